Context: an optimization exercise on an open-source flow, tuned for small area and a short achievable clock period. The choices shown serve that exercise and are no tape-out recipe. At most, simulation tests tie the RTL to the original design; equivalence was not proved. Order is by start time. A run may have started before the one above it ended, and the first run may already hold edits. The series may have gaps, and a smaller design here may also do less where the tests do not look. For runs 4, 6, 7, 10, 13, 15 and 22, only the layout was checked, not whether the RTL still works.

==> flow/design.v <==
module RegFile(clk, reset, WriteData, WriteRegister, RegWrite, ReadReg1, ReadReg2, 
               ReadData1, ReadData2);
   output [31:0] ReadData1, ReadData2;
   reg [31:0]    ReadData1, ReadData2;
   input         reset;
   input [31:0]  WriteData;
   input [4:0]   WriteRegister, ReadReg1, ReadReg2;
   input         RegWrite, clk;
   integer       i;
   reg [31:0]    Reg_File[31:0];  
   always @(*)
     begin
        ReadData1 = Reg_File[ReadReg1];
        ReadData2 = Reg_File[ReadReg2];
        if (RegWrite && ReadReg1 == WriteRegister && (ReadReg1 != 0) )
          ReadData1 = WriteData;
        if (RegWrite && ReadReg2 == WriteRegister && (ReadReg2 != 0) )
          ReadData2 = WriteData;
     end
   always @(posedge clk)
     begin
        if (reset) 
          begin
             for (i=0; i<32; i=i+1)
               Reg_File[i] <= 0;
          end
        else if (RegWrite)
          begin
             if (WriteRegister != 32'd0)
               Reg_File[WriteRegister] <= WriteData;
          end
     end
endmodule
module alu(a, b, aluop, shamt,  result, hi, lo);
   input signed    [31:0]    a, b;
   input [3:0]               aluop;
   input [4:0]               shamt;
   output signed [31:0]      result, hi, lo;
   reg signed [31:0]         result, hi, lo;
   always @(a or b or aluop or shamt)
     begin
        lo = 0;
        hi = 0;
        result = 0;
        case (aluop)
          4'b0000:    result = a & b;           
          4'b0001:    result = a | b;           
          4'b0010:    result = a+b;             
          4'b0011:    result = b << shamt;      
          4'b0100:    result = b >> shamt;      
          4'b0101:    result = b << 16;         
          4'b0110:    result = a-b;             
          4'b0111:             
            if (a < b)
              result = 1;
            else
              result = 0;
          4'b1000:    begin                 
             {hi,lo} = a*b;
          end
          default:     result = 0;
        endcase
     end
endmodule
module alucontrol(funct,opcode,aluop, shamt, aluout);
   input [5:0]    funct,opcode;
   input [1:0]    aluop;
   output [8:0]   aluout;
   reg [3:0]      alu;
   input [4:0]    shamt;    
   assign  aluout = {shamt, alu};
   always @(funct or aluop or opcode)
     begin
        case (aluop)
          2'b00:    alu = 4'b0010;         
          2'b01:    alu = 4'b0110;         
          2'b10: begin
             case (funct)
               0:    alu = 4'b0011;        
               2:    alu = 4'b0100;        
               32:   alu = 4'b0010;        
               34:   alu = 4'b0110;        
               33:   alu = 4'b0010;        
               35:   alu = 4'b0110;        
               24:   alu = 4'b1000;        
               26:   alu = 4'b1001;        
               16:   alu = 4'b0010;        
               18:   alu = 4'b0010;        
               36:   alu = 4'b0000;        
               37:   alu = 4'b0001;        
               42:   alu = 4'b0111;        
               default: alu = 4'b1111; 
             endcase
          end
          2'b11: begin                 
             case (opcode)
               8:    alu = 4'b0010;        
               12:   alu = 4'b0000;        
               13:   alu = 4'b0001;        
               10:   alu = 4'b0111;        
               15:   alu = 4'b0101;        
               default: alu = 4'b1111;
             endcase
          end
        endcase
     end
endmodule
module hazardunit(IFIDWrite,PCWrite,HazardMux);
   output     IFIDWrite, PCWrite, HazardMux;
   assign IFIDWrite = 1;
   assign PCWrite = 1;
   assign HazardMux = 0;
endmodule
module incrementer(out, in);
   output [31:0] out;
   input [31:0]  in;
   reg [31:0]    out;
   always @(in)
     out = in + 1;
endmodule
module jumpadd(BranchAddress, JOffset, BOffset, OpCode, IDEX_PC);
   output  [31:0] BranchAddress;
   reg [31:0]     BranchAddress;
   input [25:0]   JOffset;
   input [31:0]   IDEX_PC;
   input [15:0]   BOffset;
   input [5:0]    OpCode;
   always @ (JOffset or BOffset or IDEX_PC or OpCode)
     if(OpCode == 2)
       if(JOffset[25] == 1)
         BranchAddress = {6'b111111,JOffset} + IDEX_PC;
       else
         BranchAddress = {6'b0000,JOffset} + IDEX_PC;
     else
       if(BOffset[15] == 1)
         BranchAddress = {16'hffff,BOffset} + IDEX_PC;
       else
         BranchAddress = {16'h0000,BOffset} + IDEX_PC;
endmodule
module multiplycontrol(Opcode,Funct,AluMux,HiLoEnable);
   input  [5:0] Funct, Opcode;
   output [1:0] AluMux;
   output       HiLoEnable;
   reg [1:0]    AluMux;
   reg          HiLoEnable;
   always @ (Funct or Opcode)
     begin
        AluMux = 0;
        HiLoEnable = 0;
        if (Opcode == 0)
          begin
             if (Funct == 24)
               begin
                  HiLoEnable = 1;
                  AluMux = 0;
               end
             if (Funct == 16)
               begin
                  HiLoEnable = 0;
                  AluMux = 2'b01;
               end
             if (Funct == 18)
               begin
                  HiLoEnable = 0;
                  AluMux = 2'b10;
               end
          end
     end
endmodule
module mux2to1(out, in0, in1, sel);
   output [31:0] out;
   reg [31:0]    out;
   input [31:0]  in0, in1;
   input         sel;
   always @(in0, in1, sel)
     out = sel ? in1: in0;
endmodule
module mux2to1_1bit(out, in0, in1, sel);
   output  out;
   reg     out;
   input   in0, in1;
   input   sel;
   always @(in0, in1, sel)
     out = sel ? in1: in0;
endmodule
module mux2to1_5bit(out, in0, in1, sel);
   output [4:0] out;
   reg [4:0]    out;
   input [4:0]  in0, in1;
   input        sel;
   always @(in0, in1, sel)
     out = sel ? in1: in0;
endmodule
module mux3to1_32bit(out, in0,in1,in2,select);
   output [31:0] out;
   reg [31:0]    out;
   input [31:0]  in0, in1, in2;
   input [1:0]   select;
   always @(select or in0 or in2 or in1)
     begin
        case(select)
          0:    out = in0;
          1:    out = in1;
          2:    out = in2;
          default: out = in0;
        endcase
     end
endmodule
module pipecontrol(opcode, equal, RegDst, AluOp, AluSrc, BranchMux, MemRead, MemWrite, ZeroMux, RegWrite, MemToReg, IfFlush);
   input     [5:0] opcode;
   input           equal;
   output [1:0]    AluOp, BranchMux;
   output          RegDst, AluSrc, MemRead, MemWrite, ZeroMux, RegWrite, MemToReg, IfFlush;
   reg [1:0]       AluOp;
   reg             RegDst, AluSrc, MemRead, MemWrite, ZeroMux, RegWrite, MemToReg, IfFlush;
   reg [2:0]       caseoperation;
   reg [1:0]       BranchMux;
   parameter rformat = 0;
   parameter    iformat = 1;
   parameter lw    = 2;
   parameter    sw = 3;
   parameter    beq = 4;
   parameter    bne = 5;
   parameter     j = 6;
   always @ (opcode)
     begin
        caseoperation = 0;
        if (opcode == 0)
          caseoperation = rformat;
        if (opcode == 6'd8 || opcode == 6'd10 || opcode == 6'd12 || opcode == 6'd13 || opcode == 6'd15)
          caseoperation = iformat;
        if (opcode == 6'd35)
          caseoperation = lw;
        if (opcode == 6'd43)
          caseoperation = sw;
        if (opcode == 6'd4)
          caseoperation = beq;
        if (opcode == 6'd5)
          caseoperation = bne;
        if (opcode == 6'd2)
          caseoperation = j;
     end 
   always @ (caseoperation or equal)
     begin
        RegDst = 0; AluOp = 2'b00; AluSrc = 0; BranchMux = 0; MemRead = 0;
        MemWrite = 0; ZeroMux = 0; RegWrite = 0; MemToReg = 0; IfFlush = 0;
        case (caseoperation)
          rformat: begin
             RegDst = 1;
             AluOp = 2'b10;
             AluSrc = 0;
             BranchMux = 0;
             MemRead = 0;
             MemWrite = 0;
             ZeroMux = 1;         
             RegWrite = 1;
             MemToReg = 0;
             IfFlush = 0;
          end
          iformat: begin
             RegDst = 0;          
             AluOp = 2'b11;
             AluSrc = 1;
             BranchMux = 0;
             MemRead = 0;
             MemWrite = 0;
             ZeroMux = 1;         
             RegWrite = 1;
             MemToReg = 0;
             IfFlush = 0;
          end
          lw: begin
             RegDst = 0;
             AluOp = 2'b00;
             AluSrc = 1;
             BranchMux = 0;
             MemRead = 1;
             MemWrite = 0;
             ZeroMux = 1;         
             RegWrite = 1;
             MemToReg = 1;
             IfFlush = 0;
          end
          sw: begin
             RegDst = 0;             
             AluOp = 2'b00;
             AluSrc = 1;
             BranchMux = 0;
             MemRead = 0;
             MemWrite = 1;
             ZeroMux = 1;         
             RegWrite = 0;
             MemToReg = 0;         
             IfFlush = 0;
          end
          beq: begin
             RegDst = 0;             
             AluOp = 2'b01;
             AluSrc = 0;
             MemRead = 0;
             MemWrite = 0;
             ZeroMux = 0;         
             RegWrite = 0;
             MemToReg = 0;         
             if (equal == 1)
               begin IfFlush = 1; BranchMux = 1; end
             else begin IfFlush = 0; BranchMux = 0; end
          end
          bne: begin
             RegDst = 0;             
             AluOp = 2'b01;
             AluSrc = 0;
             MemRead = 0;
             MemWrite = 0;
             ZeroMux = 1;         
             RegWrite = 0;
             MemToReg = 0;         
             if (equal == 1)
               begin IfFlush = 1; BranchMux = 1; end
             else begin IfFlush = 0; BranchMux = 0; end
          end
          j: begin
             RegDst = 0;             
             AluOp = 2'b00;         
             AluSrc = 0;             
             BranchMux = 2;            
             MemRead = 0;
             MemWrite = 0;        
             ZeroMux = 0;         
             RegWrite = 0;
             MemToReg = 0;         
             IfFlush = 1;
          end
        endcase
     end
endmodule
module reg_14bitne(out, in, reset, clk);
   output [13:0]  out;
   reg [13:0]     out;
   input [13:0]   in;
   input          clk, reset;
   always @(posedge clk)
     begin
        if(reset == 1'b1)
          out <= 0;
        else
          out <= in;
     end
endmodule
module reg_2bitne(out, in, reset, clk);
   output  [1:0]  out;
   reg [1:0]      out;
   input [1:0]    in;
   input          clk, reset;
   always @(posedge clk)
     begin
        if(reset == 1'b1)
          out <= 0;
        else
          out <= in;
     end
endmodule
module reg_32bit(out, in, enable, reset, clk);
   output [31:0] out;
   reg [31:0]    out;
   input [31:0]  in;
   input         enable, clk, reset;
   always @(posedge clk)
     begin
        if(reset)
          out <= 0;
        else
          if(enable)
            out <= in;
     end
endmodule
module reg_32bitne(out, in, reset, clk);
   output [31:0] out;
   reg [31:0]    out;
   input [31:0]  in;
   input         clk, reset;
   always @(posedge clk)
     begin
        if(reset == 1'b1)
          out <= 0;
        else
          out <= in;
     end
endmodule
module reg_5bitne(out, in, reset, clk);
   output  [4:0] out;
   reg [4:0]     out;
   input [4:0]   in;
   input         clk, reset;
   always @(posedge clk)
     begin
        if(reset == 1'b1)
          out <= 0;
        else
          out <= in;
     end
endmodule
module signextend(extendout, in);
   input [15:0] in;
   output [31:0] extendout;
   reg [31:0]    extendout;
   always @(in)
     if (in[15] == 1)
       extendout = {16'hffff,in};
     else
       extendout = {16'h0000,in};
endmodule
module signextend26(extendout, in);
   input [25:0] in;
   output [31:0] extendout;
   reg [31:0]    extendout;
   always @(in)
     if (in[25] == 1)
       extendout = {6'b111111,in};
     else
       extendout = {6'b000000,in};
endmodule
module stallmux(wb, m, ex, MemToReg, RegWrite,
                MemRead, MemWrite,
                RegDst, AluOp, AluSrc, AluMux, HiLoEnable,
                HazardMuxSelect);
   output [1:0] wb;
   output [1:0] m;
   output [13:0] ex;
   reg [1:0]    wb;
   reg [1:0]    m;
   reg [13:0]   ex;
   input        MemToReg, RegWrite, MemRead, MemWrite, RegDst, AluSrc, HazardMuxSelect;
   input [1:0]  AluMux;
   input        HiLoEnable;
   input [8:0]  AluOp;
   always @(MemToReg or RegWrite or MemRead or MemWrite or RegDst or AluOp or AluSrc or HazardMuxSelect
            or AluMux or HiLoEnable)
     begin
        if(~HazardMuxSelect)
          begin
             wb = {MemToReg, RegWrite};
             m  = {MemRead, MemWrite};
             ex =    {RegDst, AluOp, AluSrc, AluMux, HiLoEnable};
          end
        else
          begin
             wb = 0;
             m  = 0;
             ex = 0;
          end
     end
endmodule
module CPU(clk, Reset, imem_addr, imem_data, dmem_addr, dmem_wdata, dmem_we, dmem_re,
           dmem_rdata, wb_we, wb_dest, wb_data);
   input         Reset, clk;
   output [31:0] imem_addr;
   input [31:0]  imem_data;
   output [31:0] dmem_addr, dmem_wdata;
   output        dmem_we, dmem_re;
   input [31:0]  dmem_rdata;
   output        wb_we;
   output [4:0]  wb_dest;
   output [31:0] wb_data;
   wire [31:0]   PCIn, PCOut, IncrementedAddress, BranchAddress, InstructionOut;
   wire [31:0]   LoadAddress, InstructionAddress, JumpAddress;
   wire          PCWrite, IF_Flush, IF_FlushorReset, IFID_Enable;
   wire [1:0]    PCSelect;
   wire [31:0]   IDEX_Instruction, IDEX_PC;
   wire          HazardMuxSelect;
   wire [5:0]    OpCode;
   assign OpCode = IDEX_Instruction[31:26];
   wire          RegDst, Equal, AluSrc, MemRead, MemWrite;
   wire          ZeroMuxSelect, RegWrite, MemToReg;
   wire [1:0]    AluOp;
   wire [5:0]    Funct;
   assign Funct = IDEX_Instruction[5:0];
   wire [1:0]    AluMux;
   wire          HiLoEnable;
   wire [1:0]    WBControl, MEMControl;
   wire [13:0]   EXControl;
   wire [15:0]   BOffset;
   assign BOffset = IDEX_Instruction[15:0];
   wire [25:0]   JOffset;
   assign JOffset     = IDEX_Instruction[25:0];
   wire          CompareOut;
   assign CompareOut = (RegSrcA == RegSrcB);
   wire [4:0]    ReadReg1, ReadReg2;
   assign ReadReg1 = IDEX_Instruction[25:21];
   assign ReadReg2 = IDEX_Instruction[20:16];
   wire [31:0]   RegSrcA, RegSrcB;
   wire [31:0]   Immediate;
   wire [8:0]    AluCntrlOut;
   wire [4:0]    Shamt;
   assign Shamt = IDEX_Instruction[10:6];
   wire [1:0]    IDEX_WBControl, IDEX_MEMControl;
   wire [13:0]   IDEX_EXControl;
   wire [31:0]   IDEX_A, IDEX_B;
   wire [31:0]   IDEX_Immediate;
   wire [4:0]    IDEX_Rs, IDEX_Rt, IDEX_Rd;
   wire          MemReadEx;
   assign MemReadEx = IDEX_MEMControl[1];
   wire [1:0]    MuxASelect;
   wire [1:0]    MuxBSelect;
   wire [31:0]   AluA, AluB, AluIB;
   wire          EX_AluSrc,  EX_HiLoEnable, EX_RegDst;
   wire [8:0]    EX_AluCntrlOut;
   wire [1:0]    EX_AluMuxSelect;
   assign EX_HiLoEnable = IDEX_EXControl[0];
   assign EX_AluMuxSelect = IDEX_EXControl[2:1];
   assign EX_AluSrc = IDEX_EXControl[3];
   assign EX_AluCntrlOut = IDEX_EXControl[12:4];
   assign EX_RegDst =     IDEX_EXControl[13];
   wire [31:0]   AluResult, Hi, Lo, AluMuxResult;
   wire [31:0]   HiRegOut, LoRegOut;
   wire [4:0]    RegDestMuxOut;
   wire [1:0]    EXMEM_WBControl;
   wire [1:0]    EXMEM_MEMControl;
   wire [31:0]   MEM_Data;
   wire [31:0]   MemAluOut;
   wire [4:0]    MemDest;
   wire          MEM_RegWrite;
   assign MEM_RegWrite = EXMEM_WBControl[0];   
   wire          MEM_MemRead;
   wire          MEM_MemWrite;
   assign MEM_MemRead = EXMEM_MEMControl[1];
   assign MEM_MemWrite = EXMEM_MEMControl[0];
   wire [31:0]   MemOut;
   wire [1:0]    WB_WBControl;
   wire [31:0]   WBMemOut, WBAluOut;
   wire          RegWriteWB;
   assign RegWriteWB =  WB_WBControl[0];
   wire          MemToRegSelect;
   assign MemToRegSelect = WB_WBControl[1];
   wire [31:0]   WriteBackData;
   wire [4:0]    WriteBackDest;
   assign wb_data = WriteBackData;
   assign wb_dest = WriteBackDest;
   assign wb_we = RegWriteWB & (WriteBackDest != 5'd0);
   reg_32bit             PC(PCOut, PCIn, PCWrite, Reset, clk);
   assign imem_addr = PCOut;
   assign InstructionOut = imem_data;
   incrementer            Increment(IncrementedAddress, PCOut);
   mux3to1_32bit                BranchMux(PCIn, IncrementedAddress, BranchAddress, JumpAddress, PCSelect);
   reg_32bit            IFID_PCReg(IDEX_PC, IncrementedAddress, IFID_Enable, IF_FlushorReset, clk);
   or                     FlushOr(IF_FlushorReset, IF_Flush, Reset);
   reg_32bit            IFID_InstructionReg(IDEX_Instruction, InstructionOut, IFID_Enable, IF_FlushorReset, clk);
   hazardunit       HazardDetectionUnit(IFID_Enable,PCWrite,HazardMuxSelect);
   pipecontrol       Control(OpCode, Equal, RegDst, AluOp, AluSrc, PCSelect, MemRead, MemWrite,
                             ZeroMuxSelect, RegWrite, MemToReg, IF_Flush);
   multiplycontrol  MultControl(OpCode,Funct,AluMux,HiLoEnable);
   stallmux StalMux(WBControl, MEMControl, EXControl, MemToReg, RegWrite,
                    MemRead, MemWrite,
                    RegDst, AluCntrlOut, AluSrc, AluMux, HiLoEnable,
                    HazardMuxSelect);
   jumpadd  SmartAddressAdder(BranchAddress, JOffset, BOffset, OpCode, IDEX_PC);
   mux2to1_1bit ZeroMux(Equal, CompareOut, ~CompareOut, ZeroMuxSelect);
   RegFile RegisterFile(clk, Reset, WriteBackData, WriteBackDest, RegWriteWB, ReadReg1, ReadReg2, 
                        RegSrcA, RegSrcB);
   signextend SignExtender(Immediate, BOffset);
   signextend26 SignExtender26(JumpAddress, IDEX_Instruction[25:0]);
   alucontrol AluCntrl(Funct, OpCode, AluOp , Shamt, AluCntrlOut);
   reg_2bitne  IDEX_WBReg(IDEX_WBControl, WBControl, Reset, clk);
   reg_2bitne  IDEX_MEMReg(IDEX_MEMControl, MEMControl, Reset, clk);
   reg_14bitne IDEX_EXReg(IDEX_EXControl, EXControl, Reset, clk);
   reg_32bitne IDEX_RegSrcA(IDEX_A, RegSrcA, Reset, clk);
   reg_32bitne IDEX_RegSrcB(IDEX_B, RegSrcB, Reset, clk);
   reg_32bitne IDEX_ImmediateReg(IDEX_Immediate,
                                 HazardMuxSelect?0:Immediate,
                                 Reset, clk);
   reg_5bitne  IDEX_RsReg(IDEX_Rs,
                          HazardMuxSelect?0:IDEX_Instruction[25:21],
                          Reset, clk);
   reg_5bitne  IDEX_RtReg(IDEX_Rt,
                          HazardMuxSelect?0:IDEX_Instruction[20:16],
                          Reset, clk);
   reg_5bitne  IDEX_RdReg(IDEX_Rd,
                          HazardMuxSelect?0:IDEX_Instruction[15:11],
                          Reset, clk);
   mux2to1 ImmAluBMux(AluIB, IDEX_B, IDEX_Immediate, EX_AluSrc);
   alu MarkAlu(IDEX_A,
               AluIB,
               EX_AluCntrlOut[3:0],
               EX_AluCntrlOut[8:4],
               AluResult,
               Hi,
               Lo);
   reg_32bit HiReg(HiRegOut, Hi, EX_HiLoEnable, Reset, clk);
   reg_32bit LoReg(LoRegOut, Lo, EX_HiLoEnable, Reset, clk);
   mux3to1_32bit AluResultMux(AluMuxResult,
                              AluResult,
                              HiRegOut,
                              LoRegOut,
                              EX_AluMuxSelect);
   mux2to1_5bit RegDstMux(RegDestMuxOut, IDEX_Rt, IDEX_Rd, EX_RegDst);
   reg_2bitne  EXMEM_WBReg(EXMEM_WBControl, IDEX_WBControl, Reset, clk);
   reg_2bitne  EXMEM_MEMReg(EXMEM_MEMControl, IDEX_MEMControl, Reset, clk);
   reg_32bitne EXMEM_ALUReg(MemAluOut, AluMuxResult, Reset, clk);
   reg_5bitne  EXMEM_RegDest(MemDest, RegDestMuxOut, Reset, clk);
   reg_32bitne EXMEM_MemData(MEM_Data, IDEX_B, Reset, clk);
   assign dmem_addr = MemAluOut;
   assign dmem_wdata = MEM_Data;
   assign dmem_we = MEM_MemWrite;
   assign dmem_re = MEM_MemRead;
   assign MemOut = dmem_rdata;
   reg_2bitne  MEMWB_WBControl(WB_WBControl, EXMEM_WBControl, Reset, clk);
   reg_32bitne MEMWB_MemDataReg(WBMemOut, MemOut, Reset, clk);
   reg_32bitne MEMWB_ALUReg(WBAluOut, MemAluOut, Reset, clk);
   reg_5bitne MEMWB_DataMem(WriteBackDest, MemDest, Reset, clk);
   mux2to1 MemToRegMux(WriteBackData, WBAluOut, WBMemOut, MemToRegSelect);
endmodule
==> flow/run.sh <==
#!/bin/bash
# synth_recipe.tcl (not shown) runs the flow's synth.tcl, then flattens the netlist and writes it again
# the make line also repeats each setting of config.mk as NAME=value (left out here)
make -C /OpenROAD-flow-scripts/flow DESIGN_CONFIG=/design/flow/config.mk WORK_HOME=/design/flow/orfs CLKGATE_MAP_FILE= SYNTH_SCRIPT=/design/flow/synth_recipe.tcl finish
==> flow/config.mk <==
export PLATFORM = sky130hd
export DESIGN_NAME = CPU
export DESIGN_NICKNAME = CPU
export VERILOG_FILES = /design/flow/design.v
export SDC_FILE = /design/flow/constraint.sdc
export NUM_CORES = 8
export LEC_CHECK = 0
export CAP_MARGIN = 20
export CORE_MARGIN = 2
export CORE_UTILIZATION = 40
export SLEW_MARGIN = 20
==> flow/constraint.sdc <==
create_clock -name core_clock -period 11.0 [get_ports {clk}]
set_input_delay 2.2000 -clock core_clock [delete_from_list [all_inputs] [get_ports {clk}]]
set_output_delay 2.2000 -clock core_clock [all_outputs]
set_load 0.01 [all_outputs]
==> results.txt, run 1 <==
* Post-synth top area cell: edfxtp_1
* # rows at 192
* CTS H-tree lvls at 4
* CP delay by family, top: adder cells
* Crit path largest cell delay at 0.67 ns
* Syn. warnings at 22
* Simple-Gate Fraction of Synth Area at 12.6%
* Layout Nets at 11.6k
* Core footprint at 274000 µm²
* Period utilization at 94.6%
* Maximum clock frequency at 0.0961 GHz
* Starting Density at 40.2%
* Post-CTS Hold Fix Bufs at 0
* TritonCTS clock tree: built
* Clk buf depth at 3
* Max_cap viols at 0
* CP Data Required Time at 11.77 ns
* Synth unique cells at 83
* Setup TNS at 0 ns
* Vias at 84.6k
* M2 GR Usage at 51.4%
* Status: complete, no violations
* P&R area growth vs syn at 11.0%
* Synthesized area at 110000 µm²
* RSZ-0062 raised after global routing: false
* Worst hold path depth at 1
* # fillers at 25.4k
* First-pass GRT wire length at 634 mm
* GR Overflow Total at 0
* Drt total wl at 446 mm
* Area taken by multi-input logic gates at 64800 µm²
* Dpl hpwl at 314 mm
* Top-area cell type share of the netlist area at 28.0%
* CP max FO at 18
* Synth top area cells: edfxtp_1, fa_1, mux4_2, dfxtp_1, nor2_1
* Critical path arrival at 11.19 ns
* Root buf cell: clkbuf_16
* Routed len/inst at 32.1 µm
* Final hold vios at 0
* Post-route DRC violation count at 0
* Crit-path slowest cell: dfxtp_2
* Endpoint class of the critical path: flip-flop
* ANT nets after route at 0
* Max Slew Vio Count at 0
* DIE AREA at 279000 µm²
* DRT Pass-1 Iters at 7
* Layout cells sized above 1 at 12.3%
* Most Frequent Cell on Critical Path: fa_1
* Die outline height at 528 µm
* TritonCTS buffer count at 150
* Buf/Inv on CP at 7
* Post-synth top cells: nor2_1, inv_1, fa_1
* Clock tree sinks at 1428
* GR Util met1 at 37.2%
* GRT Overall Usage at 31.8%
* Hold WC Path Type: flip-flop to flip-flop
* Pin slew with the least headroom to its limit at 1.18 ns
* Multiplexer share of the synthesized area at 12.8%
* Critical path class: flip-flop to flip-flop
* Busiest grt layer: met2
* Largest family of logic cells by synthesized area: adder cells
* Mean Syn Cell Area at 10.8 µm²
* Sequential Area at 38900 µm²
* Crit path depth at 30
* Cell depth of the worst flop-to-flop path at 30
* Crit start category: flip-flop
* Synth async-reset ratio at 0%
* Count of flip-flops with a built-in enable after synthesis at 1024
* Synthesized netlist cell count at 10.2k
* Worst skew pair latency at 0.87 ns
* Clock skew at 0.0593 ns
* Setup bufs post-CTS at 0
* Final min period at 10.41 ns
* CTS resizes at 0
* Port bufs at 201
* Synth Area in Adders at 23.4%
* Seq cells post-synth at 1428
* Largest net degree at the start of global routing at 102
* Gpl congestion at 1.04
* Most numerous cell in the Yosys netlist: nor2_1
* Initial antenna violation count at 25
* Final setup vio count at 0
* First DRT Iteration DRCs at 10.1k
* GR Util met3 at 6.69%
* Register area share after synthesis at 35.3%
* Synth Area in XOR/XNOR at 1.45%
* Clock slew at reported path FFs at 0.06 ns
* Die width at 528 µm
* Slew headroom at 19.5%
* Vias per cell at 6.09
* Vias in the first global route at 87.9k
* Compound-Gate Fraction of Synth Area at 7.63%
* IO Pins at 202
* Synth Flop Type: edfxtp_1
[cell usage in the layout (no fill, tap or decap), types with 23 or more instances in the layout]
master,netlist,final
a211oi_1,65,63
a21o_1,81,81
a21oi_1,288,278
a221oi_1,78,78
a22oi_1,182,182
a31oi_1,31,30
and2_1,46,46
buf_4,32,314
clkbuf_1,585,33
clkbuf_16,0,153
clkdlybuf4s50_1,0,200
clkinv_1,27,53
conb_1,1,32
dfxtp_1,404,382
edfxtp_1,1024,1024
fa_1,1085,1085
ha_1,317,316
inv_1,1118,1117
mux2i_1,309,262
mux2i_4,0,44
mux4_2,486,486
nand2_1,738,707
nand2_2,1,31
nand2b_1,69,38
nand2b_4,0,28
nand3_1,77,77
nand4_1,44,44
nor2_1,1853,1849
nor2b_1,196,191
nor3_1,58,55
nor3_2,28,31
nor4_1,27,23
o211ai_1,23,23
o21ai_0,231,231
o21bai_1,24,24
o22ai_1,50,50
xnor2_1,100,100
xor2_1,82,82
[registers in the layout (all words and copies together), names as in the netlist, 5 cells and up, named ones only]
| register | count |
|---|---|
| PC.out | 32 |
| MEMWB_ALUReg.out | 32 |
| IDEX_RegSrcB.out | 32 |
| IFID_InstructionReg.out | 32 |
| MEMWB_MemDataReg.out | 32 |
| IDEX_ImmediateReg.out | 11 |
| IDEX_EXReg.out | 14 |
| EXMEM_MemData.out | 32 |
| MEMWB_DataMem.out | 5 |
| LoReg.out | 32 |
| HiReg.out | 32 |
| IFID_PCReg.out | 32 |
| RegisterFile.Reg_File | 1024 |
| IDEX_RtReg.out | 5 |
| IDEX_RegSrcA.out | 32 |
| EXMEM_RegDest.out | 5 |
| EXMEM_ALUReg.out | 32 |
[worst paths after layout]
kind / end / slack [ns] / startpoint
min: MEMWB_DataMem.out[2]$_SDFF_PP0_ / 0.42 / EXMEM_RegDest.out[2]$_SDFF_PP0_
min reg2reg: MEMWB_DataMem.out[2]$_SDFF_PP0_ / 0.42 / EXMEM_RegDest.out[2]$_SDFF_PP0_
max reg2reg: HiReg.out[30]$_SDFFE_PP0P_ / 0.59 / IDEX_EXReg.out[3]$_SDFF_PP0_
max: HiReg.out[30]$_SDFFE_PP0P_ / 0.59 / IDEX_EXReg.out[3]$_SDFF_PP0_
[cell families after synthesis]
family | Yosys count
xor gates and xnor gates | 182
adders and majority gates | 1402
buffers and inverters | 1904
other | 1
AOI/OAI and AO/OA | 1254
and+or+nand+nor | 3248
DFF | 1428
muxes | 801
[cell type report]
cell class | instances | share of cell area [%]
clock buffers | 191 | 3.28
diodes | 9 | 0.0184
inverters | 1150 | 3.54
flip-flops and latches | 1428 | 31.8
well taps | 3589 | 3.68
repair buffers | 527 | 3.78
multi-input cells | 6919 | 53.1
clock inverters | 77 | 0.756
[per-layer routing]
layer	up-vias	part of all wire, %
li1	34500	-
met4	16	9.1
met2	5537	47
met3	1558	10
met1	43000	34
met5	-	0.026
[metrics by stage]
| stage | cells | instance area [µm²] | hold WS (ns) | setup WS, ns | utilization, % |
|---|---|---|---|---|---|
| 6_report | 13900 | 122000 | 0.422 | 0.589 | 44.6 |
| 5_1_grt | 13900 | 122000 | 0.443 | 0.281 | 44.6 |
| 4_1_cts | 13900 | 122000 | 0.426 | 0.687 | 44.6 |
| 3_5_place_dp | 13600 | 117000 | 0.426 | 0.782 | 42.8 |
| 3_3_place_gp | 13600 | 117000 | 0.421 | 0.704 | 42.8 |
| 2_1_floorplan | 10300 | 110000 | 0.403 | 1.77 | - |
Power of run 1 is not shown: the default activity estimate is doubtful for this run.
==> inputs of run 2 (changes only) <==
==> flow/design.v (replaced) <==
module mul_tree(a, neg, one, two, accs, accc, s, c);
  input [31:0] a;
  input [7:0] neg, one, two;
  input [47:0] accs, accc;
  output [63:0] s, c;
  wire pp1;
  wire pp2;
  wire pp3;
  wire pp4;
  wire pp5;
  wire pp6;
  wire pp7;
  wire pp8;
  wire pp9;
  wire pp10;
  wire pp11;
  wire pp12;
  wire pp13;
  wire pp14;
  wire pp15;
  wire pp16;
  wire pp17;
  wire pp18;
  wire pp19;
  wire pp20;
  wire pp21;
  wire pp22;
  wire pp23;
  wire pp24;
  wire pp25;
  wire pp26;
  wire pp27;
  wire pp28;
  wire pp29;
  wire pp30;
  wire pp31;
  wire pp32;
  wire pp33;
  wire pp34;
  wire pp35;
  wire pp36;
  wire pp37;
  wire pp38;
  wire pp39;
  wire pp40;
  wire pp41;
  wire pp42;
  wire pp43;
  wire pp44;
  wire pp45;
  wire pp46;
  wire pp47;
  wire pp48;
  wire pp49;
  wire pp50;
  wire pp51;
  wire pp52;
  wire pp53;
  wire pp54;
  wire pp55;
  wire pp56;
  wire pp57;
  wire pp58;
  wire pp59;
  wire pp60;
  wire pp61;
  wire pp62;
  wire pp63;
  wire pp64;
  wire pp65;
  wire pp66;
  wire pp67;
  wire pp68;
  wire pp69;
  wire pp70;
  wire pp71;
  wire pp72;
  wire pp73;
  wire pp74;
  wire pp75;
  wire pp76;
  wire pp77;
  wire pp78;
  wire pp79;
  wire pp80;
  wire pp81;
  wire pp82;
  wire pp83;
  wire pp84;
  wire pp85;
  wire pp86;
  wire pp87;
  wire pp88;
  wire pp89;
  wire pp90;
  wire pp91;
  wire pp92;
  wire pp93;
  wire pp94;
  wire pp95;
  wire pp96;
  wire pp97;
  wire pp98;
  wire pp99;
  wire pp100;
  wire pp101;
  wire pp102;
  wire pp103;
  wire pp104;
  wire pp105;
  wire pp106;
  wire pp107;
  wire pp108;
  wire pp109;
  wire pp110;
  wire pp111;
  wire pp112;
  wire pp113;
  wire pp114;
  wire pp115;
  wire pp116;
  wire pp117;
  wire pp118;
  wire pp119;
  wire pp120;
  wire pp121;
  wire pp122;
  wire pp123;
  wire pp124;
  wire pp125;
  wire pp126;
  wire pp127;
  wire pp128;
  wire pp129;
  wire pp130;
  wire pp131;
  wire pp132;
  wire pp133;
  wire pp134;
  wire pp135;
  wire pp136;
  wire pp137;
  wire pp138;
  wire pp139;
  wire pp140;
  wire pp141;
  wire pp142;
  wire pp143;
  wire pp144;
  wire pp145;
  wire pp146;
  wire pp147;
  wire pp148;
  wire pp149;
  wire pp150;
  wire pp151;
  wire pp152;
  wire pp153;
  wire pp154;
  wire pp155;
  wire pp156;
  wire pp157;
  wire pp158;
  wire pp159;
  wire pp160;
  wire pp161;
  wire pp162;
  wire pp163;
  wire pp164;
  wire pp165;
  wire pp166;
  wire pp167;
  wire pp168;
  wire pp169;
  wire pp170;
  wire pp171;
  wire pp172;
  wire pp173;
  wire pp174;
  wire pp175;
  wire pp176;
  wire pp177;
  wire pp178;
  wire pp179;
  wire pp180;
  wire pp181;
  wire pp182;
  wire pp183;
  wire pp184;
  wire pp185;
  wire pp186;
  wire pp187;
  wire pp188;
  wire pp189;
  wire pp190;
  wire pp191;
  wire pp192;
  wire pp193;
  wire pp194;
  wire pp195;
  wire pp196;
  wire pp197;
  wire pp198;
  wire pp199;
  wire pp200;
  wire pp201;
  wire pp202;
  wire pp203;
  wire pp204;
  wire pp205;
  wire pp206;
  wire pp207;
  wire pp208;
  wire pp209;
  wire pp210;
  wire pp211;
  wire pp212;
  wire pp213;
  wire pp214;
  wire pp215;
  wire pp216;
  wire pp217;
  wire pp218;
  wire pp219;
  wire pp220;
  wire pp221;
  wire pp222;
  wire pp223;
  wire pp224;
  wire pp225;
  wire pp226;
  wire pp227;
  wire pp228;
  wire pp229;
  wire pp230;
  wire pp231;
  wire pp232;
  wire pp233;
  wire pp234;
  wire pp235;
  wire pp236;
  wire pp237;
  wire pp238;
  wire pp239;
  wire pp240;
  wire pp241;
  wire pp242;
  wire pp243;
  wire pp244;
  wire pp245;
  wire pp246;
  wire pp247;
  wire pp248;
  wire pp249;
  wire pp250;
  wire pp251;
  wire pp252;
  wire pp253;
  wire pp254;
  wire pp255;
  wire pp256;
  wire pp257;
  wire pp258;
  wire pp259;
  wire pp260;
  wire pp261;
  wire pp262;
  wire pp263;
  wire pp264;
  wire s265;
  wire c266;
  wire s267;
  wire c268;
  wire s269;
  wire c270;
  wire s271;
  wire c272;
  wire s273;
  wire c274;
  wire s275;
  wire c276;
  wire s277;
  wire c278;
  wire s279;
  wire c280;
  wire s281;
  wire c282;
  wire s283;
  wire c284;
  wire s285;
  wire c286;
  wire s287;
  wire c288;
  wire s289;
  wire c290;
  wire s291;
  wire c292;
  wire s293;
  wire c294;
  wire s295;
  wire c296;
  wire s297;
  wire c298;
  wire s299;
  wire c300;
  wire s301;
  wire c302;
  wire s303;
  wire c304;
  wire s305;
  wire c306;
  wire s307;
  wire c308;
  wire s309;
  wire c310;
  wire s311;
  wire c312;
  wire s313;
  wire c314;
  wire s315;
  wire c316;
  wire s317;
  wire c318;
  wire s319;
  wire c320;
  wire s321;
  wire c322;
  wire s323;
  wire c324;
  wire s325;
  wire c326;
  wire s327;
  wire c328;
  wire s329;
  wire c330;
  wire s331;
  wire c332;
  wire s333;
  wire c334;
  wire s335;
  wire c336;
  wire s337;
  wire c338;
  wire s339;
  wire c340;
  wire s341;
  wire c342;
  wire s343;
  wire c344;
  wire s345;
  wire c346;
  wire s347;
  wire c348;
  wire s349;
  wire c350;
  wire s351;
  wire c352;
  wire s353;
  wire c354;
  wire s355;
  wire c356;
  wire s357;
  wire c358;
  wire s359;
  wire c360;
  wire s361;
  wire c362;
  wire s363;
  wire c364;
  wire s365;
  wire c366;
  wire s367;
  wire c368;
  wire s369;
  wire c370;
  wire s371;
  wire c372;
  wire s373;
  wire c374;
  wire s375;
  wire c376;
  wire s377;
  wire c378;
  wire s379;
  wire c380;
  wire s381;
  wire c382;
  wire s383;
  wire c384;
  wire s385;
  wire c386;
  wire s387;
  wire c388;
  wire s389;
  wire c390;
  wire s391;
  wire c392;
  wire s393;
  wire c394;
  wire s395;
  wire c396;
  wire s397;
  wire c398;
  wire s399;
  wire c400;
  wire s401;
  wire c402;
  wire s403;
  wire c404;
  wire s405;
  wire c406;
  wire s407;
  wire c408;
  wire s409;
  wire c410;
  wire s411;
  wire c412;
  wire s413;
  wire c414;
  wire s415;
  wire c416;
  wire s417;
  wire c418;
  wire s419;
  wire c420;
  wire s421;
  wire c422;
  wire s423;
  wire c424;
  wire s425;
  wire c426;
  wire s427;
  wire c428;
  wire s429;
  wire c430;
  wire s431;
  wire c432;
  wire s433;
  wire c434;
  wire s435;
  wire c436;
  wire s437;
  wire c438;
  wire s439;
  wire c440;
  wire s441;
  wire c442;
  wire s443;
  wire c444;
  wire s445;
  wire c446;
  wire s447;
  wire c448;
  wire s449;
  wire c450;
  wire s451;
  wire c452;
  wire s453;
  wire c454;
  wire s455;
  wire c456;
  wire s457;
  wire c458;
  wire s459;
  wire c460;
  wire s461;
  wire c462;
  wire s463;
  wire c464;
  wire s465;
  wire c466;
  wire s467;
  wire c468;
  wire s469;
  wire c470;
  wire s471;
  wire c472;
  wire s473;
  wire c474;
  wire s475;
  wire c476;
  wire s477;
  wire c478;
  wire s479;
  wire c480;
  wire s481;
  wire c482;
  wire s483;
  wire c484;
  wire s485;
  wire c486;
  wire s487;
  wire c488;
  wire s489;
  wire c490;
  wire s491;
  wire c492;
  wire s493;
  wire c494;
  wire s495;
  wire c496;
  wire s497;
  wire c498;
  wire s499;
  wire c500;
  wire s501;
  wire c502;
  wire s503;
  wire c504;
  wire s505;
  wire c506;
  wire s507;
  wire c508;
  wire s509;
  wire c510;
  wire s511;
  wire c512;
  wire s513;
  wire c514;
  wire s515;
  wire c516;
  wire s517;
  wire c518;
  wire s519;
  wire c520;
  wire s521;
  wire c522;
  wire s523;
  wire c524;
  wire s525;
  wire c526;
  wire s527;
  wire c528;
  wire s529;
  wire c530;
  wire s531;
  wire c532;
  wire s533;
  wire c534;
  wire s535;
  wire c536;
  wire s537;
  wire c538;
  wire s539;
  wire c540;
  wire s541;
  wire c542;
  wire s543;
  wire c544;
  wire s545;
  wire c546;
  wire s547;
  wire c548;
  wire s549;
  wire c550;
  wire s551;
  wire c552;
  wire s553;
  wire c554;
  wire s555;
  wire c556;
  wire s557;
  wire c558;
  wire s559;
  wire c560;
  wire s561;
  wire c562;
  wire s563;
  wire c564;
  wire s565;
  wire c566;
  wire s567;
  wire c568;
  wire s569;
  wire c570;
  wire s571;
  wire c572;
  wire s573;
  wire c574;
  wire s575;
  wire c576;
  wire s577;
  wire c578;
  wire s579;
  wire c580;
  wire s581;
  wire c582;
  wire s583;
  wire c584;
  wire s585;
  wire c586;
  wire s587;
  wire c588;
  wire s589;
  wire c590;
  wire s591;
  wire c592;
  wire s593;
  wire c594;
  wire s595;
  wire c596;
  wire s597;
  wire c598;
  wire s599;
  wire c600;
  wire s601;
  wire c602;
  wire s603;
  wire c604;
  wire s605;
  wire c606;
  wire s607;
  wire c608;
  wire s609;
  wire c610;
  wire s611;
  wire c612;
  wire s613;
  wire c614;
  wire s615;
  wire c616;
  wire s617;
  wire c618;
  wire s619;
  wire c620;
  wire s621;
  wire c622;
  wire s623;
  wire c624;
  wire s625;
  wire c626;
  wire s627;
  wire c628;
  wire s629;
  wire c630;
  wire s631;
  wire c632;
  wire s633;
  wire c634;
  wire s635;
  wire c636;
  wire s637;
  wire c638;
  wire s639;
  wire c640;
  wire s641;
  wire c642;
  wire s643;
  wire c644;
  wire s645;
  wire c646;
  wire s647;
  wire c648;
  wire s649;
  wire c650;
  wire s651;
  wire c652;
  wire s653;
  wire c654;
  wire s655;
  wire c656;
  wire s657;
  wire c658;
  wire s659;
  wire c660;
  wire s661;
  wire c662;
  wire s663;
  wire c664;
  wire s665;
  wire c666;
  wire s667;
  wire c668;
  wire s669;
  wire c670;
  wire s671;
  wire c672;
  wire s673;
  wire c674;
  wire s675;
  wire c676;
  wire s677;
  wire c678;
  wire s679;
  wire c680;
  wire s681;
  wire c682;
  wire s683;
  wire c684;
  wire s685;
  wire c686;
  wire s687;
  wire c688;
  wire s689;
  wire c690;
  wire s691;
  wire c692;
  wire s693;
  wire c694;
  wire s695;
  wire c696;
  wire s697;
  wire c698;
  wire s699;
  wire c700;
  wire s701;
  wire c702;
  wire s703;
  wire c704;
  wire s705;
  wire c706;
  wire s707;
  wire c708;
  wire s709;
  wire c710;
  wire s711;
  wire c712;
  wire s713;
  wire c714;
  wire s715;
  wire c716;
  wire s717;
  wire c718;
  wire s719;
  wire c720;
  wire s721;
  wire c722;
  wire s723;
  wire c724;
  wire s725;
  wire c726;
  wire s727;
  wire c728;
  wire s729;
  wire c730;
  wire s731;
  wire c732;
  wire s733;
  wire c734;
  wire s735;
  wire c736;
  wire s737;
  wire c738;
  wire s739;
  wire c740;
  wire s741;
  wire c742;
  wire s743;
  wire c744;
  wire s745;
  wire c746;
  wire s747;
  wire c748;
  wire s749;
  wire c750;
  wire s751;
  wire c752;
  wire s753;
  wire c754;
  wire s755;
  wire c756;
  wire s757;
  wire c758;
  wire s759;
  wire c760;
  wire s761;
  wire c762;
  wire s763;
  wire c764;
  wire s765;
  wire c766;
  wire s767;
  wire c768;
  wire s769;
  wire c770;
  wire s771;
  wire c772;
  wire s773;
  wire c774;
  wire s775;
  wire c776;
  wire s777;
  wire c778;
  wire s779;
  wire c780;
  wire s781;
  wire c782;
  wire s783;
  wire c784;
  wire s785;
  wire c786;
  wire s787;
  wire c788;
  wire s789;
  wire c790;
  wire s791;
  wire c792;
  wire s793;
  wire c794;
  wire s795;
  wire c796;
  wire s797;
  wire c798;
  wire s799;
  wire c800;
  wire s801;
  wire c802;
  wire s803;
  wire c804;
  wire s805;
  wire c806;
  wire s807;
  wire c808;
  wire s809;
  wire c810;
  wire s811;
  wire c812;
  wire s813;
  wire c814;
  wire s815;
  wire c816;
  wire s817;
  wire c818;
  wire s819;
  wire c820;
  wire s821;
  wire c822;
  wire s823;
  wire c824;
  wire s825;
  wire c826;
  wire s827;
  wire c828;
  wire s829;
  wire c830;
  wire s831;
  wire c832;
  wire s833;
  wire c834;
  wire s835;
  wire c836;
  wire s837;
  wire c838;
  wire s839;
  wire c840;
  wire s841;
  wire c842;
  wire s843;
  wire c844;
  wire s845;
  wire c846;
  wire s847;
  wire c848;
  wire s849;
  wire c850;
  wire s851;
  wire c852;
  wire s853;
  wire c854;
  wire s855;
  wire c856;
  wire s857;
  wire c858;
  wire s859;
  wire c860;
  wire s861;
  wire c862;
  wire s863;
  wire c864;
  wire s865;
  wire c866;
  wire s867;
  wire c868;
  wire s869;
  wire c870;
  wire s871;
  wire c872;
  assign pp1 = (one[0] & a[0]) ^ neg[0];
  assign pp2 = ((one[0] & a[1]) | (two[0] & a[0])) ^ neg[0];
  assign pp3 = ((one[0] & a[2]) | (two[0] & a[1])) ^ neg[0];
  assign pp4 = ((one[0] & a[3]) | (two[0] & a[2])) ^ neg[0];
  assign pp5 = ((one[0] & a[4]) | (two[0] & a[3])) ^ neg[0];
  assign pp6 = ((one[0] & a[5]) | (two[0] & a[4])) ^ neg[0];
  assign pp7 = ((one[0] & a[6]) | (two[0] & a[5])) ^ neg[0];
  assign pp8 = ((one[0] & a[7]) | (two[0] & a[6])) ^ neg[0];
  assign pp9 = ((one[0] & a[8]) | (two[0] & a[7])) ^ neg[0];
  assign pp10 = ((one[0] & a[9]) | (two[0] & a[8])) ^ neg[0];
  assign pp11 = ((one[0] & a[10]) | (two[0] & a[9])) ^ neg[0];
  assign pp12 = ((one[0] & a[11]) | (two[0] & a[10])) ^ neg[0];
  assign pp13 = ((one[0] & a[12]) | (two[0] & a[11])) ^ neg[0];
  assign pp14 = ((one[0] & a[13]) | (two[0] & a[12])) ^ neg[0];
  assign pp15 = ((one[0] & a[14]) | (two[0] & a[13])) ^ neg[0];
  assign pp16 = ((one[0] & a[15]) | (two[0] & a[14])) ^ neg[0];
  assign pp17 = ((one[0] & a[16]) | (two[0] & a[15])) ^ neg[0];
  assign pp18 = ((one[0] & a[17]) | (two[0] & a[16])) ^ neg[0];
  assign pp19 = ((one[0] & a[18]) | (two[0] & a[17])) ^ neg[0];
  assign pp20 = ((one[0] & a[19]) | (two[0] & a[18])) ^ neg[0];
  assign pp21 = ((one[0] & a[20]) | (two[0] & a[19])) ^ neg[0];
  assign pp22 = ((one[0] & a[21]) | (two[0] & a[20])) ^ neg[0];
  assign pp23 = ((one[0] & a[22]) | (two[0] & a[21])) ^ neg[0];
  assign pp24 = ((one[0] & a[23]) | (two[0] & a[22])) ^ neg[0];
  assign pp25 = ((one[0] & a[24]) | (two[0] & a[23])) ^ neg[0];
  assign pp26 = ((one[0] & a[25]) | (two[0] & a[24])) ^ neg[0];
  assign pp27 = ((one[0] & a[26]) | (two[0] & a[25])) ^ neg[0];
  assign pp28 = ((one[0] & a[27]) | (two[0] & a[26])) ^ neg[0];
  assign pp29 = ((one[0] & a[28]) | (two[0] & a[27])) ^ neg[0];
  assign pp30 = ((one[0] & a[29]) | (two[0] & a[28])) ^ neg[0];
  assign pp31 = ((one[0] & a[30]) | (two[0] & a[29])) ^ neg[0];
  assign pp32 = ((one[0] & a[31]) | (two[0] & a[30])) ^ neg[0];
  assign pp33 = ~(((one[0] & a[31]) | (two[0] & a[31])) ^ neg[0]);
  assign pp34 = (one[1] & a[0]) ^ neg[1];
  assign pp35 = ((one[1] & a[1]) | (two[1] & a[0])) ^ neg[1];
  assign pp36 = ((one[1] & a[2]) | (two[1] & a[1])) ^ neg[1];
  assign pp37 = ((one[1] & a[3]) | (two[1] & a[2])) ^ neg[1];
  assign pp38 = ((one[1] & a[4]) | (two[1] & a[3])) ^ neg[1];
  assign pp39 = ((one[1] & a[5]) | (two[1] & a[4])) ^ neg[1];
  assign pp40 = ((one[1] & a[6]) | (two[1] & a[5])) ^ neg[1];
  assign pp41 = ((one[1] & a[7]) | (two[1] & a[6])) ^ neg[1];
  assign pp42 = ((one[1] & a[8]) | (two[1] & a[7])) ^ neg[1];
  assign pp43 = ((one[1] & a[9]) | (two[1] & a[8])) ^ neg[1];
  assign pp44 = ((one[1] & a[10]) | (two[1] & a[9])) ^ neg[1];
  assign pp45 = ((one[1] & a[11]) | (two[1] & a[10])) ^ neg[1];
  assign pp46 = ((one[1] & a[12]) | (two[1] & a[11])) ^ neg[1];
  assign pp47 = ((one[1] & a[13]) | (two[1] & a[12])) ^ neg[1];
  assign pp48 = ((one[1] & a[14]) | (two[1] & a[13])) ^ neg[1];
  assign pp49 = ((one[1] & a[15]) | (two[1] & a[14])) ^ neg[1];
  assign pp50 = ((one[1] & a[16]) | (two[1] & a[15])) ^ neg[1];
  assign pp51 = ((one[1] & a[17]) | (two[1] & a[16])) ^ neg[1];
  assign pp52 = ((one[1] & a[18]) | (two[1] & a[17])) ^ neg[1];
  assign pp53 = ((one[1] & a[19]) | (two[1] & a[18])) ^ neg[1];
  assign pp54 = ((one[1] & a[20]) | (two[1] & a[19])) ^ neg[1];
  assign pp55 = ((one[1] & a[21]) | (two[1] & a[20])) ^ neg[1];
  assign pp56 = ((one[1] & a[22]) | (two[1] & a[21])) ^ neg[1];
  assign pp57 = ((one[1] & a[23]) | (two[1] & a[22])) ^ neg[1];
  assign pp58 = ((one[1] & a[24]) | (two[1] & a[23])) ^ neg[1];
  assign pp59 = ((one[1] & a[25]) | (two[1] & a[24])) ^ neg[1];
  assign pp60 = ((one[1] & a[26]) | (two[1] & a[25])) ^ neg[1];
  assign pp61 = ((one[1] & a[27]) | (two[1] & a[26])) ^ neg[1];
  assign pp62 = ((one[1] & a[28]) | (two[1] & a[27])) ^ neg[1];
  assign pp63 = ((one[1] & a[29]) | (two[1] & a[28])) ^ neg[1];
  assign pp64 = ((one[1] & a[30]) | (two[1] & a[29])) ^ neg[1];
  assign pp65 = ((one[1] & a[31]) | (two[1] & a[30])) ^ neg[1];
  assign pp66 = ~(((one[1] & a[31]) | (two[1] & a[31])) ^ neg[1]);
  assign pp67 = (one[2] & a[0]) ^ neg[2];
  assign pp68 = ((one[2] & a[1]) | (two[2] & a[0])) ^ neg[2];
  assign pp69 = ((one[2] & a[2]) | (two[2] & a[1])) ^ neg[2];
  assign pp70 = ((one[2] & a[3]) | (two[2] & a[2])) ^ neg[2];
  assign pp71 = ((one[2] & a[4]) | (two[2] & a[3])) ^ neg[2];
  assign pp72 = ((one[2] & a[5]) | (two[2] & a[4])) ^ neg[2];
  assign pp73 = ((one[2] & a[6]) | (two[2] & a[5])) ^ neg[2];
  assign pp74 = ((one[2] & a[7]) | (two[2] & a[6])) ^ neg[2];
  assign pp75 = ((one[2] & a[8]) | (two[2] & a[7])) ^ neg[2];
  assign pp76 = ((one[2] & a[9]) | (two[2] & a[8])) ^ neg[2];
  assign pp77 = ((one[2] & a[10]) | (two[2] & a[9])) ^ neg[2];
  assign pp78 = ((one[2] & a[11]) | (two[2] & a[10])) ^ neg[2];
  assign pp79 = ((one[2] & a[12]) | (two[2] & a[11])) ^ neg[2];
  assign pp80 = ((one[2] & a[13]) | (two[2] & a[12])) ^ neg[2];
  assign pp81 = ((one[2] & a[14]) | (two[2] & a[13])) ^ neg[2];
  assign pp82 = ((one[2] & a[15]) | (two[2] & a[14])) ^ neg[2];
  assign pp83 = ((one[2] & a[16]) | (two[2] & a[15])) ^ neg[2];
  assign pp84 = ((one[2] & a[17]) | (two[2] & a[16])) ^ neg[2];
  assign pp85 = ((one[2] & a[18]) | (two[2] & a[17])) ^ neg[2];
  assign pp86 = ((one[2] & a[19]) | (two[2] & a[18])) ^ neg[2];
  assign pp87 = ((one[2] & a[20]) | (two[2] & a[19])) ^ neg[2];
  assign pp88 = ((one[2] & a[21]) | (two[2] & a[20])) ^ neg[2];
  assign pp89 = ((one[2] & a[22]) | (two[2] & a[21])) ^ neg[2];
  assign pp90 = ((one[2] & a[23]) | (two[2] & a[22])) ^ neg[2];
  assign pp91 = ((one[2] & a[24]) | (two[2] & a[23])) ^ neg[2];
  assign pp92 = ((one[2] & a[25]) | (two[2] & a[24])) ^ neg[2];
  assign pp93 = ((one[2] & a[26]) | (two[2] & a[25])) ^ neg[2];
  assign pp94 = ((one[2] & a[27]) | (two[2] & a[26])) ^ neg[2];
  assign pp95 = ((one[2] & a[28]) | (two[2] & a[27])) ^ neg[2];
  assign pp96 = ((one[2] & a[29]) | (two[2] & a[28])) ^ neg[2];
  assign pp97 = ((one[2] & a[30]) | (two[2] & a[29])) ^ neg[2];
  assign pp98 = ((one[2] & a[31]) | (two[2] & a[30])) ^ neg[2];
  assign pp99 = ~(((one[2] & a[31]) | (two[2] & a[31])) ^ neg[2]);
  assign pp100 = (one[3] & a[0]) ^ neg[3];
  assign pp101 = ((one[3] & a[1]) | (two[3] & a[0])) ^ neg[3];
  assign pp102 = ((one[3] & a[2]) | (two[3] & a[1])) ^ neg[3];
  assign pp103 = ((one[3] & a[3]) | (two[3] & a[2])) ^ neg[3];
  assign pp104 = ((one[3] & a[4]) | (two[3] & a[3])) ^ neg[3];
  assign pp105 = ((one[3] & a[5]) | (two[3] & a[4])) ^ neg[3];
  assign pp106 = ((one[3] & a[6]) | (two[3] & a[5])) ^ neg[3];
  assign pp107 = ((one[3] & a[7]) | (two[3] & a[6])) ^ neg[3];
  assign pp108 = ((one[3] & a[8]) | (two[3] & a[7])) ^ neg[3];
  assign pp109 = ((one[3] & a[9]) | (two[3] & a[8])) ^ neg[3];
  assign pp110 = ((one[3] & a[10]) | (two[3] & a[9])) ^ neg[3];
  assign pp111 = ((one[3] & a[11]) | (two[3] & a[10])) ^ neg[3];
  assign pp112 = ((one[3] & a[12]) | (two[3] & a[11])) ^ neg[3];
  assign pp113 = ((one[3] & a[13]) | (two[3] & a[12])) ^ neg[3];
  assign pp114 = ((one[3] & a[14]) | (two[3] & a[13])) ^ neg[3];
  assign pp115 = ((one[3] & a[15]) | (two[3] & a[14])) ^ neg[3];
  assign pp116 = ((one[3] & a[16]) | (two[3] & a[15])) ^ neg[3];
  assign pp117 = ((one[3] & a[17]) | (two[3] & a[16])) ^ neg[3];
  assign pp118 = ((one[3] & a[18]) | (two[3] & a[17])) ^ neg[3];
  assign pp119 = ((one[3] & a[19]) | (two[3] & a[18])) ^ neg[3];
  assign pp120 = ((one[3] & a[20]) | (two[3] & a[19])) ^ neg[3];
  assign pp121 = ((one[3] & a[21]) | (two[3] & a[20])) ^ neg[3];
  assign pp122 = ((one[3] & a[22]) | (two[3] & a[21])) ^ neg[3];
  assign pp123 = ((one[3] & a[23]) | (two[3] & a[22])) ^ neg[3];
  assign pp124 = ((one[3] & a[24]) | (two[3] & a[23])) ^ neg[3];
  assign pp125 = ((one[3] & a[25]) | (two[3] & a[24])) ^ neg[3];
  assign pp126 = ((one[3] & a[26]) | (two[3] & a[25])) ^ neg[3];
  assign pp127 = ((one[3] & a[27]) | (two[3] & a[26])) ^ neg[3];
  assign pp128 = ((one[3] & a[28]) | (two[3] & a[27])) ^ neg[3];
  assign pp129 = ((one[3] & a[29]) | (two[3] & a[28])) ^ neg[3];
  assign pp130 = ((one[3] & a[30]) | (two[3] & a[29])) ^ neg[3];
  assign pp131 = ((one[3] & a[31]) | (two[3] & a[30])) ^ neg[3];
  assign pp132 = ~(((one[3] & a[31]) | (two[3] & a[31])) ^ neg[3]);
  assign pp133 = (one[4] & a[0]) ^ neg[4];
  assign pp134 = ((one[4] & a[1]) | (two[4] & a[0])) ^ neg[4];
  assign pp135 = ((one[4] & a[2]) | (two[4] & a[1])) ^ neg[4];
  assign pp136 = ((one[4] & a[3]) | (two[4] & a[2])) ^ neg[4];
  assign pp137 = ((one[4] & a[4]) | (two[4] & a[3])) ^ neg[4];
  assign pp138 = ((one[4] & a[5]) | (two[4] & a[4])) ^ neg[4];
  assign pp139 = ((one[4] & a[6]) | (two[4] & a[5])) ^ neg[4];
  assign pp140 = ((one[4] & a[7]) | (two[4] & a[6])) ^ neg[4];
  assign pp141 = ((one[4] & a[8]) | (two[4] & a[7])) ^ neg[4];
  assign pp142 = ((one[4] & a[9]) | (two[4] & a[8])) ^ neg[4];
  assign pp143 = ((one[4] & a[10]) | (two[4] & a[9])) ^ neg[4];
  assign pp144 = ((one[4] & a[11]) | (two[4] & a[10])) ^ neg[4];
  assign pp145 = ((one[4] & a[12]) | (two[4] & a[11])) ^ neg[4];
  assign pp146 = ((one[4] & a[13]) | (two[4] & a[12])) ^ neg[4];
  assign pp147 = ((one[4] & a[14]) | (two[4] & a[13])) ^ neg[4];
  assign pp148 = ((one[4] & a[15]) | (two[4] & a[14])) ^ neg[4];
  assign pp149 = ((one[4] & a[16]) | (two[4] & a[15])) ^ neg[4];
  assign pp150 = ((one[4] & a[17]) | (two[4] & a[16])) ^ neg[4];
  assign pp151 = ((one[4] & a[18]) | (two[4] & a[17])) ^ neg[4];
  assign pp152 = ((one[4] & a[19]) | (two[4] & a[18])) ^ neg[4];
  assign pp153 = ((one[4] & a[20]) | (two[4] & a[19])) ^ neg[4];
  assign pp154 = ((one[4] & a[21]) | (two[4] & a[20])) ^ neg[4];
  assign pp155 = ((one[4] & a[22]) | (two[4] & a[21])) ^ neg[4];
  assign pp156 = ((one[4] & a[23]) | (two[4] & a[22])) ^ neg[4];
  assign pp157 = ((one[4] & a[24]) | (two[4] & a[23])) ^ neg[4];
  assign pp158 = ((one[4] & a[25]) | (two[4] & a[24])) ^ neg[4];
  assign pp159 = ((one[4] & a[26]) | (two[4] & a[25])) ^ neg[4];
  assign pp160 = ((one[4] & a[27]) | (two[4] & a[26])) ^ neg[4];
  assign pp161 = ((one[4] & a[28]) | (two[4] & a[27])) ^ neg[4];
  assign pp162 = ((one[4] & a[29]) | (two[4] & a[28])) ^ neg[4];
  assign pp163 = ((one[4] & a[30]) | (two[4] & a[29])) ^ neg[4];
  assign pp164 = ((one[4] & a[31]) | (two[4] & a[30])) ^ neg[4];
  assign pp165 = ~(((one[4] & a[31]) | (two[4] & a[31])) ^ neg[4]);
  assign pp166 = (one[5] & a[0]) ^ neg[5];
  assign pp167 = ((one[5] & a[1]) | (two[5] & a[0])) ^ neg[5];
  assign pp168 = ((one[5] & a[2]) | (two[5] & a[1])) ^ neg[5];
  assign pp169 = ((one[5] & a[3]) | (two[5] & a[2])) ^ neg[5];
  assign pp170 = ((one[5] & a[4]) | (two[5] & a[3])) ^ neg[5];
  assign pp171 = ((one[5] & a[5]) | (two[5] & a[4])) ^ neg[5];
  assign pp172 = ((one[5] & a[6]) | (two[5] & a[5])) ^ neg[5];
  assign pp173 = ((one[5] & a[7]) | (two[5] & a[6])) ^ neg[5];
  assign pp174 = ((one[5] & a[8]) | (two[5] & a[7])) ^ neg[5];
  assign pp175 = ((one[5] & a[9]) | (two[5] & a[8])) ^ neg[5];
  assign pp176 = ((one[5] & a[10]) | (two[5] & a[9])) ^ neg[5];
  assign pp177 = ((one[5] & a[11]) | (two[5] & a[10])) ^ neg[5];
  assign pp178 = ((one[5] & a[12]) | (two[5] & a[11])) ^ neg[5];
  assign pp179 = ((one[5] & a[13]) | (two[5] & a[12])) ^ neg[5];
  assign pp180 = ((one[5] & a[14]) | (two[5] & a[13])) ^ neg[5];
  assign pp181 = ((one[5] & a[15]) | (two[5] & a[14])) ^ neg[5];
  assign pp182 = ((one[5] & a[16]) | (two[5] & a[15])) ^ neg[5];
  assign pp183 = ((one[5] & a[17]) | (two[5] & a[16])) ^ neg[5];
  assign pp184 = ((one[5] & a[18]) | (two[5] & a[17])) ^ neg[5];
  assign pp185 = ((one[5] & a[19]) | (two[5] & a[18])) ^ neg[5];
  assign pp186 = ((one[5] & a[20]) | (two[5] & a[19])) ^ neg[5];
  assign pp187 = ((one[5] & a[21]) | (two[5] & a[20])) ^ neg[5];
  assign pp188 = ((one[5] & a[22]) | (two[5] & a[21])) ^ neg[5];
  assign pp189 = ((one[5] & a[23]) | (two[5] & a[22])) ^ neg[5];
  assign pp190 = ((one[5] & a[24]) | (two[5] & a[23])) ^ neg[5];
  assign pp191 = ((one[5] & a[25]) | (two[5] & a[24])) ^ neg[5];
  assign pp192 = ((one[5] & a[26]) | (two[5] & a[25])) ^ neg[5];
  assign pp193 = ((one[5] & a[27]) | (two[5] & a[26])) ^ neg[5];
  assign pp194 = ((one[5] & a[28]) | (two[5] & a[27])) ^ neg[5];
  assign pp195 = ((one[5] & a[29]) | (two[5] & a[28])) ^ neg[5];
  assign pp196 = ((one[5] & a[30]) | (two[5] & a[29])) ^ neg[5];
  assign pp197 = ((one[5] & a[31]) | (two[5] & a[30])) ^ neg[5];
  assign pp198 = ~(((one[5] & a[31]) | (two[5] & a[31])) ^ neg[5]);
  assign pp199 = (one[6] & a[0]) ^ neg[6];
  assign pp200 = ((one[6] & a[1]) | (two[6] & a[0])) ^ neg[6];
  assign pp201 = ((one[6] & a[2]) | (two[6] & a[1])) ^ neg[6];
  assign pp202 = ((one[6] & a[3]) | (two[6] & a[2])) ^ neg[6];
  assign pp203 = ((one[6] & a[4]) | (two[6] & a[3])) ^ neg[6];
  assign pp204 = ((one[6] & a[5]) | (two[6] & a[4])) ^ neg[6];
  assign pp205 = ((one[6] & a[6]) | (two[6] & a[5])) ^ neg[6];
  assign pp206 = ((one[6] & a[7]) | (two[6] & a[6])) ^ neg[6];
  assign pp207 = ((one[6] & a[8]) | (two[6] & a[7])) ^ neg[6];
  assign pp208 = ((one[6] & a[9]) | (two[6] & a[8])) ^ neg[6];
  assign pp209 = ((one[6] & a[10]) | (two[6] & a[9])) ^ neg[6];
  assign pp210 = ((one[6] & a[11]) | (two[6] & a[10])) ^ neg[6];
  assign pp211 = ((one[6] & a[12]) | (two[6] & a[11])) ^ neg[6];
  assign pp212 = ((one[6] & a[13]) | (two[6] & a[12])) ^ neg[6];
  assign pp213 = ((one[6] & a[14]) | (two[6] & a[13])) ^ neg[6];
  assign pp214 = ((one[6] & a[15]) | (two[6] & a[14])) ^ neg[6];
  assign pp215 = ((one[6] & a[16]) | (two[6] & a[15])) ^ neg[6];
  assign pp216 = ((one[6] & a[17]) | (two[6] & a[16])) ^ neg[6];
  assign pp217 = ((one[6] & a[18]) | (two[6] & a[17])) ^ neg[6];
  assign pp218 = ((one[6] & a[19]) | (two[6] & a[18])) ^ neg[6];
  assign pp219 = ((one[6] & a[20]) | (two[6] & a[19])) ^ neg[6];
  assign pp220 = ((one[6] & a[21]) | (two[6] & a[20])) ^ neg[6];
  assign pp221 = ((one[6] & a[22]) | (two[6] & a[21])) ^ neg[6];
  assign pp222 = ((one[6] & a[23]) | (two[6] & a[22])) ^ neg[6];
  assign pp223 = ((one[6] & a[24]) | (two[6] & a[23])) ^ neg[6];
  assign pp224 = ((one[6] & a[25]) | (two[6] & a[24])) ^ neg[6];
  assign pp225 = ((one[6] & a[26]) | (two[6] & a[25])) ^ neg[6];
  assign pp226 = ((one[6] & a[27]) | (two[6] & a[26])) ^ neg[6];
  assign pp227 = ((one[6] & a[28]) | (two[6] & a[27])) ^ neg[6];
  assign pp228 = ((one[6] & a[29]) | (two[6] & a[28])) ^ neg[6];
  assign pp229 = ((one[6] & a[30]) | (two[6] & a[29])) ^ neg[6];
  assign pp230 = ((one[6] & a[31]) | (two[6] & a[30])) ^ neg[6];
  assign pp231 = ~(((one[6] & a[31]) | (two[6] & a[31])) ^ neg[6]);
  assign pp232 = (one[7] & a[0]) ^ neg[7];
  assign pp233 = ((one[7] & a[1]) | (two[7] & a[0])) ^ neg[7];
  assign pp234 = ((one[7] & a[2]) | (two[7] & a[1])) ^ neg[7];
  assign pp235 = ((one[7] & a[3]) | (two[7] & a[2])) ^ neg[7];
  assign pp236 = ((one[7] & a[4]) | (two[7] & a[3])) ^ neg[7];
  assign pp237 = ((one[7] & a[5]) | (two[7] & a[4])) ^ neg[7];
  assign pp238 = ((one[7] & a[6]) | (two[7] & a[5])) ^ neg[7];
  assign pp239 = ((one[7] & a[7]) | (two[7] & a[6])) ^ neg[7];
  assign pp240 = ((one[7] & a[8]) | (two[7] & a[7])) ^ neg[7];
  assign pp241 = ((one[7] & a[9]) | (two[7] & a[8])) ^ neg[7];
  assign pp242 = ((one[7] & a[10]) | (two[7] & a[9])) ^ neg[7];
  assign pp243 = ((one[7] & a[11]) | (two[7] & a[10])) ^ neg[7];
  assign pp244 = ((one[7] & a[12]) | (two[7] & a[11])) ^ neg[7];
  assign pp245 = ((one[7] & a[13]) | (two[7] & a[12])) ^ neg[7];
  assign pp246 = ((one[7] & a[14]) | (two[7] & a[13])) ^ neg[7];
  assign pp247 = ((one[7] & a[15]) | (two[7] & a[14])) ^ neg[7];
  assign pp248 = ((one[7] & a[16]) | (two[7] & a[15])) ^ neg[7];
  assign pp249 = ((one[7] & a[17]) | (two[7] & a[16])) ^ neg[7];
  assign pp250 = ((one[7] & a[18]) | (two[7] & a[17])) ^ neg[7];
  assign pp251 = ((one[7] & a[19]) | (two[7] & a[18])) ^ neg[7];
  assign pp252 = ((one[7] & a[20]) | (two[7] & a[19])) ^ neg[7];
  assign pp253 = ((one[7] & a[21]) | (two[7] & a[20])) ^ neg[7];
  assign pp254 = ((one[7] & a[22]) | (two[7] & a[21])) ^ neg[7];
  assign pp255 = ((one[7] & a[23]) | (two[7] & a[22])) ^ neg[7];
  assign pp256 = ((one[7] & a[24]) | (two[7] & a[23])) ^ neg[7];
  assign pp257 = ((one[7] & a[25]) | (two[7] & a[24])) ^ neg[7];
  assign pp258 = ((one[7] & a[26]) | (two[7] & a[25])) ^ neg[7];
  assign pp259 = ((one[7] & a[27]) | (two[7] & a[26])) ^ neg[7];
  assign pp260 = ((one[7] & a[28]) | (two[7] & a[27])) ^ neg[7];
  assign pp261 = ((one[7] & a[29]) | (two[7] & a[28])) ^ neg[7];
  assign pp262 = ((one[7] & a[30]) | (two[7] & a[29])) ^ neg[7];
  assign pp263 = ((one[7] & a[31]) | (two[7] & a[30])) ^ neg[7];
  assign pp264 = ~(((one[7] & a[31]) | (two[7] & a[31])) ^ neg[7]);
  assign s265 = accs[0] ^ accc[0];
  assign c266 = accs[0] & accc[0];
  assign s267 = accs[1] ^ accc[1] ^ pp18;
  assign c268 = (accs[1] & accc[1]) | (pp18 & (accs[1] ^ accc[1]));
  assign s269 = accs[2] ^ accc[2] ^ pp19;
  assign c270 = (accs[2] & accc[2]) | (pp19 & (accs[2] ^ accc[2]));
  assign s271 = accs[3] ^ accc[3] ^ pp20;
  assign c272 = (accs[3] & accc[3]) | (pp20 & (accs[3] ^ accc[3]));
  assign s273 = accs[4] ^ accc[4] ^ pp21;
  assign c274 = (accs[4] & accc[4]) | (pp21 & (accs[4] ^ accc[4]));
  assign s275 = accs[5] ^ accc[5] ^ pp22;
  assign c276 = (accs[5] & accc[5]) | (pp22 & (accs[5] ^ accc[5]));
  assign s277 = accs[6] ^ accc[6] ^ pp23;
  assign c278 = (accs[6] & accc[6]) | (pp23 & (accs[6] ^ accc[6]));
  assign s279 = accs[7] ^ accc[7] ^ pp24;
  assign c280 = (accs[7] & accc[7]) | (pp24 & (accs[7] ^ accc[7]));
  assign s281 = accs[8] ^ accc[8] ^ pp25;
  assign c282 = (accs[8] & accc[8]) | (pp25 & (accs[8] ^ accc[8]));
  assign s283 = accs[9] ^ accc[9] ^ pp26;
  assign c284 = (accs[9] & accc[9]) | (pp26 & (accs[9] ^ accc[9]));
  assign s285 = accs[10] ^ accc[10] ^ pp27;
  assign c286 = (accs[10] & accc[10]) | (pp27 & (accs[10] ^ accc[10]));
  assign s287 = accs[11] ^ accc[11] ^ pp28;
  assign c288 = (accs[11] & accc[11]) | (pp28 & (accs[11] ^ accc[11]));
  assign s289 = accs[12] ^ accc[12] ^ pp29;
  assign c290 = (accs[12] & accc[12]) | (pp29 & (accs[12] ^ accc[12]));
  assign s291 = accs[13] ^ accc[13] ^ pp30;
  assign c292 = (accs[13] & accc[13]) | (pp30 & (accs[13] ^ accc[13]));
  assign s293 = accs[14] ^ accc[14] ^ pp31;
  assign c294 = (accs[14] & accc[14]) | (pp31 & (accs[14] ^ accc[14]));
  assign s295 = accs[15] ^ accc[15] ^ pp32;
  assign c296 = (accs[15] & accc[15]) | (pp32 & (accs[15] ^ accc[15]));
  assign s297 = 1'b1 ^ accs[16] ^ accc[16];
  assign c298 = (1'b1 & accs[16]) | (accc[16] & (1'b1 ^ accs[16]));
  assign s299 = pp33 ^ pp64;
  assign c300 = pp33 & pp64;
  assign s301 = 1'b1 ^ accs[17] ^ accc[17];
  assign c302 = (1'b1 & accs[17]) | (accc[17] & (1'b1 ^ accs[17]));
  assign s303 = pp65 ^ pp96;
  assign c304 = pp65 & pp96;
  assign s305 = accs[18] ^ accc[18] ^ pp66;
  assign c306 = (accs[18] & accc[18]) | (pp66 & (accs[18] ^ accc[18]));
  assign s307 = 1'b1 ^ accs[19];
  assign c308 = 1'b1 & accs[19];
  assign s309 = neg[5] ^ pp11;
  assign c310 = neg[5] & pp11;
  assign s311 = pp12 ^ pp43;
  assign c312 = pp12 & pp43;
  assign s313 = neg[6] ^ pp13 ^ pp44;
  assign c314 = (neg[6] & pp13) | (pp44 & (neg[6] ^ pp13));
  assign s315 = pp75 ^ pp106;
  assign c316 = pp75 & pp106;
  assign s317 = pp14 ^ pp45 ^ pp76;
  assign c318 = (pp14 & pp45) | (pp76 & (pp14 ^ pp45));
  assign s319 = pp107 ^ pp138;
  assign c320 = pp107 & pp138;
  assign s321 = neg[7] ^ pp15 ^ pp46;
  assign c322 = (neg[7] & pp15) | (pp46 & (neg[7] ^ pp15));
  assign s323 = pp77 ^ pp108 ^ pp139;
  assign c324 = (pp77 & pp108) | (pp139 & (pp77 ^ pp108));
  assign s325 = pp170 ^ pp201;
  assign c326 = pp170 & pp201;
  assign s327 = pp16 ^ pp47 ^ pp78;
  assign c328 = (pp16 & pp47) | (pp78 & (pp16 ^ pp47));
  assign s329 = pp109 ^ pp140 ^ pp171;
  assign c330 = (pp109 & pp140) | (pp171 & (pp109 ^ pp140));
  assign s331 = pp202 ^ pp233;
  assign c332 = pp202 & pp233;
  assign s333 = s265 ^ pp17 ^ pp48;
  assign c334 = (s265 & pp17) | (pp48 & (s265 ^ pp17));
  assign s335 = pp79 ^ pp110 ^ pp141;
  assign c336 = (pp79 & pp110) | (pp141 & (pp79 ^ pp110));
  assign s337 = pp172 ^ pp203 ^ pp234;
  assign c338 = (pp172 & pp203) | (pp234 & (pp172 ^ pp203));
  assign s339 = c266 ^ pp49 ^ pp80;
  assign c340 = (c266 & pp49) | (pp80 & (c266 ^ pp49));
  assign s341 = pp111 ^ pp142 ^ pp173;
  assign c342 = (pp111 & pp142) | (pp173 & (pp111 ^ pp142));
  assign s343 = pp204 ^ pp235 ^ s267;
  assign c344 = (pp204 & pp235) | (s267 & (pp204 ^ pp235));
  assign s345 = pp50 ^ pp81 ^ pp112;
  assign c346 = (pp50 & pp81) | (pp112 & (pp50 ^ pp81));
  assign s347 = pp143 ^ pp174 ^ pp205;
  assign c348 = (pp143 & pp174) | (pp205 & (pp143 ^ pp174));
  assign s349 = pp236 ^ c268 ^ s269;
  assign c350 = (pp236 & c268) | (s269 & (pp236 ^ c268));
  assign s351 = pp51 ^ pp82 ^ pp113;
  assign c352 = (pp51 & pp82) | (pp113 & (pp51 ^ pp82));
  assign s353 = pp144 ^ pp175 ^ pp206;
  assign c354 = (pp144 & pp175) | (pp206 & (pp144 ^ pp175));
  assign s355 = pp237 ^ c270 ^ s271;
  assign c356 = (pp237 & c270) | (s271 & (pp237 ^ c270));
  assign s357 = pp52 ^ pp83 ^ pp114;
  assign c358 = (pp52 & pp83) | (pp114 & (pp52 ^ pp83));
  assign s359 = pp145 ^ pp176 ^ pp207;
  assign c360 = (pp145 & pp176) | (pp207 & (pp145 ^ pp176));
  assign s361 = pp238 ^ c272 ^ s273;
  assign c362 = (pp238 & c272) | (s273 & (pp238 ^ c272));
  assign s363 = pp53 ^ pp84 ^ pp115;
  assign c364 = (pp53 & pp84) | (pp115 & (pp53 ^ pp84));
  assign s365 = pp146 ^ pp177 ^ pp208;
  assign c366 = (pp146 & pp177) | (pp208 & (pp146 ^ pp177));
  assign s367 = pp239 ^ c274 ^ s275;
  assign c368 = (pp239 & c274) | (s275 & (pp239 ^ c274));
  assign s369 = pp54 ^ pp85 ^ pp116;
  assign c370 = (pp54 & pp85) | (pp116 & (pp54 ^ pp85));
  assign s371 = pp147 ^ pp178 ^ pp209;
  assign c372 = (pp147 & pp178) | (pp209 & (pp147 ^ pp178));
  assign s373 = pp240 ^ c276 ^ s277;
  assign c374 = (pp240 & c276) | (s277 & (pp240 ^ c276));
  assign s375 = pp55 ^ pp86 ^ pp117;
  assign c376 = (pp55 & pp86) | (pp117 & (pp55 ^ pp86));
  assign s377 = pp148 ^ pp179 ^ pp210;
  assign c378 = (pp148 & pp179) | (pp210 & (pp148 ^ pp179));
  assign s379 = pp241 ^ c278 ^ s279;
  assign c380 = (pp241 & c278) | (s279 & (pp241 ^ c278));
  assign s381 = pp56 ^ pp87 ^ pp118;
  assign c382 = (pp56 & pp87) | (pp118 & (pp56 ^ pp87));
  assign s383 = pp149 ^ pp180 ^ pp211;
  assign c384 = (pp149 & pp180) | (pp211 & (pp149 ^ pp180));
  assign s385 = pp242 ^ c280 ^ s281;
  assign c386 = (pp242 & c280) | (s281 & (pp242 ^ c280));
  assign s387 = pp57 ^ pp88 ^ pp119;
  assign c388 = (pp57 & pp88) | (pp119 & (pp57 ^ pp88));
  assign s389 = pp150 ^ pp181 ^ pp212;
  assign c390 = (pp150 & pp181) | (pp212 & (pp150 ^ pp181));
  assign s391 = pp243 ^ c282 ^ s283;
  assign c392 = (pp243 & c282) | (s283 & (pp243 ^ c282));
  assign s393 = pp58 ^ pp89 ^ pp120;
  assign c394 = (pp58 & pp89) | (pp120 & (pp58 ^ pp89));
  assign s395 = pp151 ^ pp182 ^ pp213;
  assign c396 = (pp151 & pp182) | (pp213 & (pp151 ^ pp182));
  assign s397 = pp244 ^ c284 ^ s285;
  assign c398 = (pp244 & c284) | (s285 & (pp244 ^ c284));
  assign s399 = pp59 ^ pp90 ^ pp121;
  assign c400 = (pp59 & pp90) | (pp121 & (pp59 ^ pp90));
  assign s401 = pp152 ^ pp183 ^ pp214;
  assign c402 = (pp152 & pp183) | (pp214 & (pp152 ^ pp183));
  assign s403 = pp245 ^ c286 ^ s287;
  assign c404 = (pp245 & c286) | (s287 & (pp245 ^ c286));
  assign s405 = pp60 ^ pp91 ^ pp122;
  assign c406 = (pp60 & pp91) | (pp122 & (pp60 ^ pp91));
  assign s407 = pp153 ^ pp184 ^ pp215;
  assign c408 = (pp153 & pp184) | (pp215 & (pp153 ^ pp184));
  assign s409 = pp246 ^ c288 ^ s289;
  assign c410 = (pp246 & c288) | (s289 & (pp246 ^ c288));
  assign s411 = pp61 ^ pp92 ^ pp123;
  assign c412 = (pp61 & pp92) | (pp123 & (pp61 ^ pp92));
  assign s413 = pp154 ^ pp185 ^ pp216;
  assign c414 = (pp154 & pp185) | (pp216 & (pp154 ^ pp185));
  assign s415 = pp247 ^ c290 ^ s291;
  assign c416 = (pp247 & c290) | (s291 & (pp247 ^ c290));
  assign s417 = pp62 ^ pp93 ^ pp124;
  assign c418 = (pp62 & pp93) | (pp124 & (pp62 ^ pp93));
  assign s419 = pp155 ^ pp186 ^ pp217;
  assign c420 = (pp155 & pp186) | (pp217 & (pp155 ^ pp186));
  assign s421 = pp248 ^ c292 ^ s293;
  assign c422 = (pp248 & c292) | (s293 & (pp248 ^ c292));
  assign s423 = pp63 ^ pp94 ^ pp125;
  assign c424 = (pp63 & pp94) | (pp125 & (pp63 ^ pp94));
  assign s425 = pp156 ^ pp187 ^ pp218;
  assign c426 = (pp156 & pp187) | (pp218 & (pp156 ^ pp187));
  assign s427 = pp249 ^ c294 ^ s295;
  assign c428 = (pp249 & c294) | (s295 & (pp249 ^ c294));
  assign s429 = s297 ^ pp95 ^ pp126;
  assign c430 = (s297 & pp95) | (pp126 & (s297 ^ pp95));
  assign s431 = pp157 ^ pp188 ^ pp219;
  assign c432 = (pp157 & pp188) | (pp219 & (pp157 ^ pp188));
  assign s433 = pp250 ^ s299 ^ c296;
  assign c434 = (pp250 & s299) | (c296 & (pp250 ^ s299));
  assign s435 = c298 ^ s301 ^ pp127;
  assign c436 = (c298 & s301) | (pp127 & (c298 ^ s301));
  assign s437 = pp158 ^ pp189 ^ pp220;
  assign c438 = (pp158 & pp189) | (pp220 & (pp158 ^ pp189));
  assign s439 = pp251 ^ c300 ^ s303;
  assign c440 = (pp251 & c300) | (s303 & (pp251 ^ c300));
  assign s441 = c302 ^ pp97 ^ pp128;
  assign c442 = (c302 & pp97) | (pp128 & (c302 ^ pp97));
  assign s443 = pp159 ^ pp190 ^ pp221;
  assign c444 = (pp159 & pp190) | (pp221 & (pp159 ^ pp190));
  assign s445 = pp252 ^ c304 ^ s305;
  assign c446 = (pp252 & c304) | (s305 & (pp252 ^ c304));
  assign s447 = accc[19] ^ s307 ^ pp98;
  assign c448 = (accc[19] & s307) | (pp98 & (accc[19] ^ s307));
  assign s449 = pp129 ^ pp160 ^ pp191;
  assign c450 = (pp129 & pp160) | (pp191 & (pp129 ^ pp160));
  assign s451 = pp222 ^ pp253 ^ c306;
  assign c452 = (pp222 & pp253) | (c306 & (pp222 ^ pp253));
  assign s453 = accs[20] ^ accc[20] ^ c308;
  assign c454 = (accs[20] & accc[20]) | (c308 & (accs[20] ^ accc[20]));
  assign s455 = pp99 ^ pp130 ^ pp161;
  assign c456 = (pp99 & pp130) | (pp161 & (pp99 ^ pp130));
  assign s457 = pp192 ^ pp223 ^ pp254;
  assign c458 = (pp192 & pp223) | (pp254 & (pp192 ^ pp223));
  assign s459 = 1'b1 ^ accs[21] ^ accc[21];
  assign c460 = (1'b1 & accs[21]) | (accc[21] & (1'b1 ^ accs[21]));
  assign s461 = pp131 ^ pp162 ^ pp193;
  assign c462 = (pp131 & pp162) | (pp193 & (pp131 ^ pp162));
  assign s463 = pp224 ^ pp255;
  assign c464 = pp224 & pp255;
  assign s465 = accs[22] ^ accc[22] ^ pp132;
  assign c466 = (accs[22] & accc[22]) | (pp132 & (accs[22] ^ accc[22]));
  assign s467 = pp163 ^ pp194 ^ pp225;
  assign c468 = (pp163 & pp194) | (pp225 & (pp163 ^ pp194));
  assign s469 = 1'b1 ^ accs[23] ^ accc[23];
  assign c470 = (1'b1 & accs[23]) | (accc[23] & (1'b1 ^ accs[23]));
  assign s471 = pp164 ^ pp195;
  assign c472 = pp164 & pp195;
  assign s473 = accs[24] ^ accc[24] ^ pp165;
  assign c474 = (accs[24] & accc[24]) | (pp165 & (accs[24] ^ accc[24]));
  assign s475 = 1'b1 ^ accs[25];
  assign c476 = 1'b1 & accs[25];
  assign s477 = neg[3] ^ pp7;
  assign c478 = neg[3] & pp7;
  assign s479 = pp8 ^ pp39;
  assign c480 = pp8 & pp39;
  assign s481 = neg[4] ^ pp9 ^ pp40;
  assign c482 = (neg[4] & pp9) | (pp40 & (neg[4] ^ pp9));
  assign s483 = pp71 ^ pp102;
  assign c484 = pp71 & pp102;
  assign s485 = pp10 ^ pp41 ^ pp72;
  assign c486 = (pp10 & pp41) | (pp72 & (pp10 ^ pp41));
  assign s487 = pp103 ^ pp134;
  assign c488 = pp103 & pp134;
  assign s489 = pp42 ^ pp73 ^ pp104;
  assign c490 = (pp42 & pp73) | (pp104 & (pp42 ^ pp73));
  assign s491 = pp135 ^ pp166 ^ s309;
  assign c492 = (pp135 & pp166) | (s309 & (pp135 ^ pp166));
  assign s493 = pp74 ^ pp105 ^ pp136;
  assign c494 = (pp74 & pp105) | (pp136 & (pp74 ^ pp105));
  assign s495 = pp167 ^ c310 ^ s311;
  assign c496 = (pp167 & c310) | (s311 & (pp167 ^ c310));
  assign s497 = pp137 ^ pp168 ^ pp199;
  assign c498 = (pp137 & pp168) | (pp199 & (pp137 ^ pp168));
  assign s499 = c312 ^ s315 ^ s313;
  assign c500 = (c312 & s315) | (s313 & (c312 ^ s315));
  assign s501 = pp169 ^ pp200 ^ c316;
  assign c502 = (pp169 & pp200) | (c316 & (pp169 ^ pp200));
  assign s503 = s319 ^ c314 ^ s317;
  assign c504 = (s319 & c314) | (s317 & (s319 ^ c314));
  assign s505 = pp232 ^ c320 ^ s325;
  assign c506 = (pp232 & c320) | (s325 & (pp232 ^ c320));
  assign s507 = c318 ^ s321 ^ s323;
  assign c508 = (c318 & s321) | (s323 & (c318 ^ s321));
  assign s509 = c326 ^ s331 ^ c322;
  assign c510 = (c326 & s331) | (c322 & (c326 ^ s331));
  assign s511 = c324 ^ s327 ^ s329;
  assign c512 = (c324 & s327) | (s329 & (c324 ^ s327));
  assign s513 = c332 ^ c328 ^ c330;
  assign c514 = (c332 & c328) | (c330 & (c332 ^ c328));
  assign s515 = s333 ^ s335 ^ s337;
  assign c516 = (s333 & s335) | (s337 & (s333 ^ s335));
  assign s517 = c334 ^ c336 ^ c338;
  assign c518 = (c334 & c336) | (c338 & (c334 ^ c336));
  assign s519 = s339 ^ s341 ^ s343;
  assign c520 = (s339 & s341) | (s343 & (s339 ^ s341));
  assign s521 = c340 ^ c342 ^ s345;
  assign c522 = (c340 & c342) | (s345 & (c340 ^ c342));
  assign s523 = s347 ^ c344 ^ s349;
  assign c524 = (s347 & c344) | (s349 & (s347 ^ c344));
  assign s525 = c346 ^ c348 ^ s351;
  assign c526 = (c346 & c348) | (s351 & (c346 ^ c348));
  assign s527 = s353 ^ c350 ^ s355;
  assign c528 = (s353 & c350) | (s355 & (s353 ^ c350));
  assign s529 = c352 ^ c354 ^ s357;
  assign c530 = (c352 & c354) | (s357 & (c352 ^ c354));
  assign s531 = s359 ^ c356 ^ s361;
  assign c532 = (s359 & c356) | (s361 & (s359 ^ c356));
  assign s533 = c358 ^ c360 ^ s363;
  assign c534 = (c358 & c360) | (s363 & (c358 ^ c360));
  assign s535 = s365 ^ c362 ^ s367;
  assign c536 = (s365 & c362) | (s367 & (s365 ^ c362));
  assign s537 = c364 ^ c366 ^ s369;
  assign c538 = (c364 & c366) | (s369 & (c364 ^ c366));
  assign s539 = s371 ^ c368 ^ s373;
  assign c540 = (s371 & c368) | (s373 & (s371 ^ c368));
  assign s541 = c370 ^ c372 ^ s375;
  assign c542 = (c370 & c372) | (s375 & (c370 ^ c372));
  assign s543 = s377 ^ c374 ^ s379;
  assign c544 = (s377 & c374) | (s379 & (s377 ^ c374));
  assign s545 = c376 ^ c378 ^ s381;
  assign c546 = (c376 & c378) | (s381 & (c376 ^ c378));
  assign s547 = s383 ^ c380 ^ s385;
  assign c548 = (s383 & c380) | (s385 & (s383 ^ c380));
  assign s549 = c382 ^ c384 ^ s387;
  assign c550 = (c382 & c384) | (s387 & (c382 ^ c384));
  assign s551 = s389 ^ c386 ^ s391;
  assign c552 = (s389 & c386) | (s391 & (s389 ^ c386));
  assign s553 = c388 ^ c390 ^ s393;
  assign c554 = (c388 & c390) | (s393 & (c388 ^ c390));
  assign s555 = s395 ^ c392 ^ s397;
  assign c556 = (s395 & c392) | (s397 & (s395 ^ c392));
  assign s557 = c394 ^ c396 ^ s399;
  assign c558 = (c394 & c396) | (s399 & (c394 ^ c396));
  assign s559 = s401 ^ c398 ^ s403;
  assign c560 = (s401 & c398) | (s403 & (s401 ^ c398));
  assign s561 = c400 ^ c402 ^ s405;
  assign c562 = (c400 & c402) | (s405 & (c400 ^ c402));
  assign s563 = s407 ^ c404 ^ s409;
  assign c564 = (s407 & c404) | (s409 & (s407 ^ c404));
  assign s565 = c406 ^ c408 ^ s411;
  assign c566 = (c406 & c408) | (s411 & (c406 ^ c408));
  assign s567 = s413 ^ c410 ^ s415;
  assign c568 = (s413 & c410) | (s415 & (s413 ^ c410));
  assign s569 = c412 ^ c414 ^ s417;
  assign c570 = (c412 & c414) | (s417 & (c412 ^ c414));
  assign s571 = s419 ^ c416 ^ s421;
  assign c572 = (s419 & c416) | (s421 & (s419 ^ c416));
  assign s573 = c418 ^ c420 ^ s423;
  assign c574 = (c418 & c420) | (s423 & (c418 ^ c420));
  assign s575 = s425 ^ c422 ^ s427;
  assign c576 = (s425 & c422) | (s427 & (s425 ^ c422));
  assign s577 = c424 ^ c426 ^ s429;
  assign c578 = (c424 & c426) | (s429 & (c424 ^ c426));
  assign s579 = s431 ^ c428 ^ s433;
  assign c580 = (s431 & c428) | (s433 & (s431 ^ c428));
  assign s581 = c430 ^ c432 ^ s435;
  assign c582 = (c430 & c432) | (s435 & (c430 ^ c432));
  assign s583 = s437 ^ c434 ^ s439;
  assign c584 = (s437 & c434) | (s439 & (s437 ^ c434));
  assign s585 = c436 ^ c438 ^ s441;
  assign c586 = (c436 & c438) | (s441 & (c436 ^ c438));
  assign s587 = s443 ^ c440 ^ s445;
  assign c588 = (s443 & c440) | (s445 & (s443 ^ c440));
  assign s589 = c442 ^ c444 ^ s447;
  assign c590 = (c442 & c444) | (s447 & (c442 ^ c444));
  assign s591 = s449 ^ c446 ^ s451;
  assign c592 = (s449 & c446) | (s451 & (s449 ^ c446));
  assign s593 = s453 ^ c448 ^ c450;
  assign c594 = (s453 & c448) | (c450 & (s453 ^ c448));
  assign s595 = s455 ^ s457 ^ c452;
  assign c596 = (s455 & s457) | (c452 & (s455 ^ s457));
  assign s597 = s459 ^ c454 ^ s463;
  assign c598 = (s459 & c454) | (s463 & (s459 ^ c454));
  assign s599 = c456 ^ c458 ^ s461;
  assign c600 = (c456 & c458) | (s461 & (c456 ^ c458));
  assign s601 = c460 ^ pp256 ^ c464;
  assign c602 = (c460 & pp256) | (c464 & (c460 ^ pp256));
  assign s603 = c462 ^ s465 ^ s467;
  assign c604 = (c462 & s465) | (s467 & (c462 ^ s465));
  assign s605 = s469 ^ pp226 ^ pp257;
  assign c606 = (s469 & pp226) | (pp257 & (s469 ^ pp226));
  assign s607 = s471 ^ c466 ^ c468;
  assign c608 = (s471 & c466) | (c468 & (s471 ^ c466));
  assign s609 = c470 ^ pp196 ^ pp227;
  assign c610 = (c470 & pp196) | (pp227 & (c470 ^ pp196));
  assign s611 = pp258 ^ c472 ^ s473;
  assign c612 = (pp258 & c472) | (s473 & (pp258 ^ c472));
  assign s613 = accc[25] ^ s475 ^ pp197;
  assign c614 = (accc[25] & s475) | (pp197 & (accc[25] ^ s475));
  assign s615 = pp228 ^ pp259 ^ c474;
  assign c616 = (pp228 & pp259) | (c474 & (pp228 ^ pp259));
  assign s617 = accs[26] ^ accc[26] ^ c476;
  assign c618 = (accs[26] & accc[26]) | (c476 & (accs[26] ^ accc[26]));
  assign s619 = pp198 ^ pp229 ^ pp260;
  assign c620 = (pp198 & pp229) | (pp260 & (pp198 ^ pp229));
  assign s621 = 1'b1 ^ accs[27] ^ accc[27];
  assign c622 = (1'b1 & accs[27]) | (accc[27] & (1'b1 ^ accs[27]));
  assign s623 = pp230 ^ pp261;
  assign c624 = pp230 & pp261;
  assign s625 = accs[28] ^ accc[28] ^ pp231;
  assign c626 = (accs[28] & accc[28]) | (pp231 & (accs[28] ^ accc[28]));
  assign s627 = 1'b1 ^ accs[29];
  assign c628 = 1'b1 & accs[29];
  assign s629 = neg[2] ^ pp5;
  assign c630 = neg[2] & pp5;
  assign s631 = pp6 ^ pp37;
  assign c632 = pp6 & pp37;
  assign s633 = pp38 ^ pp69 ^ pp100;
  assign c634 = (pp38 & pp69) | (pp100 & (pp38 ^ pp69));
  assign s635 = pp70 ^ pp101 ^ c478;
  assign c636 = (pp70 & pp101) | (c478 & (pp70 ^ pp101));
  assign s637 = pp133 ^ c480 ^ s483;
  assign c638 = (pp133 & c480) | (s483 & (pp133 ^ c480));
  assign s639 = c484 ^ s487 ^ c482;
  assign c640 = (c484 & s487) | (c482 & (c484 ^ s487));
  assign s641 = c488 ^ c486 ^ s489;
  assign c642 = (c488 & c486) | (s489 & (c488 ^ c486));
  assign s643 = c490 ^ s493 ^ c492;
  assign c644 = (c490 & s493) | (c492 & (c490 ^ s493));
  assign s645 = c494 ^ s497 ^ c496;
  assign c646 = (c494 & s497) | (c496 & (c494 ^ s497));
  assign s647 = c498 ^ s501 ^ c500;
  assign c648 = (c498 & s501) | (c500 & (c498 ^ s501));
  assign s649 = c502 ^ s505 ^ c504;
  assign c650 = (c502 & s505) | (c504 & (c502 ^ s505));
  assign s651 = c506 ^ c508 ^ s509;
  assign c652 = (c506 & c508) | (s509 & (c506 ^ c508));
  assign s653 = c510 ^ c512 ^ s513;
  assign c654 = (c510 & c512) | (s513 & (c510 ^ c512));
  assign s655 = c514 ^ c516 ^ s517;
  assign c656 = (c514 & c516) | (s517 & (c514 ^ c516));
  assign s657 = c518 ^ s521 ^ c520;
  assign c658 = (c518 & s521) | (c520 & (c518 ^ s521));
  assign s659 = c522 ^ s525 ^ c524;
  assign c660 = (c522 & s525) | (c524 & (c522 ^ s525));
  assign s661 = c526 ^ s529 ^ c528;
  assign c662 = (c526 & s529) | (c528 & (c526 ^ s529));
  assign s663 = c530 ^ s533 ^ c532;
  assign c664 = (c530 & s533) | (c532 & (c530 ^ s533));
  assign s665 = c534 ^ s537 ^ c536;
  assign c666 = (c534 & s537) | (c536 & (c534 ^ s537));
  assign s667 = c538 ^ s541 ^ c540;
  assign c668 = (c538 & s541) | (c540 & (c538 ^ s541));
  assign s669 = c542 ^ s545 ^ c544;
  assign c670 = (c542 & s545) | (c544 & (c542 ^ s545));
  assign s671 = c546 ^ s549 ^ c548;
  assign c672 = (c546 & s549) | (c548 & (c546 ^ s549));
  assign s673 = c550 ^ s553 ^ c552;
  assign c674 = (c550 & s553) | (c552 & (c550 ^ s553));
  assign s675 = c554 ^ s557 ^ c556;
  assign c676 = (c554 & s557) | (c556 & (c554 ^ s557));
  assign s677 = c558 ^ s561 ^ c560;
  assign c678 = (c558 & s561) | (c560 & (c558 ^ s561));
  assign s679 = c562 ^ s565 ^ c564;
  assign c680 = (c562 & s565) | (c564 & (c562 ^ s565));
  assign s681 = c566 ^ s569 ^ c568;
  assign c682 = (c566 & s569) | (c568 & (c566 ^ s569));
  assign s683 = c570 ^ s573 ^ c572;
  assign c684 = (c570 & s573) | (c572 & (c570 ^ s573));
  assign s685 = c574 ^ s577 ^ c576;
  assign c686 = (c574 & s577) | (c576 & (c574 ^ s577));
  assign s687 = c578 ^ s581 ^ c580;
  assign c688 = (c578 & s581) | (c580 & (c578 ^ s581));
  assign s689 = c582 ^ s585 ^ c584;
  assign c690 = (c582 & s585) | (c584 & (c582 ^ s585));
  assign s691 = c586 ^ s589 ^ c588;
  assign c692 = (c586 & s589) | (c588 & (c586 ^ s589));
  assign s693 = c590 ^ s593 ^ c592;
  assign c694 = (c590 & s593) | (c592 & (c590 ^ s593));
  assign s695 = c594 ^ s597 ^ s599;
  assign c696 = (c594 & s597) | (s599 & (c594 ^ s597));
  assign s697 = s601 ^ c598 ^ c600;
  assign c698 = (s601 & c598) | (c600 & (s601 ^ c598));
  assign s699 = s605 ^ c602 ^ c604;
  assign c700 = (s605 & c602) | (c604 & (s605 ^ c602));
  assign s701 = c606 ^ s609 ^ c608;
  assign c702 = (c606 & s609) | (c608 & (c606 ^ s609));
  assign s703 = c610 ^ s613 ^ c612;
  assign c704 = (c610 & s613) | (c612 & (c610 ^ s613));
  assign s705 = s617 ^ c614 ^ s619;
  assign c706 = (s617 & c614) | (s619 & (s617 ^ c614));
  assign s707 = s621 ^ c618 ^ s623;
  assign c708 = (s621 & c618) | (s623 & (s621 ^ c618));
  assign s709 = c622 ^ pp262 ^ c624;
  assign c710 = (c622 & pp262) | (c624 & (c622 ^ pp262));
  assign s711 = accc[29] ^ s627 ^ pp263;
  assign c712 = (accc[29] & s627) | (pp263 & (accc[29] ^ s627));
  assign s713 = accs[30] ^ accc[30] ^ c628;
  assign c714 = (accs[30] & accc[30]) | (c628 & (accs[30] ^ accc[30]));
  assign s715 = 1'b1 ^ accs[31];
  assign c716 = 1'b1 & accs[31];
  assign s717 = 1'b1 ^ accs[32];
  assign c718 = 1'b1 & accs[32];
  assign s719 = 1'b1 ^ accs[33];
  assign c720 = 1'b1 & accs[33];
  assign s721 = 1'b1 ^ accs[34];
  assign c722 = 1'b1 & accs[34];
  assign s723 = 1'b1 ^ accs[35];
  assign c724 = 1'b1 & accs[35];
  assign s725 = 1'b1 ^ accs[36];
  assign c726 = 1'b1 & accs[36];
  assign s727 = 1'b1 ^ accs[37];
  assign c728 = 1'b1 & accs[37];
  assign s729 = 1'b1 ^ accs[38];
  assign c730 = 1'b1 & accs[38];
  assign s731 = 1'b1 ^ accs[39];
  assign c732 = 1'b1 & accs[39];
  assign s733 = 1'b1 ^ accs[40];
  assign c734 = 1'b1 & accs[40];
  assign s735 = 1'b1 ^ accs[41];
  assign c736 = 1'b1 & accs[41];
  assign s737 = 1'b1 ^ accs[42];
  assign c738 = 1'b1 & accs[42];
  assign s739 = 1'b1 ^ accs[43];
  assign c740 = 1'b1 & accs[43];
  assign s741 = 1'b1 ^ accs[44];
  assign c742 = 1'b1 & accs[44];
  assign s743 = 1'b1 ^ accs[45];
  assign c744 = 1'b1 & accs[45];
  assign s745 = 1'b1 ^ accs[46];
  assign c746 = 1'b1 & accs[46];
  assign s747 = 1'b1 ^ accs[47];
  assign c748 = 1'b1 & accs[47];
  assign s749 = neg[1] ^ pp3;
  assign c750 = neg[1] & pp3;
  assign s751 = pp4 ^ pp35;
  assign c752 = pp4 & pp35;
  assign s753 = pp36 ^ pp67 ^ s629;
  assign c754 = (pp36 & pp67) | (s629 & (pp36 ^ pp67));
  assign s755 = pp68 ^ c630 ^ s631;
  assign c756 = (pp68 & c630) | (s631 & (pp68 ^ c630));
  assign s757 = c632 ^ s477 ^ s633;
  assign c758 = (c632 & s477) | (s633 & (c632 ^ s477));
  assign s759 = s479 ^ c634 ^ s635;
  assign c760 = (s479 & c634) | (s635 & (s479 ^ c634));
  assign s761 = s481 ^ c636 ^ s637;
  assign c762 = (s481 & c636) | (s637 & (s481 ^ c636));
  assign s763 = s485 ^ c638 ^ s639;
  assign c764 = (s485 & c638) | (s639 & (s485 ^ c638));
  assign s765 = c640 ^ s491 ^ s641;
  assign c766 = (c640 & s491) | (s641 & (c640 ^ s491));
  assign s767 = s495 ^ c642 ^ s643;
  assign c768 = (s495 & c642) | (s643 & (s495 ^ c642));
  assign s769 = s499 ^ c644 ^ s645;
  assign c770 = (s499 & c644) | (s645 & (s499 ^ c644));
  assign s771 = s503 ^ c646 ^ s647;
  assign c772 = (s503 & c646) | (s647 & (s503 ^ c646));
  assign s773 = s507 ^ c648 ^ s649;
  assign c774 = (s507 & c648) | (s649 & (s507 ^ c648));
  assign s775 = s511 ^ c650 ^ s651;
  assign c776 = (s511 & c650) | (s651 & (s511 ^ c650));
  assign s777 = s515 ^ c652 ^ s653;
  assign c778 = (s515 & c652) | (s653 & (s515 ^ c652));
  assign s779 = c654 ^ s655 ^ s519;
  assign c780 = (c654 & s655) | (s519 & (c654 ^ s655));
  assign s781 = c656 ^ s523 ^ s657;
  assign c782 = (c656 & s523) | (s657 & (c656 ^ s523));
  assign s783 = s527 ^ c658 ^ s659;
  assign c784 = (s527 & c658) | (s659 & (s527 ^ c658));
  assign s785 = s531 ^ c660 ^ s661;
  assign c786 = (s531 & c660) | (s661 & (s531 ^ c660));
  assign s787 = s535 ^ c662 ^ s663;
  assign c788 = (s535 & c662) | (s663 & (s535 ^ c662));
  assign s789 = s539 ^ c664 ^ s665;
  assign c790 = (s539 & c664) | (s665 & (s539 ^ c664));
  assign s791 = s543 ^ c666 ^ s667;
  assign c792 = (s543 & c666) | (s667 & (s543 ^ c666));
  assign s793 = s547 ^ c668 ^ s669;
  assign c794 = (s547 & c668) | (s669 & (s547 ^ c668));
  assign s795 = s551 ^ c670 ^ s671;
  assign c796 = (s551 & c670) | (s671 & (s551 ^ c670));
  assign s797 = s555 ^ c672 ^ s673;
  assign c798 = (s555 & c672) | (s673 & (s555 ^ c672));
  assign s799 = s559 ^ c674 ^ s675;
  assign c800 = (s559 & c674) | (s675 & (s559 ^ c674));
  assign s801 = s563 ^ c676 ^ s677;
  assign c802 = (s563 & c676) | (s677 & (s563 ^ c676));
  assign s803 = s567 ^ c678 ^ s679;
  assign c804 = (s567 & c678) | (s679 & (s567 ^ c678));
  assign s805 = s571 ^ c680 ^ s681;
  assign c806 = (s571 & c680) | (s681 & (s571 ^ c680));
  assign s807 = s575 ^ c682 ^ s683;
  assign c808 = (s575 & c682) | (s683 & (s575 ^ c682));
  assign s809 = s579 ^ c684 ^ s685;
  assign c810 = (s579 & c684) | (s685 & (s579 ^ c684));
  assign s811 = s583 ^ c686 ^ s687;
  assign c812 = (s583 & c686) | (s687 & (s583 ^ c686));
  assign s813 = s587 ^ c688 ^ s689;
  assign c814 = (s587 & c688) | (s689 & (s587 ^ c688));
  assign s815 = s591 ^ c690 ^ s691;
  assign c816 = (s591 & c690) | (s691 & (s591 ^ c690));
  assign s817 = s595 ^ c692 ^ s693;
  assign c818 = (s595 & c692) | (s693 & (s595 ^ c692));
  assign s819 = c596 ^ s695 ^ c694;
  assign c820 = (c596 & s695) | (c694 & (c596 ^ s695));
  assign s821 = s603 ^ c696 ^ s697;
  assign c822 = (s603 & c696) | (s697 & (s603 ^ c696));
  assign s823 = s607 ^ c698 ^ s699;
  assign c824 = (s607 & c698) | (s699 & (s607 ^ c698));
  assign s825 = s611 ^ c700 ^ s701;
  assign c826 = (s611 & c700) | (s701 & (s611 ^ c700));
  assign s827 = s615 ^ c702 ^ s703;
  assign c828 = (s615 & c702) | (s703 & (s615 ^ c702));
  assign s829 = c616 ^ s705 ^ c704;
  assign c830 = (c616 & s705) | (c704 & (c616 ^ s705));
  assign s831 = c620 ^ s707 ^ c706;
  assign c832 = (c620 & s707) | (c706 & (c620 ^ s707));
  assign s833 = s625 ^ s709 ^ c708;
  assign c834 = (s625 & s709) | (c708 & (s625 ^ s709));
  assign s835 = c626 ^ s711 ^ c710;
  assign c836 = (c626 & s711) | (c710 & (c626 ^ s711));
  assign s837 = pp264 ^ s713 ^ c712;
  assign c838 = (pp264 & s713) | (c712 & (pp264 ^ s713));
  assign s839 = accc[31] ^ s715 ^ c714;
  assign c840 = (accc[31] & s715) | (c714 & (accc[31] ^ s715));
  assign s841 = accc[32] ^ c716 ^ s717;
  assign c842 = (accc[32] & c716) | (s717 & (accc[32] ^ c716));
  assign s843 = accc[33] ^ c718 ^ s719;
  assign c844 = (accc[33] & c718) | (s719 & (accc[33] ^ c718));
  assign s845 = accc[34] ^ c720 ^ s721;
  assign c846 = (accc[34] & c720) | (s721 & (accc[34] ^ c720));
  assign s847 = accc[35] ^ c722 ^ s723;
  assign c848 = (accc[35] & c722) | (s723 & (accc[35] ^ c722));
  assign s849 = accc[36] ^ c724 ^ s725;
  assign c850 = (accc[36] & c724) | (s725 & (accc[36] ^ c724));
  assign s851 = accc[37] ^ c726 ^ s727;
  assign c852 = (accc[37] & c726) | (s727 & (accc[37] ^ c726));
  assign s853 = accc[38] ^ c728 ^ s729;
  assign c854 = (accc[38] & c728) | (s729 & (accc[38] ^ c728));
  assign s855 = accc[39] ^ c730 ^ s731;
  assign c856 = (accc[39] & c730) | (s731 & (accc[39] ^ c730));
  assign s857 = accc[40] ^ c732 ^ s733;
  assign c858 = (accc[40] & c732) | (s733 & (accc[40] ^ c732));
  assign s859 = accc[41] ^ c734 ^ s735;
  assign c860 = (accc[41] & c734) | (s735 & (accc[41] ^ c734));
  assign s861 = accc[42] ^ c736 ^ s737;
  assign c862 = (accc[42] & c736) | (s737 & (accc[42] ^ c736));
  assign s863 = accc[43] ^ c738 ^ s739;
  assign c864 = (accc[43] & c738) | (s739 & (accc[43] ^ c738));
  assign s865 = accc[44] ^ c740 ^ s741;
  assign c866 = (accc[44] & c740) | (s741 & (accc[44] ^ c740));
  assign s867 = accc[45] ^ c742 ^ s743;
  assign c868 = (accc[45] & c742) | (s743 & (accc[45] ^ c742));
  assign s869 = accc[46] ^ c744 ^ s745;
  assign c870 = (accc[46] & c744) | (s745 & (accc[46] ^ c744));
  assign s871 = accc[47] ^ c746 ^ s747;
  assign c872 = (accc[47] & c746) | (s747 & (accc[47] ^ c746));
  assign s[0] = neg[0];
  assign c[0] = pp1;
  assign s[1] = pp2;
  assign c[1] = 1'b0;
  assign s[2] = s749;
  assign c[2] = pp34;
  assign s[3] = c750;
  assign c[3] = s751;
  assign s[4] = c752;
  assign c[4] = s753;
  assign s[5] = c754;
  assign c[5] = s755;
  assign s[6] = c756;
  assign c[6] = s757;
  assign s[7] = c758;
  assign c[7] = s759;
  assign s[8] = c760;
  assign c[8] = s761;
  assign s[9] = c762;
  assign c[9] = s763;
  assign s[10] = c764;
  assign c[10] = s765;
  assign s[11] = c766;
  assign c[11] = s767;
  assign s[12] = c768;
  assign c[12] = s769;
  assign s[13] = c770;
  assign c[13] = s771;
  assign s[14] = c772;
  assign c[14] = s773;
  assign s[15] = c774;
  assign c[15] = s775;
  assign s[16] = c776;
  assign c[16] = s777;
  assign s[17] = c778;
  assign c[17] = s779;
  assign s[18] = c780;
  assign c[18] = s781;
  assign s[19] = c782;
  assign c[19] = s783;
  assign s[20] = c784;
  assign c[20] = s785;
  assign s[21] = c786;
  assign c[21] = s787;
  assign s[22] = c788;
  assign c[22] = s789;
  assign s[23] = c790;
  assign c[23] = s791;
  assign s[24] = c792;
  assign c[24] = s793;
  assign s[25] = c794;
  assign c[25] = s795;
  assign s[26] = c796;
  assign c[26] = s797;
  assign s[27] = c798;
  assign c[27] = s799;
  assign s[28] = c800;
  assign c[28] = s801;
  assign s[29] = c802;
  assign c[29] = s803;
  assign s[30] = c804;
  assign c[30] = s805;
  assign s[31] = c806;
  assign c[31] = s807;
  assign s[32] = c808;
  assign c[32] = s809;
  assign s[33] = c810;
  assign c[33] = s811;
  assign s[34] = c812;
  assign c[34] = s813;
  assign s[35] = c814;
  assign c[35] = s815;
  assign s[36] = c816;
  assign c[36] = s817;
  assign s[37] = c818;
  assign c[37] = s819;
  assign s[38] = c820;
  assign c[38] = s821;
  assign s[39] = c822;
  assign c[39] = s823;
  assign s[40] = c824;
  assign c[40] = s825;
  assign s[41] = c826;
  assign c[41] = s827;
  assign s[42] = c828;
  assign c[42] = s829;
  assign s[43] = c830;
  assign c[43] = s831;
  assign s[44] = c832;
  assign c[44] = s833;
  assign s[45] = c834;
  assign c[45] = s835;
  assign s[46] = c836;
  assign c[46] = s837;
  assign s[47] = c838;
  assign c[47] = s839;
  assign s[48] = c840;
  assign c[48] = s841;
  assign s[49] = c842;
  assign c[49] = s843;
  assign s[50] = c844;
  assign c[50] = s845;
  assign s[51] = c846;
  assign c[51] = s847;
  assign s[52] = c848;
  assign c[52] = s849;
  assign s[53] = c850;
  assign c[53] = s851;
  assign s[54] = c852;
  assign c[54] = s853;
  assign s[55] = c854;
  assign c[55] = s855;
  assign s[56] = c856;
  assign c[56] = s857;
  assign s[57] = c858;
  assign c[57] = s859;
  assign s[58] = c860;
  assign c[58] = s861;
  assign s[59] = c862;
  assign c[59] = s863;
  assign s[60] = c864;
  assign c[60] = s865;
  assign s[61] = c866;
  assign c[61] = s867;
  assign s[62] = c868;
  assign c[62] = s869;
  assign s[63] = c870;
  assign c[63] = s871;
endmodule
module CPU(clk, Reset, imem_addr, imem_data, dmem_addr, dmem_wdata, dmem_we, dmem_re,
           dmem_rdata, wb_we, wb_dest, wb_data);
   input         Reset, clk;
   output [31:0] imem_addr;
   input [31:0]  imem_data;
   output [31:0] dmem_addr, dmem_wdata;
   output        dmem_we, dmem_re;
   input [31:0]  dmem_rdata;
   output        wb_we;
   output [4:0]  wb_dest;
   output [31:0] wb_data;
   integer       i;
   reg [31:0]    pc;
   reg [31:0]    ir;                  
   reg           idv;                 
   reg [31:0]    e_a, e_b;            
   reg [15:0]    e_imm;
   reg [4:0]     e_sh, e_dest;
   reg           e_we, e_mr, e_mw, e_mult;
   reg           e_src, e_add, e_sub, e_and, e_or, e_slt, e_sll, e_srl, e_mfhi, e_mflo;
   reg [31:0]    m_res, m_sd;         
   reg [4:0]     m_dest;
   reg           m_we, m_mr, m_mw, m_mfhi, m_mflo;
   reg [31:0]    w_data;              
   reg [4:0]     w_dest;
   reg           w_we;
   reg           rclr;                
   reg [31:0]    ma;                  
   reg [7:0]     cneg, cone, ctwo;    
   reg [7:0]     lneg, lone, ltwo;    
   reg [63:0]    hs, hc;              
   reg           p2;                  
   reg           hz;                  
   reg [31:0]    rf [1:31];
   wire [4:0]    rs = ir[25:21];
   wire [4:0]    rt = ir[20:16];
   wire [4:0]    rd = ir[15:11];
   reg [31:0]    rf_a, rf_b;
   always @(*) begin
      rf_a = 32'd0;
      rf_b = 32'd0;
      for (i = 1; i < 32; i = i + 1) begin
         rf_a = rf_a | ({32{rs == i}} & rf[i]);
         rf_b = rf_b | ({32{rt == i}} & rf[i]);
      end
   end
   wire [31:0]   va = (w_we && w_dest == rs) ? w_data : rf_a;
   wire [31:0]   vb = (w_we && w_dest == rt) ? w_data : rf_b;
   always @(posedge clk) begin
      for (i = 1; i < 32; i = i + 1)
        if (rclr || (w_we && w_dest == i))
          rf[i] <= rclr ? 32'd0 : w_data;
   end
   wire [5:0]    op = ir[31:26];
   wire [5:0]    fn = ir[5:0];
   wire          d_j    = op == 6'd2;
   wire          d_beq  = op == 6'd4;
   wire          d_bne  = op == 6'd5;
   wire          d_addi = op == 6'd8;
   wire          d_slti = op == 6'd10;
   wire          d_andi = op == 6'd12;
   wire          d_ori  = op == 6'd13;
   wire          d_lui  = op == 6'd15;
   wire          d_lw   = op == 6'd35;
   wire          d_sw   = op == 6'd43;
   wire          d_imm  = d_addi | d_slti | d_andi | d_ori | d_lui;
   wire          d_r    = ~(d_j | d_beq | d_bne | d_imm | d_lw | d_sw);
   wire          d_op0  = op == 6'd0;
   wire          f_add  = fn == 6'd32 || fn == 6'd33 || (!d_op0 && (fn == 6'd16 || fn == 6'd18));
   wire          f_sub  = fn == 6'd34 || fn == 6'd35;
   wire [4:0]    d_dest = d_r ? rd : rt;
   wire          d_we   = idv & (d_r | d_imm | d_lw) & (d_dest != 5'd0);
   wire          d_mult = idv & d_op0 & (fn == 6'd24);
   wire          eq     = va == vb;
   wire          taken  = idv & ((d_beq & eq) | (d_bne & ~eq));
   wire          jump   = idv & d_j;
   wire [31:0]   target = pc + {{16{ir[15]}}, ir[15:0]};
   wire [31:0]   pc_next = taken ? target : jump ? {{6{ir[25]}}, ir[25:0]} : pc + 32'd1;
   assign imem_addr = pc;
   always @(posedge clk) begin
      ir <= imem_data;
      if (Reset) begin
         pc <= 32'd0;
         idv <= 1'b0;
      end else begin
         pc <= pc_next;
         idv <= ~(taken | jump);
      end
   end
   wire [32:0]   bx = {vb, 1'b0};
   reg [15:0]    bneg, bone, btwo;
   always @(*) begin
      for (i = 0; i < 16; i = i + 1) begin
         bone[i] = bx[2*i+1] ^ bx[2*i];
         btwo[i] = (bx[2*i+2] & ~bx[2*i+1] & ~bx[2*i]) | (~bx[2*i+2] & bx[2*i+1] & bx[2*i]);
         bneg[i] = bx[2*i+2] & ~(bx[2*i+1] & bx[2*i]);
      end
   end
   always @(posedge clk) begin
      e_a <= va;
      e_b <= vb;
      e_imm <= ir[15:0];
      e_sh <= d_lui ? 5'd16 : ir[10:6];
      e_dest <= d_dest;
      e_src <= ~d_r;
      e_add <= d_lw | d_sw | d_addi | (d_r & f_add);
      e_sub <= d_r & f_sub;
      e_and <= d_andi | (d_r & fn == 6'd36);
      e_or  <= d_ori | (d_r & fn == 6'd37);
      e_slt <= d_slti | (d_r & fn == 6'd42);
      e_sll <= d_lui | (d_r & fn == 6'd0);
      e_srl <= d_r & fn == 6'd2;
      e_mfhi <= d_op0 & fn == 6'd16;
      e_mflo <= d_op0 & fn == 6'd18;
      if (Reset) begin
         e_we <= 1'b0;
         e_mr <= 1'b0;
         e_mw <= 1'b0;
         e_mult <= 1'b0;
      end else begin
         e_we <= d_we;
         e_mr <= idv & d_lw;
         e_mw <= idv & d_sw;
         e_mult <= d_mult;
      end
   end
   wire [31:0]   b = e_src ? {{16{e_imm[15]}}, e_imm} : e_b;
   wire          sub = e_sub | e_slt;
   wire [31:0]   sum = e_a + (b ^ {32{sub}}) + {31'd0, sub};
   wire          lt = (e_a[31] ^ b[31]) ? e_a[31] : sum[31];
   reg [31:0]    brev, srev;
   wire [31:0]   sin = e_srl ? brev : b;
   wire [31:0]   sout = sin << e_sh;
   always @(*)
     for (i = 0; i < 32; i = i + 1) begin
        brev[i] = b[31-i];
        srev[i] = sout[31-i];
     end
   wire [31:0]   res = ({32{e_add | e_sub}} & sum)
                     | ({32{e_and}} & (e_a & b))
                     | ({32{e_or}} & (e_a | b))
                     | {31'd0, e_slt & lt}
                     | ({32{e_sll}} & sout)
                     | ({32{e_srl}} & srev);
   always @(posedge clk) begin
      m_res <= res;
      m_sd <= e_b;
      m_dest <= e_dest;
      m_mfhi <= e_mfhi;
      m_mflo <= e_mflo;
      if (Reset) begin
         m_we <= 1'b0;
         m_mr <= 1'b0;
         m_mw <= 1'b0;
      end else begin
         m_we <= e_we;
         m_mr <= e_mr;
         m_mw <= e_mw;
      end
   end
   wire          it2 = p2 & ~e_mult;
   wire [63:0]   ts, tc;
   mul_tree tree(.a(ma), .neg(cneg), .one(cone), .two(ctwo),
                 .accs(hs[47:0] & {48{it2}}), .accc(hc[47:0] & {48{it2}}),
                 .s(ts), .c(tc));
   always @(posedge clk) begin
      if (d_mult) begin
         ma <= va;
         cneg <= bneg[15:8];
         cone <= bone[15:8];
         ctwo <= btwo[15:8];
         lneg <= bneg[7:0];
         lone <= bone[7:0];
         ltwo <= btwo[7:0];
      end else if (e_mult) begin
         cneg <= lneg;
         cone <= lone;
         ctwo <= ltwo;
      end
      if (e_mult | it2) begin
         hs <= ts;
         hc <= tc;
      end
      p2 <= ~Reset & e_mult;
      if (Reset)
        hz <= 1'b1;
      else if (e_mult)
        hz <= 1'b0;
   end
   wire [63:0]   hilo = hs + hc;
   assign dmem_addr = m_res;
   assign dmem_wdata = m_sd;
   assign dmem_we = m_mw;
   assign dmem_re = m_mr;
   always @(posedge clk) begin
      rclr <= Reset;
      w_dest <= m_dest;
      w_we <= ~Reset & m_we;
      if (m_mr)
        w_data <= dmem_rdata;
      else if (m_mfhi)
        w_data <= hz ? 32'd0 : hilo[63:32];
      else if (m_mflo)
        w_data <= hz ? 32'd0 : hilo[31:0];
      else
        w_data <= m_res;
   end
   assign wb_we = w_we;
   assign wb_dest = w_dest;
   assign wb_data = w_data;
endmodule
==> results.txt, run 2 <==
* Max Slew Vio Count at 0
* First DRT Iteration DRCs at 14.3k
* TritonCTS buffer count at 160
* Final setup vio count at 0
* GR Overflow Total at 0
* Layout Nets at 7473
* DIE AREA at 205000 µm²
* Post-route DRC violation count at 0
* Commonest non-fill, non-tap cell in the layout: edfxtp_1
* CP cell instances: buf_4 -> nand2b_1 -> nor2_4 -> buf_4 -> a22oi_1 -> nand4_1 -> nor4_1 -> buf_4 -> nor2_1 -> xnor2_1 -> nand4_1 -> nor4_2 -> nand4b_2 -> mux2i_4 -> buf_4 -> mux2_1
* Core footprint at 200000 µm²
* Die outline height at 453 µm
* RSZ-0062 raised after global routing: false
* Drt total wl at 404 mm
* Register area share after synthesis at 51.8%
* Root buf cell: clkbuf_16
* Top Registers: rf x992, hs x64, hc x63
* Worst r2r src: ir[19]$_DFF_P_
* Synthesized area at 80600 µm²
* Critical path class: flip-flop to flip-flop
* R2R Path End: pc[19]$_SDFF_PP0_
* Worst skew pair latency at 0.85 ns
* Clk buf depth at 3
* Placed cell area at 86100 µm²
* Most numerous cell in the Yosys netlist: edfxtp_1
* Flop-to-flop setup slack at 4.21 ns
* Vias per cell at 7.06
* Synthesized netlist cell count at 6915
* ANT nets after route at 0
* Mean Syn Cell Area at 11.7 µm²
* Starting Density at 40.3%
* Vias at 69.3k
* Synth top area cells: edfxtp_1, a22oi_1, dfxtp_1, fa_1, xor2_1
* Clock slew at reported path FFs at 0.06 ns
* Period utilization at 61.7%
* Post-synth top cells: edfxtp_1, a22oi_1, nand2_1
* Layout cells sized above 1 at 9.99%
* Clock skew at 0.0679 ns
* Status: complete, no violations
* P&R area growth vs syn at 13.6%
* Synth Flop Type: edfxtp_1
* Critical path arrival at 7.50 ns
* First-pass GRT wire length at 543 mm
* Port bufs at 201
* Worst setup endpoint: pc[19]$_SDFF_PP0_
* Slew headroom at 6.86%
* Top-area cell type share of the netlist area at 44.7%
* Cell depth of the worst flop-to-flop path at 16
* Most Frequent Cell on Critical Path: buf_4
* Crit-path slowest cell: nor2_4
* Post-synth top area cell: edfxtp_1
* Most flops, register: rf
* Final hold vios at 0
* Buf/Inv on CP at 4
* IO Pins at 202
* Vias in the first global route at 65.0k
* Count of flip-flops with a built-in enable after synthesis at 1199
* Setup bufs post-CTS at 0
* CP Data Required Time at 11.71 ns
* Crit path largest cell delay at 1.19 ns
* Most frequent cells in the layout: edfxtp_1, a22oi_1, nand2_1
* Crit path depth at 16
* # rows at 164
* Synth async-reset ratio at 0%
* Endpoint class of the critical path: flip-flop
* Max reg flops at 992
* CTS resizes at 0
* Max_cap viols at 0
* Final min period at 6.79 ns
* Setup crit start: ir[19]$_DFF_P_
* Pin slew with the least headroom to its limit at 1.40 ns
* CP delay by family, top: simple AND/OR/NAND/NOR gates
* TritonCTS clock tree: built
* CP max FO at 33
* Clock tree sinks at 1483
* Initial antenna violation count at 35
* Hold Startpoint: e_dest[3]$_DFF_P_
* Syn. warnings at 2
* Post-CTS Hold Fix Bufs at 0
* Die width at 453 µm
* Setup TNS at 0 ns
* Dpl hpwl at 260 mm
* DRT Pass-1 Iters at 14
* Routed len/inst at 41.2 µm
* Maximum clock frequency at 0.147 GHz
* Seq cells post-synth at 1483
* GRT Overall Usage at 38.2%
* Synth unique cells at 100
* Crit start category: flip-flop
* Gpl congestion at 1.03
* Final Non-Filler Cells at 9806
* Largest net degree at the start of global routing at 95
* Hold WC Path Type: flip-flop to flip-flop
* CTS H-tree lvls at 4
* Design Area, Final at 91500 µm²
* DP Cell Count at 9472
[run 2: cell count changes in the layout (fill, tap and decap cells not counted), moves of 131 or more]
cell | previous run | this run
nor2_1 | 1849 | 322
fa_1 | 1085 | 259
inv_1 | 1117 | 310
a22oi_1 | 182 | 856
mux4_2 | 486 | 18
nand2_1 | 707 | 437
mux2i_1 | 262 | 46
edfxtp_1 | 1024 | 1199
xor2_1 | 82 | 242
ha_1 | 316 | 168
a22o_1 | 20 | 151
[run 2: worst min-delay path by stage]
stage / slack, ns / endpoint / cells past startpoint
after detailed placement: 0.31 / m_dest[2]$_DFF_P_ / 0
after CTS: 0.33 / m_dest[0]$_DFF_P_ / 0
after floorplan: 0.31 / m_dest[0]$_DFF_P_ / 0
after global placement: 0.31 / w_dest[3]$_DFF_P_ / 0
final: 0.33 / m_dest[3]$_DFF_P_ / 0
after global routing: 0.33 / m_dest[0]$_DFF_P_ / 0
[run 2: metal layers]
layer  vias to the layer above  wire length [µm]  part of all wire [%]  track usage [%]
met4                        29             38800                   9.6             28.8
met3                      2081             56000                    14             14.2
met1                     33900            140000                    35             46.2
met5                         -               361                 0.089             1.07
met2                      6760            168000                    42             55.3
li1                      26500                 -                     -                -
[run 2: layout make-up]
cell class,instances,area [µm²]
Multi-Input combinational cell,4603,36300
Fill cell,18200,108000
Antenna cell,33,82.6
Clock buffer,208,4340
Clock inverter,91,921
Inverter,318,1190
Sequential cell,1483,41700
Timing Repair Buffer,414,3630
Tap cell,2656,3320
[run 2: cell families after synthesis]
group | after synthesis | share of synthesized area (%)
compound gates | 2053 | 18.7
simple gates | 1518 | 9.08
flops | 1483 | 51.8
buf+inv | 829 | 4.20
xor+xnor | 469 | 5.10
fa+ha+maj | 427 | 9.05
mux | 136 | 2.10
[run 2: per-stage QoR]
stage / util [%] / hold slack (ns) / setup slack [ns]
finish: 45.8 / 0.328 / 4.21
global route: 45.8 / 0.330 / 4.19
CTS: 45.7 / 0.327 / 4.64
detailed placement: 43.1 / 0.312 / 4.68
global placement: 43.1 / 0.312 / 4.72
floorplan: - / 0.310 / 6.35
Power of run 2 is not shown: the default activity estimate is doubtful for this run.
==> inputs of run 3 (changes only) <==
==> flow/flow/run.sh (new file) <==
#!/bin/bash
# Standard ORFS layout; repair_timing asked for extra setup slack.
set -uo pipefail
bash standard.sh SETUP_SLACK_MARGIN=7.3 finish > standard.log 2>&1
==> flow/standard.sh (new file) <==
#!/bin/bash
# synth_recipe.tcl (not shown) runs the flow's synth.tcl, then flattens the netlist and writes it again
# the make line also repeats each setting of config.mk as NAME=value (left out here)
make -C /OpenROAD-flow-scripts/flow DESIGN_CONFIG=/design/flow/config.mk WORK_HOME=/design/flow/orfs CLKGATE_MAP_FILE= SYNTH_SCRIPT=/design/flow/synth_recipe.tcl "${@:-finish}"
removed: flow/run.sh
==> results.txt, run 3 <==
* Root buf cell: clkbuf_16
* First DRT Iteration DRCs at 15.4k
* Status: complete, no violations
* First-pass GRT wire length at 578 mm
* Crit start category: flip-flop
* Initial antenna violation count at 31
* Routed len/inst at 42.0 µm
* Starting Density at 40.3%
* Maximum clock frequency at 0.207 GHz
* Endpoint class of the critical path: flip-flop
* Mean Syn Cell Area at 11.7 µm²
* Vias in the first global route at 68.5k
* # rows at 164
* Post-CTS Hold Fix Bufs at 0
* Critical path arrival at 5.57 ns
* CP cell instances: buf_12 -> buf_4 -> nor3_1 -> buf_4 -> a22oi_1 -> a2bb2oi_1 -> a41oi_4 -> xnor2_1 -> nand4_1 -> nor4_4 -> nand4b_4 -> mux2i_4 -> buf_12 -> buf_12 -> buf_16 -> mux2_4
* Max_cap viols at 0
* Synth unique cells at 100
* Hold WC Path Type: flip-flop to flip-flop
* Cell depth of the worst flop-to-flop path at 16
* Crit-path slowest cell: nor3_1
* Slew headroom at 10.4%
* Die outline height at 453 µm
* GR Overflow Total at 0
* Worst hold path depth at 0
* Busiest grt layer: met2
* CTS H-tree lvls at 4
* Synthesized netlist cell count at 6915
* Clk buf depth at 3
* GRT Overall Usage at 41.0%
* Layout Nets at 7975
* Final min period at 4.82 ns
* Post-route DRC violation count at 0
* Final setup vio count at 0
* DRT Pass-1 Iters at 15
* Core footprint at 200000 µm²
* Critical path class: flip-flop to flip-flop
* Setup TNS at 0 ns
* Vias at 73.0k
* Hold Path End: w_dest[4]$_DFF_P_
* Die width at 453 µm
* Clock tree sinks at 1483
* Hold Startpoint: m_dest[4]$_DFF_P_
* TritonCTS buffer count at 162
* Most frequent cells in the layout: edfxtp_1, a22oi_1, buf_4
* Flop-to-flop setup slack at 6.18 ns
* Most numerous cell in the Yosys netlist: edfxtp_1
* M2 GR Usage at 58.3%
* CP max FO at 8
* Port bufs at 201
* Register area share after synthesis at 51.8%
* Post-synth top cells: edfxtp_1, a22oi_1, nand2_1
* GR Util met1 at 48.2%
* Clock skew at 0.0744 ns
* Worst skew pair latency at 0.89 ns
* Largest net degree at the start of global routing at 68
* Top-area cell type share of the netlist area at 44.7%
* Commonest non-fill, non-tap cell in the layout: edfxtp_1
* Worst r2r src: ir[19]$_DFF_P_
* Most Frequent Cell on Critical Path: buf_12
* Most flops, register: rf
* ANT nets after route at 0
* Seq cells post-synth at 1483
* Setup crit start: ir[19]$_DFF_P_
* RSZ-0062 raised after global routing: true
* Synth top area cells: edfxtp_1, a22oi_1, dfxtp_1, fa_1, xor2_1
* Count of flip-flops with a built-in enable after synthesis at 1199
* Clock slew at reported path FFs at 0.06 ns
* Layout cells sized above 1 at 24.1%
* Synth async-reset ratio at 0%
* R2R Path End: pc[11]$_SDFF_PP0_
* Top Registers: rf x992, hs x64, hc x63
* Final hold vios at 0
* Period utilization at 43.9%
* Synthesized area at 80600 µm²
* Vias per cell at 7.08
* Max reg flops at 992
* Drt total wl at 433 mm
* Crit path largest cell delay at 0.97 ns
* TritonCTS clock tree: built
* Dpl hpwl at 267 mm
* Synth Flop Type: edfxtp_1
* IO Pins at 202
* P&R area growth vs syn at 24.6%
* Syn. warnings at 2
* CP Data Required Time at 11.75 ns
* GR Util met3 at 17.5%
* Post-synth top area cell: edfxtp_1
* Max Slew Vio Count at 0
* DIE AREA at 205000 µm²
* Pin slew with the least headroom to its limit at 1.34 ns
* Gpl congestion at 1.05
==> run 3: cell counts after synthesis <==
No cell type changed its count.
==> run 3: cell type report <==
cell class	instances	area [µm²]
fillers	17600	99500
flip-flops and latches	1483	42100
multi-input cells	4604	38700
repair buffers	912	9410
clock buffers	199	4280
well taps	2656	3320
clock inverters	101	1240
inverters	318	1210
diodes	39	97.6
repair inverters	1	7.51
==> run 3: worst max path at each step <==
stage                                   end  slack [ns]
after global routing      pc[26]$_SDFF_PP0_        6.26
after detailed placement  pc[30]$_SDFF_PP0_        4.62
after global placement     pc[3]$_SDFF_PP0_        4.63
final                     pc[11]$_SDFF_PP0_        6.18
after CTS                 pc[25]$_SDFF_PP0_        6.57
after floorplan           m_res[30]$_DFF_P_        6.97
==> run 3: worst max-delay path, delay by kind of cell (launching register included) <==
kind	cells	cell delay [ns]
and+or+nand+nor	4	1.71
AOI/OAI and AO/OA	3	0.77
muxes	2	0.53
DFF	1	0.35
xor gates and xnor gates	1	0.17
buffers and inverters	6	1.09
==> run 3: timing repair <==
action / 4_1_cts / 5_1_grt
resized for setup: 1217 / 236
setup endpoints to repair: 405 / 206
pin swaps: 231 / 101
cloned: 34 / 3
buffers inserted: 368 / 80
==> run 3: layer usage <==
metal,wire length [µm],up-vias
met4,46600,28
met3,63500,2443
met5,459,-
met1,145000,35800
li1,-,27600
met2,178000,7165
==> run 3: kinds of logic after synthesis <==
logic type	Yosys count	synth area share (%)
simple gates	1518	9.08
compound gates	2053	18.7
fa+ha+maj	427	9.05
mux	136	2.10
flops	1483	51.8
xor+xnor	469	5.10
buf+inv	829	4.20
==> run 3: per-stage QoR <==
step	utilization, %	hold slack, ns	worst slack [ns]	instance area, µm²	cells
final	50.2	0.321	6.18	100000	10300
after global routing	50.2	0.325	6.26	100000	10300
after CTS	49.5	0.323	6.57	99000	10200
after detailed placement	43.2	0.312	4.62	86300	9489
after global placement	43.1	0.310	4.63	86200	9486
after floorplan	-	0.310	6.97	80700	6915
Power of run 3 is not shown: the default activity estimate is doubtful for this run.
==> inputs of run 4 (changes only) <==
--- a/flow/design.v
+++ b/flow/design.v
@@ -1891,6 +1891,9 @@
    reg [31:0]    pc;
    reg [31:0]    ir;                  
    reg           idv;                 
+   reg [31:1]    sa, sb;              
+   reg           ba, bb;              
+   reg           i_j, i_beq, i_bne;   
    reg [31:0]    e_a, e_b;            
    reg [15:0]    e_imm;
    reg [4:0]     e_sh, e_dest;
@@ -1900,6 +1903,7 @@
    reg [4:0]     m_dest;
    reg           m_we, m_mr, m_mw, m_mfhi, m_mflo;
    reg [31:0]    w_data;              
+   reg [31:0]    w_rfd;               
    reg [4:0]     w_dest;
    reg           w_we;
    reg           rclr;                
@@ -1913,21 +1917,19 @@
    wire [4:0]    rs = ir[25:21];
    wire [4:0]    rt = ir[20:16];
    wire [4:0]    rd = ir[15:11];
-   reg [31:0]    rf_a, rf_b;
+   reg [31:0]    va, vb;
    always @(*) begin
-      rf_a = 32'd0;
-      rf_b = 32'd0;
+      va = {32{ba}} & w_rfd;
+      vb = {32{bb}} & w_rfd;
       for (i = 1; i < 32; i = i + 1) begin
-         rf_a = rf_a | ({32{rs == i}} & rf[i]);
-         rf_b = rf_b | ({32{rt == i}} & rf[i]);
+         va = va | ({32{sa[i]}} & rf[i]);
+         vb = vb | ({32{sb[i]}} & rf[i]);
       end
    end
-   wire [31:0]   va = (w_we && w_dest == rs) ? w_data : rf_a;
-   wire [31:0]   vb = (w_we && w_dest == rt) ? w_data : rf_b;
    always @(posedge clk) begin
       for (i = 1; i < 32; i = i + 1)
         if (rclr || (w_we && w_dest == i))
-          rf[i] <= rclr ? 32'd0 : w_data;
+          rf[i] <= w_rfd;
    end
    wire [5:0]    op = ir[31:26];
    wire [5:0]    fn = ir[5:0];
@@ -1946,17 +1948,33 @@
    wire          d_op0  = op == 6'd0;
    wire          f_add  = fn == 6'd32 || fn == 6'd33 || (!d_op0 && (fn == 6'd16 || fn == 6'd18));
    wire          f_sub  = fn == 6'd34 || fn == 6'd35;
+   wire          d_subm = (d_r & f_sub) | d_slti | (d_r & fn == 6'd42);
    wire [4:0]    d_dest = d_r ? rd : rt;
    wire          d_we   = idv & (d_r | d_imm | d_lw) & (d_dest != 5'd0);
    wire          d_mult = idv & d_op0 & (fn == 6'd24);
    wire          eq     = va == vb;
-   wire          taken  = idv & ((d_beq & eq) | (d_bne & ~eq));
-   wire          jump   = idv & d_j;
+   wire          taken  = idv & ((i_beq & eq) | (i_bne & ~eq));
+   wire          jump   = idv & i_j;
    wire [31:0]   target = pc + {{16{ir[15]}}, ir[15:0]};
    wire [31:0]   pc_next = taken ? target : jump ? {{6{ir[25]}}, ir[25:0]} : pc + 32'd1;
    assign imem_addr = pc;
+   wire [5:0]    f_op = imem_data[31:26];
+   wire [4:0]    f_rs = imem_data[25:21];
+   wire [4:0]    f_rt = imem_data[20:16];
+   wire          f_wbe = ~Reset & m_we;      
+   wire          f_ba = f_wbe && m_dest == f_rs;
+   wire          f_bb = f_wbe && m_dest == f_rt;
    always @(posedge clk) begin
       ir <= imem_data;
+      i_j <= f_op == 6'd2;
+      i_beq <= f_op == 6'd4;
+      i_bne <= f_op == 6'd5;
+      ba <= f_ba;
+      bb <= f_bb;
+      for (i = 1; i < 32; i = i + 1) begin
+         sa[i] <= ~f_ba && f_rs == i;
+         sb[i] <= ~f_bb && f_rt == i;
+      end
       if (Reset) begin
          pc <= 32'd0;
          idv <= 1'b0;
@@ -1976,8 +1994,8 @@
    end
    always @(posedge clk) begin
       e_a <= va;
-      e_b <= vb;
-      e_imm <= ir[15:0];
+      e_b <= vb ^ {32{d_subm}};       
+      e_imm <= ir[15:0] ^ {16{d_subm}};
       e_sh <= d_lui ? 5'd16 : ir[10:6];
       e_dest <= d_dest;
       e_src <= ~d_r;
@@ -2004,8 +2022,8 @@
    end
    wire [31:0]   b = e_src ? {{16{e_imm[15]}}, e_imm} : e_b;
    wire          sub = e_sub | e_slt;
-   wire [31:0]   sum = e_a + (b ^ {32{sub}}) + {31'd0, sub};
-   wire          lt = (e_a[31] ^ b[31]) ? e_a[31] : sum[31];
+   wire [31:0]   sum = e_a + b + {31'd0, sub};
+   wire          lt = (e_a[31] ^ ~b[31]) ? e_a[31] : sum[31];
    reg [31:0]    brev, srev;
    wire [31:0]   sin = e_srl ? brev : b;
    wire [31:0]   sout = sin << e_sh;
@@ -2070,18 +2088,16 @@
    assign dmem_wdata = m_sd;
    assign dmem_we = m_mw;
    assign dmem_re = m_mr;
+   wire [31:0]   wsel = m_mr ? dmem_rdata
+                      : m_mfhi ? (hz ? 32'd0 : hilo[63:32])
+                      : m_mflo ? (hz ? 32'd0 : hilo[31:0])
+                      : m_res;
    always @(posedge clk) begin
       rclr <= Reset;
       w_dest <= m_dest;
       w_we <= ~Reset & m_we;
-      if (m_mr)
-        w_data <= dmem_rdata;
-      else if (m_mfhi)
-        w_data <= hz ? 32'd0 : hilo[63:32];
-      else if (m_mflo)
-        w_data <= hz ? 32'd0 : hilo[31:0];
-      else
-        w_data <= m_res;
+      w_data <= wsel;
+      w_rfd <= Reset ? 32'd0 : wsel;
    end
    assign wb_we = w_we;
    assign wb_dest = w_dest;
==> flow/flow/run.sh (replaced) <==
#!/bin/bash
# Standard ORFS layout with stronger timing repair: repair_timing aims for
# extra setup slack and may swap cells across footprints; ports get buf_2
# buffers instead of the default delay-cell buffers; a denser core.
set -uo pipefail
bash standard.sh \
  SETUP_SLACK_MARGIN=7.2 \
  MATCH_CELL_FOOTPRINT=0 \
  "BUFFER_PORTS_ARGS=-buffer_cell sky130_fd_sc_hd__buf_2" \
  CORE_UTILIZATION=55 \
  PLACE_DENSITY=0.65 \
  finish > standard.log 2>&1
==> results.txt, run 4 <==
* Mean Syn Cell Area at 11.9 µm²
* Status: complete, no violations
* Post-synth top cells: a22oi_1, edfxtp_1, inv_1
* Synth async-reset ratio at 0%
* Layout Nets at 7673
* Most flops, register: rf
* Synth Flop Type: edfxtp_1
* Maximum clock frequency at 0.243 GHz
* Gpl congestion at 0.998
* First DRT Iteration DRCs at 14.4k
* CP cell instances: buf_12 -> mux2_4 -> inv_2 -> fa_2 -> nor2b_2 -> o21ai_2 -> a21boi_2 -> o211ai_1 -> a21oi_1 -> nor2b_2 -> o31a_1 -> o31a_1 -> a21oi_2 -> nand2_1 -> a21oi_2 -> fa_2 -> inv_2 -> a222oi_1 -> o21ai_1 -> a31oi_1 -> o21ai_1
* Critical path class: flip-flop to flip-flop
* Drt total wl at 364 mm
* Max_cap viols at 0
* Root buf cell: clkbuf_16
* Port bufs at 201
* RSZ-0062 raised after global routing: true
* CTS H-tree lvls at 4
* Pin slew with the least headroom to its limit at 1.21 ns
* Core footprint at 148000 µm²
* Final hold vios at 0
* Buf/Inv on CP at 3
* Synthesized area at 81900 µm²
* Die width at 390 µm
* Max reg flops at 992
* Core Util, Final at 64.5%
* Most frequent cells in the layout: a22oi_1, edfxtp_1, inv_1
* Endpoint class of the critical path: flip-flop
* Count of flip-flops with a built-in enable after synthesis at 1199
* Post-synth top area cell: edfxtp_1
* Hold WC Path Type: flip-flop to flip-flop
* Max Slew Vio Count at 0
* Crit-path slowest cell: dfxtp_4
* Area taken by multi-input logic gates at 36300 µm²
* Hold slack at 0.329 ns
* Crit path largest cell delay at 0.36 ns
* DP Cell Count at 8715
* DIE AREA at 152000 µm²
* Final setup vio count at 0
* Vias per cell at 7.49
* Largest net degree at the start of global routing at 81
* Post-CTS Hold Fix Bufs at 0
* Top-area cell type share of the netlist area at 44.0%
* # rows at 141
* Starting Density at 55.4%
* Slew headroom at 19.4%
* DRT Pass-1 Iters at 11
* CP delay by family, top: compound AO/OA/AOI/OAI gates
* P&R area growth vs syn at 16.5%
* CP Data Required Time at 11.67 ns
* Commonest non-fill, non-tap cell in the layout: a22oi_1
* Layout cells sized above 1 at 19.0%
* Synth top area cells: edfxtp_1, a22oi_1, dfxtp_1, fa_1, ha_1
* Post-route DRC violation count at 0
* # fillers at 11.2k
* Dpl hpwl at 215 mm
* Clk buf depth at 3
* Final min period at 4.12 ns
* Top Registers: rf x992, hs x64, hc x63
* Crit start category: flip-flop
* Syn. warnings at 2
* Clock slew at reported path FFs at 0.06 ns
* Period utilization at 37.5%
* First-pass GRT wire length at 492 mm
* ANT nets after route at 0
* Initial antenna violation count at 27
* GRT Overall Usage at 46.2%
* Vias at 69.2k
* IO Pins at 202
* Clock skew at 0.0615 ns
* Synthesized netlist cell count at 6887
* Register area share after synthesis at 53.3%
* TritonCTS clock tree: built
* Seq cells post-synth at 1582
* Critical path arrival at 4.79 ns
* GR Overflow Total at 0
* Most numerous cell in the Yosys netlist: a22oi_1
* Sequential Area at 43900 µm²
* Routed len/inst at 39.3 µm
* Setup TNS at 0 ns
* Worst skew pair latency at 0.84 ns
* Die outline height at 390 µm
* TritonCTS buffer count at 162
* Vias in the first global route at 64.1k
* Synth unique cells at 83
* Clock tree sinks at 1582
* CP max FO at 7
* Final Non-Filler Cells at 9243
-- run 4: cell count changes after synthesis, moves of 91 or more --
cell | before | now
nand4_1 | 157 | 282
nand2_1 | 446 | 355
a221oi_1 | 143 | 15
buf_2 | 140 | 48
nor2_1 | 376 | 265
dfxtp_1 | 284 | 383
a22o_1 | 151 | 2
a22oi_1 | 856 | 1294
inv_1 | 310 | 423
-- run 4: layout make-up --
type	instances	share of cell area, %
Tap cell	1930	2.53
Timing Repair Buffer	589	5.65
Inverter	431	1.70
Multi-Input combinational cell	4379	38.0
Sequential cell	1582	46.0
Clock buffer	199	4.58
Clock inverter	104	1.43
Timing Repair inverter	1	0.00525
Antenna cell	28	0.0734
-- run 4: final timing paths --
path	cells past startpoint	to	slack [ns]	from
setup / recovery	21	m_res[0]$_DFF_P_	6.88	e_src$_DFF_P_
hold / removal	0	m_mfhi$_DFF_P_	0.33	e_mfhi$_DFF_P_
setup reg to reg	21	m_res[0]$_DFF_P_	6.88	e_src$_DFF_P_
hold reg to reg	0	m_mfhi$_DFF_P_	0.33	e_mfhi$_DFF_P_
-- run 4: logic make-up (layout without fill, tap and decap cells) --
group	after synthesis	in the layout	synth area share (%)
multiplexers	112	112	1.80
XOR/XNOR	476	476	5.09
other	0	28	0
AO/OA/AOI/OAI	2038	2038	17.9
AND/OR/NAND/NOR	1292	1292	8.10
adder cells (fa/ha/maj)	461	461	9.44
flip-flops	1582	1582	53.3
buffers and inverters	926	1324	4.38
-- run 4: metal layers --
layer	up-vias	GRT usage [%]	part of all wire, %	routed length, µm
met4	17	33.4	10	37500
met2	7104	64.7	40	146000
met5	-	0	0.065	237
li1	26700	-	-	-
met1	33100	58.0	33	120000
met3	2224	18.5	17	60100
-- run 4: through the flow --
stage / area, µm² / setup WS [ns]
after floorplan: 82000 / 7.09
after global placement: 85300 / 6.00
after detailed placement: 85300 / 5.99
after CTS: 92800 / 6.95
after global routing: 95400 / 6.71
final: 95400 / 6.88
-- run 4: repair_timing --
| action | in CTS | in global routing |
|---|---|---|
| pin swaps | 99 | 118 |
| buffers inserted | 64 | 112 |
| gates resized for setup | 300 | 329 |
| cloned | 10 | 10 |
| setup endpoints to repair | 170 | 123 |
-- run 4: worst reg2reg max path, cell delays in order, from the launching register on --
cell and delay [ns]:
dfxtp_4 0.36, buf_12 0.15, mux2_4 0.21, inv_2 0.04, fa_2 0.36, nor2b_2 0.14, o21ai_2 0.07, a21boi_2 0.18
o211ai_1 0.20, a21oi_1 0.21, nor2b_2 0.07, o31a_1 0.31, o31a_1 0.30, a21oi_2 0.18, nand2_1 0.10, a21oi_2 0.17
fa_2 0.22, inv_2 0.03, a222oi_1 0.34, o21ai_1 0.12, a31oi_1 0.14, o21ai_1 0.08
Power of run 4 is not shown: the default activity estimate is doubtful for this run.
==> inputs of run 5 (changes only) <==
--- a/flow/design.v
+++ b/flow/design.v
@@ -1903,7 +1903,6 @@
    reg [4:0]     m_dest;
    reg           m_we, m_mr, m_mw, m_mfhi, m_mflo;
    reg [31:0]    w_data;              
-   reg [31:0]    w_rfd;               
    reg [4:0]     w_dest;
    reg           w_we;
    reg           rclr;                
@@ -1919,8 +1918,8 @@
    wire [4:0]    rd = ir[15:11];
    reg [31:0]    va, vb;
    always @(*) begin
-      va = {32{ba}} & w_rfd;
-      vb = {32{bb}} & w_rfd;
+      va = {32{ba}} & w_data;
+      vb = {32{bb}} & w_data;
       for (i = 1; i < 32; i = i + 1) begin
          va = va | ({32{sa[i]}} & rf[i]);
          vb = vb | ({32{sb[i]}} & rf[i]);
@@ -1929,7 +1928,7 @@
    always @(posedge clk) begin
       for (i = 1; i < 32; i = i + 1)
         if (rclr || (w_we && w_dest == i))
-          rf[i] <= w_rfd;
+          rf[i] <= rclr ? 32'd0 : w_data;
    end
    wire [5:0]    op = ir[31:26];
    wire [5:0]    fn = ir[5:0];
@@ -1948,7 +1947,6 @@
    wire          d_op0  = op == 6'd0;
    wire          f_add  = fn == 6'd32 || fn == 6'd33 || (!d_op0 && (fn == 6'd16 || fn == 6'd18));
    wire          f_sub  = fn == 6'd34 || fn == 6'd35;
-   wire          d_subm = (d_r & f_sub) | d_slti | (d_r & fn == 6'd42);
    wire [4:0]    d_dest = d_r ? rd : rt;
    wire          d_we   = idv & (d_r | d_imm | d_lw) & (d_dest != 5'd0);
    wire          d_mult = idv & d_op0 & (fn == 6'd24);
@@ -1994,8 +1992,8 @@
    end
    always @(posedge clk) begin
       e_a <= va;
-      e_b <= vb ^ {32{d_subm}};       
-      e_imm <= ir[15:0] ^ {16{d_subm}};
+      e_b <= vb;
+      e_imm <= ir[15:0];
       e_sh <= d_lui ? 5'd16 : ir[10:6];
       e_dest <= d_dest;
       e_src <= ~d_r;
@@ -2022,8 +2020,8 @@
    end
    wire [31:0]   b = e_src ? {{16{e_imm[15]}}, e_imm} : e_b;
    wire          sub = e_sub | e_slt;
-   wire [31:0]   sum = e_a + b + {31'd0, sub};
-   wire          lt = (e_a[31] ^ ~b[31]) ? e_a[31] : sum[31];
+   wire [31:0]   sum = e_a + (b ^ {32{sub}}) + {31'd0, sub};
+   wire          lt = (e_a[31] ^ b[31]) ? e_a[31] : sum[31];
    reg [31:0]    brev, srev;
    wire [31:0]   sin = e_srl ? brev : b;
    wire [31:0]   sout = sin << e_sh;
@@ -2088,16 +2086,18 @@
    assign dmem_wdata = m_sd;
    assign dmem_we = m_mw;
    assign dmem_re = m_mr;
-   wire [31:0]   wsel = m_mr ? dmem_rdata
-                      : m_mfhi ? (hz ? 32'd0 : hilo[63:32])
-                      : m_mflo ? (hz ? 32'd0 : hilo[31:0])
-                      : m_res;
    always @(posedge clk) begin
       rclr <= Reset;
       w_dest <= m_dest;
       w_we <= ~Reset & m_we;
-      w_data <= wsel;
-      w_rfd <= Reset ? 32'd0 : wsel;
+      if (m_mr)
+        w_data <= dmem_rdata;
+      else if (m_mfhi)
+        w_data <= hz ? 32'd0 : hilo[63:32];
+      else if (m_mflo)
+        w_data <= hz ? 32'd0 : hilo[31:0];
+      else
+        w_data <= m_res;
    end
    assign wb_we = w_we;
    assign wb_dest = w_dest;
==> flow/flow/run.sh (replaced) <==
#!/bin/bash
# Standard ORFS layout with stronger timing repair: repair_timing aims for
# extra setup slack, may swap cells across footprints, and ports get buf_4
# buffers instead of the default delay-cell buffers.
set -uo pipefail
bash standard.sh \
  SETUP_SLACK_MARGIN=7.2 \
  MATCH_CELL_FOOTPRINT=0 \
  "BUFFER_PORTS_ARGS=-buffer_cell sky130_fd_sc_hd__buf_4" \
  finish > standard.log 2>&1
==> results.txt, run 5 <==
* Synth top area cells: edfxtp_1, a22oi_1, dfxtp_1, fa_1, ha_1
* First-pass GRT wire length at 520 mm
* Endpoint class of the critical path: flip-flop
* TritonCTS buffer count at 161
* Final setup vio count at 0
* Cell depth of the worst flop-to-flop path at 12
* Vias per cell at 7.05
* DIE AREA at 205000 µm²
* Core footprint at 200000 µm²
* Count of flip-flops with a built-in enable after synthesis at 1199
* Post-CTS Hold Fix Bufs at 0
* Post-route DRC violation count at 0
* Layout Nets at 7520
* Hold WC Path Type: flip-flop to flip-flop
* DRT Pass-1 Iters at 15
* Status: complete, no violations
* Register area share after synthesis at 53.3%
* Drt total wl at 386 mm
* Port bufs at 201
* Synth async-reset ratio at 0%
* Die outline height at 453 µm
* Setup TNS at 0 ns
* Starting Density at 40.4%
* # rows at 164
* Pre-CTS setup slack at 6.52 ns
* Clock slew at reported path FFs at 0.07 ns
* Slew headroom at 20.3%
* Clock tree sinks at 1550
* Largest net degree at the start of global routing at 82
* Die width at 453 µm
* Gpl congestion at 0.955
* Commonest non-fill, non-tap cell in the layout: a22oi_1
* RSZ-0062 raised after global routing: true
* P&R area growth vs syn at 17.5%
* Worst skew pair latency at 0.84 ns
* Most flops, register: rf
* Max reg flops at 992
* Synth Flop Type: edfxtp_1
* Vias in the first global route at 65.0k
* Layout cells sized above 1 at 17.9%
* Post-synth top cells: a22oi_1, edfxtp_1, clkbuf_1
* IO Pins at 202
* CP Data Required Time at 11.56 ns
* GR Util met3 at 17.4%
* Final hold vios at 0
* TritonCTS clock tree: built
* Vias at 69.4k
* Clk buf depth at 3
* Max Slew Vio Count at 0
* Max_cap viols at 0
* GRT Overall Usage at 36.1%
* Post-synth top area cell: edfxtp_1
* Pin slew with the least headroom to its limit at 1.20 ns
* Final min period at 3.89 ns
* M2 GR Usage at 51.7%
* Seq cells post-synth at 1550
* First DRT Iteration DRCs at 14.8k
* Dpl hpwl at 213 mm
* GR Util met1 at 43.0%
* Syn. warnings at 2
* Crit start category: flip-flop
* # fillers at 17.6k
* Top-area cell type share of the netlist area at 44.6%
* Flop-to-flop setup slack at 7.11 ns
* Synthesized netlist cell count at 6751
* Maximum clock frequency at 0.257 GHz
* Critical path class: flip-flop to flip-flop
* Busiest grt layer: met2
* Synthesized area at 80700 µm²
* Most frequent cells in the layout: a22oi_1, edfxtp_1, buf_4
* Worst hold path depth at 0
* GR Overflow Total at 0
* Top Registers: rf x992, hs x64, hc x63
* Root buf cell: clkbuf_16
* ANT nets after route at 0
* Routed len/inst at 39.2 µm
* CP max FO at 7
* Mean Syn Cell Area at 12.0 µm²
* Period utilization at 35.4%
* Initial antenna violation count at 25
* CTS H-tree lvls at 4
* Critical path arrival at 4.45 ns
* Clock skew at 0.0346 ns
* Most numerous cell in the Yosys netlist: a22oi_1
* PnR worst setup slack at 7.11 ns
* Synth unique cells at 80
[run 5: cell count changes after synthesis, sizes merged, moves of 24 or more]
cell,before,now
inv,424,346
nor2b,35,71
dfxtp,383,351
ha,200,168
clkbuf,391,362
mux2,29,53
[run 5: kinds of logic after synthesis]
| kind of cell | count (synthesis) | synth area share (%) |
|---|---|---|
| xor+xnor | 458 | 4.97 |
| compound gates | 2061 | 18.3 |
| fa+ha+maj | 427 | 9.03 |
| simple gates | 1298 | 8.43 |
| flops | 1550 | 53.3 |
| buf+inv | 834 | 4.00 |
| mux | 123 | 1.98 |
[run 5: final cells by class]
type	instances	area (µm²)	share of cell area (%)
diodes	31	77.6	0.0818
flip-flops and latches	1550	43300	45.6
multi-input cells	4367	35600	37.6
inverters	349	1310	1.38
clock inverters	99	1030	1.09
clock buffers	198	4340	4.57
well taps	2656	3320	3.50
repair buffers	598	5880	6.20
[run 5: worst paths after layout]
| path | startpoint | end |
|---|---|---|
| max | ctwo[0]$_DFFE_PP_ | hc[22]$_DFFE_PP_ |
| min | e_dest[2]$_DFF_P_ | m_dest[2]$_DFF_P_ |
| max reg2reg | ctwo[0]$_DFFE_PP_ | hc[22]$_DFFE_PP_ |
| min reg2reg | e_dest[2]$_DFF_P_ | m_dest[2]$_DFF_P_ |
[run 5: routing by layer]
metal / share of wire [%] / vias to the layer above
met5: 0.29 / -
met4: 8.7 / 31
met3: 16 / 2217
met2: 41 / 6994
met1: 34 / 33700
li1: - / 26500
[run 5: timing repair]
| item | in CTS | in global routing |
|---|---|---|
| gates cloned | 7 | 6 |
| resized for setup | 205 | 198 |
| setup endpoints to repair | 151 | 98 |
| pin swaps | 43 | 88 |
| buffers inserted | 128 | 84 |
[run 5: critical path, stage by stage (launching register included)]
cell and delay [ns]:
edfxtp_1 0.45, buf_12 0.18, buf_4 0.15, a22oi_2 0.20, xor2_1 0.22, fa_1 0.49, fa_1 0.55, inv_2 0.05
fa_2 0.33, inv_2 0.06, fa_1 0.45, inv_2 0.08, fa_1 0.42
[run 5: per-stage QoR]
| step | instances | instance area, µm² | utilization (%) | hold WS [ns] |
|---|---|---|---|---|
| finish | 9848 | 94900 | 47.4 | 0.321 |
| detailed placement | 9295 | 85400 | 42.7 | 0.313 |
| CTS | 9727 | 93100 | 46.5 | 0.320 |
| global placement | 9295 | 85400 | 42.7 | 0.316 |
| global route | 9819 | 94800 | 47.4 | 0.323 |
| floorplan | 6751 | 80800 | - | 0.310 |
Power of run 5 is not shown: the default activity estimate is doubtful for this run.
==> inputs of run 6 (changes only) <==
--- a/flow/design.v
+++ b/flow/design.v
@@ -1902,10 +1902,12 @@
    reg [31:0]    m_res, m_sd;         
    reg [4:0]     m_dest;
    reg           m_we, m_mr, m_mw, m_mfhi, m_mflo;
+   reg           m_ld;                
    reg [31:0]    w_data;              
+   reg [31:0]    w_rfd;               
    reg [4:0]     w_dest;
    reg           w_we;
-   reg           rclr;                
+   reg [31:1]    wen;                 
    reg [31:0]    ma;                  
    reg [7:0]     cneg, cone, ctwo;    
    reg [7:0]     lneg, lone, ltwo;    
@@ -1916,19 +1918,16 @@
    wire [4:0]    rs = ir[25:21];
    wire [4:0]    rt = ir[20:16];
    wire [4:0]    rd = ir[15:11];
-   reg [31:0]    va, vb;
-   always @(*) begin
-      va = {32{ba}} & w_data;
-      vb = {32{bb}} & w_data;
-      for (i = 1; i < 32; i = i + 1) begin
-         va = va | ({32{sa[i]}} & rf[i]);
-         vb = vb | ({32{sb[i]}} & rf[i]);
-      end
-   end
+   reg [991:0]   rfv;                 
+   always @(*)
+     for (i = 1; i < 32; i = i + 1)
+       rfv[32*i-32 +: 32] = rf[i];
+   wire [31:0]   va, vb, pc_next;
+   wire          redirect;
    always @(posedge clk) begin
       for (i = 1; i < 32; i = i + 1)
-        if (rclr || (w_we && w_dest == i))
-          rf[i] <= rclr ? 32'd0 : w_data;
+        if (wen[i])
+          rf[i] <= w_rfd;
    end
    wire [5:0]    op = ir[31:26];
    wire [5:0]    fn = ir[5:0];
@@ -1947,14 +1946,13 @@
    wire          d_op0  = op == 6'd0;
    wire          f_add  = fn == 6'd32 || fn == 6'd33 || (!d_op0 && (fn == 6'd16 || fn == 6'd18));
    wire          f_sub  = fn == 6'd34 || fn == 6'd35;
+   wire          d_subm = (d_r & f_sub) | d_slti | (d_r & fn == 6'd42);
    wire [4:0]    d_dest = d_r ? rd : rt;
    wire          d_we   = idv & (d_r | d_imm | d_lw) & (d_dest != 5'd0);
    wire          d_mult = idv & d_op0 & (fn == 6'd24);
-   wire          eq     = va == vb;
-   wire          taken  = idv & ((i_beq & eq) | (i_bne & ~eq));
-   wire          jump   = idv & i_j;
-   wire [31:0]   target = pc + {{16{ir[15]}}, ir[15:0]};
-   wire [31:0]   pc_next = taken ? target : jump ? {{6{ir[25]}}, ir[25:0]} : pc + 32'd1;
+   idread idr(.rfv(rfv), .sa(sa), .sb(sb), .ba(ba), .bb(bb), .wd(w_rfd),
+              .pc(pc), .ir(ir[25:0]), .idv(idv), .i_beq(i_beq), .i_bne(i_bne), .i_j(i_j),
+              .va(va), .vb(vb), .pc_next(pc_next), .redirect(redirect));
    assign imem_addr = pc;
    wire [5:0]    f_op = imem_data[31:26];
    wire [4:0]    f_rs = imem_data[25:21];
@@ -1978,7 +1976,7 @@
          idv <= 1'b0;
       end else begin
          pc <= pc_next;
-         idv <= ~(taken | jump);
+         idv <= ~redirect;
       end
    end
    wire [32:0]   bx = {vb, 1'b0};
@@ -1992,8 +1990,8 @@
    end
    always @(posedge clk) begin
       e_a <= va;
-      e_b <= vb;
-      e_imm <= ir[15:0];
+      e_b <= vb ^ {32{d_subm}};       
+      e_imm <= ir[15:0] ^ {16{d_subm}};
       e_sh <= d_lui ? 5'd16 : ir[10:6];
       e_dest <= d_dest;
       e_src <= ~d_r;
@@ -2018,29 +2016,16 @@
          e_mult <= d_mult;
       end
    end
-   wire [31:0]   b = e_src ? {{16{e_imm[15]}}, e_imm} : e_b;
-   wire          sub = e_sub | e_slt;
-   wire [31:0]   sum = e_a + (b ^ {32{sub}}) + {31'd0, sub};
-   wire          lt = (e_a[31] ^ b[31]) ? e_a[31] : sum[31];
-   reg [31:0]    brev, srev;
-   wire [31:0]   sin = e_srl ? brev : b;
-   wire [31:0]   sout = sin << e_sh;
-   always @(*)
-     for (i = 0; i < 32; i = i + 1) begin
-        brev[i] = b[31-i];
-        srev[i] = sout[31-i];
-     end
-   wire [31:0]   res = ({32{e_add | e_sub}} & sum)
-                     | ({32{e_and}} & (e_a & b))
-                     | ({32{e_or}} & (e_a | b))
-                     | {31'd0, e_slt & lt}
-                     | ({32{e_sll}} & sout)
-                     | ({32{e_srl}} & srev);
+   wire [31:0]   res;
+   alu32 alu(.a(e_a), .bq(e_b), .imm(e_imm), .src(e_src), .sh(e_sh),
+             .op_add(e_add), .op_sub(e_sub), .op_and(e_and), .op_or(e_or),
+             .op_slt(e_slt), .op_sll(e_sll), .op_srl(e_srl), .res(res));
    always @(posedge clk) begin
       m_res <= res;
       m_sd <= e_b;
       m_dest <= e_dest;
       m_mfhi <= e_mfhi;
+      m_ld <= e_mr;
       m_mflo <= e_mflo;
       if (Reset) begin
          m_we <= 1'b0;
@@ -2058,19 +2043,13 @@
                  .accs(hs[47:0] & {48{it2}}), .accc(hc[47:0] & {48{it2}}),
                  .s(ts), .c(tc));
    always @(posedge clk) begin
-      if (d_mult) begin
-         ma <= va;
-         cneg <= bneg[15:8];
-         cone <= bone[15:8];
-         ctwo <= btwo[15:8];
-         lneg <= bneg[7:0];
-         lone <= bone[7:0];
-         ltwo <= btwo[7:0];
-      end else if (e_mult) begin
-         cneg <= lneg;
-         cone <= lone;
-         ctwo <= ltwo;
-      end
+      ma <= d_mult ? va : e_a;
+      lneg <= bneg[7:0];
+      lone <= bone[7:0];
+      ltwo <= btwo[7:0];
+      cneg <= d_mult ? bneg[15:8] : lneg;
+      cone <= d_mult ? bone[15:8] : lone;
+      ctwo <= d_mult ? btwo[15:8] : ltwo;
       if (e_mult | it2) begin
          hs <= ts;
          hc <= tc;
@@ -2081,25 +2060,88 @@
       else if (e_mult)
         hz <= 1'b0;
    end
-   wire [63:0]   hilo = hs + hc;
    assign dmem_addr = m_res;
    assign dmem_wdata = m_sd;
    assign dmem_we = m_mw;
    assign dmem_re = m_mr;
+   wire [31:0]   wsel;
+   wbsel wbs(.hs(hs), .hc(hc), .hz(hz), .ld(m_ld), .mfhi(m_mfhi), .mflo(m_mflo),
+             .rdata(dmem_rdata), .res(m_res), .wsel(wsel));
    always @(posedge clk) begin
-      rclr <= Reset;
+      for (i = 1; i < 32; i = i + 1)
+        wen[i] <= Reset | (m_we && m_dest == i);
       w_dest <= m_dest;
       w_we <= ~Reset & m_we;
-      if (m_mr)
-        w_data <= dmem_rdata;
-      else if (m_mfhi)
-        w_data <= hz ? 32'd0 : hilo[63:32];
-      else if (m_mflo)
-        w_data <= hz ? 32'd0 : hilo[31:0];
-      else
-        w_data <= m_res;
+      w_data <= wsel;
+      w_rfd <= Reset ? 32'd0 : wsel;
    end
    assign wb_we = w_we;
    assign wb_dest = w_dest;
    assign wb_data = w_data;
 endmodule
+module idread(rfv, sa, sb, ba, bb, wd, pc, ir, idv, i_beq, i_bne, i_j,
+              va, vb, pc_next, redirect);
+   input [991:0] rfv;
+   input [31:1]  sa, sb;
+   input         ba, bb;
+   input [31:0]  wd, pc;
+   input [25:0]  ir;
+   input         idv, i_beq, i_bne, i_j;
+   output reg [31:0] va, vb;
+   output [31:0] pc_next;
+   output        redirect;
+   integer       i;
+   always @(*) begin
+      va = {32{ba}} & wd;
+      vb = {32{bb}} & wd;
+      for (i = 1; i < 32; i = i + 1) begin
+         va = va | ({32{sa[i]}} & rfv[32*i-32 +: 32]);
+         vb = vb | ({32{sb[i]}} & rfv[32*i-32 +: 32]);
+      end
+   end
+   wire          eq     = va == vb;
+   wire          taken  = idv & ((i_beq & eq) | (i_bne & ~eq));
+   wire          jump   = idv & i_j;
+   wire [31:0]   target = pc + {{16{ir[15]}}, ir[15:0]};
+   assign pc_next = taken ? target : jump ? {{6{ir[25]}}, ir[25:0]} : pc + 32'd1;
+   assign redirect = taken | jump;
+endmodule
+module alu32(a, bq, imm, src, sh, op_add, op_sub, op_and, op_or, op_slt, op_sll, op_srl, res);
+   input [31:0]  a, bq;
+   input [15:0]  imm;
+   input         src;
+   input [4:0]   sh;
+   input         op_add, op_sub, op_and, op_or, op_slt, op_sll, op_srl;
+   output [31:0] res;
+   integer       i;
+   wire [31:0]   b = src ? {{16{imm[15]}}, imm} : bq;
+   wire          sub = op_sub | op_slt;
+   wire [32:0]   sum1 = {a, 1'b1} + {b, sub};    
+   wire [31:0]   sum = sum1[32:1];
+   wire          lt = (a[31] ^ ~b[31]) ? a[31] : sum[31];
+   reg [31:0]    brev, srev;
+   wire [31:0]   sin = op_srl ? brev : b;
+   wire [31:0]   sout = sin << sh;
+   always @(*)
+     for (i = 0; i < 32; i = i + 1) begin
+        brev[i] = b[31-i];
+        srev[i] = sout[31-i];
+     end
+   assign res = ({32{op_add | op_sub}} & sum)
+              | ({32{op_and}} & (a & b))
+              | ({32{op_or}} & (a | b))
+              | {31'd0, op_slt & lt}
+              | ({32{op_sll}} & sout)
+              | ({32{op_srl}} & srev);
+endmodule
+module wbsel(hs, hc, hz, ld, mfhi, mflo, rdata, res, wsel);
+   input [63:0]  hs, hc;
+   input         hz, ld, mfhi, mflo;
+   input [31:0]  rdata, res;
+   output [31:0] wsel;
+   wire [63:0]   hilo = hs + hc;
+   assign wsel = ld ? rdata
+               : mfhi ? (hz ? 32'd0 : hilo[63:32])
+               : mflo ? (hz ? 32'd0 : hilo[31:0])
+               : res;
+endmodule
==> flow/flow/run.sh (replaced) <==
#!/bin/bash
# Standard ORFS layout with stronger timing repair: repair_timing aims for
# extra setup slack and may swap cells across footprints; ports get buf_2
# buffers instead of the default delay-cell buffers; clock tree leaves drive
# sink clusters of up to 20 and no dummy loads are added.
set -uo pipefail
bash standard.sh \
  SETUP_SLACK_MARGIN=7.3 \
  MATCH_CELL_FOOTPRINT=0 \
  SYNTH_HIERARCHICAL=1 \
  "BUFFER_PORTS_ARGS=-buffer_cell sky130_fd_sc_hd__buf_2" \
  CORE_UTILIZATION=45 \
  "CTS_ARGS=-sink_clustering_enable -repair_clock_nets -dont_use_dummy_load -sink_clustering_size 20 -sink_clustering_max_diameter 60" \
  finish > standard.log 2>&1
==> results.txt, run 6 <==
* Post-route DRC violation count at 0
* Slew headroom at 21.5%
* DP Cell Count at 9542
* Final setup vio count at 0
* Syn. warnings at 10
* Pin slew with the least headroom to its limit at 1.18 ns
* Critical path arrival at 4.68 ns
* Routed len/inst at 40.1 µm
* Clock skew at 0.110 ns
* Top Registers: rf x992, hc x64, hs x64
* GR Overflow Total at 0
* Period utilization at 36.6%
* Most numerous cell in the Yosys netlist: a22oi_1
* Synthesized netlist cell count at 7270
* Layout cells sized above 1 at 21.7%
* Post-synth top area cell: edfxtp_1
* Max Slew Vio Count at 0
* Vias per cell at 7.17
* Die width at 443 µm
* Synth async-reset ratio at 0%
* Most frequent cells in the layout: a22oi_1, edfxtp_1, inv_1
* Gpl congestion at 0.969
* Hold WC Path Type: flip-flop to flip-flop
* Pre-CTS setup slack at 6.05 ns
* Max_cap viols at 0
* Core footprint at 192000 µm²
* Endpoint class of the critical path: flip-flop
* Starting Density at 45.1%
* RSZ-0062 raised after global routing: true
* Seq cells post-synth at 1614
* Maximum clock frequency at 0.248 GHz
* DRT Pass-1 Iters at 9
* CP max FO at 32
* Status: complete, no violations
* Top-area cell type share of the netlist area at 38.8%
* TritonCTS buffer count at 139
* TritonCTS clock tree: built
* Commonest non-fill, non-tap cell in the layout: a22oi_1
* PnR worst setup slack at 6.97 ns
* Synth unique cells at 112
* Drt total wl at 397 mm
* Layout Nets at 7887
* P&R area growth vs syn at 12.1%
* Largest net degree at the start of global routing at 72
* First DRT Iteration DRCs at 15.2k
* DIE AREA at 196000 µm²
* Clock slew at reported path FFs at 0.08 ns
* Worst skew pair latency at 0.84 ns
* Max reg flops at 992
* Final hold vios at 0
* Clk buf depth at 3
* CP Data Required Time at 11.65 ns
* Synth Flop Type: edfxtp_1
* Clock tree sinks at 1614
* Final Non-Filler Cells at 9905
* Crit start category: flip-flop
* Setup TNS at 0 ns
* Register area share after synthesis at 50.2%
* ANT nets after route at 0
* Die outline height at 443 µm
* First-pass GRT wire length at 528 mm
* GRT Overall Usage at 38.5%
* Port bufs at 201
* Count of flip-flops with a built-in enable after synthesis at 1120
* Vias at 71.0k
* Initial antenna violation count at 25
* Mean Syn Cell Area at 11.9 µm²
* Root buf cell: clkbuf_16
* Critical path class: flip-flop to flip-flop
* Core Util, Final at 50.6%
* Synthesized area at 86600 µm²
* Dpl hpwl at 226 mm
* # rows at 161
* CTS H-tree lvls at 4
* Most flops, register: rf
* Vias in the first global route at 66.4k
* Post-synth top cells: a22oi_1, edfxtp_1, dfxtp_1
* Post-CTS Hold Fix Bufs at 0
* Synth top area cells: edfxtp_1, dfxtp_1, a22oi_1, fa_1, ha_1
* Final min period at 4.03 ns
* IO Pins at 202
==> run 6: cell families (layout without fill, tap and decap cells) <==
logic type | count (synthesis) | after routing | share of synthesized area [%]
adder cells (fa/ha/maj) | 461 | 461 | 8.93
flip-flops | 1614 | 1614 | 50.2
other | 1 | 22 | 0.00433
XOR/XNOR | 480 | 480 | 4.85
buffers and inverters | 1081 | 1169 | 6.44
multiplexers | 274 | 274 | 3.99
AND/OR/NAND/NOR | 1309 | 1309 | 8.13
AO/OA/AOI/OAI | 2050 | 2050 | 17.4
==> run 6: routing by layer <==
metal	global-route usage [%]	part of all wire, %	routed length (µm)
met1	48.2	35	138000
met3	14.7	15	60000
met2	54.9	41	163000
met5	0.562	0.033	133
met4	25.8	9.2	36500
==> run 6: what timing repair did <==
item | in CTS | in global routing
setup endpoints to repair | 203 | 140
pin swaps | 138 | 144
cloned | 12 | 11
buffers inserted | 70 | 110
hold endpoints to repair | 0 | 0
gates resized for setup | 576 | 288
==> run 6: layout make-up <==
class / count / area [µm²]
fill: 16700 / 94900
sequential: 1614 / 43800
multi-input combinational: 4575 / 39600
timing repair buffer: 576 / 5240
clock buffer: 139 / 3480
tap: 2526 / 3160
inverter: 453 / 1750
antenna: 21 / 52.6
timing repair inverter: 1 / 5.00
==> run 6: critical path, cell delays in order (launching register included) <==
cell and delay [ns]:
dfxtp_2 0.32, buf_6 0.22, a22oi_1 0.29, nand4_1 0.20
or4_4 0.71, xor2_1 0.20, nor4_1 0.32, nand4_1 0.20
nor2_4 0.28, mux2i_4 0.33, buf_12 0.17, mux2_4 0.30
nor2b_4 0.12
==> run 6: path summary, 6_finish.rpt <==
| path | depth (start not counted) | slack, ns | to | start |
|---|---|---|---|---|
| max | 12 | 6.97 | pc[10]$_SDFF_PP0_ | sa[15]$_DFF_P_ |
| min | 0 | 0.33 | m_dest[0]$_DFF_P_ | e_dest[0]$_DFF_P_ |
| max reg2reg | 12 | 6.97 | pc[10]$_SDFF_PP0_ | sa[15]$_DFF_P_ |
| min reg2reg | 0 | 0.33 | m_dest[0]$_DFF_P_ | e_dest[0]$_DFF_P_ |
==> run 6: Yosys stat by module (local to each module, per instance) <==
module | cells | times used | flip-flops and latches
CPU | 2263 | 1 | 1614
idread | 1981 | 1 | 0
mul_tree | 1418 | 1 | 0
alu32 | 889 | 1 | 0
wbsel | 719 | 1 | 0
==> run 6: through the flow <==
stage | hold WS, ns | cell area, µm²
final | 0.331 | 97100
after global routing | 0.340 | 97100
after CTS | 0.331 | 94600
after detailed placement | 0.312 | 88500
after global placement | 0.311 | 88400
after floorplan | 0.310 | 86700
Power of run 6 is not shown: the default activity estimate is doubtful for this run.
==> inputs of run 7 (changes only) <==
--- a/flow/design.v
+++ b/flow/design.v
@@ -1918,12 +1918,15 @@
    wire [4:0]    rs = ir[25:21];
    wire [4:0]    rt = ir[20:16];
    wire [4:0]    rd = ir[15:11];
-   reg [991:0]   rfv;                 
-   always @(*)
-     for (i = 1; i < 32; i = i + 1)
-       rfv[32*i-32 +: 32] = rf[i];
-   wire [31:0]   va, vb, pc_next;
-   wire          redirect;
+   reg [31:0]    va, vb;
+   always @(*) begin
+      va = {32{ba}} & w_rfd;
+      vb = {32{bb}} & w_rfd;
+      for (i = 1; i < 32; i = i + 1) begin
+         va = va | ({32{sa[i]}} & rf[i]);
+         vb = vb | ({32{sb[i]}} & rf[i]);
+      end
+   end
    always @(posedge clk) begin
       for (i = 1; i < 32; i = i + 1)
         if (wen[i])
@@ -1950,9 +1953,11 @@
    wire [4:0]    d_dest = d_r ? rd : rt;
    wire          d_we   = idv & (d_r | d_imm | d_lw) & (d_dest != 5'd0);
    wire          d_mult = idv & d_op0 & (fn == 6'd24);
-   idread idr(.rfv(rfv), .sa(sa), .sb(sb), .ba(ba), .bb(bb), .wd(w_rfd),
-              .pc(pc), .ir(ir[25:0]), .idv(idv), .i_beq(i_beq), .i_bne(i_bne), .i_j(i_j),
-              .va(va), .vb(vb), .pc_next(pc_next), .redirect(redirect));
+   wire          eq     = va == vb;
+   wire          taken  = idv & ((i_beq & eq) | (i_bne & ~eq));
+   wire          jump   = idv & i_j;
+   wire [31:0]   target = pc + {{16{ir[15]}}, ir[15:0]};
+   wire [31:0]   pc_next = taken ? target : jump ? {{6{ir[25]}}, ir[25:0]} : pc + 32'd1;
    assign imem_addr = pc;
    wire [5:0]    f_op = imem_data[31:26];
    wire [4:0]    f_rs = imem_data[25:21];
@@ -1976,7 +1981,7 @@
          idv <= 1'b0;
       end else begin
          pc <= pc_next;
-         idv <= ~redirect;
+         idv <= ~(taken | jump);
       end
    end
    wire [32:0]   bx = {vb, 1'b0};
@@ -2016,10 +2021,25 @@
          e_mult <= d_mult;
       end
    end
-   wire [31:0]   res;
-   alu32 alu(.a(e_a), .bq(e_b), .imm(e_imm), .src(e_src), .sh(e_sh),
-             .op_add(e_add), .op_sub(e_sub), .op_and(e_and), .op_or(e_or),
-             .op_slt(e_slt), .op_sll(e_sll), .op_srl(e_srl), .res(res));
+   wire [31:0]   b = e_src ? {{16{e_imm[15]}}, e_imm} : e_b;
+   wire          sub = e_sub | e_slt;
+   wire [32:0]   sum1 = {e_a, 1'b1} + {b, sub};    
+   wire [31:0]   sum = sum1[32:1];
+   wire          lt = (e_a[31] ^ ~b[31]) ? e_a[31] : sum[31];
+   reg [31:0]    brev, srev;
+   wire [31:0]   sin = e_srl ? brev : b;
+   wire [31:0]   sout = sin << e_sh;
+   always @(*)
+     for (i = 0; i < 32; i = i + 1) begin
+        brev[i] = b[31-i];
+        srev[i] = sout[31-i];
+     end
+   wire [31:0]   res = ({32{e_add | e_sub}} & sum)
+                     | ({32{e_and}} & (e_a & b))
+                     | ({32{e_or}} & (e_a | b))
+                     | {31'd0, e_slt & lt}
+                     | ({32{e_sll}} & sout)
+                     | ({32{e_srl}} & srev);
    always @(posedge clk) begin
       m_res <= res;
       m_sd <= e_b;
@@ -2060,13 +2080,15 @@
       else if (e_mult)
         hz <= 1'b0;
    end
+   wire [63:0]   hilo = hs + hc;
    assign dmem_addr = m_res;
    assign dmem_wdata = m_sd;
    assign dmem_we = m_mw;
    assign dmem_re = m_mr;
-   wire [31:0]   wsel;
-   wbsel wbs(.hs(hs), .hc(hc), .hz(hz), .ld(m_ld), .mfhi(m_mfhi), .mflo(m_mflo),
-             .rdata(dmem_rdata), .res(m_res), .wsel(wsel));
+   wire [31:0]   wsel = m_ld ? dmem_rdata
+                      : m_mfhi ? (hz ? 32'd0 : hilo[63:32])
+                      : m_mflo ? (hz ? 32'd0 : hilo[31:0])
+                      : m_res;
    always @(posedge clk) begin
       for (i = 1; i < 32; i = i + 1)
         wen[i] <= Reset | (m_we && m_dest == i);
@@ -2079,69 +2101,3 @@
    assign wb_dest = w_dest;
    assign wb_data = w_data;
 endmodule
-module idread(rfv, sa, sb, ba, bb, wd, pc, ir, idv, i_beq, i_bne, i_j,
-              va, vb, pc_next, redirect);
-   input [991:0] rfv;
-   input [31:1]  sa, sb;
-   input         ba, bb;
-   input [31:0]  wd, pc;
-   input [25:0]  ir;
-   input         idv, i_beq, i_bne, i_j;
-   output reg [31:0] va, vb;
-   output [31:0] pc_next;
-   output        redirect;
-   integer       i;
-   always @(*) begin
-      va = {32{ba}} & wd;
-      vb = {32{bb}} & wd;
-      for (i = 1; i < 32; i = i + 1) begin
-         va = va | ({32{sa[i]}} & rfv[32*i-32 +: 32]);
-         vb = vb | ({32{sb[i]}} & rfv[32*i-32 +: 32]);
-      end
-   end
-   wire          eq     = va == vb;
-   wire          taken  = idv & ((i_beq & eq) | (i_bne & ~eq));
-   wire          jump   = idv & i_j;
-   wire [31:0]   target = pc + {{16{ir[15]}}, ir[15:0]};
-   assign pc_next = taken ? target : jump ? {{6{ir[25]}}, ir[25:0]} : pc + 32'd1;
-   assign redirect = taken | jump;
-endmodule
-module alu32(a, bq, imm, src, sh, op_add, op_sub, op_and, op_or, op_slt, op_sll, op_srl, res);
-   input [31:0]  a, bq;
-   input [15:0]  imm;
-   input         src;
-   input [4:0]   sh;
-   input         op_add, op_sub, op_and, op_or, op_slt, op_sll, op_srl;
-   output [31:0] res;
-   integer       i;
-   wire [31:0]   b = src ? {{16{imm[15]}}, imm} : bq;
-   wire          sub = op_sub | op_slt;
-   wire [32:0]   sum1 = {a, 1'b1} + {b, sub};    
-   wire [31:0]   sum = sum1[32:1];
-   wire          lt = (a[31] ^ ~b[31]) ? a[31] : sum[31];
-   reg [31:0]    brev, srev;
-   wire [31:0]   sin = op_srl ? brev : b;
-   wire [31:0]   sout = sin << sh;
-   always @(*)
-     for (i = 0; i < 32; i = i + 1) begin
-        brev[i] = b[31-i];
-        srev[i] = sout[31-i];
-     end
-   assign res = ({32{op_add | op_sub}} & sum)
-              | ({32{op_and}} & (a & b))
-              | ({32{op_or}} & (a | b))
-              | {31'd0, op_slt & lt}
-              | ({32{op_sll}} & sout)
-              | ({32{op_srl}} & srev);
-endmodule
-module wbsel(hs, hc, hz, ld, mfhi, mflo, rdata, res, wsel);
-   input [63:0]  hs, hc;
-   input         hz, ld, mfhi, mflo;
-   input [31:0]  rdata, res;
-   output [31:0] wsel;
-   wire [63:0]   hilo = hs + hc;
-   assign wsel = ld ? rdata
-               : mfhi ? (hz ? 32'd0 : hilo[63:32])
-               : mflo ? (hz ? 32'd0 : hilo[31:0])
-               : res;
-endmodule
--- a/flow/flow/run.sh
+++ b/flow/flow/run.sh
@@ -7,7 +7,6 @@
 bash standard.sh \
   SETUP_SLACK_MARGIN=7.3 \
   MATCH_CELL_FOOTPRINT=0 \
-  SYNTH_HIERARCHICAL=1 \
   "BUFFER_PORTS_ARGS=-buffer_cell sky130_fd_sc_hd__buf_2" \
   CORE_UTILIZATION=45 \
   "CTS_ARGS=-sink_clustering_enable -repair_clock_nets -dont_use_dummy_load -sink_clustering_size 20 -sink_clustering_max_diameter 60" \
==> results.txt, run 7 <==
* Status: complete, no violations
* # rows at 156
* RSZ-0062 raised after global routing: true
* Synth unique cells at 93
* Clock slew at reported path FFs at 0.08 ns
* GRT Overall Usage at 39.2%
* Core footprint at 181000 µm²
* Seq cells post-synth at 1613
* Crit path largest cell delay at 0.46 ns
* Post-synth top area cell: edfxtp_1
* Dpl hpwl at 227 mm
* CTS H-tree lvls at 4
* Post-synth top cells: a22oi_1, edfxtp_1, dfxtp_1
* Synthesized area at 82200 µm²
* Clock tree sinks at 1613
* TritonCTS buffer count at 132
* Setup TNS at 0 ns
* Final Non-Filler Cells at 9679
* ANT nets after route at 0
* Initial antenna violation count at 21
* Top Registers: rf x992, hs x64, hc x63
* Critical path class: flip-flop to flip-flop
* Most flops, register: rf
* Pin slew with the least headroom to its limit at 1.16 ns
* Port bufs at 201
* Most frequent cells in the layout: a22oi_1, edfxtp_1, inv_1
* DRT Pass-1 Iters at 13
* GR Overflow Total at 0
* Clock skew at 0.130 ns
* Synthesized netlist cell count at 7029
* Max reg flops at 992
* Die width at 431 µm
* DP Cell Count at 9297
* Synth top area cells: edfxtp_1, dfxtp_1, a22oi_1, fa_1, ha_1
* Slew headroom at 22.5%
* Count of flip-flops with a built-in enable after synthesis at 1119
* Final min period at 4.24 ns
* Maximum clock frequency at 0.236 GHz
* Crit start category: flip-flop
* Endpoint class of the critical path: flip-flop
* Most numerous cell in the Yosys netlist: a22oi_1
* CP max FO at 6
* Register area share after synthesis at 52.9%
* TritonCTS clock tree: built
* Pre-CTS setup slack at 5.74 ns
* P&R area growth vs syn at 15.4%
* Clk buf depth at 3
* Syn. warnings at 2
* Cell depth of the worst flop-to-flop path at 18
* Commonest non-fill, non-tap cell in the layout: a22oi_1
* Vias in the first global route at 65.0k
* Max Slew Vio Count at 0
* Starting Density at 45.4%
* Drt total wl at 378 mm
* CP cell instances: buf_12 -> mux2i_4 -> inv_2 -> ha_2 -> or3_1 -> a211oi_2 -> o31a_1 -> o311a_1 -> nor3_4 -> a311oi_2 -> o21bai_1 -> a21o_1 -> a211oi_2 -> o21bai_1 -> fa_2 -> a21oi_2 -> o21ai_1 -> a21o_1
* Post-CTS Hold Fix Bufs at 0
* Root buf cell: clkbuf_16
* Routed len/inst at 39.1 µm
* Worst hold path depth at 0
* CP Data Required Time at 11.65 ns
* Mean Syn Cell Area at 11.7 µm²
* DIE AREA at 186000 µm²
* Layout cells sized above 1 at 20.0%
* Die outline height at 431 µm
* Period utilization at 38.6%
* Final setup vio count at 0
* PnR worst setup slack at 6.76 ns
* Top-area cell type share of the netlist area at 40.9%
* Crit-path slowest cell: fa_2
* Vias at 69.2k
* Final hold vios at 0
* Largest net degree at the start of global routing at 106
* Vias per cell at 7.15
* Synth Flop Type: edfxtp_1
* Gpl congestion at 1.02
* Synth async-reset ratio at 0%
* Max_cap viols at 0
* Hold WC Path Type: flip-flop to flip-flop
* First DRT Iteration DRCs at 14.4k
* Post-route DRC violation count at 0
* Critical path arrival at 4.89 ns
* Worst skew pair latency at 0.83 ns
* First-pass GRT wire length at 513 mm
* Layout Nets at 7827
* IO Pins at 202
run 7: cell types whose count changed in the layout (fill, tap and decap cells not counted), sizes merged, moves of 62 or more:
cell | before | now
or4 | 64 | 1
mux2i | 133 | 62
buf | 558 | 628
nand2 | 267 | 398
nor4 | 12 | 74
and2 | 121 | 46
mux2 | 108 | 35
run 7: cell type report:
class / instances / area, µm²
Multi-Input combinational cell: 4468 / 37300
Timing Repair Buffer: 642 / 5710
Antenna cell: 10 / 25.0
Sequential cell: 1613 / 43900
Inverter: 444 / 1680
Clock buffer: 132 / 3300
Fill cell: 15500 / 86300
Tap cell: 2370 / 2970
run 7: kinds of logic (layout without fill, tap and decap cells):
| kind of cell | Yosys count | after routing | synth area share [%] |
|---|---|---|---|
| AOI/OAI and AO/OA | 2072 | 2072 | 17.9 |
| DFF | 1613 | 1613 | 52.9 |
| and+or+nand+nor | 1332 | 1332 | 8.33 |
| buffers and inverters | 948 | 1218 | 4.43 |
| xor gates and xnor gates | 485 | 485 | 5.17 |
| adders and majority gates | 460 | 460 | 9.38 |
| muxes | 119 | 119 | 1.84 |
| other | 0 | 10 | 0 |
run 7: per-layer routing:
layer | GRT usage [%] | part of all wire, % | wire (µm) | up-vias
met4 | 25.4 | 9.0 | 34100 | 20
met3 | 16.1 | 15 | 57700 | 2117
met5 | 0.494 | 0.084 | 316 | -
li1 | - | - | - | 26900
met1 | 48.7 | 35 | 131000 | 33500
met2 | 56.2 | 41 | 155000 | 6635
run 7: worst max-delay path: cells and delay by family, from the launching register on:
family                   cells  cell delay (ns)
AO/OA/AOI/OAI               11             2.10
adder cells (fa/ha/maj)      2             0.67
buffers and inverters        2             0.21
flip-flops                   1             0.38
multiplexers                 1             0.27
AND/OR/NAND/NOR              2             0.46
run 7: worst paths after layout:
| kind | endpoint | startpoint | slack (ns) |
|---|---|---|---|
| max | m_res[31]$_DFF_P_ | e_src$_DFF_P_ | 6.76 |
| min | m_dest[3]$_DFF_P_ | e_dest[3]$_DFF_P_ | 0.30 |
| max reg2reg | m_res[31]$_DFF_P_ | e_src$_DFF_P_ | 6.76 |
| min reg2reg | m_dest[3]$_DFF_P_ | e_dest[3]$_DFF_P_ | 0.30 |
run 7: repair_timing:
action,in CTS,in global routing
endpoints found under the setup margin,256,168
gates cloned,13,4
pin swaps,108,167
buffers inserted,119,104
resized for setup,524,308
run 7: per-stage QoR:
stage | util [%] | hold slack [ns] | cell area [µm²]
after global placement | 47.5 | 0.311 | 86100
after floorplan | - | 0.310 | 82300
after detailed placement | 47.5 | 0.312 | 86100
after global routing | 52.4 | 0.295 | 94800
after CTS | 51.2 | 0.296 | 92700
final | 52.4 | 0.296 | 94900
Power of run 7 is not shown: the default activity estimate is doubtful for this run.
==> inputs of run 8 (changes only) <==
==> flow/design.v: back to that of run 5 <==
--- a/flow/flow/run.sh
+++ b/flow/flow/run.sh
@@ -5,9 +5,8 @@
 # sink clusters of up to 20 and no dummy loads are added.
 set -uo pipefail
 bash standard.sh \
-  SETUP_SLACK_MARGIN=7.3 \
+  SETUP_SLACK_MARGIN=7.2 \
   MATCH_CELL_FOOTPRINT=0 \
   "BUFFER_PORTS_ARGS=-buffer_cell sky130_fd_sc_hd__buf_2" \
-  CORE_UTILIZATION=45 \
   "CTS_ARGS=-sink_clustering_enable -repair_clock_nets -dont_use_dummy_load -sink_clustering_size 20 -sink_clustering_max_diameter 60" \
   finish > standard.log 2>&1
==> results.txt, run 8 <==
* Largest family of logic cells by synthesized area: compound AO/OA/AOI/OAI gates
* Slew headroom at 21.3%
* Compound-Gate Fraction of Synth Area at 18.3%
* CP delay by family, top: adder cells
* Syn. warnings at 2
* First-pass GRT wire length at 516 mm
* Port bufs at 201
* CP Data Required Time at 11.47 ns
* Multiplexer share of the synthesized area at 1.98%
* GRT Overall Usage at 36.0%
* Dpl hpwl at 211 mm
* Maximum clock frequency at 0.252 GHz
* Most flops, register: rf
* GR Overflow Total at 0
* Final setup vio count at 0
* Status: complete, no violations
* Top-area cell type share of the netlist area at 44.6%
* RSZ-0062 raised after global routing: true
* Root buf cell: clkbuf_16
* Simple-Gate Fraction of Synth Area at 8.43%
* Synthesized netlist cell count at 6751
* Layout cells sized above 1 at 17.7%
* Post-synth top cells: a22oi_1, edfxtp_1, clkbuf_1
* CP cell instances: buf_4 -> buf_6 -> clkbuf_16 -> a22oi_2 -> xor2_1 -> fa_2 -> fa_1 -> inv_2 -> fa_2 -> inv_2 -> fa_1 -> inv_2 -> fa_1
* Largest net degree at the start of global routing at 80
* Synth async-reset ratio at 0%
* Layout Nets at 7533
* Gpl congestion at 0.962
* Setup TNS at 0 ns
* Routed len/inst at 39.9 µm
* Final hold vios at 0
* Synth top area cells: edfxtp_1, a22oi_1, dfxtp_1, fa_1, ha_1
* Synth unique cells at 80
* Max Slew Vio Count at 0
* Clk buf depth at 3
* Synthesized area at 80700 µm²
* Crit start category: flip-flop
* Clock slew at reported path FFs at 0.07 ns
* Endpoint class of the critical path: flip-flop
* Critical path arrival at 4.44 ns
* Post-synth top area cell: edfxtp_1
* Synth Area in Adders at 9.03%
* Count of flip-flops with a built-in enable after synthesis at 1199
* P&R area growth vs syn at 15.1%
* Hold WC Path Type: flip-flop to flip-flop
* Commonest non-fill, non-tap cell in the layout: a22oi_1
* Die width at 453 µm
* Buf/Inv on CP at 6
* Critical path class: flip-flop to flip-flop
* Initial antenna violation count at 34
* Synth Area in XOR/XNOR at 4.97%
* CTS H-tree lvls at 3
* # rows at 164
* Synth Flop Type: edfxtp_1
* Clock skew at 0.123 ns
* TritonCTS buffer count at 117
* Period utilization at 36.1%
* Pin slew with the least headroom to its limit at 1.18 ns
* Most frequent cells in the layout: a22oi_1, edfxtp_1, nand2_1
* Max reg flops at 992
* Worst skew pair latency at 0.85 ns
* Post-route DRC violation count at 0
* Top Registers: rf x992, hs x64, hc x63
* Mean Syn Cell Area at 12.0 µm²
* Vias at 69.4k
* Final min period at 3.98 ns
* Max_cap viols at 0
* Vias per cell at 7.13
* Vias in the first global route at 63.6k
* DRT Pass-1 Iters at 17
* IO Pins at 202
* TritonCTS clock tree: built
* Die outline height at 453 µm
* First DRT Iteration DRCs at 15.3k
* Crit path largest cell delay at 0.53 ns
* Clock tree sinks at 1550
* Drt total wl at 388 mm
* CP max FO at 8
* Starting Density at 40.4%
* Crit-path slowest cell: fa_1
* DIE AREA at 205000 µm²
* Register area share after synthesis at 53.3%
* ANT nets after route at 0
* # fillers at 17.9k
* Most numerous cell in the Yosys netlist: a22oi_1
* Core footprint at 200000 µm²
* Seq cells post-synth at 1550
==> run 8: kinds of logic (layout without fill, tap and decap cells) <==
kind of cell	after synthesis	count (layout)
adder cells (fa/ha/maj)	427	427
AO/OA/AOI/OAI	2061	2061
other	0	44
buffers and inverters	834	1120
multiplexers	123	123
AND/OR/NAND/NOR	1298	1299
flip-flops	1550	1550
XOR/XNOR	458	458
==> run 8: path summary, 6_finish.rpt <==
check | slack [ns] | to | depth (start not counted) | startpoint
min reg2reg | 0.32 | m_dest[1]$_DFF_P_ | 0 | e_dest[1]$_DFF_P_
min | 0.32 | m_dest[1]$_DFF_P_ | 0 | e_dest[1]$_DFF_P_
max | 7.02 | hc[31]$_DFFE_PP_ | 13 | ctwo[0]$_DFFE_PP_
max reg2reg | 7.02 | hc[31]$_DFFE_PP_ | 13 | ctwo[0]$_DFFE_PP_
==> run 8: layout make-up <==
cell class | instances | area [µm²] | area share, %
diodes | 44 | 110 | 0.118
clock buffers | 117 | 2930 | 3.15
inverters | 349 | 1310 | 1.41
multi-input cells | 4368 | 35700 | 38.4
flip-flops and latches | 1550 | 43300 | 46.6
well taps | 2656 | 3320 | 3.58
repair buffers | 654 | 6300 | 6.78
==> run 8: metal layers <==
metal	part of all wire, %	track usage (%)	wire length, µm	vias to the layer above
met1	34	42.6	131000	33700
met4	8.9	22.7	34600	40
met5	0.29	1.70	1140	-
li1	-	-	-	26400
met3	16	17.4	63300	2193
met2	41	51.8	159000	6998
==> run 8: metrics by stage <==
stage | cells | util (%) | hold slack [ns] | setup slack (ns) | instance area [µm²]
after global placement | 9290 | 42.4 | 0.316 | 6.62 | 84900
final | 9738 | 46.4 | 0.324 | 7.02 | 92900
after global routing | 9706 | 46.4 | 0.332 | 6.93 | 92800
after detailed placement | 9290 | 42.4 | 0.314 | 6.53 | 84900
after floorplan | 6751 | - | 0.310 | 7.09 | 80800
after CTS | 9564 | 45.3 | 0.327 | 7.06 | 90700
==> run 8: timing repair <==
item	CTS	global route
gates resized for setup	229	194
buffers inserted	150	120
pin swaps	86	87
gates cloned	7	10
hold buffers	0	0
endpoints found under the setup margin	151	127
Power of run 8 is not shown: the default activity estimate is doubtful for this run.
==> inputs of run 9 (changes only) <==
--- a/flow/flow/run.sh
+++ b/flow/flow/run.sh
@@ -5,7 +5,7 @@
 # sink clusters of up to 20 and no dummy loads are added.
 set -uo pipefail
 bash standard.sh \
-  SETUP_SLACK_MARGIN=7.2 \
+  SETUP_SLACK_MARGIN=7.5 \
   MATCH_CELL_FOOTPRINT=0 \
   "BUFFER_PORTS_ARGS=-buffer_cell sky130_fd_sc_hd__buf_2" \
   "CTS_ARGS=-sink_clustering_enable -repair_clock_nets -dont_use_dummy_load -sink_clustering_size 20 -sink_clustering_max_diameter 60" \
==> results.txt, run 9 <==
* Count of flip-flops with a built-in enable after synthesis at 1199
* P&R area growth vs syn at 17.9%
* Maximum clock frequency at 0.260 GHz
* Area taken by multi-input logic gates at 36300 µm²
* Worst skew pair latency at 0.84 ns
* Worst r2r src: sb[28]$_DFF_P_
* DIE AREA at 205000 µm²
* Critical path class: flip-flop to flip-flop
* Layout cells sized above 1 at 21.2%
* Commonest non-fill, non-tap cell in the layout: a22oi_1
* RSZ-0062 raised after global routing: true
* Post-CTS Hold Fix Bufs at 0
* Max Slew Vio Count at 0
* CTS H-tree lvls at 4
* Post-synth top cells: a22oi_1, edfxtp_1, clkbuf_1
* Vias at 69.0k
* Post-synth top area cell: edfxtp_1
* Pin slew with the least headroom to its limit at 1.18 ns
* Synthesized area at 80700 µm²
* Top-area cell type share of the netlist area at 44.6%
* Clock skew at 0.0823 ns
* Status: complete, no violations
* Port bufs at 201
* Register area share after synthesis at 53.3%
* # fillers at 17.7k
* Root buf cell: clkbuf_16
* Crit-path slowest cell: dfxtp_4
* Largest net degree at the start of global routing at 73
* TritonCTS buffer count at 130
* Final hold vios at 0
* CP cell instances: buf_8 -> a22oi_1 -> nand4_1 -> nor4_4 -> buf_4 -> xnor2_1 -> nor4_2 -> nand2_1 -> o311ai_4 -> o41ai_4 -> buf_6 -> clkbuf_16 -> a211o_1 -> a21oi_2
* TritonCTS clock tree: built
* Setup crit start: sb[28]$_DFF_P_
* Setup TNS at 0 ns
* Vias in the first global route at 65.0k
* Drt total wl at 381 mm
* Gpl congestion at 0.979
* ANT nets after route at 0
* Max reg flops at 992
* Syn. warnings at 2
* Synth Flop Type: edfxtp_1
* Clk buf depth at 3
* Endpoint class of the critical path: flip-flop
* Crit start category: flip-flop
* Clock tree sinks at 1550
* Dpl hpwl at 216 mm
* Die outline height at 453 µm
* DRT Pass-1 Iters at 12
* Vias per cell at 7.04
* First DRT Iteration DRCs at 13.5k
* Critical path arrival at 4.54 ns
* CP delay by family, top: simple AND/OR/NAND/NOR gates
* Top Registers: rf x992, hs x64, hc x63
* Layout Nets at 7624
* Die width at 453 µm
* Mean Syn Cell Area at 12.0 µm²
* CP Data Required Time at 11.69 ns
* Sequential Area at 43500 µm²
* Core footprint at 200000 µm²
* Hold Startpoint: e_dest[1]$_DFF_P_
* Crit path largest cell delay at 0.46 ns
* Routed len/inst at 38.9 µm
* Most flops, register: rf
* Post-route DRC violation count at 0
* Hold WC Path Type: flip-flop to flip-flop
* Synth top area cells: edfxtp_1, a22oi_1, dfxtp_1, fa_1, ha_1
* Synth async-reset ratio at 0%
* CP max FO at 20
* # rows at 164
* Final min period at 3.85 ns
* PnR worst setup slack at 7.15 ns
* Synthesized netlist cell count at 6751
* Pre-CTS setup slack at 6.45 ns
* GR Overflow Total at 0
* Synth unique cells at 80
* GRT Overall Usage at 35.8%
* Initial antenna violation count at 20
* Max_cap viols at 0
* IO Pins at 202
* Most numerous cell in the Yosys netlist: a22oi_1
* Clock slew at reported path FFs at 0.07 ns
* Buf/Inv on CP at 4
* Final setup vio count at 0
* Seq cells post-synth at 1550
* Flop-to-flop setup slack at 7.15 ns
* First-pass GRT wire length at 515 mm
* Slew headroom at 21.4%
* Most frequent cells in the layout: a22oi_1, edfxtp_1, buf_4
* Period utilization at 35.0%
* Starting Density at 40.4%
[run 9: per-layer routing]
layer  track usage [%]  part of all wire, %
met5              1.31                 0.11
met4              22.7                  8.7
met3              14.7                   16
met2              52.9                   42
met1              43.2                   34
[run 9: path summary, 6_finish.rpt]
kind                            depth (start not counted)           endpoint
worst max-delay path                                   14  pc[29]$_SDFF_PP0_
worst min register to register                          0  m_dest[1]$_DFF_P_
worst max register to register                         14  pc[29]$_SDFF_PP0_
worst min-delay path                                    0  m_dest[1]$_DFF_P_
[run 9: cell families after synthesis]
logic type / count (synthesis) / synth area share [%]
and+or+nand+nor: 1298 / 8.43
buffers and inverters: 834 / 4.00
muxes: 123 / 1.98
AOI/OAI and AO/OA: 2061 / 18.3
xor gates and xnor gates: 458 / 4.97
DFF: 1550 / 53.3
adders and majority gates: 427 / 9.03
[run 9: metrics by stage]
step	cells	instance area (µm²)	hold slack, ns	util [%]
after floorplan	6751	81200	0.310	-
after global placement	9310	85100	0.313	42.5
after detailed placement	9310	85100	0.312	42.5
after CTS	9725	93700	0.314	46.9
after global routing	9786	95100	0.328	47.5
final	9799	95200	0.312	47.6
[run 9: cell type report]
| class | instances | share of cell area, % |
|---|---|---|
| Antenna cell | 14 | 0.0368 |
| Clock buffer | 130 | 3.42 |
| Inverter | 349 | 1.38 |
| Multi-Input combinational cell | 4367 | 38.1 |
| Sequential cell | 1550 | 45.7 |
| Tap cell | 2656 | 3.49 |
| Timing Repair Buffer | 733 | 7.82 |
[run 9: timing repair]
action | 4_1_cts | 5_1_grt
cloned | 24 | 1
endpoints found under the setup margin | 265 | 183
resized for setup | 689 | 218
pin swaps | 73 | 109
buffers inserted | 261 | 59
hold endpoints to repair | 0 | 0
Power of run 9 is not shown: the default activity estimate is doubtful for this run.
==> inputs of run 10 (changes only) <==
--- a/flow/design.v
+++ b/flow/design.v
@@ -1951,10 +1951,15 @@
    wire          d_we   = idv & (d_r | d_imm | d_lw) & (d_dest != 5'd0);
    wire          d_mult = idv & d_op0 & (fn == 6'd24);
    wire          eq     = va == vb;
-   wire          taken  = idv & ((i_beq & eq) | (i_bne & ~eq));
    wire          jump   = idv & i_j;
+   wire          br_eq  = idv & i_beq;    
+   wire          br_ne  = idv & i_bne;    
    wire [31:0]   target = pc + {{16{ir[15]}}, ir[15:0]};
-   wire [31:0]   pc_next = taken ? target : jump ? {{6{ir[25]}}, ir[25:0]} : pc + 32'd1;
+   wire [31:0]   seq    = jump ? {{6{ir[25]}}, ir[25:0]} : pc + 32'd1;
+   wire [31:0]   pc_eq  = br_eq ? target : seq;
+   wire [31:0]   pc_ne  = br_ne ? target : seq;
+   wire [31:0]   pc_next = eq ? pc_eq : pc_ne;
+   wire          redirect = eq ? (br_eq | jump) : (br_ne | jump);
    assign imem_addr = pc;
    wire [5:0]    f_op = imem_data[31:26];
    wire [4:0]    f_rs = imem_data[25:21];
@@ -1978,7 +1983,7 @@
          idv <= 1'b0;
       end else begin
          pc <= pc_next;
-         idv <= ~(taken | jump);
+         idv <= ~redirect;
       end
    end
    wire [32:0]   bx = {vb, 1'b0};
--- a/flow/flow/run.sh
+++ b/flow/flow/run.sh
@@ -5,7 +5,7 @@
 # sink clusters of up to 20 and no dummy loads are added.
 set -uo pipefail
 bash standard.sh \
-  SETUP_SLACK_MARGIN=7.5 \
+  SETUP_SLACK_MARGIN=7.4 \
   MATCH_CELL_FOOTPRINT=0 \
   "BUFFER_PORTS_ARGS=-buffer_cell sky130_fd_sc_hd__buf_2" \
   "CTS_ARGS=-sink_clustering_enable -repair_clock_nets -dont_use_dummy_load -sink_clustering_size 20 -sink_clustering_max_diameter 60" \
==> results.txt, run 10 <==
* Clk buf depth at 3
* Gpl congestion at 0.991
* Synth top area cells: edfxtp_1, a22oi_1, dfxtp_1, fa_1, ha_1
* Clock tree sinks at 1550
* Met3 wire length at 58.0 mm
* Max Slew Vio Count at 0
* Worst hold path depth at 0
* Vias per cell at 7.09
* CP Data Required Time at 11.77 ns
* GR Overflow Total at 0
* Final hold vios at 0
* Synth Flop Type: edfxtp_1
* Dpl hpwl at 235 mm
* Setup TNS at 0 ns
* ANT nets after route at 0
* Setup crit start: sb[16]$_DFF_P_
* Flop-to-flop setup slack at 6.96 ns
* Met2 Routed Length at 172 mm
* Routed len/inst at 40.9 µm
* Count of flip-flops with a built-in enable after synthesis at 1199
* Die outline height at 453 µm
* Pre-CTS setup slack at 6.17 ns
* Design Area, Final at 96900 µm²
* Hold Path End: m_dest[4]$_DFF_P_
* GRT Overall Usage at 38.0%
* Post-Route M1 WL at 141 mm
* Cell depth of the worst flop-to-flop path at 13
* R2R Path End: pc[15]$_SDFF_PP0_
* Final setup vio count at 0
* DRT Pass-1 Iters at 15
* Register area share after synthesis at 53.4%
* Port bufs at 201
* DIE AREA at 205000 µm²
* Most flops, register: rf
* Highest routed layer: met5
* Initial antenna violation count at 16
* Placed cell area at 85300 µm²
* Layout cells sized above 1 at 22.8%
* Clock skew at 0.0958 ns
* Maximum clock frequency at 0.248 GHz
* Top Registers: rf x992, hs x64, hc x63
* Synthesized netlist cell count at 6770
* Synthesized area at 80600 µm²
* TritonCTS buffer count at 136
* Starting Density at 40.3%
* Most numerous cell in the Yosys netlist: a22oi_1
* Synth unique cells at 78
* Endpoint class of the critical path: flip-flop
* Status: complete, no violations
* Hold WC Path Type: flip-flop to flip-flop
* Top-area cell type share of the netlist area at 44.7%
* Slew headroom at 21.3%
* PnR worst setup slack at 6.96 ns
* Max_cap viols at 0
* Period utilization at 36.7%
* Critical path class: flip-flop to flip-flop
* Largest net degree at the start of global routing at 76
* Post-synth top cells: a22oi_1, edfxtp_1, inv_1
* Post-synth top area cell: edfxtp_1
* Final min period at 4.04 ns
* Critical path arrival at 4.81 ns
* Max reg flops at 992
* Worst r2r src: sb[16]$_DFF_P_
* Core footprint at 200000 µm²
* Root buf cell: clkbuf_16
* Crit start category: flip-flop
* Pin slew with the least headroom to its limit at 1.18 ns
* First DRT Iteration DRCs at 14.4k
* Drt total wl at 407 mm
* Hold Startpoint: e_dest[4]$_DFF_P_
* Clock slew at reported path FFs at 0.08 ns
* P&R area growth vs syn at 20.1%
* Vias at 70.5k
* Synth async-reset ratio at 0%
* # rows at 164
* First-pass GRT wire length at 541 mm
* RSZ-0062 raised after global routing: true
* Layout Nets at 7764
* IO Pins at 202
* Mean Syn Cell Area at 11.9 µm²
* Worst skew pair latency at 0.84 ns
* Commonest non-fill, non-tap cell in the layout: a22oi_1
* CP max FO at 32
* Syn. warnings at 2
* Most frequent cells in the layout: a22oi_1, edfxtp_1, buf_4
* Vias in the first global route at 65.8k
* Post-route DRC violation count at 0
* CTS H-tree lvls at 4
* Seq cells post-synth at 1550
* Die width at 453 µm
* TritonCTS clock tree: built
-- run 10: worst max-delay path by stage --
stage	end	slack, ns	cells after the start
finish	pc[15]$_SDFF_PP0_	6.96	13
global route	pc[15]$_SDFF_PP0_	7.03	14
detailed placement	pc[15]$_SDFF_PP0_	6.17	12
global placement	pc[15]$_SDFF_PP0_	5.31	13
floorplan	rf[25][0]$_DFFE_PP_	7.09	4
CTS	hc[23]$_DFFE_PP_	7.17	12
-- run 10: logic make-up after synthesis --
family                     after synthesis  share of synthesized area, %
muxes                                  120                          1.94
and+or+nand+nor                       1301                          8.20
buffers and inverters                  848                          4.07
DFF                                   1550                          53.4
xor gates and xnor gates               463                          5.03
adders and majority gates              427                          9.04
AOI/OAI and AO/OA                     2061                          18.3
-- run 10: metal layers --
metal	vias up	GRT usage [%]
met5	-	1.21
met3	2132	14.6
met1	34700	46.1
li1	26900	-
met2	6753	56.1
met4	18	24.9
-- run 10: layout make-up --
cell class / count / area (µm²)
Antenna cell: 22 / 55.1
Clock buffer: 136 / 3400
Fill cell: 17700 / 103000
Inverter: 366 / 1390
Multi-Input combinational cell: 4372 / 36500
Sequential cell: 1550 / 43500
Tap cell: 2656 / 3320
Timing Repair Buffer: 843 / 8680
Timing Repair inverter: 2 / 12.5
-- run 10: timing repair --
action	CTS	global route
setup endpoints to repair	235	162
resized for setup	737	287
pin swaps	125	142
cloned	35	13
buffers inserted	269	106
hold buffers	0	0
-- run 10: metrics by stage --
stage / util [%] / instances / hold slack [ns]
2_1_floorplan: - / 6770 / 0.310
3_3_place_gp: 42.6 / 9359 / 0.313
3_5_place_dp: 42.6 / 9366 / 0.312
4_1_cts: 47.2 / 9806 / 0.309
5_1_grt: 48.4 / 9926 / 0.319
6_report: 48.4 / 9947 / 0.314
-- run 10: worst max-delay path, cell delays in order, from the launching register on --
cell and delay (ns):
dfxtp_2 0.33, buf_12 0.19, a22oi_1 0.24, nand4_1 0.18, nor4_4 0.53, buf_6 0.18, xnor2_1 0.11, nand4_1 0.40
nor4b_4 0.57, a21oi_2 0.11, a41o_4 0.32, buf_12 0.16, or3_1 0.37, a21oi_1 0.15
Power of run 10 is not shown: the default activity estimate is doubtful for this run.
==> inputs of run 11 (changes only) <==
--- a/flow/design.v
+++ b/flow/design.v
@@ -1910,7 +1910,7 @@
    reg [7:0]     cneg, cone, ctwo;    
    reg [7:0]     lneg, lone, ltwo;    
    reg [63:0]    hs, hc;              
-   reg           p2;                  
+   reg           it2;                 
    reg           hz;                  
    reg [31:0]    rf [1:31];
    wire [4:0]    rs = ir[25:21];
@@ -2057,30 +2057,23 @@
          m_mw <= e_mw;
       end
    end
-   wire          it2 = p2 & ~e_mult;
    wire [63:0]   ts, tc;
    mul_tree tree(.a(ma), .neg(cneg), .one(cone), .two(ctwo),
                  .accs(hs[47:0] & {48{it2}}), .accc(hc[47:0] & {48{it2}}),
                  .s(ts), .c(tc));
    always @(posedge clk) begin
-      if (d_mult) begin
-         ma <= va;
-         cneg <= bneg[15:8];
-         cone <= bone[15:8];
-         ctwo <= btwo[15:8];
-         lneg <= bneg[7:0];
-         lone <= bone[7:0];
-         ltwo <= btwo[7:0];
-      end else if (e_mult) begin
-         cneg <= lneg;
-         cone <= lone;
-         ctwo <= ltwo;
-      end
+      ma <= d_mult ? va : e_a;
+      lneg <= bneg[7:0];
+      lone <= bone[7:0];
+      ltwo <= btwo[7:0];
+      cneg <= d_mult ? bneg[15:8] : lneg;
+      cone <= d_mult ? bone[15:8] : lone;
+      ctwo <= d_mult ? btwo[15:8] : ltwo;
       if (e_mult | it2) begin
          hs <= ts;
          hc <= tc;
       end
-      p2 <= ~Reset & e_mult;
+      it2 <= ~Reset & e_mult & ~d_mult;
       if (Reset)
         hz <= 1'b1;
       else if (e_mult)
==> results.txt, run 11 <==
* Status: complete, no violations
* First-pass GRT wire length at 514 mm
* Dpl hpwl at 220 mm
* Synthesized area at 80100 µm²
* Commonest non-fill, non-tap cell in the layout: a22oi_1
* Synth unique cells at 100
* Crit path largest cell delay at 0.56 ns
* Die outline height at 452 µm
* Crit start category: flip-flop
* Mean Syn Cell Area at 11.7 µm²
* Max reg flops at 992
* Die width at 452 µm
* ANT nets after route at 0
* Cell depth of the worst flop-to-flop path at 12
* Most flops, register: rf
* Compound-Gate Fraction of Synth Area at 18.5%
* Root buf cell: clkbuf_16
* Worst skew pair latency at 0.85 ns
* Top-area cell type share of the netlist area at 41.9%
* Starting Density at 40.2%
* Max Slew Vio Count at 0
* IO Pins at 202
* Final hold vios at 0
* TritonCTS clock tree: built
* Period utilization at 34.6%
* Hold slack at 0.333 ns
* GRT Overall Usage at 35.8%
* CP max FO at 5
* Synth Flop Type: edfxtp_1
* First DRT Iteration DRCs at 14.6k
* # rows at 164
* Register area share after synthesis at 52.7%
* Multiplexer share of the synthesized area at 1.76%
* Slew headroom at 25.2%
* Simple-Gate Fraction of Synth Area at 8.47%
* GR Overflow Total at 0
* RSZ-0062 raised after global routing: true
* Clock slew at reported path FFs at 0.07 ns
* DRT Pass-1 Iters at 16
* Post-synth top cells: a22oi_1, edfxtp_1, dfxtp_1
* Flop-to-flop setup slack at 7.20 ns
* Post-route DRC violation count at 0
* Top Registers: rf x992, hs x64, hc x63
* Max_cap viols at 0
* CTS H-tree lvls at 4
* Critical path arrival at 4.29 ns
* Final setup vio count at 0
* Critical path class: flip-flop to flip-flop
* Most numerous cell in the Yosys netlist: a22oi_1
* Setup TNS at 0 ns
* Clk buf depth at 3
* Seq cells post-synth at 1548
* Core footprint at 199000 µm²
* Endpoint class of the critical path: flip-flop
* Most frequent cells in the layout: a22oi_1, edfxtp_1, nand2_1
* Post-synth top area cell: edfxtp_1
* Vias per cell at 7.02
* Drt total wl at 379 mm
* Gpl congestion at 0.996
* Most Frequent Cell on Critical Path: fa_2
* Layout Nets at 7692
* Hold WC Path Type: flip-flop to flip-flop
* Synth Area in Adders at 9.10%
* P&R area growth vs syn at 17.3%
* Count of flip-flops with a built-in enable after synthesis at 1119
* DIE AREA at 204000 µm²
* Crit-path slowest cell: fa_2
* Vias at 69.3k
* Synth Area in XOR/XNOR at 5.16%
* CP Data Required Time at 11.49 ns
* Largest net degree at the start of global routing at 107
* Syn. warnings at 2
* Core Util, Final at 47.1%
* Vias in the first global route at 65.0k
* Maximum clock frequency at 0.263 GHz
* Routed len/inst at 38.4 µm
* Synth top area cells: edfxtp_1, a22oi_1, dfxtp_1, fa_1, ha_1
* Final min period at 3.80 ns
* # fillers at 17.9k
* Layout cells sized above 1 at 21.2%
* Synth async-reset ratio at 0%
* Port bufs at 201
* Synthesized netlist cell count at 6849
* Largest family of logic cells by synthesized area: compound AO/OA/AOI/OAI gates
* Pin slew with the least headroom to its limit at 1.12 ns
* CP cell instances: clkbuf_16 -> buf_12 -> a22oi_2 -> xor2_1 -> fa_2 -> fa_2 -> inv_2 -> fa_2 -> inv_2 -> fa_1 -> inv_2 -> fa_2
* Clock tree sinks at 1548
* Clock skew at 0.131 ns
* Initial antenna violation count at 22
* Worst hold path depth at 0
* TritonCTS buffer count at 134
## run 11: cell count changes after synthesis, sizes merged, moves of 12 or more
cell,delta
mux2,-12
o21ai,+27
edfxtp,-80
nand2,+64
a21o,-20
nor2b,-14
or4,-14
a21oi,+13
buf,-23
clkbuf,+42
dfxtp,+78
## run 11: critical path, delay by kind of cell (launching register included)
family	cells	cell delay [ns]
AOI/OAI and AO/OA	1	0.14
xor gates and xnor gates	1	0.23
adders and majority gates	5	2.23
buffers and inverters	5	0.47
DFF	1	0.40
## run 11: worst paths after layout
kind                                         from                 to
worst min-delay path            e_dest[1]$_DFF_P_  m_dest[1]$_DFF_P_
worst max-delay path              cone[0]$_DFF_P_   hc[23]$_DFFE_PP_
worst min register to register  e_dest[1]$_DFF_P_  m_dest[1]$_DFF_P_
worst max register to register    cone[0]$_DFF_P_   hc[23]$_DFFE_PP_
## run 11: cells by family (layout without fill, tap and decap cells)
kind of cell    after synthesis  after routing
xor+xnor                    472            472
mux                         103            103
buf+inv                     877           1225
other cells                   0             11
compound gates             2079           2079
fa+ha+maj                   427            427
flops                      1548           1548
simple gates               1343           1343
## run 11: layout make-up
type                       instances  area (µm²)  share of cell area (%)
sequential                      1548       42800                    45.5
multi-input combinational       4424       36600                    39.0
timing repair buffer             716        6470                    6.88
clock buffer                     134        3350                    3.57
tap                             2656        3320                    3.54
inverter                         373        1410                    1.50
antenna                           11        27.5                  0.0293
timing repair inverter             2        12.5                  0.0133
## run 11: through the flow
stage               cell area [µm²]  instances  worst slack (ns)
floorplan                     80300       6849              7.09
global placement              84600       9425              6.33
detailed placement            84600       9425              6.50
CTS                           92200       9759              7.26
global route                  94000       9856              7.11
finish                        94000       9864              7.20
## run 11: layer usage
layer  share of wire [%]  global-route usage [%]
met1                  35                    45.9
met2                  39                    49.0
met5               0.065                  0.0933
met4                 8.6                    22.3
met3                  17                    15.9
## run 11: what timing repair did
item	CTS	global route
hold buffers	0	0
endpoints found under the hold margin	0	0
cloned	19	4
setup endpoints to repair	249	142
resized for setup	697	230
pin swaps	145	123
setup buffers	181	90
Power of run 11 is not shown: the default activity estimate is doubtful for this run.
==> inputs of run 12 (changes only) <==
--- a/flow/flow/run.sh
+++ b/flow/flow/run.sh
@@ -5,7 +5,7 @@
 # sink clusters of up to 20 and no dummy loads are added.
 set -uo pipefail
 bash standard.sh \
-  SETUP_SLACK_MARGIN=7.4 \
+  SETUP_SLACK_MARGIN=7.6 \
   MATCH_CELL_FOOTPRINT=0 \
   "BUFFER_PORTS_ARGS=-buffer_cell sky130_fd_sc_hd__buf_2" \
   "CTS_ARGS=-sink_clustering_enable -repair_clock_nets -dont_use_dummy_load -sink_clustering_size 20 -sink_clustering_max_diameter 60" \
==> results.txt, run 12 <==
* Status: complete, no violations
* Clock skew at 0.122 ns
* Most Frequent Cell on Critical Path: nand4_1
* Post-route DRC violation count at 0
* Vias at 71.2k
* Vias per cell at 7.07
* # fillers at 17.4k
* Starting Density at 40.2%
* Design Area, Final at 98100 µm²
* Most flops, register: rf
* Post-CTS Hold Fix Bufs at 0
* Post-Route M1 WL at 147 mm
* Port bufs at 201
* Worst skew pair latency at 0.87 ns
* Crit path largest cell delay at 0.47 ns
* P&R area growth vs syn at 22.4%
* GRT Overall Usage at 38.6%
* Pin slew with the least headroom to its limit at 1.19 ns
* Top-area cell type share of the netlist area at 41.9%
* Post-synth top area cell: edfxtp_1
* Largest net degree at the start of global routing at 79
* Clock tree sinks at 1548
* Hold WC Path Type: flip-flop to flip-flop
* Synth Area in XOR/XNOR at 5.16%
* Crit start category: flip-flop
* Vias in the first global route at 67.1k
* Critical path class: flip-flop to flip-flop
* DRT Pass-1 Iters at 15
* Critical path arrival at 4.52 ns
* Clk buf depth at 3
* Clock slew at reported path FFs at 0.08 ns
* Setup TNS at 0 ns
* Synth Flop Type: edfxtp_1
* # rows at 164
* Core footprint at 199000 µm²
* ANT nets after route at 0
* First-pass GRT wire length at 547 mm
* Layout cells sized above 1 at 25.9%
* Max_cap viols at 0
* Post-synth top cells: a22oi_1, edfxtp_1, dfxtp_1
* TritonCTS buffer count at 136
* Maximum clock frequency at 0.263 GHz
* CP Data Required Time at 11.71 ns
* Commonest non-fill, non-tap cell in the layout: a22oi_1
* Routed len/inst at 40.8 µm
* Multiplexer share of the synthesized area at 1.76%
* Gpl congestion at 1.03
* Max reg flops at 992
* First DRT Iteration DRCs at 15.2k
* Met3 wire length at 68.0 mm
* Largest family of logic cells by synthesized area: compound AO/OA/AOI/OAI gates
* Register area share after synthesis at 52.7%
* Period utilization at 34.6%
* Die outline height at 452 µm
* Seq cells post-synth at 1548
* Met2 Routed Length at 160 mm
* CTS H-tree lvls at 4
* Count of flip-flops with a built-in enable after synthesis at 1119
* Hold slack at 0.322 ns
* Most numerous cell in the Yosys netlist: a22oi_1
* DIE AREA at 204000 µm²
* Slew headroom at 20.5%
* Final min period at 3.81 ns
* Synth top area cells: edfxtp_1, a22oi_1, dfxtp_1, fa_1, ha_1
* Crit-path slowest cell: dfxtp_4
* Compound-Gate Fraction of Synth Area at 18.5%
* Final setup vio count at 0
* Most frequent cells in the layout: a22oi_1, edfxtp_1, buf_4
* Dpl hpwl at 242 mm
* Highest routed layer: met5
* CP max FO at 19
* DP Cell Count at 9416
* Final Non-Filler Cells at 10.1k
* Syn. warnings at 2
* Synth async-reset ratio at 0%
* Simple-Gate Fraction of Synth Area at 8.47%
* IO Pins at 202
* Synth Area in Adders at 9.10%
* TritonCTS clock tree: built
* Synth unique cells at 100
* Layout Nets at 7897
* Mean Syn Cell Area at 11.7 µm²
* Synthesized area at 80100 µm²
* GR Overflow Total at 0
* Endpoint class of the critical path: flip-flop
* RSZ-0062 raised after global routing: true
* Drt total wl at 411 mm
* Final hold vios at 0
* Root buf cell: clkbuf_16
* Die width at 452 µm
* Initial antenna violation count at 25
* Max Slew Vio Count at 0
* Synthesized netlist cell count at 6849
* Placed cell area at 84700 µm²
* Top Registers: rf x992, hs x64, hc x63
* CP cell instances: buf_8 -> a22oi_1 -> nand4_1 -> nor4_4 -> buf_6 -> xnor2_1 -> nand4_1 -> nor4_2 -> nand2_2 -> mux2i_2 -> nor2b_4 -> buf_12 -> clkbuf_16 -> a211o_1 -> a21oi_2
## run 12: repair_timing
action | in CTS | in global routing
gates cloned | 31 | 9
resized for setup | 1013 | 341
buffers inserted | 327 | 139
setup endpoints to repair | 295 | 284
pin swaps | 161 | 189
## run 12: through the flow
step | setup WS, ns | util, %
2_1_floorplan | 7.09 | -
6_report | 7.19 | 49.2
3_5_place_dp | 6.49 | 42.5
3_3_place_gp | 6.05 | 42.5
4_1_cts | 7.23 | 47.8
5_1_grt | 7.17 | 49.2
## run 12: worst paths after layout
check                                        from                end  slack [ns]  cells past startpoint
worst max-delay path               sb[19]$_DFF_P_  pc[12]$_SDFF_PP0_        7.19                     15
worst min-delay path            e_dest[2]$_DFF_P_  m_dest[2]$_DFF_P_        0.32                      0
worst max register to register     sb[19]$_DFF_P_  pc[12]$_SDFF_PP0_        7.19                     15
worst min register to register  e_dest[2]$_DFF_P_  m_dest[2]$_DFF_P_        0.32                      0
## run 12: cell families after synthesis
logic type                 Yosys count
buffers and inverters              877
DFF                               1548
and+or+nand+nor                   1343
AOI/OAI and AO/OA                 2079
muxes                              103
adders and majority gates          427
xor gates and xnor gates           472
## run 12: final cells by class
class,count,area [µm²],area share (%)
Antenna cell,11,27.5,0.0281
Clock buffer,136,3400,3.47
Inverter,373,1420,1.45
Multi-Input combinational cell,4425,37400,38.1
Sequential cell,1548,42900,43.8
Tap cell,2656,3320,3.39
Timing Repair Buffer,918,9590,9.77
Timing Repair inverter,2,15.0,0.0153
## run 12: layer usage
metal  GRT usage (%)  vias to the layer above
li1                -                    27100
met1            49.9                    35000
met2            52.8                     7107
met3            16.4                     1928
met4            24.4                       30
met5           0.163                        -
## run 12: critical path, delay by kind of cell, from the launching register on
family | cells | cell delay [ns]
xor gates and xnor gates | 1 | 0.13
buffers and inverters | 4 | 0.80
muxes | 1 | 0.27
and+or+nand+nor | 6 | 1.31
DFF | 1 | 0.47
AOI/OAI and AO/OA | 3 | 0.67
Power of run 12 is not shown: the default activity estimate is doubtful for this run.
==> inputs of run 13 (changes only) <==
--- a/flow/design.v
+++ b/flow/design.v
@@ -1895,10 +1895,10 @@
    reg           ba, bb;              
    reg           i_j, i_beq, i_bne;   
    reg [31:0]    e_a, e_b;            
-   reg [15:0]    e_imm;
+   reg [31:0]    e_sd;                
    reg [4:0]     e_sh, e_dest;
    reg           e_we, e_mr, e_mw, e_mult;
-   reg           e_src, e_add, e_sub, e_and, e_or, e_slt, e_sll, e_srl, e_mfhi, e_mflo;
+   reg           e_add, e_sub, e_and, e_or, e_slt, e_sll, e_srl, e_mfhi, e_mflo;
    reg [31:0]    m_res, m_sd;         
    reg [4:0]     m_dest;
    reg           m_we, m_mr, m_mw, m_mfhi, m_mflo;
@@ -1947,6 +1947,7 @@
    wire          d_op0  = op == 6'd0;
    wire          f_add  = fn == 6'd32 || fn == 6'd33 || (!d_op0 && (fn == 6'd16 || fn == 6'd18));
    wire          f_sub  = fn == 6'd34 || fn == 6'd35;
+   wire          d_subm = (d_r & (f_sub | fn == 6'd42)) | d_slti;
    wire [4:0]    d_dest = d_r ? rd : rt;
    wire          d_we   = idv & (d_r | d_imm | d_lw) & (d_dest != 5'd0);
    wire          d_mult = idv & d_op0 & (fn == 6'd24);
@@ -1997,11 +1998,10 @@
    end
    always @(posedge clk) begin
       e_a <= va;
-      e_b <= vb;
-      e_imm <= ir[15:0];
+      e_b <= (d_r ? vb : {{16{ir[15]}}, ir[15:0]}) ^ {32{d_subm}};
+      e_sd <= vb;
       e_sh <= d_lui ? 5'd16 : ir[10:6];
       e_dest <= d_dest;
-      e_src <= ~d_r;
       e_add <= d_lw | d_sw | d_addi | (d_r & f_add);
       e_sub <= d_r & f_sub;
       e_and <= d_andi | (d_r & fn == 6'd36);
@@ -2023,10 +2023,10 @@
          e_mult <= d_mult;
       end
    end
-   wire [31:0]   b = e_src ? {{16{e_imm[15]}}, e_imm} : e_b;
+   wire [31:0]   b = e_b;
    wire          sub = e_sub | e_slt;
-   wire [31:0]   sum = e_a + (b ^ {32{sub}}) + {31'd0, sub};
-   wire          lt = (e_a[31] ^ b[31]) ? e_a[31] : sum[31];
+   wire [31:0]   sum = e_a + b + {31'd0, sub};
+   wire          lt = (e_a[31] ^ ~b[31]) ? e_a[31] : sum[31];
    reg [31:0]    brev, srev;
    wire [31:0]   sin = e_srl ? brev : b;
    wire [31:0]   sout = sin << e_sh;
@@ -2043,7 +2043,7 @@
                      | ({32{e_srl}} & srev);
    always @(posedge clk) begin
       m_res <= res;
-      m_sd <= e_b;
+      m_sd <= e_sd;
       m_dest <= e_dest;
       m_mfhi <= e_mfhi;
       m_mflo <= e_mflo;
--- a/flow/flow/run.sh
+++ b/flow/flow/run.sh
@@ -5,7 +5,7 @@
 # sink clusters of up to 20 and no dummy loads are added.
 set -uo pipefail
 bash standard.sh \
-  SETUP_SLACK_MARGIN=7.6 \
+  SETUP_SLACK_MARGIN=7.4 \
   MATCH_CELL_FOOTPRINT=0 \
   "BUFFER_PORTS_ARGS=-buffer_cell sky130_fd_sc_hd__buf_2" \
   "CTS_ARGS=-sink_clustering_enable -repair_clock_nets -dont_use_dummy_load -sink_clustering_size 20 -sink_clustering_max_diameter 60" \
==> results.txt, run 13 <==
* Critical path arrival at 4.70 ns
* Starting Density at 40.1%
* Synth top area cells: edfxtp_1, dfxtp_1, a22oi_1, fa_1, ha_1
* Top-area cell type share of the netlist area at 41.5%
* Endpoint class of the critical path: flip-flop
* Synthesized area at 81000 µm²
* Top Registers: rf x992, hs x64, hc x63
* Register area share after synthesis at 52.5%
* Synth Flop Type: edfxtp_1
* R2R Path End: pc[10]$_SDFF_PP0_
* Post-synth top cells: edfxtp_1, a22oi_1, dfxtp_1
* Crit start category: flip-flop
* Status: complete, no violations
* Synth unique cells at 83
* Crit path largest cell delay at 0.60 ns
* TritonCTS clock tree: built
* Crit-path slowest cell: or4_4
* CP max FO at 32
* Largest net degree at the start of global routing at 88
* Core footprint at 202000 µm²
* Final setup vio count at 0
* Max_cap viols at 0
* Initial antenna violation count at 25
* Gpl congestion at 1.01
* DIE AREA at 206000 µm²
* Synthesized netlist cell count at 6920
* P&R area growth vs syn at 18.1%
* CTS H-tree lvls at 4
* Max reg flops at 992
* Post-route DRC violation count at 0
* Vias at 70.6k
* GR Overflow Total at 0
* Root buf cell: clkbuf_16
* Pin slew with the least headroom to its limit at 1.20 ns
* Mean Syn Cell Area at 11.7 µm²
* Layout Nets at 7813
* Hold Path End: m_mfhi$_DFF_P_
* Period utilization at 36.4%
* Vias in the first global route at 65.9k
* Dpl hpwl at 233 mm
* Count of flip-flops with a built-in enable after synthesis at 1119
* Worst skew pair latency at 0.87 ns
* Drt total wl at 401 mm
* Clock slew at reported path FFs at 0.06 ns
* Routed len/inst at 40.1 µm
* TritonCTS buffer count at 135
* Maximum clock frequency at 0.250 GHz
* IO Pins at 202
* Hold Startpoint: e_mfhi$_DFF_P_
* # rows at 165
* Slew headroom at 19.1%
* ANT nets after route at 0
* RSZ-0062 raised after global routing: true
* Port bufs at 201
* Sequential Area at 43000 µm²
* Commonest non-fill, non-tap cell in the layout: edfxtp_1
* Die width at 454 µm
* Most flops, register: rf
* Clock tree sinks at 1563
* Syn. warnings at 2
* DRT Pass-1 Iters at 17
* Most frequent cells in the layout: edfxtp_1, a22oi_1, nand2_1
* Hold WC Path Type: flip-flop to flip-flop
* Cell depth of the worst flop-to-flop path at 15
* Final hold vios at 0
* Final min period at 4.00 ns
* CP Data Required Time at 11.70 ns
* Seq cells post-synth at 1563
* Critical path class: flip-flop to flip-flop
* First-pass GRT wire length at 536 mm
* First DRT Iteration DRCs at 14.8k
* Vias per cell at 7.07
* Post-CTS Hold Fix Bufs at 0
* Worst r2r src: sa[9]$_DFF_P_
* Setup TNS at 0 ns
* Layout cells sized above 1 at 21.5%
* Synth async-reset ratio at 0%
* Most numerous cell in the Yosys netlist: edfxtp_1
* Die outline height at 454 µm
* # fillers at 17.9k
* Max Slew Vio Count at 0
* Clock skew at 0.147 ns
* Post-synth top area cell: edfxtp_1
* Area taken by multi-input logic gates at 36700 µm²
* Worst hold path depth at 0
* CP cell instances: buf_12 -> a22o_1 -> a221oi_1 -> nand3_1 -> or4_4 -> xnor2_1 -> nand4_1 -> nor4_2 -> nand2_2 -> mux2i_2 -> nor2b_4 -> buf_6 -> clkbuf_16 -> a211o_1 -> a21oi_2
* Flop-to-flop setup slack at 7.00 ns
* GRT Overall Usage at 37.5%
* Clk buf depth at 3
[run 13: final cells by class]
type / count / share of cell area, %
Antenna cell: 25 / 0.0654
Sequential cell: 1563 / 45.0
Clock buffer: 135 / 3.53
Timing Repair Buffer: 739 / 7.86
Inverter: 400 / 1.58
Multi-Input combinational cell: 4447 / 38.4
Tap cell: 2672 / 3.50
[run 13: stage by stage]
step / cells / hold WS (ns) / worst slack (ns) / utilization, % / instance area (µm²)
floorplan: 6920 / 0.310 / 7.39 / - / 81100
global placement: 9484 / 0.311 / 5.95 / 42.2 / 85100
detailed placement: 9484 / 0.312 / 6.03 / 42.2 / 85100
CTS: 9889 / 0.315 / 7.21 / 46.6 / 94100
global route: 9968 / 0.332 / 7.10 / 47.4 / 95600
finish: 9981 / 0.313 / 7.00 / 47.4 / 95600
[run 13: cells by family (layout without fill, tap and decap cells)]
logic type,after synthesis,after routing,synth area share [%]
AOI/OAI and AO/OA,2038,2038,18.3
xor gates and xnor gates,472,472,5.12
adders and majority gates,461,461,9.55
buffers and inverters,910,1274,4.42
DFF,1563,1563,52.5
muxes,91,91,1.64
other,0,25,0
and+or+nand+nor,1385,1385,8.45
[run 13: worst max-delay path by stage]
stage	from	to	slack, ns	cells past startpoint
after floorplan	ma[17]$_DFF_P_	hc[19]$_DFFE_PP_	7.39	12
after global placement	sb[21]$_DFF_P_	pc[30]$_SDFF_PP0_	5.95	15
after detailed placement	sb[21]$_DFF_P_	pc[30]$_SDFF_PP0_	6.03	15
after CTS	ctwo[0]$_DFF_P_	hc[27]$_DFFE_PP_	7.21	11
after global routing	sb[5]$_DFF_P_	pc[11]$_SDFF_PP0_	7.10	16
final	sa[9]$_DFF_P_	pc[10]$_SDFF_PP0_	7.00	15
[run 13: repair_timing]
| action | in CTS | in global routing |
|---|---|---|
| setup endpoints to repair | 260 | 133 |
| pin swaps | 159 | 120 |
| setup buffers | 239 | 61 |
| resized for setup | 847 | 186 |
| gates cloned | 31 | 6 |
[run 13: layer usage]
| metal | up-vias | track usage [%] | share of wire [%] |
|---|---|---|---|
| met5 | - | 1.70 | 0.19 |
| met4 | 28 | 26.5 | 9.6 |
| met3 | 2330 | 17.2 | 16 |
| met2 | 7191 | 54.1 | 41 |
| met1 | 34200 | 44.0 | 33 |
| li1 | 26800 | - | - |
[run 13: critical path: cells and delay by family, from the launching register on]
kind                   cells  cell delay, ns
XOR/XNOR                   1            0.19
flip-flops                 1            0.32
AO/OA/AOI/OAI              4            1.14
multiplexers               1            0.25
buffers and inverters      3            0.45
AND/OR/NAND/NOR            6            1.38
Power of run 13 is not shown: the default activity estimate is doubtful for this run.
==> inputs of run 14 (changes only) <==
--- a/flow/design.v
+++ b/flow/design.v
@@ -1895,10 +1895,10 @@
    reg           ba, bb;              
    reg           i_j, i_beq, i_bne;   
    reg [31:0]    e_a, e_b;            
-   reg [31:0]    e_sd;                
+   reg [15:0]    e_imm;
    reg [4:0]     e_sh, e_dest;
    reg           e_we, e_mr, e_mw, e_mult;
-   reg           e_add, e_sub, e_and, e_or, e_slt, e_sll, e_srl, e_mfhi, e_mflo;
+   reg           e_src, e_add, e_sub, e_and, e_or, e_slt, e_sll, e_srl, e_mfhi, e_mflo;
    reg [31:0]    m_res, m_sd;         
    reg [4:0]     m_dest;
    reg           m_we, m_mr, m_mw, m_mfhi, m_mflo;
@@ -1947,7 +1947,6 @@
    wire          d_op0  = op == 6'd0;
    wire          f_add  = fn == 6'd32 || fn == 6'd33 || (!d_op0 && (fn == 6'd16 || fn == 6'd18));
    wire          f_sub  = fn == 6'd34 || fn == 6'd35;
-   wire          d_subm = (d_r & (f_sub | fn == 6'd42)) | d_slti;
    wire [4:0]    d_dest = d_r ? rd : rt;
    wire          d_we   = idv & (d_r | d_imm | d_lw) & (d_dest != 5'd0);
    wire          d_mult = idv & d_op0 & (fn == 6'd24);
@@ -1998,10 +1997,11 @@
    end
    always @(posedge clk) begin
       e_a <= va;
-      e_b <= (d_r ? vb : {{16{ir[15]}}, ir[15:0]}) ^ {32{d_subm}};
-      e_sd <= vb;
+      e_b <= vb;
+      e_imm <= ir[15:0];
       e_sh <= d_lui ? 5'd16 : ir[10:6];
       e_dest <= d_dest;
+      e_src <= ~d_r;
       e_add <= d_lw | d_sw | d_addi | (d_r & f_add);
       e_sub <= d_r & f_sub;
       e_and <= d_andi | (d_r & fn == 6'd36);
@@ -2023,10 +2023,10 @@
          e_mult <= d_mult;
       end
    end
-   wire [31:0]   b = e_b;
+   wire [31:0]   b = e_src ? {{16{e_imm[15]}}, e_imm} : e_b;
    wire          sub = e_sub | e_slt;
-   wire [31:0]   sum = e_a + b + {31'd0, sub};
-   wire          lt = (e_a[31] ^ ~b[31]) ? e_a[31] : sum[31];
+   wire [31:0]   sum = e_a + (b ^ {32{sub}}) + {31'd0, sub};
+   wire          lt = (e_a[31] ^ b[31]) ? e_a[31] : sum[31];
    reg [31:0]    brev, srev;
    wire [31:0]   sin = e_srl ? brev : b;
    wire [31:0]   sout = sin << e_sh;
@@ -2043,7 +2043,7 @@
                      | ({32{e_srl}} & srev);
    always @(posedge clk) begin
       m_res <= res;
-      m_sd <= e_sd;
+      m_sd <= e_b;
       m_dest <= e_dest;
       m_mfhi <= e_mfhi;
       m_mflo <= e_mflo;
==> flow/flow/run.sh (replaced) <==
#!/bin/bash
# Standard ORFS layout with stronger timing repair: repair_timing aims for
# extra setup slack and may swap cells across footprints; ports get buf_2
# buffers instead of the default delay-cell buffers; clock tree leaves drive
# sink clusters of up to 25 and no dummy loads are added; design repair aims
# closer to the slew and capacitance limits.
set -uo pipefail
bash standard.sh \
  SETUP_SLACK_MARGIN=7.4 \
  MATCH_CELL_FOOTPRINT=0 \
  "BUFFER_PORTS_ARGS=-buffer_cell sky130_fd_sc_hd__buf_2" \
  CAP_MARGIN=10 \
  SLEW_MARGIN=10 \
  "CTS_ARGS=-sink_clustering_enable -repair_clock_nets -dont_use_dummy_load -sink_clustering_size 25 -sink_clustering_max_diameter 80" \
  finish > standard.log 2>&1
==> results.txt, run 14 <==
* IO Pins at 202
* CP Data Required Time at 11.68 ns
* Most numerous cell in the Yosys netlist: a22oi_1
* Routed len/inst at 38.7 µm
* Clock slew at reported path FFs at 0.10 ns
* Flop-to-flop setup slack at 7.25 ns
* Top-area cell type share of the netlist area at 41.9%
* Final min period at 3.75 ns
* Syn. warnings at 2
* Gpl congestion at 0.996
* Pin slew with the least headroom to its limit at 1.13 ns
* Max Slew Vio Count at 0
* Synth Flop Type: edfxtp_1
* RSZ-0062 raised after global routing: true
* Crit start category: flip-flop
* Final setup vio count at 0
* Synthesized area at 80100 µm²
* CP max FO at 32
* Setup TNS at 0 ns
* Most flops, register: rf
* Largest net degree at the start of global routing at 107
* Synth async-reset ratio at 0%
* Synth unique cells at 100
* Post-synth top area cell: edfxtp_1
* First-pass GRT wire length at 512 mm
* GRT Overall Usage at 35.6%
* Top Registers: rf x992, hs x64, hc x63
* CTS H-tree lvls at 3
* DIE AREA at 204000 µm²
* Vias at 69.2k
* Maximum clock frequency at 0.266 GHz
* Critical path arrival at 4.44 ns
* GR Overflow Total at 0
* Hold slack at 0.332 ns
* Post-synth top cells: a22oi_1, edfxtp_1, dfxtp_1
* P&R area growth vs syn at 16.2%
* Layout Nets at 7629
* Initial antenna violation count at 30
* Seq cells post-synth at 1548
* Synth top area cells: edfxtp_1, a22oi_1, dfxtp_1, fa_1, ha_1
* Mean Syn Cell Area at 11.7 µm²
* Final Non-Filler Cells at 9804
* First DRT Iteration DRCs at 15.1k
* # rows at 164
* Drt total wl at 380 mm
* DRT Pass-1 Iters at 14
* Max_cap viols at 0
* Worst skew pair latency at 0.82 ns
* Clock skew at 0.124 ns
* TritonCTS clock tree: built
* Register area share after synthesis at 52.7%
* # fillers at 17.9k
* Synthesized netlist cell count at 6849
* Vias in the first global route at 64.5k
* Max reg flops at 992
* Critical path class: flip-flop to flip-flop
* Post-route DRC violation count at 0
* Clock tree sinks at 1548
* Dpl hpwl at 220 mm
* Post-CTS Hold Fix Bufs at 0
* Port bufs at 201
* ANT nets after route at 0
* Layout cells sized above 1 at 20.8%
* Core Util, Final at 46.7%
* Clk buf depth at 3
* Commonest non-fill, non-tap cell in the layout: a22oi_1
* Status: complete, no violations
* Hold WC Path Type: flip-flop to flip-flop
* Period utilization at 34.1%
* Final hold vios at 0
* Die outline height at 452 µm
* Core footprint at 199000 µm²
* Most frequent cells in the layout: a22oi_1, edfxtp_1, nand2_1
* Area taken by multi-input logic gates at 36900 µm²
* Count of flip-flops with a built-in enable after synthesis at 1119
* TritonCTS buffer count at 97
* Slew headroom at 24.3%
* Die width at 452 µm
* Starting Density at 40.2%
* DP Cell Count at 9425
* Endpoint class of the critical path: flip-flop
* Vias per cell at 7.06
* Root buf cell: clkbuf_16
* Sequential Area at 42700 µm²
[run 14: cell types whose count changed in the layout (fill, tap and decap cells not counted), moves of 56 or more]
cell / previous run / this run
a221oi_1: 79 / 6
a22o_1: 118 / 10
a22oi_1: 1052 / 1230
clkbuf_16: 169 / 113
nand3_1: 153 / 65
nand4_1: 179 / 290
[run 14: worst max-delay path, cell delays in order, from the launching register on]
cell	delay, ns
dfxtp_2	0.34
buf_12	0.17
a22oi_1	0.33
nand4_1	0.20
nor4_4	0.48
buf_6	0.20
xnor2_4	0.13
nand4_1	0.13
nor4_2	0.33
nand2_2	0.17
mux2i_2	0.26
nor2b_4	0.08
buf_8	0.15
clkbuf_16	0.17
a211o_1	0.24
a21oi_2	0.11
[run 14: logic make-up after synthesis]
family          count (synthesis)  share of synthesized area, %
flops                        1548                          52.7
simple gates                 1343                          8.47
compound gates               2079                          18.5
xor+xnor                      472                          5.16
mux                           103                          1.76
fa+ha+maj                     427                          9.10
buf+inv                       877                          4.30
[run 14: area by class of cell]
cell class | instances | area share, %
Tap cell | 2656 | 3.57
Timing Repair Buffer | 690 | 6.75
Inverter | 373 | 1.52
Clock buffer | 97 | 2.61
Antenna cell | 14 | 0.0376
Sequential cell | 1548 | 45.9
Multi-Input combinational cell | 4424 | 39.6
Timing Repair inverter | 2 | 0.0134
[run 14: metrics by stage]
stage / setup slack (ns) / cell area, µm²
5_1_grt: 7.22 / 93100
3_5_place_dp: 6.48 / 84600
3_3_place_gp: 6.33 / 84600
4_1_cts: 7.31 / 91200
6_report: 7.25 / 93100
2_1_floorplan: 7.09 / 80300
[run 14: what timing repair did]
item	CTS	global route
resized for setup	674	296
pin swaps	120	157
setup buffers	180	67
gates cloned	15	6
setup endpoints to repair	241	148
[run 14: per-layer routing]
| layer | GRT usage, % | share of wire (%) |
|---|---|---|
| met3 | 15.3 | 17 |
| met5 | 0.746 | 0.11 |
| met4 | 21.4 | 8.4 |
| met1 | 46.1 | 35 |
| met2 | 48.9 | 39 |
[run 14: final timing paths]
path                            cells after the start                 to      startpoint
worst min register to register                      0     m_mfhi$_DFF_P_  e_mfhi$_DFF_P_
worst max-delay path                               15  pc[27]$_SDFF_PP0_  sb[14]$_DFF_P_
worst min-delay path                                0     m_mfhi$_DFF_P_  e_mfhi$_DFF_P_
worst max register to register                     15  pc[27]$_SDFF_PP0_  sb[14]$_DFF_P_
Power of run 14 is not shown: the default activity estimate is doubtful for this run.
==> inputs of run 15 (changes only) <==
==> flow/design.v (replaced) <==
module mul_tree(a, neg, one, two, accs, accc, s, c);
  input [31:0] a;
  input [7:0] neg, one, two;
  input [47:0] accs, accc;
  output [63:0] s, c;
  wire pp1;
  wire pp2;
  wire pp3;
  wire pp4;
  wire pp5;
  wire pp6;
  wire pp7;
  wire pp8;
  wire pp9;
  wire pp10;
  wire pp11;
  wire pp12;
  wire pp13;
  wire pp14;
  wire pp15;
  wire pp16;
  wire pp17;
  wire pp18;
  wire pp19;
  wire pp20;
  wire pp21;
  wire pp22;
  wire pp23;
  wire pp24;
  wire pp25;
  wire pp26;
  wire pp27;
  wire pp28;
  wire pp29;
  wire pp30;
  wire pp31;
  wire pp32;
  wire pp33;
  wire pp34;
  wire pp35;
  wire pp36;
  wire pp37;
  wire pp38;
  wire pp39;
  wire pp40;
  wire pp41;
  wire pp42;
  wire pp43;
  wire pp44;
  wire pp45;
  wire pp46;
  wire pp47;
  wire pp48;
  wire pp49;
  wire pp50;
  wire pp51;
  wire pp52;
  wire pp53;
  wire pp54;
  wire pp55;
  wire pp56;
  wire pp57;
  wire pp58;
  wire pp59;
  wire pp60;
  wire pp61;
  wire pp62;
  wire pp63;
  wire pp64;
  wire pp65;
  wire pp66;
  wire pp67;
  wire pp68;
  wire pp69;
  wire pp70;
  wire pp71;
  wire pp72;
  wire pp73;
  wire pp74;
  wire pp75;
  wire pp76;
  wire pp77;
  wire pp78;
  wire pp79;
  wire pp80;
  wire pp81;
  wire pp82;
  wire pp83;
  wire pp84;
  wire pp85;
  wire pp86;
  wire pp87;
  wire pp88;
  wire pp89;
  wire pp90;
  wire pp91;
  wire pp92;
  wire pp93;
  wire pp94;
  wire pp95;
  wire pp96;
  wire pp97;
  wire pp98;
  wire pp99;
  wire pp100;
  wire pp101;
  wire pp102;
  wire pp103;
  wire pp104;
  wire pp105;
  wire pp106;
  wire pp107;
  wire pp108;
  wire pp109;
  wire pp110;
  wire pp111;
  wire pp112;
  wire pp113;
  wire pp114;
  wire pp115;
  wire pp116;
  wire pp117;
  wire pp118;
  wire pp119;
  wire pp120;
  wire pp121;
  wire pp122;
  wire pp123;
  wire pp124;
  wire pp125;
  wire pp126;
  wire pp127;
  wire pp128;
  wire pp129;
  wire pp130;
  wire pp131;
  wire pp132;
  wire pp133;
  wire pp134;
  wire pp135;
  wire pp136;
  wire pp137;
  wire pp138;
  wire pp139;
  wire pp140;
  wire pp141;
  wire pp142;
  wire pp143;
  wire pp144;
  wire pp145;
  wire pp146;
  wire pp147;
  wire pp148;
  wire pp149;
  wire pp150;
  wire pp151;
  wire pp152;
  wire pp153;
  wire pp154;
  wire pp155;
  wire pp156;
  wire pp157;
  wire pp158;
  wire pp159;
  wire pp160;
  wire pp161;
  wire pp162;
  wire pp163;
  wire pp164;
  wire pp165;
  wire pp166;
  wire pp167;
  wire pp168;
  wire pp169;
  wire pp170;
  wire pp171;
  wire pp172;
  wire pp173;
  wire pp174;
  wire pp175;
  wire pp176;
  wire pp177;
  wire pp178;
  wire pp179;
  wire pp180;
  wire pp181;
  wire pp182;
  wire pp183;
  wire pp184;
  wire pp185;
  wire pp186;
  wire pp187;
  wire pp188;
  wire pp189;
  wire pp190;
  wire pp191;
  wire pp192;
  wire pp193;
  wire pp194;
  wire pp195;
  wire pp196;
  wire pp197;
  wire pp198;
  wire pp199;
  wire pp200;
  wire pp201;
  wire pp202;
  wire pp203;
  wire pp204;
  wire pp205;
  wire pp206;
  wire pp207;
  wire pp208;
  wire pp209;
  wire pp210;
  wire pp211;
  wire pp212;
  wire pp213;
  wire pp214;
  wire pp215;
  wire pp216;
  wire pp217;
  wire pp218;
  wire pp219;
  wire pp220;
  wire pp221;
  wire pp222;
  wire pp223;
  wire pp224;
  wire pp225;
  wire pp226;
  wire pp227;
  wire pp228;
  wire pp229;
  wire pp230;
  wire pp231;
  wire pp232;
  wire pp233;
  wire pp234;
  wire pp235;
  wire pp236;
  wire pp237;
  wire pp238;
  wire pp239;
  wire pp240;
  wire pp241;
  wire pp242;
  wire pp243;
  wire pp244;
  wire pp245;
  wire pp246;
  wire pp247;
  wire pp248;
  wire pp249;
  wire pp250;
  wire pp251;
  wire pp252;
  wire pp253;
  wire pp254;
  wire pp255;
  wire pp256;
  wire pp257;
  wire pp258;
  wire pp259;
  wire pp260;
  wire pp261;
  wire pp262;
  wire pp263;
  wire pp264;
  wire t265;
  wire t266;
  wire t267;
  wire co268;
  wire s269;
  wire cy270;
  wire t271;
  wire t272;
  wire t273;
  wire co274;
  wire s275;
  wire cy276;
  wire t277;
  wire t278;
  wire t279;
  wire co280;
  wire s281;
  wire cy282;
  wire t283;
  wire t284;
  wire t285;
  wire co286;
  wire s287;
  wire cy288;
  wire t289;
  wire t290;
  wire t291;
  wire co292;
  wire s293;
  wire cy294;
  wire t295;
  wire t296;
  wire t297;
  wire co298;
  wire s299;
  wire cy300;
  wire t301;
  wire t302;
  wire t303;
  wire co304;
  wire s305;
  wire cy306;
  wire t307;
  wire t308;
  wire t309;
  wire co310;
  wire s311;
  wire cy312;
  wire t313;
  wire t314;
  wire t315;
  wire co316;
  wire s317;
  wire cy318;
  wire t319;
  wire t320;
  wire t321;
  wire co322;
  wire s323;
  wire cy324;
  wire t325;
  wire t326;
  wire t327;
  wire co328;
  wire s329;
  wire cy330;
  wire t331;
  wire t332;
  wire t333;
  wire co334;
  wire s335;
  wire cy336;
  wire t337;
  wire t338;
  wire t339;
  wire co340;
  wire s341;
  wire cy342;
  wire t343;
  wire t344;
  wire t345;
  wire co346;
  wire s347;
  wire cy348;
  wire t349;
  wire t350;
  wire t351;
  wire co352;
  wire s353;
  wire cy354;
  wire t355;
  wire t356;
  wire t357;
  wire co358;
  wire s359;
  wire cy360;
  wire t361;
  wire t362;
  wire t363;
  wire co364;
  wire s365;
  wire cy366;
  wire t367;
  wire t368;
  wire t369;
  wire co370;
  wire s371;
  wire cy372;
  wire t373;
  wire t374;
  wire t375;
  wire co376;
  wire s377;
  wire cy378;
  wire t379;
  wire t380;
  wire t381;
  wire co382;
  wire s383;
  wire cy384;
  wire t385;
  wire t386;
  wire t387;
  wire co388;
  wire s389;
  wire cy390;
  wire t391;
  wire t392;
  wire t393;
  wire co394;
  wire s395;
  wire cy396;
  wire t397;
  wire t398;
  wire t399;
  wire co400;
  wire s401;
  wire cy402;
  wire t403;
  wire t404;
  wire t405;
  wire co406;
  wire s407;
  wire cy408;
  wire t409;
  wire t410;
  wire t411;
  wire co412;
  wire s413;
  wire cy414;
  wire t415;
  wire t416;
  wire t417;
  wire co418;
  wire s419;
  wire cy420;
  wire t421;
  wire t422;
  wire t423;
  wire co424;
  wire s425;
  wire cy426;
  wire t427;
  wire t428;
  wire t429;
  wire co430;
  wire s431;
  wire cy432;
  wire t433;
  wire t434;
  wire t435;
  wire co436;
  wire s437;
  wire cy438;
  wire t439;
  wire t440;
  wire t441;
  wire co442;
  wire s443;
  wire cy444;
  wire t445;
  wire t446;
  wire t447;
  wire co448;
  wire s449;
  wire cy450;
  wire t451;
  wire t452;
  wire t453;
  wire co454;
  wire s455;
  wire cy456;
  wire t457;
  wire t458;
  wire t459;
  wire co460;
  wire s461;
  wire cy462;
  wire t463;
  wire t464;
  wire t465;
  wire co466;
  wire s467;
  wire cy468;
  wire t469;
  wire t470;
  wire t471;
  wire co472;
  wire s473;
  wire cy474;
  wire s475;
  wire c476;
  wire t477;
  wire t478;
  wire t479;
  wire co480;
  wire s481;
  wire cy482;
  wire t483;
  wire t484;
  wire t485;
  wire co486;
  wire s487;
  wire cy488;
  wire t489;
  wire t490;
  wire t491;
  wire co492;
  wire s493;
  wire cy494;
  wire t495;
  wire t496;
  wire t497;
  wire co498;
  wire s499;
  wire cy500;
  wire s501;
  wire c502;
  wire t503;
  wire t504;
  wire t505;
  wire co506;
  wire s507;
  wire cy508;
  wire t509;
  wire t510;
  wire t511;
  wire co512;
  wire s513;
  wire cy514;
  wire t515;
  wire t516;
  wire t517;
  wire co518;
  wire s519;
  wire cy520;
  wire t521;
  wire t522;
  wire t523;
  wire co524;
  wire s525;
  wire cy526;
  wire t527;
  wire t528;
  wire t529;
  wire co530;
  wire s531;
  wire cy532;
  wire t533;
  wire t534;
  wire t535;
  wire co536;
  wire s537;
  wire cy538;
  wire t539;
  wire t540;
  wire t541;
  wire co542;
  wire s543;
  wire cy544;
  wire t545;
  wire t546;
  wire t547;
  wire co548;
  wire s549;
  wire cy550;
  wire t551;
  wire t552;
  wire t553;
  wire co554;
  wire s555;
  wire cy556;
  wire t557;
  wire t558;
  wire t559;
  wire co560;
  wire s561;
  wire cy562;
  wire t563;
  wire t564;
  wire t565;
  wire co566;
  wire s567;
  wire cy568;
  wire t569;
  wire t570;
  wire t571;
  wire co572;
  wire s573;
  wire cy574;
  wire t575;
  wire t576;
  wire t577;
  wire co578;
  wire s579;
  wire cy580;
  wire t581;
  wire t582;
  wire t583;
  wire co584;
  wire s585;
  wire cy586;
  wire t587;
  wire t588;
  wire t589;
  wire co590;
  wire s591;
  wire cy592;
  wire t593;
  wire t594;
  wire t595;
  wire co596;
  wire s597;
  wire cy598;
  wire t599;
  wire t600;
  wire t601;
  wire co602;
  wire s603;
  wire cy604;
  wire t605;
  wire t606;
  wire t607;
  wire co608;
  wire s609;
  wire cy610;
  wire t611;
  wire t612;
  wire t613;
  wire co614;
  wire s615;
  wire cy616;
  wire t617;
  wire t618;
  wire t619;
  wire co620;
  wire s621;
  wire cy622;
  wire t623;
  wire t624;
  wire t625;
  wire co626;
  wire s627;
  wire cy628;
  wire t629;
  wire t630;
  wire t631;
  wire co632;
  wire s633;
  wire cy634;
  wire t635;
  wire t636;
  wire t637;
  wire co638;
  wire s639;
  wire cy640;
  wire t641;
  wire t642;
  wire t643;
  wire co644;
  wire s645;
  wire cy646;
  wire t647;
  wire t648;
  wire t649;
  wire co650;
  wire s651;
  wire cy652;
  wire t653;
  wire t654;
  wire t655;
  wire co656;
  wire s657;
  wire cy658;
  wire t659;
  wire t660;
  wire t661;
  wire co662;
  wire s663;
  wire cy664;
  wire t665;
  wire t666;
  wire t667;
  wire co668;
  wire s669;
  wire cy670;
  wire t671;
  wire t672;
  wire t673;
  wire co674;
  wire s675;
  wire cy676;
  wire t677;
  wire t678;
  wire t679;
  wire co680;
  wire s681;
  wire cy682;
  wire t683;
  wire t684;
  wire t685;
  wire co686;
  wire s687;
  wire cy688;
  wire t689;
  wire t690;
  wire t691;
  wire co692;
  wire s693;
  wire cy694;
  wire t695;
  wire t696;
  wire t697;
  wire co698;
  wire s699;
  wire cy700;
  wire t701;
  wire t702;
  wire t703;
  wire co704;
  wire s705;
  wire cy706;
  wire t707;
  wire t708;
  wire t709;
  wire co710;
  wire s711;
  wire cy712;
  wire t713;
  wire t714;
  wire t715;
  wire co716;
  wire s717;
  wire cy718;
  wire t719;
  wire t720;
  wire t721;
  wire co722;
  wire s723;
  wire cy724;
  wire t725;
  wire t726;
  wire t727;
  wire co728;
  wire s729;
  wire cy730;
  wire t731;
  wire t732;
  wire t733;
  wire co734;
  wire s735;
  wire cy736;
  wire t737;
  wire t738;
  wire t739;
  wire co740;
  wire s741;
  wire cy742;
  wire t743;
  wire t744;
  wire t745;
  wire co746;
  wire s747;
  wire cy748;
  wire t749;
  wire t750;
  wire t751;
  wire co752;
  wire s753;
  wire cy754;
  wire t755;
  wire t756;
  wire t757;
  wire co758;
  wire s759;
  wire cy760;
  wire t761;
  wire t762;
  wire t763;
  wire co764;
  wire s765;
  wire cy766;
  wire t767;
  wire t768;
  wire t769;
  wire co770;
  wire s771;
  wire cy772;
  wire t773;
  wire t774;
  wire t775;
  wire co776;
  wire s777;
  wire cy778;
  wire t779;
  wire t780;
  wire t781;
  wire co782;
  wire s783;
  wire cy784;
  wire t785;
  wire t786;
  wire t787;
  wire co788;
  wire s789;
  wire cy790;
  wire t791;
  wire t792;
  wire t793;
  wire co794;
  wire s795;
  wire cy796;
  wire t797;
  wire t798;
  wire t799;
  wire co800;
  wire s801;
  wire cy802;
  wire s803;
  wire c804;
  wire s805;
  wire c806;
  wire s807;
  wire c808;
  wire s809;
  wire c810;
  wire s811;
  wire c812;
  wire s813;
  wire c814;
  wire s815;
  wire c816;
  wire s817;
  wire c818;
  wire s819;
  wire c820;
  wire s821;
  wire c822;
  wire s823;
  wire c824;
  wire s825;
  wire c826;
  wire s827;
  wire c828;
  wire s829;
  wire c830;
  wire s831;
  wire c832;
  wire s833;
  wire c834;
  wire s835;
  wire c836;
  wire s837;
  wire c838;
  wire s839;
  wire c840;
  wire s841;
  wire c842;
  wire s843;
  wire c844;
  wire s845;
  wire c846;
  wire s847;
  wire c848;
  wire s849;
  wire c850;
  wire s851;
  wire c852;
  wire s853;
  wire c854;
  wire s855;
  wire c856;
  wire s857;
  wire c858;
  wire s859;
  wire c860;
  wire s861;
  wire c862;
  wire s863;
  wire c864;
  wire s865;
  wire c866;
  wire s867;
  wire c868;
  wire s869;
  wire c870;
  wire s871;
  wire c872;
  wire s873;
  wire c874;
  wire s875;
  wire c876;
  wire s877;
  wire c878;
  wire s879;
  wire c880;
  wire s881;
  wire c882;
  wire s883;
  wire c884;
  wire s885;
  wire c886;
  wire s887;
  wire c888;
  wire s889;
  wire c890;
  wire s891;
  wire c892;
  wire s893;
  wire c894;
  wire s895;
  wire c896;
  wire s897;
  wire c898;
  wire s899;
  wire c900;
  wire s901;
  wire c902;
  wire s903;
  wire c904;
  wire s905;
  wire c906;
  wire s907;
  wire c908;
  wire s909;
  wire c910;
  wire s911;
  wire c912;
  wire s913;
  wire c914;
  wire s915;
  wire c916;
  wire s917;
  wire c918;
  wire s919;
  wire c920;
  wire s921;
  wire c922;
  wire s923;
  wire c924;
  wire s925;
  wire c926;
  wire s927;
  wire c928;
  wire s929;
  wire c930;
  wire s931;
  wire c932;
  wire s933;
  wire c934;
  wire s935;
  wire c936;
  wire s937;
  wire c938;
  wire s939;
  wire c940;
  wire s941;
  wire c942;
  wire s943;
  wire c944;
  wire s945;
  wire c946;
  wire s947;
  wire c948;
  wire s949;
  wire c950;
  wire s951;
  wire c952;
  wire s953;
  wire c954;
  wire s955;
  wire c956;
  wire s957;
  wire c958;
  wire s959;
  wire c960;
  wire s961;
  wire c962;
  wire s963;
  wire c964;
  wire s965;
  wire c966;
  wire s967;
  wire c968;
  wire s969;
  wire c970;
  wire s971;
  wire c972;
  wire s973;
  wire c974;
  wire s975;
  wire c976;
  wire s977;
  wire c978;
  wire s979;
  wire c980;
  wire s981;
  wire c982;
  wire s983;
  wire c984;
  wire s985;
  wire c986;
  wire s987;
  wire c988;
  wire s989;
  wire c990;
  wire s991;
  wire c992;
  wire s993;
  wire c994;
  wire s995;
  wire c996;
  wire s997;
  wire c998;
  wire s999;
  wire c1000;
  wire s1001;
  wire c1002;
  wire s1003;
  wire c1004;
  wire s1005;
  wire c1006;
  wire s1007;
  wire c1008;
  wire s1009;
  wire c1010;
  wire s1011;
  wire c1012;
  wire s1013;
  wire c1014;
  wire s1015;
  wire c1016;
  wire s1017;
  wire c1018;
  wire s1019;
  wire c1020;
  wire s1021;
  wire c1022;
  wire s1023;
  wire c1024;
  wire s1025;
  wire c1026;
  wire s1027;
  wire c1028;
  wire s1029;
  wire c1030;
  wire s1031;
  wire c1032;
  wire s1033;
  wire c1034;
  wire s1035;
  wire c1036;
  wire s1037;
  wire c1038;
  wire s1039;
  wire c1040;
  wire s1041;
  wire c1042;
  wire s1043;
  wire c1044;
  wire s1045;
  wire c1046;
  wire s1047;
  wire c1048;
  wire s1049;
  wire c1050;
  wire s1051;
  wire c1052;
  wire s1053;
  wire c1054;
  assign pp1 = (one[0] & a[0]) ^ neg[0];
  assign pp2 = ((one[0] & a[1]) | (two[0] & a[0])) ^ neg[0];
  assign pp3 = ((one[0] & a[2]) | (two[0] & a[1])) ^ neg[0];
  assign pp4 = ((one[0] & a[3]) | (two[0] & a[2])) ^ neg[0];
  assign pp5 = ((one[0] & a[4]) | (two[0] & a[3])) ^ neg[0];
  assign pp6 = ((one[0] & a[5]) | (two[0] & a[4])) ^ neg[0];
  assign pp7 = ((one[0] & a[6]) | (two[0] & a[5])) ^ neg[0];
  assign pp8 = ((one[0] & a[7]) | (two[0] & a[6])) ^ neg[0];
  assign pp9 = ((one[0] & a[8]) | (two[0] & a[7])) ^ neg[0];
  assign pp10 = ((one[0] & a[9]) | (two[0] & a[8])) ^ neg[0];
  assign pp11 = ((one[0] & a[10]) | (two[0] & a[9])) ^ neg[0];
  assign pp12 = ((one[0] & a[11]) | (two[0] & a[10])) ^ neg[0];
  assign pp13 = ((one[0] & a[12]) | (two[0] & a[11])) ^ neg[0];
  assign pp14 = ((one[0] & a[13]) | (two[0] & a[12])) ^ neg[0];
  assign pp15 = ((one[0] & a[14]) | (two[0] & a[13])) ^ neg[0];
  assign pp16 = ((one[0] & a[15]) | (two[0] & a[14])) ^ neg[0];
  assign pp17 = ((one[0] & a[16]) | (two[0] & a[15])) ^ neg[0];
  assign pp18 = ((one[0] & a[17]) | (two[0] & a[16])) ^ neg[0];
  assign pp19 = ((one[0] & a[18]) | (two[0] & a[17])) ^ neg[0];
  assign pp20 = ((one[0] & a[19]) | (two[0] & a[18])) ^ neg[0];
  assign pp21 = ((one[0] & a[20]) | (two[0] & a[19])) ^ neg[0];
  assign pp22 = ((one[0] & a[21]) | (two[0] & a[20])) ^ neg[0];
  assign pp23 = ((one[0] & a[22]) | (two[0] & a[21])) ^ neg[0];
  assign pp24 = ((one[0] & a[23]) | (two[0] & a[22])) ^ neg[0];
  assign pp25 = ((one[0] & a[24]) | (two[0] & a[23])) ^ neg[0];
  assign pp26 = ((one[0] & a[25]) | (two[0] & a[24])) ^ neg[0];
  assign pp27 = ((one[0] & a[26]) | (two[0] & a[25])) ^ neg[0];
  assign pp28 = ((one[0] & a[27]) | (two[0] & a[26])) ^ neg[0];
  assign pp29 = ((one[0] & a[28]) | (two[0] & a[27])) ^ neg[0];
  assign pp30 = ((one[0] & a[29]) | (two[0] & a[28])) ^ neg[0];
  assign pp31 = ((one[0] & a[30]) | (two[0] & a[29])) ^ neg[0];
  assign pp32 = ((one[0] & a[31]) | (two[0] & a[30])) ^ neg[0];
  assign pp33 = ~(((one[0] & a[31]) | (two[0] & a[31])) ^ neg[0]);
  assign pp34 = (one[1] & a[0]) ^ neg[1];
  assign pp35 = ((one[1] & a[1]) | (two[1] & a[0])) ^ neg[1];
  assign pp36 = ((one[1] & a[2]) | (two[1] & a[1])) ^ neg[1];
  assign pp37 = ((one[1] & a[3]) | (two[1] & a[2])) ^ neg[1];
  assign pp38 = ((one[1] & a[4]) | (two[1] & a[3])) ^ neg[1];
  assign pp39 = ((one[1] & a[5]) | (two[1] & a[4])) ^ neg[1];
  assign pp40 = ((one[1] & a[6]) | (two[1] & a[5])) ^ neg[1];
  assign pp41 = ((one[1] & a[7]) | (two[1] & a[6])) ^ neg[1];
  assign pp42 = ((one[1] & a[8]) | (two[1] & a[7])) ^ neg[1];
  assign pp43 = ((one[1] & a[9]) | (two[1] & a[8])) ^ neg[1];
  assign pp44 = ((one[1] & a[10]) | (two[1] & a[9])) ^ neg[1];
  assign pp45 = ((one[1] & a[11]) | (two[1] & a[10])) ^ neg[1];
  assign pp46 = ((one[1] & a[12]) | (two[1] & a[11])) ^ neg[1];
  assign pp47 = ((one[1] & a[13]) | (two[1] & a[12])) ^ neg[1];
  assign pp48 = ((one[1] & a[14]) | (two[1] & a[13])) ^ neg[1];
  assign pp49 = ((one[1] & a[15]) | (two[1] & a[14])) ^ neg[1];
  assign pp50 = ((one[1] & a[16]) | (two[1] & a[15])) ^ neg[1];
  assign pp51 = ((one[1] & a[17]) | (two[1] & a[16])) ^ neg[1];
  assign pp52 = ((one[1] & a[18]) | (two[1] & a[17])) ^ neg[1];
  assign pp53 = ((one[1] & a[19]) | (two[1] & a[18])) ^ neg[1];
  assign pp54 = ((one[1] & a[20]) | (two[1] & a[19])) ^ neg[1];
  assign pp55 = ((one[1] & a[21]) | (two[1] & a[20])) ^ neg[1];
  assign pp56 = ((one[1] & a[22]) | (two[1] & a[21])) ^ neg[1];
  assign pp57 = ((one[1] & a[23]) | (two[1] & a[22])) ^ neg[1];
  assign pp58 = ((one[1] & a[24]) | (two[1] & a[23])) ^ neg[1];
  assign pp59 = ((one[1] & a[25]) | (two[1] & a[24])) ^ neg[1];
  assign pp60 = ((one[1] & a[26]) | (two[1] & a[25])) ^ neg[1];
  assign pp61 = ((one[1] & a[27]) | (two[1] & a[26])) ^ neg[1];
  assign pp62 = ((one[1] & a[28]) | (two[1] & a[27])) ^ neg[1];
  assign pp63 = ((one[1] & a[29]) | (two[1] & a[28])) ^ neg[1];
  assign pp64 = ((one[1] & a[30]) | (two[1] & a[29])) ^ neg[1];
  assign pp65 = ((one[1] & a[31]) | (two[1] & a[30])) ^ neg[1];
  assign pp66 = ~(((one[1] & a[31]) | (two[1] & a[31])) ^ neg[1]);
  assign pp67 = (one[2] & a[0]) ^ neg[2];
  assign pp68 = ((one[2] & a[1]) | (two[2] & a[0])) ^ neg[2];
  assign pp69 = ((one[2] & a[2]) | (two[2] & a[1])) ^ neg[2];
  assign pp70 = ((one[2] & a[3]) | (two[2] & a[2])) ^ neg[2];
  assign pp71 = ((one[2] & a[4]) | (two[2] & a[3])) ^ neg[2];
  assign pp72 = ((one[2] & a[5]) | (two[2] & a[4])) ^ neg[2];
  assign pp73 = ((one[2] & a[6]) | (two[2] & a[5])) ^ neg[2];
  assign pp74 = ((one[2] & a[7]) | (two[2] & a[6])) ^ neg[2];
  assign pp75 = ((one[2] & a[8]) | (two[2] & a[7])) ^ neg[2];
  assign pp76 = ((one[2] & a[9]) | (two[2] & a[8])) ^ neg[2];
  assign pp77 = ((one[2] & a[10]) | (two[2] & a[9])) ^ neg[2];
  assign pp78 = ((one[2] & a[11]) | (two[2] & a[10])) ^ neg[2];
  assign pp79 = ((one[2] & a[12]) | (two[2] & a[11])) ^ neg[2];
  assign pp80 = ((one[2] & a[13]) | (two[2] & a[12])) ^ neg[2];
  assign pp81 = ((one[2] & a[14]) | (two[2] & a[13])) ^ neg[2];
  assign pp82 = ((one[2] & a[15]) | (two[2] & a[14])) ^ neg[2];
  assign pp83 = ((one[2] & a[16]) | (two[2] & a[15])) ^ neg[2];
  assign pp84 = ((one[2] & a[17]) | (two[2] & a[16])) ^ neg[2];
  assign pp85 = ((one[2] & a[18]) | (two[2] & a[17])) ^ neg[2];
  assign pp86 = ((one[2] & a[19]) | (two[2] & a[18])) ^ neg[2];
  assign pp87 = ((one[2] & a[20]) | (two[2] & a[19])) ^ neg[2];
  assign pp88 = ((one[2] & a[21]) | (two[2] & a[20])) ^ neg[2];
  assign pp89 = ((one[2] & a[22]) | (two[2] & a[21])) ^ neg[2];
  assign pp90 = ((one[2] & a[23]) | (two[2] & a[22])) ^ neg[2];
  assign pp91 = ((one[2] & a[24]) | (two[2] & a[23])) ^ neg[2];
  assign pp92 = ((one[2] & a[25]) | (two[2] & a[24])) ^ neg[2];
  assign pp93 = ((one[2] & a[26]) | (two[2] & a[25])) ^ neg[2];
  assign pp94 = ((one[2] & a[27]) | (two[2] & a[26])) ^ neg[2];
  assign pp95 = ((one[2] & a[28]) | (two[2] & a[27])) ^ neg[2];
  assign pp96 = ((one[2] & a[29]) | (two[2] & a[28])) ^ neg[2];
  assign pp97 = ((one[2] & a[30]) | (two[2] & a[29])) ^ neg[2];
  assign pp98 = ((one[2] & a[31]) | (two[2] & a[30])) ^ neg[2];
  assign pp99 = ~(((one[2] & a[31]) | (two[2] & a[31])) ^ neg[2]);
  assign pp100 = (one[3] & a[0]) ^ neg[3];
  assign pp101 = ((one[3] & a[1]) | (two[3] & a[0])) ^ neg[3];
  assign pp102 = ((one[3] & a[2]) | (two[3] & a[1])) ^ neg[3];
  assign pp103 = ((one[3] & a[3]) | (two[3] & a[2])) ^ neg[3];
  assign pp104 = ((one[3] & a[4]) | (two[3] & a[3])) ^ neg[3];
  assign pp105 = ((one[3] & a[5]) | (two[3] & a[4])) ^ neg[3];
  assign pp106 = ((one[3] & a[6]) | (two[3] & a[5])) ^ neg[3];
  assign pp107 = ((one[3] & a[7]) | (two[3] & a[6])) ^ neg[3];
  assign pp108 = ((one[3] & a[8]) | (two[3] & a[7])) ^ neg[3];
  assign pp109 = ((one[3] & a[9]) | (two[3] & a[8])) ^ neg[3];
  assign pp110 = ((one[3] & a[10]) | (two[3] & a[9])) ^ neg[3];
  assign pp111 = ((one[3] & a[11]) | (two[3] & a[10])) ^ neg[3];
  assign pp112 = ((one[3] & a[12]) | (two[3] & a[11])) ^ neg[3];
  assign pp113 = ((one[3] & a[13]) | (two[3] & a[12])) ^ neg[3];
  assign pp114 = ((one[3] & a[14]) | (two[3] & a[13])) ^ neg[3];
  assign pp115 = ((one[3] & a[15]) | (two[3] & a[14])) ^ neg[3];
  assign pp116 = ((one[3] & a[16]) | (two[3] & a[15])) ^ neg[3];
  assign pp117 = ((one[3] & a[17]) | (two[3] & a[16])) ^ neg[3];
  assign pp118 = ((one[3] & a[18]) | (two[3] & a[17])) ^ neg[3];
  assign pp119 = ((one[3] & a[19]) | (two[3] & a[18])) ^ neg[3];
  assign pp120 = ((one[3] & a[20]) | (two[3] & a[19])) ^ neg[3];
  assign pp121 = ((one[3] & a[21]) | (two[3] & a[20])) ^ neg[3];
  assign pp122 = ((one[3] & a[22]) | (two[3] & a[21])) ^ neg[3];
  assign pp123 = ((one[3] & a[23]) | (two[3] & a[22])) ^ neg[3];
  assign pp124 = ((one[3] & a[24]) | (two[3] & a[23])) ^ neg[3];
  assign pp125 = ((one[3] & a[25]) | (two[3] & a[24])) ^ neg[3];
  assign pp126 = ((one[3] & a[26]) | (two[3] & a[25])) ^ neg[3];
  assign pp127 = ((one[3] & a[27]) | (two[3] & a[26])) ^ neg[3];
  assign pp128 = ((one[3] & a[28]) | (two[3] & a[27])) ^ neg[3];
  assign pp129 = ((one[3] & a[29]) | (two[3] & a[28])) ^ neg[3];
  assign pp130 = ((one[3] & a[30]) | (two[3] & a[29])) ^ neg[3];
  assign pp131 = ((one[3] & a[31]) | (two[3] & a[30])) ^ neg[3];
  assign pp132 = ~(((one[3] & a[31]) | (two[3] & a[31])) ^ neg[3]);
  assign pp133 = (one[4] & a[0]) ^ neg[4];
  assign pp134 = ((one[4] & a[1]) | (two[4] & a[0])) ^ neg[4];
  assign pp135 = ((one[4] & a[2]) | (two[4] & a[1])) ^ neg[4];
  assign pp136 = ((one[4] & a[3]) | (two[4] & a[2])) ^ neg[4];
  assign pp137 = ((one[4] & a[4]) | (two[4] & a[3])) ^ neg[4];
  assign pp138 = ((one[4] & a[5]) | (two[4] & a[4])) ^ neg[4];
  assign pp139 = ((one[4] & a[6]) | (two[4] & a[5])) ^ neg[4];
  assign pp140 = ((one[4] & a[7]) | (two[4] & a[6])) ^ neg[4];
  assign pp141 = ((one[4] & a[8]) | (two[4] & a[7])) ^ neg[4];
  assign pp142 = ((one[4] & a[9]) | (two[4] & a[8])) ^ neg[4];
  assign pp143 = ((one[4] & a[10]) | (two[4] & a[9])) ^ neg[4];
  assign pp144 = ((one[4] & a[11]) | (two[4] & a[10])) ^ neg[4];
  assign pp145 = ((one[4] & a[12]) | (two[4] & a[11])) ^ neg[4];
  assign pp146 = ((one[4] & a[13]) | (two[4] & a[12])) ^ neg[4];
  assign pp147 = ((one[4] & a[14]) | (two[4] & a[13])) ^ neg[4];
  assign pp148 = ((one[4] & a[15]) | (two[4] & a[14])) ^ neg[4];
  assign pp149 = ((one[4] & a[16]) | (two[4] & a[15])) ^ neg[4];
  assign pp150 = ((one[4] & a[17]) | (two[4] & a[16])) ^ neg[4];
  assign pp151 = ((one[4] & a[18]) | (two[4] & a[17])) ^ neg[4];
  assign pp152 = ((one[4] & a[19]) | (two[4] & a[18])) ^ neg[4];
  assign pp153 = ((one[4] & a[20]) | (two[4] & a[19])) ^ neg[4];
  assign pp154 = ((one[4] & a[21]) | (two[4] & a[20])) ^ neg[4];
  assign pp155 = ((one[4] & a[22]) | (two[4] & a[21])) ^ neg[4];
  assign pp156 = ((one[4] & a[23]) | (two[4] & a[22])) ^ neg[4];
  assign pp157 = ((one[4] & a[24]) | (two[4] & a[23])) ^ neg[4];
  assign pp158 = ((one[4] & a[25]) | (two[4] & a[24])) ^ neg[4];
  assign pp159 = ((one[4] & a[26]) | (two[4] & a[25])) ^ neg[4];
  assign pp160 = ((one[4] & a[27]) | (two[4] & a[26])) ^ neg[4];
  assign pp161 = ((one[4] & a[28]) | (two[4] & a[27])) ^ neg[4];
  assign pp162 = ((one[4] & a[29]) | (two[4] & a[28])) ^ neg[4];
  assign pp163 = ((one[4] & a[30]) | (two[4] & a[29])) ^ neg[4];
  assign pp164 = ((one[4] & a[31]) | (two[4] & a[30])) ^ neg[4];
  assign pp165 = ~(((one[4] & a[31]) | (two[4] & a[31])) ^ neg[4]);
  assign pp166 = (one[5] & a[0]) ^ neg[5];
  assign pp167 = ((one[5] & a[1]) | (two[5] & a[0])) ^ neg[5];
  assign pp168 = ((one[5] & a[2]) | (two[5] & a[1])) ^ neg[5];
  assign pp169 = ((one[5] & a[3]) | (two[5] & a[2])) ^ neg[5];
  assign pp170 = ((one[5] & a[4]) | (two[5] & a[3])) ^ neg[5];
  assign pp171 = ((one[5] & a[5]) | (two[5] & a[4])) ^ neg[5];
  assign pp172 = ((one[5] & a[6]) | (two[5] & a[5])) ^ neg[5];
  assign pp173 = ((one[5] & a[7]) | (two[5] & a[6])) ^ neg[5];
  assign pp174 = ((one[5] & a[8]) | (two[5] & a[7])) ^ neg[5];
  assign pp175 = ((one[5] & a[9]) | (two[5] & a[8])) ^ neg[5];
  assign pp176 = ((one[5] & a[10]) | (two[5] & a[9])) ^ neg[5];
  assign pp177 = ((one[5] & a[11]) | (two[5] & a[10])) ^ neg[5];
  assign pp178 = ((one[5] & a[12]) | (two[5] & a[11])) ^ neg[5];
  assign pp179 = ((one[5] & a[13]) | (two[5] & a[12])) ^ neg[5];
  assign pp180 = ((one[5] & a[14]) | (two[5] & a[13])) ^ neg[5];
  assign pp181 = ((one[5] & a[15]) | (two[5] & a[14])) ^ neg[5];
  assign pp182 = ((one[5] & a[16]) | (two[5] & a[15])) ^ neg[5];
  assign pp183 = ((one[5] & a[17]) | (two[5] & a[16])) ^ neg[5];
  assign pp184 = ((one[5] & a[18]) | (two[5] & a[17])) ^ neg[5];
  assign pp185 = ((one[5] & a[19]) | (two[5] & a[18])) ^ neg[5];
  assign pp186 = ((one[5] & a[20]) | (two[5] & a[19])) ^ neg[5];
  assign pp187 = ((one[5] & a[21]) | (two[5] & a[20])) ^ neg[5];
  assign pp188 = ((one[5] & a[22]) | (two[5] & a[21])) ^ neg[5];
  assign pp189 = ((one[5] & a[23]) | (two[5] & a[22])) ^ neg[5];
  assign pp190 = ((one[5] & a[24]) | (two[5] & a[23])) ^ neg[5];
  assign pp191 = ((one[5] & a[25]) | (two[5] & a[24])) ^ neg[5];
  assign pp192 = ((one[5] & a[26]) | (two[5] & a[25])) ^ neg[5];
  assign pp193 = ((one[5] & a[27]) | (two[5] & a[26])) ^ neg[5];
  assign pp194 = ((one[5] & a[28]) | (two[5] & a[27])) ^ neg[5];
  assign pp195 = ((one[5] & a[29]) | (two[5] & a[28])) ^ neg[5];
  assign pp196 = ((one[5] & a[30]) | (two[5] & a[29])) ^ neg[5];
  assign pp197 = ((one[5] & a[31]) | (two[5] & a[30])) ^ neg[5];
  assign pp198 = ~(((one[5] & a[31]) | (two[5] & a[31])) ^ neg[5]);
  assign pp199 = (one[6] & a[0]) ^ neg[6];
  assign pp200 = ((one[6] & a[1]) | (two[6] & a[0])) ^ neg[6];
  assign pp201 = ((one[6] & a[2]) | (two[6] & a[1])) ^ neg[6];
  assign pp202 = ((one[6] & a[3]) | (two[6] & a[2])) ^ neg[6];
  assign pp203 = ((one[6] & a[4]) | (two[6] & a[3])) ^ neg[6];
  assign pp204 = ((one[6] & a[5]) | (two[6] & a[4])) ^ neg[6];
  assign pp205 = ((one[6] & a[6]) | (two[6] & a[5])) ^ neg[6];
  assign pp206 = ((one[6] & a[7]) | (two[6] & a[6])) ^ neg[6];
  assign pp207 = ((one[6] & a[8]) | (two[6] & a[7])) ^ neg[6];
  assign pp208 = ((one[6] & a[9]) | (two[6] & a[8])) ^ neg[6];
  assign pp209 = ((one[6] & a[10]) | (two[6] & a[9])) ^ neg[6];
  assign pp210 = ((one[6] & a[11]) | (two[6] & a[10])) ^ neg[6];
  assign pp211 = ((one[6] & a[12]) | (two[6] & a[11])) ^ neg[6];
  assign pp212 = ((one[6] & a[13]) | (two[6] & a[12])) ^ neg[6];
  assign pp213 = ((one[6] & a[14]) | (two[6] & a[13])) ^ neg[6];
  assign pp214 = ((one[6] & a[15]) | (two[6] & a[14])) ^ neg[6];
  assign pp215 = ((one[6] & a[16]) | (two[6] & a[15])) ^ neg[6];
  assign pp216 = ((one[6] & a[17]) | (two[6] & a[16])) ^ neg[6];
  assign pp217 = ((one[6] & a[18]) | (two[6] & a[17])) ^ neg[6];
  assign pp218 = ((one[6] & a[19]) | (two[6] & a[18])) ^ neg[6];
  assign pp219 = ((one[6] & a[20]) | (two[6] & a[19])) ^ neg[6];
  assign pp220 = ((one[6] & a[21]) | (two[6] & a[20])) ^ neg[6];
  assign pp221 = ((one[6] & a[22]) | (two[6] & a[21])) ^ neg[6];
  assign pp222 = ((one[6] & a[23]) | (two[6] & a[22])) ^ neg[6];
  assign pp223 = ((one[6] & a[24]) | (two[6] & a[23])) ^ neg[6];
  assign pp224 = ((one[6] & a[25]) | (two[6] & a[24])) ^ neg[6];
  assign pp225 = ((one[6] & a[26]) | (two[6] & a[25])) ^ neg[6];
  assign pp226 = ((one[6] & a[27]) | (two[6] & a[26])) ^ neg[6];
  assign pp227 = ((one[6] & a[28]) | (two[6] & a[27])) ^ neg[6];
  assign pp228 = ((one[6] & a[29]) | (two[6] & a[28])) ^ neg[6];
  assign pp229 = ((one[6] & a[30]) | (two[6] & a[29])) ^ neg[6];
  assign pp230 = ((one[6] & a[31]) | (two[6] & a[30])) ^ neg[6];
  assign pp231 = ~(((one[6] & a[31]) | (two[6] & a[31])) ^ neg[6]);
  assign pp232 = (one[7] & a[0]) ^ neg[7];
  assign pp233 = ((one[7] & a[1]) | (two[7] & a[0])) ^ neg[7];
  assign pp234 = ((one[7] & a[2]) | (two[7] & a[1])) ^ neg[7];
  assign pp235 = ((one[7] & a[3]) | (two[7] & a[2])) ^ neg[7];
  assign pp236 = ((one[7] & a[4]) | (two[7] & a[3])) ^ neg[7];
  assign pp237 = ((one[7] & a[5]) | (two[7] & a[4])) ^ neg[7];
  assign pp238 = ((one[7] & a[6]) | (two[7] & a[5])) ^ neg[7];
  assign pp239 = ((one[7] & a[7]) | (two[7] & a[6])) ^ neg[7];
  assign pp240 = ((one[7] & a[8]) | (two[7] & a[7])) ^ neg[7];
  assign pp241 = ((one[7] & a[9]) | (two[7] & a[8])) ^ neg[7];
  assign pp242 = ((one[7] & a[10]) | (two[7] & a[9])) ^ neg[7];
  assign pp243 = ((one[7] & a[11]) | (two[7] & a[10])) ^ neg[7];
  assign pp244 = ((one[7] & a[12]) | (two[7] & a[11])) ^ neg[7];
  assign pp245 = ((one[7] & a[13]) | (two[7] & a[12])) ^ neg[7];
  assign pp246 = ((one[7] & a[14]) | (two[7] & a[13])) ^ neg[7];
  assign pp247 = ((one[7] & a[15]) | (two[7] & a[14])) ^ neg[7];
  assign pp248 = ((one[7] & a[16]) | (two[7] & a[15])) ^ neg[7];
  assign pp249 = ((one[7] & a[17]) | (two[7] & a[16])) ^ neg[7];
  assign pp250 = ((one[7] & a[18]) | (two[7] & a[17])) ^ neg[7];
  assign pp251 = ((one[7] & a[19]) | (two[7] & a[18])) ^ neg[7];
  assign pp252 = ((one[7] & a[20]) | (two[7] & a[19])) ^ neg[7];
  assign pp253 = ((one[7] & a[21]) | (two[7] & a[20])) ^ neg[7];
  assign pp254 = ((one[7] & a[22]) | (two[7] & a[21])) ^ neg[7];
  assign pp255 = ((one[7] & a[23]) | (two[7] & a[22])) ^ neg[7];
  assign pp256 = ((one[7] & a[24]) | (two[7] & a[23])) ^ neg[7];
  assign pp257 = ((one[7] & a[25]) | (two[7] & a[24])) ^ neg[7];
  assign pp258 = ((one[7] & a[26]) | (two[7] & a[25])) ^ neg[7];
  assign pp259 = ((one[7] & a[27]) | (two[7] & a[26])) ^ neg[7];
  assign pp260 = ((one[7] & a[28]) | (two[7] & a[27])) ^ neg[7];
  assign pp261 = ((one[7] & a[29]) | (two[7] & a[28])) ^ neg[7];
  assign pp262 = ((one[7] & a[30]) | (two[7] & a[29])) ^ neg[7];
  assign pp263 = ((one[7] & a[31]) | (two[7] & a[30])) ^ neg[7];
  assign pp264 = ~(((one[7] & a[31]) | (two[7] & a[31])) ^ neg[7]);
  assign t265 = neg[7] ^ pp15;
  assign t266 = pp46 ^ pp77;
  assign t267 = t265 ^ t266;
  assign co268 = (neg[7] & pp46) | (pp15 & (neg[7] | pp46));
  assign s269 = t267;
  assign cy270 = pp77 & ~t267;
  assign t271 = pp16 ^ pp47;
  assign t272 = pp78 ^ pp109;
  assign t273 = t271 ^ t272;
  assign co274 = (pp16 & pp78) | (pp47 & (pp16 | pp78));
  assign s275 = t273 ^ co268;
  assign cy276 = t273 ? co268 : pp109;
  assign t277 = accs[0] ^ accc[0];
  assign t278 = pp17 ^ pp48;
  assign t279 = t277 ^ t278;
  assign co280 = (accs[0] & pp17) | (accc[0] & (accs[0] | pp17));
  assign s281 = t279 ^ co274;
  assign cy282 = t279 ? co274 : pp48;
  assign t283 = accs[1] ^ accc[1];
  assign t284 = pp18 ^ pp49;
  assign t285 = t283 ^ t284;
  assign co286 = (accs[1] & pp18) | (accc[1] & (accs[1] | pp18));
  assign s287 = t285 ^ co280;
  assign cy288 = t285 ? co280 : pp49;
  assign t289 = accs[2] ^ accc[2];
  assign t290 = pp19 ^ pp50;
  assign t291 = t289 ^ t290;
  assign co292 = (accs[2] & pp19) | (accc[2] & (accs[2] | pp19));
  assign s293 = t291 ^ co286;
  assign cy294 = t291 ? co286 : pp50;
  assign t295 = accs[3] ^ accc[3];
  assign t296 = pp20 ^ pp51;
  assign t297 = t295 ^ t296;
  assign co298 = (accs[3] & pp20) | (accc[3] & (accs[3] | pp20));
  assign s299 = t297 ^ co292;
  assign cy300 = t297 ? co292 : pp51;
  assign t301 = accs[4] ^ accc[4];
  assign t302 = pp21 ^ pp52;
  assign t303 = t301 ^ t302;
  assign co304 = (accs[4] & pp21) | (accc[4] & (accs[4] | pp21));
  assign s305 = t303 ^ co298;
  assign cy306 = t303 ? co298 : pp52;
  assign t307 = accs[5] ^ accc[5];
  assign t308 = pp22 ^ pp53;
  assign t309 = t307 ^ t308;
  assign co310 = (accs[5] & pp22) | (accc[5] & (accs[5] | pp22));
  assign s311 = t309 ^ co304;
  assign cy312 = t309 ? co304 : pp53;
  assign t313 = accs[6] ^ accc[6];
  assign t314 = pp23 ^ pp54;
  assign t315 = t313 ^ t314;
  assign co316 = (accs[6] & pp23) | (accc[6] & (accs[6] | pp23));
  assign s317 = t315 ^ co310;
  assign cy318 = t315 ? co310 : pp54;
  assign t319 = accs[7] ^ accc[7];
  assign t320 = pp24 ^ pp55;
  assign t321 = t319 ^ t320;
  assign co322 = (accs[7] & pp24) | (accc[7] & (accs[7] | pp24));
  assign s323 = t321 ^ co316;
  assign cy324 = t321 ? co316 : pp55;
  assign t325 = accs[8] ^ accc[8];
  assign t326 = pp25 ^ pp56;
  assign t327 = t325 ^ t326;
  assign co328 = (accs[8] & pp25) | (accc[8] & (accs[8] | pp25));
  assign s329 = t327 ^ co322;
  assign cy330 = t327 ? co322 : pp56;
  assign t331 = accs[9] ^ accc[9];
  assign t332 = pp26 ^ pp57;
  assign t333 = t331 ^ t332;
  assign co334 = (accs[9] & pp26) | (accc[9] & (accs[9] | pp26));
  assign s335 = t333 ^ co328;
  assign cy336 = t333 ? co328 : pp57;
  assign t337 = accs[10] ^ accc[10];
  assign t338 = pp27 ^ pp58;
  assign t339 = t337 ^ t338;
  assign co340 = (accs[10] & pp27) | (accc[10] & (accs[10] | pp27));
  assign s341 = t339 ^ co334;
  assign cy342 = t339 ? co334 : pp58;
  assign t343 = accs[11] ^ accc[11];
  assign t344 = pp28 ^ pp59;
  assign t345 = t343 ^ t344;
  assign co346 = (accs[11] & pp28) | (accc[11] & (accs[11] | pp28));
  assign s347 = t345 ^ co340;
  assign cy348 = t345 ? co340 : pp59;
  assign t349 = accs[12] ^ accc[12];
  assign t350 = pp29 ^ pp60;
  assign t351 = t349 ^ t350;
  assign co352 = (accs[12] & pp29) | (accc[12] & (accs[12] | pp29));
  assign s353 = t351 ^ co346;
  assign cy354 = t351 ? co346 : pp60;
  assign t355 = accs[13] ^ accc[13];
  assign t356 = pp30 ^ pp61;
  assign t357 = t355 ^ t356;
  assign co358 = (accs[13] & pp30) | (accc[13] & (accs[13] | pp30));
  assign s359 = t357 ^ co352;
  assign cy360 = t357 ? co352 : pp61;
  assign t361 = accs[14] ^ accc[14];
  assign t362 = pp31 ^ pp62;
  assign t363 = t361 ^ t362;
  assign co364 = (accs[14] & pp31) | (accc[14] & (accs[14] | pp31));
  assign s365 = t363 ^ co358;
  assign cy366 = t363 ? co358 : pp62;
  assign t367 = accs[15] ^ accc[15];
  assign t368 = pp32 ^ pp63;
  assign t369 = t367 ^ t368;
  assign co370 = (accs[15] & pp32) | (accc[15] & (accs[15] | pp32));
  assign s371 = t369 ^ co364;
  assign cy372 = t369 ? co364 : pp63;
  assign t373 = 1'b1 ^ accs[16];
  assign t374 = accc[16] ^ pp33;
  assign t375 = t373 ^ t374;
  assign co376 = (1'b1 & accc[16]) | (accs[16] & (1'b1 | accc[16]));
  assign s377 = t375 ^ co370;
  assign cy378 = t375 ? co370 : pp33;
  assign t379 = pp64 ^ pp95;
  assign t380 = pp126 ^ pp157;
  assign t381 = t379 ^ t380;
  assign co382 = (pp64 & pp126) | (pp95 & (pp64 | pp126));
  assign s383 = t381;
  assign cy384 = pp157 & ~t381;
  assign t385 = 1'b1 ^ accs[17];
  assign t386 = accc[17] ^ pp65;
  assign t387 = t385 ^ t386;
  assign co388 = (1'b1 & accc[17]) | (accs[17] & (1'b1 | accc[17]));
  assign s389 = t387 ^ co376;
  assign cy390 = t387 ? co376 : pp65;
  assign t391 = pp96 ^ pp127;
  assign t392 = pp158 ^ pp189;
  assign t393 = t391 ^ t392;
  assign co394 = (pp96 & pp158) | (pp127 & (pp96 | pp158));
  assign s395 = t393 ^ co382;
  assign cy396 = t393 ? co382 : pp189;
  assign t397 = accs[18] ^ accc[18];
  assign t398 = pp66 ^ pp97;
  assign t399 = t397 ^ t398;
  assign co400 = (accs[18] & pp66) | (accc[18] & (accs[18] | pp66));
  assign s401 = t399 ^ co388;
  assign cy402 = t399 ? co388 : pp97;
  assign t403 = pp128 ^ pp159;
  assign t404 = pp190 ^ pp221;
  assign t405 = t403 ^ t404;
  assign co406 = (pp128 & pp190) | (pp159 & (pp128 | pp190));
  assign s407 = t405 ^ co394;
  assign cy408 = t405 ? co394 : pp221;
  assign t409 = 1'b1 ^ accs[19];
  assign t410 = accc[19] ^ pp98;
  assign t411 = t409 ^ t410;
  assign co412 = (1'b1 & accc[19]) | (accs[19] & (1'b1 | accc[19]));
  assign s413 = t411 ^ co400;
  assign cy414 = t411 ? co400 : pp98;
  assign t415 = pp129 ^ pp160;
  assign t416 = pp191 ^ pp222;
  assign t417 = t415 ^ t416;
  assign co418 = (pp129 & pp191) | (pp160 & (pp129 | pp191));
  assign s419 = t417 ^ co406;
  assign cy420 = t417 ? co406 : pp222;
  assign t421 = accs[20] ^ accc[20];
  assign t422 = pp99 ^ pp130;
  assign t423 = t421 ^ t422;
  assign co424 = (accs[20] & pp99) | (accc[20] & (accs[20] | pp99));
  assign s425 = t423 ^ co412;
  assign cy426 = t423 ? co412 : pp130;
  assign t427 = 1'b1 ^ accs[21];
  assign t428 = accc[21] ^ pp131;
  assign t429 = t427 ^ t428;
  assign co430 = (1'b1 & accc[21]) | (accs[21] & (1'b1 | accc[21]));
  assign s431 = t429 ^ co424;
  assign cy432 = t429 ? co424 : pp131;
  assign t433 = accs[22] ^ accc[22];
  assign t434 = pp132 ^ pp163;
  assign t435 = t433 ^ t434;
  assign co436 = (accs[22] & pp132) | (accc[22] & (accs[22] | pp132));
  assign s437 = t435 ^ co430;
  assign cy438 = t435 ? co430 : pp163;
  assign t439 = 1'b1 ^ accs[23];
  assign t440 = accc[23] ^ pp164;
  assign t441 = t439 ^ t440;
  assign co442 = (1'b1 & accc[23]) | (accs[23] & (1'b1 | accc[23]));
  assign s443 = t441 ^ co436;
  assign cy444 = t441 ? co436 : pp164;
  assign t445 = neg[3] ^ pp7;
  assign t446 = pp38 ^ pp69;
  assign t447 = t445 ^ t446;
  assign co448 = (neg[3] & pp38) | (pp7 & (neg[3] | pp38));
  assign s449 = t447;
  assign cy450 = pp69 & ~t447;
  assign t451 = pp8 ^ pp39;
  assign t452 = pp70 ^ pp101;
  assign t453 = t451 ^ t452;
  assign co454 = (pp8 & pp70) | (pp39 & (pp8 | pp70));
  assign s455 = t453 ^ co448;
  assign cy456 = t453 ? co448 : pp101;
  assign t457 = neg[4] ^ pp9;
  assign t458 = pp40 ^ pp71;
  assign t459 = t457 ^ t458;
  assign co460 = (neg[4] & pp40) | (pp9 & (neg[4] | pp40));
  assign s461 = t459 ^ co454;
  assign cy462 = t459 ? co454 : pp71;
  assign t463 = pp10 ^ pp41;
  assign t464 = pp72 ^ pp103;
  assign t465 = t463 ^ t464;
  assign co466 = (pp10 & pp72) | (pp41 & (pp10 | pp72));
  assign s467 = t465 ^ co460;
  assign cy468 = t465 ? co460 : pp103;
  assign t469 = neg[5] ^ pp11;
  assign t470 = pp42 ^ pp73;
  assign t471 = t469 ^ t470;
  assign co472 = (neg[5] & pp42) | (pp11 & (neg[5] | pp42));
  assign s473 = t471 ^ co466;
  assign cy474 = t471 ? co466 : pp73;
  assign s475 = pp104 ^ pp135 ^ pp166;
  assign c476 = (pp104 & pp135) | (pp166 & (pp104 ^ pp135));
  assign t477 = pp12 ^ pp43;
  assign t478 = pp74 ^ pp105;
  assign t479 = t477 ^ t478;
  assign co480 = (pp12 & pp74) | (pp43 & (pp12 | pp74));
  assign s481 = t479 ^ co472;
  assign cy482 = t479 ? co472 : pp105;
  assign t483 = neg[6] ^ pp13;
  assign t484 = pp44 ^ pp75;
  assign t485 = t483 ^ t484;
  assign co486 = (neg[6] & pp44) | (pp13 & (neg[6] | pp44));
  assign s487 = t485 ^ co480;
  assign cy488 = t485 ? co480 : pp75;
  assign t489 = pp106 ^ pp137;
  assign t490 = pp168 ^ pp199;
  assign t491 = t489 ^ t490;
  assign co492 = (pp106 & pp168) | (pp137 & (pp106 | pp168));
  assign s493 = t491;
  assign cy494 = pp199 & ~t491;
  assign t495 = pp14 ^ pp45;
  assign t496 = pp76 ^ pp107;
  assign t497 = t495 ^ t496;
  assign co498 = (pp14 & pp76) | (pp45 & (pp14 | pp76));
  assign s499 = t497 ^ co486;
  assign cy500 = t497 ? co486 : pp107;
  assign s501 = pp138 ^ pp169 ^ pp200;
  assign c502 = (pp138 & pp169) | (pp200 & (pp138 ^ pp169));
  assign t503 = pp108 ^ pp139;
  assign t504 = pp170 ^ pp201;
  assign t505 = t503 ^ t504;
  assign co506 = (pp108 & pp170) | (pp139 & (pp108 | pp170));
  assign s507 = t505 ^ co498;
  assign cy508 = t505 ? co498 : pp201;
  assign t509 = pp140 ^ pp171;
  assign t510 = pp202 ^ pp233;
  assign t511 = t509 ^ t510;
  assign co512 = (pp140 & pp202) | (pp171 & (pp140 | pp202));
  assign s513 = t511 ^ co506;
  assign cy514 = t511 ? co506 : pp233;
  assign t515 = pp79 ^ pp110;
  assign t516 = pp141 ^ pp172;
  assign t517 = t515 ^ t516;
  assign co518 = (pp79 & pp141) | (pp110 & (pp79 | pp141));
  assign s519 = t517 ^ co512;
  assign cy520 = t517 ? co512 : pp172;
  assign t521 = pp203 ^ pp234;
  assign t522 = s281 ^ cy276;
  assign t523 = t521 ^ t522;
  assign co524 = (pp203 & s281) | (pp234 & (pp203 | s281));
  assign s525 = t523;
  assign cy526 = cy276 & ~t523;
  assign t527 = pp80 ^ pp111;
  assign t528 = pp142 ^ pp173;
  assign t529 = t527 ^ t528;
  assign co530 = (pp80 & pp142) | (pp111 & (pp80 | pp142));
  assign s531 = t529 ^ co518;
  assign cy532 = t529 ? co518 : pp173;
  assign t533 = pp204 ^ pp235;
  assign t534 = s287 ^ cy282;
  assign t535 = t533 ^ t534;
  assign co536 = (pp204 & s287) | (pp235 & (pp204 | s287));
  assign s537 = t535 ^ co524;
  assign cy538 = t535 ? co524 : cy282;
  assign t539 = pp81 ^ pp112;
  assign t540 = pp143 ^ pp174;
  assign t541 = t539 ^ t540;
  assign co542 = (pp81 & pp143) | (pp112 & (pp81 | pp143));
  assign s543 = t541 ^ co530;
  assign cy544 = t541 ? co530 : pp174;
  assign t545 = pp205 ^ pp236;
  assign t546 = s293 ^ cy288;
  assign t547 = t545 ^ t546;
  assign co548 = (pp205 & s293) | (pp236 & (pp205 | s293));
  assign s549 = t547 ^ co536;
  assign cy550 = t547 ? co536 : cy288;
  assign t551 = pp82 ^ pp113;
  assign t552 = pp144 ^ pp175;
  assign t553 = t551 ^ t552;
  assign co554 = (pp82 & pp144) | (pp113 & (pp82 | pp144));
  assign s555 = t553 ^ co542;
  assign cy556 = t553 ? co542 : pp175;
  assign t557 = pp206 ^ pp237;
  assign t558 = s299 ^ cy294;
  assign t559 = t557 ^ t558;
  assign co560 = (pp206 & s299) | (pp237 & (pp206 | s299));
  assign s561 = t559 ^ co548;
  assign cy562 = t559 ? co548 : cy294;
  assign t563 = pp83 ^ pp114;
  assign t564 = pp145 ^ pp176;
  assign t565 = t563 ^ t564;
  assign co566 = (pp83 & pp145) | (pp114 & (pp83 | pp145));
  assign s567 = t565 ^ co554;
  assign cy568 = t565 ? co554 : pp176;
  assign t569 = pp207 ^ pp238;
  assign t570 = s305 ^ cy300;
  assign t571 = t569 ^ t570;
  assign co572 = (pp207 & s305) | (pp238 & (pp207 | s305));
  assign s573 = t571 ^ co560;
  assign cy574 = t571 ? co560 : cy300;
  assign t575 = pp84 ^ pp115;
  assign t576 = pp146 ^ pp177;
  assign t577 = t575 ^ t576;
  assign co578 = (pp84 & pp146) | (pp115 & (pp84 | pp146));
  assign s579 = t577 ^ co566;
  assign cy580 = t577 ? co566 : pp177;
  assign t581 = pp208 ^ pp239;
  assign t582 = s311 ^ cy306;
  assign t583 = t581 ^ t582;
  assign co584 = (pp208 & s311) | (pp239 & (pp208 | s311));
  assign s585 = t583 ^ co572;
  assign cy586 = t583 ? co572 : cy306;
  assign t587 = pp85 ^ pp116;
  assign t588 = pp147 ^ pp178;
  assign t589 = t587 ^ t588;
  assign co590 = (pp85 & pp147) | (pp116 & (pp85 | pp147));
  assign s591 = t589 ^ co578;
  assign cy592 = t589 ? co578 : pp178;
  assign t593 = pp209 ^ pp240;
  assign t594 = s317 ^ cy312;
  assign t595 = t593 ^ t594;
  assign co596 = (pp209 & s317) | (pp240 & (pp209 | s317));
  assign s597 = t595 ^ co584;
  assign cy598 = t595 ? co584 : cy312;
  assign t599 = pp86 ^ pp117;
  assign t600 = pp148 ^ pp179;
  assign t601 = t599 ^ t600;
  assign co602 = (pp86 & pp148) | (pp117 & (pp86 | pp148));
  assign s603 = t601 ^ co590;
  assign cy604 = t601 ? co590 : pp179;
  assign t605 = pp210 ^ pp241;
  assign t606 = s323 ^ cy318;
  assign t607 = t605 ^ t606;
  assign co608 = (pp210 & s323) | (pp241 & (pp210 | s323));
  assign s609 = t607 ^ co596;
  assign cy610 = t607 ? co596 : cy318;
  assign t611 = pp87 ^ pp118;
  assign t612 = pp149 ^ pp180;
  assign t613 = t611 ^ t612;
  assign co614 = (pp87 & pp149) | (pp118 & (pp87 | pp149));
  assign s615 = t613 ^ co602;
  assign cy616 = t613 ? co602 : pp180;
  assign t617 = pp211 ^ pp242;
  assign t618 = s329 ^ cy324;
  assign t619 = t617 ^ t618;
  assign co620 = (pp211 & s329) | (pp242 & (pp211 | s329));
  assign s621 = t619 ^ co608;
  assign cy622 = t619 ? co608 : cy324;
  assign t623 = pp88 ^ pp119;
  assign t624 = pp150 ^ pp181;
  assign t625 = t623 ^ t624;
  assign co626 = (pp88 & pp150) | (pp119 & (pp88 | pp150));
  assign s627 = t625 ^ co614;
  assign cy628 = t625 ? co614 : pp181;
  assign t629 = pp212 ^ pp243;
  assign t630 = s335 ^ cy330;
  assign t631 = t629 ^ t630;
  assign co632 = (pp212 & s335) | (pp243 & (pp212 | s335));
  assign s633 = t631 ^ co620;
  assign cy634 = t631 ? co620 : cy330;
  assign t635 = pp89 ^ pp120;
  assign t636 = pp151 ^ pp182;
  assign t637 = t635 ^ t636;
  assign co638 = (pp89 & pp151) | (pp120 & (pp89 | pp151));
  assign s639 = t637 ^ co626;
  assign cy640 = t637 ? co626 : pp182;
  assign t641 = pp213 ^ pp244;
  assign t642 = s341 ^ cy336;
  assign t643 = t641 ^ t642;
  assign co644 = (pp213 & s341) | (pp244 & (pp213 | s341));
  assign s645 = t643 ^ co632;
  assign cy646 = t643 ? co632 : cy336;
  assign t647 = pp90 ^ pp121;
  assign t648 = pp152 ^ pp183;
  assign t649 = t647 ^ t648;
  assign co650 = (pp90 & pp152) | (pp121 & (pp90 | pp152));
  assign s651 = t649 ^ co638;
  assign cy652 = t649 ? co638 : pp183;
  assign t653 = pp214 ^ pp245;
  assign t654 = s347 ^ cy342;
  assign t655 = t653 ^ t654;
  assign co656 = (pp214 & s347) | (pp245 & (pp214 | s347));
  assign s657 = t655 ^ co644;
  assign cy658 = t655 ? co644 : cy342;
  assign t659 = pp91 ^ pp122;
  assign t660 = pp153 ^ pp184;
  assign t661 = t659 ^ t660;
  assign co662 = (pp91 & pp153) | (pp122 & (pp91 | pp153));
  assign s663 = t661 ^ co650;
  assign cy664 = t661 ? co650 : pp184;
  assign t665 = pp215 ^ pp246;
  assign t666 = s353 ^ cy348;
  assign t667 = t665 ^ t666;
  assign co668 = (pp215 & s353) | (pp246 & (pp215 | s353));
  assign s669 = t667 ^ co656;
  assign cy670 = t667 ? co656 : cy348;
  assign t671 = pp92 ^ pp123;
  assign t672 = pp154 ^ pp185;
  assign t673 = t671 ^ t672;
  assign co674 = (pp92 & pp154) | (pp123 & (pp92 | pp154));
  assign s675 = t673 ^ co662;
  assign cy676 = t673 ? co662 : pp185;
  assign t677 = pp216 ^ pp247;
  assign t678 = s359 ^ cy354;
  assign t679 = t677 ^ t678;
  assign co680 = (pp216 & s359) | (pp247 & (pp216 | s359));
  assign s681 = t679 ^ co668;
  assign cy682 = t679 ? co668 : cy354;
  assign t683 = pp93 ^ pp124;
  assign t684 = pp155 ^ pp186;
  assign t685 = t683 ^ t684;
  assign co686 = (pp93 & pp155) | (pp124 & (pp93 | pp155));
  assign s687 = t685 ^ co674;
  assign cy688 = t685 ? co674 : pp186;
  assign t689 = pp217 ^ pp248;
  assign t690 = s365 ^ cy360;
  assign t691 = t689 ^ t690;
  assign co692 = (pp217 & s365) | (pp248 & (pp217 | s365));
  assign s693 = t691 ^ co680;
  assign cy694 = t691 ? co680 : cy360;
  assign t695 = pp94 ^ pp125;
  assign t696 = pp156 ^ pp187;
  assign t697 = t695 ^ t696;
  assign co698 = (pp94 & pp156) | (pp125 & (pp94 | pp156));
  assign s699 = t697 ^ co686;
  assign cy700 = t697 ? co686 : pp187;
  assign t701 = pp218 ^ pp249;
  assign t702 = s371 ^ cy366;
  assign t703 = t701 ^ t702;
  assign co704 = (pp218 & s371) | (pp249 & (pp218 | s371));
  assign s705 = t703 ^ co692;
  assign cy706 = t703 ? co692 : cy366;
  assign t707 = pp188 ^ pp219;
  assign t708 = pp250 ^ s383;
  assign t709 = t707 ^ t708;
  assign co710 = (pp188 & pp250) | (pp219 & (pp188 | pp250));
  assign s711 = t709 ^ co698;
  assign cy712 = t709 ? co698 : s383;
  assign t713 = pp220 ^ pp251;
  assign t714 = cy384 ^ s389;
  assign t715 = t713 ^ t714;
  assign co716 = (pp220 & cy384) | (pp251 & (pp220 | cy384));
  assign s717 = t715 ^ co710;
  assign cy718 = t715 ? co710 : s389;
  assign t719 = pp252 ^ s401;
  assign t720 = s407 ^ cy390;
  assign t721 = t719 ^ t720;
  assign co722 = (pp252 & s407) | (s401 & (pp252 | s407));
  assign s723 = t721 ^ co716;
  assign cy724 = t721 ? co716 : cy390;
  assign t725 = pp253 ^ s413;
  assign t726 = s419 ^ cy402;
  assign t727 = t725 ^ t726;
  assign co728 = (pp253 & s419) | (s413 & (pp253 | s419));
  assign s729 = t727 ^ co722;
  assign cy730 = t727 ? co722 : cy402;
  assign t731 = pp161 ^ pp192;
  assign t732 = pp223 ^ pp254;
  assign t733 = t731 ^ t732;
  assign co734 = (pp161 & pp223) | (pp192 & (pp161 | pp223));
  assign s735 = t733 ^ co728;
  assign cy736 = t733 ? co728 : pp254;
  assign t737 = co418 ^ s425;
  assign t738 = cy414 ^ cy420;
  assign t739 = t737 ^ t738;
  assign co740 = (co418 & cy414) | (s425 & (co418 | cy414));
  assign s741 = t739;
  assign cy742 = cy420 & ~t739;
  assign t743 = pp162 ^ pp193;
  assign t744 = pp224 ^ pp255;
  assign t745 = t743 ^ t744;
  assign co746 = (pp162 & pp224) | (pp193 & (pp162 | pp224));
  assign s747 = t745 ^ co734;
  assign cy748 = t745 ? co734 : pp255;
  assign t749 = pp194 ^ pp225;
  assign t750 = pp256 ^ s437;
  assign t751 = t749 ^ t750;
  assign co752 = (pp194 & pp256) | (pp225 & (pp194 | pp256));
  assign s753 = t751 ^ co746;
  assign cy754 = t751 ? co746 : s437;
  assign t755 = pp195 ^ pp226;
  assign t756 = pp257 ^ s443;
  assign t757 = t755 ^ t756;
  assign co758 = (pp195 & pp257) | (pp226 & (pp195 | pp257));
  assign s759 = t757 ^ co752;
  assign cy760 = t757 ? co752 : s443;
  assign t761 = accs[24] ^ accc[24];
  assign t762 = co442 ^ pp165;
  assign t763 = t761 ^ t762;
  assign co764 = (accs[24] & co442) | (accc[24] & (accs[24] | co442));
  assign s765 = t763 ^ co758;
  assign cy766 = t763 ? co758 : pp165;
  assign t767 = pp196 ^ pp227;
  assign t768 = pp258 ^ cy444;
  assign t769 = t767 ^ t768;
  assign co770 = (pp196 & pp258) | (pp227 & (pp196 | pp258));
  assign s771 = t769;
  assign cy772 = cy444 & ~t769;
  assign t773 = 1'b1 ^ accs[25];
  assign t774 = accc[25] ^ pp197;
  assign t775 = t773 ^ t774;
  assign co776 = (1'b1 & accc[25]) | (accs[25] & (1'b1 | accc[25]));
  assign s777 = t775 ^ co764;
  assign cy778 = t775 ? co764 : pp197;
  assign t779 = accs[26] ^ accc[26];
  assign t780 = pp198 ^ pp229;
  assign t781 = t779 ^ t780;
  assign co782 = (accs[26] & pp198) | (accc[26] & (accs[26] | pp198));
  assign s783 = t781 ^ co776;
  assign cy784 = t781 ? co776 : pp229;
  assign t785 = 1'b1 ^ accs[27];
  assign t786 = accc[27] ^ pp230;
  assign t787 = t785 ^ t786;
  assign co788 = (1'b1 & accc[27]) | (accs[27] & (1'b1 | accc[27]));
  assign s789 = t787 ^ co782;
  assign cy790 = t787 ? co782 : pp230;
  assign t791 = accs[28] ^ accc[28];
  assign t792 = pp231 ^ pp262;
  assign t793 = t791 ^ t792;
  assign co794 = (accs[28] & pp231) | (accc[28] & (accs[28] | pp231));
  assign s795 = t793 ^ co788;
  assign cy796 = t793 ? co788 : pp262;
  assign t797 = 1'b1 ^ accs[29];
  assign t798 = accc[29] ^ pp263;
  assign t799 = t797 ^ t798;
  assign co800 = (1'b1 & accc[29]) | (accs[29] & (1'b1 | accc[29]));
  assign s801 = t799 ^ co794;
  assign cy802 = t799 ? co794 : pp263;
  assign s803 = accs[30] ^ accc[30] ^ pp264;
  assign c804 = (accs[30] & accc[30]) | (pp264 & (accs[30] ^ accc[30]));
  assign s805 = pp136 ^ pp167;
  assign c806 = pp136 & pp167;
  assign s807 = co492 ^ s501;
  assign c808 = co492 & s501;
  assign s809 = pp232 ^ s269 ^ c502;
  assign c810 = (pp232 & s269) | (c502 & (pp232 ^ s269));
  assign s811 = cy270 ^ s513;
  assign c812 = cy270 & s513;
  assign s813 = s377 ^ cy372 ^ cy700;
  assign c814 = (s377 & cy372) | (cy700 & (s377 ^ cy372));
  assign s815 = s395 ^ cy378;
  assign c816 = s395 & cy378;
  assign s817 = s747 ^ s431 ^ cy426;
  assign c818 = (s747 & s431) | (cy426 & (s747 ^ s431));
  assign s819 = pp228 ^ pp259 ^ co770;
  assign c820 = (pp228 & pp259) | (co770 & (pp228 ^ pp259));
  assign s821 = neg[2] ^ pp5;
  assign c822 = neg[2] & pp5;
  assign s823 = pp6 ^ pp37;
  assign c824 = pp6 & pp37;
  assign s825 = pp102 ^ pp133;
  assign c826 = pp102 & pp133;
  assign s827 = pp134 ^ s467;
  assign c828 = pp134 & s467;
  assign s829 = s475 ^ s473;
  assign c830 = s475 & s473;
  assign s831 = s805 ^ c476 ^ s481;
  assign c832 = (s805 & c476) | (s481 & (s805 ^ c476));
  assign s833 = c806 ^ s493 ^ s487;
  assign c834 = (c806 & s493) | (s487 & (c806 ^ s493));
  assign s835 = cy494 ^ s499 ^ cy488;
  assign c836 = (cy494 & s499) | (cy488 & (cy494 ^ s499));
  assign s837 = s507 ^ cy500 ^ c808;
  assign c838 = (s507 & cy500) | (c808 & (s507 ^ cy500));
  assign s839 = s275 ^ cy508 ^ c810;
  assign c840 = (s275 & cy508) | (c810 & (s275 ^ cy508));
  assign s841 = s519 ^ cy514 ^ c812;
  assign c842 = (s519 & cy514) | (c812 & (s519 ^ cy514));
  assign s843 = s531 ^ cy520 ^ cy526;
  assign c844 = (s531 & cy520) | (cy526 & (s531 ^ cy520));
  assign s845 = s543 ^ cy532 ^ s549;
  assign c846 = (s543 & cy532) | (s549 & (s543 ^ cy532));
  assign s847 = s555 ^ cy544 ^ s561;
  assign c848 = (s555 & cy544) | (s561 & (s555 ^ cy544));
  assign s849 = s567 ^ cy556 ^ s573;
  assign c850 = (s567 & cy556) | (s573 & (s567 ^ cy556));
  assign s851 = s579 ^ cy568 ^ s585;
  assign c852 = (s579 & cy568) | (s585 & (s579 ^ cy568));
  assign s853 = s591 ^ cy580 ^ s597;
  assign c854 = (s591 & cy580) | (s597 & (s591 ^ cy580));
  assign s855 = s603 ^ cy592 ^ s609;
  assign c856 = (s603 & cy592) | (s609 & (s603 ^ cy592));
  assign s857 = s615 ^ cy604 ^ s621;
  assign c858 = (s615 & cy604) | (s621 & (s615 ^ cy604));
  assign s859 = s627 ^ cy616 ^ s633;
  assign c860 = (s627 & cy616) | (s633 & (s627 ^ cy616));
  assign s861 = s639 ^ cy628 ^ s645;
  assign c862 = (s639 & cy628) | (s645 & (s639 ^ cy628));
  assign s863 = s651 ^ cy640 ^ s657;
  assign c864 = (s651 & cy640) | (s657 & (s651 ^ cy640));
  assign s865 = s663 ^ cy652 ^ s669;
  assign c866 = (s663 & cy652) | (s669 & (s663 ^ cy652));
  assign s867 = s675 ^ cy664 ^ s681;
  assign c868 = (s675 & cy664) | (s681 & (s675 ^ cy664));
  assign s869 = s687 ^ cy676 ^ s693;
  assign c870 = (s687 & cy676) | (s693 & (s687 ^ cy676));
  assign s871 = s699 ^ cy688 ^ s705;
  assign c872 = (s699 & cy688) | (s705 & (s699 ^ cy688));
  assign s873 = co704 ^ s711 ^ s813;
  assign c874 = (co704 & s711) | (s813 & (co704 ^ s711));
  assign s875 = s815 ^ cy712 ^ c814;
  assign c876 = (s815 & cy712) | (c814 & (s815 ^ cy712));
  assign s877 = cy396 ^ c816 ^ s723;
  assign c878 = (cy396 & c816) | (s723 & (cy396 ^ c816));
  assign s879 = cy408 ^ s729;
  assign c880 = cy408 & s729;
  assign s881 = s741 ^ s735;
  assign c882 = s741 & s735;
  assign s883 = co740 ^ s817 ^ cy736;
  assign c884 = (co740 & s817) | (cy736 & (co740 ^ s817));
  assign s885 = cy432 ^ cy748 ^ c818;
  assign c886 = (cy432 & cy748) | (c818 & (cy432 ^ cy748));
  assign s887 = cy438 ^ s759;
  assign c888 = cy438 & s759;
  assign s889 = s765 ^ s771;
  assign c890 = s765 & s771;
  assign s891 = s777 ^ cy766 ^ s819;
  assign c892 = (s777 & cy766) | (s819 & (s777 ^ cy766));
  assign s893 = pp260 ^ s783 ^ cy778;
  assign c894 = (pp260 & s783) | (cy778 & (pp260 ^ s783));
  assign s895 = pp261 ^ s789;
  assign c896 = pp261 & s789;
  assign s897 = 1'b1 ^ accs[31];
  assign c898 = 1'b1 & accs[31];
  assign s899 = 1'b1 ^ accs[32];
  assign c900 = 1'b1 & accs[32];
  assign s901 = 1'b1 ^ accs[33];
  assign c902 = 1'b1 & accs[33];
  assign s903 = 1'b1 ^ accs[34];
  assign c904 = 1'b1 & accs[34];
  assign s905 = 1'b1 ^ accs[35];
  assign c906 = 1'b1 & accs[35];
  assign s907 = 1'b1 ^ accs[36];
  assign c908 = 1'b1 & accs[36];
  assign s909 = 1'b1 ^ accs[37];
  assign c910 = 1'b1 & accs[37];
  assign s911 = 1'b1 ^ accs[38];
  assign c912 = 1'b1 & accs[38];
  assign s913 = 1'b1 ^ accs[39];
  assign c914 = 1'b1 & accs[39];
  assign s915 = 1'b1 ^ accs[40];
  assign c916 = 1'b1 & accs[40];
  assign s917 = 1'b1 ^ accs[41];
  assign c918 = 1'b1 & accs[41];
  assign s919 = 1'b1 ^ accs[42];
  assign c920 = 1'b1 & accs[42];
  assign s921 = 1'b1 ^ accs[43];
  assign c922 = 1'b1 & accs[43];
  assign s923 = 1'b1 ^ accs[44];
  assign c924 = 1'b1 & accs[44];
  assign s925 = 1'b1 ^ accs[45];
  assign c926 = 1'b1 & accs[45];
  assign s927 = 1'b1 ^ accs[46];
  assign c928 = 1'b1 & accs[46];
  assign s929 = 1'b1 ^ accs[47];
  assign c930 = 1'b1 & accs[47];
  assign s931 = neg[1] ^ pp3;
  assign c932 = neg[1] & pp3;
  assign s933 = pp4 ^ pp35;
  assign c934 = pp4 & pp35;
  assign s935 = pp36 ^ pp67 ^ s821;
  assign c936 = (pp36 & pp67) | (s821 & (pp36 ^ pp67));
  assign s937 = pp68 ^ c822 ^ s823;
  assign c938 = (pp68 & c822) | (s823 & (pp68 ^ c822));
  assign s939 = pp100 ^ c824 ^ s449;
  assign c940 = (pp100 & c824) | (s449 & (pp100 ^ c824));
  assign s941 = cy450 ^ s455;
  assign c942 = cy450 & s455;
  assign s943 = s825 ^ s461 ^ cy456;
  assign c944 = (s825 & s461) | (cy456 & (s825 ^ s461));
  assign s945 = c826 ^ cy462 ^ s827;
  assign c946 = (c826 & cy462) | (s827 & (c826 ^ cy462));
  assign s947 = cy468 ^ c828 ^ s829;
  assign c948 = (cy468 & c828) | (s829 & (cy468 ^ c828));
  assign s949 = cy474 ^ c830 ^ s831;
  assign c950 = (cy474 & c830) | (s831 & (cy474 ^ c830));
  assign s951 = cy482 ^ c832 ^ s833;
  assign c952 = (cy482 & c832) | (s833 & (cy482 ^ c832));
  assign s953 = s807 ^ c834 ^ s835;
  assign c954 = (s807 & c834) | (s835 & (s807 ^ c834));
  assign s955 = s809 ^ c836 ^ s837;
  assign c956 = (s809 & c836) | (s837 & (s809 ^ c836));
  assign s957 = s811 ^ c838 ^ s839;
  assign c958 = (s811 & c838) | (s839 & (s811 ^ c838));
  assign s959 = s525 ^ c840 ^ s841;
  assign c960 = (s525 & c840) | (s841 & (s525 ^ c840));
  assign s961 = c842 ^ s537 ^ s843;
  assign c962 = (c842 & s537) | (s843 & (c842 ^ s537));
  assign s963 = cy538 ^ c844 ^ s845;
  assign c964 = (cy538 & c844) | (s845 & (cy538 ^ c844));
  assign s965 = cy550 ^ c846 ^ s847;
  assign c966 = (cy550 & c846) | (s847 & (cy550 ^ c846));
  assign s967 = cy562 ^ c848 ^ s849;
  assign c968 = (cy562 & c848) | (s849 & (cy562 ^ c848));
  assign s969 = cy574 ^ c850 ^ s851;
  assign c970 = (cy574 & c850) | (s851 & (cy574 ^ c850));
  assign s971 = cy586 ^ c852 ^ s853;
  assign c972 = (cy586 & c852) | (s853 & (cy586 ^ c852));
  assign s973 = cy598 ^ c854 ^ s855;
  assign c974 = (cy598 & c854) | (s855 & (cy598 ^ c854));
  assign s975 = cy610 ^ c856 ^ s857;
  assign c976 = (cy610 & c856) | (s857 & (cy610 ^ c856));
  assign s977 = cy622 ^ c858 ^ s859;
  assign c978 = (cy622 & c858) | (s859 & (cy622 ^ c858));
  assign s979 = cy634 ^ c860 ^ s861;
  assign c980 = (cy634 & c860) | (s861 & (cy634 ^ c860));
  assign s981 = cy646 ^ c862 ^ s863;
  assign c982 = (cy646 & c862) | (s863 & (cy646 ^ c862));
  assign s983 = cy658 ^ c864 ^ s865;
  assign c984 = (cy658 & c864) | (s865 & (cy658 ^ c864));
  assign s985 = cy670 ^ c866 ^ s867;
  assign c986 = (cy670 & c866) | (s867 & (cy670 ^ c866));
  assign s987 = cy682 ^ c868 ^ s869;
  assign c988 = (cy682 & c868) | (s869 & (cy682 ^ c868));
  assign s989 = cy694 ^ c870 ^ s871;
  assign c990 = (cy694 & c870) | (s871 & (cy694 ^ c870));
  assign s991 = cy706 ^ s873 ^ c872;
  assign c992 = (cy706 & s873) | (c872 & (cy706 ^ s873));
  assign s993 = s717 ^ c874 ^ s875;
  assign c994 = (s717 & c874) | (s875 & (s717 ^ c874));
  assign s995 = cy718 ^ c876 ^ s877;
  assign c996 = (cy718 & c876) | (s877 & (cy718 ^ c876));
  assign s997 = cy724 ^ s879 ^ c878;
  assign c998 = (cy724 & s879) | (c878 & (cy724 ^ s879));
  assign s999 = cy730 ^ c880 ^ s881;
  assign c1000 = (cy730 & c880) | (s881 & (cy730 ^ c880));
  assign s1001 = cy742 ^ c882 ^ s883;
  assign c1002 = (cy742 & c882) | (s883 & (cy742 ^ c882));
  assign s1003 = s753 ^ s885 ^ c884;
  assign c1004 = (s753 & s885) | (c884 & (s753 ^ s885));
  assign s1005 = cy754 ^ c886 ^ s887;
  assign c1006 = (cy754 & c886) | (s887 & (cy754 ^ c886));
  assign s1007 = cy760 ^ s889 ^ c888;
  assign c1008 = (cy760 & s889) | (c888 & (cy760 ^ s889));
  assign s1009 = cy772 ^ c890 ^ s891;
  assign c1010 = (cy772 & c890) | (s891 & (cy772 ^ c890));
  assign s1011 = c820 ^ s893 ^ c892;
  assign c1012 = (c820 & s893) | (c892 & (c820 ^ s893));
  assign s1013 = cy784 ^ s895 ^ c894;
  assign c1014 = (cy784 & s895) | (c894 & (cy784 ^ s895));
  assign s1015 = s795 ^ cy790 ^ c896;
  assign c1016 = (s795 & cy790) | (c896 & (s795 ^ cy790));
  assign s1017 = s801 ^ cy796;
  assign c1018 = s801 & cy796;
  assign s1019 = co800 ^ s803 ^ cy802;
  assign c1020 = (co800 & s803) | (cy802 & (co800 ^ s803));
  assign s1021 = accc[31] ^ s897 ^ c804;
  assign c1022 = (accc[31] & s897) | (c804 & (accc[31] ^ s897));
  assign s1023 = accc[32] ^ c898 ^ s899;
  assign c1024 = (accc[32] & c898) | (s899 & (accc[32] ^ c898));
  assign s1025 = accc[33] ^ c900 ^ s901;
  assign c1026 = (accc[33] & c900) | (s901 & (accc[33] ^ c900));
  assign s1027 = accc[34] ^ c902 ^ s903;
  assign c1028 = (accc[34] & c902) | (s903 & (accc[34] ^ c902));
  assign s1029 = accc[35] ^ c904 ^ s905;
  assign c1030 = (accc[35] & c904) | (s905 & (accc[35] ^ c904));
  assign s1031 = accc[36] ^ c906 ^ s907;
  assign c1032 = (accc[36] & c906) | (s907 & (accc[36] ^ c906));
  assign s1033 = accc[37] ^ c908 ^ s909;
  assign c1034 = (accc[37] & c908) | (s909 & (accc[37] ^ c908));
  assign s1035 = accc[38] ^ c910 ^ s911;
  assign c1036 = (accc[38] & c910) | (s911 & (accc[38] ^ c910));
  assign s1037 = accc[39] ^ c912 ^ s913;
  assign c1038 = (accc[39] & c912) | (s913 & (accc[39] ^ c912));
  assign s1039 = accc[40] ^ c914 ^ s915;
  assign c1040 = (accc[40] & c914) | (s915 & (accc[40] ^ c914));
  assign s1041 = accc[41] ^ c916 ^ s917;
  assign c1042 = (accc[41] & c916) | (s917 & (accc[41] ^ c916));
  assign s1043 = accc[42] ^ c918 ^ s919;
  assign c1044 = (accc[42] & c918) | (s919 & (accc[42] ^ c918));
  assign s1045 = accc[43] ^ c920 ^ s921;
  assign c1046 = (accc[43] & c920) | (s921 & (accc[43] ^ c920));
  assign s1047 = accc[44] ^ c922 ^ s923;
  assign c1048 = (accc[44] & c922) | (s923 & (accc[44] ^ c922));
  assign s1049 = accc[45] ^ c924 ^ s925;
  assign c1050 = (accc[45] & c924) | (s925 & (accc[45] ^ c924));
  assign s1051 = accc[46] ^ c926 ^ s927;
  assign c1052 = (accc[46] & c926) | (s927 & (accc[46] ^ c926));
  assign s1053 = accc[47] ^ c928 ^ s929;
  assign c1054 = (accc[47] & c928) | (s929 & (accc[47] ^ c928));
  assign s[0] = neg[0];
  assign c[0] = pp1;
  assign s[1] = pp2;
  assign c[1] = 1'b0;
  assign s[2] = s931;
  assign c[2] = pp34;
  assign s[3] = c932;
  assign c[3] = s933;
  assign s[4] = c934;
  assign c[4] = s935;
  assign s[5] = c936;
  assign c[5] = s937;
  assign s[6] = c938;
  assign c[6] = s939;
  assign s[7] = c940;
  assign c[7] = s941;
  assign s[8] = c942;
  assign c[8] = s943;
  assign s[9] = c944;
  assign c[9] = s945;
  assign s[10] = c946;
  assign c[10] = s947;
  assign s[11] = c948;
  assign c[11] = s949;
  assign s[12] = c950;
  assign c[12] = s951;
  assign s[13] = c952;
  assign c[13] = s953;
  assign s[14] = c954;
  assign c[14] = s955;
  assign s[15] = c956;
  assign c[15] = s957;
  assign s[16] = c958;
  assign c[16] = s959;
  assign s[17] = c960;
  assign c[17] = s961;
  assign s[18] = c962;
  assign c[18] = s963;
  assign s[19] = c964;
  assign c[19] = s965;
  assign s[20] = c966;
  assign c[20] = s967;
  assign s[21] = c968;
  assign c[21] = s969;
  assign s[22] = c970;
  assign c[22] = s971;
  assign s[23] = c972;
  assign c[23] = s973;
  assign s[24] = c974;
  assign c[24] = s975;
  assign s[25] = c976;
  assign c[25] = s977;
  assign s[26] = c978;
  assign c[26] = s979;
  assign s[27] = c980;
  assign c[27] = s981;
  assign s[28] = c982;
  assign c[28] = s983;
  assign s[29] = c984;
  assign c[29] = s985;
  assign s[30] = c986;
  assign c[30] = s987;
  assign s[31] = c988;
  assign c[31] = s989;
  assign s[32] = c990;
  assign c[32] = s991;
  assign s[33] = c992;
  assign c[33] = s993;
  assign s[34] = c994;
  assign c[34] = s995;
  assign s[35] = c996;
  assign c[35] = s997;
  assign s[36] = c998;
  assign c[36] = s999;
  assign s[37] = c1000;
  assign c[37] = s1001;
  assign s[38] = c1002;
  assign c[38] = s1003;
  assign s[39] = c1004;
  assign c[39] = s1005;
  assign s[40] = c1006;
  assign c[40] = s1007;
  assign s[41] = c1008;
  assign c[41] = s1009;
  assign s[42] = c1010;
  assign c[42] = s1011;
  assign s[43] = c1012;
  assign c[43] = s1013;
  assign s[44] = c1014;
  assign c[44] = s1015;
  assign s[45] = c1016;
  assign c[45] = s1017;
  assign s[46] = c1018;
  assign c[46] = s1019;
  assign s[47] = c1020;
  assign c[47] = s1021;
  assign s[48] = c1022;
  assign c[48] = s1023;
  assign s[49] = c1024;
  assign c[49] = s1025;
  assign s[50] = c1026;
  assign c[50] = s1027;
  assign s[51] = c1028;
  assign c[51] = s1029;
  assign s[52] = c1030;
  assign c[52] = s1031;
  assign s[53] = c1032;
  assign c[53] = s1033;
  assign s[54] = c1034;
  assign c[54] = s1035;
  assign s[55] = c1036;
  assign c[55] = s1037;
  assign s[56] = c1038;
  assign c[56] = s1039;
  assign s[57] = c1040;
  assign c[57] = s1041;
  assign s[58] = c1042;
  assign c[58] = s1043;
  assign s[59] = c1044;
  assign c[59] = s1045;
  assign s[60] = c1046;
  assign c[60] = s1047;
  assign s[61] = c1048;
  assign c[61] = s1049;
  assign s[62] = c1050;
  assign c[62] = s1051;
  assign s[63] = c1052;
  assign c[63] = s1053;
endmodule
module CPU(clk, Reset, imem_addr, imem_data, dmem_addr, dmem_wdata, dmem_we, dmem_re,
           dmem_rdata, wb_we, wb_dest, wb_data);
   input         Reset, clk;
   output [31:0] imem_addr;
   input [31:0]  imem_data;
   output [31:0] dmem_addr, dmem_wdata;
   output        dmem_we, dmem_re;
   input [31:0]  dmem_rdata;
   output        wb_we;
   output [4:0]  wb_dest;
   output [31:0] wb_data;
   integer       i;
   reg [31:0]    pc;
   reg [31:0]    ir;                  
   reg           idv;                 
   reg [31:1]    sa, sb;              
   reg           ba, bb;              
   reg           i_j, i_beq, i_bne;   
   reg [31:0]    e_a, e_b;            
   reg [15:0]    e_imm;
   reg [4:0]     e_sh, e_dest;
   reg           e_we, e_mr, e_mw, e_mult;
   reg           e_src, e_add, e_sub, e_and, e_or, e_slt, e_sll, e_srl, e_mfhi, e_mflo;
   reg [31:0]    m_res, m_sd;         
   reg [4:0]     m_dest;
   reg           m_we, m_mr, m_mw, m_mfhi, m_mflo;
   reg [31:0]    w_data;              
   reg [4:0]     w_dest;
   reg           w_we;
   reg           rclr;                
   reg [31:0]    ma;                  
   reg [7:0]     cneg, cone, ctwo;    
   reg [7:0]     lneg, lone, ltwo;    
   reg [63:0]    hs, hc;              
   reg           it2;                 
   reg           hz;                  
   reg [31:0]    rf [1:31];
   wire [4:0]    rs = ir[25:21];
   wire [4:0]    rt = ir[20:16];
   wire [4:0]    rd = ir[15:11];
   reg [31:0]    va, vb;
   always @(*) begin
      va = {32{ba}} & w_data;
      vb = {32{bb}} & w_data;
      for (i = 1; i < 32; i = i + 1) begin
         va = va | ({32{sa[i]}} & rf[i]);
         vb = vb | ({32{sb[i]}} & rf[i]);
      end
   end
   always @(posedge clk) begin
      for (i = 1; i < 32; i = i + 1)
        if (rclr || (w_we && w_dest == i))
          rf[i] <= rclr ? 32'd0 : w_data;
   end
   wire [5:0]    op = ir[31:26];
   wire [5:0]    fn = ir[5:0];
   wire          d_j    = op == 6'd2;
   wire          d_beq  = op == 6'd4;
   wire          d_bne  = op == 6'd5;
   wire          d_addi = op == 6'd8;
   wire          d_slti = op == 6'd10;
   wire          d_andi = op == 6'd12;
   wire          d_ori  = op == 6'd13;
   wire          d_lui  = op == 6'd15;
   wire          d_lw   = op == 6'd35;
   wire          d_sw   = op == 6'd43;
   wire          d_imm  = d_addi | d_slti | d_andi | d_ori | d_lui;
   wire          d_r    = ~(d_j | d_beq | d_bne | d_imm | d_lw | d_sw);
   wire          d_op0  = op == 6'd0;
   wire          f_add  = fn == 6'd32 || fn == 6'd33 || (!d_op0 && (fn == 6'd16 || fn == 6'd18));
   wire          f_sub  = fn == 6'd34 || fn == 6'd35;
   wire [4:0]    d_dest = d_r ? rd : rt;
   wire          d_we   = idv & (d_r | d_imm | d_lw) & (d_dest != 5'd0);
   wire          d_mult = idv & d_op0 & (fn == 6'd24);
   wire          eq     = va == vb;
   wire          jump   = idv & i_j;
   wire          br_eq  = idv & i_beq;    
   wire          br_ne  = idv & i_bne;    
   wire [31:0]   target = pc + {{16{ir[15]}}, ir[15:0]};
   wire [31:0]   seq    = jump ? {{6{ir[25]}}, ir[25:0]} : pc + 32'd1;
   wire [31:0]   pc_eq  = br_eq ? target : seq;
   wire [31:0]   pc_ne  = br_ne ? target : seq;
   wire [31:0]   pc_next = eq ? pc_eq : pc_ne;
   wire          redirect = eq ? (br_eq | jump) : (br_ne | jump);
   assign imem_addr = pc;
   wire [5:0]    f_op = imem_data[31:26];
   wire [4:0]    f_rs = imem_data[25:21];
   wire [4:0]    f_rt = imem_data[20:16];
   wire          f_wbe = ~Reset & m_we;      
   wire          f_ba = f_wbe && m_dest == f_rs;
   wire          f_bb = f_wbe && m_dest == f_rt;
   always @(posedge clk) begin
      ir <= imem_data;
      i_j <= f_op == 6'd2;
      i_beq <= f_op == 6'd4;
      i_bne <= f_op == 6'd5;
      ba <= f_ba;
      bb <= f_bb;
      for (i = 1; i < 32; i = i + 1) begin
         sa[i] <= ~f_ba && f_rs == i;
         sb[i] <= ~f_bb && f_rt == i;
      end
      if (Reset) begin
         pc <= 32'd0;
         idv <= 1'b0;
      end else begin
         pc <= pc_next;
         idv <= ~redirect;
      end
   end
   wire [32:0]   bx = {vb, 1'b0};
   reg [15:0]    bneg, bone, btwo;
   always @(*) begin
      for (i = 0; i < 16; i = i + 1) begin
         bone[i] = bx[2*i+1] ^ bx[2*i];
         btwo[i] = (bx[2*i+2] & ~bx[2*i+1] & ~bx[2*i]) | (~bx[2*i+2] & bx[2*i+1] & bx[2*i]);
         bneg[i] = bx[2*i+2] & ~(bx[2*i+1] & bx[2*i]);
      end
   end
   always @(posedge clk) begin
      e_a <= va;
      e_b <= vb;
      e_imm <= ir[15:0];
      e_sh <= d_lui ? 5'd16 : ir[10:6];
      e_dest <= d_dest;
      e_src <= ~d_r;
      e_add <= d_lw | d_sw | d_addi | (d_r & f_add);
      e_sub <= d_r & f_sub;
      e_and <= d_andi | (d_r & fn == 6'd36);
      e_or  <= d_ori | (d_r & fn == 6'd37);
      e_slt <= d_slti | (d_r & fn == 6'd42);
      e_sll <= d_lui | (d_r & fn == 6'd0);
      e_srl <= d_r & fn == 6'd2;
      e_mfhi <= d_op0 & fn == 6'd16;
      e_mflo <= d_op0 & fn == 6'd18;
      if (Reset) begin
         e_we <= 1'b0;
         e_mr <= 1'b0;
         e_mw <= 1'b0;
         e_mult <= 1'b0;
      end else begin
         e_we <= d_we;
         e_mr <= idv & d_lw;
         e_mw <= idv & d_sw;
         e_mult <= d_mult;
      end
   end
   wire [31:0]   b = e_src ? {{16{e_imm[15]}}, e_imm} : e_b;
   wire          sub = e_sub | e_slt;
   wire [31:0]   sum = e_a + (b ^ {32{sub}}) + {31'd0, sub};
   wire          lt = (e_a[31] ^ b[31]) ? e_a[31] : sum[31];
   reg [31:0]    brev, srev;
   wire [31:0]   sin = e_srl ? brev : b;
   wire [31:0]   sout = sin << e_sh;
   always @(*)
     for (i = 0; i < 32; i = i + 1) begin
        brev[i] = b[31-i];
        srev[i] = sout[31-i];
     end
   wire [31:0]   res = ({32{e_add | e_sub}} & sum)
                     | ({32{e_and}} & (e_a & b))
                     | ({32{e_or}} & (e_a | b))
                     | {31'd0, e_slt & lt}
                     | ({32{e_sll}} & sout)
                     | ({32{e_srl}} & srev);
   always @(posedge clk) begin
      m_res <= res;
      m_sd <= e_b;
      m_dest <= e_dest;
      m_mfhi <= e_mfhi;
      m_mflo <= e_mflo;
      if (Reset) begin
         m_we <= 1'b0;
         m_mr <= 1'b0;
         m_mw <= 1'b0;
      end else begin
         m_we <= e_we;
         m_mr <= e_mr;
         m_mw <= e_mw;
      end
   end
   wire [63:0]   ts, tc;
   mul_tree tree(.a(ma), .neg(cneg), .one(cone), .two(ctwo),
                 .accs(hs[47:0] & {48{it2}}), .accc(hc[47:0] & {48{it2}}),
                 .s(ts), .c(tc));
   always @(posedge clk) begin
      ma <= d_mult ? va : e_a;
      lneg <= bneg[7:0];
      lone <= bone[7:0];
      ltwo <= btwo[7:0];
      cneg <= d_mult ? bneg[15:8] : lneg;
      cone <= d_mult ? bone[15:8] : lone;
      ctwo <= d_mult ? btwo[15:8] : ltwo;
      if (e_mult | it2) begin
         hs <= ts;
         hc <= tc;
      end
      it2 <= ~Reset & e_mult & ~d_mult;
      if (Reset)
        hz <= 1'b1;
      else if (e_mult)
        hz <= 1'b0;
   end
   wire [63:0]   hilo = hs + hc;
   assign dmem_addr = m_res;
   assign dmem_wdata = m_sd;
   assign dmem_we = m_mw;
   assign dmem_re = m_mr;
   always @(posedge clk) begin
      rclr <= Reset;
      w_dest <= m_dest;
      w_we <= ~Reset & m_we;
      if (m_mr)
        w_data <= dmem_rdata;
      else if (m_mfhi)
        w_data <= hz ? 32'd0 : hilo[63:32];
      else if (m_mflo)
        w_data <= hz ? 32'd0 : hilo[31:0];
      else
        w_data <= m_res;
   end
   assign wb_we = w_we;
   assign wb_dest = w_dest;
   assign wb_data = w_data;
endmodule
==> results.txt, run 15 <==
* Status: complete, no violations
* GRT Overall Usage at 38.3%
* Endpoint class of the critical path: flip-flop
* P&R area growth vs syn at 19.8%
* Most frequent cells in the layout: edfxtp_1, a22oi_1, nand2_1
* Count of flip-flops with a built-in enable after synthesis at 1119
* Seq cells post-synth at 1548
* Max reg flops at 992
* Register area share after synthesis at 51.3%
* IO Pins at 202
* Post-CTS Hold Fix Bufs at 0
* Initial antenna violation count at 41
* Critical path arrival at 4.59 ns
* Layout Nets at 8186
* ANT nets after route at 0
* Most flops, register: rf
* RSZ-0062 raised after global routing: true
* DRT Pass-1 Iters at 21
* TritonCTS clock tree: built
* Synth top area cells: edfxtp_1, dfxtp_1, a22oi_1, xnor2_1, nand2_1
* Die outline height at 457 µm
* First-pass GRT wire length at 561 mm
* Post-synth top cells: edfxtp_1, a22oi_1, xnor2_1
* Most numerous cell in the Yosys netlist: edfxtp_1
* Vias per cell at 7.24
* Starting Density at 40.2%
* Synth async-reset ratio at 0%
* Max_cap viols at 0
* CP Data Required Time at 11.62 ns
* Dpl hpwl at 243 mm
* Vias in the first global route at 68.9k
* # fillers at 18.3k
* Top Registers: rf x992, hs x64, hc x63
* Top-area cell type share of the netlist area at 40.9%
* GR Overflow Total at 0
* Pin slew with the least headroom to its limit at 1.25 ns
* Final min period at 3.97 ns
* Critical path class: flip-flop to flip-flop
* CP max FO at 13
* Setup TNS at 0 ns
* Synth unique cells at 89
* Mean Syn Cell Area at 11.2 µm²
* Drt total wl at 428 mm
* CTS H-tree lvls at 3
* Worst skew pair latency at 0.85 ns
* Routed len/inst at 40.4 µm
* Vias at 76.7k
* Syn. warnings at 2
* Slew headroom at 16.8%
* Commonest non-fill, non-tap cell in the layout: edfxtp_1
* Core footprint at 204000 µm²
* Final hold vios at 0
* Hold WC Path Type: flip-flop to flip-flop
* Max Slew Vio Count at 0
* Clock tree sinks at 1548
* Root buf cell: clkbuf_16
* Clock slew at reported path FFs at 0.10 ns
* First DRT Iteration DRCs at 16.3k
* Period utilization at 36.0%
* Post-route DRC violation count at 0
* Clock skew at 0.166 ns
* Crit start category: flip-flop
* Area taken by multi-input logic gates at 39900 µm²
* # rows at 166
* Synthesized area at 82200 µm²
* DIE AREA at 209000 µm²
* Die width at 457 µm
* Synth Flop Type: edfxtp_1
* Port bufs at 201
* Sequential Area at 42800 µm²
* Post-synth top area cell: edfxtp_1
* Synthesized netlist cell count at 7370
* Largest net degree at the start of global routing at 71
* Maximum clock frequency at 0.252 GHz
* Gpl congestion at 1.01
* Clk buf depth at 3
* TritonCTS buffer count at 99
* Final setup vio count at 0
* Layout cells sized above 1 at 22.2%
[run 15: cell types whose count changed after synthesis, moves of 138 or more]
cell,before,now
xnor2_1,233,598
a22oi_1,1298,1024
inv_1,366,186
nand2_1,410,589
fa_1,259,92
a22o_1,10,157
a221oi_1,9,147
[run 15: critical path: stages (launching register included)]
cell	delay [ns]
dfxtp_2	0.34
buf_8	0.18
clkbuf_16	0.25
a221oi_2	0.29
nand3_1	0.12
or4_4	0.68
xnor2_2	0.18
nand4_1	0.18
nor4_4	0.31
buf_4	0.19
a21bo_1	0.15
a21boi_4	0.10
buf_12	0.15
buf_8	0.13
a211o_1	0.28
a21oi_2	0.16
[run 15: worst paths after layout]
| check | end | depth (start not counted) | start | slack, ns |
|---|---|---|---|---|
| worst max-delay path | pc[18]$_SDFF_PP0_ | 15 | sb[8]$_DFF_P_ | 7.03 |
| worst min-delay path | m_dest[3]$_DFF_P_ | 0 | e_dest[3]$_DFF_P_ | 0.33 |
| worst max register to register | pc[18]$_SDFF_PP0_ | 15 | sb[8]$_DFF_P_ | 7.03 |
| worst min register to register | m_dest[3]$_DFF_P_ | 0 | e_dest[3]$_DFF_P_ | 0.33 |
[run 15: layer usage]
metal	track usage (%)	routed length [µm]	vias up
li1	-	-	29100
met1	47.1	145000	37000
met2	52.6	167000	8106
met3	17.4	73700	2437
met4	27.3	42200	40
met5	0.918	633	-
[run 15: timing repair]
| action | 4_1_cts | 5_1_grt |
|---|---|---|
| gates resized for setup | 802 | 338 |
| endpoints found under the setup margin | 220 | 147 |
| pin swaps | 124 | 198 |
| gates cloned | 34 | 23 |
| buffers inserted | 260 | 185 |
[run 15: logic make-up (layout without fill, tap and decap cells)]
family | after synthesis | in the layout | share of synthesized area [%]
AO/OA/AOI/OAI | 2212 | 2212 | 19.7
XOR/XNOR | 784 | 784 | 8.37
adder cells (fa/ha/maj) | 322 | 322 | 5.53
buffers and inverters | 705 | 1199 | 3.42
flip-flops | 1548 | 1548 | 51.3
multiplexers | 125 | 125 | 1.98
other | 0 | 38 | 0
AND/OR/NAND/NOR | 1674 | 1674 | 9.70
[run 15: metrics by stage]
stage | cell area, µm² | setup WS (ns) | std cells | util [%] | hold slack [ns]
after global routing | 98400 | 7.00 | 10600 | 48.2 | 0.339
after detailed placement | 86400 | 5.98 | 9951 | 42.3 | 0.315
after global placement | 86400 | 5.91 | 9951 | 42.3 | 0.316
final | 98500 | 7.03 | 10600 | 48.2 | 0.334
after floorplan | 82300 | 7.09 | 7370 | - | 0.310
after CTS | 94800 | 7.24 | 10300 | 46.4 | 0.336
[run 15: final cells by class]
cell class | instances | share of cell area (%)
sequential | 1548 | 43.4
timing repair inverter | 1 | 0.00508
antenna | 38 | 0.0965
inverter | 194 | 0.749
timing repair buffer | 905 | 9.27
multi-input combinational | 5117 | 40.5
clock buffer | 99 | 2.52
tap | 2688 | 3.41
Power of run 15 is not shown: the default activity estimate is doubtful for this run.
==> inputs of run 16 (changes only) <==
==> flow/design.v: back to that of run 11 <==
--- a/flow/flow/run.sh
+++ b/flow/flow/run.sh
@@ -6,7 +6,7 @@
 # closer to the slew and capacitance limits.
 set -uo pipefail
 bash standard.sh \
-  SETUP_SLACK_MARGIN=7.4 \
+  SETUP_SLACK_MARGIN=7.25 \
   MATCH_CELL_FOOTPRINT=0 \
   "BUFFER_PORTS_ARGS=-buffer_cell sky130_fd_sc_hd__buf_2" \
   CAP_MARGIN=10 \
==> results.txt, run 16 <==
* Port bufs at 201
* Vias in the first global route at 64.1k
* Gpl congestion at 1.03
* Synthesized area at 80100 µm²
* CTS H-tree lvls at 3
* P&R area growth vs syn at 12.9%
* Hold Startpoint: e_dest[0]$_DFF_P_
* ANT nets after route at 0
* Clock skew at 0.125 ns
* First DRT Iteration DRCs at 14.4k
* DRT Pass-1 Iters at 22
* Layout Nets at 7483
* Vias per cell at 7.06
* Most frequent cells in the layout: a22oi_1, edfxtp_1, nand2_1
* CP max FO at 18
* Worst hold path depth at 0
* Initial antenna violation count at 33
* Largest net degree at the start of global routing at 96
* Vias at 68.1k
* First-pass GRT wire length at 524 mm
* Flop-to-flop setup slack at 6.95 ns
* Most flops, register: rf
* Most numerous cell in the Yosys netlist: a22oi_1
* TritonCTS clock tree: built
* Drt total wl at 389 mm
* Syn. warnings at 2
* Post-route DRC violation count at 0
* # rows at 164
* Synth async-reset ratio at 0%
* Worst r2r src: sb[29]$_DFF_P_
* Maximum clock frequency at 0.247 GHz
* Synth top area cells: edfxtp_1, a22oi_1, dfxtp_1, fa_1, ha_1
* Commonest non-fill, non-tap cell in the layout: a22oi_1
* Setup TNS at 0 ns
* Sequential Area at 42600 µm²
* IO Pins at 202
* R2R Path End: pc[4]$_SDFF_PP0_
* Crit start category: flip-flop
* Critical path class: flip-flop to flip-flop
* Core footprint at 199000 µm²
* Max_cap viols at 0
* Slew headroom at 22.4%
* Hold Path End: m_dest[0]$_DFF_P_
* Routed len/inst at 40.3 µm
* Clk buf depth at 3
* Critical path arrival at 4.66 ns
* Pin slew with the least headroom to its limit at 1.16 ns
* Clock tree sinks at 1548
* Synth unique cells at 100
* Synth Flop Type: edfxtp_1
* Post-synth top area cell: edfxtp_1
* Clock slew at reported path FFs at 0.08 ns
* Top-area cell type share of the netlist area at 41.9%
* Die width at 452 µm
* Dpl hpwl at 242 mm
* Layout cells sized above 1 at 16.8%
* Endpoint class of the critical path: flip-flop
* CP Data Required Time at 11.61 ns
* Final hold vios at 0
* Worst skew pair latency at 0.81 ns
* Synthesized netlist cell count at 6849
* GRT Overall Usage at 36.7%
* DIE AREA at 204000 µm²
* Status: complete, no violations
* TritonCTS buffer count at 97
* Post-CTS Hold Fix Bufs at 0
* Hold WC Path Type: flip-flop to flip-flop
* Root buf cell: clkbuf_16
* Mean Syn Cell Area at 11.7 µm²
* # fillers at 18.2k
* GR Overflow Total at 0
* Starting Density at 40.2%
* Cell depth of the worst flop-to-flop path at 14
* Count of flip-flops with a built-in enable after synthesis at 1119
* Final min period at 4.05 ns
* Final setup vio count at 0
* Max reg flops at 992
* Period utilization at 36.8%
* Register area share after synthesis at 52.7%
* Post-synth top cells: a22oi_1, edfxtp_1, dfxtp_1
* Area taken by multi-input logic gates at 36100 µm²
* RSZ-0062 raised after global routing: true
* Top Registers: rf x992, hs x64, hc x63
* Max Slew Vio Count at 0
* Seq cells post-synth at 1548
* Die outline height at 452 µm
==> run 16: cell types whose count changed after synthesis, moves of 94 or more <==
cell      previous run  this run
xnor2_1            598       233
a22oi_1           1024      1298
inv_1              186       366
nand2_1            589       410
fa_1                92       259
a22o_1             157        10
a221oi_1           147         9
nand4_1            195       290
nor2_1             356       262
==> run 16: cell families (layout without fill, tap and decap cells) <==
kind of cell | after synthesis | after routing | share of synthesized area (%)
AOI/OAI and AO/OA | 2079 | 2079 | 18.5
muxes | 103 | 103 | 1.76
buffers and inverters | 877 | 1015 | 4.30
other | 0 | 7 | 0
xor gates and xnor gates | 472 | 472 | 5.16
DFF | 1548 | 1548 | 52.7
adders and majority gates | 427 | 427 | 9.10
and+or+nand+nor | 1343 | 1344 | 8.47
==> run 16: cell type report <==
type                            count  share of cell area [%]
Multi-Input combinational cell   4425                    39.9
Tap cell                         2656                    3.67
Clock buffer                       97                    2.68
Timing Repair Buffer              543                    5.11
Inverter                          373                    1.56
Timing Repair inverter              2                  0.0138
Antenna cell                        7                  0.0194
Sequential cell                  1548                    47.1
==> run 16: critical path, cell delays in order, from the launching register on <==
cell	delay [ns]
dfxtp_4	0.50
buf_6	0.29
a22oi_1	0.20
nand4_1	0.19
nor4_4	0.77
xnor2_1	0.20
nand4_1	0.13
nor4_2	0.32
nand2_2	0.17
mux2i_2	0.27
nor2b_4	0.09
buf_12	0.15
clkbuf_16	0.16
a211o_1	0.22
a21oi_1	0.13
==> run 16: stage by stage <==
step / setup slack (ns) / area [µm²] / hold WS, ns / utilization [%] / instances
2_1_floorplan: 7.09 / 80200 / 0.310 / - / 6849
3_3_place_gp: 6.12 / 84600 / 0.311 / 42.4 / 9419
3_5_place_dp: 6.17 / 84600 / 0.313 / 42.4 / 9419
4_1_cts: 7.23 / 89200 / 0.325 / 44.7 / 9591
5_1_grt: 7.07 / 90400 / 0.336 / 45.3 / 9646
6_report: 6.95 / 90400 / 0.325 / 45.3 / 9651
==> run 16: per-layer routing <==
| layer | vias up | share of wire (%) | global-route usage (%) |
|---|---|---|---|
| met5 | - | 0.090 | 0.560 |
| met3 | 1630 | 16 | 14.7 |
| met1 | 33600 | 36 | 48.0 |
| met4 | 34 | 7.9 | 21.7 |
| li1 | 26200 | - | - |
| met2 | 6608 | 40 | 50.9 |
==> run 16: worst max-delay path by stage <==
| stage | endpoint | slack (ns) | start |
|---|---|---|---|
| floorplan | rf[25][0]$_DFFE_PP_ | 7.09 | w_dest[3]$_DFF_P_ |
| global placement | pc[30]$_SDFF_PP0_ | 6.12 | sa[24]$_DFF_P_ |
| detailed placement | pc[16]$_SDFF_PP0_ | 6.17 | sa[24]$_DFF_P_ |
| CTS | hs[20]$_DFFE_PP_ | 7.23 | ctwo[0]$_DFF_P_ |
| global route | pc[4]$_SDFF_PP0_ | 7.07 | sa[6]$_DFF_P_ |
| finish | pc[4]$_SDFF_PP0_ | 6.95 | sb[29]$_DFF_P_ |
==> run 16: timing repair <==
item / 4_1_cts / 5_1_grt
pin swaps: 68 / 120
setup buffers: 65 / 46
cloned: 10 / 7
endpoints found under the hold margin: 0 / 0
resized for setup: 408 / 204
endpoints found under the setup margin: 177 / 101
Power of run 16 is not shown: the default activity estimate is doubtful for this run.
==> inputs of run 17 (changes only) <==
--- a/flow/flow/run.sh
+++ b/flow/flow/run.sh
@@ -6,10 +6,11 @@
 # closer to the slew and capacitance limits.
 set -uo pipefail
 bash standard.sh \
-  SETUP_SLACK_MARGIN=7.25 \
+  SETUP_SLACK_MARGIN=7.4 \
   MATCH_CELL_FOOTPRINT=0 \
   "BUFFER_PORTS_ARGS=-buffer_cell sky130_fd_sc_hd__buf_2" \
   CAP_MARGIN=10 \
+  PLACE_DENSITY=0.70 \
   SLEW_MARGIN=10 \
   "CTS_ARGS=-sink_clustering_enable -repair_clock_nets -dont_use_dummy_load -sink_clustering_size 25 -sink_clustering_max_diameter 80" \
   finish > standard.log 2>&1
==> results.txt, run 17 <==
* Port bufs at 201
* Post-synth top cells: a22oi_1, edfxtp_1, dfxtp_1
* Commonest non-fill, non-tap cell in the layout: a22oi_1
* Endpoint class of the critical path: flip-flop
* Most frequent cells in the layout: a22oi_1, edfxtp_1, nand2_1
* Busiest grt layer: met2
* Buf/Inv on CP at 5
* Status: complete, no violations
* GR Overflow Total at 0
* Worst skew pair latency at 0.84 ns
* Flop-to-flop setup slack at 7.19 ns
* Synthesized netlist cell count at 6849
* Clk buf depth at 3
* Worst r2r src: ctwo[0]$_DFF_P_
* Slew headroom at 22.5%
* Hold WC Path Type: flip-flop to flip-flop
* Post-CTS Hold Fix Bufs at 0
* Layout Nets at 7579
* Post-synth top area cell: edfxtp_1
* Clock tree sinks at 1548
* First DRT Iteration DRCs at 14.6k
* Max_cap viols at 0
* Dpl hpwl at 215 mm
* Starting Density at 40.2%
* Initial antenna violation count at 22
* Post-route DRC violation count at 0
* CP max FO at 8
* Critical path class: flip-flop to flip-flop
* TritonCTS clock tree: built
* Synthesized area at 80100 µm²
* Largest net degree at the start of global routing at 107
* M2 GR Usage at 48.6%
* CP delay by family, top: adder cells
* Final setup vio count at 0
* Pin slew with the least headroom to its limit at 1.16 ns
* Final hold vios at 0
* CTS H-tree lvls at 3
* Max reg flops at 992
* Register area share after synthesis at 52.7%
* Crit-path slowest cell: fa_1
* Cell depth of the worst flop-to-flop path at 12
* DRT Pass-1 Iters at 10
* Crit path depth at 12
* Setup TNS at 0 ns
* Vias at 69.5k
* GR Util met3 at 14.8%
* Synth async-reset ratio at 0%
* Most flops, register: rf
* # rows at 164
* Most numerous cell in the Yosys netlist: a22oi_1
* CP Data Required Time at 11.49 ns
* Die width at 452 µm
* Crit start category: flip-flop
* GR Util met1 at 43.8%
* Setup crit start: ctwo[0]$_DFF_P_
* Drt total wl at 375 mm
* Top-area cell type share of the netlist area at 41.9%
* Mean Syn Cell Area at 11.7 µm²
* R2R Path End: hc[24]$_DFFE_PP_
* Max Slew Vio Count at 0
* First-pass GRT wire length at 503 mm
* Syn. warnings at 2
* Crit path largest cell delay at 0.58 ns
* # fillers at 17.9k
* Clock skew at 0.159 ns
* IO Pins at 202
* Period utilization at 34.6%
* GRT Overall Usage at 34.8%
* Vias per cell at 7.13
* Clock slew at reported path FFs at 0.09 ns
* Die outline height at 452 µm
* Synth Flop Type: edfxtp_1
* Worst setup endpoint: hc[24]$_DFFE_PP_
* Top Registers: rf x992, hs x64, hc x63
* Critical path arrival at 4.30 ns
* Routed len/inst at 38.5 µm
* TritonCTS buffer count at 96
* Maximum clock frequency at 0.263 GHz
* CP cell instances: clkbuf_16 -> buf_4 -> a22oi_2 -> xor2_2 -> fa_1 -> fa_1 -> inv_2 -> fa_2 -> inv_2 -> fa_1 -> inv_2 -> fa_2
* Seq cells post-synth at 1548
* Root buf cell: clkbuf_16
* DIE AREA at 204000 µm²
* Final min period at 3.81 ns
* Core footprint at 199000 µm²
* Synth top area cells: edfxtp_1, a22oi_1, dfxtp_1, fa_1, ha_1
* Count of flip-flops with a built-in enable after synthesis at 1119
* RSZ-0062 raised after global routing: true
* Gpl congestion at 1.02
* ANT nets after route at 0
* P&R area growth vs syn at 15.5%
* Synth unique cells at 100
* Vias in the first global route at 64.6k
* Layout cells sized above 1 at 20.4%
-- run 17: cell count changes in the layout (fill, tap and decap cells not counted), moves of 17 or more --
cell,change
buf_2,-31
a22oi_1,-87
buf_8,+18
dfxtp_2,+30
buf_6,+19
a22oi_2,+87
dfxtp_4,+17
dfxtp_1,-47
buf_4,+73
-- run 17: layout make-up --
cell class / instances / area [µm²] / share of cell area (%)
sequential: 1548 / 42700 / 46.1
multi-input combinational: 4424 / 36800 / 39.8
timing repair buffer: 642 / 5910 / 6.39
tap: 2656 / 3320 / 3.59
clock buffer: 96 / 2400 / 2.60
inverter: 373 / 1410 / 1.52
antenna: 9 / 22.5 / 0.0243
timing repair inverter: 1 / 5.00 / 0.00541
-- run 17: worst min path at each step --
| stage | slack, ns | from | cells past startpoint | endpoint |
|---|---|---|---|---|
| 4_1_cts | 0.33 | e_mflo$_DFF_P_ | 0 | m_mflo$_DFF_P_ |
| 5_1_grt | 0.34 | e_mfhi$_DFF_P_ | 0 | m_mfhi$_DFF_P_ |
| 3_5_place_dp | 0.31 | e_dest[1]$_DFF_P_ | 0 | m_dest[1]$_DFF_P_ |
| 2_1_floorplan | 0.31 | e_dest[0]$_DFF_P_ | 0 | m_dest[0]$_DFF_P_ |
| 6_report | 0.34 | e_mflo$_DFF_P_ | 0 | m_mflo$_DFF_P_ |
| 3_3_place_gp | 0.31 | e_dest[1]$_DFF_P_ | 0 | m_dest[1]$_DFF_P_ |
-- run 17: what timing repair did --
item / CTS / global route
endpoints found under the setup margin: 226 / 152
pin swaps: 116 / 151
cloned: 9 / 13
buffers inserted: 94 / 119
gates resized for setup: 535 / 442
-- run 17: cells by family (layout without fill, tap and decap cells) --
kind of cell | after synthesis | in the layout | synth area share (%)
muxes | 103 | 103 | 1.76
DFF | 1548 | 1548 | 52.7
adders and majority gates | 427 | 427 | 9.10
xor gates and xnor gates | 472 | 472 | 5.16
and+or+nand+nor | 1343 | 1343 | 8.47
AOI/OAI and AO/OA | 2079 | 2079 | 18.5
buffers and inverters | 877 | 1112 | 4.30
other | 0 | 9 | 0
-- run 17: worst reg2reg max path, cell delays in order, from the launching register on --
cell	delay (ns)
dfxtp_4	0.41
clkbuf_16	0.19
buf_4	0.15
a22oi_2	0.22
xor2_2	0.19
fa_1	0.48
fa_1	0.58
inv_2	0.04
fa_2	0.32
inv_2	0.06
fa_1	0.42
inv_2	0.07
fa_2	0.42
-- run 17: through the flow --
step / hold WS, ns / utilization, % / setup WS, ns / cell area [µm²] / instances
global route: 0.344 / 46.4 / 7.11 / 92600 / 9744
floorplan: 0.310 / - / 7.09 / 80300 / 6849
global placement: 0.313 / 42.4 / 6.26 / 84500 / 9408
finish: 0.337 / 46.4 / 7.19 / 92600 / 9749
detailed placement: 0.313 / 42.4 / 6.43 / 84500 / 9409
CTS: 0.335 / 44.9 / 7.21 / 89500 / 9608
-- run 17: metal layers --
metal  share of wire, %  routed length (µm)
met5              0.048                 181
met2                 39              148000
met3                 18               65900
met4                9.4               35300
met1                 34              126000
Power of run 17 is not shown: the default activity estimate is doubtful for this run.
==> inputs of run 18 (changes only) <==
--- a/flow/flow/run.sh
+++ b/flow/flow/run.sh
@@ -6,11 +6,10 @@
 # closer to the slew and capacitance limits.
 set -uo pipefail
 bash standard.sh \
-  SETUP_SLACK_MARGIN=7.4 \
+  SETUP_SLACK_MARGIN=7.5 \
   MATCH_CELL_FOOTPRINT=0 \
   "BUFFER_PORTS_ARGS=-buffer_cell sky130_fd_sc_hd__buf_2" \
   CAP_MARGIN=10 \
-  PLACE_DENSITY=0.70 \
   SLEW_MARGIN=10 \
   "CTS_ARGS=-sink_clustering_enable -repair_clock_nets -dont_use_dummy_load -sink_clustering_size 25 -sink_clustering_max_diameter 80" \
   finish > standard.log 2>&1
==> results.txt, run 18 <==
* Status: complete, no violations
* Compound-Gate Fraction of Synth Area at 18.5%
* Mean Syn Cell Area at 11.7 µm²
* GR Overflow Total at 0
* Top Registers: rf x992, hs x64, hc x63
* P&R area growth vs syn at 17.3%
* Max Slew Vio Count at 0
* TritonCTS buffer count at 102
* Slew headroom at 18.5%
* Dpl hpwl at 221 mm
* Period utilization at 35.2%
* Synth unique cells at 100
* Hold WC Path Type: flip-flop to flip-flop
* Clock tree sinks at 1548
* CP cell instances: buf_8 -> a22oi_1 -> nand4_1 -> nor4_4 -> buf_6 -> xnor2_4 -> nand4_1 -> nor4_2 -> nand2_2 -> mux2i_2 -> nor2b_4 -> buf_12 -> buf_12 -> a211o_1 -> a21oi_2
* Synth Flop Type: edfxtp_1
* IO Pins at 202
* Port bufs at 201
* Top-area cell type share of the netlist area at 41.9%
* Most numerous cell in the Yosys netlist: a22oi_1
* Post-synth top area cell: edfxtp_1
* Critical path arrival at 4.49 ns
* Final min period at 3.87 ns
* Synth Area in XOR/XNOR at 5.16%
* Setup crit start: sa[24]$_DFF_P_
* Setup TNS at 0 ns
* Syn. warnings at 2
* Synth Area in Adders at 9.10%
* Critical path class: flip-flop to flip-flop
* Final setup vio count at 0
* Clk buf depth at 3
* Pin slew with the least headroom to its limit at 1.22 ns
* Largest family of logic cells by synthesized area: compound AO/OA/AOI/OAI gates
* Hold Startpoint: e_dest[3]$_DFF_P_
* TritonCTS clock tree: built
* # fillers at 17.8k
* Post-synth top cells: a22oi_1, edfxtp_1, dfxtp_1
* Crit path largest cell delay at 0.34 ns
* Die width at 452 µm
* Worst r2r src: sa[24]$_DFF_P_
* Simple-Gate Fraction of Synth Area at 8.47%
* CTS H-tree lvls at 3
* CP max FO at 32
* Drt total wl at 385 mm
* Largest net degree at the start of global routing at 106
* Synthesized area at 80100 µm²
* Commonest non-fill, non-tap cell in the layout: a22oi_1
* Initial antenna violation count at 26
* First DRT Iteration DRCs at 14.3k
* Root buf cell: clkbuf_16
* Seq cells post-synth at 1548
* Final hold vios at 0
* Crit start category: flip-flop
* Design Area, Final at 94000 µm²
* Synthesized netlist cell count at 6849
* Count of flip-flops with a built-in enable after synthesis at 1119
* Vias in the first global route at 65.0k
* Post-CTS Hold Fix Bufs at 0
* Layout cells sized above 1 at 22.1%
* Maximum clock frequency at 0.258 GHz
* Clock slew at reported path FFs at 0.10 ns
* Synth async-reset ratio at 0%
* Crit-path slowest cell: dfxtp_2
* Most flops, register: rf
* DRT Pass-1 Iters at 12
* Die outline height at 452 µm
* Routed len/inst at 39.1 µm
* Post-route DRC violation count at 0
* DIE AREA at 204000 µm²
* Max reg flops at 992
* Vias at 69.0k
* Synth top area cells: edfxtp_1, a22oi_1, dfxtp_1, fa_1, ha_1
* Layout Nets at 7680
* Gpl congestion at 0.996
* Placed cell area at 84700 µm²
* # rows at 164
* First-pass GRT wire length at 520 mm
* ANT nets after route at 0
* Vias per cell at 7.00
* Max_cap viols at 0
* Worst skew pair latency at 0.80 ns
* Endpoint class of the critical path: flip-flop
* CP delay by family, top: simple AND/OR/NAND/NOR gates
* CP Data Required Time at 11.62 ns
* Core footprint at 199000 µm²
* Starting Density at 40.2%
* GRT Overall Usage at 36.3%
* Register area share after synthesis at 52.7%
* Multiplexer share of the synthesized area at 1.76%
* Clock skew at 0.107 ns
* RSZ-0062 raised after global routing: true
* Most frequent cells in the layout: a22oi_1, edfxtp_1, nand2_1
* Buf/Inv on CP at 4
run 18: cell counts after synthesis:
No cell type changed its count.
run 18: logic make-up (layout without fill, tap and decap cells):
kind of cell / after synthesis / in the layout
DFF: 1548 / 1548
other: 0 / 6
xor gates and xnor gates: 472 / 472
buffers and inverters: 877 / 1213
AOI/OAI and AO/OA: 2079 / 2079
muxes: 103 / 103
and+or+nand+nor: 1343 / 1343
adders and majority gates: 427 / 427
run 18: worst paths after layout:
path	endpoint	slack (ns)	depth (start not counted)
worst max-delay path	pc[12]$_SDFF_PP0_	7.13	15
worst min-delay path	m_dest[3]$_DFF_P_	0.33	0
worst max register to register	pc[12]$_SDFF_PP0_	7.13	15
worst min register to register	m_dest[3]$_DFF_P_	0.33	0
run 18: area by class of cell:
cell class              instances  area (µm²)  share of cell area, %
flip-flops and latches       1548       42800                   45.6
multi-input cells            4424       37000                   39.3
repair buffers                735        6880                   7.32
well taps                    2656        3320                   3.54
clock buffers                 102        2550                   2.72
inverters                     373        1420                   1.51
repair inverters                3        22.5                 0.0240
diodes                          6        15.0                 0.0160
run 18: per-layer routing:
metal	up-vias	wire (µm)	GRT usage, %
met5	-	241	0.140
met1	33600	137000	46.8
li1	26600	-	-
met3	1786	65500	15.8
met2	6961	152000	50.3
met4	34	30700	21.1
run 18: repair_timing:
action,4_1_cts,5_1_grt
gates cloned,21,5
setup endpoints to repair,262,160
pin swaps,159,152
setup buffers,208,85
endpoints found under the hold margin,0,0
gates resized for setup,854,246
run 18: stage by stage:
step                hold slack (ns)  cells  setup slack (ns)  util [%]
finish                        0.333   9847              7.13      47.1
global placement              0.312   9419              6.40      42.4
global route                  0.343   9842              7.15      47.1
CTS                           0.334   9751              7.24      46.2
detailed placement            0.314   9420              6.46      42.4
floorplan                     0.310   6849              7.09         -
Power of run 18 is not shown: the default activity estimate is doubtful for this run.
==> inputs of run 19 (changes only) <==
==> flow/flow/run.sh (replaced) <==
#!/bin/bash
# Standard ORFS layout with stronger timing repair: repair_timing aims for
# extra setup slack and may swap cells across footprints; ports get buf_1
# buffers instead of the default delay-cell buffers; clock tree leaves drive
# sink clusters of up to 27 and no dummy loads are added; design repair aims
# closer to the slew and capacitance limits.
set -uo pipefail
bash standard.sh \
  SETUP_SLACK_MARGIN=7.4 \
  MATCH_CELL_FOOTPRINT=0 \
  "BUFFER_PORTS_ARGS=-buffer_cell sky130_fd_sc_hd__buf_1" \
  CAP_MARGIN=10 \
  SLEW_MARGIN=10 \
  "CTS_ARGS=-sink_clustering_enable -repair_clock_nets -dont_use_dummy_load -sink_clustering_size 27 -sink_clustering_max_diameter 80" \
  finish > standard.log 2>&1
==> results.txt, run 19 <==
* Worst r2r src: sb[26]$_DFF_P_
* Cell depth of the worst flop-to-flop path at 15
* Vias at 68.8k
* TritonCTS clock tree: built
* Mean Syn Cell Area at 11.7 µm²
* CP cell instances: buf_8 -> a22oi_1 -> nand4_1 -> nor4_4 -> buf_6 -> xnor2_1 -> nand4_1 -> nor4_4 -> nand2_2 -> mux2i_2 -> nor2b_4 -> buf_12 -> clkbuf_16 -> a211o_1 -> a21oi_2
* CP max FO at 22
* Largest net degree at the start of global routing at 107
* P&R area growth vs syn at 15.5%
* Critical path arrival at 4.46 ns
* Synth unique cells at 100
* Die outline height at 452 µm
* Initial antenna violation count at 29
* Post-synth top cells: a22oi_1, edfxtp_1, dfxtp_1
* Clock skew at 0.140 ns
* GRT Overall Usage at 36.5%
* Max_cap viols at 0
* Drt total wl at 388 mm
* Synthesized area at 80100 µm²
* Max reg flops at 992
* First-pass GRT wire length at 524 mm
* Final hold vios at 0
* Setup TNS at 0 ns
* Worst skew pair latency at 0.83 ns
* Max Slew Vio Count at 0
* Synth async-reset ratio at 0%
* Sequential Area at 42700 µm²
* CTS H-tree lvls at 3
* Syn. warnings at 2
* Post-CTS Hold Fix Bufs at 0
* Register area share after synthesis at 52.7%
* Vias in the first global route at 64.8k
* Final setup vio count at 0
* Dpl hpwl at 228 mm
* Most flops, register: rf
* Synth Flop Type: edfxtp_1
* Post-route DRC violation count at 0
* Clock tree sinks at 1548
* Hold Startpoint: e_dest[4]$_DFF_P_
* Crit-path slowest cell: dfxtp_4
* Count of flip-flops with a built-in enable after synthesis at 1119
* Most numerous cell in the Yosys netlist: a22oi_1
* Clk buf depth at 3
* Layout Nets at 7607
* IO Pins at 202
* Critical path class: flip-flop to flip-flop
* Port bufs at 201
* R2R Path End: pc[2]$_SDFF_PP0_
* Gpl congestion at 0.982
* Commonest non-fill, non-tap cell in the layout: a22oi_1
* Die width at 452 µm
* # rows at 164
* Clock slew at reported path FFs at 0.10 ns
* Period utilization at 34.5%
* TritonCTS buffer count at 98
* Synth top area cells: edfxtp_1, a22oi_1, dfxtp_1, fa_1, ha_1
* Worst hold path depth at 0
* GR Overflow Total at 0
* Final min period at 3.79 ns
* Post-synth top area cell: edfxtp_1
* DIE AREA at 204000 µm²
* Crit start category: flip-flop
* First DRT Iteration DRCs at 14.2k
* Vias per cell at 7.04
* CP Data Required Time at 11.67 ns
* Status: complete, no violations
* ANT nets after route at 0
* Top Registers: rf x992, hs x64, hc x63
* Routed len/inst at 39.7 µm
* Pin slew with the least headroom to its limit at 1.18 ns
* Slew headroom at 21.6%
* Hold WC Path Type: flip-flop to flip-flop
* Hold Path End: m_dest[4]$_DFF_P_
* # fillers at 18.0k
* Starting Density at 40.2%
* Layout cells sized above 1 at 17.6%
* Root buf cell: clkbuf_16
* Area taken by multi-input logic gates at 36700 µm²
* Crit path largest cell delay at 0.49 ns
* Maximum clock frequency at 0.264 GHz
* Flop-to-flop setup slack at 7.21 ns
* Synthesized netlist cell count at 6849
* Core footprint at 199000 µm²
* Endpoint class of the critical path: flip-flop
* Most frequent cells in the layout: a22oi_1, edfxtp_1, nand2_1
* RSZ-0062 raised after global routing: true
* Top-area cell type share of the netlist area at 41.9%
* Seq cells post-synth at 1548
* DRT Pass-1 Iters at 12
-- run 19: repair_timing --
action | in CTS | in global routing
setup buffers | 140 | 74
endpoints found under the setup margin | 237 | 124
gates resized for setup | 704 | 234
gates cloned | 16 | 7
pin swaps | 102 | 158
-- run 19: area by class of cell --
cell class / count / share of cell area, %
antenna: 9 / 0.0243
clock buffer: 98 / 2.65
inverter: 373 / 1.52
multi-input combinational: 4424 / 39.6
sequential: 1548 / 46.2
tap: 2656 / 3.59
timing repair buffer: 669 / 6.38
-- run 19: per-layer routing --
layer | GRT usage (%) | share of wire, %
met1 | 47.6 | 35
met2 | 50.2 | 40
met3 | 15.5 | 17
met4 | 21.9 | 8.0
met5 | 0.443 | 0.15
-- run 19: critical path: cells and delay by family (launching register included) --
kind / cells / cell delay, ns
and+or+nand+nor: 6 / 1.30
buffers and inverters: 4 / 0.81
AOI/OAI and AO/OA: 3 / 0.65
DFF: 1 / 0.49
muxes: 1 / 0.25
xor gates and xnor gates: 1 / 0.12
-- run 19: worst max-delay path by stage --
stage	start	slack, ns	end
after floorplan	w_dest[3]$_DFF_P_	7.09	rf[25][0]$_DFFE_PP_
after global placement	sb[30]$_DFF_P_	6.34	pc[29]$_SDFF_PP0_
after detailed placement	sb[30]$_DFF_P_	6.34	pc[7]$_SDFF_PP0_
after CTS	cone[0]$_DFF_P_	7.29	hc[19]$_DFFE_PP_
after global routing	sb[22]$_DFF_P_	7.20	pc[18]$_SDFF_PP0_
final	sb[26]$_DFF_P_	7.21	pc[2]$_SDFF_PP0_
-- run 19: logic make-up after synthesis --
| group | synth area share (%) |
|---|---|
| DFF | 52.7 |
| and+or+nand+nor | 8.47 |
| xor gates and xnor gates | 5.16 |
| AOI/OAI and AO/OA | 18.5 |
| muxes | 1.76 |
| buffers and inverters | 4.30 |
| adders and majority gates | 9.10 |
-- run 19: stage by stage --
step                hold slack [ns]  worst slack (ns)  std cells  util, %  cell area, µm²
CTS                           0.320              7.29       9687     45.6           90900
finish                        0.315              7.21       9777     46.4           92500
detailed placement            0.314              6.34       9433     42.3           84400
floorplan                     0.310              7.09       6849        -           80300
global route                  0.317              7.20       9770     46.4           92500
global placement              0.314              6.34       9433     42.3           84400
Power of run 19 is not shown: the default activity estimate is doubtful for this run.
==> inputs of run 20 (changes only) <==
==> flow/flow/run.sh (replaced) <==
#!/bin/bash
# Standard ORFS layout with stronger timing repair: repair_timing aims for
# extra setup slack and may swap cells across footprints; ports get buf_2
# buffers instead of the default delay-cell buffers; clock tree leaves drive
# sink clusters of up to 25 and no dummy loads are added; design repair aims
# closer to the slew and capacitance limits.
set -uo pipefail
bash standard.sh \
  SETUP_SLACK_MARGIN=7.35 \
  MATCH_CELL_FOOTPRINT=0 \
  "BUFFER_PORTS_ARGS=-buffer_cell sky130_fd_sc_hd__buf_2" \
  CAP_MARGIN=10 \
  SLEW_MARGIN=10 \
  "CTS_ARGS=-sink_clustering_enable -repair_clock_nets -dont_use_dummy_load -sink_clustering_size 25 -sink_clustering_max_diameter 80" \
  finish > standard.log 2>&1
==> results.txt, run 20 <==
* Cell depth of the worst flop-to-flop path at 15
* RSZ-0062 raised after global routing: true
* Setup TNS at 0 ns
* Slew headroom at 23.7%
* Critical path class: flip-flop to flip-flop
* Most numerous cell in the Yosys netlist: a22oi_1
* TritonCTS clock tree: built
* Synth Flop Type: edfxtp_1
* Vias per cell at 7.07
* Count of flip-flops with a built-in enable after synthesis at 1119
* Syn. warnings at 2
* Layout Nets at 7609
* Max_cap viols at 0
* Dpl hpwl at 226 mm
* Vias at 69.1k
* CTS H-tree lvls at 3
* Die width at 452 µm
* Root buf cell: clkbuf_16
* Maximum clock frequency at 0.262 GHz
* Max reg flops at 992
* P&R area growth vs syn at 15.7%
* Top-area cell type share of the netlist area at 41.9%
* Post-route DRC violation count at 0
* Crit path largest cell delay at 0.37 ns
* Design Area, Final at 92700 µm²
* Worst hold path depth at 0
* Max Slew Vio Count at 0
* Endpoint class of the critical path: flip-flop
* Routed len/inst at 39.3 µm
* Placed cell area at 84700 µm²
* DRT Pass-1 Iters at 12
* Vias in the first global route at 63.8k
* Final min period at 3.82 ns
* Clk buf depth at 3
* Final setup vio count at 0
* Crit path depth at 15
* Period utilization at 34.7%
* Sequential Area at 42700 µm²
* Synth async-reset ratio at 0%
* Most frequent cells in the layout: a22oi_1, edfxtp_1, nand2_1
* Hold WC Path Type: flip-flop to flip-flop
* Layout cells sized above 1 at 19.6%
* Clock tree sinks at 1548
* Die outline height at 452 µm
* Core footprint at 199000 µm²
* DIE AREA at 204000 µm²
* Status: complete, no violations
* Core Util, Final at 46.5%
* CP delay by family, top: simple AND/OR/NAND/NOR gates
* Gpl congestion at 0.988
* Area taken by multi-input logic gates at 36400 µm²
* Initial antenna violation count at 19
* # fillers at 18.0k
* First DRT Iteration DRCs at 15.4k
* Synthesized area at 80100 µm²
* Synth unique cells at 100
* # rows at 164
* Post-synth top cells: a22oi_1, edfxtp_1, dfxtp_1
* CP Data Required Time at 11.65 ns
* Post-CTS Hold Fix Bufs at 0
* Commonest non-fill, non-tap cell in the layout: a22oi_1
* TritonCTS buffer count at 101
* First-pass GRT wire length at 511 mm
* CP cell instances: buf_6 -> a22oi_1 -> nand4_1 -> nor4_4 -> buf_6 -> xnor2_1 -> nand4_1 -> nor4_2 -> nand2_2 -> mux2i_2 -> nor2b_4 -> buf_12 -> clkbuf_16 -> a211o_1 -> a21oi_2
* Critical path arrival at 4.46 ns
* Most flops, register: rf
* Top Registers: rf x992, hs x64, hc x63
* Final hold vios at 0
* Pin slew with the least headroom to its limit at 1.14 ns
* ANT nets after route at 0
* Seq cells post-synth at 1548
* Largest net degree at the start of global routing at 107
* Port bufs at 201
* Clock slew at reported path FFs at 0.10 ns
* Register area share after synthesis at 52.7%
* Mean Syn Cell Area at 11.7 µm²
* GRT Overall Usage at 35.7%
* GR Overflow Total at 0
* Buf/Inv on CP at 4
* Post-synth top area cell: edfxtp_1
* Synth top area cells: edfxtp_1, a22oi_1, dfxtp_1, fa_1, ha_1
* Crit-path slowest cell: a22oi_1
* Worst skew pair latency at 0.81 ns
* Starting Density at 40.2%
* Crit start category: flip-flop
* Clock skew at 0.111 ns
* CP max FO at 32
* Drt total wl at 385 mm
* Synthesized netlist cell count at 6849
* IO Pins at 202
-- run 20: routing by layer --
metal  GRT usage, %  vias to the layer above  share of wire (%)
met2           50.2                     6953                 40
li1               -                    26500                  -
met1           46.5                    33900                 35
met3           14.5                     1806                 17
met5           1.05                        -              0.090
met4           19.8                       20                7.9
-- run 20: final cells by class --
type | instances | share of cell area [%]
sequential | 1548 | 46.0
multi-input combinational | 4424 | 39.2
timing repair buffer | 667 | 6.86
tap | 2656 | 3.59
clock buffer | 101 | 2.73
inverter | 373 | 1.52
antenna | 16 | 0.0432
timing repair inverter | 1 | 0.00810
-- run 20: cell families after synthesis --
logic type / Yosys count / synth area share, %
AOI/OAI and AO/OA: 2079 / 18.5
xor gates and xnor gates: 472 / 5.16
adders and majority gates: 427 / 9.10
buffers and inverters: 877 / 4.30
DFF: 1548 / 52.7
muxes: 103 / 1.76
and+or+nand+nor: 1343 / 8.47
-- run 20: final timing paths --
path	start	to	slack, ns
worst max-delay path	sb[24]$_DFF_P_	pc[17]$_SDFF_PP0_	7.18
worst min-delay path	e_dest[1]$_DFF_P_	m_dest[1]$_DFF_P_	0.32
worst max register to register	sb[24]$_DFF_P_	pc[17]$_SDFF_PP0_	7.18
worst min register to register	e_dest[1]$_DFF_P_	m_dest[1]$_DFF_P_	0.32
-- run 20: through the flow --
stage / hold slack (ns) / cells / setup slack (ns)
floorplan: 0.310 / 6849 / 7.09
global placement: 0.314 / 9429 / 6.47
detailed placement: 0.313 / 9430 / 6.37
CTS: 0.328 / 9638 / 7.25
global route: 0.335 / 9772 / 7.13
finish: 0.321 / 9786 / 7.18
-- run 20: repair_timing --
item | in CTS | in global routing
gates resized for setup | 522 | 311
setup endpoints to repair | 220 | 131
gates cloned | 10 | 18
buffers inserted | 97 | 114
pin swaps | 92 | 131
Power of run 20 is not shown: the default activity estimate is doubtful for this run.
==> inputs of run 21 (changes only) <==
--- a/flow/flow/run.sh
+++ b/flow/flow/run.sh
@@ -6,7 +6,7 @@
 # closer to the slew and capacitance limits.
 set -uo pipefail
 bash standard.sh \
-  SETUP_SLACK_MARGIN=7.35 \
+  SETUP_SLACK_MARGIN=7.45 \
   MATCH_CELL_FOOTPRINT=0 \
   "BUFFER_PORTS_ARGS=-buffer_cell sky130_fd_sc_hd__buf_2" \
   CAP_MARGIN=10 \
==> results.txt, run 21 <==
* Status: complete, no violations
* Root buf cell: clkbuf_16
* Largest net degree at the start of global routing at 107
* ANT nets after route at 0
* Period utilization at 34.7%
* Dpl hpwl at 221 mm
* RSZ-0062 raised after global routing: true
* # rows at 164
* Vias at 69.5k
* Top-area cell type share of the netlist area at 41.9%
* Setup crit start: sb[7]$_DFF_P_
* Worst skew pair latency at 0.85 ns
* Top Registers: rf x992, hs x64, hc x63
* Routed len/inst at 39.8 µm
* Vias per cell at 7.04
* Commonest non-fill, non-tap cell in the layout: a22oi_1
* Slew headroom at 21.6%
* Cell depth of the worst flop-to-flop path at 15
* Layout Nets at 7685
* Die width at 452 µm
* Final Non-Filler Cells at 9866
* R2R Path End: pc[11]$_SDFF_PP0_
* Post-synth top area cell: edfxtp_1
* Most numerous cell in the Yosys netlist: a22oi_1
* PnR worst setup slack at 7.18 ns
* TritonCTS buffer count at 103
* First-pass GRT wire length at 528 mm
* Most flops, register: rf
* Core Util, Final at 47.3%
* CP max FO at 32
* Flop-to-flop setup slack at 7.18 ns
* Maximum clock frequency at 0.262 GHz
* Layout cells sized above 1 at 21.8%
* Seq cells post-synth at 1548
* Clock skew at 0.147 ns
* DRT Pass-1 Iters at 14
* Crit start category: flip-flop
* Clk buf depth at 3
* Post-route DRC violation count at 0
* Vias in the first global route at 65.2k
* Final hold vios at 0
* Final setup vio count at 0
* Final min period at 3.82 ns
* Critical path arrival at 4.48 ns
* Synthesized netlist cell count at 6849
* Syn. warnings at 2
* Endpoint class of the critical path: flip-flop
* Count of flip-flops with a built-in enable after synthesis at 1119
* Synth async-reset ratio at 0%
* TritonCTS clock tree: built
* Max_cap viols at 0
* GR Overflow Total at 0
* Hold WC Path Type: flip-flop to flip-flop
* Worst setup endpoint: pc[11]$_SDFF_PP0_
* Max reg flops at 992
* Synth unique cells at 100
* Most frequent cells in the layout: a22oi_1, edfxtp_1, nand2_1
* P&R area growth vs syn at 17.8%
* Die outline height at 452 µm
* Pre-CTS setup slack at 6.37 ns
* Max Slew Vio Count at 0
* DIE AREA at 204000 µm²
* Synthesized area at 80100 µm²
* Initial antenna violation count at 24
* Pin slew with the least headroom to its limit at 1.18 ns
* Synth top area cells: edfxtp_1, a22oi_1, dfxtp_1, fa_1, ha_1
* CTS H-tree lvls at 3
* First DRT Iteration DRCs at 14.5k
* Mean Syn Cell Area at 11.7 µm²
* Register area share after synthesis at 52.7%
* Core footprint at 199000 µm²
* Post-synth top cells: a22oi_1, edfxtp_1, dfxtp_1
* Drt total wl at 393 mm
* IO Pins at 202
* Clock tree sinks at 1548
* Hold Startpoint: e_mfhi$_DFF_P_
* CP Data Required Time at 11.66 ns
* Setup TNS at 0 ns
* GRT Overall Usage at 36.9%
* Worst r2r src: sb[7]$_DFF_P_
* Port bufs at 201
* Gpl congestion at 0.987
* Synth Flop Type: edfxtp_1
* Clock slew at reported path FFs at 0.09 ns
* DP Cell Count at 9419
* Starting Density at 40.2%
* Critical path class: flip-flop to flip-flop
run 21: through the flow:
stage | area, µm² | hold WS [ns]
3_3_place_gp | 84600 | 0.314
3_5_place_dp | 84600 | 0.316
4_1_cts | 92500 | 0.328
2_1_floorplan | 80400 | 0.310
6_report | 94400 | 0.318
5_1_grt | 94400 | 0.330
run 21: worst min path at each step:
stage | to | slack [ns] | cells past startpoint
6_report | m_mfhi$_DFF_P_ | 0.32 | 0
3_3_place_gp | m_dest[4]$_DFF_P_ | 0.31 | 0
5_1_grt | m_dest[0]$_DFF_P_ | 0.33 | 0
3_5_place_dp | m_mfhi$_DFF_P_ | 0.32 | 0
4_1_cts | m_dest[0]$_DFF_P_ | 0.33 | 0
2_1_floorplan | m_dest[0]$_DFF_P_ | 0.31 | 0
run 21: layout make-up:
cell class	count	area [µm²]
fillers	17800	105000
repair buffers	740	7230
flip-flops and latches	1548	42800
diodes	20	50.0
clock buffers	103	2580
multi-input cells	4424	37000
well taps	2656	3320
repair inverters	2	15.0
inverters	373	1410
run 21: logic make-up (layout without fill, tap and decap cells):
kind of cell / Yosys count / count (layout) / synth area share [%]
AND/OR/NAND/NOR: 1343 / 1343 / 8.47
buffers and inverters: 877 / 1218 / 4.30
other: 0 / 20 / 0
multiplexers: 103 / 103 / 1.76
XOR/XNOR: 472 / 472 / 5.16
AO/OA/AOI/OAI: 2079 / 2079 / 18.5
flip-flops: 1548 / 1548 / 52.7
adder cells (fa/ha/maj): 427 / 427 / 9.10
run 21: critical path, cell delays in order, from the launching register on:
cell       delay (ns)
dfxtp_2          0.34
buf_12           0.16
a22oi_1          0.30
nand4_1          0.19
nor4_4           0.46
buf_6            0.19
xnor2_2          0.10
nand4_1          0.21
nor4_2           0.39
nand2_2          0.16
mux2i_2          0.26
nor2b_4          0.08
buf_12           0.15
clkbuf_16        0.17
a211o_1          0.24
a21oi_2          0.11
run 21: timing repair:
action | in CTS | in global routing
gates resized for setup | 821 | 280
pin swaps | 105 | 122
gates cloned | 31 | 3
setup buffers | 223 | 67
setup endpoints to repair | 260 | 154
hold buffers | 0 | 0
run 21: metal layers:
layer | up-vias | share of wire, % | global-route usage, %
met4 | 31 | 8.5 | 22.3
li1 | 26700 | - | -
met3 | 1871 | 17 | 16.4
met1 | 33800 | 35 | 47.5
met5 | - | 0.12 | 0.0466
met2 | 7094 | 39 | 50.6
Power of run 21 is not shown: the default activity estimate is doubtful for this run.
==> inputs of run 22 (changes only) <==
--- a/flow/design.v
+++ b/flow/design.v
@@ -1902,7 +1902,9 @@
    reg [31:0]    m_res, m_sd;         
    reg [4:0]     m_dest;
    reg           m_we, m_mr, m_mw, m_mfhi, m_mflo;
+   reg           m_ld;                
    reg [31:0]    w_data;              
+   reg [31:0]    w_rfd;               
    reg [4:0]     w_dest;
    reg           w_we;
    reg           rclr;                
@@ -1918,8 +1920,8 @@
    wire [4:0]    rd = ir[15:11];
    reg [31:0]    va, vb;
    always @(*) begin
-      va = {32{ba}} & w_data;
-      vb = {32{bb}} & w_data;
+      va = {32{ba}} & w_rfd;
+      vb = {32{bb}} & w_rfd;
       for (i = 1; i < 32; i = i + 1) begin
          va = va | ({32{sa[i]}} & rf[i]);
          vb = vb | ({32{sb[i]}} & rf[i]);
@@ -1928,7 +1930,7 @@
    always @(posedge clk) begin
       for (i = 1; i < 32; i = i + 1)
         if (rclr || (w_we && w_dest == i))
-          rf[i] <= rclr ? 32'd0 : w_data;
+          rf[i] <= w_rfd;
    end
    wire [5:0]    op = ir[31:26];
    wire [5:0]    fn = ir[5:0];
@@ -2046,6 +2048,7 @@
       m_sd <= e_b;
       m_dest <= e_dest;
       m_mfhi <= e_mfhi;
+      m_ld <= e_mr;
       m_mflo <= e_mflo;
       if (Reset) begin
          m_we <= 1'b0;
@@ -2084,18 +2087,16 @@
    assign dmem_wdata = m_sd;
    assign dmem_we = m_mw;
    assign dmem_re = m_mr;
+   wire [31:0]   wsel = m_ld ? dmem_rdata
+                      : m_mfhi ? (hz ? 32'd0 : hilo[63:32])
+                      : m_mflo ? (hz ? 32'd0 : hilo[31:0])
+                      : m_res;
    always @(posedge clk) begin
       rclr <= Reset;
       w_dest <= m_dest;
       w_we <= ~Reset & m_we;
-      if (m_mr)
-        w_data <= dmem_rdata;
-      else if (m_mfhi)
-        w_data <= hz ? 32'd0 : hilo[63:32];
-      else if (m_mflo)
-        w_data <= hz ? 32'd0 : hilo[31:0];
-      else
-        w_data <= m_res;
+      w_data <= wsel;
+      w_rfd <= Reset ? 32'd0 : wsel;
    end
    assign wb_we = w_we;
    assign wb_dest = w_dest;
--- a/flow/flow/run.sh
+++ b/flow/flow/run.sh
@@ -6,7 +6,7 @@
 # closer to the slew and capacitance limits.
 set -uo pipefail
 bash standard.sh \
-  SETUP_SLACK_MARGIN=7.45 \
+  SETUP_SLACK_MARGIN=7.4 \
   MATCH_CELL_FOOTPRINT=0 \
   "BUFFER_PORTS_ARGS=-buffer_cell sky130_fd_sc_hd__buf_2" \
   CAP_MARGIN=10 \
==> results.txt, run 22 <==
* Status: complete, no violations
* Critical path class: flip-flop to flip-flop
* Final setup vio count at 0
* Period utilization at 35.0%
* Synth unique cells at 89
* Final min period at 3.85 ns
* Worst skew pair latency at 0.82 ns
* P&R area growth vs syn at 16.8%
* Most numerous cell in the Yosys netlist: a22oi_1
* Count of flip-flops with a built-in enable after synthesis at 1119
* Top-area cell type share of the netlist area at 41.3%
* Post-synth top cells: a22oi_1, edfxtp_1, dfxtp_1
* Clock slew at reported path FFs at 0.10 ns
* Clock skew at 0.129 ns
* # fillers at 18.1k
* TritonCTS buffer count at 96
* CTS H-tree lvls at 3
* Crit-path slowest cell: dfxtp_4
* Post-synth top area cell: edfxtp_1
* Gpl congestion at 0.997
* Clk buf depth at 3
* Synth top area cells: edfxtp_1, a22oi_1, dfxtp_1, fa_1, xor2_1
* Commonest non-fill, non-tap cell in the layout: a22oi_1
* Seq cells post-synth at 1581
* Root buf cell: clkbuf_16
* Crit start category: flip-flop
* Syn. warnings at 2
* Endpoint class of the critical path: flip-flop
* DRT Pass-1 Iters at 15
* Slew headroom at 18.3%
* Register area share after synthesis at 52.6%
* Crit path largest cell delay at 0.42 ns
* Top Registers: rf x992, hs x64, hc x63
* Largest net degree at the start of global routing at 107
* Clock tree sinks at 1581
* Synthesized netlist cell count at 6952
* Final hold vios at 0
* Synth async-reset ratio at 0%
* Setup TNS at 0 ns
* Vias per cell at 7.06
* IO Pins at 202
* First DRT Iteration DRCs at 15.5k
* Vias at 70.3k
* Synth Flop Type: edfxtp_1
* Initial antenna violation count at 21
* Most flops, register: rf
* Post-route DRC violation count at 0
* Synthesized area at 81400 µm²
* RSZ-0062 raised after global routing: true
* First-pass GRT wire length at 530 mm
* ANT nets after route at 0
* # rows at 165
* CP Data Required Time at 11.63 ns
* Routed len/inst at 40.3 µm
* Pin slew with the least headroom to its limit at 1.22 ns
* Maximum clock frequency at 0.260 GHz
* Hold WC Path Type: flip-flop to flip-flop
* Core footprint at 202000 µm²
* Die outline height at 455 µm
* GR Overflow Total at 0
* DIE AREA at 207000 µm²
* Mean Syn Cell Area at 11.7 µm²
* Port bufs at 201
* Layout cells sized above 1 at 21.1%
* Vias in the first global route at 65.5k
* Layout Nets at 7753
* Max_cap viols at 0
* Dpl hpwl at 238 mm
* CP max FO at 18
* Most frequent cells in the layout: a22oi_1, edfxtp_1, nand2_1
* TritonCTS clock tree: built
* Drt total wl at 401 mm
* Die width at 455 µm
* CP cell instances: buf_8 -> a22oi_1 -> nand4_1 -> nor4_2 -> buf_4 -> xor2_1 -> nor4_2 -> nand4_1 -> nor2_4 -> mux2i_4 -> buf_6 -> buf_12 -> clkbuf_16 -> a211o_1 -> a21oi_1
* GRT Overall Usage at 36.7%
* Starting Density at 40.2%
* Max reg flops at 992
* Max Slew Vio Count at 0
* Critical path arrival at 4.47 ns
-- run 22: worst max-delay path: cells and delay by family, from the launching register on --
kind	cells	cell delay (ns)
simple gates	5	1.41
mux	1	0.38
buf+inv	5	0.91
flops	1	0.42
xor+xnor	1	0.14
compound gates	3	0.37
-- run 22: final timing paths --
path | startpoint | endpoint | slack (ns) | cells past startpoint
worst min register to register | e_mflo$_DFF_P_ | m_mflo$_DFF_P_ | 0.32 | 0
worst max-delay path | sa[4]$_DFF_P_ | pc[4]$_SDFF_PP0_ | 7.15 | 15
worst min-delay path | e_mflo$_DFF_P_ | m_mflo$_DFF_P_ | 0.32 | 0
worst max register to register | sa[4]$_DFF_P_ | pc[4]$_SDFF_PP0_ | 7.15 | 15
-- run 22: what timing repair did --
item                                    in CTS  in global routing
gates cloned                                14                 17
hold endpoints to repair                     0                  0
pin swaps                                  137                174
resized for setup                          671                290
buffers inserted                           157                125
endpoints found under the setup margin     225                140
hold buffers                                 0                  0
-- run 22: metrics by stage --
step | hold WS, ns | worst slack, ns | std cells | cell area, µm² | util [%]
2_1_floorplan | 0.310 | 7.09 | 6952 | 81600 | -
3_3_place_gp | 0.311 | 6.00 | 9521 | 85800 | 42.4
3_5_place_dp | 0.314 | 5.95 | 9521 | 85800 | 42.4
4_1_cts | 0.325 | 7.20 | 9788 | 92300 | 45.6
5_1_grt | 0.304 | 7.11 | 9951 | 95100 | 47.0
6_report | 0.321 | 7.15 | 9963 | 95100 | 47.0
-- run 22: cell families (layout without fill, tap and decap cells) --
logic type	count (synthesis)	in the layout	synth area share, %
AND/OR/NAND/NOR	1389	1389	8.71
AO/OA/AOI/OAI	2070	2070	18.2
buffers and inverters	885	1191	4.23
XOR/XNOR	461	461	4.96
flip-flops	1581	1581	52.6
adder cells (fa/ha/maj)	427	427	8.95
multiplexers	139	139	2.32
other	0	33	0
-- run 22: layout make-up --
cell class                 instances  area, µm²  share of cell area (%)
inverter                         375       1410                    1.48
sequential                      1581      43300                    45.5
antenna                           33       82.6                  0.0868
clock buffer                      96       2400                    2.53
timing repair buffer             720       6920                    7.28
tap                             2672       3340                    3.52
multi-input combinational       4486      37600                    39.6
-- run 22: metal layers --
metal  global-route usage [%]  wire, µm  vias to the layer above
met1                     45.0    138000                    34300
met5                    0.689       197                        -
li1                         -         -                    27000
met3                     13.6     58700                     2180
met2                     53.0    166000                     6766
met4                     26.2     38900                       16
Power of run 22 is not shown: the default activity estimate is doubtful for this run.
==> inputs of run 23 (changes only) <==
--- a/flow/design.v
+++ b/flow/design.v
@@ -1902,9 +1902,7 @@
    reg [31:0]    m_res, m_sd;         
    reg [4:0]     m_dest;
    reg           m_we, m_mr, m_mw, m_mfhi, m_mflo;
-   reg           m_ld;                
    reg [31:0]    w_data;              
-   reg [31:0]    w_rfd;               
    reg [4:0]     w_dest;
    reg           w_we;
    reg           rclr;                
@@ -1920,8 +1918,8 @@
    wire [4:0]    rd = ir[15:11];
    reg [31:0]    va, vb;
    always @(*) begin
-      va = {32{ba}} & w_rfd;
-      vb = {32{bb}} & w_rfd;
+      va = {32{ba}} & w_data;
+      vb = {32{bb}} & w_data;
       for (i = 1; i < 32; i = i + 1) begin
          va = va | ({32{sa[i]}} & rf[i]);
          vb = vb | ({32{sb[i]}} & rf[i]);
@@ -1930,7 +1928,7 @@
    always @(posedge clk) begin
       for (i = 1; i < 32; i = i + 1)
         if (rclr || (w_we && w_dest == i))
-          rf[i] <= w_rfd;
+          rf[i] <= rclr ? 32'd0 : w_data;
    end
    wire [5:0]    op = ir[31:26];
    wire [5:0]    fn = ir[5:0];
@@ -2048,7 +2046,6 @@
       m_sd <= e_b;
       m_dest <= e_dest;
       m_mfhi <= e_mfhi;
-      m_ld <= e_mr;
       m_mflo <= e_mflo;
       if (Reset) begin
          m_we <= 1'b0;
@@ -2087,16 +2084,18 @@
    assign dmem_wdata = m_sd;
    assign dmem_we = m_mw;
    assign dmem_re = m_mr;
-   wire [31:0]   wsel = m_ld ? dmem_rdata
-                      : m_mfhi ? (hz ? 32'd0 : hilo[63:32])
-                      : m_mflo ? (hz ? 32'd0 : hilo[31:0])
-                      : m_res;
    always @(posedge clk) begin
       rclr <= Reset;
       w_dest <= m_dest;
       w_we <= ~Reset & m_we;
-      w_data <= wsel;
-      w_rfd <= Reset ? 32'd0 : wsel;
+      if (m_mr)
+        w_data <= dmem_rdata;
+      else if (m_mfhi)
+        w_data <= hz ? 32'd0 : hilo[63:32];
+      else if (m_mflo)
+        w_data <= hz ? 32'd0 : hilo[31:0];
+      else
+        w_data <= m_res;
    end
    assign wb_we = w_we;
    assign wb_dest = w_dest;
==> flow/flow/run.sh (replaced) <==
#!/bin/bash
# Standard ORFS layout with stronger timing repair: repair_timing aims for
# extra setup slack and may swap cells across footprints; ports get buf_1
# buffers instead of the default delay-cell buffers; clock tree leaves drive
# sink clusters of up to 25 and no dummy loads are added; design repair aims
# closer to the slew and capacitance limits.
set -uo pipefail
bash standard.sh \
  SETUP_SLACK_MARGIN=7.4 \
  MATCH_CELL_FOOTPRINT=0 \
  "BUFFER_PORTS_ARGS=-buffer_cell sky130_fd_sc_hd__buf_1" \
  CAP_MARGIN=10 \
  SLEW_MARGIN=10 \
  "CTS_ARGS=-sink_clustering_enable -repair_clock_nets -dont_use_dummy_load -sink_clustering_size 25 -sink_clustering_max_diameter 80" \
  finish > standard.log 2>&1
==> results.txt, run 23 <==
* Largest net degree at the start of global routing at 107
* Setup TNS at 0 ns
* Vias at 69.1k
* Clk buf depth at 3
* Post-synth top area cell: edfxtp_1
* Syn. warnings at 2
* Crit path largest cell delay at 0.42 ns
* Most flops, register: rf
* Max reg flops at 992
* DRT Pass-1 Iters at 17
* Top-area cell type share of the netlist area at 41.9%
* Synth Flop Type: edfxtp_1
* First-pass GRT wire length at 524 mm
* Synth async-reset ratio at 0%
* Pin slew with the least headroom to its limit at 1.16 ns
* Critical path class: flip-flop to flip-flop
* Routed len/inst at 39.7 µm
* Endpoint class of the critical path: flip-flop
* Count of flip-flops with a built-in enable after synthesis at 1119
* P&R area growth vs syn at 16.0%
* Top Registers: rf x992, hs x64, hc x63
* Port bufs at 201
* Core footprint at 199000 µm²
* Worst skew pair latency at 0.84 ns
* TritonCTS buffer count at 101
* Clock skew at 0.166 ns
* Slew headroom at 22.5%
* Hold WC Path Type: flip-flop to flip-flop
* Synthesized area at 80100 µm²
* Vias in the first global route at 65.0k
* Post-synth top cells: a22oi_1, edfxtp_1, dfxtp_1
* GRT Overall Usage at 36.6%
* Maximum clock frequency at 0.262 GHz
* CP delay by family, top: simple AND/OR/NAND/NOR gates
* Max Slew Vio Count at 0
* Commonest non-fill, non-tap cell in the layout: a22oi_1
* Layout cells sized above 1 at 17.9%
* # rows at 164
* Buf/Inv on CP at 4
* CP cell instances: buf_6 -> a22oi_1 -> nand4_1 -> nor4_4 -> buf_4 -> xnor2_1 -> nand4_1 -> nor4_4 -> nand2_2 -> mux2i_2 -> nor2b_4 -> buf_12 -> clkbuf_16 -> a211o_1 -> a21oi_1
* Post-CTS Hold Fix Bufs at 0
* Crit start category: flip-flop
* Synthesized netlist cell count at 6849
* Most frequent cells in the layout: a22oi_1, edfxtp_1, nand2_1
* Root buf cell: clkbuf_16
* DP Cell Count at 9433
* IO Pins at 202
* Register area share after synthesis at 52.7%
* Dpl hpwl at 228 mm
* CP max FO at 32
* Die outline height at 452 µm
* Final hold vios at 0
* Die width at 452 µm
* Crit-path slowest cell: nor4_4
* ANT nets after route at 0
* Starting Density at 40.2%
* Max_cap viols at 0
* First DRT Iteration DRCs at 14.7k
* Final min period at 3.81 ns
* CP Data Required Time at 11.68 ns
* Synth unique cells at 100
* Mean Syn Cell Area at 11.7 µm²
* DIE AREA at 204000 µm²
* Critical path arrival at 4.50 ns
* Final Non-Filler Cells at 9801
* CTS H-tree lvls at 3
* TritonCTS clock tree: built
* Post-route DRC violation count at 0
* Status: complete, no violations
* Synth top area cells: edfxtp_1, a22oi_1, dfxtp_1, fa_1, ha_1
* Period utilization at 34.7%
* Initial antenna violation count at 24
* Vias per cell at 7.05
* Clock slew at reported path FFs at 0.09 ns
* Gpl congestion at 0.982
* Seq cells post-synth at 1548
* Final setup vio count at 0
* Most numerous cell in the Yosys netlist: a22oi_1
* Drt total wl at 389 mm
* Clock tree sinks at 1548
* Core Util, Final at 46.6%
* RSZ-0062 raised after global routing: true
* GR Overflow Total at 0
* Layout Nets at 7632
[run 23: routing by layer]
metal	GRT usage, %	wire (µm)	share of wire (%)	up-vias
li1	-	-	-	26600
met1	47.4	138000	35	33800
met2	50.2	153000	39	6866
met3	15.7	65600	17	1792
met4	22.1	31600	8.1	38
met5	0.0233	472	0.12	-
[run 23: layout make-up]
cell class              count  area (µm²)
well taps                2656        3320
fillers                 17900      107000
inverters                 373        1410
flip-flops and latches   1548       42800
diodes                      8        20.0
repair buffers            691        6240
multi-input cells        4424       36700
clock buffers             101        2530
[run 23: path summary, 6_finish.rpt]
| path | depth (start not counted) | slack [ns] | endpoint | start |
|---|---|---|---|---|
| worst max-delay path | 15 | 7.19 | pc[2]$_SDFF_PP0_ | sb[28]$_DFF_P_ |
| worst min-delay path | 0 | 0.32 | m_dest[4]$_DFF_P_ | e_dest[4]$_DFF_P_ |
| worst max register to register | 15 | 7.19 | pc[2]$_SDFF_PP0_ | sb[28]$_DFF_P_ |
| worst min register to register | 0 | 0.32 | m_dest[4]$_DFF_P_ | e_dest[4]$_DFF_P_ |
[run 23: cells by family (layout without fill, tap and decap cells)]
| logic type | count (synthesis) | count (layout) | synth area share (%) |
|---|---|---|---|
| AOI/OAI and AO/OA | 2079 | 2079 | 18.5 |
| muxes | 103 | 103 | 1.76 |
| buffers and inverters | 877 | 1165 | 4.30 |
| and+or+nand+nor | 1343 | 1343 | 8.47 |
| adders and majority gates | 427 | 427 | 9.10 |
| other | 0 | 8 | 0 |
| xor gates and xnor gates | 472 | 472 | 5.16 |
| DFF | 1548 | 1548 | 52.7 |
[run 23: per-stage QoR]
step                hold slack [ns]  instance area, µm²  setup slack [ns]
global route                  0.336               92900              7.16
finish                        0.322               92900              7.19
detailed placement            0.314               84400              6.34
CTS                           0.323               91200              7.29
global placement              0.314               84400              6.34
floorplan                     0.310               80300              7.09
[run 23: repair_timing]
action / in CTS / in global routing
cloned: 15 / 9
setup endpoints to repair: 234 / 122
pin swaps: 143 / 173
setup buffers: 157 / 78
resized for setup: 736 / 231
endpoints found under the hold margin: 0 / 0
Power of run 23 is not shown: the default activity estimate is doubtful for this run.

port drivers added, routing unchanged:
No port has a modelled driver above. Below, the same layouts with a new extraction and two added sets of constraints. Step 1 assumes that a clkbuf_16 drives the clock port and a buf_2 every other input. Step 2 moves the port delays by t, midway between the first and last clock arrival at a register: inputs arrive t later, outputs are due t later. That takes back most of the time a late clock gives input paths. a / b / c = no drivers / after step 1 / after step 2; a / b = the first two.
run	t (ns)	slack for setup (ns)	hold WS [ns]	worst setup path at the end
run 1	0.925	0.589 / 0.589 / 0.589	0.422 / 0.422 / 0.422	register to register
run 2	0.907	4.208 / 4.208 / 4.208	0.328 / 0.328 / 0.328	register to register
run 3	0.948	6.176 / 6.176 / 6.176	0.321 / 0.321 / 0.321	register to register
run 4	0.889	6.880 / 6.880 / 6.614	0.329 / 0.329 / 0.329	input to register
run 5	0.911	7.108 / 7.108 / 6.627	0.321 / 0.321 / 0.321	input to register
run 6	0.879	6.973 / 6.973 / 6.695	0.331 / 0.331 / 0.331	input to register
run 7	0.861	6.756 / 6.756 / 6.536	0.296 / 0.296 / 0.296	input to register
run 8	0.883	7.024 / 7.024 / 6.868	0.324 / 0.324 / 0.324	input to register
run 9	0.892	7.147 / 7.147 / 6.876	0.312 / 0.312 / 0.312	input to register
run 10	0.890	6.962 / 6.962 / 6.962	0.314 / 0.314 / 0.314	register to register
run 11	0.890	7.198 / 7.198 / 6.763	0.333 / 0.333 / 0.333	input to register
run 12	0.905	7.193 / 7.133 / 6.922	0.322 / 0.322 / 0.322	input to register
run 13	0.901	6.997 / 6.997 / 6.432	0.313 / 0.313 / 0.313	input to register
run 14	0.858	7.246 / 7.246 / 6.769	0.332 / 0.332 / 0.332	input to register
run 15	0.861	7.035 / 7.035 / 6.629	0.334 / 0.334 / 0.334	input to register
run 16	0.835	6.950 / 6.950 / 6.605	0.325 / 0.325 / 0.325	input to register
run 17	0.850	7.191 / 7.191 / 6.901	0.337 / 0.337 / 0.337	input to register
run 18	0.841	7.128 / 7.128 / 6.873	0.333 / 0.333 / 0.333	input to register
run 19	0.849	7.210 / 7.210 / 6.778	0.315 / 0.315 / 0.315	input to register
run 20	0.851	7.183 / 7.183 / 6.638	0.321 / 0.321 / 0.321	input to register
run 21	0.873	7.180 / 7.180 / 6.687	0.318 / 0.318 / 0.318	input to register
run 22	0.841	7.154 / 7.154 / 6.634	0.321 / 0.321 / 0.321	input to register
run 23	0.853	7.186 / 7.186 / 6.674	0.322 / 0.322 / 0.322	input to register
After both steps setup and hold are still met in every run listed. The setup slack of run 13, which loses most, moves by 0.000 ns with the drivers and by -0.565 ns with both steps.
